From an optimization exercise on the open Yosys and OpenROAD flow, aimed at small area; shortcuts taken in it are not production practice.
Function was checked by simulation only, so behaviour that the tests miss may differ from the original.
Order is by start time. A run may have started before the one above it ended, and the first run may already hold edits.
Not every run is shown, and edits may drop behaviour that the tests do not exercise.
No activity file was given, so power comes from the tool's default toggle rates.

==> design.v <==
module  top (clk,reset,data1,data2,data3,data4,data5,data6,data7,data8,data9,data10,data11,data12,data13,data14,data15,data16,data17,data18,data19,data20,
	dataen1,dataen2,dataen3,dataen4,dataen5,dataen6,dataen7,dataen8,dataen9,dataen10,dataen11,dataen12,dataen13,dataen14,dataen15,dataen16,dataen17,dataen18,dataen19,dataen20,
	datao1,datao2,datao3,datao4,datao5,datao6,datao7,datao8,datao9,datao10,datao11,datao12,datao13,datao14,datao15,datao16,datao17,datao18,datao19,datao20);
input clk,reset;
input [31:0] data1,data2,data3,data4,data5,data6,data7,data8,data9,data10,
	    data11,data12,data13,data14,data15,data16,data17,data18,data19,data20;
output [31:0] datao1,datao2,datao3,datao4,datao5,datao6,datao7,datao8,datao9,datao10,datao11,datao12,datao13,datao14,datao15,datao16,datao17,datao18,datao19,datao20;
input dataen1,dataen2,dataen3,dataen4,dataen5,dataen6,dataen7,dataen8,dataen9,dataen10,dataen11,dataen12,dataen13,dataen14,dataen15,dataen16,dataen17,dataen18,dataen19,dataen20;
reg [24:0] r_datao1_p;
reg [0:0] r_datao1_a;
reg [24:0] r_data11out2_p;
reg [2:0] r_data11out2_a;
reg [24:0] r_data11out3_p;
reg [4:0] r_data11out3_a;
reg [24:0] r_data11out6_p;
reg [6:0] r_data11out6_a;
reg [24:0] r_datao2_p;
reg [0:0] r_datao2_a;
reg [24:0] r_data12out2_p;
reg [2:0] r_data12out2_a;
reg [24:0] r_data12out3_p;
reg [6:0] r_data12out3_a;
reg [24:0] r_data12out4_p;
reg [0:0] r_data12out4_a;
reg [24:0] r_datao3_p;
reg [0:0] r_datao3_a;
reg [24:0] r_data13out2_p;
reg [2:0] r_data13out2_a;
reg [24:0] r_data13out3_p;
reg [6:0] r_data13out3_a;
reg [24:0] r_data13out4_p;
reg [1:0] r_data13out4_a;
reg [24:0] r_datao4_p;
reg [0:0] r_datao4_a;
reg [24:0] r_data14out2_p;
reg [2:0] r_data14out2_a;
reg [24:0] r_data14out3_p;
reg [6:0] r_data14out3_a;
reg [24:0] r_data14out4_p;
reg [1:0] r_data14out4_a;
reg [24:0] r_datao5_p;
reg [0:0] r_datao5_a;
reg [24:0] r_datao6_p;
reg [1:0] r_datao6_a;
reg [24:0] r_data15out3_p;
reg [4:0] r_data15out3_a;
reg [24:0] r_data15out4_p;
reg [2:0] r_data15out4_a;
reg [24:0] r_data15out7_p;
reg [6:0] r_data15out7_a;
reg [24:0] r_data21out1_p;
reg [2:0] r_data21out1_a;
reg [24:0] r_data21out2_p;
reg [3:0] r_data21out2_a;
reg [24:0] r_data21out3_p;
reg [6:0] r_data21out3_a;
reg [24:0] r_datao19_p;
reg [0:0] r_datao19_a;
reg [24:0] r_data22out1_p;
reg [0:0] r_data22out1_a;
reg [24:0] r_data22out2_p;
reg [3:0] r_data22out2_a;
reg [24:0] r_data22out3_p;
reg [4:0] r_data22out3_a;
reg [24:0] r_data22out4_p;
reg [1:0] r_data22out4_a;
reg [24:0] r_data22out6_p;
reg [6:0] r_data22out6_a;
reg [24:0] r_data22out8_p;
reg [0:0] r_data22out8_a;
reg [24:0] r_data23out1_p;
reg [0:0] r_data23out1_a;
reg [24:0] r_data23out2_p;
reg [3:0] r_data23out2_a;
reg [24:0] r_data23out3_p;
reg [6:0] r_data23out3_a;
reg [24:0] r_data23out4_p;
reg [2:0] r_data23out4_a;
reg [24:0] r_data24out1_p;
reg [0:0] r_data24out1_a;
reg [24:0] r_data24out2_p;
reg [3:0] r_data24out2_a;
reg [24:0] r_data24out3_p;
reg [4:0] r_data24out3_a;
reg [24:0] r_data24out4_p;
reg [2:0] r_data24out4_a;
reg [24:0] r_data24out5_p;
reg [2:0] r_data24out5_a;
reg [24:0] r_data24out7_p;
reg [5:0] r_data24out7_a;
reg [24:0] r_data25out1_p;
reg [2:0] r_data25out1_a;
reg [24:0] r_datao7_p;
reg [3:0] r_datao7_a;
reg [24:0] r_data25out3_p;
reg [6:0] r_data25out3_a;
reg [24:0] r_data31out1_p;
reg [3:0] r_data31out1_a;
reg [24:0] r_data31out3_p;
reg [6:0] r_data31out3_a;
reg [24:0] r_datao18_p;
reg [1:0] r_datao18_a;
reg [24:0] r_data32out1_p;
reg [3:0] r_data32out1_a;
reg [24:0] r_data32out2_p;
reg [2:0] r_data32out2_a;
reg [24:0] r_data32out3_p;
reg [4:0] r_data32out3_a;
reg [24:0] r_data33out1_p;
reg [1:0] r_data33out1_a;
reg [24:0] r_data33out2_p;
reg [3:0] r_data33out2_a;
reg [24:0] r_data33out3_p;
reg [4:0] r_data33out3_a;
reg [24:0] r_data33out4_p;
reg [2:0] r_data33out4_a;
reg [24:0] r_data33out5_p;
reg [3:0] r_data33out5_a;
reg [24:0] r_data33out6_p;
reg [6:0] r_data33out6_a;
reg [24:0] r_data33out7_p;
reg [5:0] r_data33out7_a;
reg [24:0] r_data33out8_p;
reg [2:0] r_data33out8_a;
reg [24:0] r_data34out1_p;
reg [1:0] r_data34out1_a;
reg [24:0] r_data34out2_p;
reg [3:0] r_data34out2_a;
reg [24:0] r_data34out3_p;
reg [4:0] r_data34out3_a;
reg [24:0] r_data35out1_p;
reg [3:0] r_data35out1_a;
reg [24:0] r_datao8_p;
reg [3:0] r_datao8_a;
reg [24:0] r_data35out3_p;
reg [6:0] r_data35out3_a;
reg [24:0] r_data35out4_p;
reg [3:0] r_data35out4_a;
reg [24:0] r_data41out1_p;
reg [4:0] r_data41out1_a;
reg [24:0] r_data41out2_p;
reg [3:0] r_data41out2_a;
reg [24:0] r_data41out3_p;
reg [6:0] r_data41out3_a;
reg [24:0] r_datao17_p;
reg [1:0] r_datao17_a;
reg [24:0] r_data42out1_p;
reg [2:0] r_data42out1_a;
reg [24:0] r_data42out2_p;
reg [3:0] r_data42out2_a;
reg [24:0] r_data42out3_p;
reg [4:0] r_data42out3_a;
reg [24:0] r_data42out5_p;
reg [4:0] r_data42out5_a;
reg [24:0] r_data42out7_p;
reg [4:0] r_data42out7_a;
reg [24:0] r_data43out1_p;
reg [4:0] r_data43out1_a;
reg [24:0] r_data43out2_p;
reg [3:0] r_data43out2_a;
reg [24:0] r_data43out3_p;
reg [4:0] r_data43out3_a;
reg [24:0] r_data44out1_p;
reg [2:0] r_data44out1_a;
reg [24:0] r_data44out2_p;
reg [3:0] r_data44out2_a;
reg [24:0] r_data44out3_p;
reg [4:0] r_data44out3_a;
reg [24:0] r_data44out6_p;
reg [6:0] r_data44out6_a;
reg [24:0] r_data44out8_p;
reg [3:0] r_data44out8_a;
reg [24:0] r_data45out1_p;
reg [4:0] r_data45out1_a;
reg [24:0] r_datao9_p;
reg [3:0] r_datao9_a;
reg [24:0] r_data45out3_p;
reg [6:0] r_data45out3_a;
reg [24:0] r_data45out4_p;
reg [3:0] r_data45out4_a;
reg [24:0] r_data51out1_p;
reg [2:0] r_data51out1_a;
reg [24:0] r_data51out2_p;
reg [3:0] r_data51out2_a;
reg [24:0] r_datao15_p;
reg [4:0] r_datao15_a;
reg [24:0] r_datao16_p;
reg [0:0] r_datao16_a;
reg [24:0] r_data51out5_p;
reg [4:0] r_data51out5_a;
reg [24:0] r_data52out1_p;
reg [4:0] r_data52out1_a;
reg [24:0] r_data52out2_p;
reg [3:0] r_data52out2_a;
reg [24:0] r_datao14_p;
reg [6:0] r_datao14_a;
reg [24:0] r_data53out1_p;
reg [4:0] r_data53out1_a;
reg [24:0] r_data53out2_p;
reg [3:0] r_data53out2_a;
reg [24:0] r_datao13_p;
reg [6:0] r_datao13_a;
reg [24:0] r_data54out1_p;
reg [4:0] r_data54out1_a;
reg [24:0] r_data54out2_p;
reg [3:0] r_data54out2_a;
reg [24:0] r_datao12_p;
reg [6:0] r_datao12_a;
reg [24:0] r_data55out1_p;
reg [2:0] r_data55out1_a;
reg [24:0] r_datao10_p;
reg [3:0] r_datao10_a;
reg [24:0] r_datao11_p;
reg [4:0] r_datao11_a;
reg [24:0] r_data55out8_p;
reg [4:0] r_data55out8_a;
wire [6:0] a11_1 = data1[24:18];
wire [24:0] p11_1 = {data1[31:25],data1[17:0]};
wire v11_1 = |a11_1;
wire l11_1_1 = v11_1 & (((a11_1[6:3] == 4'd0) & ((3'd1 == a11_1[2:0]))) | (~(a11_1[6:3] == 4'd0) & (((3'd1 == a11_1[2:0]) & (4'd0 >= a11_1[6:3])))));
wire l11_1_2 = v11_1 & (((a11_1[6:3] == 4'd0) & ((3'd1 < a11_1[2:0]))));
wire l11_1_3 = v11_1 & ((~(a11_1[6:3] == 4'd0) & (((3'd1 == a11_1[2:0]) & (4'd0 < a11_1[6:3])))));
wire l11_1_6 = v11_1 & ((~(a11_1[6:3] == 4'd0) & (((3'd1 < a11_1[2:0]) & (4'd0 < a11_1[6:3])))));
wire [6:0] a11_2 = {1'b0,1'b0,1'b0,1'b0,1'b0,1'b0,r_data12out4_a[0]};
wire [24:0] p11_2 = r_data12out4_p;
wire v11_2 = |a11_2;
wire l11_2_1 = v11_2 & (((a11_2[6:3] == 4'd0) & ((7'd1 == a11_2))) | (~(a11_2[6:3] == 4'd0) & (((3'd1 == a11_2[2:0]) & (4'd0 >= a11_2[6:3])))));
wire [6:0] a11_3 = {1'b0,1'b0,1'b0,1'b0,r_data21out1_a[2],r_data21out1_a[1],r_data21out1_a[0]};
wire [24:0] p11_3 = r_data21out1_p;
wire v11_3 = |a11_3;
wire l11_3_1 = v11_3 & (((a11_3[6:3] == 4'd0) & ((7'd1 == a11_3))) | (~(a11_3[6:3] == 4'd0) & (((3'd1 == a11_3[2:0]) & (4'd0 >= a11_3[6:3])))));
wire l11_3_2 = v11_3 & (((a11_3[6:3] == 4'd0) & ((7'd1 < a11_3))));
wire [6:0] a11_4 = data20[24:18];
wire [24:0] p11_4 = {data20[31:25],data20[17:0]};
wire v11_4 = |a11_4;
wire l11_4_1 = v11_4 & (((a11_4[6:3] == 4'd0) & ((7'd1 == a11_4))) | (~(a11_4[6:3] == 4'd0) & (((3'd1 == a11_4[2:0]) & (4'd0 >= a11_4[6:3])))));
wire l11_4_2 = v11_4 & (((a11_4[6:3] == 4'd0) & ((7'd1 < a11_4))));
wire l11_4_3 = v11_4 & ((~(a11_4[6:3] == 4'd0) & (((3'd1 == a11_4[2:0]) & (4'd0 < a11_4[6:3])))));
wire l11_4_6 = v11_4 & ((~(a11_4[6:3] == 4'd0) & (((3'd1 < a11_4[2:0]) & (4'd0 < a11_4[6:3])))));
wire [6:0] a11_6 = {1'b0,1'b0,1'b0,1'b0,1'b0,1'b0,r_data22out8_a[0]};
wire [24:0] p11_6 = r_data22out8_p;
wire v11_6 = |a11_6;
wire l11_6_1 = v11_6 & (((a11_6[6:3] == 4'd0) & ((7'd1 == a11_6))) | (~(a11_6[6:3] == 4'd0) & (((3'd1 == a11_6[2:0]) & (4'd0 >= a11_6[6:3])))));
wire f11_1 = v11_1;
wire f11_2 = v11_2 & ~v11_1;
wire f11_3 = v11_3 & ~v11_1 & ~v11_2;
wire f11_4 = v11_4 & ~v11_1 & ~v11_2 & ~v11_3;
wire f11_6 = v11_6 & ~v11_1 & ~v11_2 & ~v11_3 & ~v11_4;
wire any11 = v11_1 | v11_2 | v11_3 | v11_4 | v11_6;
wire [24:0] bus11_p = (v11_1 ? p11_1 : (v11_2 ? p11_2 : (v11_3 ? p11_3 : (v11_4 ? p11_4 : p11_6))));
wire [6:0] bus11_a = (v11_1 ? a11_1 : (v11_2 ? a11_2 : (v11_3 ? a11_3 : (v11_4 ? a11_4 : a11_6))));
wire ld11_1 = (f11_1 & l11_1_1) | (f11_2 & l11_2_1) | (f11_3 & l11_3_1) | (f11_4 & l11_4_1) | (f11_6 & l11_6_1);
wire [24:0] d11_1_p = bus11_p;
wire [6:0] d11_1_a = bus11_a;
always @(posedge clk or negedge reset)
  if (!reset) r_datao1_a <= 1'd0;
  else if (ld11_1) r_datao1_a <= {d11_1_a[0]};
  else if (!any11) r_datao1_a <= 1'd0;
always @(posedge clk or negedge reset)
  if (!reset) r_datao1_p <= 25'd0;
  else if (ld11_1) r_datao1_p <= d11_1_p;
  else if (!any11) r_datao1_p <= 25'd0;
wire ld11_2 = (f11_1 & l11_1_2) | (f11_3 & l11_3_2) | (f11_4 & l11_4_2);
wire [24:0] d11_2_p = bus11_p;
wire [6:0] d11_2_a = bus11_a;
always @(posedge clk or negedge reset)
  if (!reset) r_data11out2_a <= 3'd0;
  else if (ld11_2) r_data11out2_a <= {d11_2_a[2],d11_2_a[1],d11_2_a[0]};
  else if (!any11) r_data11out2_a <= 3'd0;
always @(posedge clk)
  if (ld11_2) r_data11out2_p <= d11_2_p;
wire ld11_3 = (f11_1 & l11_1_3) | (f11_4 & l11_4_3);
wire [24:0] d11_3_p = bus11_p;
wire [6:0] d11_3_a = bus11_a;
always @(posedge clk or negedge reset)
  if (!reset) r_data11out3_a <= 5'd0;
  else if (ld11_3) r_data11out3_a <= {d11_3_a[6],d11_3_a[5],d11_3_a[4],d11_3_a[3],d11_3_a[0]};
  else if (!any11) r_data11out3_a <= 5'd0;
always @(posedge clk)
  if (ld11_3) r_data11out3_p <= d11_3_p;
wire ld11_6 = (f11_1 & l11_1_6) | (f11_4 & l11_4_6);
wire [24:0] d11_6_p = bus11_p;
wire [6:0] d11_6_a = bus11_a;
always @(posedge clk or negedge reset)
  if (!reset) r_data11out6_a <= 7'd0;
  else if (ld11_6) r_data11out6_a <= {d11_6_a[6],d11_6_a[5],d11_6_a[4],d11_6_a[3],d11_6_a[2],d11_6_a[1],d11_6_a[0]};
  else if (!any11) r_data11out6_a <= 7'd0;
always @(posedge clk)
  if (ld11_6) r_data11out6_p <= d11_6_p;
wire [6:0] a12_1 = data2[24:18];
wire [24:0] p12_1 = {data2[31:25],data2[17:0]};
wire v12_1 = |a12_1;
wire l12_1_1 = v12_1 & (((a12_1[6:3] == 4'd0) & ((3'd2 == a12_1[2:0]))) | (~(a12_1[6:3] == 4'd0) & ((4'd0 >= a12_1[6:3]))));
wire l12_1_2 = v12_1 & (((a12_1[6:3] == 4'd0) & ((3'd2 < a12_1[2:0]))));
wire l12_1_3 = v12_1 & ((~(a12_1[6:3] == 4'd0) & ((4'd0 < a12_1[6:3]))));
wire l12_1_4 = v12_1 & (((a12_1[6:3] == 4'd0) & ((3'd2 > a12_1[2:0]))));
wire [6:0] a12_2 = {1'b0,1'b0,1'b0,1'b0,1'b0,r_data13out4_a[1],r_data13out4_a[0]};
wire [24:0] p12_2 = r_data13out4_p;
wire v12_2 = |a12_2;
wire l12_2_1 = v12_2 & (((a12_2[6:3] == 4'd0) & ((7'd2 == a12_2))) | (~(a12_2[6:3] == 4'd0) & ((4'd0 >= a12_2[6:3]))));
wire l12_2_4 = v12_2 & (((a12_2[6:3] == 4'd0) & ((7'd2 > a12_2))));
wire [6:0] a12_3 = {1'b0,1'b0,1'b0,1'b0,1'b0,r_data22out1_a[0],1'b0};
wire [24:0] p12_3 = r_data22out1_p;
wire v12_3 = |a12_3;
wire l12_3_1 = v12_3 & (((a12_3[6:3] == 4'd0) & ((7'd2 == a12_3))) | (~(a12_3[6:3] == 4'd0) & ((4'd0 >= a12_3[6:3]))));
wire [6:0] a12_4 = {1'b0,1'b0,1'b0,1'b0,r_data11out2_a[2],r_data11out2_a[1],r_data11out2_a[0]};
wire [24:0] p12_4 = r_data11out2_p;
wire v12_4 = |a12_4;
wire l12_4_1 = v12_4 & (((a12_4[6:3] == 4'd0) & ((7'd2 == a12_4))) | (~(a12_4[6:3] == 4'd0) & ((4'd0 >= a12_4[6:3]))));
wire l12_4_2 = v12_4 & (((a12_4[6:3] == 4'd0) & ((7'd2 < a12_4))));
wire f12_1 = v12_1;
wire f12_2 = v12_2 & ~v12_1;
wire f12_3 = v12_3 & ~v12_1 & ~v12_2;
wire f12_4 = v12_4 & ~v12_1 & ~v12_2 & ~v12_3;
wire any12 = v12_1 | v12_2 | v12_3 | v12_4;
wire [24:0] bus12_p = (v12_1 ? p12_1 : (v12_2 ? p12_2 : (v12_3 ? p12_3 : p12_4)));
wire [6:0] bus12_a = (v12_1 ? a12_1 : (v12_2 ? a12_2 : (v12_3 ? a12_3 : a12_4)));
wire ld12_1 = (f12_1 & l12_1_1) | (f12_2 & l12_2_1) | (f12_3 & l12_3_1) | (f12_4 & l12_4_1);
wire [24:0] d12_1_p = bus12_p;
wire [6:0] d12_1_a = bus12_a;
always @(posedge clk or negedge reset)
  if (!reset) r_datao2_a <= 1'd0;
  else if (ld12_1) r_datao2_a <= {d12_1_a[1]};
  else if (!any12) r_datao2_a <= 1'd0;
always @(posedge clk or negedge reset)
  if (!reset) r_datao2_p <= 25'd0;
  else if (ld12_1) r_datao2_p <= d12_1_p;
  else if (!any12) r_datao2_p <= 25'd0;
wire ld12_2 = (f12_1 & l12_1_2) | (f12_4 & l12_4_2);
wire [24:0] d12_2_p = bus12_p;
wire [6:0] d12_2_a = bus12_a;
always @(posedge clk or negedge reset)
  if (!reset) r_data12out2_a <= 3'd0;
  else if (ld12_2) r_data12out2_a <= {d12_2_a[2],d12_2_a[1],d12_2_a[0]};
  else if (!any12) r_data12out2_a <= 3'd0;
always @(posedge clk)
  if (ld12_2) r_data12out2_p <= d12_2_p;
wire ld12_3 = (f12_1 & l12_1_3);
wire [24:0] d12_3_p = p12_1;
wire [6:0] d12_3_a = a12_1;
always @(posedge clk or negedge reset)
  if (!reset) r_data12out3_a <= 7'd0;
  else if (ld12_3) r_data12out3_a <= {d12_3_a[6],d12_3_a[5],d12_3_a[4],d12_3_a[3],d12_3_a[2],d12_3_a[1],d12_3_a[0]};
  else if (!any12) r_data12out3_a <= 7'd0;
always @(posedge clk)
  if (ld12_3) r_data12out3_p <= d12_3_p;
wire ld12_4 = (f12_1 & l12_1_4) | (f12_2 & l12_2_4);
wire [24:0] d12_4_p = bus12_p;
wire [6:0] d12_4_a = bus12_a;
always @(posedge clk or negedge reset)
  if (!reset) r_data12out4_a <= 1'd0;
  else if (ld12_4) r_data12out4_a <= {d12_4_a[0]};
  else if (!any12) r_data12out4_a <= 1'd0;
always @(posedge clk)
  if (ld12_4) r_data12out4_p <= d12_4_p;
wire [6:0] a13_1 = data3[24:18];
wire [24:0] p13_1 = {data3[31:25],data3[17:0]};
wire v13_1 = |a13_1;
wire l13_1_1 = v13_1 & (((a13_1[6:3] == 4'd0) & ((3'd3 == a13_1[2:0]))) | (~(a13_1[6:3] == 4'd0) & ((4'd0 >= a13_1[6:3]))));
wire l13_1_2 = v13_1 & (((a13_1[6:3] == 4'd0) & ((3'd3 < a13_1[2:0]))));
wire l13_1_3 = v13_1 & ((~(a13_1[6:3] == 4'd0) & ((4'd0 < a13_1[6:3]))));
wire l13_1_4 = v13_1 & (((a13_1[6:3] == 4'd0) & ((3'd3 > a13_1[2:0]))));
wire [6:0] a13_2 = {1'b0,1'b0,1'b0,1'b0,1'b0,r_data14out4_a[1],r_data14out4_a[0]};
wire [24:0] p13_2 = r_data14out4_p;
wire v13_2 = |a13_2;
wire l13_2_1 = v13_2 & (((a13_2[6:3] == 4'd0) & ((7'd3 == a13_2))) | (~(a13_2[6:3] == 4'd0) & ((4'd0 >= a13_2[6:3]))));
wire l13_2_4 = v13_2 & (((a13_2[6:3] == 4'd0) & ((7'd3 > a13_2))));
wire [6:0] a13_3 = {1'b0,1'b0,1'b0,1'b0,1'b0,r_data23out1_a[0],r_data23out1_a[0]};
wire [24:0] p13_3 = r_data23out1_p;
wire v13_3 = |a13_3;
wire l13_3_1 = v13_3 & (((a13_3[6:3] == 4'd0) & ((7'd3 == a13_3))) | (~(a13_3[6:3] == 4'd0) & ((4'd0 >= a13_3[6:3]))));
wire [6:0] a13_4 = {1'b0,1'b0,1'b0,1'b0,r_data12out2_a[2],r_data12out2_a[1],r_data12out2_a[0]};
wire [24:0] p13_4 = r_data12out2_p;
wire v13_4 = |a13_4;
wire l13_4_1 = v13_4 & (((a13_4[6:3] == 4'd0) & ((7'd3 == a13_4))) | (~(a13_4[6:3] == 4'd0) & ((4'd0 >= a13_4[6:3]))));
wire l13_4_2 = v13_4 & (((a13_4[6:3] == 4'd0) & ((7'd3 < a13_4))));
wire f13_1 = v13_1;
wire f13_2 = v13_2 & ~v13_1;
wire f13_3 = v13_3 & ~v13_1 & ~v13_2;
wire f13_4 = v13_4 & ~v13_1 & ~v13_2 & ~v13_3;
wire any13 = v13_1 | v13_2 | v13_3 | v13_4;
wire [24:0] bus13_p = (v13_1 ? p13_1 : (v13_2 ? p13_2 : (v13_3 ? p13_3 : p13_4)));
wire [6:0] bus13_a = (v13_1 ? a13_1 : (v13_2 ? a13_2 : (v13_3 ? a13_3 : a13_4)));
wire ld13_1 = (f13_1 & l13_1_1) | (f13_2 & l13_2_1) | (f13_3 & l13_3_1) | (f13_4 & l13_4_1);
wire [24:0] d13_1_p = bus13_p;
wire [6:0] d13_1_a = bus13_a;
always @(posedge clk or negedge reset)
  if (!reset) r_datao3_a <= 1'd0;
  else if (ld13_1) r_datao3_a <= {d13_1_a[0]};
  else if (!any13) r_datao3_a <= 1'd0;
always @(posedge clk or negedge reset)
  if (!reset) r_datao3_p <= 25'd0;
  else if (ld13_1) r_datao3_p <= d13_1_p;
  else if (!any13) r_datao3_p <= 25'd0;
wire ld13_2 = (f13_1 & l13_1_2) | (f13_4 & l13_4_2);
wire [24:0] d13_2_p = bus13_p;
wire [6:0] d13_2_a = bus13_a;
always @(posedge clk or negedge reset)
  if (!reset) r_data13out2_a <= 3'd0;
  else if (ld13_2) r_data13out2_a <= {d13_2_a[2],d13_2_a[1],d13_2_a[0]};
  else if (!any13) r_data13out2_a <= 3'd0;
always @(posedge clk)
  if (ld13_2) r_data13out2_p <= d13_2_p;
wire ld13_3 = (f13_1 & l13_1_3);
wire [24:0] d13_3_p = p13_1;
wire [6:0] d13_3_a = a13_1;
always @(posedge clk or negedge reset)
  if (!reset) r_data13out3_a <= 7'd0;
  else if (ld13_3) r_data13out3_a <= {d13_3_a[6],d13_3_a[5],d13_3_a[4],d13_3_a[3],d13_3_a[2],d13_3_a[1],d13_3_a[0]};
  else if (!any13) r_data13out3_a <= 7'd0;
always @(posedge clk)
  if (ld13_3) r_data13out3_p <= d13_3_p;
wire ld13_4 = (f13_1 & l13_1_4) | (f13_2 & l13_2_4);
wire [24:0] d13_4_p = bus13_p;
wire [6:0] d13_4_a = bus13_a;
always @(posedge clk or negedge reset)
  if (!reset) r_data13out4_a <= 2'd0;
  else if (ld13_4) r_data13out4_a <= {d13_4_a[1],d13_4_a[0]};
  else if (!any13) r_data13out4_a <= 2'd0;
always @(posedge clk)
  if (ld13_4) r_data13out4_p <= d13_4_p;
wire [6:0] a14_1 = data4[24:18];
wire [24:0] p14_1 = {data4[31:25],data4[17:0]};
wire v14_1 = |a14_1;
wire l14_1_1 = v14_1 & (((a14_1[6:3] == 4'd0) & ((3'd4 == a14_1[2:0]))) | (~(a14_1[6:3] == 4'd0) & ((4'd0 >= a14_1[6:3]))));
wire l14_1_2 = v14_1 & (((a14_1[6:3] == 4'd0) & ((3'd4 < a14_1[2:0]))));
wire l14_1_3 = v14_1 & ((~(a14_1[6:3] == 4'd0) & ((4'd0 < a14_1[6:3]))));
wire l14_1_4 = v14_1 & (((a14_1[6:3] == 4'd0) & ((3'd4 > a14_1[2:0]))));
wire [6:0] a14_2 = {1'b0,1'b0,1'b0,1'b0,r_data15out4_a[2],r_data15out4_a[1],r_data15out4_a[0]};
wire [24:0] p14_2 = r_data15out4_p;
wire v14_2 = |a14_2;
wire l14_2_1 = v14_2 & (((a14_2[6:3] == 4'd0) & ((7'd4 == a14_2))) | (~(a14_2[6:3] == 4'd0) & ((4'd0 >= a14_2[6:3]))));
wire l14_2_4 = v14_2 & (((a14_2[6:3] == 4'd0) & ((7'd4 > a14_2))));
wire [6:0] a14_3 = {1'b0,1'b0,1'b0,1'b0,r_data24out1_a[0],1'b0,1'b0};
wire [24:0] p14_3 = r_data24out1_p;
wire v14_3 = |a14_3;
wire l14_3_1 = v14_3 & (((a14_3[6:3] == 4'd0) & ((7'd4 == a14_3))) | (~(a14_3[6:3] == 4'd0) & ((4'd0 >= a14_3[6:3]))));
wire [6:0] a14_4 = {1'b0,1'b0,1'b0,1'b0,r_data13out2_a[2],r_data13out2_a[1],r_data13out2_a[0]};
wire [24:0] p14_4 = r_data13out2_p;
wire v14_4 = |a14_4;
wire l14_4_1 = v14_4 & (((a14_4[6:3] == 4'd0) & ((7'd4 == a14_4))) | (~(a14_4[6:3] == 4'd0) & ((4'd0 >= a14_4[6:3]))));
wire l14_4_2 = v14_4 & (((a14_4[6:3] == 4'd0) & ((7'd4 < a14_4))));
wire f14_1 = v14_1;
wire f14_2 = v14_2 & ~v14_1;
wire f14_3 = v14_3 & ~v14_1 & ~v14_2;
wire f14_4 = v14_4 & ~v14_1 & ~v14_2 & ~v14_3;
wire any14 = v14_1 | v14_2 | v14_3 | v14_4;
wire [24:0] bus14_p = (v14_1 ? p14_1 : (v14_2 ? p14_2 : (v14_3 ? p14_3 : p14_4)));
wire [6:0] bus14_a = (v14_1 ? a14_1 : (v14_2 ? a14_2 : (v14_3 ? a14_3 : a14_4)));
wire ld14_1 = (f14_1 & l14_1_1) | (f14_2 & l14_2_1) | (f14_3 & l14_3_1) | (f14_4 & l14_4_1);
wire [24:0] d14_1_p = bus14_p;
wire [6:0] d14_1_a = bus14_a;
always @(posedge clk or negedge reset)
  if (!reset) r_datao4_a <= 1'd0;
  else if (ld14_1) r_datao4_a <= {d14_1_a[2]};
  else if (!any14) r_datao4_a <= 1'd0;
always @(posedge clk or negedge reset)
  if (!reset) r_datao4_p <= 25'd0;
  else if (ld14_1) r_datao4_p <= d14_1_p;
  else if (!any14) r_datao4_p <= 25'd0;
wire ld14_2 = (f14_1 & l14_1_2) | (f14_4 & l14_4_2);
wire [24:0] d14_2_p = bus14_p;
wire [6:0] d14_2_a = bus14_a;
always @(posedge clk or negedge reset)
  if (!reset) r_data14out2_a <= 3'd0;
  else if (ld14_2) r_data14out2_a <= {d14_2_a[2],d14_2_a[1],d14_2_a[0]};
  else if (!any14) r_data14out2_a <= 3'd0;
always @(posedge clk)
  if (ld14_2) r_data14out2_p <= d14_2_p;
wire ld14_3 = (f14_1 & l14_1_3);
wire [24:0] d14_3_p = p14_1;
wire [6:0] d14_3_a = a14_1;
always @(posedge clk or negedge reset)
  if (!reset) r_data14out3_a <= 7'd0;
  else if (ld14_3) r_data14out3_a <= {d14_3_a[6],d14_3_a[5],d14_3_a[4],d14_3_a[3],d14_3_a[2],d14_3_a[1],d14_3_a[0]};
  else if (!any14) r_data14out3_a <= 7'd0;
always @(posedge clk)
  if (ld14_3) r_data14out3_p <= d14_3_p;
wire ld14_4 = (f14_1 & l14_1_4) | (f14_2 & l14_2_4);
wire [24:0] d14_4_p = bus14_p;
wire [6:0] d14_4_a = bus14_a;
always @(posedge clk or negedge reset)
  if (!reset) r_data14out4_a <= 2'd0;
  else if (ld14_4) r_data14out4_a <= {d14_4_a[1],d14_4_a[0]};
  else if (!any14) r_data14out4_a <= 2'd0;
always @(posedge clk)
  if (ld14_4) r_data14out4_p <= d14_4_p;
wire [6:0] a15_1 = data5[24:18];
wire [24:0] p15_1 = {data5[31:25],data5[17:0]};
wire v15_1 = |a15_1;
wire l15_1_1 = v15_1 & (((a15_1[6:3] == 4'd0) & ((3'd5 == a15_1[2:0]))) | (~(a15_1[6:3] == 4'd0) & (((3'd5 == a15_1[2:0]) & (4'd0 >= a15_1[6:3])))));
wire l15_1_2 = v15_1 & (((a15_1[6:3] == 4'd0) & ((3'd5 < a15_1[2:0]))));
wire l15_1_3 = v15_1 & ((~(a15_1[6:3] == 4'd0) & (((3'd5 == a15_1[2:0]) & (4'd0 < a15_1[6:3])))));
wire l15_1_4 = v15_1 & (((a15_1[6:3] == 4'd0) & ((3'd5 > a15_1[2:0]))));
wire l15_1_7 = v15_1 & ((~(a15_1[6:3] == 4'd0) & (((3'd5 > a15_1[2:0]) & (4'd0 <= a15_1[6:3])))));
wire [6:0] a15_2 = data6[24:18];
wire [24:0] p15_2 = {data6[31:25],data6[17:0]};
wire v15_2 = |a15_2;
wire l15_2_1 = v15_2 & (((a15_2[6:3] == 4'd0) & ((7'd5 == a15_2))) | (~(a15_2[6:3] == 4'd0) & (((3'd5 == a15_2[2:0]) & (4'd0 >= a15_2[6:3])))));
wire l15_2_2 = v15_2 & (((a15_2[6:3] == 4'd0) & ((7'd5 < a15_2))));
wire l15_2_3 = v15_2 & ((~(a15_2[6:3] == 4'd0) & (((3'd5 == a15_2[2:0]) & (4'd0 < a15_2[6:3])))));
wire l15_2_4 = v15_2 & (((a15_2[6:3] == 4'd0) & ((7'd5 > a15_2))));
wire l15_2_7 = v15_2 & ((~(a15_2[6:3] == 4'd0) & (((3'd5 > a15_2[2:0]) & (4'd0 <= a15_2[6:3])))));
wire [6:0] a15_3 = {1'b0,1'b0,1'b0,1'b0,r_data25out1_a[2],r_data25out1_a[1],r_data25out1_a[0]};
wire [24:0] p15_3 = r_data25out1_p;
wire v15_3 = |a15_3;
wire l15_3_1 = v15_3 & (((a15_3[6:3] == 4'd0) & ((7'd5 == a15_3))) | (~(a15_3[6:3] == 4'd0) & (((3'd5 == a15_3[2:0]) & (4'd0 >= a15_3[6:3])))));
wire l15_3_2 = v15_3 & (((a15_3[6:3] == 4'd0) & ((7'd5 < a15_3))));
wire l15_3_4 = v15_3 & (((a15_3[6:3] == 4'd0) & ((7'd5 > a15_3))));
wire [6:0] a15_4 = {1'b0,1'b0,1'b0,1'b0,r_data14out2_a[2],r_data14out2_a[1],r_data14out2_a[0]};
wire [24:0] p15_4 = r_data14out2_p;
wire v15_4 = |a15_4;
wire l15_4_1 = v15_4 & (((a15_4[6:3] == 4'd0) & ((7'd5 == a15_4))) | (~(a15_4[6:3] == 4'd0) & (((3'd5 == a15_4[2:0]) & (4'd0 >= a15_4[6:3])))));
wire l15_4_2 = v15_4 & (((a15_4[6:3] == 4'd0) & ((7'd5 < a15_4))));
wire [6:0] a15_7 = {1'b0,1'b0,1'b0,1'b0,r_data24out5_a[2],r_data24out5_a[1],r_data24out5_a[0]};
wire [24:0] p15_7 = r_data24out5_p;
wire v15_7 = |a15_7;
wire l15_7_1 = v15_7 & (((a15_7[6:3] == 4'd0) & ((7'd5 == a15_7))) | (~(a15_7[6:3] == 4'd0) & (((3'd5 == a15_7[2:0]) & (4'd0 >= a15_7[6:3])))));
wire l15_7_2 = v15_7 & (((a15_7[6:3] == 4'd0) & ((7'd5 < a15_7))));
wire f15_1 = v15_1;
wire f15_2 = v15_2 & ~v15_1;
wire f15_3 = v15_3 & ~v15_1 & ~v15_2;
wire f15_4 = v15_4 & ~v15_1 & ~v15_2 & ~v15_3;
wire f15_7 = v15_7 & ~v15_1 & ~v15_2 & ~v15_3 & ~v15_4;
wire any15 = v15_1 | v15_2 | v15_3 | v15_4 | v15_7;
wire [24:0] bus15_p = (v15_1 ? p15_1 : (v15_2 ? p15_2 : (v15_3 ? p15_3 : (v15_4 ? p15_4 : p15_7))));
wire [6:0] bus15_a = (v15_1 ? a15_1 : (v15_2 ? a15_2 : (v15_3 ? a15_3 : (v15_4 ? a15_4 : a15_7))));
wire ld15_1 = (f15_1 & l15_1_1) | (f15_2 & l15_2_1) | (f15_3 & l15_3_1) | (f15_4 & l15_4_1) | (f15_7 & l15_7_1);
wire [24:0] d15_1_p = bus15_p;
wire [6:0] d15_1_a = bus15_a;
always @(posedge clk or negedge reset)
  if (!reset) r_datao5_a <= 1'd0;
  else if (ld15_1) r_datao5_a <= {d15_1_a[0]};
  else if (!any15) r_datao5_a <= 1'd0;
always @(posedge clk or negedge reset)
  if (!reset) r_datao5_p <= 25'd0;
  else if (ld15_1) r_datao5_p <= d15_1_p;
  else if (!any15) r_datao5_p <= 25'd0;
wire ld15_2 = (f15_1 & l15_1_2) | (f15_2 & l15_2_2) | (f15_3 & l15_3_2) | (f15_4 & l15_4_2) | (f15_7 & l15_7_2);
wire [24:0] d15_2_p = bus15_p;
wire [6:0] d15_2_a = bus15_a;
always @(posedge clk or negedge reset)
  if (!reset) r_datao6_a <= 2'd0;
  else if (ld15_2) r_datao6_a <= {d15_2_a[1],d15_2_a[0]};
  else if (!any15) r_datao6_a <= 2'd0;
always @(posedge clk or negedge reset)
  if (!reset) r_datao6_p <= 25'd0;
  else if (ld15_2) r_datao6_p <= d15_2_p;
  else if (!any15) r_datao6_p <= 25'd0;
wire ld15_3 = (f15_1 & l15_1_3) | (f15_2 & l15_2_3);
wire [24:0] d15_3_p = bus15_p;
wire [6:0] d15_3_a = bus15_a;
always @(posedge clk or negedge reset)
  if (!reset) r_data15out3_a <= 5'd0;
  else if (ld15_3) r_data15out3_a <= {d15_3_a[6],d15_3_a[5],d15_3_a[4],d15_3_a[3],d15_3_a[0]};
  else if (!any15) r_data15out3_a <= 5'd0;
always @(posedge clk)
  if (ld15_3) r_data15out3_p <= d15_3_p;
wire ld15_4 = (f15_1 & l15_1_4) | (f15_2 & l15_2_4) | (f15_3 & l15_3_4);
wire [24:0] d15_4_p = bus15_p;
wire [6:0] d15_4_a = bus15_a;
always @(posedge clk or negedge reset)
  if (!reset) r_data15out4_a <= 3'd0;
  else if (ld15_4) r_data15out4_a <= {d15_4_a[2],d15_4_a[1],d15_4_a[0]};
  else if (!any15) r_data15out4_a <= 3'd0;
always @(posedge clk)
  if (ld15_4) r_data15out4_p <= d15_4_p;
wire ld15_7 = (f15_1 & l15_1_7) | (f15_2 & l15_2_7);
wire [24:0] d15_7_p = bus15_p;
wire [6:0] d15_7_a = bus15_a;
always @(posedge clk or negedge reset)
  if (!reset) r_data15out7_a <= 7'd0;
  else if (ld15_7) r_data15out7_a <= {d15_7_a[6],d15_7_a[5],d15_7_a[4],d15_7_a[3],d15_7_a[2],d15_7_a[1],d15_7_a[0]};
  else if (!any15) r_data15out7_a <= 7'd0;
always @(posedge clk)
  if (ld15_7) r_data15out7_p <= d15_7_p;
wire [6:0] a21_1 = {r_data11out3_a[4],r_data11out3_a[3],r_data11out3_a[2],r_data11out3_a[1],1'b0,1'b0,r_data11out3_a[0]};
wire [24:0] p21_1 = r_data11out3_p;
wire v21_1 = |a21_1;
wire l21_1_3 = v21_1 & ((~(a21_1[6:3] == 4'd1) & ((4'd1 < a21_1[6:3]))));
wire l21_1_4 = v21_1 & (((a21_1[6:3] == 4'd1) & ((3'd1 > a21_1[2:0]) | (3'd1 == a21_1[2:0]))));
wire [6:0] a21_2 = {1'b0,1'b0,1'b0,r_data22out4_a[1],1'b0,1'b0,r_data22out4_a[0]};
wire [24:0] p21_2 = r_data22out4_p;
wire v21_2 = |a21_2;
wire l21_2_2 = v21_2 & (((a21_2[6:3] == 4'd1) & ((7'd1 < a21_2))));
wire [6:0] a21_3 = {1'b0,1'b0,1'b0,r_data31out1_a[3],r_data31out1_a[2],r_data31out1_a[1],r_data31out1_a[0]};
wire [24:0] p21_3 = r_data31out1_p;
wire v21_3 = |a21_3;
wire l21_3_1 = v21_3 & ((~(a21_3[6:3] == 4'd1) & ((4'd1 >= a21_3[6:3]))));
wire l21_3_2 = v21_3 & (((a21_3[6:3] == 4'd1) & ((7'd1 < a21_3))));
wire [6:0] a21_4 = data19[24:18];
wire [24:0] p21_4 = {data19[31:25],data19[17:0]};
wire v21_4 = |a21_4;
wire l21_4_1 = v21_4 & ((~(a21_4[6:3] == 4'd1) & ((4'd1 >= a21_4[6:3]))));
wire l21_4_2 = v21_4 & (((a21_4[6:3] == 4'd1) & ((7'd1 < a21_4))));
wire l21_4_3 = v21_4 & ((~(a21_4[6:3] == 4'd1) & ((4'd1 < a21_4[6:3]))));
wire f21_1 = v21_1;
wire f21_2 = v21_2 & ~v21_1;
wire f21_3 = v21_3 & ~v21_1 & ~v21_2;
wire f21_4 = v21_4 & ~v21_1 & ~v21_2 & ~v21_3;
wire any21 = v21_1 | v21_2 | v21_3 | v21_4;
wire [24:0] bus21_p = (v21_1 ? p21_1 : (v21_2 ? p21_2 : (v21_3 ? p21_3 : p21_4)));
wire [6:0] bus21_a = (v21_1 ? a21_1 : (v21_2 ? a21_2 : (v21_3 ? a21_3 : a21_4)));
wire ld21_1 = (f21_3 & l21_3_1) | (f21_4 & l21_4_1);
wire [24:0] d21_1_p = bus21_p;
wire [6:0] d21_1_a = bus21_a;
always @(posedge clk or negedge reset)
  if (!reset) r_data21out1_a <= 3'd0;
  else if (ld21_1) r_data21out1_a <= {d21_1_a[2],d21_1_a[1],d21_1_a[0]};
  else if (!any21) r_data21out1_a <= 3'd0;
always @(posedge clk)
  if (ld21_1) r_data21out1_p <= d21_1_p;
wire ld21_2 = (f21_2 & l21_2_2) | (f21_3 & l21_3_2) | (f21_4 & l21_4_2);
wire [24:0] d21_2_p = bus21_p;
wire [6:0] d21_2_a = bus21_a;
always @(posedge clk or negedge reset)
  if (!reset) r_data21out2_a <= 4'd0;
  else if (ld21_2) r_data21out2_a <= {d21_2_a[3],d21_2_a[2],d21_2_a[1],d21_2_a[0]};
  else if (!any21) r_data21out2_a <= 4'd0;
always @(posedge clk)
  if (ld21_2) r_data21out2_p <= d21_2_p;
wire ld21_3 = (f21_1 & l21_1_3) | (f21_4 & l21_4_3);
wire [24:0] d21_3_p = bus21_p;
wire [6:0] d21_3_a = bus21_a;
always @(posedge clk or negedge reset)
  if (!reset) r_data21out3_a <= 7'd0;
  else if (ld21_3) r_data21out3_a <= {d21_3_a[6],d21_3_a[5],d21_3_a[4],d21_3_a[3],d21_3_a[2],d21_3_a[1],d21_3_a[0]};
  else if (!any21) r_data21out3_a <= 7'd0;
always @(posedge clk)
  if (ld21_3) r_data21out3_p <= d21_3_p;
wire ld21_4 = (f21_1 & l21_1_4);
wire [24:0] d21_4_p = p21_1;
wire [6:0] d21_4_a = a21_1;
always @(posedge clk or negedge reset)
  if (!reset) r_datao19_a <= 1'd0;
  else if (ld21_4) r_datao19_a <= {d21_4_a[0]};
  else if (!any21) r_datao19_a <= 1'd0;
always @(posedge clk or negedge reset)
  if (!reset) r_datao19_p <= 25'd0;
  else if (ld21_4) r_datao19_p <= d21_4_p;
  else if (!any21) r_datao19_p <= 25'd0;
wire [6:0] a22_1 = {r_data12out3_a[6],r_data12out3_a[5],r_data12out3_a[4],r_data12out3_a[3],r_data12out3_a[2],r_data12out3_a[1],r_data12out3_a[0]};
wire [24:0] p22_1 = r_data12out3_p;
wire v22_1 = |a22_1;
wire l22_1_2 = v22_1 & (((a22_1[6:3] == 4'd1) & ((3'd2 < a22_1[2:0]))));
wire l22_1_3 = v22_1 & ((~(a22_1[6:3] == 4'd1) & (((3'd2 == a22_1[2:0]) & (4'd1 < a22_1[6:3])))));
wire l22_1_4 = v22_1 & (((a22_1[6:3] == 4'd1) & ((3'd2 > a22_1[2:0]))));
wire l22_1_6 = v22_1 & ((~(a22_1[6:3] == 4'd1) & (((3'd2 < a22_1[2:0]) & (4'd1 < a22_1[6:3])))));
wire [6:0] a22_2 = {1'b0,1'b0,1'b0,r_data23out4_a[2],1'b0,r_data23out4_a[1],r_data23out4_a[0]};
wire [24:0] p22_2 = r_data23out4_p;
wire v22_2 = |a22_2;
wire l22_2_2 = v22_2 & (((a22_2[6:3] == 4'd1) & ((7'd2 < a22_2))));
wire [6:0] a22_3 = {1'b0,1'b0,1'b0,r_data32out1_a[3],r_data32out1_a[2],r_data32out1_a[1],r_data32out1_a[0]};
wire [24:0] p22_3 = r_data32out1_p;
wire v22_3 = |a22_3;
wire l22_3_1 = v22_3 & ((~(a22_3[6:3] == 4'd1) & (((3'd2 == a22_3[2:0]) & (4'd1 >= a22_3[6:3])))));
wire l22_3_2 = v22_3 & (((a22_3[6:3] == 4'd1) & ((7'd2 < a22_3))));
wire l22_3_8 = v22_3 & ((~(a22_3[6:3] == 4'd1) & (((3'd2 > a22_3[2:0]) & (4'd1 > a22_3[6:3])))));
wire [6:0] a22_4 = {1'b0,1'b0,1'b0,r_data21out2_a[3],r_data21out2_a[2],r_data21out2_a[1],r_data21out2_a[0]};
wire [24:0] p22_4 = r_data21out2_p;
wire v22_4 = |a22_4;
wire l22_4_2 = v22_4 & (((a22_4[6:3] == 4'd1) & ((7'd2 < a22_4))));
wire [6:0] a22_6 = {1'b0,1'b0,1'b0,r_data33out8_a[2],1'b0,r_data33out8_a[1],r_data33out8_a[0]};
wire [24:0] p22_6 = r_data33out8_p;
wire v22_6 = |a22_6;
wire l22_6_1 = v22_6 & ((~(a22_6[6:3] == 4'd1) & (((3'd2 == a22_6[2:0]) & (4'd1 >= a22_6[6:3])))));
wire l22_6_2 = v22_6 & (((a22_6[6:3] == 4'd1) & ((7'd2 < a22_6))));
wire l22_6_8 = v22_6 & ((~(a22_6[6:3] == 4'd1) & (((3'd2 > a22_6[2:0]) & (4'd1 > a22_6[6:3])))));
wire [6:0] a22_8 = {r_data11out6_a[6],r_data11out6_a[5],r_data11out6_a[4],r_data11out6_a[3],r_data11out6_a[2],r_data11out6_a[1],r_data11out6_a[0]};
wire [24:0] p22_8 = r_data11out6_p;
wire v22_8 = |a22_8;
wire l22_8_2 = v22_8 & (((a22_8[6:3] == 4'd1) & ((7'd2 < a22_8))));
wire l22_8_3 = v22_8 & ((~(a22_8[6:3] == 4'd1) & (((3'd2 == a22_8[2:0]) & (4'd1 < a22_8[6:3])))));
wire l22_8_6 = v22_8 & ((~(a22_8[6:3] == 4'd1) & (((3'd2 < a22_8[2:0]) & (4'd1 < a22_8[6:3])))));
wire f22_1 = v22_1;
wire f22_2 = v22_2 & ~v22_1;
wire f22_3 = v22_3 & ~v22_1 & ~v22_2;
wire f22_4 = v22_4 & ~v22_1 & ~v22_2 & ~v22_3;
wire f22_6 = v22_6 & ~v22_1 & ~v22_2 & ~v22_3 & ~v22_4;
wire f22_8 = v22_8 & ~v22_1 & ~v22_2 & ~v22_3 & ~v22_4 & ~v22_6;
wire any22 = v22_1 | v22_2 | v22_3 | v22_4 | v22_6 | v22_8;
wire [24:0] bus22_p = (v22_1 ? p22_1 : (v22_2 ? p22_2 : (v22_3 ? p22_3 : (v22_4 ? p22_4 : (v22_6 ? p22_6 : p22_8)))));
wire [6:0] bus22_a = (v22_1 ? a22_1 : (v22_2 ? a22_2 : (v22_3 ? a22_3 : (v22_4 ? a22_4 : (v22_6 ? a22_6 : a22_8)))));
wire ld22_1 = (f22_3 & l22_3_1) | (f22_6 & l22_6_1);
wire [24:0] d22_1_p = bus22_p;
wire [6:0] d22_1_a = bus22_a;
always @(posedge clk or negedge reset)
  if (!reset) r_data22out1_a <= 1'd0;
  else if (ld22_1) r_data22out1_a <= {d22_1_a[1]};
  else if (!any22) r_data22out1_a <= 1'd0;
always @(posedge clk)
  if (ld22_1) r_data22out1_p <= d22_1_p;
wire ld22_2 = (f22_1 & l22_1_2) | (f22_2 & l22_2_2) | (f22_3 & l22_3_2) | (f22_4 & l22_4_2) | (f22_6 & l22_6_2) | (f22_8 & l22_8_2);
wire [24:0] d22_2_p = bus22_p;
wire [6:0] d22_2_a = bus22_a;
always @(posedge clk or negedge reset)
  if (!reset) r_data22out2_a <= 4'd0;
  else if (ld22_2) r_data22out2_a <= {d22_2_a[3],d22_2_a[2],d22_2_a[1],d22_2_a[0]};
  else if (!any22) r_data22out2_a <= 4'd0;
always @(posedge clk)
  if (ld22_2) r_data22out2_p <= d22_2_p;
wire ld22_3 = (f22_1 & l22_1_3) | (f22_8 & l22_8_3);
wire [24:0] d22_3_p = bus22_p;
wire [6:0] d22_3_a = bus22_a;
always @(posedge clk or negedge reset)
  if (!reset) r_data22out3_a <= 5'd0;
  else if (ld22_3) r_data22out3_a <= {d22_3_a[6],d22_3_a[5],d22_3_a[4],d22_3_a[3],d22_3_a[1]};
  else if (!any22) r_data22out3_a <= 5'd0;
always @(posedge clk)
  if (ld22_3) r_data22out3_p <= d22_3_p;
wire ld22_4 = (f22_1 & l22_1_4);
wire [24:0] d22_4_p = p22_1;
wire [6:0] d22_4_a = a22_1;
always @(posedge clk or negedge reset)
  if (!reset) r_data22out4_a <= 2'd0;
  else if (ld22_4) r_data22out4_a <= {d22_4_a[3],d22_4_a[0]};
  else if (!any22) r_data22out4_a <= 2'd0;
always @(posedge clk)
  if (ld22_4) r_data22out4_p <= d22_4_p;
wire ld22_6 = (f22_1 & l22_1_6) | (f22_8 & l22_8_6);
wire [24:0] d22_6_p = bus22_p;
wire [6:0] d22_6_a = bus22_a;
always @(posedge clk or negedge reset)
  if (!reset) r_data22out6_a <= 7'd0;
  else if (ld22_6) r_data22out6_a <= {d22_6_a[6],d22_6_a[5],d22_6_a[4],d22_6_a[3],d22_6_a[2],d22_6_a[1],d22_6_a[0]};
  else if (!any22) r_data22out6_a <= 7'd0;
always @(posedge clk)
  if (ld22_6) r_data22out6_p <= d22_6_p;
wire ld22_8 = (f22_3 & l22_3_8) | (f22_6 & l22_6_8);
wire [24:0] d22_8_p = bus22_p;
wire [6:0] d22_8_a = bus22_a;
always @(posedge clk or negedge reset)
  if (!reset) r_data22out8_a <= 1'd0;
  else if (ld22_8) r_data22out8_a <= {d22_8_a[0]};
  else if (!any22) r_data22out8_a <= 1'd0;
always @(posedge clk)
  if (ld22_8) r_data22out8_p <= d22_8_p;
wire [6:0] a23_1 = {r_data13out3_a[6],r_data13out3_a[5],r_data13out3_a[4],r_data13out3_a[3],r_data13out3_a[2],r_data13out3_a[1],r_data13out3_a[0]};
wire [24:0] p23_1 = r_data13out3_p;
wire v23_1 = |a23_1;
wire l23_1_2 = v23_1 & (((a23_1[6:3] == 4'd1) & ((3'd3 < a23_1[2:0]))));
wire l23_1_3 = v23_1 & ((~(a23_1[6:3] == 4'd1) & ((4'd1 < a23_1[6:3]))));
wire l23_1_4 = v23_1 & (((a23_1[6:3] == 4'd1) & ((3'd3 > a23_1[2:0]))));
wire [6:0] a23_2 = {1'b0,1'b0,1'b0,r_data24out4_a[2],1'b0,r_data24out4_a[1],r_data24out4_a[0]};
wire [24:0] p23_2 = r_data24out4_p;
wire v23_2 = |a23_2;
wire l23_2_2 = v23_2 & (((a23_2[6:3] == 4'd1) & ((7'd3 < a23_2))));
wire [6:0] a23_3 = {1'b0,1'b0,1'b0,r_data33out1_a[1],1'b0,r_data33out1_a[0],r_data33out1_a[0]};
wire [24:0] p23_3 = r_data33out1_p;
wire v23_3 = |a23_3;
wire l23_3_1 = v23_3 & ((~(a23_3[6:3] == 4'd1) & ((4'd1 >= a23_3[6:3]))));
wire l23_3_2 = v23_3 & (((a23_3[6:3] == 4'd1) & ((7'd3 < a23_3))));
wire [6:0] a23_4 = {1'b0,1'b0,1'b0,r_data22out2_a[3],r_data22out2_a[2],r_data22out2_a[1],r_data22out2_a[0]};
wire [24:0] p23_4 = r_data22out2_p;
wire v23_4 = |a23_4;
wire l23_4_2 = v23_4 & (((a23_4[6:3] == 4'd1) & ((7'd3 < a23_4))));
wire f23_1 = v23_1;
wire f23_2 = v23_2 & ~v23_1;
wire f23_3 = v23_3 & ~v23_1 & ~v23_2;
wire f23_4 = v23_4 & ~v23_1 & ~v23_2 & ~v23_3;
wire any23 = v23_1 | v23_2 | v23_3 | v23_4;
wire [24:0] bus23_p = (v23_1 ? p23_1 : (v23_2 ? p23_2 : (v23_3 ? p23_3 : p23_4)));
wire [6:0] bus23_a = (v23_1 ? a23_1 : (v23_2 ? a23_2 : (v23_3 ? a23_3 : a23_4)));
wire ld23_1 = (f23_3 & l23_3_1);
wire [24:0] d23_1_p = p23_3;
wire [6:0] d23_1_a = a23_3;
always @(posedge clk or negedge reset)
  if (!reset) r_data23out1_a <= 1'd0;
  else if (ld23_1) r_data23out1_a <= {d23_1_a[0]};
  else if (!any23) r_data23out1_a <= 1'd0;
always @(posedge clk)
  if (ld23_1) r_data23out1_p <= d23_1_p;
wire ld23_2 = (f23_1 & l23_1_2) | (f23_2 & l23_2_2) | (f23_3 & l23_3_2) | (f23_4 & l23_4_2);
wire [24:0] d23_2_p = bus23_p;
wire [6:0] d23_2_a = bus23_a;
always @(posedge clk or negedge reset)
  if (!reset) r_data23out2_a <= 4'd0;
  else if (ld23_2) r_data23out2_a <= {d23_2_a[3],d23_2_a[2],d23_2_a[1],d23_2_a[0]};
  else if (!any23) r_data23out2_a <= 4'd0;
always @(posedge clk)
  if (ld23_2) r_data23out2_p <= d23_2_p;
wire ld23_3 = (f23_1 & l23_1_3);
wire [24:0] d23_3_p = p23_1;
wire [6:0] d23_3_a = a23_1;
always @(posedge clk or negedge reset)
  if (!reset) r_data23out3_a <= 7'd0;
  else if (ld23_3) r_data23out3_a <= {d23_3_a[6],d23_3_a[5],d23_3_a[4],d23_3_a[3],d23_3_a[2],d23_3_a[1],d23_3_a[0]};
  else if (!any23) r_data23out3_a <= 7'd0;
always @(posedge clk)
  if (ld23_3) r_data23out3_p <= d23_3_p;
wire ld23_4 = (f23_1 & l23_1_4);
wire [24:0] d23_4_p = p23_1;
wire [6:0] d23_4_a = a23_1;
always @(posedge clk or negedge reset)
  if (!reset) r_data23out4_a <= 3'd0;
  else if (ld23_4) r_data23out4_a <= {d23_4_a[3],d23_4_a[1],d23_4_a[0]};
  else if (!any23) r_data23out4_a <= 3'd0;
always @(posedge clk)
  if (ld23_4) r_data23out4_p <= d23_4_p;
wire [6:0] a24_1 = {r_data14out3_a[6],r_data14out3_a[5],r_data14out3_a[4],r_data14out3_a[3],r_data14out3_a[2],r_data14out3_a[1],r_data14out3_a[0]};
wire [24:0] p24_1 = r_data14out3_p;
wire v24_1 = |a24_1;
wire l24_1_2 = v24_1 & (((a24_1[6:3] == 4'd1) & ((3'd4 < a24_1[2:0]))));
wire l24_1_3 = v24_1 & ((~(a24_1[6:3] == 4'd1) & (((3'd4 == a24_1[2:0]) & (4'd1 < a24_1[6:3])))));
wire l24_1_4 = v24_1 & (((a24_1[6:3] == 4'd1) & ((3'd4 > a24_1[2:0]))));
wire l24_1_7 = v24_1 & ((~(a24_1[6:3] == 4'd1) & (((3'd4 > a24_1[2:0]) & (4'd1 <= a24_1[6:3])))));
wire [6:0] a24_3 = {1'b0,1'b0,1'b0,r_data34out1_a[1],r_data34out1_a[0],1'b0,1'b0};
wire [24:0] p24_3 = r_data34out1_p;
wire v24_3 = |a24_3;
wire l24_3_1 = v24_3 & ((~(a24_3[6:3] == 4'd1) & (((3'd4 == a24_3[2:0]) & (4'd1 >= a24_3[6:3])))));
wire l24_3_2 = v24_3 & (((a24_3[6:3] == 4'd1) & ((7'd4 < a24_3))));
wire [6:0] a24_4 = {1'b0,1'b0,1'b0,r_data23out2_a[3],r_data23out2_a[2],r_data23out2_a[1],r_data23out2_a[0]};
wire [24:0] p24_4 = r_data23out2_p;
wire v24_4 = |a24_4;
wire l24_4_2 = v24_4 & (((a24_4[6:3] == 4'd1) & ((7'd4 < a24_4))));
wire [6:0] a24_5 = {r_data15out7_a[6],r_data15out7_a[5],r_data15out7_a[4],r_data15out7_a[3],r_data15out7_a[2],r_data15out7_a[1],r_data15out7_a[0]};
wire [24:0] p24_5 = r_data15out7_p;
wire v24_5 = |a24_5;
wire l24_5_2 = v24_5 & (((a24_5[6:3] == 4'd1) & ((7'd4 < a24_5))));
wire l24_5_3 = v24_5 & ((~(a24_5[6:3] == 4'd1) & (((3'd4 == a24_5[2:0]) & (4'd1 < a24_5[6:3])))));
wire l24_5_7 = v24_5 & ((~(a24_5[6:3] == 4'd1) & (((3'd4 > a24_5[2:0]) & (4'd1 <= a24_5[6:3])))));
wire [6:0] a24_7 = {1'b0,1'b0,1'b0,r_data33out5_a[3],r_data33out5_a[2],r_data33out5_a[1],r_data33out5_a[0]};
wire [24:0] p24_7 = r_data33out5_p;
wire v24_7 = |a24_7;
wire l24_7_1 = v24_7 & ((~(a24_7[6:3] == 4'd1) & (((3'd4 == a24_7[2:0]) & (4'd1 >= a24_7[6:3])))));
wire l24_7_2 = v24_7 & (((a24_7[6:3] == 4'd1) & ((7'd4 < a24_7))));
wire l24_7_5 = v24_7 & ((~(a24_7[6:3] == 4'd1) & (((3'd4 < a24_7[2:0]) & (4'd1 >= a24_7[6:3])))));
wire f24_1 = v24_1;
wire f24_3 = v24_3 & ~v24_1;
wire f24_4 = v24_4 & ~v24_1 & ~v24_3;
wire f24_5 = v24_5 & ~v24_1 & ~v24_3 & ~v24_4;
wire f24_7 = v24_7 & ~v24_1 & ~v24_3 & ~v24_4 & ~v24_5;
wire any24 = v24_1 | v24_3 | v24_4 | v24_5 | v24_7;
wire [24:0] bus24_p = (v24_1 ? p24_1 : (v24_3 ? p24_3 : (v24_4 ? p24_4 : (v24_5 ? p24_5 : p24_7))));
wire [6:0] bus24_a = (v24_1 ? a24_1 : (v24_3 ? a24_3 : (v24_4 ? a24_4 : (v24_5 ? a24_5 : a24_7))));
wire ld24_1 = (f24_3 & l24_3_1) | (f24_7 & l24_7_1);
wire [24:0] d24_1_p = bus24_p;
wire [6:0] d24_1_a = bus24_a;
always @(posedge clk or negedge reset)
  if (!reset) r_data24out1_a <= 1'd0;
  else if (ld24_1) r_data24out1_a <= {d24_1_a[2]};
  else if (!any24) r_data24out1_a <= 1'd0;
always @(posedge clk)
  if (ld24_1) r_data24out1_p <= d24_1_p;
wire ld24_2 = (f24_1 & l24_1_2) | (f24_3 & l24_3_2) | (f24_4 & l24_4_2) | (f24_5 & l24_5_2) | (f24_7 & l24_7_2);
wire [24:0] d24_2_p = bus24_p;
wire [6:0] d24_2_a = bus24_a;
always @(posedge clk or negedge reset)
  if (!reset) r_data24out2_a <= 4'd0;
  else if (ld24_2) r_data24out2_a <= {d24_2_a[3],d24_2_a[2],d24_2_a[1],d24_2_a[0]};
  else if (!any24) r_data24out2_a <= 4'd0;
always @(posedge clk)
  if (ld24_2) r_data24out2_p <= d24_2_p;
wire ld24_3 = (f24_1 & l24_1_3) | (f24_5 & l24_5_3);
wire [24:0] d24_3_p = bus24_p;
wire [6:0] d24_3_a = bus24_a;
always @(posedge clk or negedge reset)
  if (!reset) r_data24out3_a <= 5'd0;
  else if (ld24_3) r_data24out3_a <= {d24_3_a[6],d24_3_a[5],d24_3_a[4],d24_3_a[3],d24_3_a[2]};
  else if (!any24) r_data24out3_a <= 5'd0;
always @(posedge clk)
  if (ld24_3) r_data24out3_p <= d24_3_p;
wire ld24_4 = (f24_1 & l24_1_4);
wire [24:0] d24_4_p = p24_1;
wire [6:0] d24_4_a = a24_1;
always @(posedge clk or negedge reset)
  if (!reset) r_data24out4_a <= 3'd0;
  else if (ld24_4) r_data24out4_a <= {d24_4_a[3],d24_4_a[1],d24_4_a[0]};
  else if (!any24) r_data24out4_a <= 3'd0;
always @(posedge clk)
  if (ld24_4) r_data24out4_p <= d24_4_p;
wire ld24_5 = (f24_7 & l24_7_5);
wire [24:0] d24_5_p = p24_7;
wire [6:0] d24_5_a = a24_7;
always @(posedge clk or negedge reset)
  if (!reset) r_data24out5_a <= 3'd0;
  else if (ld24_5) r_data24out5_a <= {d24_5_a[2],d24_5_a[1],d24_5_a[0]};
  else if (!any24) r_data24out5_a <= 3'd0;
always @(posedge clk)
  if (ld24_5) r_data24out5_p <= d24_5_p;
wire ld24_7 = (f24_1 & l24_1_7) | (f24_5 & l24_5_7);
wire [24:0] d24_7_p = bus24_p;
wire [6:0] d24_7_a = bus24_a;
always @(posedge clk or negedge reset)
  if (!reset) r_data24out7_a <= 6'd0;
  else if (ld24_7) r_data24out7_a <= {d24_7_a[6],d24_7_a[5],d24_7_a[4],d24_7_a[3],d24_7_a[1],d24_7_a[0]};
  else if (!any24) r_data24out7_a <= 6'd0;
always @(posedge clk)
  if (ld24_7) r_data24out7_p <= d24_7_p;
wire [6:0] a25_1 = {r_data15out3_a[4],r_data15out3_a[3],r_data15out3_a[2],r_data15out3_a[1],r_data15out3_a[0],1'b0,r_data15out3_a[0]};
wire [24:0] p25_1 = r_data15out3_p;
wire v25_1 = |a25_1;
wire l25_1_2 = v25_1 & (((a25_1[6:3] == 4'd1) & ((3'd5 < a25_1[2:0]) | (3'd5 == a25_1[2:0]))));
wire l25_1_3 = v25_1 & ((~(a25_1[6:3] == 4'd1) & ((4'd1 < a25_1[6:3]))));
wire [6:0] a25_2 = data7[24:18];
wire [24:0] p25_2 = {data7[31:25],data7[17:0]};
wire v25_2 = |a25_2;
wire l25_2_1 = v25_2 & ((~(a25_2[6:3] == 4'd1) & ((4'd1 >= a25_2[6:3]))));
wire l25_2_2 = v25_2 & (((a25_2[6:3] == 4'd1) & ((7'd5 < a25_2) | (7'd5 == a25_2))));
wire l25_2_3 = v25_2 & ((~(a25_2[6:3] == 4'd1) & ((4'd1 < a25_2[6:3]))));
wire [6:0] a25_3 = {1'b0,1'b0,1'b0,r_data35out1_a[3],r_data35out1_a[2],r_data35out1_a[1],r_data35out1_a[0]};
wire [24:0] p25_3 = r_data35out1_p;
wire v25_3 = |a25_3;
wire l25_3_1 = v25_3 & ((~(a25_3[6:3] == 4'd1) & ((4'd1 >= a25_3[6:3]))));
wire l25_3_2 = v25_3 & (((a25_3[6:3] == 4'd1) & ((7'd5 < a25_3) | (7'd5 == a25_3))));
wire [6:0] a25_4 = {1'b0,1'b0,1'b0,r_data24out2_a[3],r_data24out2_a[2],r_data24out2_a[1],r_data24out2_a[0]};
wire [24:0] p25_4 = r_data24out2_p;
wire v25_4 = |a25_4;
wire l25_4_2 = v25_4 & (((a25_4[6:3] == 4'd1) & ((7'd5 < a25_4) | (7'd5 == a25_4))));
wire f25_1 = v25_1;
wire f25_2 = v25_2 & ~v25_1;
wire f25_3 = v25_3 & ~v25_1 & ~v25_2;
wire f25_4 = v25_4 & ~v25_1 & ~v25_2 & ~v25_3;
wire any25 = v25_1 | v25_2 | v25_3 | v25_4;
wire [24:0] bus25_p = (v25_1 ? p25_1 : (v25_2 ? p25_2 : (v25_3 ? p25_3 : p25_4)));
wire [6:0] bus25_a = (v25_1 ? a25_1 : (v25_2 ? a25_2 : (v25_3 ? a25_3 : a25_4)));
wire ld25_1 = (f25_2 & l25_2_1) | (f25_3 & l25_3_1);
wire [24:0] d25_1_p = bus25_p;
wire [6:0] d25_1_a = bus25_a;
always @(posedge clk or negedge reset)
  if (!reset) r_data25out1_a <= 3'd0;
  else if (ld25_1) r_data25out1_a <= {d25_1_a[2],d25_1_a[1],d25_1_a[0]};
  else if (!any25) r_data25out1_a <= 3'd0;
always @(posedge clk)
  if (ld25_1) r_data25out1_p <= d25_1_p;
wire ld25_2 = (f25_1 & l25_1_2) | (f25_2 & l25_2_2) | (f25_3 & l25_3_2) | (f25_4 & l25_4_2);
wire [24:0] d25_2_p = bus25_p;
wire [6:0] d25_2_a = bus25_a;
always @(posedge clk or negedge reset)
  if (!reset) r_datao7_a <= 4'd0;
  else if (ld25_2) r_datao7_a <= {d25_2_a[3],d25_2_a[2],d25_2_a[1],d25_2_a[0]};
  else if (!any25) r_datao7_a <= 4'd0;
always @(posedge clk or negedge reset)
  if (!reset) r_datao7_p <= 25'd0;
  else if (ld25_2) r_datao7_p <= d25_2_p;
  else if (!any25) r_datao7_p <= 25'd0;
wire ld25_3 = (f25_1 & l25_1_3) | (f25_2 & l25_2_3);
wire [24:0] d25_3_p = bus25_p;
wire [6:0] d25_3_a = bus25_a;
always @(posedge clk or negedge reset)
  if (!reset) r_data25out3_a <= 7'd0;
  else if (ld25_3) r_data25out3_a <= {d25_3_a[6],d25_3_a[5],d25_3_a[4],d25_3_a[3],d25_3_a[2],d25_3_a[1],d25_3_a[0]};
  else if (!any25) r_data25out3_a <= 7'd0;
always @(posedge clk)
  if (ld25_3) r_data25out3_p <= d25_3_p;
wire [6:0] a31_1 = {r_data21out3_a[6],r_data21out3_a[5],r_data21out3_a[4],r_data21out3_a[3],r_data21out3_a[2],r_data21out3_a[1],r_data21out3_a[0]};
wire [24:0] p31_1 = r_data21out3_p;
wire v31_1 = |a31_1;
wire l31_1_3 = v31_1 & ((~(a31_1[6:3] == 4'd2) & ((4'd2 < a31_1[6:3]))));
wire l31_1_4 = v31_1 & (((a31_1[6:3] == 4'd2) & ((3'd1 > a31_1[2:0]) | (3'd1 == a31_1[2:0]))));
wire [6:0] a31_3 = {1'b0,1'b0,r_data41out1_a[4],r_data41out1_a[3],r_data41out1_a[2],r_data41out1_a[1],r_data41out1_a[0]};
wire [24:0] p31_3 = r_data41out1_p;
wire v31_3 = |a31_3;
wire l31_3_1 = v31_3 & ((~(a31_3[6:3] == 4'd2) & ((4'd2 >= a31_3[6:3]))));
wire [6:0] a31_4 = data18[24:18];
wire [24:0] p31_4 = {data18[31:25],data18[17:0]};
wire v31_4 = |a31_4;
wire l31_4_1 = v31_4 & ((~(a31_4[6:3] == 4'd2) & ((4'd2 >= a31_4[6:3]))));
wire l31_4_3 = v31_4 & ((~(a31_4[6:3] == 4'd2) & ((4'd2 < a31_4[6:3]))));
wire f31_1 = v31_1;
wire f31_3 = v31_3 & ~v31_1;
wire f31_4 = v31_4 & ~v31_1 & ~v31_3;
wire any31 = v31_1 | v31_3 | v31_4;
wire [24:0] bus31_p = (v31_1 ? p31_1 : (v31_3 ? p31_3 : p31_4));
wire [6:0] bus31_a = (v31_1 ? a31_1 : (v31_3 ? a31_3 : a31_4));
wire ld31_1 = (f31_3 & l31_3_1) | (f31_4 & l31_4_1);
wire [24:0] d31_1_p = bus31_p;
wire [6:0] d31_1_a = bus31_a;
always @(posedge clk or negedge reset)
  if (!reset) r_data31out1_a <= 4'd0;
  else if (ld31_1) r_data31out1_a <= {d31_1_a[3],d31_1_a[2],d31_1_a[1],d31_1_a[0]};
  else if (!any31) r_data31out1_a <= 4'd0;
always @(posedge clk)
  if (ld31_1) r_data31out1_p <= d31_1_p;
wire ld31_3 = (f31_1 & l31_1_3) | (f31_4 & l31_4_3);
wire [24:0] d31_3_p = bus31_p;
wire [6:0] d31_3_a = bus31_a;
always @(posedge clk or negedge reset)
  if (!reset) r_data31out3_a <= 7'd0;
  else if (ld31_3) r_data31out3_a <= {d31_3_a[6],d31_3_a[5],d31_3_a[4],d31_3_a[3],d31_3_a[2],d31_3_a[1],d31_3_a[0]};
  else if (!any31) r_data31out3_a <= 7'd0;
always @(posedge clk)
  if (ld31_3) r_data31out3_p <= d31_3_p;
wire ld31_4 = (f31_1 & l31_1_4);
wire [24:0] d31_4_p = p31_1;
wire [6:0] d31_4_a = a31_1;
always @(posedge clk or negedge reset)
  if (!reset) r_datao18_a <= 2'd0;
  else if (ld31_4) r_datao18_a <= {d31_4_a[4],d31_4_a[0]};
  else if (!any31) r_datao18_a <= 2'd0;
always @(posedge clk or negedge reset)
  if (!reset) r_datao18_p <= 25'd0;
  else if (ld31_4) r_datao18_p <= d31_4_p;
  else if (!any31) r_datao18_p <= 25'd0;
wire [6:0] a32_1 = {r_data22out3_a[4],r_data22out3_a[3],r_data22out3_a[2],r_data22out3_a[1],1'b0,r_data22out3_a[0],1'b0};
wire [24:0] p32_1 = r_data22out3_p;
wire v32_1 = |a32_1;
wire l32_1_3 = v32_1 & ((~(a32_1[6:3] == 4'd2) & ((4'd2 < a32_1[6:3]))));
wire [6:0] a32_2 = {1'b0,1'b0,r_data33out4_a[2],1'b0,1'b0,r_data33out4_a[1],r_data33out4_a[0]};
wire [24:0] p32_2 = r_data33out4_p;
wire v32_2 = |a32_2;
wire l32_2_2 = v32_2 & (((a32_2[6:3] == 4'd2) & ((7'd2 < a32_2))));
wire [6:0] a32_3 = {1'b0,1'b0,r_data42out1_a[2],r_data42out1_a[1],1'b0,r_data42out1_a[0],1'b0};
wire [24:0] p32_3 = r_data42out1_p;
wire v32_3 = |a32_3;
wire l32_3_1 = v32_3 & ((~(a32_3[6:3] == 4'd2) & ((4'd2 >= a32_3[6:3]))));
wire l32_3_2 = v32_3 & (((a32_3[6:3] == 4'd2) & ((7'd2 < a32_3))));
wire [6:0] a32_4 = {1'b0,1'b0,1'b0,r_data31out1_a[3],r_data31out1_a[2],r_data31out1_a[1],r_data31out1_a[0]};
wire [24:0] p32_4 = r_data31out1_p;
wire v32_4 = |a32_4;
wire l32_4_1 = v32_4 & ((~(a32_4[6:3] == 4'd2) & ((4'd2 >= a32_4[6:3]))));
wire f32_1 = v32_1;
wire f32_2 = v32_2 & ~v32_1;
wire f32_3 = v32_3 & ~v32_1 & ~v32_2;
wire f32_4 = v32_4 & ~v32_1 & ~v32_2 & ~v32_3;
wire any32 = v32_1 | v32_2 | v32_3 | v32_4;
wire [24:0] bus32_p = (v32_2 ? p32_2 : (v32_3 ? p32_3 : p32_4));
wire [6:0] bus32_a = (v32_2 ? a32_2 : (v32_3 ? a32_3 : a32_4));
wire ld32_1 = (f32_3 & l32_3_1) | (f32_4 & l32_4_1);
wire [24:0] d32_1_p = bus32_p;
wire [6:0] d32_1_a = bus32_a;
always @(posedge clk or negedge reset)
  if (!reset) r_data32out1_a <= 4'd0;
  else if (ld32_1) r_data32out1_a <= {d32_1_a[3],d32_1_a[2],d32_1_a[1],d32_1_a[0]};
  else if (!any32) r_data32out1_a <= 4'd0;
always @(posedge clk)
  if (ld32_1) r_data32out1_p <= d32_1_p;
wire ld32_2 = (f32_2 & l32_2_2) | (f32_3 & l32_3_2);
wire [24:0] d32_2_p = bus32_p;
wire [6:0] d32_2_a = bus32_a;
always @(posedge clk or negedge reset)
  if (!reset) r_data32out2_a <= 3'd0;
  else if (ld32_2) r_data32out2_a <= {d32_2_a[4],d32_2_a[1],d32_2_a[0]};
  else if (!any32) r_data32out2_a <= 3'd0;
always @(posedge clk)
  if (ld32_2) r_data32out2_p <= d32_2_p;
wire ld32_3 = (f32_1 & l32_1_3);
wire [24:0] d32_3_p = p32_1;
wire [6:0] d32_3_a = a32_1;
always @(posedge clk or negedge reset)
  if (!reset) r_data32out3_a <= 5'd0;
  else if (ld32_3) r_data32out3_a <= {d32_3_a[6],d32_3_a[5],d32_3_a[4],d32_3_a[3],d32_3_a[1]};
  else if (!any32) r_data32out3_a <= 5'd0;
always @(posedge clk)
  if (ld32_3) r_data32out3_p <= d32_3_p;
wire [6:0] a33_1 = {r_data23out3_a[6],r_data23out3_a[5],r_data23out3_a[4],r_data23out3_a[3],r_data23out3_a[2],r_data23out3_a[1],r_data23out3_a[0]};
wire [24:0] p33_1 = r_data23out3_p;
wire v33_1 = |a33_1;
wire l33_1_2 = v33_1 & (((a33_1[6:3] == 4'd2) & ((3'd3 < a33_1[2:0]))));
wire l33_1_3 = v33_1 & ((~(a33_1[6:3] == 4'd2) & (((3'd3 == a33_1[2:0]) & (4'd2 < a33_1[6:3])))));
wire l33_1_4 = v33_1 & (((a33_1[6:3] == 4'd2) & ((3'd3 > a33_1[2:0]))));
wire l33_1_6 = v33_1 & ((~(a33_1[6:3] == 4'd2) & (((3'd3 < a33_1[2:0]) & (4'd2 < a33_1[6:3])))));
wire l33_1_7 = v33_1 & ((~(a33_1[6:3] == 4'd2) & (((3'd3 > a33_1[2:0]) & (4'd2 <= a33_1[6:3])))));
wire [6:0] a33_3 = {1'b0,1'b0,r_data43out1_a[4],r_data43out1_a[3],r_data43out1_a[2],r_data43out1_a[1],r_data43out1_a[0]};
wire [24:0] p33_3 = r_data43out1_p;
wire v33_3 = |a33_3;
wire l33_3_1 = v33_3 & ((~(a33_3[6:3] == 4'd2) & (((3'd3 == a33_3[2:0]) & (4'd2 >= a33_3[6:3])))));
wire l33_3_2 = v33_3 & (((a33_3[6:3] == 4'd2) & ((7'd3 < a33_3))));
wire l33_3_5 = v33_3 & ((~(a33_3[6:3] == 4'd2) & (((3'd3 < a33_3[2:0]) & (4'd2 >= a33_3[6:3])))));
wire l33_3_8 = v33_3 & ((~(a33_3[6:3] == 4'd2) & (((3'd3 > a33_3[2:0]) & (4'd2 > a33_3[6:3])))));
wire [6:0] a33_4 = {1'b0,1'b0,r_data32out2_a[2],1'b0,1'b0,r_data32out2_a[1],r_data32out2_a[0]};
wire [24:0] p33_4 = r_data32out2_p;
wire v33_4 = |a33_4;
wire l33_4_2 = v33_4 & (((a33_4[6:3] == 4'd2) & ((7'd3 < a33_4))));
wire [6:0] a33_5 = {r_data24out7_a[5],r_data24out7_a[4],r_data24out7_a[3],r_data24out7_a[2],1'b0,r_data24out7_a[1],r_data24out7_a[0]};
wire [24:0] p33_5 = r_data24out7_p;
wire v33_5 = |a33_5;
wire l33_5_2 = v33_5 & (((a33_5[6:3] == 4'd2) & ((7'd3 < a33_5))));
wire l33_5_3 = v33_5 & ((~(a33_5[6:3] == 4'd2) & (((3'd3 == a33_5[2:0]) & (4'd2 < a33_5[6:3])))));
wire l33_5_7 = v33_5 & ((~(a33_5[6:3] == 4'd2) & (((3'd3 > a33_5[2:0]) & (4'd2 <= a33_5[6:3])))));
wire [6:0] a33_6 = {1'b0,1'b0,r_data44out8_a[3],r_data44out8_a[2],1'b0,r_data44out8_a[1],r_data44out8_a[0]};
wire [24:0] p33_6 = r_data44out8_p;
wire v33_6 = |a33_6;
wire l33_6_1 = v33_6 & ((~(a33_6[6:3] == 4'd2) & (((3'd3 == a33_6[2:0]) & (4'd2 >= a33_6[6:3])))));
wire l33_6_2 = v33_6 & (((a33_6[6:3] == 4'd2) & ((7'd3 < a33_6))));
wire l33_6_8 = v33_6 & ((~(a33_6[6:3] == 4'd2) & (((3'd3 > a33_6[2:0]) & (4'd2 > a33_6[6:3])))));
wire [6:0] a33_7 = {1'b0,1'b0,r_data42out5_a[4],r_data42out5_a[3],r_data42out5_a[2],r_data42out5_a[1],r_data42out5_a[0]};
wire [24:0] p33_7 = r_data42out5_p;
wire v33_7 = |a33_7;
wire l33_7_1 = v33_7 & ((~(a33_7[6:3] == 4'd2) & (((3'd3 == a33_7[2:0]) & (4'd2 >= a33_7[6:3])))));
wire l33_7_2 = v33_7 & (((a33_7[6:3] == 4'd2) & ((7'd3 < a33_7))));
wire l33_7_5 = v33_7 & ((~(a33_7[6:3] == 4'd2) & (((3'd3 < a33_7[2:0]) & (4'd2 >= a33_7[6:3])))));
wire [6:0] a33_8 = {r_data22out6_a[6],r_data22out6_a[5],r_data22out6_a[4],r_data22out6_a[3],r_data22out6_a[2],r_data22out6_a[1],r_data22out6_a[0]};
wire [24:0] p33_8 = r_data22out6_p;
wire v33_8 = |a33_8;
wire l33_8_2 = v33_8 & (((a33_8[6:3] == 4'd2) & ((7'd3 < a33_8))));
wire l33_8_3 = v33_8 & ((~(a33_8[6:3] == 4'd2) & (((3'd3 == a33_8[2:0]) & (4'd2 < a33_8[6:3])))));
wire l33_8_6 = v33_8 & ((~(a33_8[6:3] == 4'd2) & (((3'd3 < a33_8[2:0]) & (4'd2 < a33_8[6:3])))));
wire f33_1 = v33_1;
wire f33_3 = v33_3 & ~v33_1;
wire f33_4 = v33_4 & ~v33_1 & ~v33_3;
wire f33_5 = v33_5 & ~v33_1 & ~v33_3 & ~v33_4;
wire f33_6 = v33_6 & ~v33_1 & ~v33_3 & ~v33_4 & ~v33_5;
wire f33_7 = v33_7 & ~v33_1 & ~v33_3 & ~v33_4 & ~v33_5 & ~v33_6;
wire f33_8 = v33_8 & ~v33_1 & ~v33_3 & ~v33_4 & ~v33_5 & ~v33_6 & ~v33_7;
wire any33 = v33_1 | v33_3 | v33_4 | v33_5 | v33_6 | v33_7 | v33_8;
wire [24:0] bus33_p = (v33_1 ? p33_1 : (v33_3 ? p33_3 : (v33_4 ? p33_4 : (v33_5 ? p33_5 : (v33_6 ? p33_6 : (v33_7 ? p33_7 : p33_8))))));
wire [6:0] bus33_a = (v33_1 ? a33_1 : (v33_3 ? a33_3 : (v33_4 ? a33_4 : (v33_5 ? a33_5 : (v33_6 ? a33_6 : (v33_7 ? a33_7 : a33_8))))));
wire ld33_1 = (f33_3 & l33_3_1) | (f33_6 & l33_6_1) | (f33_7 & l33_7_1);
wire [24:0] d33_1_p = bus33_p;
wire [6:0] d33_1_a = bus33_a;
always @(posedge clk or negedge reset)
  if (!reset) r_data33out1_a <= 2'd0;
  else if (ld33_1) r_data33out1_a <= {d33_1_a[3],d33_1_a[0]};
  else if (!any33) r_data33out1_a <= 2'd0;
always @(posedge clk)
  if (ld33_1) r_data33out1_p <= d33_1_p;
wire ld33_2 = (f33_1 & l33_1_2) | (f33_3 & l33_3_2) | (f33_4 & l33_4_2) | (f33_5 & l33_5_2) | (f33_6 & l33_6_2) | (f33_7 & l33_7_2) | (f33_8 & l33_8_2);
wire [24:0] d33_2_p = bus33_p;
wire [6:0] d33_2_a = bus33_a;
always @(posedge clk or negedge reset)
  if (!reset) r_data33out2_a <= 4'd0;
  else if (ld33_2) r_data33out2_a <= {d33_2_a[4],d33_2_a[2],d33_2_a[1],d33_2_a[0]};
  else if (!any33) r_data33out2_a <= 4'd0;
always @(posedge clk)
  if (ld33_2) r_data33out2_p <= d33_2_p;
wire ld33_3 = (f33_1 & l33_1_3) | (f33_5 & l33_5_3) | (f33_8 & l33_8_3);
wire [24:0] d33_3_p = bus33_p;
wire [6:0] d33_3_a = bus33_a;
always @(posedge clk or negedge reset)
  if (!reset) r_data33out3_a <= 5'd0;
  else if (ld33_3) r_data33out3_a <= {d33_3_a[6],d33_3_a[5],d33_3_a[4],d33_3_a[3],d33_3_a[0]};
  else if (!any33) r_data33out3_a <= 5'd0;
always @(posedge clk)
  if (ld33_3) r_data33out3_p <= d33_3_p;
wire ld33_4 = (f33_1 & l33_1_4);
wire [24:0] d33_4_p = p33_1;
wire [6:0] d33_4_a = a33_1;
always @(posedge clk or negedge reset)
  if (!reset) r_data33out4_a <= 3'd0;
  else if (ld33_4) r_data33out4_a <= {d33_4_a[4],d33_4_a[1],d33_4_a[0]};
  else if (!any33) r_data33out4_a <= 3'd0;
always @(posedge clk)
  if (ld33_4) r_data33out4_p <= d33_4_p;
wire ld33_5 = (f33_3 & l33_3_5) | (f33_7 & l33_7_5);
wire [24:0] d33_5_p = bus33_p;
wire [6:0] d33_5_a = bus33_a;
always @(posedge clk or negedge reset)
  if (!reset) r_data33out5_a <= 4'd0;
  else if (ld33_5) r_data33out5_a <= {d33_5_a[3],d33_5_a[2],d33_5_a[1],d33_5_a[0]};
  else if (!any33) r_data33out5_a <= 4'd0;
always @(posedge clk)
  if (ld33_5) r_data33out5_p <= d33_5_p;
wire ld33_6 = (f33_1 & l33_1_6) | (f33_8 & l33_8_6);
wire [24:0] d33_6_p = bus33_p;
wire [6:0] d33_6_a = bus33_a;
always @(posedge clk or negedge reset)
  if (!reset) r_data33out6_a <= 7'd0;
  else if (ld33_6) r_data33out6_a <= {d33_6_a[6],d33_6_a[5],d33_6_a[4],d33_6_a[3],d33_6_a[2],d33_6_a[1],d33_6_a[0]};
  else if (!any33) r_data33out6_a <= 7'd0;
always @(posedge clk)
  if (ld33_6) r_data33out6_p <= d33_6_p;
wire ld33_7 = (f33_1 & l33_1_7) | (f33_5 & l33_5_7);
wire [24:0] d33_7_p = bus33_p;
wire [6:0] d33_7_a = bus33_a;
always @(posedge clk or negedge reset)
  if (!reset) r_data33out7_a <= 6'd0;
  else if (ld33_7) r_data33out7_a <= {d33_7_a[6],d33_7_a[5],d33_7_a[4],d33_7_a[3],d33_7_a[1],d33_7_a[0]};
  else if (!any33) r_data33out7_a <= 6'd0;
always @(posedge clk)
  if (ld33_7) r_data33out7_p <= d33_7_p;
wire ld33_8 = (f33_3 & l33_3_8) | (f33_6 & l33_6_8);
wire [24:0] d33_8_p = bus33_p;
wire [6:0] d33_8_a = bus33_a;
always @(posedge clk or negedge reset)
  if (!reset) r_data33out8_a <= 3'd0;
  else if (ld33_8) r_data33out8_a <= {d33_8_a[3],d33_8_a[1],d33_8_a[0]};
  else if (!any33) r_data33out8_a <= 3'd0;
always @(posedge clk)
  if (ld33_8) r_data33out8_p <= d33_8_p;
wire [6:0] a34_1 = {r_data24out3_a[4],r_data24out3_a[3],r_data24out3_a[2],r_data24out3_a[1],r_data24out3_a[0],1'b0,1'b0};
wire [24:0] p34_1 = r_data24out3_p;
wire v34_1 = |a34_1;
wire l34_1_3 = v34_1 & ((~(a34_1[6:3] == 4'd2) & ((4'd2 < a34_1[6:3]))));
wire [6:0] a34_2 = {1'b0,1'b0,r_data35out4_a[3],1'b0,r_data35out4_a[2],r_data35out4_a[1],r_data35out4_a[0]};
wire [24:0] p34_2 = r_data35out4_p;
wire v34_2 = |a34_2;
wire l34_2_2 = v34_2 & (((a34_2[6:3] == 4'd2) & ((7'd4 < a34_2))));
wire [6:0] a34_3 = {1'b0,1'b0,r_data44out1_a[2],r_data44out1_a[1],r_data44out1_a[0],1'b0,1'b0};
wire [24:0] p34_3 = r_data44out1_p;
wire v34_3 = |a34_3;
wire l34_3_1 = v34_3 & ((~(a34_3[6:3] == 4'd2) & ((4'd2 >= a34_3[6:3]))));
wire l34_3_2 = v34_3 & (((a34_3[6:3] == 4'd2) & ((7'd4 < a34_3))));
wire [6:0] a34_4 = {1'b0,1'b0,r_data33out2_a[3],1'b0,r_data33out2_a[2],r_data33out2_a[1],r_data33out2_a[0]};
wire [24:0] p34_4 = r_data33out2_p;
wire v34_4 = |a34_4;
wire l34_4_2 = v34_4 & (((a34_4[6:3] == 4'd2) & ((7'd4 < a34_4))));
wire f34_1 = v34_1;
wire f34_2 = v34_2 & ~v34_1;
wire f34_3 = v34_3 & ~v34_1 & ~v34_2;
wire f34_4 = v34_4 & ~v34_1 & ~v34_2 & ~v34_3;
wire any34 = v34_1 | v34_2 | v34_3 | v34_4;
wire [24:0] bus34_p = (v34_2 ? p34_2 : (v34_3 ? p34_3 : p34_4));
wire [6:0] bus34_a = (v34_2 ? a34_2 : (v34_3 ? a34_3 : a34_4));
wire ld34_1 = (f34_3 & l34_3_1);
wire [24:0] d34_1_p = p34_3;
wire [6:0] d34_1_a = a34_3;
always @(posedge clk or negedge reset)
  if (!reset) r_data34out1_a <= 2'd0;
  else if (ld34_1) r_data34out1_a <= {d34_1_a[3],d34_1_a[2]};
  else if (!any34) r_data34out1_a <= 2'd0;
always @(posedge clk)
  if (ld34_1) r_data34out1_p <= d34_1_p;
wire ld34_2 = (f34_2 & l34_2_2) | (f34_3 & l34_3_2) | (f34_4 & l34_4_2);
wire [24:0] d34_2_p = bus34_p;
wire [6:0] d34_2_a = bus34_a;
always @(posedge clk or negedge reset)
  if (!reset) r_data34out2_a <= 4'd0;
  else if (ld34_2) r_data34out2_a <= {d34_2_a[4],d34_2_a[2],d34_2_a[1],d34_2_a[0]};
  else if (!any34) r_data34out2_a <= 4'd0;
always @(posedge clk)
  if (ld34_2) r_data34out2_p <= d34_2_p;
wire ld34_3 = (f34_1 & l34_1_3);
wire [24:0] d34_3_p = p34_1;
wire [6:0] d34_3_a = a34_1;
always @(posedge clk or negedge reset)
  if (!reset) r_data34out3_a <= 5'd0;
  else if (ld34_3) r_data34out3_a <= {d34_3_a[6],d34_3_a[5],d34_3_a[4],d34_3_a[3],d34_3_a[2]};
  else if (!any34) r_data34out3_a <= 5'd0;
always @(posedge clk)
  if (ld34_3) r_data34out3_p <= d34_3_p;
wire [6:0] a35_1 = {r_data25out3_a[6],r_data25out3_a[5],r_data25out3_a[4],r_data25out3_a[3],r_data25out3_a[2],r_data25out3_a[1],r_data25out3_a[0]};
wire [24:0] p35_1 = r_data25out3_p;
wire v35_1 = |a35_1;
wire l35_1_2 = v35_1 & (((a35_1[6:3] == 4'd2) & ((3'd5 < a35_1[2:0]) | (3'd5 == a35_1[2:0]))));
wire l35_1_3 = v35_1 & ((~(a35_1[6:3] == 4'd2) & ((4'd2 < a35_1[6:3]))));
wire l35_1_4 = v35_1 & (((a35_1[6:3] == 4'd2) & ((3'd5 > a35_1[2:0]))));
wire [6:0] a35_2 = data8[24:18];
wire [24:0] p35_2 = {data8[31:25],data8[17:0]};
wire v35_2 = |a35_2;
wire l35_2_1 = v35_2 & ((~(a35_2[6:3] == 4'd2) & ((4'd2 >= a35_2[6:3]))));
wire l35_2_2 = v35_2 & (((a35_2[6:3] == 4'd2) & ((7'd5 < a35_2) | (7'd5 == a35_2))));
wire l35_2_3 = v35_2 & ((~(a35_2[6:3] == 4'd2) & ((4'd2 < a35_2[6:3]))));
wire [6:0] a35_3 = {1'b0,1'b0,r_data45out1_a[4],r_data45out1_a[3],r_data45out1_a[2],r_data45out1_a[1],r_data45out1_a[0]};
wire [24:0] p35_3 = r_data45out1_p;
wire v35_3 = |a35_3;
wire l35_3_1 = v35_3 & ((~(a35_3[6:3] == 4'd2) & ((4'd2 >= a35_3[6:3]))));
wire l35_3_2 = v35_3 & (((a35_3[6:3] == 4'd2) & ((7'd5 < a35_3) | (7'd5 == a35_3))));
wire [6:0] a35_4 = {1'b0,1'b0,r_data34out2_a[3],1'b0,r_data34out2_a[2],r_data34out2_a[1],r_data34out2_a[0]};
wire [24:0] p35_4 = r_data34out2_p;
wire v35_4 = |a35_4;
wire l35_4_2 = v35_4 & (((a35_4[6:3] == 4'd2) & ((7'd5 < a35_4) | (7'd5 == a35_4))));
wire f35_1 = v35_1;
wire f35_2 = v35_2 & ~v35_1;
wire f35_3 = v35_3 & ~v35_1 & ~v35_2;
wire f35_4 = v35_4 & ~v35_1 & ~v35_2 & ~v35_3;
wire any35 = v35_1 | v35_2 | v35_3 | v35_4;
wire [24:0] bus35_p = (v35_1 ? p35_1 : (v35_2 ? p35_2 : (v35_3 ? p35_3 : p35_4)));
wire [6:0] bus35_a = (v35_1 ? a35_1 : (v35_2 ? a35_2 : (v35_3 ? a35_3 : a35_4)));
wire ld35_1 = (f35_2 & l35_2_1) | (f35_3 & l35_3_1);
wire [24:0] d35_1_p = bus35_p;
wire [6:0] d35_1_a = bus35_a;
always @(posedge clk or negedge reset)
  if (!reset) r_data35out1_a <= 4'd0;
  else if (ld35_1) r_data35out1_a <= {d35_1_a[3],d35_1_a[2],d35_1_a[1],d35_1_a[0]};
  else if (!any35) r_data35out1_a <= 4'd0;
always @(posedge clk)
  if (ld35_1) r_data35out1_p <= d35_1_p;
wire ld35_2 = (f35_1 & l35_1_2) | (f35_2 & l35_2_2) | (f35_3 & l35_3_2) | (f35_4 & l35_4_2);
wire [24:0] d35_2_p = bus35_p;
wire [6:0] d35_2_a = bus35_a;
always @(posedge clk or negedge reset)
  if (!reset) r_datao8_a <= 4'd0;
  else if (ld35_2) r_datao8_a <= {d35_2_a[4],d35_2_a[2],d35_2_a[1],d35_2_a[0]};
  else if (!any35) r_datao8_a <= 4'd0;
always @(posedge clk or negedge reset)
  if (!reset) r_datao8_p <= 25'd0;
  else if (ld35_2) r_datao8_p <= d35_2_p;
  else if (!any35) r_datao8_p <= 25'd0;
wire ld35_3 = (f35_1 & l35_1_3) | (f35_2 & l35_2_3);
wire [24:0] d35_3_p = bus35_p;
wire [6:0] d35_3_a = bus35_a;
always @(posedge clk or negedge reset)
  if (!reset) r_data35out3_a <= 7'd0;
  else if (ld35_3) r_data35out3_a <= {d35_3_a[6],d35_3_a[5],d35_3_a[4],d35_3_a[3],d35_3_a[2],d35_3_a[1],d35_3_a[0]};
  else if (!any35) r_data35out3_a <= 7'd0;
always @(posedge clk)
  if (ld35_3) r_data35out3_p <= d35_3_p;
wire ld35_4 = (f35_1 & l35_1_4);
wire [24:0] d35_4_p = p35_1;
wire [6:0] d35_4_a = a35_1;
always @(posedge clk or negedge reset)
  if (!reset) r_data35out4_a <= 4'd0;
  else if (ld35_4) r_data35out4_a <= {d35_4_a[4],d35_4_a[2],d35_4_a[1],d35_4_a[0]};
  else if (!any35) r_data35out4_a <= 4'd0;
always @(posedge clk)
  if (ld35_4) r_data35out4_p <= d35_4_p;
wire [6:0] a41_1 = {r_data31out3_a[6],r_data31out3_a[5],r_data31out3_a[4],r_data31out3_a[3],r_data31out3_a[2],r_data31out3_a[1],r_data31out3_a[0]};
wire [24:0] p41_1 = r_data31out3_p;
wire v41_1 = |a41_1;
wire l41_1_2 = v41_1 & (((a41_1[6:3] == 4'd3) & ((3'd1 < a41_1[2:0]))));
wire l41_1_3 = v41_1 & ((~(a41_1[6:3] == 4'd3) & ((4'd3 < a41_1[6:3]))));
wire l41_1_4 = v41_1 & (((a41_1[6:3] == 4'd3) & ((3'd1 > a41_1[2:0]) | (3'd1 == a41_1[2:0]))));
wire [6:0] a41_3 = {1'b0,1'b0,r_data51out1_a[2],r_data51out1_a[1],1'b0,1'b0,r_data51out1_a[0]};
wire [24:0] p41_3 = r_data51out1_p;
wire v41_3 = |a41_3;
wire l41_3_1 = v41_3 & ((~(a41_3[6:3] == 4'd3) & ((4'd3 >= a41_3[6:3]))));
wire l41_3_2 = v41_3 & (((a41_3[6:3] == 4'd3) & ((7'd1 < a41_3))));
wire [6:0] a41_4 = data17[24:18];
wire [24:0] p41_4 = {data17[31:25],data17[17:0]};
wire v41_4 = |a41_4;
wire l41_4_1 = v41_4 & ((~(a41_4[6:3] == 4'd3) & ((4'd3 >= a41_4[6:3]))));
wire l41_4_2 = v41_4 & (((a41_4[6:3] == 4'd3) & ((7'd1 < a41_4))));
wire l41_4_3 = v41_4 & ((~(a41_4[6:3] == 4'd3) & ((4'd3 < a41_4[6:3]))));
wire f41_1 = v41_1;
wire f41_3 = v41_3 & ~v41_1;
wire f41_4 = v41_4 & ~v41_1 & ~v41_3;
wire any41 = v41_1 | v41_3 | v41_4;
wire [24:0] bus41_p = (v41_1 ? p41_1 : (v41_3 ? p41_3 : p41_4));
wire [6:0] bus41_a = (v41_1 ? a41_1 : (v41_3 ? a41_3 : a41_4));
wire ld41_1 = (f41_3 & l41_3_1) | (f41_4 & l41_4_1);
wire [24:0] d41_1_p = bus41_p;
wire [6:0] d41_1_a = bus41_a;
always @(posedge clk or negedge reset)
  if (!reset) r_data41out1_a <= 5'd0;
  else if (ld41_1) r_data41out1_a <= {d41_1_a[4],d41_1_a[3],d41_1_a[2],d41_1_a[1],d41_1_a[0]};
  else if (!any41) r_data41out1_a <= 5'd0;
always @(posedge clk)
  if (ld41_1) r_data41out1_p <= d41_1_p;
wire ld41_2 = (f41_1 & l41_1_2) | (f41_3 & l41_3_2) | (f41_4 & l41_4_2);
wire [24:0] d41_2_p = bus41_p;
wire [6:0] d41_2_a = bus41_a;
always @(posedge clk or negedge reset)
  if (!reset) r_data41out2_a <= 4'd0;
  else if (ld41_2) r_data41out2_a <= {d41_2_a[3],d41_2_a[2],d41_2_a[1],d41_2_a[0]};
  else if (!any41) r_data41out2_a <= 4'd0;
always @(posedge clk)
  if (ld41_2) r_data41out2_p <= d41_2_p;
wire ld41_3 = (f41_1 & l41_1_3) | (f41_4 & l41_4_3);
wire [24:0] d41_3_p = bus41_p;
wire [6:0] d41_3_a = bus41_a;
always @(posedge clk or negedge reset)
  if (!reset) r_data41out3_a <= 7'd0;
  else if (ld41_3) r_data41out3_a <= {d41_3_a[6],d41_3_a[5],d41_3_a[4],d41_3_a[3],d41_3_a[2],d41_3_a[1],d41_3_a[0]};
  else if (!any41) r_data41out3_a <= 7'd0;
always @(posedge clk)
  if (ld41_3) r_data41out3_p <= d41_3_p;
wire ld41_4 = (f41_1 & l41_1_4);
wire [24:0] d41_4_p = p41_1;
wire [6:0] d41_4_a = a41_1;
always @(posedge clk or negedge reset)
  if (!reset) r_datao17_a <= 2'd0;
  else if (ld41_4) r_datao17_a <= {d41_4_a[3],d41_4_a[0]};
  else if (!any41) r_datao17_a <= 2'd0;
always @(posedge clk or negedge reset)
  if (!reset) r_datao17_p <= 25'd0;
  else if (ld41_4) r_datao17_p <= d41_4_p;
  else if (!any41) r_datao17_p <= 25'd0;
wire [6:0] a42_1 = {r_data32out3_a[4],r_data32out3_a[3],r_data32out3_a[2],r_data32out3_a[1],1'b0,r_data32out3_a[0],1'b0};
wire [24:0] p42_1 = r_data32out3_p;
wire v42_1 = |a42_1;
wire l42_1_3 = v42_1 & ((~(a42_1[6:3] == 4'd3) & (((3'd2 == a42_1[2:0]) & (4'd3 < a42_1[6:3])))));
wire [6:0] a42_3 = {1'b0,1'b0,r_data52out1_a[4],r_data52out1_a[3],r_data52out1_a[2],r_data52out1_a[1],r_data52out1_a[0]};
wire [24:0] p42_3 = r_data52out1_p;
wire v42_3 = |a42_3;
wire l42_3_1 = v42_3 & ((~(a42_3[6:3] == 4'd3) & (((3'd2 == a42_3[2:0]) & (4'd3 >= a42_3[6:3])))));
wire l42_3_2 = v42_3 & (((a42_3[6:3] == 4'd3) & ((7'd2 < a42_3))));
wire l42_3_5 = v42_3 & ((~(a42_3[6:3] == 4'd3) & (((3'd2 < a42_3[2:0]) & (4'd3 >= a42_3[6:3])))));
wire [6:0] a42_4 = {1'b0,1'b0,r_data41out2_a[3],r_data41out2_a[3],r_data41out2_a[2],r_data41out2_a[1],r_data41out2_a[0]};
wire [24:0] p42_4 = r_data41out2_p;
wire v42_4 = |a42_4;
wire l42_4_2 = v42_4 & (((a42_4[6:3] == 4'd3) & ((7'd2 < a42_4))));
wire [6:0] a42_5 = {r_data33out7_a[5],r_data33out7_a[4],r_data33out7_a[3],r_data33out7_a[2],1'b0,r_data33out7_a[1],r_data33out7_a[0]};
wire [24:0] p42_5 = r_data33out7_p;
wire v42_5 = |a42_5;
wire l42_5_2 = v42_5 & (((a42_5[6:3] == 4'd3) & ((7'd2 < a42_5))));
wire l42_5_3 = v42_5 & ((~(a42_5[6:3] == 4'd3) & (((3'd2 == a42_5[2:0]) & (4'd3 < a42_5[6:3])))));
wire l42_5_7 = v42_5 & ((~(a42_5[6:3] == 4'd3) & (((3'd2 > a42_5[2:0]) & (4'd3 <= a42_5[6:3])))));
wire [6:0] a42_7 = {1'b0,1'b0,r_data51out5_a[4],r_data51out5_a[3],r_data51out5_a[2],r_data51out5_a[1],r_data51out5_a[0]};
wire [24:0] p42_7 = r_data51out5_p;
wire v42_7 = |a42_7;
wire l42_7_1 = v42_7 & ((~(a42_7[6:3] == 4'd3) & (((3'd2 == a42_7[2:0]) & (4'd3 >= a42_7[6:3])))));
wire l42_7_2 = v42_7 & (((a42_7[6:3] == 4'd3) & ((7'd2 < a42_7))));
wire l42_7_5 = v42_7 & ((~(a42_7[6:3] == 4'd3) & (((3'd2 < a42_7[2:0]) & (4'd3 >= a42_7[6:3])))));
wire f42_1 = v42_1;
wire f42_3 = v42_3 & ~v42_1;
wire f42_4 = v42_4 & ~v42_1 & ~v42_3;
wire f42_5 = v42_5 & ~v42_1 & ~v42_3 & ~v42_4;
wire f42_7 = v42_7 & ~v42_1 & ~v42_3 & ~v42_4 & ~v42_5;
wire any42 = v42_1 | v42_3 | v42_4 | v42_5 | v42_7;
wire [24:0] bus42_p = (v42_1 ? p42_1 : (v42_3 ? p42_3 : (v42_4 ? p42_4 : (v42_5 ? p42_5 : p42_7))));
wire [6:0] bus42_a = (v42_1 ? a42_1 : (v42_3 ? a42_3 : (v42_4 ? a42_4 : (v42_5 ? a42_5 : a42_7))));
wire ld42_1 = (f42_3 & l42_3_1) | (f42_7 & l42_7_1);
wire [24:0] d42_1_p = bus42_p;
wire [6:0] d42_1_a = bus42_a;
always @(posedge clk or negedge reset)
  if (!reset) r_data42out1_a <= 3'd0;
  else if (ld42_1) r_data42out1_a <= {d42_1_a[4],d42_1_a[3],d42_1_a[1]};
  else if (!any42) r_data42out1_a <= 3'd0;
always @(posedge clk)
  if (ld42_1) r_data42out1_p <= d42_1_p;
wire ld42_2 = (f42_3 & l42_3_2) | (f42_4 & l42_4_2) | (f42_5 & l42_5_2) | (f42_7 & l42_7_2);
wire [24:0] d42_2_p = bus42_p;
wire [6:0] d42_2_a = bus42_a;
always @(posedge clk or negedge reset)
  if (!reset) r_data42out2_a <= 4'd0;
  else if (ld42_2) r_data42out2_a <= {d42_2_a[3],d42_2_a[2],d42_2_a[1],d42_2_a[0]};
  else if (!any42) r_data42out2_a <= 4'd0;
always @(posedge clk)
  if (ld42_2) r_data42out2_p <= d42_2_p;
wire ld42_3 = (f42_1 & l42_1_3) | (f42_5 & l42_5_3);
wire [24:0] d42_3_p = bus42_p;
wire [6:0] d42_3_a = bus42_a;
always @(posedge clk or negedge reset)
  if (!reset) r_data42out3_a <= 5'd0;
  else if (ld42_3) r_data42out3_a <= {d42_3_a[6],d42_3_a[5],d42_3_a[4],d42_3_a[3],d42_3_a[1]};
  else if (!any42) r_data42out3_a <= 5'd0;
always @(posedge clk)
  if (ld42_3) r_data42out3_p <= d42_3_p;
wire ld42_5 = (f42_3 & l42_3_5) | (f42_7 & l42_7_5);
wire [24:0] d42_5_p = bus42_p;
wire [6:0] d42_5_a = bus42_a;
always @(posedge clk or negedge reset)
  if (!reset) r_data42out5_a <= 5'd0;
  else if (ld42_5) r_data42out5_a <= {d42_5_a[4],d42_5_a[3],d42_5_a[2],d42_5_a[1],d42_5_a[0]};
  else if (!any42) r_data42out5_a <= 5'd0;
always @(posedge clk)
  if (ld42_5) r_data42out5_p <= d42_5_p;
wire ld42_7 = (f42_5 & l42_5_7);
wire [24:0] d42_7_p = p42_5;
wire [6:0] d42_7_a = a42_5;
always @(posedge clk or negedge reset)
  if (!reset) r_data42out7_a <= 5'd0;
  else if (ld42_7) r_data42out7_a <= {d42_7_a[6],d42_7_a[5],d42_7_a[4],d42_7_a[3],d42_7_a[0]};
  else if (!any42) r_data42out7_a <= 5'd0;
always @(posedge clk)
  if (ld42_7) r_data42out7_p <= d42_7_p;
wire [6:0] a43_1 = {r_data33out3_a[4],r_data33out3_a[3],r_data33out3_a[2],r_data33out3_a[1],1'b0,r_data33out3_a[0],r_data33out3_a[0]};
wire [24:0] p43_1 = r_data33out3_p;
wire v43_1 = |a43_1;
wire l43_1_3 = v43_1 & ((~(a43_1[6:3] == 4'd3) & ((4'd3 < a43_1[6:3]))));
wire [6:0] a43_3 = {1'b0,1'b0,r_data53out1_a[4],r_data53out1_a[3],r_data53out1_a[2],r_data53out1_a[1],r_data53out1_a[0]};
wire [24:0] p43_3 = r_data53out1_p;
wire v43_3 = |a43_3;
wire l43_3_1 = v43_3 & ((~(a43_3[6:3] == 4'd3) & ((4'd3 >= a43_3[6:3]))));
wire l43_3_2 = v43_3 & (((a43_3[6:3] == 4'd3) & ((7'd3 < a43_3))));
wire [6:0] a43_4 = {1'b0,1'b0,r_data42out2_a[3],r_data42out2_a[3],r_data42out2_a[2],r_data42out2_a[1],r_data42out2_a[0]};
wire [24:0] p43_4 = r_data42out2_p;
wire v43_4 = |a43_4;
wire l43_4_2 = v43_4 & (((a43_4[6:3] == 4'd3) & ((7'd3 < a43_4))));
wire f43_1 = v43_1;
wire f43_3 = v43_3 & ~v43_1;
wire f43_4 = v43_4 & ~v43_1 & ~v43_3;
wire any43 = v43_1 | v43_3 | v43_4;
wire [24:0] bus43_p = (v43_3 ? p43_3 : p43_4);
wire [6:0] bus43_a = (v43_3 ? a43_3 : a43_4);
wire ld43_1 = (f43_3 & l43_3_1);
wire [24:0] d43_1_p = p43_3;
wire [6:0] d43_1_a = a43_3;
always @(posedge clk or negedge reset)
  if (!reset) r_data43out1_a <= 5'd0;
  else if (ld43_1) r_data43out1_a <= {d43_1_a[4],d43_1_a[3],d43_1_a[2],d43_1_a[1],d43_1_a[0]};
  else if (!any43) r_data43out1_a <= 5'd0;
always @(posedge clk)
  if (ld43_1) r_data43out1_p <= d43_1_p;
wire ld43_2 = (f43_3 & l43_3_2) | (f43_4 & l43_4_2);
wire [24:0] d43_2_p = bus43_p;
wire [6:0] d43_2_a = bus43_a;
always @(posedge clk or negedge reset)
  if (!reset) r_data43out2_a <= 4'd0;
  else if (ld43_2) r_data43out2_a <= {d43_2_a[3],d43_2_a[2],d43_2_a[1],d43_2_a[0]};
  else if (!any43) r_data43out2_a <= 4'd0;
always @(posedge clk)
  if (ld43_2) r_data43out2_p <= d43_2_p;
wire ld43_3 = (f43_1 & l43_1_3);
wire [24:0] d43_3_p = p43_1;
wire [6:0] d43_3_a = a43_1;
always @(posedge clk or negedge reset)
  if (!reset) r_data43out3_a <= 5'd0;
  else if (ld43_3) r_data43out3_a <= {d43_3_a[6],d43_3_a[5],d43_3_a[4],d43_3_a[3],d43_3_a[0]};
  else if (!any43) r_data43out3_a <= 5'd0;
always @(posedge clk)
  if (ld43_3) r_data43out3_p <= d43_3_p;
wire [6:0] a44_1 = {r_data34out3_a[4],r_data34out3_a[3],r_data34out3_a[2],r_data34out3_a[1],r_data34out3_a[0],1'b0,1'b0};
wire [24:0] p44_1 = r_data34out3_p;
wire v44_1 = |a44_1;
wire l44_1_3 = v44_1 & ((~(a44_1[6:3] == 4'd3) & (((3'd4 == a44_1[2:0]) & (4'd3 < a44_1[6:3])))));
wire [6:0] a44_2 = {1'b0,1'b0,r_data45out4_a[3],r_data45out4_a[3],r_data45out4_a[2],r_data45out4_a[1],r_data45out4_a[0]};
wire [24:0] p44_2 = r_data45out4_p;
wire v44_2 = |a44_2;
wire l44_2_2 = v44_2 & (((a44_2[6:3] == 4'd3) & ((7'd4 < a44_2))));
wire [6:0] a44_3 = {1'b0,1'b0,r_data54out1_a[4],r_data54out1_a[3],r_data54out1_a[2],r_data54out1_a[1],r_data54out1_a[0]};
wire [24:0] p44_3 = r_data54out1_p;
wire v44_3 = |a44_3;
wire l44_3_1 = v44_3 & ((~(a44_3[6:3] == 4'd3) & (((3'd4 == a44_3[2:0]) & (4'd3 >= a44_3[6:3])))));
wire l44_3_2 = v44_3 & (((a44_3[6:3] == 4'd3) & ((7'd4 < a44_3))));
wire l44_3_8 = v44_3 & ((~(a44_3[6:3] == 4'd3) & (((3'd4 > a44_3[2:0]) & (4'd3 > a44_3[6:3])))));
wire [6:0] a44_4 = {1'b0,1'b0,r_data43out2_a[3],r_data43out2_a[3],r_data43out2_a[2],r_data43out2_a[1],r_data43out2_a[0]};
wire [24:0] p44_4 = r_data43out2_p;
wire v44_4 = |a44_4;
wire l44_4_2 = v44_4 & (((a44_4[6:3] == 4'd3) & ((7'd4 < a44_4))));
wire [6:0] a44_6 = {1'b0,1'b0,r_data55out8_a[4],r_data55out8_a[3],r_data55out8_a[2],r_data55out8_a[1],r_data55out8_a[0]};
wire [24:0] p44_6 = r_data55out8_p;
wire v44_6 = |a44_6;
wire l44_6_1 = v44_6 & ((~(a44_6[6:3] == 4'd3) & (((3'd4 == a44_6[2:0]) & (4'd3 >= a44_6[6:3])))));
wire l44_6_2 = v44_6 & (((a44_6[6:3] == 4'd3) & ((7'd4 < a44_6))));
wire l44_6_8 = v44_6 & ((~(a44_6[6:3] == 4'd3) & (((3'd4 > a44_6[2:0]) & (4'd3 > a44_6[6:3])))));
wire [6:0] a44_8 = {r_data33out6_a[6],r_data33out6_a[5],r_data33out6_a[4],r_data33out6_a[3],r_data33out6_a[2],r_data33out6_a[1],r_data33out6_a[0]};
wire [24:0] p44_8 = r_data33out6_p;
wire v44_8 = |a44_8;
wire l44_8_2 = v44_8 & (((a44_8[6:3] == 4'd3) & ((7'd4 < a44_8))));
wire l44_8_3 = v44_8 & ((~(a44_8[6:3] == 4'd3) & (((3'd4 == a44_8[2:0]) & (4'd3 < a44_8[6:3])))));
wire l44_8_6 = v44_8 & ((~(a44_8[6:3] == 4'd3) & (((3'd4 < a44_8[2:0]) & (4'd3 < a44_8[6:3])))));
wire f44_1 = v44_1;
wire f44_2 = v44_2 & ~v44_1;
wire f44_3 = v44_3 & ~v44_1 & ~v44_2;
wire f44_4 = v44_4 & ~v44_1 & ~v44_2 & ~v44_3;
wire f44_6 = v44_6 & ~v44_1 & ~v44_2 & ~v44_3 & ~v44_4;
wire f44_8 = v44_8 & ~v44_1 & ~v44_2 & ~v44_3 & ~v44_4 & ~v44_6;
wire any44 = v44_1 | v44_2 | v44_3 | v44_4 | v44_6 | v44_8;
wire [24:0] bus44_p = (v44_1 ? p44_1 : (v44_2 ? p44_2 : (v44_3 ? p44_3 : (v44_4 ? p44_4 : (v44_6 ? p44_6 : p44_8)))));
wire [6:0] bus44_a = (v44_1 ? a44_1 : (v44_2 ? a44_2 : (v44_3 ? a44_3 : (v44_4 ? a44_4 : (v44_6 ? a44_6 : a44_8)))));
wire ld44_1 = (f44_3 & l44_3_1) | (f44_6 & l44_6_1);
wire [24:0] d44_1_p = bus44_p;
wire [6:0] d44_1_a = bus44_a;
always @(posedge clk or negedge reset)
  if (!reset) r_data44out1_a <= 3'd0;
  else if (ld44_1) r_data44out1_a <= {d44_1_a[4],d44_1_a[3],d44_1_a[2]};
  else if (!any44) r_data44out1_a <= 3'd0;
always @(posedge clk)
  if (ld44_1) r_data44out1_p <= d44_1_p;
wire ld44_2 = (f44_2 & l44_2_2) | (f44_3 & l44_3_2) | (f44_4 & l44_4_2) | (f44_6 & l44_6_2) | (f44_8 & l44_8_2);
wire [24:0] d44_2_p = bus44_p;
wire [6:0] d44_2_a = bus44_a;
always @(posedge clk or negedge reset)
  if (!reset) r_data44out2_a <= 4'd0;
  else if (ld44_2) r_data44out2_a <= {d44_2_a[3],d44_2_a[2],d44_2_a[1],d44_2_a[0]};
  else if (!any44) r_data44out2_a <= 4'd0;
always @(posedge clk)
  if (ld44_2) r_data44out2_p <= d44_2_p;
wire ld44_3 = (f44_1 & l44_1_3) | (f44_8 & l44_8_3);
wire [24:0] d44_3_p = bus44_p;
wire [6:0] d44_3_a = bus44_a;
always @(posedge clk or negedge reset)
  if (!reset) r_data44out3_a <= 5'd0;
  else if (ld44_3) r_data44out3_a <= {d44_3_a[6],d44_3_a[5],d44_3_a[4],d44_3_a[3],d44_3_a[2]};
  else if (!any44) r_data44out3_a <= 5'd0;
always @(posedge clk)
  if (ld44_3) r_data44out3_p <= d44_3_p;
wire ld44_6 = (f44_8 & l44_8_6);
wire [24:0] d44_6_p = p44_8;
wire [6:0] d44_6_a = a44_8;
always @(posedge clk or negedge reset)
  if (!reset) r_data44out6_a <= 7'd0;
  else if (ld44_6) r_data44out6_a <= {d44_6_a[6],d44_6_a[5],d44_6_a[4],d44_6_a[3],d44_6_a[2],d44_6_a[1],d44_6_a[0]};
  else if (!any44) r_data44out6_a <= 7'd0;
always @(posedge clk)
  if (ld44_6) r_data44out6_p <= d44_6_p;
wire ld44_8 = (f44_3 & l44_3_8) | (f44_6 & l44_6_8);
wire [24:0] d44_8_p = bus44_p;
wire [6:0] d44_8_a = bus44_a;
always @(posedge clk or negedge reset)
  if (!reset) r_data44out8_a <= 4'd0;
  else if (ld44_8) r_data44out8_a <= {d44_8_a[4],d44_8_a[3],d44_8_a[1],d44_8_a[0]};
  else if (!any44) r_data44out8_a <= 4'd0;
always @(posedge clk)
  if (ld44_8) r_data44out8_p <= d44_8_p;
wire [6:0] a45_1 = {r_data35out3_a[6],r_data35out3_a[5],r_data35out3_a[4],r_data35out3_a[3],r_data35out3_a[2],r_data35out3_a[1],r_data35out3_a[0]};
wire [24:0] p45_1 = r_data35out3_p;
wire v45_1 = |a45_1;
wire l45_1_2 = v45_1 & (((a45_1[6:3] == 4'd3) & ((3'd5 < a45_1[2:0]) | (3'd5 == a45_1[2:0]))));
wire l45_1_3 = v45_1 & ((~(a45_1[6:3] == 4'd3) & ((4'd3 < a45_1[6:3]))));
wire l45_1_4 = v45_1 & (((a45_1[6:3] == 4'd3) & ((3'd5 > a45_1[2:0]))));
wire [6:0] a45_2 = data9[24:18];
wire [24:0] p45_2 = {data9[31:25],data9[17:0]};
wire v45_2 = |a45_2;
wire l45_2_1 = v45_2 & ((~(a45_2[6:3] == 4'd3) & ((4'd3 >= a45_2[6:3]))));
wire l45_2_2 = v45_2 & (((a45_2[6:3] == 4'd3) & ((7'd5 < a45_2) | (7'd5 == a45_2))));
wire l45_2_3 = v45_2 & ((~(a45_2[6:3] == 4'd3) & ((4'd3 < a45_2[6:3]))));
wire [6:0] a45_3 = {1'b0,1'b0,r_data55out1_a[2],r_data55out1_a[1],r_data55out1_a[0],1'b0,r_data55out1_a[0]};
wire [24:0] p45_3 = r_data55out1_p;
wire v45_3 = |a45_3;
wire l45_3_1 = v45_3 & ((~(a45_3[6:3] == 4'd3) & ((4'd3 >= a45_3[6:3]))));
wire l45_3_2 = v45_3 & (((a45_3[6:3] == 4'd3) & ((7'd5 < a45_3) | (7'd5 == a45_3))));
wire [6:0] a45_4 = {1'b0,1'b0,r_data44out2_a[3],r_data44out2_a[3],r_data44out2_a[2],r_data44out2_a[1],r_data44out2_a[0]};
wire [24:0] p45_4 = r_data44out2_p;
wire v45_4 = |a45_4;
wire l45_4_2 = v45_4 & (((a45_4[6:3] == 4'd3) & ((7'd5 < a45_4) | (7'd5 == a45_4))));
wire f45_1 = v45_1;
wire f45_2 = v45_2 & ~v45_1;
wire f45_3 = v45_3 & ~v45_1 & ~v45_2;
wire f45_4 = v45_4 & ~v45_1 & ~v45_2 & ~v45_3;
wire any45 = v45_1 | v45_2 | v45_3 | v45_4;
wire [24:0] bus45_p = (v45_1 ? p45_1 : (v45_2 ? p45_2 : (v45_3 ? p45_3 : p45_4)));
wire [6:0] bus45_a = (v45_1 ? a45_1 : (v45_2 ? a45_2 : (v45_3 ? a45_3 : a45_4)));
wire ld45_1 = (f45_2 & l45_2_1) | (f45_3 & l45_3_1);
wire [24:0] d45_1_p = bus45_p;
wire [6:0] d45_1_a = bus45_a;
always @(posedge clk or negedge reset)
  if (!reset) r_data45out1_a <= 5'd0;
  else if (ld45_1) r_data45out1_a <= {d45_1_a[4],d45_1_a[3],d45_1_a[2],d45_1_a[1],d45_1_a[0]};
  else if (!any45) r_data45out1_a <= 5'd0;
always @(posedge clk)
  if (ld45_1) r_data45out1_p <= d45_1_p;
wire ld45_2 = (f45_1 & l45_1_2) | (f45_2 & l45_2_2) | (f45_3 & l45_3_2) | (f45_4 & l45_4_2);
wire [24:0] d45_2_p = bus45_p;
wire [6:0] d45_2_a = bus45_a;
always @(posedge clk or negedge reset)
  if (!reset) r_datao9_a <= 4'd0;
  else if (ld45_2) r_datao9_a <= {d45_2_a[3],d45_2_a[2],d45_2_a[1],d45_2_a[0]};
  else if (!any45) r_datao9_a <= 4'd0;
always @(posedge clk or negedge reset)
  if (!reset) r_datao9_p <= 25'd0;
  else if (ld45_2) r_datao9_p <= d45_2_p;
  else if (!any45) r_datao9_p <= 25'd0;
wire ld45_3 = (f45_1 & l45_1_3) | (f45_2 & l45_2_3);
wire [24:0] d45_3_p = bus45_p;
wire [6:0] d45_3_a = bus45_a;
always @(posedge clk or negedge reset)
  if (!reset) r_data45out3_a <= 7'd0;
  else if (ld45_3) r_data45out3_a <= {d45_3_a[6],d45_3_a[5],d45_3_a[4],d45_3_a[3],d45_3_a[2],d45_3_a[1],d45_3_a[0]};
  else if (!any45) r_data45out3_a <= 7'd0;
always @(posedge clk)
  if (ld45_3) r_data45out3_p <= d45_3_p;
wire ld45_4 = (f45_1 & l45_1_4);
wire [24:0] d45_4_p = p45_1;
wire [6:0] d45_4_a = a45_1;
always @(posedge clk or negedge reset)
  if (!reset) r_data45out4_a <= 4'd0;
  else if (ld45_4) r_data45out4_a <= {d45_4_a[3],d45_4_a[2],d45_4_a[1],d45_4_a[0]};
  else if (!any45) r_data45out4_a <= 4'd0;
always @(posedge clk)
  if (ld45_4) r_data45out4_p <= d45_4_p;
wire [6:0] a51_1 = {r_data41out3_a[6],r_data41out3_a[5],r_data41out3_a[4],r_data41out3_a[3],r_data41out3_a[2],r_data41out3_a[1],r_data41out3_a[0]};
wire [24:0] p51_1 = r_data41out3_p;
wire v51_1 = |a51_1;
wire l51_1_2 = v51_1 & (((a51_1[6:3] == 4'd4) & ((3'd1 < a51_1[2:0]))));
wire l51_1_3 = v51_1 & (((a51_1[6:3] == 4'd4) & ((3'd1 == a51_1[2:0]))) | (~(a51_1[6:3] == 4'd4) & (((3'd1 == a51_1[2:0]) & (4'd4 < a51_1[6:3])))));
wire l51_1_4 = v51_1 & (((a51_1[6:3] == 4'd4) & ((3'd1 > a51_1[2:0]))));
wire [6:0] a51_3 = data15[24:18];
wire [24:0] p51_3 = {data15[31:25],data15[17:0]};
wire v51_3 = |a51_3;
wire l51_3_1 = v51_3 & ((~(a51_3[6:3] == 4'd4) & (((3'd1 == a51_3[2:0]) & (4'd4 >= a51_3[6:3])))));
wire l51_3_2 = v51_3 & (((a51_3[6:3] == 4'd4) & ((7'd1 < a51_3))));
wire l51_3_3 = v51_3 & (((a51_3[6:3] == 4'd4) & ((7'd1 == a51_3))) | (~(a51_3[6:3] == 4'd4) & (((3'd1 == a51_3[2:0]) & (4'd4 < a51_3[6:3])))));
wire l51_3_5 = v51_3 & ((~(a51_3[6:3] == 4'd4) & (((3'd1 < a51_3[2:0]) & (4'd4 >= a51_3[6:3])))));
wire [6:0] a51_4 = data16[24:18];
wire [24:0] p51_4 = {data16[31:25],data16[17:0]};
wire v51_4 = |a51_4;
wire l51_4_1 = v51_4 & ((~(a51_4[6:3] == 4'd4) & (((3'd1 == a51_4[2:0]) & (4'd4 >= a51_4[6:3])))));
wire l51_4_2 = v51_4 & (((a51_4[6:3] == 4'd4) & ((7'd1 < a51_4))));
wire l51_4_3 = v51_4 & (((a51_4[6:3] == 4'd4) & ((7'd1 == a51_4))) | (~(a51_4[6:3] == 4'd4) & (((3'd1 == a51_4[2:0]) & (4'd4 < a51_4[6:3])))));
wire l51_4_5 = v51_4 & ((~(a51_4[6:3] == 4'd4) & (((3'd1 < a51_4[2:0]) & (4'd4 >= a51_4[6:3])))));
wire [6:0] a51_5 = {r_data42out7_a[4],r_data42out7_a[3],r_data42out7_a[2],r_data42out7_a[1],1'b0,1'b0,r_data42out7_a[0]};
wire [24:0] p51_5 = r_data42out7_p;
wire v51_5 = |a51_5;
wire l51_5_2 = v51_5 & (((a51_5[6:3] == 4'd4) & ((7'd1 < a51_5))));
wire l51_5_3 = v51_5 & (((a51_5[6:3] == 4'd4) & ((7'd1 == a51_5))) | (~(a51_5[6:3] == 4'd4) & (((3'd1 == a51_5[2:0]) & (4'd4 < a51_5[6:3])))));
wire f51_1 = v51_1;
wire f51_3 = v51_3 & ~v51_1;
wire f51_4 = v51_4 & ~v51_1 & ~v51_3;
wire f51_5 = v51_5 & ~v51_1 & ~v51_3 & ~v51_4;
wire any51 = v51_1 | v51_3 | v51_4 | v51_5;
wire [24:0] bus51_p = (v51_1 ? p51_1 : (v51_3 ? p51_3 : (v51_4 ? p51_4 : p51_5)));
wire [6:0] bus51_a = (v51_1 ? a51_1 : (v51_3 ? a51_3 : (v51_4 ? a51_4 : a51_5)));
wire ld51_1 = (f51_3 & l51_3_1) | (f51_4 & l51_4_1);
wire [24:0] d51_1_p = bus51_p;
wire [6:0] d51_1_a = bus51_a;
always @(posedge clk or negedge reset)
  if (!reset) r_data51out1_a <= 3'd0;
  else if (ld51_1) r_data51out1_a <= {d51_1_a[4],d51_1_a[3],d51_1_a[0]};
  else if (!any51) r_data51out1_a <= 3'd0;
always @(posedge clk)
  if (ld51_1) r_data51out1_p <= d51_1_p;
wire ld51_2 = (f51_1 & l51_1_2) | (f51_3 & l51_3_2) | (f51_4 & l51_4_2) | (f51_5 & l51_5_2);
wire [24:0] d51_2_p = bus51_p;
wire [6:0] d51_2_a = bus51_a;
always @(posedge clk or negedge reset)
  if (!reset) r_data51out2_a <= 4'd0;
  else if (ld51_2) r_data51out2_a <= {d51_2_a[5],d51_2_a[2],d51_2_a[1],d51_2_a[0]};
  else if (!any51) r_data51out2_a <= 4'd0;
always @(posedge clk)
  if (ld51_2) r_data51out2_p <= d51_2_p;
wire ld51_3 = (f51_1 & l51_1_3) | (f51_3 & l51_3_3) | (f51_4 & l51_4_3) | (f51_5 & l51_5_3);
wire [24:0] d51_3_p = bus51_p;
wire [6:0] d51_3_a = bus51_a;
always @(posedge clk or negedge reset)
  if (!reset) r_datao15_a <= 5'd0;
  else if (ld51_3) r_datao15_a <= {d51_3_a[6],d51_3_a[5],d51_3_a[4],d51_3_a[3],d51_3_a[0]};
  else if (!any51) r_datao15_a <= 5'd0;
always @(posedge clk or negedge reset)
  if (!reset) r_datao15_p <= 25'd0;
  else if (ld51_3) r_datao15_p <= d51_3_p;
  else if (!any51) r_datao15_p <= 25'd0;
wire ld51_4 = (f51_1 & l51_1_4);
wire [24:0] d51_4_p = p51_1;
wire [6:0] d51_4_a = a51_1;
always @(posedge clk or negedge reset)
  if (!reset) r_datao16_a <= 1'd0;
  else if (ld51_4) r_datao16_a <= {d51_4_a[5]};
  else if (!any51) r_datao16_a <= 1'd0;
always @(posedge clk or negedge reset)
  if (!reset) r_datao16_p <= 25'd0;
  else if (ld51_4) r_datao16_p <= d51_4_p;
  else if (!any51) r_datao16_p <= 25'd0;
wire ld51_5 = (f51_3 & l51_3_5) | (f51_4 & l51_4_5);
wire [24:0] d51_5_p = bus51_p;
wire [6:0] d51_5_a = bus51_a;
always @(posedge clk or negedge reset)
  if (!reset) r_data51out5_a <= 5'd0;
  else if (ld51_5) r_data51out5_a <= {d51_5_a[4],d51_5_a[3],d51_5_a[2],d51_5_a[1],d51_5_a[0]};
  else if (!any51) r_data51out5_a <= 5'd0;
always @(posedge clk)
  if (ld51_5) r_data51out5_p <= d51_5_p;
wire [6:0] a52_1 = {r_data42out3_a[4],r_data42out3_a[3],r_data42out3_a[2],r_data42out3_a[1],1'b0,r_data42out3_a[0],1'b0};
wire [24:0] p52_1 = r_data42out3_p;
wire v52_1 = |a52_1;
wire l52_1_3 = v52_1 & (((a52_1[6:3] == 4'd4) & ((3'd2 == a52_1[2:0]))) | (~(a52_1[6:3] == 4'd4) & ((4'd4 < a52_1[6:3]))));
wire [6:0] a52_3 = data14[24:18];
wire [24:0] p52_3 = {data14[31:25],data14[17:0]};
wire v52_3 = |a52_3;
wire l52_3_1 = v52_3 & ((~(a52_3[6:3] == 4'd4) & ((4'd4 >= a52_3[6:3]))));
wire l52_3_2 = v52_3 & (((a52_3[6:3] == 4'd4) & ((7'd2 < a52_3))));
wire l52_3_3 = v52_3 & (((a52_3[6:3] == 4'd4) & ((7'd2 == a52_3))) | (~(a52_3[6:3] == 4'd4) & ((4'd4 < a52_3[6:3]))));
wire [6:0] a52_4 = {1'b0,r_data51out2_a[3],1'b0,1'b0,r_data51out2_a[2],r_data51out2_a[1],r_data51out2_a[0]};
wire [24:0] p52_4 = r_data51out2_p;
wire v52_4 = |a52_4;
wire l52_4_2 = v52_4 & (((a52_4[6:3] == 4'd4) & ((7'd2 < a52_4))));
wire f52_1 = v52_1;
wire f52_3 = v52_3 & ~v52_1;
wire f52_4 = v52_4 & ~v52_1 & ~v52_3;
wire any52 = v52_1 | v52_3 | v52_4;
wire [24:0] bus52_p = (v52_1 ? p52_1 : (v52_3 ? p52_3 : p52_4));
wire [6:0] bus52_a = (v52_1 ? a52_1 : (v52_3 ? a52_3 : a52_4));
wire ld52_1 = (f52_3 & l52_3_1);
wire [24:0] d52_1_p = p52_3;
wire [6:0] d52_1_a = a52_3;
always @(posedge clk or negedge reset)
  if (!reset) r_data52out1_a <= 5'd0;
  else if (ld52_1) r_data52out1_a <= {d52_1_a[4],d52_1_a[3],d52_1_a[2],d52_1_a[1],d52_1_a[0]};
  else if (!any52) r_data52out1_a <= 5'd0;
always @(posedge clk)
  if (ld52_1) r_data52out1_p <= d52_1_p;
wire ld52_2 = (f52_3 & l52_3_2) | (f52_4 & l52_4_2);
wire [24:0] d52_2_p = bus52_p;
wire [6:0] d52_2_a = bus52_a;
always @(posedge clk or negedge reset)
  if (!reset) r_data52out2_a <= 4'd0;
  else if (ld52_2) r_data52out2_a <= {d52_2_a[5],d52_2_a[2],d52_2_a[1],d52_2_a[0]};
  else if (!any52) r_data52out2_a <= 4'd0;
always @(posedge clk)
  if (ld52_2) r_data52out2_p <= d52_2_p;
wire ld52_3 = (f52_1 & l52_1_3) | (f52_3 & l52_3_3);
wire [24:0] d52_3_p = bus52_p;
wire [6:0] d52_3_a = bus52_a;
always @(posedge clk or negedge reset)
  if (!reset) r_datao14_a <= 7'd0;
  else if (ld52_3) r_datao14_a <= {d52_3_a[6],d52_3_a[5],d52_3_a[4],d52_3_a[3],d52_3_a[2],d52_3_a[1],d52_3_a[0]};
  else if (!any52) r_datao14_a <= 7'd0;
always @(posedge clk or negedge reset)
  if (!reset) r_datao14_p <= 25'd0;
  else if (ld52_3) r_datao14_p <= d52_3_p;
  else if (!any52) r_datao14_p <= 25'd0;
wire [6:0] a53_1 = {r_data43out3_a[4],r_data43out3_a[3],r_data43out3_a[2],r_data43out3_a[1],1'b0,r_data43out3_a[0],r_data43out3_a[0]};
wire [24:0] p53_1 = r_data43out3_p;
wire v53_1 = |a53_1;
wire l53_1_3 = v53_1 & (((a53_1[6:3] == 4'd4) & ((3'd3 == a53_1[2:0]))) | (~(a53_1[6:3] == 4'd4) & ((4'd4 < a53_1[6:3]))));
wire [6:0] a53_3 = data13[24:18];
wire [24:0] p53_3 = {data13[31:25],data13[17:0]};
wire v53_3 = |a53_3;
wire l53_3_1 = v53_3 & ((~(a53_3[6:3] == 4'd4) & ((4'd4 >= a53_3[6:3]))));
wire l53_3_2 = v53_3 & (((a53_3[6:3] == 4'd4) & ((7'd3 < a53_3))));
wire l53_3_3 = v53_3 & (((a53_3[6:3] == 4'd4) & ((7'd3 == a53_3))) | (~(a53_3[6:3] == 4'd4) & ((4'd4 < a53_3[6:3]))));
wire [6:0] a53_4 = {1'b0,r_data52out2_a[3],1'b0,1'b0,r_data52out2_a[2],r_data52out2_a[1],r_data52out2_a[0]};
wire [24:0] p53_4 = r_data52out2_p;
wire v53_4 = |a53_4;
wire l53_4_2 = v53_4 & (((a53_4[6:3] == 4'd4) & ((7'd3 < a53_4))));
wire f53_1 = v53_1;
wire f53_3 = v53_3 & ~v53_1;
wire f53_4 = v53_4 & ~v53_1 & ~v53_3;
wire any53 = v53_1 | v53_3 | v53_4;
wire [24:0] bus53_p = (v53_1 ? p53_1 : (v53_3 ? p53_3 : p53_4));
wire [6:0] bus53_a = (v53_1 ? a53_1 : (v53_3 ? a53_3 : a53_4));
wire ld53_1 = (f53_3 & l53_3_1);
wire [24:0] d53_1_p = p53_3;
wire [6:0] d53_1_a = a53_3;
always @(posedge clk or negedge reset)
  if (!reset) r_data53out1_a <= 5'd0;
  else if (ld53_1) r_data53out1_a <= {d53_1_a[4],d53_1_a[3],d53_1_a[2],d53_1_a[1],d53_1_a[0]};
  else if (!any53) r_data53out1_a <= 5'd0;
always @(posedge clk)
  if (ld53_1) r_data53out1_p <= d53_1_p;
wire ld53_2 = (f53_3 & l53_3_2) | (f53_4 & l53_4_2);
wire [24:0] d53_2_p = bus53_p;
wire [6:0] d53_2_a = bus53_a;
always @(posedge clk or negedge reset)
  if (!reset) r_data53out2_a <= 4'd0;
  else if (ld53_2) r_data53out2_a <= {d53_2_a[5],d53_2_a[2],d53_2_a[1],d53_2_a[0]};
  else if (!any53) r_data53out2_a <= 4'd0;
always @(posedge clk)
  if (ld53_2) r_data53out2_p <= d53_2_p;
wire ld53_3 = (f53_1 & l53_1_3) | (f53_3 & l53_3_3);
wire [24:0] d53_3_p = bus53_p;
wire [6:0] d53_3_a = bus53_a;
always @(posedge clk or negedge reset)
  if (!reset) r_datao13_a <= 7'd0;
  else if (ld53_3) r_datao13_a <= {d53_3_a[6],d53_3_a[5],d53_3_a[4],d53_3_a[3],d53_3_a[2],d53_3_a[1],d53_3_a[0]};
  else if (!any53) r_datao13_a <= 7'd0;
always @(posedge clk or negedge reset)
  if (!reset) r_datao13_p <= 25'd0;
  else if (ld53_3) r_datao13_p <= d53_3_p;
  else if (!any53) r_datao13_p <= 25'd0;
wire [6:0] a54_1 = {r_data44out3_a[4],r_data44out3_a[3],r_data44out3_a[2],r_data44out3_a[1],r_data44out3_a[0],1'b0,1'b0};
wire [24:0] p54_1 = r_data44out3_p;
wire v54_1 = |a54_1;
wire l54_1_3 = v54_1 & (((a54_1[6:3] == 4'd4) & ((3'd4 == a54_1[2:0]))) | (~(a54_1[6:3] == 4'd4) & ((4'd4 < a54_1[6:3]))));
wire [6:0] a54_3 = data12[24:18];
wire [24:0] p54_3 = {data12[31:25],data12[17:0]};
wire v54_3 = |a54_3;
wire l54_3_1 = v54_3 & ((~(a54_3[6:3] == 4'd4) & ((4'd4 >= a54_3[6:3]))));
wire l54_3_2 = v54_3 & (((a54_3[6:3] == 4'd4) & ((7'd4 < a54_3))));
wire l54_3_3 = v54_3 & (((a54_3[6:3] == 4'd4) & ((7'd4 == a54_3))) | (~(a54_3[6:3] == 4'd4) & ((4'd4 < a54_3[6:3]))));
wire [6:0] a54_4 = {1'b0,r_data53out2_a[3],1'b0,1'b0,r_data53out2_a[2],r_data53out2_a[1],r_data53out2_a[0]};
wire [24:0] p54_4 = r_data53out2_p;
wire v54_4 = |a54_4;
wire l54_4_2 = v54_4 & (((a54_4[6:3] == 4'd4) & ((7'd4 < a54_4))));
wire f54_1 = v54_1;
wire f54_3 = v54_3 & ~v54_1;
wire f54_4 = v54_4 & ~v54_1 & ~v54_3;
wire any54 = v54_1 | v54_3 | v54_4;
wire [24:0] bus54_p = (v54_1 ? p54_1 : (v54_3 ? p54_3 : p54_4));
wire [6:0] bus54_a = (v54_1 ? a54_1 : (v54_3 ? a54_3 : a54_4));
wire ld54_1 = (f54_3 & l54_3_1);
wire [24:0] d54_1_p = p54_3;
wire [6:0] d54_1_a = a54_3;
always @(posedge clk or negedge reset)
  if (!reset) r_data54out1_a <= 5'd0;
  else if (ld54_1) r_data54out1_a <= {d54_1_a[4],d54_1_a[3],d54_1_a[2],d54_1_a[1],d54_1_a[0]};
  else if (!any54) r_data54out1_a <= 5'd0;
always @(posedge clk)
  if (ld54_1) r_data54out1_p <= d54_1_p;
wire ld54_2 = (f54_3 & l54_3_2) | (f54_4 & l54_4_2);
wire [24:0] d54_2_p = bus54_p;
wire [6:0] d54_2_a = bus54_a;
always @(posedge clk or negedge reset)
  if (!reset) r_data54out2_a <= 4'd0;
  else if (ld54_2) r_data54out2_a <= {d54_2_a[5],d54_2_a[2],d54_2_a[1],d54_2_a[0]};
  else if (!any54) r_data54out2_a <= 4'd0;
always @(posedge clk)
  if (ld54_2) r_data54out2_p <= d54_2_p;
wire ld54_3 = (f54_1 & l54_1_3) | (f54_3 & l54_3_3);
wire [24:0] d54_3_p = bus54_p;
wire [6:0] d54_3_a = bus54_a;
always @(posedge clk or negedge reset)
  if (!reset) r_datao12_a <= 7'd0;
  else if (ld54_3) r_datao12_a <= {d54_3_a[6],d54_3_a[5],d54_3_a[4],d54_3_a[3],d54_3_a[2],d54_3_a[1],d54_3_a[0]};
  else if (!any54) r_datao12_a <= 7'd0;
always @(posedge clk or negedge reset)
  if (!reset) r_datao12_p <= 25'd0;
  else if (ld54_3) r_datao12_p <= d54_3_p;
  else if (!any54) r_datao12_p <= 25'd0;
wire [6:0] a55_1 = {r_data45out3_a[6],r_data45out3_a[5],r_data45out3_a[4],r_data45out3_a[3],r_data45out3_a[2],r_data45out3_a[1],r_data45out3_a[0]};
wire [24:0] p55_1 = r_data45out3_p;
wire v55_1 = |a55_1;
wire l55_1_2 = v55_1 & (((a55_1[6:3] == 4'd4) & ((3'd5 < a55_1[2:0]))));
wire l55_1_3 = v55_1 & (((a55_1[6:3] == 4'd4) & ((3'd5 == a55_1[2:0]))) | (~(a55_1[6:3] == 4'd4) & (((3'd5 == a55_1[2:0]) & (4'd4 < a55_1[6:3])))));
wire [6:0] a55_2 = data10[24:18];
wire [24:0] p55_2 = {data10[31:25],data10[17:0]};
wire v55_2 = |a55_2;
wire l55_2_1 = v55_2 & ((~(a55_2[6:3] == 4'd4) & (((3'd5 == a55_2[2:0]) & (4'd4 >= a55_2[6:3])))));
wire l55_2_2 = v55_2 & (((a55_2[6:3] == 4'd4) & ((7'd5 < a55_2))));
wire l55_2_3 = v55_2 & (((a55_2[6:3] == 4'd4) & ((7'd5 == a55_2))) | (~(a55_2[6:3] == 4'd4) & (((3'd5 == a55_2[2:0]) & (4'd4 < a55_2[6:3])))));
wire l55_2_8 = v55_2 & ((~(a55_2[6:3] == 4'd4) & (((3'd5 > a55_2[2:0]) & (4'd4 > a55_2[6:3])))));
wire [6:0] a55_3 = data11[24:18];
wire [24:0] p55_3 = {data11[31:25],data11[17:0]};
wire v55_3 = |a55_3;
wire l55_3_1 = v55_3 & ((~(a55_3[6:3] == 4'd4) & (((3'd5 == a55_3[2:0]) & (4'd4 >= a55_3[6:3])))));
wire l55_3_2 = v55_3 & (((a55_3[6:3] == 4'd4) & ((7'd5 < a55_3))));
wire l55_3_3 = v55_3 & (((a55_3[6:3] == 4'd4) & ((7'd5 == a55_3))) | (~(a55_3[6:3] == 4'd4) & (((3'd5 == a55_3[2:0]) & (4'd4 < a55_3[6:3])))));
wire l55_3_8 = v55_3 & ((~(a55_3[6:3] == 4'd4) & (((3'd5 > a55_3[2:0]) & (4'd4 > a55_3[6:3])))));
wire [6:0] a55_4 = {1'b0,r_data54out2_a[3],1'b0,1'b0,r_data54out2_a[2],r_data54out2_a[1],r_data54out2_a[0]};
wire [24:0] p55_4 = r_data54out2_p;
wire v55_4 = |a55_4;
wire l55_4_2 = v55_4 & (((a55_4[6:3] == 4'd4) & ((7'd5 < a55_4))));
wire [6:0] a55_8 = {r_data44out6_a[6],r_data44out6_a[5],r_data44out6_a[4],r_data44out6_a[3],r_data44out6_a[2],r_data44out6_a[1],r_data44out6_a[0]};
wire [24:0] p55_8 = r_data44out6_p;
wire v55_8 = |a55_8;
wire l55_8_2 = v55_8 & (((a55_8[6:3] == 4'd4) & ((7'd5 < a55_8))));
wire l55_8_3 = v55_8 & (((a55_8[6:3] == 4'd4) & ((7'd5 == a55_8))) | (~(a55_8[6:3] == 4'd4) & (((3'd5 == a55_8[2:0]) & (4'd4 < a55_8[6:3])))));
wire f55_1 = v55_1;
wire f55_2 = v55_2 & ~v55_1;
wire f55_3 = v55_3 & ~v55_1 & ~v55_2;
wire f55_4 = v55_4 & ~v55_1 & ~v55_2 & ~v55_3;
wire f55_8 = v55_8 & ~v55_1 & ~v55_2 & ~v55_3 & ~v55_4;
wire any55 = v55_1 | v55_2 | v55_3 | v55_4 | v55_8;
wire [24:0] bus55_p = (v55_1 ? p55_1 : (v55_2 ? p55_2 : (v55_3 ? p55_3 : (v55_4 ? p55_4 : p55_8))));
wire [6:0] bus55_a = (v55_1 ? a55_1 : (v55_2 ? a55_2 : (v55_3 ? a55_3 : (v55_4 ? a55_4 : a55_8))));
wire ld55_1 = (f55_2 & l55_2_1) | (f55_3 & l55_3_1);
wire [24:0] d55_1_p = bus55_p;
wire [6:0] d55_1_a = bus55_a;
always @(posedge clk or negedge reset)
  if (!reset) r_data55out1_a <= 3'd0;
  else if (ld55_1) r_data55out1_a <= {d55_1_a[4],d55_1_a[3],d55_1_a[0]};
  else if (!any55) r_data55out1_a <= 3'd0;
always @(posedge clk)
  if (ld55_1) r_data55out1_p <= d55_1_p;
wire ld55_2 = (f55_1 & l55_1_2) | (f55_2 & l55_2_2) | (f55_3 & l55_3_2) | (f55_4 & l55_4_2) | (f55_8 & l55_8_2);
wire [24:0] d55_2_p = bus55_p;
wire [6:0] d55_2_a = bus55_a;
always @(posedge clk or negedge reset)
  if (!reset) r_datao10_a <= 4'd0;
  else if (ld55_2) r_datao10_a <= {d55_2_a[5],d55_2_a[2],d55_2_a[1],d55_2_a[0]};
  else if (!any55) r_datao10_a <= 4'd0;
always @(posedge clk or negedge reset)
  if (!reset) r_datao10_p <= 25'd0;
  else if (ld55_2) r_datao10_p <= d55_2_p;
  else if (!any55) r_datao10_p <= 25'd0;
wire ld55_3 = (f55_1 & l55_1_3) | (f55_2 & l55_2_3) | (f55_3 & l55_3_3) | (f55_8 & l55_8_3);
wire [24:0] d55_3_p = bus55_p;
wire [6:0] d55_3_a = bus55_a;
always @(posedge clk or negedge reset)
  if (!reset) r_datao11_a <= 5'd0;
  else if (ld55_3) r_datao11_a <= {d55_3_a[6],d55_3_a[5],d55_3_a[4],d55_3_a[3],d55_3_a[0]};
  else if (!any55) r_datao11_a <= 5'd0;
always @(posedge clk or negedge reset)
  if (!reset) r_datao11_p <= 25'd0;
  else if (ld55_3) r_datao11_p <= d55_3_p;
  else if (!any55) r_datao11_p <= 25'd0;
wire ld55_8 = (f55_2 & l55_2_8) | (f55_3 & l55_3_8);
wire [24:0] d55_8_p = bus55_p;
wire [6:0] d55_8_a = bus55_a;
always @(posedge clk or negedge reset)
  if (!reset) r_data55out8_a <= 5'd0;
  else if (ld55_8) r_data55out8_a <= {d55_8_a[4],d55_8_a[3],d55_8_a[2],d55_8_a[1],d55_8_a[0]};
  else if (!any55) r_data55out8_a <= 5'd0;
always @(posedge clk)
  if (ld55_8) r_data55out8_p <= d55_8_p;
assign datao1 = {r_datao1_p[24:18], {1'b0,1'b0,1'b0,1'b0,1'b0,1'b0,r_datao1_a[0]}, r_datao1_p[17:0]};
assign datao2 = {r_datao2_p[24:18], {1'b0,1'b0,1'b0,1'b0,1'b0,r_datao2_a[0],1'b0}, r_datao2_p[17:0]};
assign datao3 = {r_datao3_p[24:18], {1'b0,1'b0,1'b0,1'b0,1'b0,r_datao3_a[0],r_datao3_a[0]}, r_datao3_p[17:0]};
assign datao4 = {r_datao4_p[24:18], {1'b0,1'b0,1'b0,1'b0,r_datao4_a[0],1'b0,1'b0}, r_datao4_p[17:0]};
assign datao5 = {r_datao5_p[24:18], {1'b0,1'b0,1'b0,1'b0,r_datao5_a[0],1'b0,r_datao5_a[0]}, r_datao5_p[17:0]};
assign datao6 = {r_datao6_p[24:18], {1'b0,1'b0,1'b0,1'b0,r_datao6_a[1],r_datao6_a[1],r_datao6_a[0]}, r_datao6_p[17:0]};
assign datao7 = {r_datao7_p[24:18], {1'b0,1'b0,1'b0,r_datao7_a[3],r_datao7_a[2],r_datao7_a[1],r_datao7_a[0]}, r_datao7_p[17:0]};
assign datao8 = {r_datao8_p[24:18], {1'b0,1'b0,r_datao8_a[3],1'b0,r_datao8_a[2],r_datao8_a[1],r_datao8_a[0]}, r_datao8_p[17:0]};
assign datao9 = {r_datao9_p[24:18], {1'b0,1'b0,r_datao9_a[3],r_datao9_a[3],r_datao9_a[2],r_datao9_a[1],r_datao9_a[0]}, r_datao9_p[17:0]};
assign datao10 = {r_datao10_p[24:18], {1'b0,r_datao10_a[3],1'b0,1'b0,r_datao10_a[2],r_datao10_a[1],r_datao10_a[0]}, r_datao10_p[17:0]};
assign datao11 = {r_datao11_p[24:18], {r_datao11_a[4],r_datao11_a[3],r_datao11_a[2],r_datao11_a[1],r_datao11_a[0],1'b0,r_datao11_a[0]}, r_datao11_p[17:0]};
assign datao12 = {r_datao12_p[24:18], {r_datao12_a[6],r_datao12_a[5],r_datao12_a[4],r_datao12_a[3],r_datao12_a[2],r_datao12_a[1],r_datao12_a[0]}, r_datao12_p[17:0]};
assign datao13 = {r_datao13_p[24:18], {r_datao13_a[6],r_datao13_a[5],r_datao13_a[4],r_datao13_a[3],r_datao13_a[2],r_datao13_a[1],r_datao13_a[0]}, r_datao13_p[17:0]};
assign datao14 = {r_datao14_p[24:18], {r_datao14_a[6],r_datao14_a[5],r_datao14_a[4],r_datao14_a[3],r_datao14_a[2],r_datao14_a[1],r_datao14_a[0]}, r_datao14_p[17:0]};
assign datao15 = {r_datao15_p[24:18], {r_datao15_a[4],r_datao15_a[3],r_datao15_a[2],r_datao15_a[1],1'b0,1'b0,r_datao15_a[0]}, r_datao15_p[17:0]};
assign datao16 = {r_datao16_p[24:18], {1'b0,r_datao16_a[0],1'b0,1'b0,1'b0,1'b0,1'b0}, r_datao16_p[17:0]};
assign datao17 = {r_datao17_p[24:18], {1'b0,1'b0,r_datao17_a[1],r_datao17_a[1],1'b0,1'b0,r_datao17_a[0]}, r_datao17_p[17:0]};
assign datao18 = {r_datao18_p[24:18], {1'b0,1'b0,r_datao18_a[1],1'b0,1'b0,1'b0,r_datao18_a[0]}, r_datao18_p[17:0]};
assign datao19 = {r_datao19_p[24:18], {1'b0,1'b0,1'b0,r_datao19_a[0],1'b0,1'b0,r_datao19_a[0]}, r_datao19_p[17:0]};
assign datao20 = 32'd0;
endmodule
==> run.sh <==
#!/bin/bash
# synth_recipe.tcl (not shown) runs the flow's synth.tcl, then flattens the netlist and writes it again
# the make line also repeats each setting of config.mk as NAME=value (left out here)
make -C /OpenROAD-flow-scripts/flow DESIGN_CONFIG=/design/flow/config.mk WORK_HOME=/design/flow/orfs CLKGATE_MAP_FILE= SYNTH_SCRIPT=/design/flow/synth_recipe.tcl finish
==> config.mk <==
export PLATFORM = sky130hd
export DESIGN_NAME = top
export DESIGN_NICKNAME = top
export VERILOG_FILES = /design/flow/design.v
export SDC_FILE = /design/flow/constraint.sdc
export NUM_CORES = 8
export LEC_CHECK = 0
export CAP_MARGIN = 35
export CELL_PAD_IN_SITES_DETAIL_PLACEMENT = 0
export CELL_PAD_IN_SITES_GLOBAL_PLACEMENT = 1
export CORE_MARGIN = 2
export CORE_UTILIZATION = 50
export PLACE_DENSITY = 0.6
export SLEW_MARGIN = 35
==> constraint.sdc <==
create_clock -name core_clock -period 8.0 [get_ports {clk}]
set_input_delay 1.6000 -clock core_clock [delete_from_list [all_inputs] [get_ports {clk}]]
set_output_delay 1.6000 -clock core_clock [all_outputs]
set_load 0.01 [all_outputs]
==> results of run 1 <==
-- synth_stat cells, types with 23 or more instances --
| cell type | instances |
|---|---|
| a21o_1 | 79 |
| or3_1 | 32 |
| dfrtp_1 | 902 |
| clkbuf_1 | 514 |
| and2_1 | 71 |
| o21bai_1 | 28 |
| a31o_2 | 29 |
| a221o_1 | 170 |
| or4_1 | 48 |
| o211ai_1 | 57 |
| a211oi_1 | 132 |
| nor2_1 | 488 |
| nand4_1 | 23 |
| nor4_1 | 67 |
| inv_1 | 195 |
| edfxtp_1 | 2125 |
| a22o_1 | 289 |
| a22oi_1 | 76 |
| o31ai_1 | 64 |
| o21ai_0 | 472 |
| a311oi_1 | 80 |
| mux2i_1 | 498 |
| nor3_1 | 124 |
| buf_1 | 39 |
| buf_4 | 112 |
| o2bb2ai_1 | 95 |
| nand3_1 | 451 |
| a31oi_1 | 129 |
| a222oi_1 | 25 |
| a21oi_1 | 428 |
| nand2_1 | 1013 |
| buf_2 | 24 |
| mux2_2 | 54 |
| and3_1 | 31 |
-- area by class of cell --
class,count,area [um^2]
Fill cell,18970,94490
Inverter,196,735.7
Tap cell,3220,4029
Multi-Input combinational cell,5448,34850
Timing Repair Buffer,1475,14260
Antenna cell,68,170.2
Clock buffer,429,8934
Sequential cell,3027,86380
Clock inverter,154,1854
-- kinds of logic after synthesis --
family | Yosys count | share of synthesized area
AOI/OAI and AO/OA | 2321 | 0.1322
xor gates and xnor gates | 2 | 0.0001420
adders and majority gates | 2 | 0.0002028
buffers and inverters | 886 | 0.03067
DFF | 3027 | 0.7003
muxes | 552 | 0.04534
other | 1 | 0.00003040
and+or+nand+nor | 2473 | 0.09119
-- worst register-to-register path, stage by stage (launching register included) --
cell,delay [ns]
dfrtp_1,0.48
nor4_1,0.78
nand4_1,0.66
or4_2,1.10
buf_4,0.33
and2_0,0.34
o2bb2ai_1,0.19
-- power by group --
group	switching (mW)	internal, mW	total, mW
Clock	6.42	9.07	15.5
Combinational	7.91	4.96	12.9
Sequential	2.55	19.8	22.3
Total	16.9	33.8	50.7
-- metrics by stage --
stage                     std cells    util  hold slack, ns  area, um^2
after floorplan                9361       -          0.4003      123700
after global placement        13320  0.5672          0.4019      139400
after detailed placement      13360  0.5700          0.4045      140100
after CTS                     13940  0.6139          0.3852      150800
after global routing          13970  0.6149          0.3932      151100
final                         14020  0.6155          0.3895      151200
-- final timing paths --
check	end	slack, ns	cells past startpoint
setup / recovery	r_data14out2_p[13]$_DFFE_PP_	3.37	9
hold / removal	r_data34out1_p[14]$_DFFE_PP_	0.39	0
setup reg to reg	r_data33out7_a[4]$_DFFE_PN0P_	3.97	6
hold reg to reg	r_data34out1_p[14]$_DFFE_PP_	0.39	0
max in group asynchronous	r_data12out2_a[1]$_DFFE_PN0P_	5.61	3
min in group asynchronous	r_datao10_p[23]$_DFFE_PN0P_	0.68	1
-- layer usage --
metal	routed length, um	vias up	share of wire	global-route usage
met5	159	-	0.00031	0
met4	30520	22	0.060	0.2080
met3	57400	1173	0.11	0.09551
met2	230800	6871	0.45	0.6019
met1	190800	46110	0.37	0.5315
li1	-	37620	-	-
==> impl_metrics.ini, run 1 <==
[route]
drt-pass1-iter-count = 10
ant_nets = 0
drt_iter0_drc = 14190
wl_per_cell_um = 36.36
num_vias = 91800
drc_errors = 0
wirelength_um = 509700
via_per_inst = 6.549

[timing]
finalSetupViolCount = 0
slew_headroom = 0.2849
fin_tns_setup_ns = 0
finalMaxSlewViolations = 0
fin_crit_sh = 0.5782
fmax_mhz = 216.2
tightestPinTransition_ns = 1.068
period_needed_ns = 4.626
worst_slack_ns = 3.374
rsz0062_at_grt = false
finClkSkew_ns = 0.07289
hold_viol_final = 0

[yosys]
synth.cell_area_um2 = 123400
synth_edf_count = 2125
async_reset_ff_frac = 0.2980
ys.flop_type = edfxtp_1
synth_warnings = 1
synth_cells = 9264
yosysSeqAreaShare = 0.7003
synth_top_area_frac = 0.5173
synth_largest_area_cell = edfxtp_1
ys_types = 90
synth_seq_cells = 3027
avgSynthCellArea_um2 = 13.32
synth_area_leaders = edfxtp_1 (52%), dfrtp_1 (18%), mux2i_1 (4.0%), nand2_1 (3.1%), a22o_1 (2.1%)

[run_status]
status = finished clean

[setup_path]
timing.rr.start = r_data23out3_a[0]$_DFFE_PN0P_
max_stage_delay_ns = 0.75
critPathMostFrequentCell = buf_4
crit_required_ns = 8.59
start_kind = input pin
critical_path.top_delay_family = simple AND/OR/NAND/NOR gates
cp-end-kind = flop
cp-startpoint = data4[22]
crit_buf_inv = 4
crit_path_max_fanout = 54
cp_data_arrival_time_ns = 5.22
crit_type = in2reg
crit_slowest_cell = nor4_4
crit_chain = clkdlybuf4s50_1 -> nor4_4 -> clkinv_1 -> buf_4 -> or3_1 -> buf_4 -> nor3_1 -> nand2_1 -> nand2_2

[die]
die_h_um = 500.7
dieWidth_um = 500.7
coreArea_um2 = 245700
dieArea_um2 = 250700
core.rowCount = 182
io_pins = 1302
initial_core_util = 0.5021

[layout]
drive_gt1_frac = 0.1052
layout.nets = 11140
mostFrequentLayoutCells = edfxtp_1 (2125), clkdlybuf4s50_1 (1182), nand2_1 (1002)
final_common_cell = edfxtp_1
syn_to_final_growth_pct = 22.59

[global_routing]
antenna_found_initial = 66
grt_pass1_vias = 85190
grt_max_degree = 137
grt_pass1_wl_um = 683900
grtUsageTotal = 0.3963
overflow = 0

[cts]
clkSlewWorstSetupHoldPaths_ns = 0.07
cts_resized = 0
hold_buffers = 0
cts_setup_buffers = 0
root_buffer = clkbuf_16
cts_buffer_depth = 4
htreeDepth = 5
cts_tree = done
numCtsBuffers = 327
numClockSinks = 3027
insertion_delay_ns = 1.00

[min_path]
hold_start = r_data44out1_p[14]$_DFFE_PN_
hold_class = reg2reg

[placement]
post-place-ws_ns = 2.552
place_congestion = 1.001
port_buffers = 1183
hpwl_um = 381200

[flow_run]
maxCapViolCount = 0

[power]
ir_drop_v = 0.0002412
finalPower_mw = 50.67
p_leak_nw = 56.57
power_density_nw_per_um2 = 335.1
==> inputs of run 2 (changes only) <==
--- a/design.v
+++ b/design.v
@@ -247,8 +247,8 @@
 wire f11_4 = v11_4 & ~v11_1 & ~v11_2 & ~v11_3;
 wire f11_6 = v11_6 & ~v11_1 & ~v11_2 & ~v11_3 & ~v11_4;
 wire any11 = v11_1 | v11_2 | v11_3 | v11_4 | v11_6;
-wire [24:0] bus11_p = (v11_1 ? p11_1 : (v11_2 ? p11_2 : (v11_3 ? p11_3 : (v11_4 ? p11_4 : p11_6))));
-wire [6:0] bus11_a = (v11_1 ? a11_1 : (v11_2 ? a11_2 : (v11_3 ? a11_3 : (v11_4 ? a11_4 : a11_6))));
+wire [24:0] bus11_p = (({25{f11_1}} & p11_1) | ({25{f11_2}} & p11_2) | ({25{f11_3}} & p11_3) | ({25{f11_4}} & p11_4) | ({25{f11_6}} & p11_6));
+wire [6:0] bus11_a = (({7{f11_1}} & a11_1) | ({7{f11_2}} & a11_2) | ({7{f11_3}} & a11_3) | ({7{f11_4}} & a11_4) | ({7{f11_6}} & a11_6));
 wire ld11_1 = (f11_1 & l11_1_1) | (f11_2 & l11_2_1) | (f11_3 & l11_3_1) | (f11_4 & l11_4_1) | (f11_6 & l11_6_1);
 wire [24:0] d11_1_p = bus11_p;
 wire [6:0] d11_1_a = bus11_a;
@@ -313,8 +313,8 @@
 wire f12_3 = v12_3 & ~v12_1 & ~v12_2;
 wire f12_4 = v12_4 & ~v12_1 & ~v12_2 & ~v12_3;
 wire any12 = v12_1 | v12_2 | v12_3 | v12_4;
-wire [24:0] bus12_p = (v12_1 ? p12_1 : (v12_2 ? p12_2 : (v12_3 ? p12_3 : p12_4)));
-wire [6:0] bus12_a = (v12_1 ? a12_1 : (v12_2 ? a12_2 : (v12_3 ? a12_3 : a12_4)));
+wire [24:0] bus12_p = (({25{f12_1}} & p12_1) | ({25{f12_2}} & p12_2) | ({25{f12_3}} & p12_3) | ({25{f12_4}} & p12_4));
+wire [6:0] bus12_a = (({7{f12_1}} & a12_1) | ({7{f12_2}} & a12_2) | ({7{f12_3}} & a12_3) | ({7{f12_4}} & a12_4));
 wire ld12_1 = (f12_1 & l12_1_1) | (f12_2 & l12_2_1) | (f12_3 & l12_3_1) | (f12_4 & l12_4_1);
 wire [24:0] d12_1_p = bus12_p;
 wire [6:0] d12_1_a = bus12_a;
@@ -379,8 +379,8 @@
 wire f13_3 = v13_3 & ~v13_1 & ~v13_2;
 wire f13_4 = v13_4 & ~v13_1 & ~v13_2 & ~v13_3;
 wire any13 = v13_1 | v13_2 | v13_3 | v13_4;
-wire [24:0] bus13_p = (v13_1 ? p13_1 : (v13_2 ? p13_2 : (v13_3 ? p13_3 : p13_4)));
-wire [6:0] bus13_a = (v13_1 ? a13_1 : (v13_2 ? a13_2 : (v13_3 ? a13_3 : a13_4)));
+wire [24:0] bus13_p = (({25{f13_1}} & p13_1) | ({25{f13_2}} & p13_2) | ({25{f13_3}} & p13_3) | ({25{f13_4}} & p13_4));
+wire [6:0] bus13_a = (({7{f13_1}} & a13_1) | ({7{f13_2}} & a13_2) | ({7{f13_3}} & a13_3) | ({7{f13_4}} & a13_4));
 wire ld13_1 = (f13_1 & l13_1_1) | (f13_2 & l13_2_1) | (f13_3 & l13_3_1) | (f13_4 & l13_4_1);
 wire [24:0] d13_1_p = bus13_p;
 wire [6:0] d13_1_a = bus13_a;
@@ -445,8 +445,8 @@
 wire f14_3 = v14_3 & ~v14_1 & ~v14_2;
 wire f14_4 = v14_4 & ~v14_1 & ~v14_2 & ~v14_3;
 wire any14 = v14_1 | v14_2 | v14_3 | v14_4;
-wire [24:0] bus14_p = (v14_1 ? p14_1 : (v14_2 ? p14_2 : (v14_3 ? p14_3 : p14_4)));
-wire [6:0] bus14_a = (v14_1 ? a14_1 : (v14_2 ? a14_2 : (v14_3 ? a14_3 : a14_4)));
+wire [24:0] bus14_p = (({25{f14_1}} & p14_1) | ({25{f14_2}} & p14_2) | ({25{f14_3}} & p14_3) | ({25{f14_4}} & p14_4));
+wire [6:0] bus14_a = (({7{f14_1}} & a14_1) | ({7{f14_2}} & a14_2) | ({7{f14_3}} & a14_3) | ({7{f14_4}} & a14_4));
 wire ld14_1 = (f14_1 & l14_1_1) | (f14_2 & l14_2_1) | (f14_3 & l14_3_1) | (f14_4 & l14_4_1);
 wire [24:0] d14_1_p = bus14_p;
 wire [6:0] d14_1_a = bus14_a;
@@ -523,8 +523,8 @@
 wire f15_4 = v15_4 & ~v15_1 & ~v15_2 & ~v15_3;
 wire f15_7 = v15_7 & ~v15_1 & ~v15_2 & ~v15_3 & ~v15_4;
 wire any15 = v15_1 | v15_2 | v15_3 | v15_4 | v15_7;
-wire [24:0] bus15_p = (v15_1 ? p15_1 : (v15_2 ? p15_2 : (v15_3 ? p15_3 : (v15_4 ? p15_4 : p15_7))));
-wire [6:0] bus15_a = (v15_1 ? a15_1 : (v15_2 ? a15_2 : (v15_3 ? a15_3 : (v15_4 ? a15_4 : a15_7))));
+wire [24:0] bus15_p = (({25{f15_1}} & p15_1) | ({25{f15_2}} & p15_2) | ({25{f15_3}} & p15_3) | ({25{f15_4}} & p15_4) | ({25{f15_7}} & p15_7));
+wire [6:0] bus15_a = (({7{f15_1}} & a15_1) | ({7{f15_2}} & a15_2) | ({7{f15_3}} & a15_3) | ({7{f15_4}} & a15_4) | ({7{f15_7}} & a15_7));
 wire ld15_1 = (f15_1 & l15_1_1) | (f15_2 & l15_2_1) | (f15_3 & l15_3_1) | (f15_4 & l15_4_1) | (f15_7 & l15_7_1);
 wire [24:0] d15_1_p = bus15_p;
 wire [6:0] d15_1_a = bus15_a;
@@ -599,8 +599,8 @@
 wire f21_3 = v21_3 & ~v21_1 & ~v21_2;
 wire f21_4 = v21_4 & ~v21_1 & ~v21_2 & ~v21_3;
 wire any21 = v21_1 | v21_2 | v21_3 | v21_4;
-wire [24:0] bus21_p = (v21_1 ? p21_1 : (v21_2 ? p21_2 : (v21_3 ? p21_3 : p21_4)));
-wire [6:0] bus21_a = (v21_1 ? a21_1 : (v21_2 ? a21_2 : (v21_3 ? a21_3 : a21_4)));
+wire [24:0] bus21_p = (({25{f21_1}} & p21_1) | ({25{f21_2}} & p21_2) | ({25{f21_3}} & p21_3) | ({25{f21_4}} & p21_4));
+wire [6:0] bus21_a = (({7{f21_1}} & a21_1) | ({7{f21_2}} & a21_2) | ({7{f21_3}} & a21_3) | ({7{f21_4}} & a21_4));
 wire ld21_1 = (f21_3 & l21_3_1) | (f21_4 & l21_4_1);
 wire [24:0] d21_1_p = bus21_p;
 wire [6:0] d21_1_a = bus21_a;
@@ -679,8 +679,8 @@
 wire f22_6 = v22_6 & ~v22_1 & ~v22_2 & ~v22_3 & ~v22_4;
 wire f22_8 = v22_8 & ~v22_1 & ~v22_2 & ~v22_3 & ~v22_4 & ~v22_6;
 wire any22 = v22_1 | v22_2 | v22_3 | v22_4 | v22_6 | v22_8;
-wire [24:0] bus22_p = (v22_1 ? p22_1 : (v22_2 ? p22_2 : (v22_3 ? p22_3 : (v22_4 ? p22_4 : (v22_6 ? p22_6 : p22_8)))));
-wire [6:0] bus22_a = (v22_1 ? a22_1 : (v22_2 ? a22_2 : (v22_3 ? a22_3 : (v22_4 ? a22_4 : (v22_6 ? a22_6 : a22_8)))));
+wire [24:0] bus22_p = (({25{f22_1}} & p22_1) | ({25{f22_2}} & p22_2) | ({25{f22_3}} & p22_3) | ({25{f22_4}} & p22_4) | ({25{f22_6}} & p22_6) | ({25{f22_8}} & p22_8));
+wire [6:0] bus22_a = (({7{f22_1}} & a22_1) | ({7{f22_2}} & a22_2) | ({7{f22_3}} & a22_3) | ({7{f22_4}} & a22_4) | ({7{f22_6}} & a22_6) | ({7{f22_8}} & a22_8));
 wire ld22_1 = (f22_3 & l22_3_1) | (f22_6 & l22_6_1);
 wire [24:0] d22_1_p = bus22_p;
 wire [6:0] d22_1_a = bus22_a;
@@ -759,8 +759,8 @@
 wire f23_3 = v23_3 & ~v23_1 & ~v23_2;
 wire f23_4 = v23_4 & ~v23_1 & ~v23_2 & ~v23_3;
 wire any23 = v23_1 | v23_2 | v23_3 | v23_4;
-wire [24:0] bus23_p = (v23_1 ? p23_1 : (v23_2 ? p23_2 : (v23_3 ? p23_3 : p23_4)));
-wire [6:0] bus23_a = (v23_1 ? a23_1 : (v23_2 ? a23_2 : (v23_3 ? a23_3 : a23_4)));
+wire [24:0] bus23_p = (({25{f23_1}} & p23_1) | ({25{f23_2}} & p23_2) | ({25{f23_3}} & p23_3) | ({25{f23_4}} & p23_4));
+wire [6:0] bus23_a = (({7{f23_1}} & a23_1) | ({7{f23_2}} & a23_2) | ({7{f23_3}} & a23_3) | ({7{f23_4}} & a23_4));
 wire ld23_1 = (f23_3 & l23_3_1);
 wire [24:0] d23_1_p = p23_3;
 wire [6:0] d23_1_a = a23_3;
@@ -831,8 +831,8 @@
 wire f24_5 = v24_5 & ~v24_1 & ~v24_3 & ~v24_4;
 wire f24_7 = v24_7 & ~v24_1 & ~v24_3 & ~v24_4 & ~v24_5;
 wire any24 = v24_1 | v24_3 | v24_4 | v24_5 | v24_7;
-wire [24:0] bus24_p = (v24_1 ? p24_1 : (v24_3 ? p24_3 : (v24_4 ? p24_4 : (v24_5 ? p24_5 : p24_7))));
-wire [6:0] bus24_a = (v24_1 ? a24_1 : (v24_3 ? a24_3 : (v24_4 ? a24_4 : (v24_5 ? a24_5 : a24_7))));
+wire [24:0] bus24_p = (({25{f24_1}} & p24_1) | ({25{f24_3}} & p24_3) | ({25{f24_4}} & p24_4) | ({25{f24_5}} & p24_5) | ({25{f24_7}} & p24_7));
+wire [6:0] bus24_a = (({7{f24_1}} & a24_1) | ({7{f24_3}} & a24_3) | ({7{f24_4}} & a24_4) | ({7{f24_5}} & a24_5) | ({7{f24_7}} & a24_7));
 wire ld24_1 = (f24_3 & l24_3_1) | (f24_7 & l24_7_1);
 wire [24:0] d24_1_p = bus24_p;
 wire [6:0] d24_1_a = bus24_a;
@@ -912,8 +912,8 @@
 wire f25_3 = v25_3 & ~v25_1 & ~v25_2;
 wire f25_4 = v25_4 & ~v25_1 & ~v25_2 & ~v25_3;
 wire any25 = v25_1 | v25_2 | v25_3 | v25_4;
-wire [24:0] bus25_p = (v25_1 ? p25_1 : (v25_2 ? p25_2 : (v25_3 ? p25_3 : p25_4)));
-wire [6:0] bus25_a = (v25_1 ? a25_1 : (v25_2 ? a25_2 : (v25_3 ? a25_3 : a25_4)));
+wire [24:0] bus25_p = (({25{f25_1}} & p25_1) | ({25{f25_2}} & p25_2) | ({25{f25_3}} & p25_3) | ({25{f25_4}} & p25_4));
+wire [6:0] bus25_a = (({7{f25_1}} & a25_1) | ({7{f25_2}} & a25_2) | ({7{f25_3}} & a25_3) | ({7{f25_4}} & a25_4));
 wire ld25_1 = (f25_2 & l25_2_1) | (f25_3 & l25_3_1);
 wire [24:0] d25_1_p = bus25_p;
 wire [6:0] d25_1_a = bus25_a;
@@ -961,8 +961,8 @@
 wire f31_3 = v31_3 & ~v31_1;
 wire f31_4 = v31_4 & ~v31_1 & ~v31_3;
 wire any31 = v31_1 | v31_3 | v31_4;
-wire [24:0] bus31_p = (v31_1 ? p31_1 : (v31_3 ? p31_3 : p31_4));
-wire [6:0] bus31_a = (v31_1 ? a31_1 : (v31_3 ? a31_3 : a31_4));
+wire [24:0] bus31_p = (({25{f31_1}} & p31_1) | ({25{f31_3}} & p31_3) | ({25{f31_4}} & p31_4));
+wire [6:0] bus31_a = (({7{f31_1}} & a31_1) | ({7{f31_3}} & a31_3) | ({7{f31_4}} & a31_4));
 wire ld31_1 = (f31_3 & l31_3_1) | (f31_4 & l31_4_1);
 wire [24:0] d31_1_p = bus31_p;
 wire [6:0] d31_1_a = bus31_a;
@@ -1014,8 +1014,8 @@
 wire f32_3 = v32_3 & ~v32_1 & ~v32_2;
 wire f32_4 = v32_4 & ~v32_1 & ~v32_2 & ~v32_3;
 wire any32 = v32_1 | v32_2 | v32_3 | v32_4;
-wire [24:0] bus32_p = (v32_2 ? p32_2 : (v32_3 ? p32_3 : p32_4));
-wire [6:0] bus32_a = (v32_2 ? a32_2 : (v32_3 ? a32_3 : a32_4));
+wire [24:0] bus32_p = (({25{f32_2}} & p32_2) | ({25{f32_3}} & p32_3) | ({25{f32_4}} & p32_4));
+wire [6:0] bus32_a = (({7{f32_2}} & a32_2) | ({7{f32_3}} & a32_3) | ({7{f32_4}} & a32_4));
 wire ld32_1 = (f32_3 & l32_3_1) | (f32_4 & l32_4_1);
 wire [24:0] d32_1_p = bus32_p;
 wire [6:0] d32_1_a = bus32_a;
@@ -1094,8 +1094,8 @@
 wire f33_7 = v33_7 & ~v33_1 & ~v33_3 & ~v33_4 & ~v33_5 & ~v33_6;
 wire f33_8 = v33_8 & ~v33_1 & ~v33_3 & ~v33_4 & ~v33_5 & ~v33_6 & ~v33_7;
 wire any33 = v33_1 | v33_3 | v33_4 | v33_5 | v33_6 | v33_7 | v33_8;
-wire [24:0] bus33_p = (v33_1 ? p33_1 : (v33_3 ? p33_3 : (v33_4 ? p33_4 : (v33_5 ? p33_5 : (v33_6 ? p33_6 : (v33_7 ? p33_7 : p33_8))))));
-wire [6:0] bus33_a = (v33_1 ? a33_1 : (v33_3 ? a33_3 : (v33_4 ? a33_4 : (v33_5 ? a33_5 : (v33_6 ? a33_6 : (v33_7 ? a33_7 : a33_8))))));
+wire [24:0] bus33_p = (({25{f33_1}} & p33_1) | ({25{f33_3}} & p33_3) | ({25{f33_4}} & p33_4) | ({25{f33_5}} & p33_5) | ({25{f33_6}} & p33_6) | ({25{f33_7}} & p33_7) | ({25{f33_8}} & p33_8));
+wire [6:0] bus33_a = (({7{f33_1}} & a33_1) | ({7{f33_3}} & a33_3) | ({7{f33_4}} & a33_4) | ({7{f33_5}} & a33_5) | ({7{f33_6}} & a33_6) | ({7{f33_7}} & a33_7) | ({7{f33_8}} & a33_8));
 wire ld33_1 = (f33_3 & l33_3_1) | (f33_6 & l33_6_1) | (f33_7 & l33_7_1);
 wire [24:0] d33_1_p = bus33_p;
 wire [6:0] d33_1_a = bus33_a;
@@ -1190,8 +1190,8 @@
 wire f34_3 = v34_3 & ~v34_1 & ~v34_2;
 wire f34_4 = v34_4 & ~v34_1 & ~v34_2 & ~v34_3;
 wire any34 = v34_1 | v34_2 | v34_3 | v34_4;
-wire [24:0] bus34_p = (v34_2 ? p34_2 : (v34_3 ? p34_3 : p34_4));
-wire [6:0] bus34_a = (v34_2 ? a34_2 : (v34_3 ? a34_3 : a34_4));
+wire [24:0] bus34_p = (({25{f34_2}} & p34_2) | ({25{f34_3}} & p34_3) | ({25{f34_4}} & p34_4));
+wire [6:0] bus34_a = (({7{f34_2}} & a34_2) | ({7{f34_3}} & a34_3) | ({7{f34_4}} & a34_4));
 wire ld34_1 = (f34_3 & l34_3_1);
 wire [24:0] d34_1_p = p34_3;
 wire [6:0] d34_1_a = a34_3;
@@ -1245,8 +1245,8 @@
 wire f35_3 = v35_3 & ~v35_1 & ~v35_2;
 wire f35_4 = v35_4 & ~v35_1 & ~v35_2 & ~v35_3;
 wire any35 = v35_1 | v35_2 | v35_3 | v35_4;
-wire [24:0] bus35_p = (v35_1 ? p35_1 : (v35_2 ? p35_2 : (v35_3 ? p35_3 : p35_4)));
-wire [6:0] bus35_a = (v35_1 ? a35_1 : (v35_2 ? a35_2 : (v35_3 ? a35_3 : a35_4)));
+wire [24:0] bus35_p = (({25{f35_1}} & p35_1) | ({25{f35_2}} & p35_2) | ({25{f35_3}} & p35_3) | ({25{f35_4}} & p35_4));
+wire [6:0] bus35_a = (({7{f35_1}} & a35_1) | ({7{f35_2}} & a35_2) | ({7{f35_3}} & a35_3) | ({7{f35_4}} & a35_4));
 wire ld35_1 = (f35_2 & l35_2_1) | (f35_3 & l35_3_1);
 wire [24:0] d35_1_p = bus35_p;
 wire [6:0] d35_1_a = bus35_a;
@@ -1306,8 +1306,8 @@
 wire f41_3 = v41_3 & ~v41_1;
 wire f41_4 = v41_4 & ~v41_1 & ~v41_3;
 wire any41 = v41_1 | v41_3 | v41_4;
-wire [24:0] bus41_p = (v41_1 ? p41_1 : (v41_3 ? p41_3 : p41_4));
-wire [6:0] bus41_a = (v41_1 ? a41_1 : (v41_3 ? a41_3 : a41_4));
+wire [24:0] bus41_p = (({25{f41_1}} & p41_1) | ({25{f41_3}} & p41_3) | ({25{f41_4}} & p41_4));
+wire [6:0] bus41_a = (({7{f41_1}} & a41_1) | ({7{f41_3}} & a41_3) | ({7{f41_4}} & a41_4));
 wire ld41_1 = (f41_3 & l41_3_1) | (f41_4 & l41_4_1);
 wire [24:0] d41_1_p = bus41_p;
 wire [6:0] d41_1_a = bus41_a;
@@ -1378,8 +1378,8 @@
 wire f42_5 = v42_5 & ~v42_1 & ~v42_3 & ~v42_4;
 wire f42_7 = v42_7 & ~v42_1 & ~v42_3 & ~v42_4 & ~v42_5;
 wire any42 = v42_1 | v42_3 | v42_4 | v42_5 | v42_7;
-wire [24:0] bus42_p = (v42_1 ? p42_1 : (v42_3 ? p42_3 : (v42_4 ? p42_4 : (v42_5 ? p42_5 : p42_7))));
-wire [6:0] bus42_a = (v42_1 ? a42_1 : (v42_3 ? a42_3 : (v42_4 ? a42_4 : (v42_5 ? a42_5 : a42_7))));
+wire [24:0] bus42_p = (({25{f42_1}} & p42_1) | ({25{f42_3}} & p42_3) | ({25{f42_4}} & p42_4) | ({25{f42_5}} & p42_5) | ({25{f42_7}} & p42_7));
+wire [6:0] bus42_a = (({7{f42_1}} & a42_1) | ({7{f42_3}} & a42_3) | ({7{f42_4}} & a42_4) | ({7{f42_5}} & a42_5) | ({7{f42_7}} & a42_7));
 wire ld42_1 = (f42_3 & l42_3_1) | (f42_7 & l42_7_1);
 wire [24:0] d42_1_p = bus42_p;
 wire [6:0] d42_1_a = bus42_a;
@@ -1442,8 +1442,8 @@
 wire f43_3 = v43_3 & ~v43_1;
 wire f43_4 = v43_4 & ~v43_1 & ~v43_3;
 wire any43 = v43_1 | v43_3 | v43_4;
-wire [24:0] bus43_p = (v43_3 ? p43_3 : p43_4);
-wire [6:0] bus43_a = (v43_3 ? a43_3 : a43_4);
+wire [24:0] bus43_p = (({25{f43_3}} & p43_3) | ({25{f43_4}} & p43_4));
+wire [6:0] bus43_a = (({7{f43_3}} & a43_3) | ({7{f43_4}} & a43_4));
 wire ld43_1 = (f43_3 & l43_3_1);
 wire [24:0] d43_1_p = p43_3;
 wire [6:0] d43_1_a = a43_3;
@@ -1508,8 +1508,8 @@
 wire f44_6 = v44_6 & ~v44_1 & ~v44_2 & ~v44_3 & ~v44_4;
 wire f44_8 = v44_8 & ~v44_1 & ~v44_2 & ~v44_3 & ~v44_4 & ~v44_6;
 wire any44 = v44_1 | v44_2 | v44_3 | v44_4 | v44_6 | v44_8;
-wire [24:0] bus44_p = (v44_1 ? p44_1 : (v44_2 ? p44_2 : (v44_3 ? p44_3 : (v44_4 ? p44_4 : (v44_6 ? p44_6 : p44_8)))));
-wire [6:0] bus44_a = (v44_1 ? a44_1 : (v44_2 ? a44_2 : (v44_3 ? a44_3 : (v44_4 ? a44_4 : (v44_6 ? a44_6 : a44_8)))));
+wire [24:0] bus44_p = (({25{f44_1}} & p44_1) | ({25{f44_2}} & p44_2) | ({25{f44_3}} & p44_3) | ({25{f44_4}} & p44_4) | ({25{f44_6}} & p44_6) | ({25{f44_8}} & p44_8));
+wire [6:0] bus44_a = (({7{f44_1}} & a44_1) | ({7{f44_2}} & a44_2) | ({7{f44_3}} & a44_3) | ({7{f44_4}} & a44_4) | ({7{f44_6}} & a44_6) | ({7{f44_8}} & a44_8));
 wire ld44_1 = (f44_3 & l44_3_1) | (f44_6 & l44_6_1);
 wire [24:0] d44_1_p = bus44_p;
 wire [6:0] d44_1_a = bus44_a;
@@ -1581,8 +1581,8 @@
 wire f45_3 = v45_3 & ~v45_1 & ~v45_2;
 wire f45_4 = v45_4 & ~v45_1 & ~v45_2 & ~v45_3;
 wire any45 = v45_1 | v45_2 | v45_3 | v45_4;
-wire [24:0] bus45_p = (v45_1 ? p45_1 : (v45_2 ? p45_2 : (v45_3 ? p45_3 : p45_4)));
-wire [6:0] bus45_a = (v45_1 ? a45_1 : (v45_2 ? a45_2 : (v45_3 ? a45_3 : a45_4)));
+wire [24:0] bus45_p = (({25{f45_1}} & p45_1) | ({25{f45_2}} & p45_2) | ({25{f45_3}} & p45_3) | ({25{f45_4}} & p45_4));
+wire [6:0] bus45_a = (({7{f45_1}} & a45_1) | ({7{f45_2}} & a45_2) | ({7{f45_3}} & a45_3) | ({7{f45_4}} & a45_4));
 wire ld45_1 = (f45_2 & l45_2_1) | (f45_3 & l45_3_1);
 wire [24:0] d45_1_p = bus45_p;
 wire [6:0] d45_1_a = bus45_a;
@@ -1651,8 +1651,8 @@
 wire f51_4 = v51_4 & ~v51_1 & ~v51_3;
 wire f51_5 = v51_5 & ~v51_1 & ~v51_3 & ~v51_4;
 wire any51 = v51_1 | v51_3 | v51_4 | v51_5;
-wire [24:0] bus51_p = (v51_1 ? p51_1 : (v51_3 ? p51_3 : (v51_4 ? p51_4 : p51_5)));
-wire [6:0] bus51_a = (v51_1 ? a51_1 : (v51_3 ? a51_3 : (v51_4 ? a51_4 : a51_5)));
+wire [24:0] bus51_p = (({25{f51_1}} & p51_1) | ({25{f51_3}} & p51_3) | ({25{f51_4}} & p51_4) | ({25{f51_5}} & p51_5));
+wire [6:0] bus51_a = (({7{f51_1}} & a51_1) | ({7{f51_3}} & a51_3) | ({7{f51_4}} & a51_4) | ({7{f51_5}} & a51_5));
 wire ld51_1 = (f51_3 & l51_3_1) | (f51_4 & l51_4_1);
 wire [24:0] d51_1_p = bus51_p;
 wire [6:0] d51_1_a = bus51_a;
@@ -1720,8 +1720,8 @@
 wire f52_3 = v52_3 & ~v52_1;
 wire f52_4 = v52_4 & ~v52_1 & ~v52_3;
 wire any52 = v52_1 | v52_3 | v52_4;
-wire [24:0] bus52_p = (v52_1 ? p52_1 : (v52_3 ? p52_3 : p52_4));
-wire [6:0] bus52_a = (v52_1 ? a52_1 : (v52_3 ? a52_3 : a52_4));
+wire [24:0] bus52_p = (({25{f52_1}} & p52_1) | ({25{f52_3}} & p52_3) | ({25{f52_4}} & p52_4));
+wire [6:0] bus52_a = (({7{f52_1}} & a52_1) | ({7{f52_3}} & a52_3) | ({7{f52_4}} & a52_4));
 wire ld52_1 = (f52_3 & l52_3_1);
 wire [24:0] d52_1_p = p52_3;
 wire [6:0] d52_1_a = a52_3;
@@ -1769,8 +1769,8 @@
 wire f53_3 = v53_3 & ~v53_1;
 wire f53_4 = v53_4 & ~v53_1 & ~v53_3;
 wire any53 = v53_1 | v53_3 | v53_4;
-wire [24:0] bus53_p = (v53_1 ? p53_1 : (v53_3 ? p53_3 : p53_4));
-wire [6:0] bus53_a = (v53_1 ? a53_1 : (v53_3 ? a53_3 : a53_4));
+wire [24:0] bus53_p = (({25{f53_1}} & p53_1) | ({25{f53_3}} & p53_3) | ({25{f53_4}} & p53_4));
+wire [6:0] bus53_a = (({7{f53_1}} & a53_1) | ({7{f53_3}} & a53_3) | ({7{f53_4}} & a53_4));
 wire ld53_1 = (f53_3 & l53_3_1);
 wire [24:0] d53_1_p = p53_3;
 wire [6:0] d53_1_a = a53_3;
@@ -1818,8 +1818,8 @@
 wire f54_3 = v54_3 & ~v54_1;
 wire f54_4 = v54_4 & ~v54_1 & ~v54_3;
 wire any54 = v54_1 | v54_3 | v54_4;
-wire [24:0] bus54_p = (v54_1 ? p54_1 : (v54_3 ? p54_3 : p54_4));
-wire [6:0] bus54_a = (v54_1 ? a54_1 : (v54_3 ? a54_3 : a54_4));
+wire [24:0] bus54_p = (({25{f54_1}} & p54_1) | ({25{f54_3}} & p54_3) | ({25{f54_4}} & p54_4));
+wire [6:0] bus54_a = (({7{f54_1}} & a54_1) | ({7{f54_3}} & a54_3) | ({7{f54_4}} & a54_4));
 wire ld54_1 = (f54_3 & l54_3_1);
 wire [24:0] d54_1_p = p54_3;
 wire [6:0] d54_1_a = a54_3;
@@ -1883,8 +1883,8 @@
 wire f55_4 = v55_4 & ~v55_1 & ~v55_2 & ~v55_3;
 wire f55_8 = v55_8 & ~v55_1 & ~v55_2 & ~v55_3 & ~v55_4;
 wire any55 = v55_1 | v55_2 | v55_3 | v55_4 | v55_8;
-wire [24:0] bus55_p = (v55_1 ? p55_1 : (v55_2 ? p55_2 : (v55_3 ? p55_3 : (v55_4 ? p55_4 : p55_8))));
-wire [6:0] bus55_a = (v55_1 ? a55_1 : (v55_2 ? a55_2 : (v55_3 ? a55_3 : (v55_4 ? a55_4 : a55_8))));
+wire [24:0] bus55_p = (({25{f55_1}} & p55_1) | ({25{f55_2}} & p55_2) | ({25{f55_3}} & p55_3) | ({25{f55_4}} & p55_4) | ({25{f55_8}} & p55_8));
+wire [6:0] bus55_a = (({7{f55_1}} & a55_1) | ({7{f55_2}} & a55_2) | ({7{f55_3}} & a55_3) | ({7{f55_4}} & a55_4) | ({7{f55_8}} & a55_8));
 wire ld55_1 = (f55_2 & l55_2_1) | (f55_3 & l55_3_1);
 wire [24:0] d55_1_p = bus55_p;
 wire [6:0] d55_1_a = bus55_a;
==> run 2 against run 1 <==
Still clean. Clock power hardly changed. Hold slack better by 0.018 ns. Clock skew is 0.027 ns lower. Synthesized cell count is 4.6% lower. Sequential power hardly changed. Worst setup slack better by 0.12 ns.
==> impl_metrics.ini, run 2 <==
[setup_path]
crit_type = in2reg
timing.rr.start = r_data44out8_a[1]$_DFFE_PN0P_
crit_chain = clkdlybuf4s50_1 -> or4_1 -> buf_6 -> or2_4 -> nor3b_4 -> a41oi_1 -> inv_2
crit_required_ns = 8.59
crit_path_max_fanout = 25
crit_slowest_cell = nor3b_4
cp-end-kind = flop
start_kind = input pin
cp-startpoint = data15[24]
cp_data_arrival_time_ns = 5.10
max_stage_delay_ns = 0.69
critical_path.top_delay_family = simple AND/OR/NAND/NOR gates
crit_buf_inv = 3

[yosys]
synth_area_leaders = edfxtp_1 (53%), dfrtp_1 (19%), nand2_1 (3.4%), a221o_1 (2.8%), o21ai_0 (2.5%)
synth_edf_count = 2125
synth_seq_cells = 3027
synth_top_area_frac = 0.5306
ys.flop_type = edfxtp_1
synth_largest_area_cell = edfxtp_1
synth_most_common_cell = edfxtp_1
async_reset_ff_frac = 0.2980
synth.cell_area_um2 = 120300
ys_types = 95
synth_top_cells_by_count = edfxtp_1 (2125), nand2_1 (1084), dfrtp_1 (902), o21ai_0 (589), a21oi_1 (467)
avgSynthCellArea_um2 = 13.61
synth_warnings = 1
yosysSeqAreaShare = 0.7183
synth_cells = 8836

[die]
io_pins = 1302
die_h_um = 494.4
core.rowCount = 180
dieArea_um2 = 244500
dieWidth_um = 494.4
coreArea_um2 = 239900
initial_core_util = 0.5014

[timing]
period_needed_ns = 4.506
rsz0062_at_grt = false
worst_slack_ns = 3.494
hold_viol_final = 0
tightestPinTransition_ns = 1.080
finalMaxSlewViolations = 0
slew_headroom = 0.2801
fmax_mhz = 221.9
fin_tns_setup_ns = 0
finClkSkew_ns = 0.04554
finalSetupViolCount = 0
fin_crit_sh = 0.5632

[layout]
layout.nets = 10690
post-route-util = 0.6129
final_cells = 13570
drive_gt1_frac = 0.09978
mostFrequentLayoutCells = edfxtp_1 (2125), clkdlybuf4s50_1 (1182), nand2_1 (1073)
syn_to_final_growth_pct = 22.24
nFillCells = 18740
final_common_cell = edfxtp_1

[placement]
dp.cells = 12880
post-place-ws_ns = 2.373
port_buffers = 1183
hpwl_um = 368200
place_congestion = 1.023

[min_path]
hold_class = reg2reg
hold_start = r_data24out3_p[12]$_DFFE_PP_

[cts]
hold_buffers = 0
numCtsBuffers = 327
cts_resized = 0
cts_setup_buffers = 0
numClockSinks = 3027
cts_tree = done
root_buffer = clkbuf_16
clkSlewWorstSetupHoldPaths_ns = 0.06
cts_buffer_depth = 4
insertion_delay_ns = 0.98
htreeDepth = 5

[route]
num_vias = 89590
drt-pass1-iter-count = 14
via_per_inst = 6.603
ant_nets = 0
wirelength_um = 501200
drt_iter0_drc = 15440
drc_errors = 0
wl_per_cell_um = 36.94

[power]
finalPower_mw = 47.62
power_density_nw_per_um2 = 323.9
p_leak_nw = 54.93
ir_drop_v = 0.0002253

[global_routing]
grt_pass1_wl_um = 667600
overflow = 0
grt_max_degree = 164
antenna_found_initial = 72
grtUsageTotal = 0.3994
grt_pass1_vias = 82210

[flow_run]
maxCapViolCount = 0

[run_status]
status = finished clean
## run 2: final timing paths
path,end,slack [ns],depth (start not counted)
worst min-delay path,r_data34out3_p[12]$_DFFE_PP_,0.41,0
worst min register to register,r_data34out3_p[12]$_DFFE_PP_,0.41,0
min in group asynchronous,r_datao11_a[1]$_DFFE_PN0P_,0.49,1
worst max-delay path,r_data51out1_p[6]$_DFFE_PP_,3.49,7
worst max register to register,r_data33out1_p[21]$_DFFE_PP_,3.81,7
max in group asynchronous,r_datao3_p[9]$_DFFE_PN0P_,5.74,4
## run 2: worst reg2reg max path, cell delays in order, from the launching register on
cell and delay, ns:
dfrtp_1 0.49, nor4_1 0.76, nand2_1 0.23, or3_1 0.60, nor3_4 0.62, buf_6 0.25, a221o_1 0.62, buf_4 0.40
## run 2: cells by family (layout without fill, tap and decap cells)
family	after synthesis	after routing	share of synthesized area
adder cells (fa/ha/maj)	2	2	0.0002080
AO/OA/AOI/OAI	2439	2439	0.1470
AND/OR/NAND/NOR	2327	2327	0.09137
other	1	197	0.00003118
XOR/XNOR	2	2	0.0001457
buffers and inverters	930	2280	0.03372
multiplexers	108	108	0.009280
flip-flops	3027	3027	0.7183
## run 2: metal layers
| metal | GRT usage | up-vias | part of all wire |
|---|---|---|---|
| met5 | 0 | - | 0.00045 |
| met2 | 0.5846 | 7391 | 0.44 |
| li1 | - | 36340 | - |
| met4 | 0.2350 | 34 | 0.066 |
| met3 | 0.1048 | 1305 | 0.13 |
| met1 | 0.5392 | 44510 | 0.37 |
## run 2: cell type report
| type | instances | area [um^2] | share of cell area |
|---|---|---|---|
| repair buffers | 1401 | 13630 | 0.09274 |
| diodes | 99 | 247.7 | 0.001685 |
| clock buffers | 436 | 9057 | 0.06161 |
| well taps | 3185 | 3985 | 0.02711 |
| flip-flops and latches | 3027 | 86390 | 0.5876 |
| inverters | 296 | 1111 | 0.007558 |
| multi-input cells | 4976 | 31070 | 0.2113 |
| clock inverters | 147 | 1521 | 0.01035 |
## run 2: where the power goes
part           total, mW  leakage [nW]  internal, mW  switching (mW)
sequential          22.0          30.9          19.6            2.42
combinational       10.4          18.9          4.20            6.20
clock               15.2          5.12          8.87            6.35
total               47.6          54.9          32.6            15.0
## run 2: through the flow
| stage | area (um^2) | hold WS (ns) |
|---|---|---|
| after floorplan | 120600 | 0.4003 |
| after global placement | 135600 | 0.4018 |
| after detailed placement | 136000 | 0.4045 |
| after CTS | 146500 | 0.4094 |
| after global routing | 146800 | 0.4130 |
| final | 147000 | 0.4079 |
==> inputs of run 3 (changes only) <==
==> flow/run.sh (new file) <==
#!/bin/bash
export BUFFER_PORTS_ARGS="-buffer_cell sky130_fd_sc_hd__buf_1"
bash standard.sh > standard.log 2>&1
==> standard.sh (new file) <==
#!/bin/bash
# synth_recipe.tcl (not shown) runs the flow's synth.tcl, then flattens the netlist and writes it again
# the make line also repeats each setting of config.mk as NAME=value (left out here)
make -C /OpenROAD-flow-scripts/flow DESIGN_CONFIG=/design/flow/config.mk WORK_HOME=/design/flow/orfs CLKGATE_MAP_FILE= SYNTH_SCRIPT=/design/flow/synth_recipe.tcl "${@:-finish}"
--- a/config.mk
+++ b/config.mk
@@ -7,8 +7,9 @@
 export LEC_CHECK = 0
 export CAP_MARGIN = 35
 export CELL_PAD_IN_SITES_DETAIL_PLACEMENT = 0
-export CELL_PAD_IN_SITES_GLOBAL_PLACEMENT = 1
+export CELL_PAD_IN_SITES_GLOBAL_PLACEMENT = 0
 export CORE_MARGIN = 2
-export CORE_UTILIZATION = 50
-export PLACE_DENSITY = 0.6
+export CORE_UTILIZATION = 65
+export CTS_BUF_LIST = sky130_fd_sc_hd__clkbuf_4
+export PLACE_DENSITY = 0.75
 export SLEW_MARGIN = 35
removed: run.sh
==> run 3 against run 2 <==
Highest routed layer unchanged. Maximum frequency grew 7.7%. Global-route usage increased by 8.6 points. Still clean on timing, DRC and antenna. Cell count is essentially flat. Largest cell class unchanged. Combinational power decreased by 15%. Hold slack lost 0.17 ns.
==> impl_metrics.ini, run 3 <==
[cts]
numClockSinks = 3027
cts_resized = 0
numCtsBuffers = 743
cts_tree = done
insertion_delay_ns = 1.57
root_buffer = clkbuf_4
htreeDepth = 6
clkSlewWorstSetupHoldPaths_ns = 0.08
hold_buffers = 0
cts_buffer_depth = 4
cts_setup_buffers = 0

[timing]
hold_viol_final = 0
fin_crit_sh = 0.5231
finClkSkew_ns = 0.1293
rsz0062_at_grt = false
fin_tns_setup_ns = 0
slew_headroom = 0.2984
fin_hold_ws_ns = 0.2379
fmax_mhz = 239.0
tightestPinTransition_ns = 1.052
worst_slack_ns = 3.815
finalSetupViolCount = 0
period_needed_ns = 4.185
finalMaxSlewViolations = 0

[placement]
post-place-ws_ns = 3.017
hpwl_um = 337400
place_area_um2 = 127500
place_congestion = 1.076
port_buffers = 1183

[layout]
mostFrequentLayoutCells = edfxtp_1 (2125), buf_1 (1182), clkbuf_4 (1085)
syn_to_final_growth_pct = 14.26
nFillCells = 12220
drive_gt1_frac = 0.1526
finalInstanceArea_um2 = 137400
post-route-util = 0.7489
layout.nets = 11090
final_common_cell = edfxtp_1

[yosys]
synthSimpleGateAreaFrac = 0.09137
synth_top_area_frac = 0.5306
avgSynthCellArea_um2 = 13.61
yosysSeqAreaShare = 0.7183
synth_seq_cells = 3027
synth_area_leaders = edfxtp_1 (53%), dfrtp_1 (19%), nand2_1 (3.4%), a221o_1 (2.8%), o21ai_0 (2.5%)
synth_largest_area_cell = edfxtp_1
synth_edf_count = 2125
synth-compound-area-share = 0.1470
synthAdderAreaFrac = 0.0002081
synth_cells = 8836
synthXorXnorAreaFrac = 0.0001457
ys_types = 95
synth.cell_area_um2 = 120300
ys.flop_type = edfxtp_1
synth_top_family_by_area = compound AO/OA/AOI/OAI gates
synth_most_common_cell = edfxtp_1
synthMuxAreaShare = 0.009280
async_reset_ff_frac = 0.2980
synth_warnings = 1
synth_top_cells_by_count = edfxtp_1 (2125), nand2_1 (1084), dfrtp_1 (902), o21ai_0 (589), a21oi_1 (467)

[route]
drt-pass1-iter-count = 14
wl_per_cell_um = 34.40
via_per_inst = 6.977
drt_iter0_drc = 19090
ant_nets = 0
wirelength_um = 466500
num_vias = 94610
drc_errors = 0

[global_routing]
antenna_found_initial = 61
grt_pass1_vias = 86000
overflow = 0
grt_max_degree = 154
grt_pass1_wl_um = 629500
grtUsageTotal = 0.4854

[die]
coreArea_um2 = 183500
dieArea_um2 = 188500
core.rowCount = 157
dieWidth_um = 434.1
die_h_um = 434.1
initial_core_util = 0.6555
io_pins = 1302

[setup_path]
crit_path_max_fanout = 29
start_kind = flop
cp-end-kind = flop
cp_data_arrival_time_ns = 5.41
r2r_cells = 6
crit_type = reg2reg
crit_required_ns = 9.22

[power]
power_density_nw_per_um2 = 319.3
ir_drop_v = 0.0002323
p_leak_nw = 52.23

[flow_run]
maxCapViolCount = 0

[min_path]
hold_class = in2async

[run_status]
status = finished clean
[run 3: cell counts after synthesis]
Identical to the previous run, type by type.
[run 3: cell type report]
class	count	area (um^2)	area share
tap	2464	3083	0.02244
sequential	3027	86380	0.6287
multi-input combinational	4976	31060	0.2260
inverter	296	1111	0.008086
clock buffer	1084	8138	0.05922
clock inverter	249	1351	0.009834
timing repair buffer	1383	6085	0.04428
antenna	81	202.7	0.001475
[run 3: critical path: stages, from the launching register on]
cell and delay (ns):
dfrtp_1 0.42, nor3_1 0.77, nand2_2 0.59, a222oi_1 0.81
nand3_1 0.27, a221o_1 0.67, buf_4 0.37
[run 3: layer usage]
layer,track usage,part of all wire,wire length [um],up-vias
met3,0.1643,0.16,75150,1845
met5,0.003643,0.00045,210,-
met4,0.3261,0.080,37140,32
met1,0.6270,0.32,150400,45280
met2,0.7012,0.44,203600,9852
li1,-,-,-,37600
[run 3: logic make-up (layout without fill, tap and decap cells)]
group	Yosys count	after routing
flip-flops	3027	3027
AO/OA/AOI/OAI	2439	2439
AND/OR/NAND/NOR	2327	2327
buffers and inverters	930	3012
multiplexers	108	108
adder cells (fa/ha/maj)	2	2
XOR/XNOR	2	2
other	1	179
[run 3: worst paths after layout]
| path | start | slack, ns | endpoint |
|---|---|---|---|
| hold / removal | reset | 0.24 | r_data42out3_a[4]$_DFFE_PN0P_ |
| min in group core_clock | data14[4] | 0.28 | r_data52out1_p[4]$_DFFE_PP_ |
| setup reg to reg | r_data23out3_a[3]$_DFFE_PN0P_ | 3.82 | r_data33out1_p[2]$_DFFE_PP_ |
| hold reg to reg | r_data22out3_p[23]$_DFFE_PP_ | 0.34 | r_data32out3_p[23]$_DFFE_PP_ |
| max in group asynchronous | reset | 5.90 | r_datao13_a[3]$_DFFE_PN0P_ |
| setup / recovery | r_data23out3_a[3]$_DFFE_PN0P_ | 3.82 | r_data33out1_p[2]$_DFFE_PP_ |
[run 3: power breakdown]
part           switching, mW  internal [mW]
sequential              2.28           19.6
clock                   6.52           6.66
combinational           6.20           2.68
total                   15.0           28.9
[run 3: stage by stage]
stage | cells | power (mW)
after CTS | 13470 | 43.29
after detailed placement | 12140 | 30.43
final | 13560 | 43.88
after global placement | 12120 | 30.13
after global routing | 13490 | 45.09
after floorplan | 8933 | 25.71
==> inputs of run 4 (changes only) <==
==> flow/run.sh (replaced) <==
#!/bin/bash
# The standard layout (standard.sh) with two changes:
#  - every input and output port is buffered by a sky130_fd_sc_hd__buf_1
#    (buffer_ports otherwise picks clkdlybuf4s50_1, 2.7x larger);
#  - synthesis maps with an area-oriented ABC script (flow/synth_area.tcl, flow/area.abc).
set -euo pipefail
export BUFFER_PORTS_ARGS="-buffer_cell sky130_fd_sc_hd__buf_1"
work=$(pwd)
sed "s#SYNTH_SCRIPT=[^ ]*#SYNTH_SCRIPT=$work/flow/synth_area.tcl#" standard.sh > flow_standard.sh
bash flow_standard.sh > standard.log 2>&1
==> flow/area.abc (new file) <==
&get -n
&st
&dch
&nf -R 1000 -E 10
&put
&get -n
&st
&dch
&nf -R 1000 -E 10
&put
==> flow/synth_area.tcl (new file) <==
# The standard flow's synthesis script (synth_recipe.tcl, in the work folder) unchanged, except that
# ABC's technology mapping uses the area-oriented script area.abc beside this file.
set ::area_abc_script [file join [file dirname [file normalize [info script]]] area.abc]
proc abc {args} {
  set i [lsearch -exact $args -script]
  if { $i >= 0 } {
    lset args [expr { $i + 1 }] $::area_abc_script
  }
  yosys abc {*}$args
}
source [file join [file dirname [file dirname [file normalize [info script]]]] synth_recipe.tcl]
--- a/config.mk
+++ b/config.mk
@@ -10,6 +10,8 @@
 export CELL_PAD_IN_SITES_GLOBAL_PLACEMENT = 0
 export CORE_MARGIN = 2
 export CORE_UTILIZATION = 65
-export CTS_BUF_LIST = sky130_fd_sc_hd__clkbuf_4
+export CTS_BUF_LIST = sky130_fd_sc_hd__clkbuf_16
+export CTS_CLUSTER_DIAMETER = 80
+export CTS_CLUSTER_SIZE = 22
 export PLACE_DENSITY = 0.75
 export SLEW_MARGIN = 35
==> run 4 against run 3 <==
Sequential cell count is the same. Still clean on timing, DRC and antenna. Cell count down 14%. Non-clock buffer count increased by 20. Die area is 5.9% lower. Power down 7.5%. Critical endpoint is now r_data33out2_p[15]$_DFFE_PP_. Sequential share of layout area up 4.8 points. Register-to-register slack got worse by 0.56 ns. Clock power decreased by 33%. Via count down 9.1%. Design area shrank 7.1%. Highest routed layer unchanged.
==> impl_metrics.ini, run 4 <==
[setup_path]
max_stage_delay_ns = 0.82
critPathMostFrequentCell = buf_4
critical_path.top_delay_family = simple AND/OR/NAND/NOR gates
crit_path_max_fanout = 27
cp-end-kind = flop
crit_required_ns = 8.66
crit_slowest_cell = a221o_1
start_kind = flop
crit_buf_inv = 3
cp_data_arrival_time_ns = 5.41
r2r_cells = 11
cp-startpoint = r_data43out1_a[4]$_DFFE_PN0P_
rrSetupSlack_ns = 3.25
crit_type = reg2reg
critPathCapture = r_data33out2_p[15]$_DFFE_PP_
worst-path-stages = 11
rr_endpoint = r_data33out2_p[15]$_DFFE_PP_
crit_chain = or2_0 -> nor4_1 -> nand3_1 -> nor4_2 -> and3_1 -> and2_0 -> buf_4 -> nor2b_1 -> buf_4 -> a221o_1 -> buf_4
timing.rr.start = r_data43out1_a[4]$_DFFE_PN0P_

[power]
ir_drop_v = 0.0002435
p_leak_nw = 46.43
power_density_nw_per_um2 = 318.2

[layout]
final_common_cell = edfxtp_1
final_cells = 11610
syn_to_final_growth_pct = 12.85
mostFrequentLayoutCells = edfxtp_1 (2125), nand2_1 (1367), buf_1 (1182)
layout.nets = 9687
drive_gt1_frac = 0.06082
post-route-util = 0.7357

[timing]
rsz0062_at_grt = false
fin_hold_ws_ns = 0.4156
worst_slack_ns = 3.253
finalSetupViolCount = 0
hold_viol_final = 0
finClkSkew_ns = 0.03108
tightestPinTransition_ns = 1.079
slew_headroom = 0.2806
fin_tns_setup_ns = 0
fin_crit_sh = 0.5934
finalMaxSlewViolations = 0
fmax_mhz = 210.6
period_needed_ns = 4.747

[die]
coreArea_um2 = 173400
dieWidth_um = 421.1
die_h_um = 421.1
dieArea_um2 = 177300
initial_core_util = 0.6519
core.rowCount = 153
io_pins = 1302

[yosys]
synth_largest_area_cell = edfxtp_1
synth.cell_area_um2 = 113100
synth_warnings = 1
synth_edf_count = 2125
synth_top_cells_by_count = edfxtp_1 (2125), nand2_1 (1372), dfrtp_1 (902), a222oi_1 (591), a22o_1 (454)
async_reset_ff_frac = 0.2980
ys.flop_type = edfxtp_1
yosysSeqAreaShare = 0.7640
synth_top_area_frac = 0.5644
synth_seq_cells = 3027
synth_area_leaders = edfxtp_1 (56%), dfrtp_1 (20%), a222oi_1 (5.2%), nand2_1 (4.6%), a22o_1 (3.5%)
synth_cells = 7475
synth_most_common_cell = edfxtp_1
avgSynthCellArea_um2 = 15.13
ys_types = 61

[route]
wl_per_cell_um = 38.69
drt_iter0_drc = 21610
drc_errors = 0
num_vias = 86010
via_per_inst = 7.406
wirelength_um = 449300
drt-pass1-iter-count = 17
ant_nets = 0

[cts]
numCtsBuffers = 158
clkSlewWorstSetupHoldPaths_ns = 0.09
htreeDepth = 4
insertion_delay_ns = 0.87
cts_buffer_depth = 3
numClockSinks = 3027
cts_tree = done
cts_setup_buffers = 0
hold_buffers = 0
cts_resized = 0
root_buffer = clkbuf_16

[placement]
dp.cells = 11170
place_congestion = 1.078
port_buffers = 1183
hpwl_um = 333100
post-place-ws_ns = 2.409

[global_routing]
grtUsageTotal = 0.4971
grt_pass1_wl_um = 607000
overflow = 0
grt_pass1_vias = 77660
grt_max_degree = 169
antenna_found_initial = 67

[min_path]
hold_class = reg2reg

[flow_run]
maxCapViolCount = 0

[run_status]
status = finished clean
==> run 4: report_power, final <==
group          leakage (nW)  switching, mW  internal [mW]  total (mW)
clock network          2.75           5.05           3.86        8.91
logic                  12.6           6.40           2.74        9.15
registers              31.0           2.55           20.0        22.5
total                  46.4           14.0           26.6        40.6
==> run 4: final cells by class <==
| type | count | area, um^2 |
|---|---|---|
| Sequential cell | 3027 | 86380 |
| Fill cell | 11150 | 45840 |
| Multi-Input combinational cell | 4100 | 25640 |
| Timing Repair Buffer | 1403 | 6281 |
| Clock buffer | 169 | 4229 |
| Tap cell | 2325 | 2909 |
| Inverter | 333 | 1280 |
| Clock inverter | 126 | 551.8 |
| Antenna cell | 130 | 325.3 |
==> run 4: worst min path at each step <==
stage / from / to / cells after the start
after floorplan: r_data22out3_p[0]$_DFFE_PP_ / r_data32out3_p[0]$_DFFE_PP_ / 0
after global placement: r_data33out3_p[12]$_DFFE_PP_ / r_data43out3_p[12]$_DFFE_PP_ / 0
after detailed placement: r_data22out3_p[0]$_DFFE_PP_ / r_data32out3_p[0]$_DFFE_PP_ / 0
after CTS: r_data22out3_p[6]$_DFFE_PP_ / r_data32out3_p[6]$_DFFE_PP_ / 0
after global routing: r_data33out3_p[24]$_DFFE_PP_ / r_data43out3_p[24]$_DFFE_PP_ / 0
final: r_data22out3_p[2]$_DFFE_PP_ / r_data32out3_p[2]$_DFFE_PP_ / 0
==> run 4: kinds of logic (layout without fill, tap and decap cells) <==
family | count (synthesis) | count (layout) | share of synthesized area
adder cells (fa/ha/maj) | 2 | 2 | 0.0002213
other | 1 | 228 | 0.00003317
AO/OA/AOI/OAI | 1973 | 1973 | 0.1411
flip-flops | 3027 | 3027 | 0.7640
AND/OR/NAND/NOR | 2027 | 2027 | 0.07613
buffers and inverters | 445 | 2031 | 0.01849
==> run 4: stage by stage <==
step                      power (mW)  cell area [um^2]
after floorplan                26.02            113400
after global placement         31.05            121800
after detailed placement       31.38            122300
after CTS                      39.95            127000
after global routing           41.37            127300
final                          40.61            127600
==> run 4: metal layers <==
layer  vias to the layer above  share of wire  GRT usage
met4                        18          0.086     0.3408
met5                         -        0.00028          0
li1                      33010              -          -
met1                     41430           0.31     0.6427
met2                      9793           0.43     0.7169
met3                      1760           0.17     0.1700
==> inputs of run 5 (changes only) <==
--- a/config.mk
+++ b/config.mk
@@ -9,9 +9,9 @@
 export CELL_PAD_IN_SITES_DETAIL_PLACEMENT = 0
 export CELL_PAD_IN_SITES_GLOBAL_PLACEMENT = 0
 export CORE_MARGIN = 2
-export CORE_UTILIZATION = 65
+export CORE_UTILIZATION = 75
 export CTS_BUF_LIST = sky130_fd_sc_hd__clkbuf_16
 export CTS_CLUSTER_DIAMETER = 80
 export CTS_CLUSTER_SIZE = 22
-export PLACE_DENSITY = 0.75
+export PLACE_DENSITY = 0.85
 export SLEW_MARGIN = 35
==> run 5 against run 4 <==
Largest power group unchanged. Power rose by 0.59%. Still clean. Critical endpoint is now r_data33out1_p[14]$_DFFE_PP_. Via count grew 5.7%. Die area shrank 13%. Synthesized area stayed put. Maximum frequency is 10% lower. Global-route usage increased by 8.6 points. Wire length is 1.4% higher. First-iteration DRC count up 16%.
==> impl_metrics.ini, run 5 <==
[cts]
htreeDepth = 4
insertion_delay_ns = 0.89
cts_setup_buffers = 0
cts_buffer_depth = 3
cts_tree = done
clkSlewWorstSetupHoldPaths_ns = 0.09
numCtsBuffers = 157
cts_resized = 0
hold_buffers = 0
root_buffer = clkbuf_16
numClockSinks = 3027

[min_path]
hold_class = reg2reg
hold_depth = 0
hold_start = r_data24out3_p[7]$_DFFE_PP_

[route]
wl_per_cell_um = 40.20
drt-pass1-iter-count = 23
ant_nets = 0
wirelength_um = 455700
via_per_inst = 8.019
drt_iter0_drc = 25080
drc_errors = 0
num_vias = 90890

[yosys]
yosysSeqAreaShare = 0.7640
async_reset_ff_frac = 0.2980
avgSynthCellArea_um2 = 15.13
synth_top_area_frac = 0.5644
synth_area_leaders = edfxtp_1 (56%), dfrtp_1 (20%), a222oi_1 (5.2%), nand2_1 (4.6%), a22o_1 (3.5%)
synth_most_common_cell = edfxtp_1
synth_largest_area_cell = edfxtp_1
ys.flop_type = edfxtp_1
synth_seq_cells = 3027
synth_top_cells_by_count = edfxtp_1 (2125), nand2_1 (1372), dfrtp_1 (902), a222oi_1 (591), a22o_1 (454)
synth_warnings = 1
synth.cell_area_um2 = 113100
synth_edf_count = 2125
synth_cells = 7475
ys_types = 61

[die]
io_pins = 1302
dieWidth_um = 392.3
initial_core_util = 0.7549
core.rowCount = 142
dieArea_um2 = 153900
die_h_um = 392.3
coreArea_um2 = 149800

[timing]
fin_crit_sh = 0.6615
rsz0062_at_grt = false
finalMaxSlewViolations = 0
slew_headroom = 0.2188
tightestPinTransition_ns = 1.172
finalSetupViolCount = 0
fin_tns_setup_ns = 0
finClkSkew_ns = 0.03731
hold_viol_final = 0
period_needed_ns = 5.292
fmax_mhz = 189.0

[placement]
hpwl_um = 324600
port_buffers = 1183
dp.cells = 10850
place_congestion = 1.113

[layout]
layout.nets = 9673
mostFrequentLayoutCells = edfxtp_1 (2125), nand2_1 (1367), buf_1 (1182)
syn_to_final_growth_pct = 12.45
drive_gt1_frac = 0.05983
final_common_cell = edfxtp_1
nFillCells = 6972
final_cells = 11340

[global_routing]
overflow = 0
antenna_found_initial = 104
grt_max_degree = 160
grtUsageTotal = 0.5834
grt_pass1_wl_um = 611900
grt_pass1_vias = 81460

[run_status]
status = finished clean

[setup_path]
timing.rr.start = r_data43out1_a[4]$_DFFE_PN0P_
crit_required_ns = 8.68
cp-startpoint = r_data43out1_a[4]$_DFFE_PN0P_
cp_data_arrival_time_ns = 5.98
start_kind = flop
crit_type = reg2reg
cp-end-kind = flop
crit_path_max_fanout = 27
r2r_cells = 11

[flow_run]
maxCapViolCount = 0

[power]
ir_drop_v = 0.0002606
p_leak_nw = 46.35
power_density_nw_per_um2 = 321.2
## run 5: cell counts after synthesis
No cell type changed its count.
## run 5: layout make-up
type | instances | area, um^2 | share of cell area
Clock buffer | 160 | 4004 | 0.03149
Sequential cell | 3027 | 86380 | 0.6794
Multi-Input combinational cell | 4100 | 25660 | 0.2018
Antenna cell | 176 | 440.4 | 0.003464
Tap cell | 2016 | 2522 | 0.01984
Inverter | 333 | 1274 | 0.01002
Timing Repair Buffer | 1390 | 6212 | 0.04886
Clock inverter | 133 | 655.6 | 0.005156
## run 5: worst paths after layout
check	to	slack [ns]
setup / recovery	r_data33out1_p[14]$_DFFE_PP_	2.71
hold / removal	r_data34out3_p[7]$_DFFE_PP_	0.42
setup reg to reg	r_data33out1_p[14]$_DFFE_PP_	2.71
hold reg to reg	r_data34out3_p[7]$_DFFE_PP_	0.42
max in group asynchronous	r_datao17_p[6]$_DFFE_PN0P_	5.48
min in group asynchronous	r_datao11_p[10]$_DFFE_PN0P_	0.80
## run 5: kinds of logic (layout without fill, tap and decap cells)
family                     after synthesis  count (layout)  share of synthesized area
buffers and inverters                  445            2016                    0.01849
AOI/OAI and AO/OA                     1973            1973                     0.1411
DFF                                   3027            3027                     0.7640
and+or+nand+nor                       2027            2027                    0.07613
other                                    1             274                 0.00003317
adders and majority gates                2               2                  0.0002213
## run 5: power breakdown
part,internal (mW),switching (mW)
registers,20.0,2.58
clock network,3.70,5.11
logic,2.78,6.68
total,26.5,14.4
## run 5: metal layers
metal | GRT usage | vias to the layer above | wire length, um
met4 | 0.5046 | 46 | 55670
met1 | 0.6974 | 42020 | 123600
met2 | 0.8023 | 12630 | 186100
li1 | - | 32960 | -
met3 | 0.2676 | 3232 | 89730
met5 | 0.007974 | - | 553
## run 5: stage by stage
| step | power, mW | setup WS, ns | hold WS (ns) | utilization | area (um^2) |
|---|---|---|---|---|---|
| finish | 40.85 | 2.708 | 0.4192 | 0.8489 | 127200 |
| floorplan | 26.02 | 0.6603 | 0.4003 | - | 113400 |
| global route | 41.27 | 2.683 | 0.4291 | 0.8469 | 126800 |
| global placement | 30.76 | 2.323 | 0.4027 | 0.8099 | 121300 |
| detailed placement | 31.27 | 2.339 | 0.4045 | 0.8130 | 121800 |
| CTS | 39.72 | 3.064 | 0.4165 | 0.8442 | 126400 |
## run 5: critical path: stages, from the launching register on
cell and delay, ns:
dfrtp_1 0.53, or2_0 0.34, nor4_1 0.36, nand3_1 0.19
nor4_2 0.51, and3_1 0.39, and2_1 0.67, buf_4 0.30
nor2b_1 0.15, buf_4 0.38, a221o_1 0.86, buf_4 0.40
==> inputs of run 6 (changes only) <==
--- a/design.v
+++ b/design.v
@@ -599,35 +599,33 @@
 wire f21_3 = v21_3 & ~v21_1 & ~v21_2;
 wire f21_4 = v21_4 & ~v21_1 & ~v21_2 & ~v21_3;
 wire any21 = v21_1 | v21_2 | v21_3 | v21_4;
-wire [24:0] bus21_p = (({25{f21_1}} & p21_1) | ({25{f21_2}} & p21_2) | ({25{f21_3}} & p21_3) | ({25{f21_4}} & p21_4));
-wire [6:0] bus21_a = (({7{f21_1}} & a21_1) | ({7{f21_2}} & a21_2) | ({7{f21_3}} & a21_3) | ({7{f21_4}} & a21_4));
 wire ld21_1 = (f21_3 & l21_3_1) | (f21_4 & l21_4_1);
-wire [24:0] d21_1_p = bus21_p;
-wire [6:0] d21_1_a = bus21_a;
+wire [24:0] d21_1_p = (({25{f21_3 & l21_3_1}} & p21_3) | ({25{f21_4 & l21_4_1}} & p21_4));
+wire [6:0] d21_1_a = (({7{f21_3 & l21_3_1}} & a21_3) | ({7{f21_4 & l21_4_1}} & a21_4));
 always @(posedge clk or negedge reset)
   if (!reset) r_data21out1_a <= 3'd0;
   else if (ld21_1) r_data21out1_a <= {d21_1_a[2],d21_1_a[1],d21_1_a[0]};
   else if (!any21) r_data21out1_a <= 3'd0;
 always @(posedge clk)
-  if (ld21_1) r_data21out1_p <= d21_1_p;
+  r_data21out1_p <= d21_1_p | ({25{~ld21_1}} & r_data21out1_p);
 wire ld21_2 = (f21_2 & l21_2_2) | (f21_3 & l21_3_2) | (f21_4 & l21_4_2);
-wire [24:0] d21_2_p = bus21_p;
-wire [6:0] d21_2_a = bus21_a;
+wire [24:0] d21_2_p = (({25{f21_2 & l21_2_2}} & p21_2) | ({25{f21_3 & l21_3_2}} & p21_3) | ({25{f21_4 & l21_4_2}} & p21_4));
+wire [6:0] d21_2_a = (({7{f21_2 & l21_2_2}} & a21_2) | ({7{f21_3 & l21_3_2}} & a21_3) | ({7{f21_4 & l21_4_2}} & a21_4));
 always @(posedge clk or negedge reset)
   if (!reset) r_data21out2_a <= 4'd0;
   else if (ld21_2) r_data21out2_a <= {d21_2_a[3],d21_2_a[2],d21_2_a[1],d21_2_a[0]};
   else if (!any21) r_data21out2_a <= 4'd0;
 always @(posedge clk)
-  if (ld21_2) r_data21out2_p <= d21_2_p;
+  r_data21out2_p <= d21_2_p | ({25{~ld21_2}} & r_data21out2_p);
 wire ld21_3 = (f21_1 & l21_1_3) | (f21_4 & l21_4_3);
-wire [24:0] d21_3_p = bus21_p;
-wire [6:0] d21_3_a = bus21_a;
+wire [24:0] d21_3_p = (({25{f21_1 & l21_1_3}} & p21_1) | ({25{f21_4 & l21_4_3}} & p21_4));
+wire [6:0] d21_3_a = (({7{f21_1 & l21_1_3}} & a21_1) | ({7{f21_4 & l21_4_3}} & a21_4));
 always @(posedge clk or negedge reset)
   if (!reset) r_data21out3_a <= 7'd0;
   else if (ld21_3) r_data21out3_a <= {d21_3_a[6],d21_3_a[5],d21_3_a[4],d21_3_a[3],d21_3_a[2],d21_3_a[1],d21_3_a[0]};
   else if (!any21) r_data21out3_a <= 7'd0;
 always @(posedge clk)
-  if (ld21_3) r_data21out3_p <= d21_3_p;
+  r_data21out3_p <= d21_3_p | ({25{~ld21_3}} & r_data21out3_p);
 wire ld21_4 = (f21_1 & l21_1_4);
 wire [24:0] d21_4_p = p21_1;
 wire [6:0] d21_4_a = a21_1;
@@ -759,8 +757,6 @@
 wire f23_3 = v23_3 & ~v23_1 & ~v23_2;
 wire f23_4 = v23_4 & ~v23_1 & ~v23_2 & ~v23_3;
 wire any23 = v23_1 | v23_2 | v23_3 | v23_4;
-wire [24:0] bus23_p = (({25{f23_1}} & p23_1) | ({25{f23_2}} & p23_2) | ({25{f23_3}} & p23_3) | ({25{f23_4}} & p23_4));
-wire [6:0] bus23_a = (({7{f23_1}} & a23_1) | ({7{f23_2}} & a23_2) | ({7{f23_3}} & a23_3) | ({7{f23_4}} & a23_4));
 wire ld23_1 = (f23_3 & l23_3_1);
 wire [24:0] d23_1_p = p23_3;
 wire [6:0] d23_1_a = a23_3;
@@ -771,14 +767,14 @@
 always @(posedge clk)
   if (ld23_1) r_data23out1_p <= d23_1_p;
 wire ld23_2 = (f23_1 & l23_1_2) | (f23_2 & l23_2_2) | (f23_3 & l23_3_2) | (f23_4 & l23_4_2);
-wire [24:0] d23_2_p = bus23_p;
-wire [6:0] d23_2_a = bus23_a;
+wire [24:0] d23_2_p = (({25{f23_1 & l23_1_2}} & p23_1) | ({25{f23_2 & l23_2_2}} & p23_2) | ({25{f23_3 & l23_3_2}} & p23_3) | ({25{f23_4 & l23_4_2}} & p23_4));
+wire [6:0] d23_2_a = (({7{f23_1 & l23_1_2}} & a23_1) | ({7{f23_2 & l23_2_2}} & a23_2) | ({7{f23_3 & l23_3_2}} & a23_3) | ({7{f23_4 & l23_4_2}} & a23_4));
 always @(posedge clk or negedge reset)
   if (!reset) r_data23out2_a <= 4'd0;
   else if (ld23_2) r_data23out2_a <= {d23_2_a[3],d23_2_a[2],d23_2_a[1],d23_2_a[0]};
   else if (!any23) r_data23out2_a <= 4'd0;
 always @(posedge clk)
-  if (ld23_2) r_data23out2_p <= d23_2_p;
+  r_data23out2_p <= d23_2_p | ({25{~ld23_2}} & r_data23out2_p);
 wire ld23_3 = (f23_1 & l23_1_3);
 wire [24:0] d23_3_p = p23_1;
 wire [6:0] d23_3_a = a23_1;
@@ -961,26 +957,24 @@
 wire f31_3 = v31_3 & ~v31_1;
 wire f31_4 = v31_4 & ~v31_1 & ~v31_3;
 wire any31 = v31_1 | v31_3 | v31_4;
-wire [24:0] bus31_p = (({25{f31_1}} & p31_1) | ({25{f31_3}} & p31_3) | ({25{f31_4}} & p31_4));
-wire [6:0] bus31_a = (({7{f31_1}} & a31_1) | ({7{f31_3}} & a31_3) | ({7{f31_4}} & a31_4));
 wire ld31_1 = (f31_3 & l31_3_1) | (f31_4 & l31_4_1);
-wire [24:0] d31_1_p = bus31_p;
-wire [6:0] d31_1_a = bus31_a;
+wire [24:0] d31_1_p = (({25{f31_3 & l31_3_1}} & p31_3) | ({25{f31_4 & l31_4_1}} & p31_4));
+wire [6:0] d31_1_a = (({7{f31_3 & l31_3_1}} & a31_3) | ({7{f31_4 & l31_4_1}} & a31_4));
 always @(posedge clk or negedge reset)
   if (!reset) r_data31out1_a <= 4'd0;
   else if (ld31_1) r_data31out1_a <= {d31_1_a[3],d31_1_a[2],d31_1_a[1],d31_1_a[0]};
   else if (!any31) r_data31out1_a <= 4'd0;
 always @(posedge clk)
-  if (ld31_1) r_data31out1_p <= d31_1_p;
+  r_data31out1_p <= d31_1_p | ({25{~ld31_1}} & r_data31out1_p);
 wire ld31_3 = (f31_1 & l31_1_3) | (f31_4 & l31_4_3);
-wire [24:0] d31_3_p = bus31_p;
-wire [6:0] d31_3_a = bus31_a;
+wire [24:0] d31_3_p = (({25{f31_1 & l31_1_3}} & p31_1) | ({25{f31_4 & l31_4_3}} & p31_4));
+wire [6:0] d31_3_a = (({7{f31_1 & l31_1_3}} & a31_1) | ({7{f31_4 & l31_4_3}} & a31_4));
 always @(posedge clk or negedge reset)
   if (!reset) r_data31out3_a <= 7'd0;
   else if (ld31_3) r_data31out3_a <= {d31_3_a[6],d31_3_a[5],d31_3_a[4],d31_3_a[3],d31_3_a[2],d31_3_a[1],d31_3_a[0]};
   else if (!any31) r_data31out3_a <= 7'd0;
 always @(posedge clk)
-  if (ld31_3) r_data31out3_p <= d31_3_p;
+  r_data31out3_p <= d31_3_p | ({25{~ld31_3}} & r_data31out3_p);
 wire ld31_4 = (f31_1 & l31_1_4);
 wire [24:0] d31_4_p = p31_1;
 wire [6:0] d31_4_a = a31_1;
@@ -1014,26 +1008,24 @@
 wire f32_3 = v32_3 & ~v32_1 & ~v32_2;
 wire f32_4 = v32_4 & ~v32_1 & ~v32_2 & ~v32_3;
 wire any32 = v32_1 | v32_2 | v32_3 | v32_4;
-wire [24:0] bus32_p = (({25{f32_2}} & p32_2) | ({25{f32_3}} & p32_3) | ({25{f32_4}} & p32_4));
-wire [6:0] bus32_a = (({7{f32_2}} & a32_2) | ({7{f32_3}} & a32_3) | ({7{f32_4}} & a32_4));
 wire ld32_1 = (f32_3 & l32_3_1) | (f32_4 & l32_4_1);
-wire [24:0] d32_1_p = bus32_p;
-wire [6:0] d32_1_a = bus32_a;
+wire [24:0] d32_1_p = (({25{f32_3 & l32_3_1}} & p32_3) | ({25{f32_4 & l32_4_1}} & p32_4));
+wire [6:0] d32_1_a = (({7{f32_3 & l32_3_1}} & a32_3) | ({7{f32_4 & l32_4_1}} & a32_4));
 always @(posedge clk or negedge reset)
   if (!reset) r_data32out1_a <= 4'd0;
   else if (ld32_1) r_data32out1_a <= {d32_1_a[3],d32_1_a[2],d32_1_a[1],d32_1_a[0]};
   else if (!any32) r_data32out1_a <= 4'd0;
 always @(posedge clk)
-  if (ld32_1) r_data32out1_p <= d32_1_p;
+  r_data32out1_p <= d32_1_p | ({25{~ld32_1}} & r_data32out1_p);
 wire ld32_2 = (f32_2 & l32_2_2) | (f32_3 & l32_3_2);
-wire [24:0] d32_2_p = bus32_p;
-wire [6:0] d32_2_a = bus32_a;
+wire [24:0] d32_2_p = (({25{f32_2 & l32_2_2}} & p32_2) | ({25{f32_3 & l32_3_2}} & p32_3));
+wire [6:0] d32_2_a = (({7{f32_2 & l32_2_2}} & a32_2) | ({7{f32_3 & l32_3_2}} & a32_3));
 always @(posedge clk or negedge reset)
   if (!reset) r_data32out2_a <= 3'd0;
   else if (ld32_2) r_data32out2_a <= {d32_2_a[4],d32_2_a[1],d32_2_a[0]};
   else if (!any32) r_data32out2_a <= 3'd0;
 always @(posedge clk)
-  if (ld32_2) r_data32out2_p <= d32_2_p;
+  r_data32out2_p <= d32_2_p | ({25{~ld32_2}} & r_data32out2_p);
 wire ld32_3 = (f32_1 & l32_1_3);
 wire [24:0] d32_3_p = p32_1;
 wire [6:0] d32_3_a = a32_1;
@@ -1190,8 +1182,6 @@
 wire f34_3 = v34_3 & ~v34_1 & ~v34_2;
 wire f34_4 = v34_4 & ~v34_1 & ~v34_2 & ~v34_3;
 wire any34 = v34_1 | v34_2 | v34_3 | v34_4;
-wire [24:0] bus34_p = (({25{f34_2}} & p34_2) | ({25{f34_3}} & p34_3) | ({25{f34_4}} & p34_4));
-wire [6:0] bus34_a = (({7{f34_2}} & a34_2) | ({7{f34_3}} & a34_3) | ({7{f34_4}} & a34_4));
 wire ld34_1 = (f34_3 & l34_3_1);
 wire [24:0] d34_1_p = p34_3;
 wire [6:0] d34_1_a = a34_3;
@@ -1202,14 +1192,14 @@
 always @(posedge clk)
   if (ld34_1) r_data34out1_p <= d34_1_p;
 wire ld34_2 = (f34_2 & l34_2_2) | (f34_3 & l34_3_2) | (f34_4 & l34_4_2);
-wire [24:0] d34_2_p = bus34_p;
-wire [6:0] d34_2_a = bus34_a;
+wire [24:0] d34_2_p = (({25{f34_2 & l34_2_2}} & p34_2) | ({25{f34_3 & l34_3_2}} & p34_3) | ({25{f34_4 & l34_4_2}} & p34_4));
+wire [6:0] d34_2_a = (({7{f34_2 & l34_2_2}} & a34_2) | ({7{f34_3 & l34_3_2}} & a34_3) | ({7{f34_4 & l34_4_2}} & a34_4));
 always @(posedge clk or negedge reset)
   if (!reset) r_data34out2_a <= 4'd0;
   else if (ld34_2) r_data34out2_a <= {d34_2_a[4],d34_2_a[2],d34_2_a[1],d34_2_a[0]};
   else if (!any34) r_data34out2_a <= 4'd0;
 always @(posedge clk)
-  if (ld34_2) r_data34out2_p <= d34_2_p;
+  r_data34out2_p <= d34_2_p | ({25{~ld34_2}} & r_data34out2_p);
 wire ld34_3 = (f34_1 & l34_1_3);
 wire [24:0] d34_3_p = p34_1;
 wire [6:0] d34_3_a = a34_1;
@@ -1442,8 +1432,6 @@
 wire f43_3 = v43_3 & ~v43_1;
 wire f43_4 = v43_4 & ~v43_1 & ~v43_3;
 wire any43 = v43_1 | v43_3 | v43_4;
-wire [24:0] bus43_p = (({25{f43_3}} & p43_3) | ({25{f43_4}} & p43_4));
-wire [6:0] bus43_a = (({7{f43_3}} & a43_3) | ({7{f43_4}} & a43_4));
 wire ld43_1 = (f43_3 & l43_3_1);
 wire [24:0] d43_1_p = p43_3;
 wire [6:0] d43_1_a = a43_3;
@@ -1454,14 +1442,14 @@
 always @(posedge clk)
   if (ld43_1) r_data43out1_p <= d43_1_p;
 wire ld43_2 = (f43_3 & l43_3_2) | (f43_4 & l43_4_2);
-wire [24:0] d43_2_p = bus43_p;
-wire [6:0] d43_2_a = bus43_a;
+wire [24:0] d43_2_p = (({25{f43_3 & l43_3_2}} & p43_3) | ({25{f43_4 & l43_4_2}} & p43_4));
+wire [6:0] d43_2_a = (({7{f43_3 & l43_3_2}} & a43_3) | ({7{f43_4 & l43_4_2}} & a43_4));
 always @(posedge clk or negedge reset)
   if (!reset) r_data43out2_a <= 4'd0;
   else if (ld43_2) r_data43out2_a <= {d43_2_a[3],d43_2_a[2],d43_2_a[1],d43_2_a[0]};
   else if (!any43) r_data43out2_a <= 4'd0;
 always @(posedge clk)
-  if (ld43_2) r_data43out2_p <= d43_2_p;
+  r_data43out2_p <= d43_2_p | ({25{~ld43_2}} & r_data43out2_p);
 wire ld43_3 = (f43_1 & l43_1_3);
 wire [24:0] d43_3_p = p43_1;
 wire [6:0] d43_3_a = a43_1;
@@ -1720,8 +1708,8 @@
 wire f52_3 = v52_3 & ~v52_1;
 wire f52_4 = v52_4 & ~v52_1 & ~v52_3;
 wire any52 = v52_1 | v52_3 | v52_4;
-wire [24:0] bus52_p = (({25{f52_1}} & p52_1) | ({25{f52_3}} & p52_3) | ({25{f52_4}} & p52_4));
-wire [6:0] bus52_a = (({7{f52_1}} & a52_1) | ({7{f52_3}} & a52_3) | ({7{f52_4}} & a52_4));
+wire [24:0] bus52_p = (({25{f52_1}} & p52_1) | ({25{f52_3}} & p52_3));
+wire [6:0] bus52_a = (({7{f52_1}} & a52_1) | ({7{f52_3}} & a52_3));
 wire ld52_1 = (f52_3 & l52_3_1);
 wire [24:0] d52_1_p = p52_3;
 wire [6:0] d52_1_a = a52_3;
@@ -1732,14 +1720,14 @@
 always @(posedge clk)
   if (ld52_1) r_data52out1_p <= d52_1_p;
 wire ld52_2 = (f52_3 & l52_3_2) | (f52_4 & l52_4_2);
-wire [24:0] d52_2_p = bus52_p;
-wire [6:0] d52_2_a = bus52_a;
+wire [24:0] d52_2_p = (({25{f52_3 & l52_3_2}} & p52_3) | ({25{f52_4 & l52_4_2}} & p52_4));
+wire [6:0] d52_2_a = (({7{f52_3 & l52_3_2}} & a52_3) | ({7{f52_4 & l52_4_2}} & a52_4));
 always @(posedge clk or negedge reset)
   if (!reset) r_data52out2_a <= 4'd0;
   else if (ld52_2) r_data52out2_a <= {d52_2_a[5],d52_2_a[2],d52_2_a[1],d52_2_a[0]};
   else if (!any52) r_data52out2_a <= 4'd0;
 always @(posedge clk)
-  if (ld52_2) r_data52out2_p <= d52_2_p;
+  r_data52out2_p <= d52_2_p | ({25{~ld52_2}} & r_data52out2_p);
 wire ld52_3 = (f52_1 & l52_1_3) | (f52_3 & l52_3_3);
 wire [24:0] d52_3_p = bus52_p;
 wire [6:0] d52_3_a = bus52_a;
@@ -1769,8 +1757,8 @@
 wire f53_3 = v53_3 & ~v53_1;
 wire f53_4 = v53_4 & ~v53_1 & ~v53_3;
 wire any53 = v53_1 | v53_3 | v53_4;
-wire [24:0] bus53_p = (({25{f53_1}} & p53_1) | ({25{f53_3}} & p53_3) | ({25{f53_4}} & p53_4));
-wire [6:0] bus53_a = (({7{f53_1}} & a53_1) | ({7{f53_3}} & a53_3) | ({7{f53_4}} & a53_4));
+wire [24:0] bus53_p = (({25{f53_1}} & p53_1) | ({25{f53_3}} & p53_3));
+wire [6:0] bus53_a = (({7{f53_1}} & a53_1) | ({7{f53_3}} & a53_3));
 wire ld53_1 = (f53_3 & l53_3_1);
 wire [24:0] d53_1_p = p53_3;
 wire [6:0] d53_1_a = a53_3;
@@ -1781,14 +1769,14 @@
 always @(posedge clk)
   if (ld53_1) r_data53out1_p <= d53_1_p;
 wire ld53_2 = (f53_3 & l53_3_2) | (f53_4 & l53_4_2);
-wire [24:0] d53_2_p = bus53_p;
-wire [6:0] d53_2_a = bus53_a;
+wire [24:0] d53_2_p = (({25{f53_3 & l53_3_2}} & p53_3) | ({25{f53_4 & l53_4_2}} & p53_4));
+wire [6:0] d53_2_a = (({7{f53_3 & l53_3_2}} & a53_3) | ({7{f53_4 & l53_4_2}} & a53_4));
 always @(posedge clk or negedge reset)
   if (!reset) r_data53out2_a <= 4'd0;
   else if (ld53_2) r_data53out2_a <= {d53_2_a[5],d53_2_a[2],d53_2_a[1],d53_2_a[0]};
   else if (!any53) r_data53out2_a <= 4'd0;
 always @(posedge clk)
-  if (ld53_2) r_data53out2_p <= d53_2_p;
+  r_data53out2_p <= d53_2_p | ({25{~ld53_2}} & r_data53out2_p);
 wire ld53_3 = (f53_1 & l53_1_3) | (f53_3 & l53_3_3);
 wire [24:0] d53_3_p = bus53_p;
 wire [6:0] d53_3_a = bus53_a;
@@ -1818,8 +1806,8 @@
 wire f54_3 = v54_3 & ~v54_1;
 wire f54_4 = v54_4 & ~v54_1 & ~v54_3;
 wire any54 = v54_1 | v54_3 | v54_4;
-wire [24:0] bus54_p = (({25{f54_1}} & p54_1) | ({25{f54_3}} & p54_3) | ({25{f54_4}} & p54_4));
-wire [6:0] bus54_a = (({7{f54_1}} & a54_1) | ({7{f54_3}} & a54_3) | ({7{f54_4}} & a54_4));
+wire [24:0] bus54_p = (({25{f54_1}} & p54_1) | ({25{f54_3}} & p54_3));
+wire [6:0] bus54_a = (({7{f54_1}} & a54_1) | ({7{f54_3}} & a54_3));
 wire ld54_1 = (f54_3 & l54_3_1);
 wire [24:0] d54_1_p = p54_3;
 wire [6:0] d54_1_a = a54_3;
@@ -1830,14 +1818,14 @@
 always @(posedge clk)
   if (ld54_1) r_data54out1_p <= d54_1_p;
 wire ld54_2 = (f54_3 & l54_3_2) | (f54_4 & l54_4_2);
-wire [24:0] d54_2_p = bus54_p;
-wire [6:0] d54_2_a = bus54_a;
+wire [24:0] d54_2_p = (({25{f54_3 & l54_3_2}} & p54_3) | ({25{f54_4 & l54_4_2}} & p54_4));
+wire [6:0] d54_2_a = (({7{f54_3 & l54_3_2}} & a54_3) | ({7{f54_4 & l54_4_2}} & a54_4));
 always @(posedge clk or negedge reset)
   if (!reset) r_data54out2_a <= 4'd0;
   else if (ld54_2) r_data54out2_a <= {d54_2_a[5],d54_2_a[2],d54_2_a[1],d54_2_a[0]};
   else if (!any54) r_data54out2_a <= 4'd0;
 always @(posedge clk)
-  if (ld54_2) r_data54out2_p <= d54_2_p;
+  r_data54out2_p <= d54_2_p | ({25{~ld54_2}} & r_data54out2_p);
 wire ld54_3 = (f54_1 & l54_1_3) | (f54_3 & l54_3_3);
 wire [24:0] d54_3_p = bus54_p;
 wire [6:0] d54_3_a = bus54_a;
--- a/config.mk
+++ b/config.mk
@@ -9,9 +9,9 @@
 export CELL_PAD_IN_SITES_DETAIL_PLACEMENT = 0
 export CELL_PAD_IN_SITES_GLOBAL_PLACEMENT = 0
 export CORE_MARGIN = 2
-export CORE_UTILIZATION = 75
+export CORE_UTILIZATION = 65
 export CTS_BUF_LIST = sky130_fd_sc_hd__clkbuf_16
 export CTS_CLUSTER_DIAMETER = 80
 export CTS_CLUSTER_SIZE = 22
-export PLACE_DENSITY = 0.85
+export PLACE_DENSITY = 0.75
 export SLEW_MARGIN = 35
==> run 6 against run 5 <==
Worst setup slack gained 0.073 ns. Sequential cell count is the same. Highest routed layer unchanged. Critical endpoint is now r_data33out5_p[9]$_DFFE_PP_. Core utilization shrank 11 points. Largest power group unchanged.
==> impl_metrics.ini, run 6 <==
[die]
coreArea_um2 = 171700
die_h_um = 420
dieArea_um2 = 176400
core.rowCount = 152
dieWidth_um = 420
io_pins = 1302
initial_core_util = 0.6550

[setup_path]
crit_type = reg2reg
rrSetupSlack_ns = 2.78
crit_path_max_fanout = 25
start_kind = flop
cp-end-kind = flop
cp_data_arrival_time_ns = 5.89
crit_required_ns = 8.67
r2r_cells = 9

[run_status]
status = finished clean

[timing]
fmax_mhz = 191.6
finalSetupViolCount = 0
fin_tns_setup_ns = 0
finalMaxSlewViolations = 0
hold_viol_final = 0
slew_headroom = 0.2816
finClkSkew_ns = 0.03448
rsz0062_at_grt = false
fin_crit_sh = 0.6524
tightestPinTransition_ns = 1.077
worst_slack_ns = 2.780
period_needed_ns = 5.220

[layout]
mostFrequentLayoutCells = edfxtp_1 (1800), nand2_1 (1754), buf_1 (1182)
drive_gt1_frac = 0.05832
layout.nets = 10180
final_common_cell = edfxtp_1
final_cells = 12070
syn_to_final_growth_pct = 12.95

[global_routing]
antenna_found_initial = 76
grt_pass1_vias = 81770
grt_max_degree = 178
overflow = 0
grtUsageTotal = 0.5237
grt_pass1_wl_um = 631000

[cts]
clkSlewWorstSetupHoldPaths_ns = 0.09
htreeDepth = 4
cts_tree = done
cts_setup_buffers = 0
insertion_delay_ns = 0.88
numCtsBuffers = 160
cts_resized = 0
cts_buffer_depth = 3
numClockSinks = 3027
hold_buffers = 0
root_buffer = clkbuf_16

[power]
p_leak_nw = 48.47
power_density_nw_per_um2 = 328.8
ir_drop_v = 0.0002713

[yosys]
synth_largest_area_cell = edfxtp_1
synth_top_area_frac = 0.4805
async_reset_ff_frac = 0.2980
synth_area_leaders = edfxtp_1 (48%), dfrtp_1 (20%), nand2_1 (5.9%), dfxtp_1 (5.8%), a222oi_1 (4.6%)
synth.cell_area_um2 = 112500
synth_top_cells_by_count = edfxtp_1 (1800), nand2_1 (1755), dfrtp_1 (902), a222oi_1 (522), a22o_1 (413)
yosysSeqAreaShare = 0.7390
synth_most_common_cell = edfxtp_1
synth_edf_count = 1800
synth_warnings = 1
ys.flop_type = edfxtp_1
ys_types = 65
avgSynthCellArea_um2 = 14.09
synth_cells = 7982
synth_seq_cells = 3027

[route]
drt-pass1-iter-count = 22
drt_iter0_drc = 21960
num_vias = 90650
via_per_inst = 7.508
drc_errors = 0
ant_nets = 0
wirelength_um = 471200
wl_per_cell_um = 39.02

[placement]
place_congestion = 1.079
port_buffers = 1183
hpwl_um = 344400
dp.cells = 11660
post-place-ws_ns = 2.499

[min_path]
hold_class = reg2reg
hold_depth = 0

[flow_run]
maxCapViolCount = 0
run 6: changes by cell type in the layout (fill, tap and decap cells not counted), sizes merged, moves of 69 or more:
| cell | change |
|---|---|
| clkinv | -154 |
| o21ai | -109 |
| nand2 | +383 |
| nand3 | +72 |
| dfxtp | +325 |
| a22oi | +258 |
| edfxtp | -325 |
| a222oi | -69 |
run 6: cells by family (layout without fill, tap and decap cells):
family	Yosys count	after routing	share of synthesized area
adders and majority gates	2	2	0.0002224
DFF	3027	3027	0.7390
buffers and inverters	284	1859	0.01321
other	1	208	0.00003334
and+or+nand+nor	2562	2562	0.09623
muxes	1	1	0.00008899
AOI/OAI and AO/OA	2105	2105	0.1512
run 6: metrics by stage:
stage	instance area (um^2)	util	hold slack [ns]	total power [mW]
3_5_place_dp	121700	0.7087	0.4045	32.13
3_3_place_gp	121300	0.7061	0.4029	31.65
4_1_cts	126500	0.7369	0.4162	40.83
2_1_floorplan	112900	-	0.4003	26.67
6_report	127000	0.7398	0.4146	41.77
5_1_grt	126800	0.7386	0.4237	42.50
run 6: final cells by class:
type / count / area [um^2]
Inverter: 172 / 673.1
Sequential cell: 3027 / 83130
Clock buffer: 166 / 4154
Timing Repair Buffer: 1390 / 6230
Clock inverter: 131 / 680.7
Tap cell: 2310 / 2890
Fill cell: 11060 / 44690
Antenna cell: 110 / 275.3
Multi-Input combinational cell: 4768 / 29010
run 6: metal layers:
layer	up-vias	track usage	wire length (um)
met3	2377	0.1994	79820
met2	10200	0.7321	197300
met5	-	0.01223	526
met1	43500	0.6495	143700
met4	47	0.4280	49810
li1	34530	-	-
run 6: final timing paths:
path                                                    start                       endpoint
min in group asynchronous                               reset  r_data15out7_a[0]$_DFFE_PN0P_
worst max register to register  r_data43out1_a[4]$_DFFE_PN0P_    r_data33out5_p[9]$_DFFE_PP_
worst max-delay path            r_data43out1_a[4]$_DFFE_PN0P_    r_data33out5_p[9]$_DFFE_PP_
worst min-delay path              r_data33out3_p[5]$_DFFE_PP_    r_data43out3_p[5]$_DFFE_PP_
worst min register to register    r_data33out3_p[5]$_DFFE_PP_    r_data43out3_p[5]$_DFFE_PP_
max in group asynchronous                               reset    r_datao12_p[21]$_DFFE_PN0P_
run 6: where the power goes:
part           internal (mW)  total, mW  switching (mW)  leakage, nW
combinational           2.98       9.40            6.42         14.9
sequential              20.1       23.3            3.17         30.8
clock                   3.91       9.05            5.14         2.75
run 6: critical path, stage by stage, from the launching register on:
cell and delay, ns:
dfrtp_1 0.50, nor2_1 0.22, nor4b_1 0.40, nand2b_1 0.22, nor4_2 0.53, and3_1 0.41
and2_0 0.68, nor2b_4 0.69, a221o_1 0.96, buf_4 0.40
==> inputs of run 7 (changes only) <==
--- a/design.v
+++ b/design.v
@@ -11,7 +11,7 @@
 reg [24:0] r_data11out2_p;
 reg [2:0] r_data11out2_a;
 reg [24:0] r_data11out3_p;
-reg [4:0] r_data11out3_a;
+reg [3:0] r_data11out3_a;
 reg [24:0] r_data11out6_p;
 reg [6:0] r_data11out6_a;
 reg [24:0] r_datao2_p;
@@ -33,7 +33,7 @@
 reg [24:0] r_datao4_p;
 reg [0:0] r_datao4_a;
 reg [24:0] r_data14out2_p;
-reg [2:0] r_data14out2_a;
+reg [1:0] r_data14out2_a;
 reg [24:0] r_data14out3_p;
 reg [6:0] r_data14out3_a;
 reg [24:0] r_data14out4_p;
@@ -43,7 +43,7 @@
 reg [24:0] r_datao6_p;
 reg [1:0] r_datao6_a;
 reg [24:0] r_data15out3_p;
-reg [4:0] r_data15out3_a;
+reg [3:0] r_data15out3_a;
 reg [24:0] r_data15out4_p;
 reg [2:0] r_data15out4_a;
 reg [24:0] r_data15out7_p;
@@ -61,7 +61,7 @@
 reg [24:0] r_data22out2_p;
 reg [3:0] r_data22out2_a;
 reg [24:0] r_data22out3_p;
-reg [4:0] r_data22out3_a;
+reg [3:0] r_data22out3_a;
 reg [24:0] r_data22out4_p;
 reg [1:0] r_data22out4_a;
 reg [24:0] r_data22out6_p;
@@ -81,11 +81,11 @@
 reg [24:0] r_data24out2_p;
 reg [3:0] r_data24out2_a;
 reg [24:0] r_data24out3_p;
-reg [4:0] r_data24out3_a;
+reg [3:0] r_data24out3_a;
 reg [24:0] r_data24out4_p;
 reg [2:0] r_data24out4_a;
 reg [24:0] r_data24out5_p;
-reg [2:0] r_data24out5_a;
+reg [1:0] r_data24out5_a;
 reg [24:0] r_data24out7_p;
 reg [5:0] r_data24out7_a;
 reg [24:0] r_data25out1_p;
@@ -105,19 +105,19 @@
 reg [24:0] r_data32out2_p;
 reg [2:0] r_data32out2_a;
 reg [24:0] r_data32out3_p;
-reg [4:0] r_data32out3_a;
+reg [3:0] r_data32out3_a;
 reg [24:0] r_data33out1_p;
 reg [1:0] r_data33out1_a;
 reg [24:0] r_data33out2_p;
 reg [3:0] r_data33out2_a;
 reg [24:0] r_data33out3_p;
-reg [4:0] r_data33out3_a;
+reg [3:0] r_data33out3_a;
 reg [24:0] r_data33out4_p;
 reg [2:0] r_data33out4_a;
 reg [24:0] r_data33out5_p;
 reg [3:0] r_data33out5_a;
 reg [24:0] r_data33out6_p;
-reg [6:0] r_data33out6_a;
+reg [5:0] r_data33out6_a;
 reg [24:0] r_data33out7_p;
 reg [5:0] r_data33out7_a;
 reg [24:0] r_data33out8_p;
@@ -127,7 +127,7 @@
 reg [24:0] r_data34out2_p;
 reg [3:0] r_data34out2_a;
 reg [24:0] r_data34out3_p;
-reg [4:0] r_data34out3_a;
+reg [3:0] r_data34out3_a;
 reg [24:0] r_data35out1_p;
 reg [3:0] r_data35out1_a;
 reg [24:0] r_datao8_p;
@@ -149,7 +149,7 @@
 reg [24:0] r_data42out2_p;
 reg [3:0] r_data42out2_a;
 reg [24:0] r_data42out3_p;
-reg [4:0] r_data42out3_a;
+reg [3:0] r_data42out3_a;
 reg [24:0] r_data42out5_p;
 reg [4:0] r_data42out5_a;
 reg [24:0] r_data42out7_p;
@@ -159,15 +159,15 @@
 reg [24:0] r_data43out2_p;
 reg [3:0] r_data43out2_a;
 reg [24:0] r_data43out3_p;
-reg [4:0] r_data43out3_a;
+reg [3:0] r_data43out3_a;
 reg [24:0] r_data44out1_p;
 reg [2:0] r_data44out1_a;
 reg [24:0] r_data44out2_p;
 reg [3:0] r_data44out2_a;
 reg [24:0] r_data44out3_p;
-reg [4:0] r_data44out3_a;
+reg [3:0] r_data44out3_a;
 reg [24:0] r_data44out6_p;
-reg [6:0] r_data44out6_a;
+reg [5:0] r_data44out6_a;
 reg [24:0] r_data44out8_p;
 reg [3:0] r_data44out8_a;
 reg [24:0] r_data45out1_p;
@@ -183,7 +183,7 @@
 reg [24:0] r_data51out2_p;
 reg [3:0] r_data51out2_a;
 reg [24:0] r_datao15_p;
-reg [4:0] r_datao15_a;
+reg [3:0] r_datao15_a;
 reg [24:0] r_datao16_p;
 reg [0:0] r_datao16_a;
 reg [24:0] r_data51out5_p;
@@ -211,7 +211,7 @@
 reg [24:0] r_datao10_p;
 reg [3:0] r_datao10_a;
 reg [24:0] r_datao11_p;
-reg [4:0] r_datao11_a;
+reg [3:0] r_datao11_a;
 reg [24:0] r_data55out8_p;
 reg [4:0] r_data55out8_a;
 wire [6:0] a11_1 = data1[24:18];
@@ -273,9 +273,9 @@
 wire [24:0] d11_3_p = bus11_p;
 wire [6:0] d11_3_a = bus11_a;
 always @(posedge clk or negedge reset)
-  if (!reset) r_data11out3_a <= 5'd0;
-  else if (ld11_3) r_data11out3_a <= {d11_3_a[6],d11_3_a[5],d11_3_a[4],d11_3_a[3],d11_3_a[0]};
-  else if (!any11) r_data11out3_a <= 5'd0;
+  if (!reset) r_data11out3_a <= 4'd0;
+  else if (ld11_3) r_data11out3_a <= {d11_3_a[6],d11_3_a[5],d11_3_a[4],d11_3_a[3]};
+  else if (!any11) r_data11out3_a <= 4'd0;
 always @(posedge clk)
   if (ld11_3) r_data11out3_p <= d11_3_p;
 wire ld11_6 = (f11_1 & l11_1_6) | (f11_4 & l11_4_6);
@@ -462,9 +462,9 @@
 wire [24:0] d14_2_p = bus14_p;
 wire [6:0] d14_2_a = bus14_a;
 always @(posedge clk or negedge reset)
-  if (!reset) r_data14out2_a <= 3'd0;
-  else if (ld14_2) r_data14out2_a <= {d14_2_a[2],d14_2_a[1],d14_2_a[0]};
-  else if (!any14) r_data14out2_a <= 3'd0;
+  if (!reset) r_data14out2_a <= 2'd0;
+  else if (ld14_2) r_data14out2_a <= {d14_2_a[1],d14_2_a[0]};
+  else if (!any14) r_data14out2_a <= 2'd0;
 always @(posedge clk)
   if (ld14_2) r_data14out2_p <= d14_2_p;
 wire ld14_3 = (f14_1 & l14_1_3);
@@ -507,12 +507,12 @@
 wire l15_3_1 = v15_3 & (((a15_3[6:3] == 4'd0) & ((7'd5 == a15_3))) | (~(a15_3[6:3] == 4'd0) & (((3'd5 == a15_3[2:0]) & (4'd0 >= a15_3[6:3])))));
 wire l15_3_2 = v15_3 & (((a15_3[6:3] == 4'd0) & ((7'd5 < a15_3))));
 wire l15_3_4 = v15_3 & (((a15_3[6:3] == 4'd0) & ((7'd5 > a15_3))));
-wire [6:0] a15_4 = {1'b0,1'b0,1'b0,1'b0,r_data14out2_a[2],r_data14out2_a[1],r_data14out2_a[0]};
+wire [6:0] a15_4 = {1'b0,1'b0,1'b0,1'b0,(r_data14out2_a[0] | r_data14out2_a[1]),r_data14out2_a[1],r_data14out2_a[0]};
 wire [24:0] p15_4 = r_data14out2_p;
 wire v15_4 = |a15_4;
 wire l15_4_1 = v15_4 & (((a15_4[6:3] == 4'd0) & ((7'd5 == a15_4))) | (~(a15_4[6:3] == 4'd0) & (((3'd5 == a15_4[2:0]) & (4'd0 >= a15_4[6:3])))));
 wire l15_4_2 = v15_4 & (((a15_4[6:3] == 4'd0) & ((7'd5 < a15_4))));
-wire [6:0] a15_7 = {1'b0,1'b0,1'b0,1'b0,r_data24out5_a[2],r_data24out5_a[1],r_data24out5_a[0]};
+wire [6:0] a15_7 = {1'b0,1'b0,1'b0,1'b0,(r_data24out5_a[0] | r_data24out5_a[1]),r_data24out5_a[1],r_data24out5_a[0]};
 wire [24:0] p15_7 = r_data24out5_p;
 wire v15_7 = |a15_7;
 wire l15_7_1 = v15_7 & (((a15_7[6:3] == 4'd0) & ((7'd5 == a15_7))) | (~(a15_7[6:3] == 4'd0) & (((3'd5 == a15_7[2:0]) & (4'd0 >= a15_7[6:3])))));
@@ -551,9 +551,9 @@
 wire [24:0] d15_3_p = bus15_p;
 wire [6:0] d15_3_a = bus15_a;
 always @(posedge clk or negedge reset)
-  if (!reset) r_data15out3_a <= 5'd0;
-  else if (ld15_3) r_data15out3_a <= {d15_3_a[6],d15_3_a[5],d15_3_a[4],d15_3_a[3],d15_3_a[0]};
-  else if (!any15) r_data15out3_a <= 5'd0;
+  if (!reset) r_data15out3_a <= 4'd0;
+  else if (ld15_3) r_data15out3_a <= {d15_3_a[6],d15_3_a[5],d15_3_a[4],d15_3_a[3]};
+  else if (!any15) r_data15out3_a <= 4'd0;
 always @(posedge clk)
   if (ld15_3) r_data15out3_p <= d15_3_p;
 wire ld15_4 = (f15_1 & l15_1_4) | (f15_2 & l15_2_4) | (f15_3 & l15_3_4);
@@ -574,7 +574,7 @@
   else if (!any15) r_data15out7_a <= 7'd0;
 always @(posedge clk)
   if (ld15_7) r_data15out7_p <= d15_7_p;
-wire [6:0] a21_1 = {r_data11out3_a[4],r_data11out3_a[3],r_data11out3_a[2],r_data11out3_a[1],1'b0,1'b0,r_data11out3_a[0]};
+wire [6:0] a21_1 = {r_data11out3_a[3],r_data11out3_a[2],r_data11out3_a[1],r_data11out3_a[0],1'b0,1'b0,(r_data11out3_a[0] | r_data11out3_a[1] | r_data11out3_a[2] | r_data11out3_a[3])};
 wire [24:0] p21_1 = r_data11out3_p;
 wire v21_1 = |a21_1;
 wire l21_1_3 = v21_1 & ((~(a21_1[6:3] == 4'd1) & ((4'd1 < a21_1[6:3]))));
@@ -701,9 +701,9 @@
 wire [24:0] d22_3_p = bus22_p;
 wire [6:0] d22_3_a = bus22_a;
 always @(posedge clk or negedge reset)
-  if (!reset) r_data22out3_a <= 5'd0;
-  else if (ld22_3) r_data22out3_a <= {d22_3_a[6],d22_3_a[5],d22_3_a[4],d22_3_a[3],d22_3_a[1]};
-  else if (!any22) r_data22out3_a <= 5'd0;
+  if (!reset) r_data22out3_a <= 4'd0;
+  else if (ld22_3) r_data22out3_a <= {d22_3_a[6],d22_3_a[5],d22_3_a[4],d22_3_a[3]};
+  else if (!any22) r_data22out3_a <= 4'd0;
 always @(posedge clk)
   if (ld22_3) r_data22out3_p <= d22_3_p;
 wire ld22_4 = (f22_1 & l22_1_4);
@@ -851,9 +851,9 @@
 wire [24:0] d24_3_p = bus24_p;
 wire [6:0] d24_3_a = bus24_a;
 always @(posedge clk or negedge reset)
-  if (!reset) r_data24out3_a <= 5'd0;
-  else if (ld24_3) r_data24out3_a <= {d24_3_a[6],d24_3_a[5],d24_3_a[4],d24_3_a[3],d24_3_a[2]};
-  else if (!any24) r_data24out3_a <= 5'd0;
+  if (!reset) r_data24out3_a <= 4'd0;
+  else if (ld24_3) r_data24out3_a <= {d24_3_a[6],d24_3_a[5],d24_3_a[4],d24_3_a[3]};
+  else if (!any24) r_data24out3_a <= 4'd0;
 always @(posedge clk)
   if (ld24_3) r_data24out3_p <= d24_3_p;
 wire ld24_4 = (f24_1 & l24_1_4);
@@ -869,9 +869,9 @@
 wire [24:0] d24_5_p = p24_7;
 wire [6:0] d24_5_a = a24_7;
 always @(posedge clk or negedge reset)
-  if (!reset) r_data24out5_a <= 3'd0;
-  else if (ld24_5) r_data24out5_a <= {d24_5_a[2],d24_5_a[1],d24_5_a[0]};
-  else if (!any24) r_data24out5_a <= 3'd0;
+  if (!reset) r_data24out5_a <= 2'd0;
+  else if (ld24_5) r_data24out5_a <= {d24_5_a[1],d24_5_a[0]};
+  else if (!any24) r_data24out5_a <= 2'd0;
 always @(posedge clk)
   if (ld24_5) r_data24out5_p <= d24_5_p;
 wire ld24_7 = (f24_1 & l24_1_7) | (f24_5 & l24_5_7);
@@ -883,7 +883,7 @@
   else if (!any24) r_data24out7_a <= 6'd0;
 always @(posedge clk)
   if (ld24_7) r_data24out7_p <= d24_7_p;
-wire [6:0] a25_1 = {r_data15out3_a[4],r_data15out3_a[3],r_data15out3_a[2],r_data15out3_a[1],r_data15out3_a[0],1'b0,r_data15out3_a[0]};
+wire [6:0] a25_1 = {r_data15out3_a[3],r_data15out3_a[2],r_data15out3_a[1],r_data15out3_a[0],(r_data15out3_a[0] | r_data15out3_a[1] | r_data15out3_a[2] | r_data15out3_a[3]),1'b0,(r_data15out3_a[0] | r_data15out3_a[1] | r_data15out3_a[2] | r_data15out3_a[3])};
 wire [24:0] p25_1 = r_data15out3_p;
 wire v25_1 = |a25_1;
 wire l25_1_2 = v25_1 & (((a25_1[6:3] == 4'd1) & ((3'd5 < a25_1[2:0]) | (3'd5 == a25_1[2:0]))));
@@ -986,7 +986,7 @@
   if (!reset) r_datao18_p <= 25'd0;
   else if (ld31_4) r_datao18_p <= d31_4_p;
   else if (!any31) r_datao18_p <= 25'd0;
-wire [6:0] a32_1 = {r_data22out3_a[4],r_data22out3_a[3],r_data22out3_a[2],r_data22out3_a[1],1'b0,r_data22out3_a[0],1'b0};
+wire [6:0] a32_1 = {r_data22out3_a[3],r_data22out3_a[2],r_data22out3_a[1],r_data22out3_a[0],1'b0,(r_data22out3_a[0] | r_data22out3_a[1] | r_data22out3_a[2] | r_data22out3_a[3]),1'b0};
 wire [24:0] p32_1 = r_data22out3_p;
 wire v32_1 = |a32_1;
 wire l32_1_3 = v32_1 & ((~(a32_1[6:3] == 4'd2) & ((4'd2 < a32_1[6:3]))));
@@ -1030,9 +1030,9 @@
 wire [24:0] d32_3_p = p32_1;
 wire [6:0] d32_3_a = a32_1;
 always @(posedge clk or negedge reset)
-  if (!reset) r_data32out3_a <= 5'd0;
-  else if (ld32_3) r_data32out3_a <= {d32_3_a[6],d32_3_a[5],d32_3_a[4],d32_3_a[3],d32_3_a[1]};
-  else if (!any32) r_data32out3_a <= 5'd0;
+  if (!reset) r_data32out3_a <= 4'd0;
+  else if (ld32_3) r_data32out3_a <= {d32_3_a[6],d32_3_a[5],d32_3_a[4],d32_3_a[3]};
+  else if (!any32) r_data32out3_a <= 4'd0;
 always @(posedge clk)
   if (ld32_3) r_data32out3_p <= d32_3_p;
 wire [6:0] a33_1 = {r_data23out3_a[6],r_data23out3_a[5],r_data23out3_a[4],r_data23out3_a[3],r_data23out3_a[2],r_data23out3_a[1],r_data23out3_a[0]};
@@ -1110,9 +1110,9 @@
 wire [24:0] d33_3_p = bus33_p;
 wire [6:0] d33_3_a = bus33_a;
 always @(posedge clk or negedge reset)
-  if (!reset) r_data33out3_a <= 5'd0;
-  else if (ld33_3) r_data33out3_a <= {d33_3_a[6],d33_3_a[5],d33_3_a[4],d33_3_a[3],d33_3_a[0]};
-  else if (!any33) r_data33out3_a <= 5'd0;
+  if (!reset) r_data33out3_a <= 4'd0;
+  else if (ld33_3) r_data33out3_a <= {d33_3_a[6],d33_3_a[5],d33_3_a[4],d33_3_a[3]};
+  else if (!any33) r_data33out3_a <= 4'd0;
 always @(posedge clk)
   if (ld33_3) r_data33out3_p <= d33_3_p;
 wire ld33_4 = (f33_1 & l33_1_4);
@@ -1137,9 +1137,9 @@
 wire [24:0] d33_6_p = bus33_p;
 wire [6:0] d33_6_a = bus33_a;
 always @(posedge clk or negedge reset)
-  if (!reset) r_data33out6_a <= 7'd0;
-  else if (ld33_6) r_data33out6_a <= {d33_6_a[6],d33_6_a[5],d33_6_a[4],d33_6_a[3],d33_6_a[2],d33_6_a[1],d33_6_a[0]};
-  else if (!any33) r_data33out6_a <= 7'd0;
+  if (!reset) r_data33out6_a <= 6'd0;
+  else if (ld33_6) r_data33out6_a <= {d33_6_a[6],d33_6_a[5],d33_6_a[4],d33_6_a[3],d33_6_a[1],d33_6_a[0]};
+  else if (!any33) r_data33out6_a <= 6'd0;
 always @(posedge clk)
   if (ld33_6) r_data33out6_p <= d33_6_p;
 wire ld33_7 = (f33_1 & l33_1_7) | (f33_5 & l33_5_7);
@@ -1160,7 +1160,7 @@
   else if (!any33) r_data33out8_a <= 3'd0;
 always @(posedge clk)
   if (ld33_8) r_data33out8_p <= d33_8_p;
-wire [6:0] a34_1 = {r_data24out3_a[4],r_data24out3_a[3],r_data24out3_a[2],r_data24out3_a[1],r_data24out3_a[0],1'b0,1'b0};
+wire [6:0] a34_1 = {r_data24out3_a[3],r_data24out3_a[2],r_data24out3_a[1],r_data24out3_a[0],(r_data24out3_a[0] | r_data24out3_a[1] | r_data24out3_a[2] | r_data24out3_a[3]),1'b0,1'b0};
 wire [24:0] p34_1 = r_data24out3_p;
 wire v34_1 = |a34_1;
 wire l34_1_3 = v34_1 & ((~(a34_1[6:3] == 4'd2) & ((4'd2 < a34_1[6:3]))));
@@ -1204,9 +1204,9 @@
 wire [24:0] d34_3_p = p34_1;
 wire [6:0] d34_3_a = a34_1;
 always @(posedge clk or negedge reset)
-  if (!reset) r_data34out3_a <= 5'd0;
-  else if (ld34_3) r_data34out3_a <= {d34_3_a[6],d34_3_a[5],d34_3_a[4],d34_3_a[3],d34_3_a[2]};
-  else if (!any34) r_data34out3_a <= 5'd0;
+  if (!reset) r_data34out3_a <= 4'd0;
+  else if (ld34_3) r_data34out3_a <= {d34_3_a[6],d34_3_a[5],d34_3_a[4],d34_3_a[3]};
+  else if (!any34) r_data34out3_a <= 4'd0;
 always @(posedge clk)
   if (ld34_3) r_data34out3_p <= d34_3_p;
 wire [6:0] a35_1 = {r_data25out3_a[6],r_data25out3_a[5],r_data25out3_a[4],r_data25out3_a[3],r_data25out3_a[2],r_data25out3_a[1],r_data25out3_a[0]};
@@ -1336,7 +1336,7 @@
   if (!reset) r_datao17_p <= 25'd0;
   else if (ld41_4) r_datao17_p <= d41_4_p;
   else if (!any41) r_datao17_p <= 25'd0;
-wire [6:0] a42_1 = {r_data32out3_a[4],r_data32out3_a[3],r_data32out3_a[2],r_data32out3_a[1],1'b0,r_data32out3_a[0],1'b0};
+wire [6:0] a42_1 = {r_data32out3_a[3],r_data32out3_a[2],r_data32out3_a[1],r_data32out3_a[0],1'b0,(r_data32out3_a[0] | r_data32out3_a[1] | r_data32out3_a[2] | r_data32out3_a[3]),1'b0};
 wire [24:0] p42_1 = r_data32out3_p;
 wire v42_1 = |a42_1;
 wire l42_1_3 = v42_1 & ((~(a42_1[6:3] == 4'd3) & (((3'd2 == a42_1[2:0]) & (4'd3 < a42_1[6:3])))));
@@ -1392,9 +1392,9 @@
 wire [24:0] d42_3_p = bus42_p;
 wire [6:0] d42_3_a = bus42_a;
 always @(posedge clk or negedge reset)
-  if (!reset) r_data42out3_a <= 5'd0;
-  else if (ld42_3) r_data42out3_a <= {d42_3_a[6],d42_3_a[5],d42_3_a[4],d42_3_a[3],d42_3_a[1]};
-  else if (!any42) r_data42out3_a <= 5'd0;
+  if (!reset) r_data42out3_a <= 4'd0;
+  else if (ld42_3) r_data42out3_a <= {d42_3_a[6],d42_3_a[5],d42_3_a[4],d42_3_a[3]};
+  else if (!any42) r_data42out3_a <= 4'd0;
 always @(posedge clk)
   if (ld42_3) r_data42out3_p <= d42_3_p;
 wire ld42_5 = (f42_3 & l42_3_5) | (f42_7 & l42_7_5);
@@ -1415,7 +1415,7 @@
   else if (!any42) r_data42out7_a <= 5'd0;
 always @(posedge clk)
   if (ld42_7) r_data42out7_p <= d42_7_p;
-wire [6:0] a43_1 = {r_data33out3_a[4],r_data33out3_a[3],r_data33out3_a[2],r_data33out3_a[1],1'b0,r_data33out3_a[0],r_data33out3_a[0]};
+wire [6:0] a43_1 = {r_data33out3_a[3],r_data33out3_a[2],r_data33out3_a[1],r_data33out3_a[0],1'b0,(r_data33out3_a[0] | r_data33out3_a[1] | r_data33out3_a[2] | r_data33out3_a[3]),(r_data33out3_a[0] | r_data33out3_a[1] | r_data33out3_a[2] | r_data33out3_a[3])};
 wire [24:0] p43_1 = r_data33out3_p;
 wire v43_1 = |a43_1;
 wire l43_1_3 = v43_1 & ((~(a43_1[6:3] == 4'd3) & ((4'd3 < a43_1[6:3]))));
@@ -1454,12 +1454,12 @@
 wire [24:0] d43_3_p = p43_1;
 wire [6:0] d43_3_a = a43_1;
 always @(posedge clk or negedge reset)
-  if (!reset) r_data43out3_a <= 5'd0;
-  else if (ld43_3) r_data43out3_a <= {d43_3_a[6],d43_3_a[5],d43_3_a[4],d43_3_a[3],d43_3_a[0]};
-  else if (!any43) r_data43out3_a <= 5'd0;
+  if (!reset) r_data43out3_a <= 4'd0;
+  else if (ld43_3) r_data43out3_a <= {d43_3_a[6],d43_3_a[5],d43_3_a[4],d43_3_a[3]};
+  else if (!any43) r_data43out3_a <= 4'd0;
 always @(posedge clk)
   if (ld43_3) r_data43out3_p <= d43_3_p;
-wire [6:0] a44_1 = {r_data34out3_a[4],r_data34out3_a[3],r_data34out3_a[2],r_data34out3_a[1],r_data34out3_a[0],1'b0,1'b0};
+wire [6:0] a44_1 = {r_data34out3_a[3],r_data34out3_a[2],r_data34out3_a[1],r_data34out3_a[0],(r_data34out3_a[0] | r_data34out3_a[1] | r_data34out3_a[2] | r_data34out3_a[3]),1'b0,1'b0};
 wire [24:0] p44_1 = r_data34out3_p;
 wire v44_1 = |a44_1;
 wire l44_1_3 = v44_1 & ((~(a44_1[6:3] == 4'd3) & (((3'd4 == a44_1[2:0]) & (4'd3 < a44_1[6:3])))));
@@ -1483,7 +1483,7 @@
 wire l44_6_1 = v44_6 & ((~(a44_6[6:3] == 4'd3) & (((3'd4 == a44_6[2:0]) & (4'd3 >= a44_6[6:3])))));
 wire l44_6_2 = v44_6 & (((a44_6[6:3] == 4'd3) & ((7'd4 < a44_6))));
 wire l44_6_8 = v44_6 & ((~(a44_6[6:3] == 4'd3) & (((3'd4 > a44_6[2:0]) & (4'd3 > a44_6[6:3])))));
-wire [6:0] a44_8 = {r_data33out6_a[6],r_data33out6_a[5],r_data33out6_a[4],r_data33out6_a[3],r_data33out6_a[2],r_data33out6_a[1],r_data33out6_a[0]};
+wire [6:0] a44_8 = {r_data33out6_a[5],r_data33out6_a[4],r_data33out6_a[3],r_data33out6_a[2],(r_data33out6_a[2] | r_data33out6_a[3] | r_data33out6_a[4] | r_data33out6_a[5]),r_data33out6_a[1],r_data33out6_a[0]};
 wire [24:0] p44_8 = r_data33out6_p;
 wire v44_8 = |a44_8;
 wire l44_8_2 = v44_8 & (((a44_8[6:3] == 4'd3) & ((7'd4 < a44_8))));
@@ -1520,18 +1520,18 @@
 wire [24:0] d44_3_p = bus44_p;
 wire [6:0] d44_3_a = bus44_a;
 always @(posedge clk or negedge reset)
-  if (!reset) r_data44out3_a <= 5'd0;
-  else if (ld44_3) r_data44out3_a <= {d44_3_a[6],d44_3_a[5],d44_3_a[4],d44_3_a[3],d44_3_a[2]};
-  else if (!any44) r_data44out3_a <= 5'd0;
+  if (!reset) r_data44out3_a <= 4'd0;
+  else if (ld44_3) r_data44out3_a <= {d44_3_a[6],d44_3_a[5],d44_3_a[4],d44_3_a[3]};
+  else if (!any44) r_data44out3_a <= 4'd0;
 always @(posedge clk)
   if (ld44_3) r_data44out3_p <= d44_3_p;
 wire ld44_6 = (f44_8 & l44_8_6);
 wire [24:0] d44_6_p = p44_8;
 wire [6:0] d44_6_a = a44_8;
 always @(posedge clk or negedge reset)
-  if (!reset) r_data44out6_a <= 7'd0;
-  else if (ld44_6) r_data44out6_a <= {d44_6_a[6],d44_6_a[5],d44_6_a[4],d44_6_a[3],d44_6_a[2],d44_6_a[1],d44_6_a[0]};
-  else if (!any44) r_data44out6_a <= 7'd0;
+  if (!reset) r_data44out6_a <= 6'd0;
+  else if (ld44_6) r_data44out6_a <= {d44_6_a[6],d44_6_a[5],d44_6_a[4],d44_6_a[3],d44_6_a[1],d44_6_a[0]};
+  else if (!any44) r_data44out6_a <= 6'd0;
 always @(posedge clk)
   if (ld44_6) r_data44out6_p <= d44_6_p;
 wire ld44_8 = (f44_3 & l44_3_8) | (f44_6 & l44_6_8);
@@ -1663,9 +1663,9 @@
 wire [24:0] d51_3_p = bus51_p;
 wire [6:0] d51_3_a = bus51_a;
 always @(posedge clk or negedge reset)
-  if (!reset) r_datao15_a <= 5'd0;
-  else if (ld51_3) r_datao15_a <= {d51_3_a[6],d51_3_a[5],d51_3_a[4],d51_3_a[3],d51_3_a[0]};
-  else if (!any51) r_datao15_a <= 5'd0;
+  if (!reset) r_datao15_a <= 4'd0;
+  else if (ld51_3) r_datao15_a <= {d51_3_a[6],d51_3_a[5],d51_3_a[4],d51_3_a[3]};
+  else if (!any51) r_datao15_a <= 4'd0;
 always @(posedge clk or negedge reset)
   if (!reset) r_datao15_p <= 25'd0;
   else if (ld51_3) r_datao15_p <= d51_3_p;
@@ -1690,7 +1690,7 @@
   else if (!any51) r_data51out5_a <= 5'd0;
 always @(posedge clk)
   if (ld51_5) r_data51out5_p <= d51_5_p;
-wire [6:0] a52_1 = {r_data42out3_a[4],r_data42out3_a[3],r_data42out3_a[2],r_data42out3_a[1],1'b0,r_data42out3_a[0],1'b0};
+wire [6:0] a52_1 = {r_data42out3_a[3],r_data42out3_a[2],r_data42out3_a[1],r_data42out3_a[0],1'b0,(r_data42out3_a[0] | r_data42out3_a[1] | r_data42out3_a[2] | r_data42out3_a[3]),1'b0};
 wire [24:0] p52_1 = r_data42out3_p;
 wire v52_1 = |a52_1;
 wire l52_1_3 = v52_1 & (((a52_1[6:3] == 4'd4) & ((3'd2 == a52_1[2:0]))) | (~(a52_1[6:3] == 4'd4) & ((4'd4 < a52_1[6:3]))));
@@ -1708,8 +1708,6 @@
 wire f52_3 = v52_3 & ~v52_1;
 wire f52_4 = v52_4 & ~v52_1 & ~v52_3;
 wire any52 = v52_1 | v52_3 | v52_4;
-wire [24:0] bus52_p = (({25{f52_1}} & p52_1) | ({25{f52_3}} & p52_3));
-wire [6:0] bus52_a = (({7{f52_1}} & a52_1) | ({7{f52_3}} & a52_3));
 wire ld52_1 = (f52_3 & l52_3_1);
 wire [24:0] d52_1_p = p52_3;
 wire [6:0] d52_1_a = a52_3;
@@ -1729,17 +1727,17 @@
 always @(posedge clk)
   r_data52out2_p <= d52_2_p | ({25{~ld52_2}} & r_data52out2_p);
 wire ld52_3 = (f52_1 & l52_1_3) | (f52_3 & l52_3_3);
-wire [24:0] d52_3_p = bus52_p;
-wire [6:0] d52_3_a = bus52_a;
+wire [24:0] d52_3_p = (({25{f52_1 & l52_1_3}} & p52_1) | ({25{f52_3 & l52_3_3}} & p52_3));
+wire [6:0] d52_3_a = (({7{f52_1 & l52_1_3}} & a52_1) | ({7{f52_3 & l52_3_3}} & a52_3));
 always @(posedge clk or negedge reset)
   if (!reset) r_datao14_a <= 7'd0;
   else if (ld52_3) r_datao14_a <= {d52_3_a[6],d52_3_a[5],d52_3_a[4],d52_3_a[3],d52_3_a[2],d52_3_a[1],d52_3_a[0]};
   else if (!any52) r_datao14_a <= 7'd0;
+wire ho52_3 = any52 & ~ld52_3;
 always @(posedge clk or negedge reset)
   if (!reset) r_datao14_p <= 25'd0;
-  else if (ld52_3) r_datao14_p <= d52_3_p;
-  else if (!any52) r_datao14_p <= 25'd0;
-wire [6:0] a53_1 = {r_data43out3_a[4],r_data43out3_a[3],r_data43out3_a[2],r_data43out3_a[1],1'b0,r_data43out3_a[0],r_data43out3_a[0]};
+  else r_datao14_p <= d52_3_p | ({25{ho52_3}} & r_datao14_p);
+wire [6:0] a53_1 = {r_data43out3_a[3],r_data43out3_a[2],r_data43out3_a[1],r_data43out3_a[0],1'b0,(r_data43out3_a[0] | r_data43out3_a[1] | r_data43out3_a[2] | r_data43out3_a[3]),(r_data43out3_a[0] | r_data43out3_a[1] | r_data43out3_a[2] | r_data43out3_a[3])};
 wire [24:0] p53_1 = r_data43out3_p;
 wire v53_1 = |a53_1;
 wire l53_1_3 = v53_1 & (((a53_1[6:3] == 4'd4) & ((3'd3 == a53_1[2:0]))) | (~(a53_1[6:3] == 4'd4) & ((4'd4 < a53_1[6:3]))));
@@ -1757,8 +1755,6 @@
 wire f53_3 = v53_3 & ~v53_1;
 wire f53_4 = v53_4 & ~v53_1 & ~v53_3;
 wire any53 = v53_1 | v53_3 | v53_4;
-wire [24:0] bus53_p = (({25{f53_1}} & p53_1) | ({25{f53_3}} & p53_3));
-wire [6:0] bus53_a = (({7{f53_1}} & a53_1) | ({7{f53_3}} & a53_3));
 wire ld53_1 = (f53_3 & l53_3_1);
 wire [24:0] d53_1_p = p53_3;
 wire [6:0] d53_1_a = a53_3;
@@ -1778,17 +1774,17 @@
 always @(posedge clk)
   r_data53out2_p <= d53_2_p | ({25{~ld53_2}} & r_data53out2_p);
 wire ld53_3 = (f53_1 & l53_1_3) | (f53_3 & l53_3_3);
-wire [24:0] d53_3_p = bus53_p;
-wire [6:0] d53_3_a = bus53_a;
+wire [24:0] d53_3_p = (({25{f53_1 & l53_1_3}} & p53_1) | ({25{f53_3 & l53_3_3}} & p53_3));
+wire [6:0] d53_3_a = (({7{f53_1 & l53_1_3}} & a53_1) | ({7{f53_3 & l53_3_3}} & a53_3));
 always @(posedge clk or negedge reset)
   if (!reset) r_datao13_a <= 7'd0;
   else if (ld53_3) r_datao13_a <= {d53_3_a[6],d53_3_a[5],d53_3_a[4],d53_3_a[3],d53_3_a[2],d53_3_a[1],d53_3_a[0]};
   else if (!any53) r_datao13_a <= 7'd0;
+wire ho53_3 = any53 & ~ld53_3;
 always @(posedge clk or negedge reset)
   if (!reset) r_datao13_p <= 25'd0;
-  else if (ld53_3) r_datao13_p <= d53_3_p;
-  else if (!any53) r_datao13_p <= 25'd0;
-wire [6:0] a54_1 = {r_data44out3_a[4],r_data44out3_a[3],r_data44out3_a[2],r_data44out3_a[1],r_data44out3_a[0],1'b0,1'b0};
+  else r_datao13_p <= d53_3_p | ({25{ho53_3}} & r_datao13_p);
+wire [6:0] a54_1 = {r_data44out3_a[3],r_data44out3_a[2],r_data44out3_a[1],r_data44out3_a[0],(r_data44out3_a[0] | r_data44out3_a[1] | r_data44out3_a[2] | r_data44out3_a[3]),1'b0,1'b0};
 wire [24:0] p54_1 = r_data44out3_p;
 wire v54_1 = |a54_1;
 wire l54_1_3 = v54_1 & (((a54_1[6:3] == 4'd4) & ((3'd4 == a54_1[2:0]))) | (~(a54_1[6:3] == 4'd4) & ((4'd4 < a54_1[6:3]))));
@@ -1806,8 +1802,6 @@
 wire f54_3 = v54_3 & ~v54_1;
 wire f54_4 = v54_4 & ~v54_1 & ~v54_3;
 wire any54 = v54_1 | v54_3 | v54_4;
-wire [24:0] bus54_p = (({25{f54_1}} & p54_1) | ({25{f54_3}} & p54_3));
-wire [6:0] bus54_a = (({7{f54_1}} & a54_1) | ({7{f54_3}} & a54_3));
 wire ld54_1 = (f54_3 & l54_3_1);
 wire [24:0] d54_1_p = p54_3;
 wire [6:0] d54_1_a = a54_3;
@@ -1827,16 +1821,16 @@
 always @(posedge clk)
   r_data54out2_p <= d54_2_p | ({25{~ld54_2}} & r_data54out2_p);
 wire ld54_3 = (f54_1 & l54_1_3) | (f54_3 & l54_3_3);
-wire [24:0] d54_3_p = bus54_p;
-wire [6:0] d54_3_a = bus54_a;
+wire [24:0] d54_3_p = (({25{f54_1 & l54_1_3}} & p54_1) | ({25{f54_3 & l54_3_3}} & p54_3));
+wire [6:0] d54_3_a = (({7{f54_1 & l54_1_3}} & a54_1) | ({7{f54_3 & l54_3_3}} & a54_3));
 always @(posedge clk or negedge reset)
   if (!reset) r_datao12_a <= 7'd0;
   else if (ld54_3) r_datao12_a <= {d54_3_a[6],d54_3_a[5],d54_3_a[4],d54_3_a[3],d54_3_a[2],d54_3_a[1],d54_3_a[0]};
   else if (!any54) r_datao12_a <= 7'd0;
+wire ho54_3 = any54 & ~ld54_3;
 always @(posedge clk or negedge reset)
   if (!reset) r_datao12_p <= 25'd0;
-  else if (ld54_3) r_datao12_p <= d54_3_p;
-  else if (!any54) r_datao12_p <= 25'd0;
+  else r_datao12_p <= d54_3_p | ({25{ho54_3}} & r_datao12_p);
 wire [6:0] a55_1 = {r_data45out3_a[6],r_data45out3_a[5],r_data45out3_a[4],r_data45out3_a[3],r_data45out3_a[2],r_data45out3_a[1],r_data45out3_a[0]};
 wire [24:0] p55_1 = r_data45out3_p;
 wire v55_1 = |a55_1;
@@ -1860,7 +1854,7 @@
 wire [24:0] p55_4 = r_data54out2_p;
 wire v55_4 = |a55_4;
 wire l55_4_2 = v55_4 & (((a55_4[6:3] == 4'd4) & ((7'd5 < a55_4))));
-wire [6:0] a55_8 = {r_data44out6_a[6],r_data44out6_a[5],r_data44out6_a[4],r_data44out6_a[3],r_data44out6_a[2],r_data44out6_a[1],r_data44out6_a[0]};
+wire [6:0] a55_8 = {r_data44out6_a[5],r_data44out6_a[4],r_data44out6_a[3],r_data44out6_a[2],(r_data44out6_a[2] | r_data44out6_a[3] | r_data44out6_a[4] | r_data44out6_a[5]),r_data44out6_a[1],r_data44out6_a[0]};
 wire [24:0] p55_8 = r_data44out6_p;
 wire v55_8 = |a55_8;
 wire l55_8_2 = v55_8 & (((a55_8[6:3] == 4'd4) & ((7'd5 < a55_8))));
@@ -1897,9 +1891,9 @@
 wire [24:0] d55_3_p = bus55_p;
 wire [6:0] d55_3_a = bus55_a;
 always @(posedge clk or negedge reset)
-  if (!reset) r_datao11_a <= 5'd0;
-  else if (ld55_3) r_datao11_a <= {d55_3_a[6],d55_3_a[5],d55_3_a[4],d55_3_a[3],d55_3_a[0]};
-  else if (!any55) r_datao11_a <= 5'd0;
+  if (!reset) r_datao11_a <= 4'd0;
+  else if (ld55_3) r_datao11_a <= {d55_3_a[6],d55_3_a[5],d55_3_a[4],d55_3_a[3]};
+  else if (!any55) r_datao11_a <= 4'd0;
 always @(posedge clk or negedge reset)
   if (!reset) r_datao11_p <= 25'd0;
   else if (ld55_3) r_datao11_p <= d55_3_p;
@@ -1923,11 +1917,11 @@
 assign datao8 = {r_datao8_p[24:18], {1'b0,1'b0,r_datao8_a[3],1'b0,r_datao8_a[2],r_datao8_a[1],r_datao8_a[0]}, r_datao8_p[17:0]};
 assign datao9 = {r_datao9_p[24:18], {1'b0,1'b0,r_datao9_a[3],r_datao9_a[3],r_datao9_a[2],r_datao9_a[1],r_datao9_a[0]}, r_datao9_p[17:0]};
 assign datao10 = {r_datao10_p[24:18], {1'b0,r_datao10_a[3],1'b0,1'b0,r_datao10_a[2],r_datao10_a[1],r_datao10_a[0]}, r_datao10_p[17:0]};
-assign datao11 = {r_datao11_p[24:18], {r_datao11_a[4],r_datao11_a[3],r_datao11_a[2],r_datao11_a[1],r_datao11_a[0],1'b0,r_datao11_a[0]}, r_datao11_p[17:0]};
+assign datao11 = {r_datao11_p[24:18], {r_datao11_a[3],r_datao11_a[2],r_datao11_a[1],r_datao11_a[0],(r_datao11_a[0] | r_datao11_a[1] | r_datao11_a[2] | r_datao11_a[3]),1'b0,(r_datao11_a[0] | r_datao11_a[1] | r_datao11_a[2] | r_datao11_a[3])}, r_datao11_p[17:0]};
 assign datao12 = {r_datao12_p[24:18], {r_datao12_a[6],r_datao12_a[5],r_datao12_a[4],r_datao12_a[3],r_datao12_a[2],r_datao12_a[1],r_datao12_a[0]}, r_datao12_p[17:0]};
 assign datao13 = {r_datao13_p[24:18], {r_datao13_a[6],r_datao13_a[5],r_datao13_a[4],r_datao13_a[3],r_datao13_a[2],r_datao13_a[1],r_datao13_a[0]}, r_datao13_p[17:0]};
 assign datao14 = {r_datao14_p[24:18], {r_datao14_a[6],r_datao14_a[5],r_datao14_a[4],r_datao14_a[3],r_datao14_a[2],r_datao14_a[1],r_datao14_a[0]}, r_datao14_p[17:0]};
-assign datao15 = {r_datao15_p[24:18], {r_datao15_a[4],r_datao15_a[3],r_datao15_a[2],r_datao15_a[1],1'b0,1'b0,r_datao15_a[0]}, r_datao15_p[17:0]};
+assign datao15 = {r_datao15_p[24:18], {r_datao15_a[3],r_datao15_a[2],r_datao15_a[1],r_datao15_a[0],1'b0,1'b0,(r_datao15_a[0] | r_datao15_a[1] | r_datao15_a[2] | r_datao15_a[3])}, r_datao15_p[17:0]};
 assign datao16 = {r_datao16_p[24:18], {1'b0,r_datao16_a[0],1'b0,1'b0,1'b0,1'b0,1'b0}, r_datao16_p[17:0]};
 assign datao17 = {r_datao17_p[24:18], {1'b0,1'b0,r_datao17_a[1],r_datao17_a[1],1'b0,1'b0,r_datao17_a[0]}, r_datao17_p[17:0]};
 assign datao18 = {r_datao18_p[24:18], {1'b0,1'b0,r_datao18_a[1],1'b0,1'b0,1'b0,r_datao18_a[0]}, r_datao18_p[17:0]};
==> flow/area.abc (replaced) <==
&get -n
&st
&dch -f
&nf -R 1000 -E 10 -p
&put
&get -n
&st
&dch -f
&nf -R 1000 -E 10 -p
&put
&get -n
&st
&dch -f
&nf -R 1000 -E 10 -p
&put
&get -n
&st
&dch -f
&nf -R 1000 -E 10 -p
&put
==> config.mk (replaced) <==
export PLATFORM = sky130hd
export DESIGN_NAME = top
export DESIGN_NICKNAME = top
export VERILOG_FILES = /design/flow/design.v
export SDC_FILE = /design/flow/constraint.sdc
export NUM_CORES = 8
export LEC_CHECK = 0
export CAP_MARGIN = 15
export CELL_PAD_IN_SITES_DETAIL_PLACEMENT = 0
export CELL_PAD_IN_SITES_GLOBAL_PLACEMENT = 0
export CORE_MARGIN = 2
export CORE_UTILIZATION = 70
export CTS_BUF_LIST = sky130_fd_sc_hd__clkbuf_16
export CTS_CLUSTER_DIAMETER = 50
export CTS_CLUSTER_SIZE = 30
export PLACE_DENSITY = 0.8
export SLEW_MARGIN = 15
==> run 7 against run 6 <==
Now fails the layout checks on max-slew violations. Clock-buffer cell count grew 24. Synthesized cell count shrank 1.3%. Critical path depth grew 4. Wire length shrank 2.3%. Design area grew 0.27%. Die area shrank 7.9%. Via count grew 0.24%. Maximum frequency shrank 7.7%. Hold slack lost 0.00075 ns. Sequential cell count shrank 16. Non-clock buffer count shrank 2. Cell count shrank 2.5%. Critical endpoint is now r_datao4_p[11]$_DFFE_PN0P_. Largest cell class unchanged.
==> impl_metrics.ini, run 7 <==
[power]
ir_drop_v = 0.0003114
power_density_nw_per_um2 = 353.8
p_leak_nw = 48.28

[layout]
nFillCells = 8649
syn_to_final_growth_pct = 14.30
final_cells = 11770
mostFrequentLayoutCells = edfxtp_1 (1800), nand2_1 (1792), buf_1 (1182)
final_common_cell = edfxtp_1
layout.nets = 10100
drive_gt1_frac = 0.06726

[cts]
cts_tree = done
insertion_delay_ns = 0.92
numClockSinks = 3011
numCtsBuffers = 185
hold_buffers = 0
root_buffer = clkbuf_16
cts_resized = 0
cts_buffer_depth = 3
clkSlewWorstSetupHoldPaths_ns = 0.10
htreeDepth = 4
cts_setup_buffers = 0

[yosys]
synthAdderAreaFrac = 0.0002245
synth_top_family_by_area = compound AO/OA/AOI/OAI gates
synth_edf_count = 1800
synth_warnings = 1
avgSynthCellArea_um2 = 14.14
async_reset_ff_frac = 0.2943
synthMuxAreaShare = 0.00008981
synthSimpleGateAreaFrac = 0.09917
yosysSeqAreaShare = 0.7423
synthXorXnorAreaFrac = 0
synth_largest_area_cell = edfxtp_1
synth_area_leaders = edfxtp_1 (48%), dfrtp_1 (20%), nand2_1 (6.0%), dfxtp_1 (5.8%), a222oi_1 (5.3%)
ys.flop_type = edfxtp_1
synth_cells = 7880
ys_types = 60
synth_seq_cells = 3011
synth-compound-area-share = 0.1425
synth_most_common_cell = edfxtp_1
synth.cell_area_um2 = 111500
synth_top_cells_by_count = edfxtp_1 (1800), nand2_1 (1792), dfrtp_1 (886), a222oi_1 (589), a22o_1 (461)
synth_top_area_frac = 0.4850

[placement]
dp.cells = 11320
hpwl_um = 330400
place_congestion = 1.067
port_buffers = 1183

[timing]
fmax_mhz = 176.9
period_needed_ns = 5.654
rsz0062_at_grt = false
finClkSkew_ns = 0.05333
slew_headroom = -0.002587
hold_viol_final = 0
finalSetupViolCount = 0
tightestPinTransition_ns = 1.504
fin_tns_setup_ns = 0
fin_crit_sh = 0.7068
finalMaxSlewViolations = 2

[die]
core.rowCount = 146
coreArea_um2 = 158200
die_h_um = 403.0
initial_core_util = 0.7045
dieWidth_um = 403.0
io_pins = 1302
dieArea_um2 = 162400

[global_routing]
grt_pass1_wl_um = 625400
antenna_found_initial = 73
grtUsageTotal = 0.5578
grt_max_degree = 166
overflow = 0
grt_pass1_vias = 83640

[route]
ant_nets = 0
num_vias = 90870
drt-pass1-iter-count = 17
wl_per_cell_um = 39.11
via_per_inst = 7.719
drc_errors = 0
wirelength_um = 460400
drt_iter0_drc = 24160

[setup_path]
crit_type = in2reg
rr_endpoint = r_data24out3_a[1]$_DFFE_PN0P_
crit_chain = buf_1 -> nor4_1 -> clkinv_1 -> buf_4 -> nor2_1 -> nand2_1 -> nor2_1 -> nand2_1 -> nor2_1 -> buf_4 -> a211o_1 -> nor2_2 -> a22o_1
cp-end-kind = flop
cp-startpoint = data4[21]
start_kind = input pin
crit_required_ns = 8.78
critPathMostFrequentCell = nor2_1
cp_data_arrival_time_ns = 6.44
r2r_cells = 12
crit_slowest_cell = nor4_1
crit_path_max_fanout = 31
timing.rr.start = r_data14out3_a[5]$_DFFE_PN0P_
max_stage_delay_ns = 0.87
critPathCapture = r_datao4_p[11]$_DFFE_PN0P_
rrSetupSlack_ns = 2.85

[run_status]
violations = max-slew violations
status = complete, but fails checks

[min_path]
hold_class = reg2reg

[flow_run]
maxCapViolCount = 0
## run 7: cell count changes after synthesis, moves of 16 or more
cell	previous run	this run
nand3_1	192	248
nor2b_1	31	52
o21ai_0	300	232
clkinv_1	172	241
a22oi_1	278	148
a222oi_1	522	589
nand2_1	1755	1792
a22o_1	413	461
a21o_1	113	49
a21oi_1	172	117
and2_0	54	26
dfrtp_1	902	886
## run 7: layout make-up
type | instances | area (um^2) | share of cell area
clock inverter | 162 | 2171 | 0.01704
antenna | 95 | 237.7 | 0.001866
tap | 2072 | 2592 | 0.02035
sequential | 3011 | 82730 | 0.6494
multi-input combinational | 4613 | 27900 | 0.2190
clock buffer | 190 | 4755 | 0.03732
inverter | 241 | 904.6 | 0.007101
timing repair buffer | 1388 | 6101 | 0.04789
## run 7: worst min path at each step
stage | startpoint | end | slack [ns] | depth (start not counted)
floorplan | r_data22out3_p[0]$_DFFE_PP_ | r_data32out3_p[0]$_DFFE_PP_ | 0.40 | 0
global route | r_data33out3_p[7]$_DFFE_PP_ | r_data43out3_p[7]$_DFFE_PP_ | 0.42 | 0
global placement | r_data22out3_p[5]$_DFFE_PP_ | r_data32out3_p[5]$_DFFE_PP_ | 0.40 | 0
CTS | r_data33out3_p[7]$_DFFE_PP_ | r_data43out3_p[7]$_DFFE_PP_ | 0.40 | 0
detailed placement | r_data24out3_p[3]$_DFFE_PP_ | r_data34out3_p[3]$_DFFE_PP_ | 0.40 | 0
finish | r_data33out3_p[7]$_DFFE_PP_ | r_data43out3_p[7]$_DFFE_PP_ | 0.41 | 0
## run 7: through the flow
step | util | setup WS [ns] | hold WS, ns | total power, mW | cell area [um^2]
final | 0.8053 | 2.346 | 0.4139 | 45.08 | 127400
after CTS | 0.8027 | 2.608 | 0.4032 | 44.01 | 127000
after detailed placement | 0.7589 | 1.687 | 0.4045 | 33.05 | 120100
after global placement | 0.7589 | 1.824 | 0.4041 | 32.54 | 120000
after global routing | 0.8042 | 2.161 | 0.4166 | 45.65 | 127200
after floorplan | - | 0.06016 | 0.4003 | 27.34 | 111800
## run 7: layer usage
layer / part of all wire / global-route usage / up-vias
met2: 0.41 / 0.7783 / 11140
li1: - / - / 34170
met3: 0.18 / 0.2284 / 2788
met4: 0.12 / 0.4826 / 44
met1: 0.29 / 0.6734 / 42730
met5: 0.00093 / 0.01606 / -
## run 7: critical path: cells and delay by family
kind / cells / cell delay, ns
simple gates: 7 / 2.61
buf+inv: 4 / 0.98
compound gates: 2 / 1.23
## run 7: kinds of logic (layout without fill, tap and decap cells)
kind of cell	after synthesis	after routing
buf+inv	353	1981
fa+ha+maj	2	2
other cells	1	193
flops	3011	3011
mux	1	1
simple gates	2622	2622
compound gates	1890	1890
## run 7: report_power, final
group,total (mW),switching (mW),internal (mW)
combinational,10.1,6.92,3.16
clock,11.2,6.24,4.96
sequential,23.8,3.47,20.3
total,45.1,16.6,28.4
==> inputs of run 8 (changes only) <==
==> config.mk (replaced) <==
export PLATFORM = sky130hd
export DESIGN_NAME = top
export DESIGN_NICKNAME = top
export VERILOG_FILES = /design/flow/design.v
export SDC_FILE = /design/flow/constraint.sdc
export NUM_CORES = 8
export LEC_CHECK = 0
export CAP_MARGIN = 35
export CELL_PAD_IN_SITES_DETAIL_PLACEMENT = 0
export CELL_PAD_IN_SITES_GLOBAL_PLACEMENT = 0
export CORE_MARGIN = 2
export CORE_UTILIZATION = 65
export CTS_BUF_LIST = sky130_fd_sc_hd__clkbuf_16
export CTS_CLUSTER_DIAMETER = 80
export CTS_CLUSTER_SIZE = 22
export PLACE_DENSITY = 0.75
export SLEW_MARGIN = 35
==> run 8 against run 7 <==
Highest routed layer unchanged. Clock power shrank 21%. Combinational power hardly changed. Now clean on timing, DRC and antenna. Clock-buffer cell count fell by 28. Register-to-register slack improved by 0.50 ns. First-iteration DRC count decreased by 12%.
==> impl_metrics.ini, run 8 <==
[layout]
mostFrequentLayoutCells = edfxtp_1 (1800), nand2_1 (1788), buf_1 (1182)
final_cells = 11870
final_common_cell = edfxtp_1
post-route-util = 0.7403
syn_to_final_growth_pct = 12.81
layout.nets = 10090
drive_gt1_frac = 0.05857

[global_routing]
grtUsageTotal = 0.5188
grt_pass1_vias = 80980
grt_max_degree = 171
antenna_found_initial = 64
overflow = 0
grt_pass1_wl_um = 622800

[timing]
fmax_mhz = 208.7
period_needed_ns = 4.791
finalMaxSlewViolations = 0
hold_viol_final = 0
slew_headroom = 0.2523
finClkSkew_ns = 0.05145
fin_tns_setup_ns = 0
fin_hold_ws_ns = 0.4202
tightestPinTransition_ns = 1.122
finalSetupViolCount = 0
fin_crit_sh = 0.5988
rsz0062_at_grt = false

[yosys]
synthMuxAreaShare = 0.00008981
synthSimpleGateAreaFrac = 0.09917
synth_cells = 7880
yosysSeqAreaShare = 0.7423
synth_most_common_cell = edfxtp_1
synth_area_leaders = edfxtp_1 (48%), dfrtp_1 (20%), nand2_1 (6.0%), dfxtp_1 (5.8%), a222oi_1 (5.3%)
avgSynthCellArea_um2 = 14.14
ys_types = 60
synthAdderAreaFrac = 0.0002245
synth_top_cells_by_count = edfxtp_1 (1800), nand2_1 (1792), dfrtp_1 (886), a222oi_1 (589), a22o_1 (461)
synth_largest_area_cell = edfxtp_1
synth_top_area_frac = 0.4850
synthXorXnorAreaFrac = 0
synth_top_family_by_area = compound AO/OA/AOI/OAI gates
synth_seq_cells = 3011
synth_edf_count = 1800
synth.cell_area_um2 = 111500
async_reset_ff_frac = 0.2943
synth_warnings = 1
ys.flop_type = edfxtp_1
synth-compound-area-share = 0.1425

[die]
initial_core_util = 0.6562
coreArea_um2 = 169800
die_h_um = 418.1
dieWidth_um = 418.1
dieArea_um2 = 174800
io_pins = 1302
core.rowCount = 151

[cts]
htreeDepth = 4
numClockSinks = 3011
numCtsBuffers = 158
cts_resized = 0
hold_buffers = 0
cts_buffer_depth = 3
clkSlewWorstSetupHoldPaths_ns = 0.09
cts_setup_buffers = 0
root_buffer = clkbuf_16
insertion_delay_ns = 0.89
cts_tree = done

[route]
via_per_inst = 7.526
wirelength_um = 462200
drt-pass1-iter-count = 17
num_vias = 89340
drt_iter0_drc = 21360
wl_per_cell_um = 38.94
ant_nets = 0
drc_errors = 0

[min_path]
min_to = r_data32out3_p[7]$_DFFE_PP_
hold_class = reg2reg
hold_start = r_data22out3_p[7]$_DFFE_PP_
hold_depth = 0

[placement]
dp.cells = 11480
place_congestion = 1.050
port_buffers = 1183
hpwl_um = 338400

[setup_path]
crit_type = in2reg
critPathMostFrequentCell = buf_4
crit_path_max_fanout = 28
start_kind = input pin
crit_slowest_cell = nor4_1
crit_required_ns = 8.80
rrSetupSlack_ns = 3.35
cp-end-kind = flop
cp_data_arrival_time_ns = 5.59
timing.rr.start = r_data43out1_a[4]$_DFFE_PN0P_
r2r_cells = 9
crit_chain = buf_1 -> nor4_1 -> nand2_1 -> or2_0 -> buf_4 -> nor3_2 -> buf_4 -> o21ai_0 -> a21o_1 -> buf_6 -> nor2_1 -> buf_4 -> a22o_1
rr_endpoint = r_data33out1_p[3]$_DFFE_PP_
max_stage_delay_ns = 0.73

[power]
p_leak_nw = 47.82
ir_drop_v = 0.0002854
power_density_nw_per_um2 = 339.2
finalPower_mw = 42.65

[run_status]
status = finished clean

[flow_run]
maxCapViolCount = 0
## run 8: cell count changes in the layout (fill, tap and decap cells not counted), sizes merged
cell / before / now
clkinv: 296 / 247
diode: 95 / 91
bufinv: 4 / 0
clkbuf: 192 / 164
clkinvlp: 7 / 0
inv: 96 / 126
buf: 1386 / 1400
## run 8: cell type report
type                       count  area (um^2)
tap                         2218         2775
antenna                       91        227.7
multi-input combinational   4613        28070
sequential                  3011        82730
fill                       10720        44120
inverter                     241        927.1
clock buffer                 162         4054
timing repair buffer        1402         6281
clock inverter               132        666.9
## run 8: layer usage
metal	GRT usage	routed length [um]	part of all wire
met5	0.01000	549	0.0012
met4	0.4213	48780	0.11
met3	0.1738	76190	0.16
met2	0.7376	195600	0.42
met1	0.6513	141100	0.31
## run 8: cell families after synthesis
| logic type | after synthesis |
|---|---|
| buffers and inverters | 353 |
| multiplexers | 1 |
| other | 1 |
| AND/OR/NAND/NOR | 2622 |
| flip-flops | 3011 |
| adder cells (fa/ha/maj) | 2 |
| AO/OA/AOI/OAI | 1890 |
## run 8: worst max-delay path by stage
stage          slack [ns]  cells after the start                          to       from
3_3_place_gp         2.10                      9   r_datao4_p[2]$_DFFE_PN0P_  data4[21]
2_1_floorplan        0.06                      8      r_datao3_a$_DFFE_PN0P_  data3[21]
6_report             3.21                     13  r_datao1_p[13]$_DFFE_PN0P_  data1[21]
5_1_grt              2.94                     13  r_datao1_p[20]$_DFFE_PN0P_  data1[22]
3_5_place_dp         2.20                     10  r_datao4_p[15]$_DFFE_PN0P_  data4[21]
4_1_cts              3.06                     10  r_datao4_p[15]$_DFFE_PN0P_  data4[21]
## run 8: critical path, delay by kind of cell
kind	cells	cell delay (ns)
compound gates	3	0.76
buf+inv	5	1.21
simple gates	5	2.02
## run 8: where the power goes
part / switching, mW / leakage [nW] / total [mW] / internal, mW
sequential: 3.43 / 30.6 / 23.7 / 20.3
clock: 5.12 / 2.70 / 8.87 / 3.75
combinational: 6.86 / 14.5 / 10.0 / 3.19
total: 15.4 / 47.8 / 42.7 / 27.2
## run 8: through the flow
stage / setup slack, ns / instance area, um^2
after global placement: 2.104 / 120300
after CTS: 3.064 / 125300
after detailed placement: 2.197 / 120600
final: 3.209 / 125700
after global routing: 2.944 / 125600
after floorplan: 0.06016 / 111800
==> inputs of run 9 (changes only) <==
--- a/config.mk
+++ b/config.mk
@@ -11,7 +11,7 @@
 export CORE_MARGIN = 2
 export CORE_UTILIZATION = 65
 export CTS_BUF_LIST = sky130_fd_sc_hd__clkbuf_16
-export CTS_CLUSTER_DIAMETER = 80
-export CTS_CLUSTER_SIZE = 22
+export CTS_CLUSTER_DIAMETER = 90
+export CTS_CLUSTER_SIZE = 25
 export PLACE_DENSITY = 0.75
 export SLEW_MARGIN = 35
==> run 9 against run 8 <==
Worst setup slack worse by 0.19 ns. Die area stayed put. Clock skew is 0.014 ns lower. Power is 1.4% lower. Cell count is 0.41% lower. Hold slack worse by 0.017 ns. Synthesized cell count stayed put. Sequential power hardly changed. Largest cell class unchanged. Synthesized area stayed put. First-iteration DRC count is 1.1% higher. Sequential cell count stayed put. Critical path type unchanged.
==> impl_metrics.ini, run 9 <==
[run_status]
status = finished clean

[die]
die_h_um = 418.1
dieArea_um2 = 174800
coreArea_um2 = 169800
io_pins = 1302
core.rowCount = 151
initial_core_util = 0.6562
dieWidth_um = 418.1

[cts]
numCtsBuffers = 139
cts_buffer_depth = 3
htreeDepth = 4
root_buffer = clkbuf_16
insertion_delay_ns = 0.86
clkSlewWorstSetupHoldPaths_ns = 0.11
cts_resized = 0
cts_tree = done
numClockSinks = 3011
cts_setup_buffers = 0
hold_buffers = 0

[min_path]
hold_class = reg2reg
hold_start = r_data24out3_p[2]$_DFFE_PP_

[timing]
fmax_mhz = 200.9
fin_crit_sh = 0.6222
rsz0062_at_grt = false
period_needed_ns = 4.977
hold_viol_final = 0
finalSetupViolCount = 0
finClkSkew_ns = 0.03707
slew_headroom = 0.2382
tightestPinTransition_ns = 1.143
fin_tns_setup_ns = 0
finalMaxSlewViolations = 0

[layout]
mostFrequentLayoutCells = edfxtp_1 (1800), nand2_1 (1788), buf_1 (1182)
syn_to_final_growth_pct = 12.26
layout.nets = 10070
final_common_cell = edfxtp_1
drive_gt1_frac = 0.05628

[yosys]
yosysSeqAreaShare = 0.7423
synthAdderAreaFrac = 0.0002245
synth_edf_count = 1800
synth.cell_area_um2 = 111500
synth_top_cells_by_count = edfxtp_1 (1800), nand2_1 (1792), dfrtp_1 (886), a222oi_1 (589), a22o_1 (461)
synth-compound-area-share = 0.1425
async_reset_ff_frac = 0.2943
avgSynthCellArea_um2 = 14.14
synth_top_area_frac = 0.4850
synthMuxAreaShare = 0.00008981
synth_largest_area_cell = edfxtp_1
synthXorXnorAreaFrac = 0
synth_seq_cells = 3011
synth_area_leaders = edfxtp_1 (48%), dfrtp_1 (20%), nand2_1 (6.0%), dfxtp_1 (5.8%), a222oi_1 (5.3%)
synth_most_common_cell = edfxtp_1
synth_top_family_by_area = compound AO/OA/AOI/OAI gates
ys.flop_type = edfxtp_1
ys_types = 60
synth_cells = 7880
synth_warnings = 1
synthSimpleGateAreaFrac = 0.09917

[placement]
port_buffers = 1183
hpwl_um = 338400
place_congestion = 1.050

[power]
ir_drop_v = 0.0002931
p_leak_nw = 47.49
finalPower_mw = 42.06
power_density_nw_per_um2 = 336.1

[setup_path]
start_kind = input pin
crit_buf_inv = 4
crit_required_ns = 8.78
crit_type = in2reg
timing.rr.start = r_data43out1_a[4]$_DFFE_PN0P_
cp-startpoint = data1[22]
critPathMostFrequentCell = buf_4
cp-end-kind = flop
cp_data_arrival_time_ns = 5.76
crit_path_max_fanout = 28
crit_slowest_cell = nor4_1
max_stage_delay_ns = 0.73
critical_path.top_delay_family = simple AND/OR/NAND/NOR gates
crit_chain = buf_1 -> nor4_1 -> nand2_1 -> or2_0 -> buf_4 -> nor3_2 -> buf_4 -> o21ai_0 -> a21o_1 -> nor2_1 -> buf_4 -> a22o_1

[route]
drt-pass1-iter-count = 22
via_per_inst = 7.514
wl_per_cell_um = 39.06
num_vias = 88830
ant_nets = 0
drc_errors = 0
drt_iter0_drc = 21600
wirelength_um = 461800

[global_routing]
overflow = 0
antenna_found_initial = 70
grt_max_degree = 171
grtUsageTotal = 0.5179
grt_pass1_vias = 80860
grt_pass1_wl_um = 622400

[flow_run]
maxCapViolCount = 0
==> run 9: path summary, 6_finish.rpt <==
path	end	slack [ns]	depth (start not counted)
min reg2reg	r_data34out3_p[2]$_DFFE_PP_	0.40	0
max reg2reg	r_data33out8_p[3]$_DFFE_PN_	3.37	9
max in group asynchronous	r_datao8_p[2]$_DFFE_PN0P_	5.27	3
min in group asynchronous	r_data12out3_a[2]$_DFFE_PN0P_	0.81	1
max	r_datao1_p[20]$_DFFE_PN0P_	3.02	12
min	r_data34out3_p[2]$_DFFE_PP_	0.40	0
==> run 9: report_power, final <==
part | switching (mW) | leakage [nW] | internal (mW) | total, mW
logic | 6.85 | 14.5 | 3.19 | 10.0
clock network | 4.93 | 2.37 | 3.35 | 8.27
registers | 3.44 | 30.6 | 20.3 | 23.7
==> run 9: cell type report <==
type                       count  area (um^2)
inverter                     241        927.1
clock inverter               112        484.2
timing repair buffer        1402         6304
clock buffer                 145         3628
multi-input combinational   4613        28070
tap                         2218         2775
sequential                  3011        82730
antenna                       79        197.7
fill                       10740        44730
==> run 9: kinds of logic after synthesis <==
logic type,count (synthesis)
AO/OA/AOI/OAI,1890
multiplexers,1
other,1
adder cells (fa/ha/maj),2
AND/OR/NAND/NOR,2622
buffers and inverters,353
flip-flops,3011
==> run 9: metal layers <==
layer,global-route usage,vias to the layer above,part of all wire
met3,0.1716,2191,0.16
met1,0.6501,42600,0.30
met4,0.4273,42,0.11
met5,0.01167,-,0.0011
li1,-,33980,-
met2,0.7346,10010,0.42
==> run 9: per-stage QoR <==
stage	hold slack (ns)	cells	instance area, um^2	setup WS, ns	util
2_1_floorplan	0.4003	7977	111800	0.06016	-
3_3_place_gp	0.4035	11470	120300	2.104	0.7080
3_5_place_dp	0.4045	11480	120600	2.197	0.7101
4_1_cts	0.4151	11740	124700	3.065	0.7343
5_1_grt	0.4253	11760	125000	2.712	0.7358
6_report	0.4030	11820	125100	3.023	0.7366
==> run 9: worst reg2reg max path: cells and delay by family, from the launching register on <==
| kind | cells | cell delay [ns] |
|---|---|---|
| AO/OA/AOI/OAI | 1 | 0.88 |
| buffers and inverters | 2 | 0.76 |
| flip-flops | 1 | 0.45 |
| AND/OR/NAND/NOR | 6 | 2.36 |
==> inputs of run 10 (changes only) <==
--- a/config.mk
+++ b/config.mk
@@ -13,5 +13,6 @@
 export CTS_BUF_LIST = sky130_fd_sc_hd__clkbuf_16
 export CTS_CLUSTER_DIAMETER = 90
 export CTS_CLUSTER_SIZE = 25
+export GPL_TIMING_DRIVEN = 0
 export PLACE_DENSITY = 0.75
 export SLEW_MARGIN = 35
==> run 10 against run 9 <==
Still clean. Wire length increased by 0.97%. Core utilization up 2.2 points. Via count rose by 1.9%. Sequential power is essentially flat. Register-to-register slack worse by 0.39 ns. First-iteration DRC count down 0.21%. Worst setup slack worse by 0.25 ns. Critical endpoint is now r_datao4_p[8]$_DFFE_PN0P_.
==> impl_metrics.ini, run 10 <==
[yosys]
synth_edf_count = 1800
synthSimpleGateAreaFrac = 0.09917
synthMuxAreaShare = 0.00008981
ys.flop_type = edfxtp_1
synth_seq_cells = 3011
avgSynthCellArea_um2 = 14.14
synth_most_common_cell = edfxtp_1
yosysSeqAreaShare = 0.7423
synth.cell_area_um2 = 111500
ys_types = 60
synth_top_family_by_area = compound AO/OA/AOI/OAI gates
synth_top_cells_by_count = edfxtp_1 (1800), nand2_1 (1792), dfrtp_1 (886), a222oi_1 (589), a22o_1 (461)
synth_largest_area_cell = edfxtp_1
async_reset_ff_frac = 0.2943
synth-compound-area-share = 0.1425
synthXorXnorAreaFrac = 0
synth_cells = 7880
synthAdderAreaFrac = 0.0002245
synth_top_area_frac = 0.4850
synth_area_leaders = edfxtp_1 (48%), dfrtp_1 (20%), nand2_1 (6.0%), dfxtp_1 (5.8%), a222oi_1 (5.3%)
synth_warnings = 1

[layout]
syn_to_final_growth_pct = 15.63
drive_gt1_frac = 0.08493
mostFrequentLayoutCells = edfxtp_1 (1800), nand2_1 (1785), buf_1 (1182)
finalInstanceArea_um2 = 128900
nFillCells = 10370
multi_input_area_um2 = 28680
final_common_cell = edfxtp_1
seq_area_um2 = 82730
layout.nets = 10250

[timing]
fin_tns_setup_ns = 0
period_needed_ns = 5.229
fmax_mhz = 191.2
hold_viol_final = 0
finalMaxSlewViolations = 0
finClkSkew_ns = 0.04029
slew_headroom = 0.2589
fin_crit_sh = 0.6536
finalSetupViolCount = 0
rsz0062_at_grt = false
tightestPinTransition_ns = 1.112
worst_slack_ns = 2.771

[global_routing]
grt_max_degree = 34
overflow = 0
grt_pass1_wl_um = 629000
grt_pass1_vias = 82190
grtUsageTotal = 0.5229
met2_usage = 0.7517
met3_usage = 0.1787
antenna_found_initial = 83
busiest_layer = met2
met1_usage = 0.6475

[placement]
port_buffers = 1183
place_area_um2 = 124300
post-place-ws_ns = 2.100
hpwl_um = 345100
place_congestion = 1.041

[route]
wl_per_cell_um = 38.73
ant_nets = 0
drc_errors = 0
drt-pass1-iter-count = 21
wirelength_um = 466200
drt_iter0_drc = 21560
via_per_inst = 7.518
num_vias = 90510

[cts]
insertion_delay_ns = 0.85
hold_buffers = 0
cts_buffer_depth = 3
cts_resized = 0
root_buffer = clkbuf_16
numCtsBuffers = 140
cts_setup_buffers = 0
clkSlewWorstSetupHoldPaths_ns = 0.10
cts_tree = done
numClockSinks = 3011
htreeDepth = 4

[setup_path]
max_stage_delay_ns = 0.74
crit_slowest_cell = nor4_1
crit_path_max_fanout = 31
crit_required_ns = 8.72
start_kind = input pin
critPathMostFrequentCell = nor2_4
crit_type = in2reg
cp_data_arrival_time_ns = 5.95
cp-end-kind = flop
crit_chain = buf_1 -> nor4_1 -> clkinv_2 -> nor2_1 -> nand2_2 -> nor2_4 -> a32o_1 -> a211o_2 -> nor2_4 -> a22o_1

[die]
dieArea_um2 = 174800
core.rowCount = 151
die_h_um = 418.1
io_pins = 1302
initial_core_util = 0.6562
coreArea_um2 = 169800
dieWidth_um = 418.1

[power]
p_leak_nw = 49.17
internal_power_mw = 27.20
p_sw_mw = 15.42
ir_drop_v = 0.0002896
power_density_nw_per_um2 = 330.7
clockPowerShare = 0.197
power_frac_seq = 0.556
combPwrFrac = 0.247
p_sw_frac = 0.3618

[flow_run]
maxCapViolCount = 0

[run_status]
status = finished clean

[min_path]
hold_class = reg2reg
## run 10: cell counts after synthesis
No cell type changed its count.
## run 10: power by group through the flow
stage | registers, mW | clock network, mW | logic (mW)
after floorplan | 22.5 | 0 | 4.83
after global placement | 23.5 | 0 | 9.08
after detailed placement | 23.6 | 0 | 10.0
after CTS | 23.3 | 8.24 | 10.1
after global routing | 23.7 | 8.74 | 10.9
final | 23.7 | 8.39 | 10.5
## run 10: cells by family after synthesis
group | Yosys count
AO/OA/AOI/OAI | 1890
adder cells (fa/ha/maj) | 2
buffers and inverters | 353
flip-flops | 3011
multiplexers | 1
other | 1
AND/OR/NAND/NOR | 2622
## run 10: path summary, 6_finish.rpt
kind | from | to | slack [ns] | cells past startpoint
worst min register to register | r_data33out3_p[23]$_DFFE_PP_ | r_data43out3_p[23]$_DFFE_PP_ | 0.42 | 0
worst max register to register | r_data14out3_a[5]$_DFFE_PN0P_ | r_data24out3_a[0]$_DFFE_PN0P_ | 2.98 | 13
max in group asynchronous | reset | r_datao10_p[11]$_DFFE_PN0P_ | 4.55 | 12
min in group asynchronous | reset | r_datao1_p[12]$_DFFE_PN0P_ | 0.76 | 1
worst min-delay path | r_data33out3_p[23]$_DFFE_PP_ | r_data43out3_p[23]$_DFFE_PP_ | 0.42 | 0
worst max-delay path | data4[22] | r_datao4_p[8]$_DFFE_PN0P_ | 2.77 | 10
## run 10: final cells by class
cell class	count	area share
sequential	3011	0.6420
antenna	119	0.002311
multi-input combinational	4613	0.2226
tap	2218	0.02154
inverter	241	0.007224
clock buffer	148	0.02874
buffer	112	0.006525
clock inverter	113	0.003952
timing repair buffer	1464	0.06514
## run 10: routing by layer
| layer | share of wire | routed length (um) |
|---|---|---|
| met2 | 0.43 | 199800 |
| met3 | 0.16 | 75500 |
| met4 | 0.10 | 48430 |
| met5 | 0.00066 | 310 |
| met1 | 0.30 | 142200 |
## run 10: critical path, delay by kind of cell
kind / cells / cell delay, ns
AOI/OAI and AO/OA: 3 / 0.97
buffers and inverters: 2 / 0.88
and+or+nand+nor: 5 / 2.47
## run 10: stage by stage
step	util	hold WS (ns)	power, mW	cells
2_1_floorplan	-	0.4003	27.34	7977
3_3_place_gp	0.7008	0.4026	32.61	11380
3_5_place_dp	0.7320	0.4045	33.63	11660
4_1_cts	0.7568	0.4123	41.67	11920
5_1_grt	0.7574	0.4259	43.31	11950
6_report	0.7587	0.4192	42.61	12040
==> inputs of run 11 (changes only) <==
==> config.mk (replaced) <==
export PLATFORM = sky130hd
export DESIGN_NAME = top
export DESIGN_NICKNAME = top
export VERILOG_FILES = /design/flow/design.v
export SDC_FILE = /design/flow/constraint.sdc
export NUM_CORES = 8
export LEC_CHECK = 0
export CAP_MARGIN = 25
export CELL_PAD_IN_SITES_DETAIL_PLACEMENT = 0
export CELL_PAD_IN_SITES_GLOBAL_PLACEMENT = 0
export CORE_MARGIN = 2
export CORE_UTILIZATION = 65
export CTS_BUF_LIST = sky130_fd_sc_hd__clkbuf_16
export CTS_CLUSTER_DIAMETER = 90
export CTS_CLUSTER_SIZE = 25
export PLACE_DENSITY = 0.75
export SLEW_MARGIN = 25
==> run 11 against run 10 <==
Sequential power barely moved. Critical path depth is 2 higher. Global-route usage shrank 0.30 points. Sequential share of layout area rose by 1.9 points. Maximum frequency grew 5.1%. Hold slack lost 0.0092 ns. Core utilization is 2.2 points lower. Register-to-register slack gained 0.35 ns. Combinational power down 5%. Design area decreased by 2.9%. Clock power decreased by 0.7%. Highest routed layer unchanged.
==> impl_metrics.ini, run 11 <==
[global_routing]
antenna_found_initial = 67
grtUsageTotal = 0.5200
overflow = 0
grt_pass1_vias = 81070
grt_pass1_wl_um = 624400
grt_max_degree = 171

[yosys]
avgSynthCellArea_um2 = 14.14
synth_cells = 7880
ys.flop_type = edfxtp_1
synth.cell_area_um2 = 111500
synth_top_area_frac = 0.4850
yosysSeqAreaShare = 0.7423
synth_most_common_cell = edfxtp_1
synth_seq_cells = 3011
synth_warnings = 1
synth_edf_count = 1800
async_reset_ff_frac = 0.2943
synth_largest_area_cell = edfxtp_1
synth_top_cells_by_count = edfxtp_1 (1800), nand2_1 (1792), dfrtp_1 (886), a222oi_1 (589), a22o_1 (461)
ys_types = 60
synth_area_leaders = edfxtp_1 (48%), dfrtp_1 (20%), nand2_1 (6.0%), dfxtp_1 (5.8%), a222oi_1 (5.3%)

[run_status]
status = finished clean

[die]
die_h_um = 418.1
core.rowCount = 151
dieWidth_um = 418.1
dieArea_um2 = 174800
io_pins = 1302
coreArea_um2 = 169800
initial_core_util = 0.6562

[setup_path]
critPathMostFrequentCell = buf_4
max_stage_delay_ns = 0.72
crit_chain = buf_1 -> nor4_1 -> nand2_1 -> or2_0 -> buf_4 -> nor3_2 -> buf_4 -> o21ai_0 -> a21o_1 -> nor2_1 -> buf_4 -> a22o_1
start_kind = input pin
crit_path_max_fanout = 28
cp_data_arrival_time_ns = 5.76
crit_buf_inv = 4
crit_required_ns = 8.79
crit_slowest_cell = nor4_1
timing.rr.start = r_data43out1_a[4]$_DFFE_PN0P_
cp-end-kind = flop
crit_type = in2reg
critical_path.top_delay_family = simple AND/OR/NAND/NOR gates
cp-startpoint = data1[21]

[layout]
nFillCells = 10870
final_common_cell = edfxtp_1
drive_gt1_frac = 0.05333
syn_to_final_growth_pct = 12.22
post-route-util = 0.7364
mostFrequentLayoutCells = edfxtp_1 (1800), nand2_1 (1790), buf_1 (1182)
final_cells = 11850
layout.nets = 10070

[cts]
numCtsBuffers = 139
numClockSinks = 3011
root_buffer = clkbuf_16
cts_tree = done
cts_setup_buffers = 0
clkSlewWorstSetupHoldPaths_ns = 0.11
cts_buffer_depth = 3
hold_buffers = 0
insertion_delay_ns = 0.87
htreeDepth = 4
cts_resized = 0

[route]
drc_errors = 0
via_per_inst = 7.520
drt-pass1-iter-count = 22
ant_nets = 0
drt_iter0_drc = 21110
wirelength_um = 464100
wl_per_cell_um = 39.17
num_vias = 89090

[timing]
fin_tns_setup_ns = 0
rsz0062_at_grt = false
fmax_mhz = 201.0
finalMaxSlewViolations = 0
slew_headroom = 0.2044
period_needed_ns = 4.976
finalSetupViolCount = 0
finClkSkew_ns = 0.03380
hold_viol_final = 0
tightestPinTransition_ns = 1.193
fin_crit_sh = 0.6220
worst_slack_ns = 3.024

[min_path]
hold_class = reg2reg
hold_start = r_data24out3_p[2]$_DFFE_PP_

[flow_run]
maxCapViolCount = 0

[power]
power_density_nw_per_um2 = 336.7
p_leak_nw = 47.46
ir_drop_v = 0.0002645

[placement]
place_congestion = 1.050
port_buffers = 1183
hpwl_um = 338500
dp.cells = 11480
post-place-ws_ns = 1.903
## run 11: report_power, final
group / internal, mW / switching (mW)
registers: 20.3 / 3.44
logic: 3.19 / 6.85
clock network: 3.37 / 4.96
## run 11: path summary, 6_finish.rpt
path	to	slack (ns)	cells after the start
worst max-delay path	r_datao1_p[13]$_DFFE_PN0P_	3.02	12
worst min-delay path	r_data34out3_p[2]$_DFFE_PP_	0.41	0
worst max register to register	r_data33out5_p[10]$_DFFE_PN_	3.33	9
worst min register to register	r_data34out3_p[2]$_DFFE_PP_	0.41	0
max in group asynchronous	r_datao5_p[18]$_DFFE_PN0P_	5.20	3
min in group asynchronous	r_data12out3_a[2]$_DFFE_PN0P_	0.79	1
## run 11: kinds of logic after synthesis
logic type / count (synthesis) / synth area share
flip-flops: 3011 / 0.7423
AND/OR/NAND/NOR: 2622 / 0.09918
AO/OA/AOI/OAI: 1890 / 0.1425
buffers and inverters: 353 / 0.01566
adder cells (fa/ha/maj): 2 / 0.0002245
multiplexers: 1 / 0.00008982
other: 1 / 0.00003365
## run 11: through the flow
step / cell area (um^2) / total power, mW / hold slack (ns)
floorplan: 111800 / 27.34 / 0.4003
global placement: 120300 / 32.68 / 0.4035
detailed placement: 120500 / 33.17 / 0.4045
CTS: 124600 / 41.19 / 0.4151
global route: 124900 / 42.84 / 0.4173
finish: 125100 / 42.12 / 0.4100
## run 11: per-layer routing
layer | global-route usage | up-vias | routed length [um]
met5 | 0 | - | 342
met2 | 0.7408 | 10060 | 197400
met4 | 0.4234 | 38 | 48280
met1 | 0.6503 | 42760 | 141600
li1 | - | 34020 | -
met3 | 0.1764 | 2210 | 76440
## run 11: area by class of cell
class / count / area, um^2 / share of cell area
Clock buffer: 146 / 3654 / 0.02921
Clock inverter: 112 / 491.7 / 0.003931
Timing Repair Buffer: 1402 / 6281 / 0.05022
Tap cell: 2218 / 2775 / 0.02219
Inverter: 241 / 910.9 / 0.007283
Multi-Input combinational cell: 4613 / 27970 / 0.2237
Sequential cell: 3011 / 82730 / 0.6614
Antenna cell: 104 / 260.3 / 0.002081
==> inputs of run 12 (changes only) <==
--- a/config.mk
+++ b/config.mk
@@ -10,8 +10,8 @@
 export CELL_PAD_IN_SITES_GLOBAL_PLACEMENT = 0
 export CORE_MARGIN = 2
 export CORE_UTILIZATION = 65
-export CTS_BUF_LIST = sky130_fd_sc_hd__clkbuf_16
-export CTS_CLUSTER_DIAMETER = 90
-export CTS_CLUSTER_SIZE = 25
+export CTS_BUF_LIST = sky130_fd_sc_hd__clkbuf_8
+export CTS_CLUSTER_DIAMETER = 50
+export CTS_CLUSTER_SIZE = 14
 export PLACE_DENSITY = 0.75
 export SLEW_MARGIN = 25
==> run 12 against run 11 <==
Core utilization grew 0.52 points. Non-clock buffer count shrank 1. Still clean. Sequential share of layout area shrank 0.47 points. Critical path depth is the same.
==> impl_metrics.ini, run 12 <==
[cts]
insertion_delay_ns = 1.13
cts_tree = done
cts_resized = 0
hold_buffers = 0
clkSlewWorstSetupHoldPaths_ns = 0.09
numClockSinks = 3011
htreeDepth = 5
root_buffer = clkbuf_8
cts_buffer_depth = 4
numCtsBuffers = 279
cts_setup_buffers = 0

[yosys]
synth_largest_area_cell = edfxtp_1
synth_edf_count = 1800
synth-compound-area-share = 0.1425
synth_most_common_cell = edfxtp_1
synthAdderAreaFrac = 0.0002245
yosysSeqAreaShare = 0.7423
synth_top_area_frac = 0.4850
synthSimpleGateAreaFrac = 0.09917
synth.cell_area_um2 = 111500
async_reset_ff_frac = 0.2943
synth_top_family_by_area = compound AO/OA/AOI/OAI gates
synth_warnings = 1
ys_types = 60
synth_top_cells_by_count = edfxtp_1 (1800), nand2_1 (1792), dfrtp_1 (886), a222oi_1 (589), a22o_1 (461)
avgSynthCellArea_um2 = 14.14
synth_cells = 7880
ys.flop_type = edfxtp_1
synthMuxAreaShare = 0.00008981
synth_area_leaders = edfxtp_1 (48%), dfrtp_1 (20%), nand2_1 (6.0%), dfxtp_1 (5.8%), a222oi_1 (5.3%)
synth_seq_cells = 3011
synthXorXnorAreaFrac = 0

[placement]
port_buffers = 1183
hpwl_um = 338500
place_congestion = 1.050

[global_routing]
grt_max_degree = 171
grt_pass1_vias = 81980
met2_usage = 0.7357
busiest_layer = met2
met3_usage = 0.1821
antenna_found_initial = 71
met1_usage = 0.6483
overflow = 0
grtUsageTotal = 0.5203
grt_pass1_wl_um = 625200

[route]
drc_errors = 0
ant_nets = 0
via_per_inst = 7.413
wirelength_um = 462800
num_vias = 89460
drt_iter0_drc = 21320
drt-pass1-iter-count = 17
wl_per_cell_um = 38.35

[power]
finalPower_mw = 42.74
power_density_nw_per_um2 = 339.3
ir_drop_v = 0.0002404
p_leak_nw = 48.19

[timing]
period_needed_ns = 4.820
finClkSkew_ns = 0.06413
tightestPinTransition_ns = 1.249
finalMaxSlewViolations = 0
fin_crit_sh = 0.6025
fin_tns_setup_ns = 0
hold_viol_final = 0
finalSetupViolCount = 0
slew_headroom = 0.1674
rsz0062_at_grt = false
fmax_mhz = 207.5

[run_status]
status = finished clean

[setup_path]
critPathMostFrequentCell = buf_4
cp_data_arrival_time_ns = 5.84
crit_chain = buf_1 -> nor4_1 -> nand2_1 -> or2_0 -> buf_4 -> nor3_2 -> buf_4 -> o21ai_0 -> a21o_1 -> nor2_1 -> buf_4 -> a22o_1
crit_path_max_fanout = 28
crit_slowest_cell = nor4_1
critical_path.top_delay_family = simple AND/OR/NAND/NOR gates
start_kind = input pin
crit_required_ns = 9.02
crit_buf_inv = 4
cp-end-kind = flop
crit_type = in2reg
max_stage_delay_ns = 0.78

[die]
coreArea_um2 = 169800
io_pins = 1302
dieWidth_um = 418.1
initial_core_util = 0.6562
dieArea_um2 = 174800
die_h_um = 418.1
core.rowCount = 151

[layout]
drive_gt1_frac = 0.06934
nFillCells = 10830
layout.nets = 10210
mostFrequentLayoutCells = edfxtp_1 (1800), nand2_1 (1790), buf_1 (1182)
multi_input_area_um2 = 27970
seq_area_um2 = 82730
final_common_cell = edfxtp_1
syn_to_final_growth_pct = 13.02

[flow_run]
maxCapViolCount = 0

[min_path]
hold_class = reg2reg
run 12: power breakdown:
group	internal (mW)	leakage [nW]	switching, mW
logic	3.19	14.4	6.81
registers	20.3	30.6	3.42
clock network	3.69	3.13	5.33
run 12: through the flow:
stage	cells	hold WS (ns)	cell area (um^2)	utilization	worst slack, ns
finish	12070	0.4265	126000	0.7416	3.180
global route	12010	0.4301	125800	0.7408	2.928
CTS	11960	0.4223	125500	0.7390	3.012
detailed placement	11480	0.4045	120500	0.7093	1.903
global placement	11470	0.4035	120300	0.7080	2.104
floorplan	7977	0.4003	111800	-	0.06016
run 12: logic make-up (layout without fill, tap and decap cells):
family | count (synthesis) | after routing
buffers and inverters | 353 | 2125
muxes | 1 | 1
other | 1 | 199
AOI/OAI and AO/OA | 1890 | 1890
adders and majority gates | 2 | 2
DFF | 3011 | 3011
and+or+nand+nor | 2622 | 2622
run 12: path summary, 6_finish.rpt:
| check | start | end | slack (ns) | cells past startpoint |
|---|---|---|---|---|
| max in group asynchronous | reset | r_datao3_p[9]$_DFFE_PN0P_ | 5.46 | 3 |
| worst max-delay path | data1[21] | r_datao1_p[13]$_DFFE_PN0P_ | 3.18 | 12 |
| worst min register to register | r_data33out3_p[24]$_DFFE_PP_ | r_data43out3_p[24]$_DFFE_PP_ | 0.43 | 0 |
| worst max register to register | r_data43out1_a[4]$_DFFE_PN0P_ | r_data33out1_p[10]$_DFFE_PP_ | 3.32 | 9 |
| min in group asynchronous | reset | r_data11out6_a[0]$_DFFE_PN0P_ | 0.54 | 1 |
| worst min-delay path | r_data33out3_p[24]$_DFFE_PP_ | r_data43out3_p[24]$_DFFE_PP_ | 0.43 | 0 |
run 12: worst register-to-register path, stage by stage (launching register included):
cell     delay [ns]
dfrtp_1        0.44
or2_0          0.27
nor4_1         0.61
and3_1         0.46
and2_0         0.34
and3_1         0.44
nor2b_2        0.21
buf_4          0.34
a221o_1        1.01
buf_4          0.39
run 12: routing by layer:
metal / vias up / share of wire
met5: - / 0.00056
met4: 40 / 0.11
met3: 2254 / 0.16
met2: 10090 / 0.42
met1: 42750 / 0.31
li1: 34330 / -
run 12: cell type report:
| class | instances | share of cell area |
|---|---|---|
| diodes | 101 | 0.002007 |
| repair buffers | 1401 | 0.04978 |
| inverters | 241 | 0.007231 |
| well taps | 2218 | 0.02203 |
| flip-flops and latches | 3011 | 0.6568 |
| clock inverters | 184 | 0.007420 |
| clock buffers | 299 | 0.03267 |
| multi-input cells | 4613 | 0.2221 |
==> inputs of run 13 (changes only) <==
--- a/config.mk
+++ b/config.mk
@@ -9,9 +9,9 @@
 export CELL_PAD_IN_SITES_DETAIL_PLACEMENT = 0
 export CELL_PAD_IN_SITES_GLOBAL_PLACEMENT = 0
 export CORE_MARGIN = 2
-export CORE_UTILIZATION = 65
-export CTS_BUF_LIST = sky130_fd_sc_hd__clkbuf_8
-export CTS_CLUSTER_DIAMETER = 50
-export CTS_CLUSTER_SIZE = 14
-export PLACE_DENSITY = 0.75
+export CORE_UTILIZATION = 70
+export CTS_BUF_LIST = sky130_fd_sc_hd__clkbuf_16
+export CTS_CLUSTER_DIAMETER = 90
+export CTS_CLUSTER_SIZE = 25
+export PLACE_DENSITY = 0.8
 export SLEW_MARGIN = 25
==> run 13 against run 12 <==
Synthesized cell count unchanged. Maximum frequency down 6.6%. Via count up 1.2%. Critical path depth up 1. First-iteration DRC count up 14%. Still clean. Critical endpoint is now r_datao4_p[7]$_DFFE_PN0P_. Global-route usage up 3.1 points.
==> impl_metrics.ini, run 13 <==
[die]
io_pins = 1302
core.rowCount = 146
dieWidth_um = 403.0
dieArea_um2 = 162400
coreArea_um2 = 158200
initial_core_util = 0.7045
die_h_um = 403.0

[layout]
nFillCells = 9041
finalInstanceArea_um2 = 124900
final_common_cell = edfxtp_1
mostFrequentLayoutCells = edfxtp_1 (1800), nand2_1 (1790), buf_1 (1182)
post-route-util = 0.7898
drive_gt1_frac = 0.05386
syn_to_final_growth_pct = 12.10
layout.nets = 10070

[route]
wirelength_um = 456000
ant_nets = 0
drt-pass1-iter-count = 20
num_vias = 90560
via_per_inst = 7.735
wl_per_cell_um = 38.94
drt_iter0_drc = 24290
drc_errors = 0

[yosys]
async_reset_ff_frac = 0.2943
synth_largest_area_cell = edfxtp_1
synth.cell_area_um2 = 111500
avgSynthCellArea_um2 = 14.14
synth_top_area_frac = 0.4850
synth_area_leaders = edfxtp_1 (48%), dfrtp_1 (20%), nand2_1 (6.0%), dfxtp_1 (5.8%), a222oi_1 (5.3%)
synth_top_cells_by_count = edfxtp_1 (1800), nand2_1 (1792), dfrtp_1 (886), a222oi_1 (589), a22o_1 (461)
synth_edf_count = 1800
ys_types = 60
synth_most_common_cell = edfxtp_1
yosysSeqAreaShare = 0.7423
ys.flop_type = edfxtp_1
synth_seq_cells = 3011
synth_cells = 7880
synth_warnings = 1

[power]
ir_drop_v = 0.0002925
p_leak_nw = 47.47
power_density_nw_per_um2 = 337.0

[global_routing]
grt_pass1_wl_um = 619200
antenna_found_initial = 69
grt_max_degree = 166
overflow = 0
grtUsageTotal = 0.5513
grt_pass1_vias = 82490

[min_path]
hold_class = reg2reg

[cts]
cts_resized = 0
hold_buffers = 0
numClockSinks = 3011
cts_tree = done
cts_setup_buffers = 0
root_buffer = clkbuf_16
numCtsBuffers = 139
cts_buffer_depth = 3
insertion_delay_ns = 0.84
htreeDepth = 4
clkSlewWorstSetupHoldPaths_ns = 0.10

[timing]
fmax_mhz = 193.7
fin_crit_sh = 0.6454
finalSetupViolCount = 0
period_needed_ns = 5.163
hold_viol_final = 0
finClkSkew_ns = 0.04177
fin_tns_setup_ns = 0
rsz0062_at_grt = false
tightestPinTransition_ns = 1.195
finalMaxSlewViolations = 0
worst_slack_ns = 2.837
slew_headroom = 0.2029

[setup_path]
crit_slowest_cell = nor4_1
critical_path.top_delay_family = simple AND/OR/NAND/NOR gates
crit_chain = buf_1 -> nor4_1 -> clkinv_1 -> buf_4 -> nor2_1 -> nand2_1 -> nor2_1 -> nand2_1 -> nor2_1 -> buf_4 -> a211o_2 -> nor2_4 -> a22o_1
crit_path_max_fanout = 31
start_kind = input pin
max_stage_delay_ns = 0.87
cp_data_arrival_time_ns = 5.89
critPathMostFrequentCell = nor2_1
cp-end-kind = flop
crit_type = in2reg
crit_required_ns = 8.72
crit_buf_inv = 4

[placement]
place_congestion = 1.067
hpwl_um = 331700
post-place-ws_ns = 1.713
port_buffers = 1183
place_area_um2 = 120300

[run_status]
status = finished clean

[flow_run]
maxCapViolCount = 0
[run 13: changes by cell type in the layout (fill, tap and decap cells not counted), moves of 6 or more]
| cell | previous run | this run |
|---|---|---|
| clkinv_1 | 235 | 229 |
| diode_2 | 101 | 111 |
| bufinv_16 | 6 | 0 |
| clkinv_2 | 17 | 5 |
| inv_1 | 149 | 100 |
| clkbuf_8 | 299 | 0 |
| clkbuf_16 | 0 | 145 |
[run 13: power breakdown]
group,switching (mW),internal (mW)
Sequential,3.47,20.3
Clock,4.93,3.35
Combinational,6.85,3.20
Total,15.3,26.9
[run 13: kinds of logic after synthesis]
group,synth area share
muxes,0.00008982
buffers and inverters,0.01566
AOI/OAI and AO/OA,0.1425
other,0.00003365
DFF,0.7423
and+or+nand+nor,0.09918
adders and majority gates,0.0002245
[run 13: layer usage]
layer	up-vias	GRT usage	wire length [um]
met5	-	0.001487	400
met4	39	0.4601	50560
met3	2567	0.2067	81690
met2	11040	0.7752	191000
met1	42870	0.6826	132300
li1	34050	-	-
[run 13: area by class of cell]
cell class,instances,area [um^2],share of cell area
clock buffer,145,3628,0.02904
tap,2072,2592,0.02075
clock inverter,112,498.0,0.003986
timing repair buffer,1403,6332,0.05068
antenna,111,277.8,0.002223
inverter,241,908.4,0.007271
multi-input combinational,4613,27970,0.2239
sequential,3011,82730,0.6622
[run 13: worst paths after layout]
path                            slack (ns)                       endpoint                           from  cells after the start
max in group asynchronous             5.33    r_datao16_p[24]$_DFFE_PN0P_                          reset                      3
worst min register to register        0.40   r_data32out3_p[19]$_DFFE_PP_   r_data22out3_p[19]$_DFFE_PP_                      0
worst max-delay path                  2.84      r_datao4_p[7]$_DFFE_PN0P_                      data4[21]                     13
worst max register to register        3.11  r_data24out3_a[0]$_DFFE_PN0P_  r_data14out3_a[5]$_DFFE_PN0P_                     12
min in group asynchronous             0.91     r_datao6_p[23]$_DFFE_PN0P_                          reset                      1
worst min-delay path                  0.40   r_data32out3_p[19]$_DFFE_PP_   r_data22out3_p[19]$_DFFE_PP_                      0
[run 13: per-stage QoR]
stage	power, mW	instances	hold slack (ns)
2_1_floorplan	27.34	7977	0.4003
3_3_place_gp	32.54	11320	0.4041
3_5_place_dp	33.09	11330	0.4045
4_1_cts	41.06	11590	0.4175
5_1_grt	42.71	11630	0.4201
6_report	42.11	11710	0.4045
==> inputs of run 14 (changes only) <==
--- a/config.mk
+++ b/config.mk
@@ -9,9 +9,10 @@
 export CELL_PAD_IN_SITES_DETAIL_PLACEMENT = 0
 export CELL_PAD_IN_SITES_GLOBAL_PLACEMENT = 0
 export CORE_MARGIN = 2
-export CORE_UTILIZATION = 70
+export CORE_UTILIZATION = 65
 export CTS_BUF_LIST = sky130_fd_sc_hd__clkbuf_16
 export CTS_CLUSTER_DIAMETER = 90
 export CTS_CLUSTER_SIZE = 25
-export PLACE_DENSITY = 0.8
+export GPL_ROUTABILITY_DRIVEN = 0
+export PLACE_DENSITY = 0.75
 export SLEW_MARGIN = 25
==> run 14 against run 13 <==
Sequential power hardly changed. Non-clock buffer count is 18 lower. Synthesized cell count stayed put. Wire length is 2.7% lower. Worst setup slack better by 0.17 ns. Critical path type unchanged. Highest routed layer unchanged.
==> impl_metrics.ini, run 14 <==
[cts]
insertion_delay_ns = 0.85
numClockSinks = 3011
hold_buffers = 0
htreeDepth = 4
numCtsBuffers = 139
cts_resized = 0
cts_tree = done
clkSlewWorstSetupHoldPaths_ns = 0.10
root_buffer = clkbuf_16
cts_setup_buffers = 0
cts_buffer_depth = 3

[timing]
period_needed_ns = 4.994
rsz0062_at_grt = false
finalMaxSlewViolations = 0
slew_headroom = 0.1697
hold_viol_final = 0
finalSetupViolCount = 0
fin_crit_sh = 0.6243
finClkSkew_ns = 0.02948
tightestPinTransition_ns = 1.242
worst_slack_ns = 3.006
fin_tns_setup_ns = 0
fmax_mhz = 200.2

[die]
core.rowCount = 151
io_pins = 1302
dieArea_um2 = 174800
initial_core_util = 0.6562
die_h_um = 418.1
dieWidth_um = 418.1
coreArea_um2 = 169800

[layout]
mostFrequentLayoutCells = edfxtp_1 (1800), nand2_1 (1789), buf_1 (1182)
layout.nets = 10060
post-route-util = 0.7360
final_common_cell = edfxtp_1
finalInstanceArea_um2 = 125000
syn_to_final_growth_pct = 12.17
drive_gt1_frac = 0.05239

[yosys]
synth_edf_count = 1800
synth_seq_cells = 3011
synth.cell_area_um2 = 111500
synth_top_cells_by_count = edfxtp_1 (1800), nand2_1 (1792), dfrtp_1 (886), a222oi_1 (589), a22o_1 (461)
ys_types = 60
avgSynthCellArea_um2 = 14.14
synth_cells = 7880
yosysSeqAreaShare = 0.7423
synth_top_area_frac = 0.4850
ys.flop_type = edfxtp_1
synth_area_leaders = edfxtp_1 (48%), dfrtp_1 (20%), nand2_1 (6.0%), dfxtp_1 (5.8%), a222oi_1 (5.3%)
async_reset_ff_frac = 0.2943
synth_most_common_cell = edfxtp_1
synth_warnings = 1
synth_largest_area_cell = edfxtp_1

[min_path]
hold_start = r_data22out3_p[21]$_DFFE_PP_
hold_class = reg2reg
hold_depth = 0
min_to = r_data32out3_p[21]$_DFFE_PP_

[placement]
hpwl_um = 322100
port_buffers = 1183
post-place-ws_ns = 2.290
place_area_um2 = 120400

[route]
ant_nets = 0
drc_errors = 0
wl_per_cell_um = 37.56
drt-pass1-iter-count = 17
wirelength_um = 443800
via_per_inst = 7.472
drt_iter0_drc = 22260
num_vias = 88300

[power]
internal_power_mw = 26.85
power_frac_seq = 0.565
clockPowerShare = 0.197
ir_drop_v = 0.0002214
power_density_nw_per_um2 = 335.7
p_sw_mw = 15.11
combPwrFrac = 0.237
p_leak_nw = 47.36
p_sw_frac = 0.3600

[global_routing]
grt_pass1_vias = 78780
grtUsageTotal = 0.4959
antenna_found_initial = 66
grt_pass1_wl_um = 597700
overflow = 0
grt_max_degree = 156

[setup_path]
crit_required_ns = 8.77
start_kind = input pin
timing.rr.start = r_data41out3_a[0]$_DFFE_PN0P_
rr_endpoint = r_data51out5_a[0]$_DFFE_PN0P_
cp_data_arrival_time_ns = 5.76
cp-startpoint = data5[21]
cp-end-kind = flop
r2r_cells = 10
crit_path_max_fanout = 26
crit_type = in2reg
rrSetupSlack_ns = 3.31

[run_status]
status = finished clean

[flow_run]
maxCapViolCount = 0
==> run 14: cell counts after synthesis <==
Identical to the previous run, type by type.
==> run 14: routing by layer <==
| metal | global-route usage | up-vias | part of all wire |
|---|---|---|---|
| li1 | - | 33960 | - |
| met4 | 0.3885 | 62 | 0.099 |
| met2 | 0.7025 | 9833 | 0.42 |
| met1 | 0.6253 | 42280 | 0.31 |
| met5 | 0 | - | 0.00087 |
| met3 | 0.1759 | 2171 | 0.17 |
==> run 14: power groups by stage <==
| stage | clock network (mW) | registers (mW) | logic (mW) |
|---|---|---|---|
| floorplan | 0 | 22.5 | 4.83 |
| global placement | 0 | 23.6 | 9.18 |
| detailed placement | 0 | 23.7 | 9.47 |
| CTS | 8.14 | 23.4 | 9.55 |
| global route | 8.66 | 23.7 | 10.4 |
| finish | 8.28 | 23.7 | 9.95 |
==> run 14: logic make-up (layout without fill, tap and decap cells) <==
family                   Yosys count  in the layout  synth area share
buffers and inverters            353           1881           0.01566
other                              1            192        0.00003365
AND/OR/NAND/NOR                 2622           2622           0.09918
flip-flops                      3011           3011            0.7423
AO/OA/AOI/OAI                   1890           1890            0.1425
adder cells (fa/ha/maj)            2              2         0.0002245
multiplexers                       1              1        0.00008982
==> run 14: worst max path at each step <==
stage                     cells past startpoint  slack (ns)                    endpoint
after floorplan                               8        0.06      r_datao3_a$_DFFE_PN0P_
after global placement                        8        2.48  r_datao6_p[19]$_DFFE_PN0P_
after detailed placement                     15        2.29      r_datao2_a$_DFFE_PN0P_
after CTS                                    15        3.16  r_datao2_p[13]$_DFFE_PN0P_
after global routing                          8        2.92  r_datao5_p[23]$_DFFE_PN0P_
final                                         8        3.01  r_datao5_p[23]$_DFFE_PN0P_
==> run 14: worst max-delay path, stage by stage <==
cell and delay (ns):
buf_1 0.10, or4_1 0.61, nor4_2 0.84, and3_1 0.35, nor3b_1 0.44, o21a_1 0.87
a221o_1 0.71, a22o_1 0.24
==> run 14: cell type report <==
type	instances	area, um^2
Sequential cell	3011	82730
Antenna cell	94	235.2
Inverter	241	908.4
Timing Repair Buffer	1385	6207
Clock buffer	146	3654
Fill cell	11190	44830
Multi-Input combinational cell	4613	28020
Clock inverter	109	488.0
Tap cell	2218	2775
==> run 14: stage by stage <==
stage	total power, mW	std cells	hold WS, ns
2_1_floorplan	27.34	7977	0.4003
5_1_grt	42.77	11740	0.4260
6_report	41.96	11820	0.4237
3_3_place_gp	32.78	11450	0.4026
3_5_place_dp	33.14	11460	0.4045
4_1_cts	41.08	11710	0.4213

-- static timing again, ports no longer ideal --
In the flow no input, the clock included, has a driving cell. The finished layouts below were timed again as built, in two steps.
Step 1, drivers: a clkbuf_16 drives clk and a buf_2 each remaining input, both assumed.
Step 2 adds t to the input delays and takes it off the output delays; t is the mean of the earliest and latest rising clock arrival at the registers after step 1. Input paths then give back, and output paths get back, about the clock's delay inside the block.
Three values: ideal, step 1, step 2; two values: the first two.
| run | t (ns) | setup slack, ns | clock arrival spread, ns |
|---|---|---|---|
| run 1 | 1.087 | 3.374 / 3.460 / 2.372 | 0.075 / 0.075 |
| run 2 | 1.056 | 3.494 / 3.560 / 2.504 | 0.048 / 0.048 |
| run 3 | 1.603 | 3.815 / 3.815 / 2.986 | 0.140 / 0.140 |
| run 4 | 0.956 | 3.253 / 3.253 / 2.486 | 0.032 / 0.031 |
| run 5 | 0.965 | 2.708 / 2.708 / 2.351 | 0.043 / 0.044 |
| run 6 | 0.959 | 2.780 / 2.780 / 2.228 | 0.036 / 0.036 |
| run 7 | 0.990 | 2.346 / 2.413 / 1.424 | 0.061 / 0.061 |
| run 8 | 0.959 | 3.209 / 3.283 / 2.324 | 0.053 / 0.053 |
| run 9 | 0.940 | 3.023 / 3.095 / 2.155 | 0.038 / 0.038 |
| run 10 | 0.937 | 2.771 / 2.851 / 1.914 | 0.042 / 0.042 |
| run 11 | 0.956 | 3.024 / 3.101 / 2.144 | 0.037 / 0.037 |
| run 12 | 1.188 | 3.180 / 3.251 / 2.063 | 0.074 / 0.074 |
| run 13 | 0.923 | 2.837 / 2.904 / 1.981 | 0.045 / 0.045 |
| run 14 | 0.931 | 3.006 / 3.047 / 2.116 | 0.040 / 0.040 |
The setup slack of run 12, which loses most, moves by +0.071 ns with the drivers and by -1.117 ns with both steps.
